Context: an optimization exercise on an open-source flow, tuned for small area, a short achievable clock period and few clock cycles. The choices shown serve that exercise and are no tape-out recipe. Where RTL was checked, it was by simulation tests only, not by an equivalence proof against the original. Runs are listed by start time; runs that overlapped did not see each other's results, and the first one shown may already differ from the original design. Not every run is shown, and edits may drop behaviour that the tests do not exercise. The RTL of run 13 was laid out without a check of its function.

[design/flow/config.mk]
export PLATFORM = sky130hd
export DESIGN_NAME = filter
export DESIGN_NICKNAME = filter
export VERILOG_FILES = /design/flow/design.v
export SDC_FILE = /design/flow/constraint.sdc
export NUM_CORES = 4
export LEC_CHECK = 0
export CAP_MARGIN = 20
export CORE_MARGIN = 2
export CORE_UTILIZATION = 40
export PLACE_DENSITY = 0.6
export SLEW_MARGIN = 20
[design/flow/constraint.sdc]
create_clock -name core_clock -period 10.0 [get_ports {clk}]
set_input_delay 2.0000 -clock core_clock [delete_from_list [all_inputs] [get_ports {clk}]]
set_output_delay 2.0000 -clock core_clock [all_outputs]
set_load 0.01 [all_outputs]
[design/flow/design.v]
module filter (
	input wire clk,
	input wire rst_n,
	input wire fc_valid,
	input wire [7:0] working_pixel,
	input signed [7:0] fc,
	input wire start,
	output reg [7:0] out_pixel,
	output reg out_valid,
	output reg [15:0] addr,
	output wire wen,
	output reg en,
	output wire [7:0] d
);
	wire signed [8:0] calc_pixel = {1'b0, working_pixel};
	parameter IDLE   = 3'b000;
	parameter READfc = 3'b001;
	parameter CALC   = 3'b010;
	parameter WAIT   = 3'b011;
	parameter OUTPUT = 3'b100;
	parameter PIXELCOUNT = 16'd65535;
	integer i, j;
	reg START, FC_valid, next_out_valid;
	reg [2:0] state, next_state;
	reg [2:0] fc_i, fc_j, next_fc_i, next_fc_j;
	reg [4:0] calc_count, next_calc_count;
	reg [7:0] pixel_i, pixel_j, next_pixel_i, next_pixel_j, next_outPixel;
	reg [15:0] pixel_count, next_pixel_count;
	reg [15:0] next_addr;
	reg signed [7:0] temp_fc, next_temp_fc;
	reg signed [7:0] FC[0:4][0:4];
	reg signed [7:0] next_FC[0:4][0:4];
	reg signed [15:0] temp_pixel, next_temp_pixel;
	reg signed [10:0] padded_i, padded_j, next_padded_i, next_padded_j;
	reg signed [10:0] ibound, jbound, next_ibound, next_jbound;
	assign wen = 1'b1;
	assign d = 8'd0;
	always @(posedge clk) begin
		en <= 1;
		if( !rst_n ) begin
			START <= 1'b0;
			FC_valid <= 1'b0;
			state <= IDLE;
			for(i=0; i<5; i=i+1) begin
				for(j=0; j<5; j=j+1) begin
					FC[i][j] <= 8'd0;
				end
			end
			fc_i <= 3'd0;
			fc_j <= 3'd0;
			pixel_i <= 8'd0;
			pixel_j <= 8'd0;
			padded_i <= -2;
			padded_j <= -2;
			ibound <= 11'd0;
			jbound <= 11'd0;
			calc_count <= 5'd0;
			out_pixel <= 8'd0;
			out_valid <= 1'b0;
			pixel_count <= 16'd0;
			addr <= 16'd0;
			temp_pixel <= $signed(0);
			temp_fc <= 4'd0;
		end else begin
			START <= start;
			FC_valid <= fc_valid;
			state <= next_state;
			for(i=0; i<5; i=i+1) begin
				for(j=0; j<5; j=j+1) begin
					FC[i][j] <= next_FC[i][j];
				end
			end
			fc_i <= next_fc_i;
			fc_j <= next_fc_j;
			pixel_i <= next_pixel_i;
			pixel_j <= next_pixel_j;
			padded_i <= next_padded_i;
			padded_j <= next_padded_j;
			ibound <= next_ibound;
			jbound <= next_jbound;
			calc_count <= next_calc_count;
			out_pixel <= next_outPixel;
			out_valid <= next_out_valid;
			pixel_count <= next_pixel_count;
			addr <= next_addr;
			temp_pixel <= next_temp_pixel;
			temp_fc <= next_temp_fc;
		end
	end
	always @(*) begin
		next_fc_i = 8'd0;
		next_fc_j = 8'd0;
		next_pixel_i = 8'd0;
		next_pixel_j = 8'd0;
		next_padded_i = -2;
		next_padded_j = -2;
		next_ibound = -2;
		next_jbound = -2;
		next_calc_count = 5'd0;
		next_outPixel = 10'd0;
		next_pixel_count = 16'd0;
		next_addr = 16'd0;	
		next_temp_pixel = $signed(0);
		next_temp_fc = 4'd0;
		next_state = IDLE;
		next_out_valid = 1'b0;
		for(i=0; i<5; i=i+1) begin
			for(j=0; j<5; j=j+1) begin
				next_FC[i][j] = FC[i][j];
			end
		end
		case (state)
			IDLE: begin
				next_fc_i = 8'd0;
				next_fc_j = 8'd0;
				next_pixel_i = 8'd0;
				next_pixel_j = 8'd0;
				next_padded_i = -2;
				next_padded_j = -2;
				next_ibound = -2;
				next_jbound = -2;
				next_calc_count = 5'd0;
				next_outPixel = 10'd0;
				next_pixel_count = 16'd0;
				next_addr = 16'd0;	
				next_temp_pixel = $signed(0);
				next_temp_fc = 4'd0;
				next_out_valid = 1'b0;
				for(i=0; i<5; i=i+1) begin
					for(j=0; j<5; j=j+1) begin
						next_FC[i][j] = FC[i][j];
					end
				end
				if(START) begin
					next_state = READfc;
					next_temp_fc = fc;
				end else begin
					next_state = IDLE;
				end
			end
			READfc: begin
				next_pixel_i = 8'd0;
				next_pixel_j = 8'd0;
				next_padded_i = -2;
				next_padded_j = -2;
				next_ibound = -2;
				next_jbound = -2;
				next_calc_count = 5'd0;
				next_outPixel = 10'd0;
				next_pixel_count = 16'd0;
				next_addr = 16'd0;	
				next_temp_pixel = $signed(0);
				next_out_valid = 1'b0;
				for(i=0; i<5; i=i+1) begin
					for(j=0; j<5; j=j+1) begin
						if(i==fc_i && j==fc_j && FC_valid && START)begin
							next_FC[i][j] = temp_fc;
						end else begin
							next_FC[i][j] = FC[i][j];
						end
					end
				end
				if(FC_valid && START) begin
					if( fc_i >= 3'd4 && fc_j >= 3'd4 ) begin
						next_fc_i = 3'd0;
						next_fc_j = 3'd0;
					end else if( fc_j >= 3'd4 ) begin
						next_fc_i = fc_i + 3'd1;
						next_fc_j = 3'd0;
					end else begin
						next_fc_i = fc_i;
						next_fc_j = fc_j + 3'd1;
					end
					next_state = READfc;
					next_temp_fc = fc;
				end else begin
					next_fc_i = 3'd0;
					next_fc_j = 3'd0;
					next_temp_fc = 4'd0;
					next_state = CALC;
				end
			end
			CALC: begin
				next_addr = addr;	
				next_temp_fc = 4'd0;
				next_out_valid = 1'b0;
				for(i=0; i<5; i=i+1) begin
					for(j=0; j<5; j=j+1) begin
						next_FC[i][j] = FC[i][j];
					end
				end
				next_fc_i = fc_i;
				next_fc_j = fc_j;
				next_pixel_i = pixel_i;
				next_pixel_j = pixel_j;
				next_padded_i = padded_i;
				next_padded_j = padded_j;
				next_ibound = ibound;
				next_jbound = jbound;
				next_outPixel = 8'd0;
				next_pixel_count = pixel_count;
				next_calc_count = calc_count + 5'd1;
				next_state = CALC;
				next_temp_pixel = $signed(0);
				if(padded_i<$signed(0) || padded_j<$signed(0) || padded_i>$signed(255) || padded_j>$signed(255)) begin
					next_addr = 15'd0;
				end else begin
					next_addr = (padded_i << 8 ) + padded_j;
				end
				if( padded_i >= $signed(pixel_i + 10'd2) && padded_j >= $signed(pixel_j + 10'd2) ) begin
					next_padded_i = padded_i;
					next_padded_j = padded_j;
				end else if( padded_j >= $signed(pixel_j + 10'd2) ) begin
					next_padded_i = padded_i + 8'd1;
					next_padded_j = pixel_j - $signed(10'd2);
				end else begin
					next_padded_i = padded_i;
					next_padded_j = padded_j + $signed(10'd1);
				end
				if(calc_count < 5'd2) begin
					next_temp_pixel = $signed(0);
					next_ibound = ibound;
					next_jbound = jbound;
				end else begin
					if( ibound < $signed(0) || jbound < $signed(0) || ibound > $signed(255) || jbound > $signed(255)) begin
						next_temp_pixel = temp_pixel;
					end else begin
						next_temp_pixel = temp_pixel + calc_pixel * FC[fc_i][fc_j];
					end
					if( ibound >= $signed(pixel_i + 2) && jbound >= $signed(pixel_j + 2) ) begin
						next_ibound = ibound;
						next_jbound = jbound;
					end else if( jbound >= $signed(pixel_j + 2) ) begin
						next_ibound = ibound + $signed(10'd1);
						next_jbound = pixel_j - $signed(10'd2);
					end else begin
						next_ibound = ibound;
						next_jbound = jbound + $signed(10'd1);
					end
					if( fc_i >= 3'd4 && fc_j >= 3'd4 ) begin
						next_fc_i = 3'd0;
						next_fc_j = 3'd0;
						next_state = OUTPUT;
					end else if( fc_j >= 3'd4 ) begin
						next_fc_i = fc_i + 3'd1;
						next_fc_j = 3'd0;
					end else begin
						next_fc_i = fc_i;
						next_fc_j = fc_j + 3'd1;
					end
				end
			end
			WAIT: begin
				next_out_valid = 1'b1;
				next_calc_count = 5'd0;
				next_addr = 16'd0;	
				next_temp_fc = 4'd0;
				for(i=0; i<5; i=i+1) begin
					for(j=0; j<5; j=j+1) begin
						next_FC[i][j] = FC[i][j];
					end
				end
				next_temp_pixel = temp_pixel;
				next_outPixel = out_pixel;
				next_pixel_count = pixel_count + 16'd1;
				next_fc_i = 3'd0;
				next_fc_j = 3'd0;
				next_pixel_i = pixel_i;
				next_pixel_j = pixel_j;
				next_padded_i = padded_i;
				next_padded_j = padded_j;
				next_ibound = ibound;
				next_jbound = jbound;
				next_state = CALC;
			end
			OUTPUT: begin
				next_calc_count = 5'd0;
				next_addr = 16'd0;	
				next_temp_fc = 4'd0;
				for(i=0; i<5; i=i+1) begin
					for(j=0; j<5; j=j+1) begin
						next_FC[i][j] = FC[i][j];
					end
				end
				next_fc_i = 3'd0;
				next_fc_j = 3'd0;
				next_temp_pixel = temp_pixel;
				next_outPixel = out_pixel;
				next_pixel_count = pixel_count + 16'd1;
				if(pixel_count > PIXELCOUNT) begin
					next_out_valid = 1'b0;
					next_state = IDLE;
				end else begin
					next_out_valid = 1'b0;
					next_state = WAIT;
					if(temp_pixel > $signed(255))begin
						next_outPixel = 255;
					end else if(temp_pixel < $signed(0))begin
						next_outPixel = 0;
					end else begin
						next_outPixel = temp_pixel;
					end
					if( pixel_i >= 8'd255 && pixel_j >= 8'd255 ) begin
						next_pixel_i = 8'd0;
						next_pixel_j = 8'd0;
						next_padded_i = -2;
						next_padded_j = -2;
						next_ibound = -2;
						next_jbound = -2;
					end else if( pixel_j >= 8'd255 ) begin
						next_pixel_i = pixel_i + 8'd1;
						next_pixel_j = 8'd0;
						next_padded_i = pixel_i + 8'd1 - 2;
						next_padded_j = -2;
						next_ibound = pixel_i + 8'd1 - 2;
						next_jbound = -2;
					end else begin
						next_pixel_i = pixel_i;
						next_pixel_j = pixel_j + 8'd1;
						next_padded_i = pixel_i - 2;
						next_padded_j = pixel_j + 8'd1 - 2;
						next_ibound = pixel_i - 2;
						next_jbound = pixel_j + 8'd1 - 2;
					end
				end
			end
		endcase
	end
endmodule
[design/flow/run.sh]
#!/bin/bash
# synth_recipe.tcl (not shown) runs the flow's synth.tcl, then flattens the netlist and writes it again
# the make line also repeats each setting of config.mk as NAME=value (left out here)
make -C /OpenROAD-flow-scripts/flow DESIGN_CONFIG=/design/flow/config.mk WORK_HOME=/design/flow/orfs CLKGATE_MAP_FILE= SYNTH_SCRIPT=/design/flow/synth_recipe.tcl finish
==> run summary, run 1 <==
Fmax=114 MHz; clock-pin slew on the worst setup and hold paths=60 ps; Chip Width=224 um; Initial Util=40.5%; WL met3=3280 um; Wirelength per Cell=20.1 um; crit-path max FO=22; Final min period=8800 ps; Die Y=224 um; met2 wire len=26300 um; TritonCTS Sinks=325; FP Rows=80; final setup vio count=0; Routed WL=57700 um; Skew-Pair Late Insertion Delay=570 ps; worst reg-to-reg setup slack=1200 ps; sequential share of the synthesized area=33.7%; post-synth top area share=33.7%; critical path endpoint=temp_pixel[15]; first-pass GRT wire length=90800 um; Root Driver=clkbuf_16; Placer Congestion=0.929; area share of and/or/nand/nor cells after synthesis=19.4%; Synth Area in XOR/XNOR=2.83%; Final ANT Viol Nets=0; ratio of cells with drive above 1 in the final layout=5.98%; largest stage delay on the critical path=1080 ps; Yosys warning count=3; n_diodes=0; post-synthesis compound-gate area fraction=14.0%; port bufs=44; CTS tree=built; CP endpoint kind=register; post-synth cell types=86; Max Used Layer=met4; gr usage total=22.9%; area delta synth->final=11.4%; top cells by area, synth=dfxtp_1 34%, mux2i_1 10%, ha_1 7.8%, nor2_1 6.1%, fa_1 5.5%; # DRC=0; ys async rst share=0%; max_cap viols=0; Syn Std Cell Area=19300 um^2; RSZ-0062 raised after global routing=no; syn avg cell area=8.58 um^2; cell mode on critical path=fa_1; area leader, netlist=dfxtp_1; Setup crit start=fc_i[0]; Worst Min Path Start=calc_count[0]; worst reg2reg path startpoint=fc_i[0]; Worst Skew=27.4 ps; CTS hold repair buffers=0; initial antenna violation count=0; first drt pass iteration count=6; Mapped Cells=2253; routed vias=16.5k; critical path arrival=9290 ps; HPWL after DPL=40700 um; Post-synth EDFFs=0; post-synthesis mux area share=11.4%; Die ar.=50100 um^2; largest net degree at the start of global routing=149; M1 WL=26900 um; gr ovfl total=0; vias in the first global route=15.6k; relative slew slack=24.8%; area of the core=47700 um^2; H-Tree Depth=2; Vias/cell=5.73; Max clock buf depth=3; status=finished clean; adder-cell area share of the yosys netlist=13.3%; Worst-Margin Slew=1130 ps; Critical Path RT=10490 ps; Yosys reg bits=325; Main synth FF type=dfxtp_1; number of top-level pins=55; post-CTS setup buffer count=0; Hold Crit Depth=1; worst r2r path cells=27; largest family of logic cells by synthesized area=simple AND/OR/NAND/NOR gates; CTS buffer count=39; reg2reg end=temp_pixel[15]; CTS-repair resized insts=0; final worst path period share=88.0%; kind of critical path=reg -> reg; worst hold path class=reg -> reg; Fin. Hold Viols=0; drt first-iter violations=1528; Worst setup SP type=register; fin. max-slew vios=0; Final nets=2423; slowest CP cell=fa_1; Setup TNS=0 ps
## kinds of logic after synthesis
family,Yosys count
compound gates,410
buf+inv,253
xor+xnor,60
other cells,2
mux,213
flops,325
simple gates,816
fa+ha+maj,174
## flip-flops by register name, summed over array words and instances (netlist names), 5 cells and up
signal and cells:
addr 16, pixel_i 8, out_pixel 8, temp_fc 8
padded_j 11, pixel_j 8, temp_pixel 16, padded_i 11
jbound 11, FC 200, ibound 11, calc_count 5
## Yosys cell counts (all sizes together), types with 6 or more instances
master,count
fa,53
a22o,7
nor2,315
a311oi,7
a211oi,16
a221oi,7
or4,7
nor3b,7
buf,35
nand2b,21
a21oi,120
and3,18
a31oi,22
dfxtp,325
o221ai,6
nand4,14
o32ai,9
xor2,25
nor3,48
or3,13
and2,44
o211ai,15
o21a,9
o21ai,89
a21o,11
inv,105
mux2i,196
nand3,94
a22oi,28
clkbuf,111
nand2,177
nor4,13
mux2,13
xnor2,34
or2,6
nor2b,28
a32oi,11
ha,121
## critical path: cells and delay by family (launching register included)
| family | cells | cell delay [ps] |
|---|---|---|
| compound gates | 8 | 1440 |
| xor+xnor | 1 | 340 |
| simple gates | 6 | 1740 |
| flops | 1 | 460 |
| buf+inv | 3 | 160 |
| fa+ha+maj | 9 | 4590 |
## worst min-delay path by stage
stage                         end  slack [ps]
floorplan           calc_count[0]         420
global route        calc_count[0]         470
CTS                 calc_count[0]         460
detailed placement  calc_count[0]         440
finish              calc_count[0]         450
global placement    calc_count[0]         430
## stage by stage
step                cell area [um^2]  std cells  hold WS [ps]  setup WS [ps]  utilization (%)
global placement               20200       2802           432           1320             42.3
floorplan                      19400       2261           418           2420                -
CTS                            21500       2872           456           1200             45.1
finish                         21500       2872           450           1200             45.1
detailed placement             20200       2803           443           1260             42.3
global route                   21500       2872           471            658             45.1
## layout make-up
class | instances | area (um^2)
repair buffers | 73 | 666
inverters | 107 | 409
flip-flops and latches | 325 | 6510
well taps | 615 | 769
fillers | 4628 | 26200
clock buffers | 60 | 1190
clock inverters | 9 | 140
multi-input cells | 1683 | 11900
## routing by layer
metal | track usage, % | vias to the layer above
met1 | 32.1 | 8043
met4 | 6.11 | 0
met3 | 3.52 | 92
met5 | 0 | -
li1 | - | 7810
met2 | 36.6 | 512
## layout by cell type, fill, tap and decap left out, types with 24 or more instances in the layout
master	synthesis	layout
buf_4	10	28
nor3_1	48	47
nor2_1	314	312
nand3_1	94	94
clkbuf_16	0	40
a21oi_1	119	119
xnor2_1	33	33
dfxtp_1	325	323
clkdlybuf4s50_1	0	43
inv_1	105	104
ha_1	121	120
nor2b_1	28	27
mux2i_1	196	196
a22oi_1	27	27
and2_1	43	43
fa_1	53	53
xor2_1	25	24
o21ai_0	82	82
nand2_1	177	177
Testbench counts, summed over its fixed seeds: cycles 11,403,438.
Power of run 1 is not shown: the default activity estimate is doubtful for this run.
==> run 2: changes to the inputs <==
==> design/flow/design.v (replaced) <==
module filter (
	input wire clk,
	input wire rst_n,
	input wire fc_valid,
	input wire [7:0] working_pixel,
	input signed [7:0] fc,
	input wire start,
	output reg [7:0] out_pixel,
	output reg out_valid,
	output wire [15:0] addr,
	output wire wen,
	output wire en,
	output wire [7:0] d
);
	assign wen = 1'b1;
	assign en  = 1'b1;
	assign d   = 8'd0;
	localparam [15:0] INIT = 16'd45824;
	reg [7:0] c [0:24];
	integer k;
	always @(posedge clk) begin
		for (k = 0; k < 25; k = k + 1)
			if (fc_valid)
				c[k] <= (k == 24) ? fc : c[k+1];
			else
				c[k] <= c[(k+5)%25];
	end
	reg        fcv_d, run;
	reg  [9:0] rr;
	reg  [8:0] xx;
	reg  [2:0] a;
	assign addr = {rr[7:0], xx[7:0]};
	wire a4    = (a == 3'd4);
	wire a0    = (a == 3'd0);
	wire xend  = (xx == 9'd257);
	wire rowm1 = (rr == 10'h3fd);                
	wire row0  = (rr == 10'h3fe);
	wire rowe  = (rr == 10'd254);                
	wire x0    = (xx == 9'd0);
	wire emit0 = run & a0 & (x0 ? ~row0 : ((xx > 9'd2) & ~rowm1));
	wire rv0   = (rr[9:8] == 2'b00) & ~xx[8];
	always @(posedge clk) begin
		if (!rst_n) begin
			fcv_d <= 1'b0;
			run   <= 1'b0;
			rr    <= 10'h3fd;
			xx    <= 9'd256;
			a     <= 3'd0;
		end else begin
			fcv_d <= fc_valid;
			if (fcv_d & ~fc_valid & start)
				run <= 1'b1;
			else if (a0 & rowe & x0)
				run <= 1'b0;
			if (run) begin
				if (a4) begin
					a  <= 3'd0;
					xx <= xend ? 9'd0 : xx + 9'd1;
					rr <= rr - (xend ? 10'd3 : 10'd4);
				end else begin
					a  <= a + 3'd1;
					rr <= rr + 10'd1;
				end
			end
		end
	end
	reg rv1, sh1, em1;
	always @(posedge clk) begin
		rv1 <= rv0;
		sh1 <= a0;
		em1 <= emit0 & rst_n;
	end
	wire [7:0] pw = rv1 ? working_pixel : 8'd0;
	wire [8:0] pe = {pw, 1'b0};
	reg  [3:0] one, two, neg;
	reg        p7;
	always @(posedge clk) begin
		for (k = 0; k < 4; k = k + 1) begin
			one[k] <= pe[2*k+1] ^ pe[2*k];
			two[k] <= (pe[2*k+2] & ~pe[2*k+1] & ~pe[2*k]) | (~pe[2*k+2] & pe[2*k+1] & pe[2*k]);
			neg[k] <= pe[2*k+2];
		end
		p7 <= pw[7];
	end
	reg sh2, em2;
	always @(posedge clk) begin
		sh2 <= sh1;
		em2 <= em1 & rst_n;
	end
	reg  [15:0] as [0:4];
	reg  [15:0] ac [0:4];
	wire [15:0] bs [0:4];
	wire [15:0] bc [0:4];
	wire [15:0] ns [0:4];
	wire [15:0] nc [0:4];
	wire [7:0]  cf [0:4];
	genvar g;
	generate
		for (g = 0; g < 5; g = g + 1) begin : base
			assign bs[g] = sh2 ? ((g == 0) ? INIT  : as[g-1]) : as[g];
			assign bc[g] = sh2 ? ((g == 0) ? 16'd0 : ac[g-1]) : ac[g];
			assign cf[g] = c[10+g];
		end
	endgenerate
	wire m0_pp0_0;
	wire m0_pp0_1;
	wire m0_pp0_2;
	wire m0_pp0_3;
	wire m0_pp0_4;
	wire m0_pp0_5;
	wire m0_pp0_6;
	wire m0_pp0_7;
	wire m0_pp0_8;
	wire m0_pp1_0;
	wire m0_pp1_1;
	wire m0_pp1_2;
	wire m0_pp1_3;
	wire m0_pp1_4;
	wire m0_pp1_5;
	wire m0_pp1_6;
	wire m0_pp1_7;
	wire m0_pp1_8;
	wire m0_pp2_0;
	wire m0_pp2_1;
	wire m0_pp2_2;
	wire m0_pp2_3;
	wire m0_pp2_4;
	wire m0_pp2_5;
	wire m0_pp2_6;
	wire m0_pp2_7;
	wire m0_pp2_8;
	wire m0_pp3_0;
	wire m0_pp3_1;
	wire m0_pp3_2;
	wire m0_pp3_3;
	wire m0_pp3_4;
	wire m0_pp3_5;
	wire m0_pp3_6;
	wire m0_pp3_7;
	wire m0_pp3_8;
	wire m0_pp4_0;
	wire m0_pp4_1;
	wire m0_pp4_2;
	wire m0_pp4_3;
	wire m0_pp4_4;
	wire m0_pp4_5;
	wire m0_pp4_6;
	wire m0_pp4_7;
	wire m0_t1;
	wire m0_t2;
	wire m0_t3;
	wire m0_t4;
	wire m0_t5;
	wire m0_t6;
	wire m0_t7;
	wire m0_t8;
	wire m0_t9;
	wire m0_t10;
	wire m0_t11;
	wire m0_t12;
	wire m0_t13;
	wire m0_t14;
	wire m0_t15;
	wire m0_t16;
	wire m0_t17;
	wire m0_t18;
	wire m0_t19;
	wire m0_t20;
	wire m0_t21;
	wire m0_t22;
	wire m0_t23;
	wire m0_t24;
	wire m0_t25;
	wire m0_t26;
	wire m0_t27;
	wire m0_t28;
	wire m0_t29;
	wire m0_t30;
	wire m0_t31;
	wire m0_t32;
	wire m0_t33;
	wire m0_t34;
	wire m0_t35;
	wire m0_t36;
	wire m0_t37;
	wire m0_t38;
	wire m0_t39;
	wire m0_t40;
	wire m0_t41;
	wire m0_t42;
	wire m0_t43;
	wire m0_t44;
	wire m0_t45;
	wire m0_t46;
	wire m0_t47;
	wire m0_t48;
	wire m0_t49;
	wire m0_t50;
	wire m0_t51;
	wire m0_t52;
	wire m0_t53;
	wire m0_t54;
	wire m0_t55;
	wire m0_t56;
	wire m0_t57;
	wire m0_t58;
	wire m0_t59;
	wire m0_t60;
	wire m0_t61;
	wire m0_t62;
	wire m0_t63;
	wire m0_t64;
	wire m0_t65;
	wire m0_t66;
	wire m0_t67;
	wire m0_t68;
	wire m0_t69;
	wire m0_t70;
	wire m0_t71;
	wire m0_t72;
	wire m0_t73;
	wire m0_t74;
	wire m0_t75;
	wire m0_t76;
	wire m0_t77;
	wire m0_t78;
	wire m0_t79;
	wire m0_t80;
	wire m0_t81;
	wire m0_t82;
	wire m0_t83;
	wire m0_t84;
	wire m0_t85;
	wire m0_t86;
	wire m0_t87;
	wire m0_t88;
	wire m0_t89;
	wire m0_t90;
	wire m0_t91;
	wire m0_t92;
	wire m0_t93;
	wire m0_t94;
	wire m0_t95;
	wire m0_t96;
	wire m0_t97;
	wire m0_t98;
	wire m0_t99;
	wire m0_t100;
	wire m0_t101;
	wire m0_t102;
	wire m0_t103;
	wire m0_t104;
	wire m0_t105;
	wire m0_t106;
	wire m0_t107;
	wire m0_t108;
	wire m0_t109;
	wire m0_t110;
	wire m0_t111;
	wire m0_t112;
	wire m0_t113;
	wire m0_t114;
	wire m0_t115;
	wire m0_t116;
	assign m0_pp0_0 = neg[0] ^ (one[0] & cf[0][0]);
	assign m0_pp0_1 = neg[0] ^ ((one[0] & cf[0][1]) | (two[0] & cf[0][0]));
	assign m0_pp0_2 = neg[0] ^ ((one[0] & cf[0][2]) | (two[0] & cf[0][1]));
	assign m0_pp0_3 = neg[0] ^ ((one[0] & cf[0][3]) | (two[0] & cf[0][2]));
	assign m0_pp0_4 = neg[0] ^ ((one[0] & cf[0][4]) | (two[0] & cf[0][3]));
	assign m0_pp0_5 = neg[0] ^ ((one[0] & cf[0][5]) | (two[0] & cf[0][4]));
	assign m0_pp0_6 = neg[0] ^ ((one[0] & cf[0][6]) | (two[0] & cf[0][5]));
	assign m0_pp0_7 = neg[0] ^ ((one[0] & cf[0][7]) | (two[0] & cf[0][6]));
	assign m0_pp0_8 = ~(neg[0] ^ ((one[0] & cf[0][7]) | (two[0] & cf[0][7])));
	assign m0_pp1_0 = neg[1] ^ (one[1] & cf[0][0]);
	assign m0_pp1_1 = neg[1] ^ ((one[1] & cf[0][1]) | (two[1] & cf[0][0]));
	assign m0_pp1_2 = neg[1] ^ ((one[1] & cf[0][2]) | (two[1] & cf[0][1]));
	assign m0_pp1_3 = neg[1] ^ ((one[1] & cf[0][3]) | (two[1] & cf[0][2]));
	assign m0_pp1_4 = neg[1] ^ ((one[1] & cf[0][4]) | (two[1] & cf[0][3]));
	assign m0_pp1_5 = neg[1] ^ ((one[1] & cf[0][5]) | (two[1] & cf[0][4]));
	assign m0_pp1_6 = neg[1] ^ ((one[1] & cf[0][6]) | (two[1] & cf[0][5]));
	assign m0_pp1_7 = neg[1] ^ ((one[1] & cf[0][7]) | (two[1] & cf[0][6]));
	assign m0_pp1_8 = ~(neg[1] ^ ((one[1] & cf[0][7]) | (two[1] & cf[0][7])));
	assign m0_pp2_0 = neg[2] ^ (one[2] & cf[0][0]);
	assign m0_pp2_1 = neg[2] ^ ((one[2] & cf[0][1]) | (two[2] & cf[0][0]));
	assign m0_pp2_2 = neg[2] ^ ((one[2] & cf[0][2]) | (two[2] & cf[0][1]));
	assign m0_pp2_3 = neg[2] ^ ((one[2] & cf[0][3]) | (two[2] & cf[0][2]));
	assign m0_pp2_4 = neg[2] ^ ((one[2] & cf[0][4]) | (two[2] & cf[0][3]));
	assign m0_pp2_5 = neg[2] ^ ((one[2] & cf[0][5]) | (two[2] & cf[0][4]));
	assign m0_pp2_6 = neg[2] ^ ((one[2] & cf[0][6]) | (two[2] & cf[0][5]));
	assign m0_pp2_7 = neg[2] ^ ((one[2] & cf[0][7]) | (two[2] & cf[0][6]));
	assign m0_pp2_8 = ~(neg[2] ^ ((one[2] & cf[0][7]) | (two[2] & cf[0][7])));
	assign m0_pp3_0 = neg[3] ^ (one[3] & cf[0][0]);
	assign m0_pp3_1 = neg[3] ^ ((one[3] & cf[0][1]) | (two[3] & cf[0][0]));
	assign m0_pp3_2 = neg[3] ^ ((one[3] & cf[0][2]) | (two[3] & cf[0][1]));
	assign m0_pp3_3 = neg[3] ^ ((one[3] & cf[0][3]) | (two[3] & cf[0][2]));
	assign m0_pp3_4 = neg[3] ^ ((one[3] & cf[0][4]) | (two[3] & cf[0][3]));
	assign m0_pp3_5 = neg[3] ^ ((one[3] & cf[0][5]) | (two[3] & cf[0][4]));
	assign m0_pp3_6 = neg[3] ^ ((one[3] & cf[0][6]) | (two[3] & cf[0][5]));
	assign m0_pp3_7 = neg[3] ^ ((one[3] & cf[0][7]) | (two[3] & cf[0][6]));
	assign m0_pp3_8 = ~(neg[3] ^ ((one[3] & cf[0][7]) | (two[3] & cf[0][7])));
	assign m0_pp4_0 = p7 & cf[0][0];
	assign m0_pp4_1 = p7 & cf[0][1];
	assign m0_pp4_2 = p7 & cf[0][2];
	assign m0_pp4_3 = p7 & cf[0][3];
	assign m0_pp4_4 = p7 & cf[0][4];
	assign m0_pp4_5 = p7 & cf[0][5];
	assign m0_pp4_6 = p7 & cf[0][6];
	assign m0_pp4_7 = p7 & cf[0][7];
	filter_ha m0_t1_ha (.a(m0_pp0_6), .b(m0_pp1_4), .s(m0_t1), .co(m0_t2));
	filter_ha m0_t3_ha (.a(m0_pp0_7), .b(m0_pp1_5), .s(m0_t3), .co(m0_t4));
	filter_fa m0_t5_fa (.a(m0_pp0_8), .b(m0_pp1_6), .c(m0_pp2_4), .s(m0_t5), .co(m0_t6));
	filter_ha m0_t7_ha (.a(m0_pp1_7), .b(m0_pp2_5), .s(m0_t7), .co(m0_t8));
	filter_ha m0_t9_ha (.a(m0_pp1_8), .b(m0_pp2_6), .s(m0_t9), .co(m0_t10));
	filter_ha m0_t11_ha (.a(m0_pp0_2), .b(m0_pp1_0), .s(m0_t11), .co(m0_t12));
	filter_ha m0_t13_ha (.a(m0_pp0_3), .b(m0_pp1_1), .s(m0_t13), .co(m0_t14));
	filter_fa m0_t15_fa (.a(m0_pp0_4), .b(m0_pp1_2), .c(m0_pp2_0), .s(m0_t15), .co(m0_t16));
	filter_ha m0_t17_ha (.a(neg[2]), .b(bs[0][4]), .s(m0_t17), .co(m0_t18));
	filter_fa m0_t19_fa (.a(m0_pp0_5), .b(m0_pp1_3), .c(m0_pp2_1), .s(m0_t19), .co(m0_t20));
	filter_ha m0_t21_ha (.a(bs[0][5]), .b(bc[0][5]), .s(m0_t21), .co(m0_t22));
	filter_fa m0_t23_fa (.a(m0_pp2_2), .b(m0_pp3_0), .c(neg[3]), .s(m0_t23), .co(m0_t24));
	filter_fa m0_t25_fa (.a(bs[0][6]), .b(bc[0][6]), .c(m0_t1), .s(m0_t25), .co(m0_t26));
	filter_fa m0_t27_fa (.a(m0_pp2_3), .b(m0_pp3_1), .c(bs[0][7]), .s(m0_t27), .co(m0_t28));
	filter_fa m0_t29_fa (.a(bc[0][7]), .b(m0_t3), .c(m0_t2), .s(m0_t29), .co(m0_t30));
	filter_fa m0_t31_fa (.a(m0_pp3_2), .b(m0_pp4_0), .c(bs[0][8]), .s(m0_t31), .co(m0_t32));
	filter_fa m0_t33_fa (.a(bc[0][8]), .b(m0_t5), .c(m0_t4), .s(m0_t33), .co(m0_t34));
	filter_fa m0_t35_fa (.a(m0_pp3_3), .b(m0_pp4_1), .c(bs[0][9]), .s(m0_t35), .co(m0_t36));
	filter_fa m0_t37_fa (.a(bc[0][9]), .b(m0_t7), .c(m0_t6), .s(m0_t37), .co(m0_t38));
	filter_fa m0_t39_fa (.a(m0_pp3_4), .b(m0_pp4_2), .c(bs[0][10]), .s(m0_t39), .co(m0_t40));
	filter_fa m0_t41_fa (.a(bc[0][10]), .b(m0_t9), .c(m0_t8), .s(m0_t41), .co(m0_t42));
	filter_fa m0_t43_fa (.a(m0_pp2_7), .b(m0_pp3_5), .c(m0_pp4_3), .s(m0_t43), .co(m0_t44));
	filter_fa m0_t45_fa (.a(bs[0][11]), .b(bc[0][11]), .c(m0_t10), .s(m0_t45), .co(m0_t46));
	filter_fa m0_t47_fa (.a(m0_pp2_8), .b(m0_pp3_6), .c(m0_pp4_4), .s(m0_t47), .co(m0_t48));
	filter_ha m0_t49_ha (.a(bs[0][12]), .b(bc[0][12]), .s(m0_t49), .co(m0_t50));
	filter_fa m0_t51_fa (.a(m0_pp3_7), .b(m0_pp4_5), .c(bs[0][13]), .s(m0_t51), .co(m0_t52));
	filter_ha m0_t53_ha (.a(m0_pp3_8), .b(m0_pp4_6), .s(m0_t53), .co(m0_t54));
	filter_ha m0_t55_ha (.a(m0_pp0_0), .b(neg[0]), .s(m0_t55), .co(m0_t56));
	filter_ha m0_t57_ha (.a(m0_pp0_1), .b(bs[0][1]), .s(m0_t57), .co(m0_t58));
	filter_fa m0_t59_fa (.a(neg[1]), .b(bs[0][2]), .c(bc[0][2]), .s(m0_t59), .co(m0_t60));
	filter_fa m0_t61_fa (.a(bs[0][3]), .b(bc[0][3]), .c(m0_t13), .s(m0_t61), .co(m0_t62));
	filter_fa m0_t63_fa (.a(bc[0][4]), .b(m0_t15), .c(m0_t17), .s(m0_t63), .co(m0_t64));
	filter_fa m0_t65_fa (.a(m0_t19), .b(m0_t21), .c(m0_t16), .s(m0_t65), .co(m0_t66));
	filter_fa m0_t67_fa (.a(m0_t23), .b(m0_t25), .c(m0_t20), .s(m0_t67), .co(m0_t68));
	filter_fa m0_t69_fa (.a(m0_t27), .b(m0_t29), .c(m0_t24), .s(m0_t69), .co(m0_t70));
	filter_fa m0_t71_fa (.a(m0_t31), .b(m0_t33), .c(m0_t28), .s(m0_t71), .co(m0_t72));
	filter_fa m0_t73_fa (.a(m0_t35), .b(m0_t37), .c(m0_t32), .s(m0_t73), .co(m0_t74));
	filter_fa m0_t75_fa (.a(m0_t39), .b(m0_t41), .c(m0_t36), .s(m0_t75), .co(m0_t76));
	filter_fa m0_t77_fa (.a(m0_t43), .b(m0_t45), .c(m0_t40), .s(m0_t77), .co(m0_t78));
	filter_fa m0_t79_fa (.a(m0_t47), .b(m0_t49), .c(m0_t44), .s(m0_t79), .co(m0_t80));
	filter_fa m0_t81_fa (.a(bc[0][13]), .b(m0_t51), .c(m0_t48), .s(m0_t81), .co(m0_t82));
	filter_fa m0_t83_fa (.a(bs[0][14]), .b(bc[0][14]), .c(m0_t53), .s(m0_t83), .co(m0_t84));
	assign m0_t85 = m0_pp4_7 ^ bs[0][15] ^ bc[0][15];
	filter_ha m0_t86_ha (.a(bs[0][0]), .b(bc[0][0]), .s(m0_t86), .co(m0_t87));
	filter_fa m0_t88_fa (.a(bc[0][1]), .b(m0_t57), .c(m0_t56), .s(m0_t88), .co(m0_t89));
	filter_fa m0_t90_fa (.a(m0_t11), .b(m0_t59), .c(m0_t58), .s(m0_t90), .co(m0_t91));
	filter_fa m0_t92_fa (.a(m0_t12), .b(m0_t61), .c(m0_t60), .s(m0_t92), .co(m0_t93));
	filter_fa m0_t94_fa (.a(m0_t14), .b(m0_t63), .c(m0_t62), .s(m0_t94), .co(m0_t95));
	filter_fa m0_t96_fa (.a(m0_t18), .b(m0_t65), .c(m0_t64), .s(m0_t96), .co(m0_t97));
	filter_fa m0_t98_fa (.a(m0_t22), .b(m0_t67), .c(m0_t66), .s(m0_t98), .co(m0_t99));
	filter_fa m0_t100_fa (.a(m0_t26), .b(m0_t69), .c(m0_t68), .s(m0_t100), .co(m0_t101));
	filter_fa m0_t102_fa (.a(m0_t30), .b(m0_t71), .c(m0_t70), .s(m0_t102), .co(m0_t103));
	filter_fa m0_t104_fa (.a(m0_t34), .b(m0_t73), .c(m0_t72), .s(m0_t104), .co(m0_t105));
	filter_fa m0_t106_fa (.a(m0_t38), .b(m0_t75), .c(m0_t74), .s(m0_t106), .co(m0_t107));
	filter_fa m0_t108_fa (.a(m0_t42), .b(m0_t77), .c(m0_t76), .s(m0_t108), .co(m0_t109));
	filter_fa m0_t110_fa (.a(m0_t46), .b(m0_t79), .c(m0_t78), .s(m0_t110), .co(m0_t111));
	filter_fa m0_t112_fa (.a(m0_t50), .b(m0_t81), .c(m0_t80), .s(m0_t112), .co(m0_t113));
	filter_fa m0_t114_fa (.a(m0_t52), .b(m0_t83), .c(m0_t82), .s(m0_t114), .co(m0_t115));
	assign m0_t116 = m0_t54 ^ m0_t85 ^ m0_t84;
	assign ns[0][0] = m0_t55;
	assign nc[0][0] = m0_t86;
	assign ns[0][1] = m0_t88;
	assign nc[0][1] = m0_t87;
	assign ns[0][2] = m0_t90;
	assign nc[0][2] = m0_t89;
	assign ns[0][3] = m0_t92;
	assign nc[0][3] = m0_t91;
	assign ns[0][4] = m0_t94;
	assign nc[0][4] = m0_t93;
	assign ns[0][5] = m0_t96;
	assign nc[0][5] = m0_t95;
	assign ns[0][6] = m0_t98;
	assign nc[0][6] = m0_t97;
	assign ns[0][7] = m0_t100;
	assign nc[0][7] = m0_t99;
	assign ns[0][8] = m0_t102;
	assign nc[0][8] = m0_t101;
	assign ns[0][9] = m0_t104;
	assign nc[0][9] = m0_t103;
	assign ns[0][10] = m0_t106;
	assign nc[0][10] = m0_t105;
	assign ns[0][11] = m0_t108;
	assign nc[0][11] = m0_t107;
	assign ns[0][12] = m0_t110;
	assign nc[0][12] = m0_t109;
	assign ns[0][13] = m0_t112;
	assign nc[0][13] = m0_t111;
	assign ns[0][14] = m0_t114;
	assign nc[0][14] = m0_t113;
	assign ns[0][15] = m0_t116;
	assign nc[0][15] = m0_t115;
	wire m1_pp0_0;
	wire m1_pp0_1;
	wire m1_pp0_2;
	wire m1_pp0_3;
	wire m1_pp0_4;
	wire m1_pp0_5;
	wire m1_pp0_6;
	wire m1_pp0_7;
	wire m1_pp0_8;
	wire m1_pp1_0;
	wire m1_pp1_1;
	wire m1_pp1_2;
	wire m1_pp1_3;
	wire m1_pp1_4;
	wire m1_pp1_5;
	wire m1_pp1_6;
	wire m1_pp1_7;
	wire m1_pp1_8;
	wire m1_pp2_0;
	wire m1_pp2_1;
	wire m1_pp2_2;
	wire m1_pp2_3;
	wire m1_pp2_4;
	wire m1_pp2_5;
	wire m1_pp2_6;
	wire m1_pp2_7;
	wire m1_pp2_8;
	wire m1_pp3_0;
	wire m1_pp3_1;
	wire m1_pp3_2;
	wire m1_pp3_3;
	wire m1_pp3_4;
	wire m1_pp3_5;
	wire m1_pp3_6;
	wire m1_pp3_7;
	wire m1_pp3_8;
	wire m1_pp4_0;
	wire m1_pp4_1;
	wire m1_pp4_2;
	wire m1_pp4_3;
	wire m1_pp4_4;
	wire m1_pp4_5;
	wire m1_pp4_6;
	wire m1_pp4_7;
	wire m1_t1;
	wire m1_t2;
	wire m1_t3;
	wire m1_t4;
	wire m1_t5;
	wire m1_t6;
	wire m1_t7;
	wire m1_t8;
	wire m1_t9;
	wire m1_t10;
	wire m1_t11;
	wire m1_t12;
	wire m1_t13;
	wire m1_t14;
	wire m1_t15;
	wire m1_t16;
	wire m1_t17;
	wire m1_t18;
	wire m1_t19;
	wire m1_t20;
	wire m1_t21;
	wire m1_t22;
	wire m1_t23;
	wire m1_t24;
	wire m1_t25;
	wire m1_t26;
	wire m1_t27;
	wire m1_t28;
	wire m1_t29;
	wire m1_t30;
	wire m1_t31;
	wire m1_t32;
	wire m1_t33;
	wire m1_t34;
	wire m1_t35;
	wire m1_t36;
	wire m1_t37;
	wire m1_t38;
	wire m1_t39;
	wire m1_t40;
	wire m1_t41;
	wire m1_t42;
	wire m1_t43;
	wire m1_t44;
	wire m1_t45;
	wire m1_t46;
	wire m1_t47;
	wire m1_t48;
	wire m1_t49;
	wire m1_t50;
	wire m1_t51;
	wire m1_t52;
	wire m1_t53;
	wire m1_t54;
	wire m1_t55;
	wire m1_t56;
	wire m1_t57;
	wire m1_t58;
	wire m1_t59;
	wire m1_t60;
	wire m1_t61;
	wire m1_t62;
	wire m1_t63;
	wire m1_t64;
	wire m1_t65;
	wire m1_t66;
	wire m1_t67;
	wire m1_t68;
	wire m1_t69;
	wire m1_t70;
	wire m1_t71;
	wire m1_t72;
	wire m1_t73;
	wire m1_t74;
	wire m1_t75;
	wire m1_t76;
	wire m1_t77;
	wire m1_t78;
	wire m1_t79;
	wire m1_t80;
	wire m1_t81;
	wire m1_t82;
	wire m1_t83;
	wire m1_t84;
	wire m1_t85;
	wire m1_t86;
	wire m1_t87;
	wire m1_t88;
	wire m1_t89;
	wire m1_t90;
	wire m1_t91;
	wire m1_t92;
	wire m1_t93;
	wire m1_t94;
	wire m1_t95;
	wire m1_t96;
	wire m1_t97;
	wire m1_t98;
	wire m1_t99;
	wire m1_t100;
	wire m1_t101;
	wire m1_t102;
	wire m1_t103;
	wire m1_t104;
	wire m1_t105;
	wire m1_t106;
	wire m1_t107;
	wire m1_t108;
	wire m1_t109;
	wire m1_t110;
	wire m1_t111;
	wire m1_t112;
	wire m1_t113;
	wire m1_t114;
	wire m1_t115;
	wire m1_t116;
	assign m1_pp0_0 = neg[0] ^ (one[0] & cf[1][0]);
	assign m1_pp0_1 = neg[0] ^ ((one[0] & cf[1][1]) | (two[0] & cf[1][0]));
	assign m1_pp0_2 = neg[0] ^ ((one[0] & cf[1][2]) | (two[0] & cf[1][1]));
	assign m1_pp0_3 = neg[0] ^ ((one[0] & cf[1][3]) | (two[0] & cf[1][2]));
	assign m1_pp0_4 = neg[0] ^ ((one[0] & cf[1][4]) | (two[0] & cf[1][3]));
	assign m1_pp0_5 = neg[0] ^ ((one[0] & cf[1][5]) | (two[0] & cf[1][4]));
	assign m1_pp0_6 = neg[0] ^ ((one[0] & cf[1][6]) | (two[0] & cf[1][5]));
	assign m1_pp0_7 = neg[0] ^ ((one[0] & cf[1][7]) | (two[0] & cf[1][6]));
	assign m1_pp0_8 = ~(neg[0] ^ ((one[0] & cf[1][7]) | (two[0] & cf[1][7])));
	assign m1_pp1_0 = neg[1] ^ (one[1] & cf[1][0]);
	assign m1_pp1_1 = neg[1] ^ ((one[1] & cf[1][1]) | (two[1] & cf[1][0]));
	assign m1_pp1_2 = neg[1] ^ ((one[1] & cf[1][2]) | (two[1] & cf[1][1]));
	assign m1_pp1_3 = neg[1] ^ ((one[1] & cf[1][3]) | (two[1] & cf[1][2]));
	assign m1_pp1_4 = neg[1] ^ ((one[1] & cf[1][4]) | (two[1] & cf[1][3]));
	assign m1_pp1_5 = neg[1] ^ ((one[1] & cf[1][5]) | (two[1] & cf[1][4]));
	assign m1_pp1_6 = neg[1] ^ ((one[1] & cf[1][6]) | (two[1] & cf[1][5]));
	assign m1_pp1_7 = neg[1] ^ ((one[1] & cf[1][7]) | (two[1] & cf[1][6]));
	assign m1_pp1_8 = ~(neg[1] ^ ((one[1] & cf[1][7]) | (two[1] & cf[1][7])));
	assign m1_pp2_0 = neg[2] ^ (one[2] & cf[1][0]);
	assign m1_pp2_1 = neg[2] ^ ((one[2] & cf[1][1]) | (two[2] & cf[1][0]));
	assign m1_pp2_2 = neg[2] ^ ((one[2] & cf[1][2]) | (two[2] & cf[1][1]));
	assign m1_pp2_3 = neg[2] ^ ((one[2] & cf[1][3]) | (two[2] & cf[1][2]));
	assign m1_pp2_4 = neg[2] ^ ((one[2] & cf[1][4]) | (two[2] & cf[1][3]));
	assign m1_pp2_5 = neg[2] ^ ((one[2] & cf[1][5]) | (two[2] & cf[1][4]));
	assign m1_pp2_6 = neg[2] ^ ((one[2] & cf[1][6]) | (two[2] & cf[1][5]));
	assign m1_pp2_7 = neg[2] ^ ((one[2] & cf[1][7]) | (two[2] & cf[1][6]));
	assign m1_pp2_8 = ~(neg[2] ^ ((one[2] & cf[1][7]) | (two[2] & cf[1][7])));
	assign m1_pp3_0 = neg[3] ^ (one[3] & cf[1][0]);
	assign m1_pp3_1 = neg[3] ^ ((one[3] & cf[1][1]) | (two[3] & cf[1][0]));
	assign m1_pp3_2 = neg[3] ^ ((one[3] & cf[1][2]) | (two[3] & cf[1][1]));
	assign m1_pp3_3 = neg[3] ^ ((one[3] & cf[1][3]) | (two[3] & cf[1][2]));
	assign m1_pp3_4 = neg[3] ^ ((one[3] & cf[1][4]) | (two[3] & cf[1][3]));
	assign m1_pp3_5 = neg[3] ^ ((one[3] & cf[1][5]) | (two[3] & cf[1][4]));
	assign m1_pp3_6 = neg[3] ^ ((one[3] & cf[1][6]) | (two[3] & cf[1][5]));
	assign m1_pp3_7 = neg[3] ^ ((one[3] & cf[1][7]) | (two[3] & cf[1][6]));
	assign m1_pp3_8 = ~(neg[3] ^ ((one[3] & cf[1][7]) | (two[3] & cf[1][7])));
	assign m1_pp4_0 = p7 & cf[1][0];
	assign m1_pp4_1 = p7 & cf[1][1];
	assign m1_pp4_2 = p7 & cf[1][2];
	assign m1_pp4_3 = p7 & cf[1][3];
	assign m1_pp4_4 = p7 & cf[1][4];
	assign m1_pp4_5 = p7 & cf[1][5];
	assign m1_pp4_6 = p7 & cf[1][6];
	assign m1_pp4_7 = p7 & cf[1][7];
	filter_ha m1_t1_ha (.a(m1_pp0_6), .b(m1_pp1_4), .s(m1_t1), .co(m1_t2));
	filter_ha m1_t3_ha (.a(m1_pp0_7), .b(m1_pp1_5), .s(m1_t3), .co(m1_t4));
	filter_fa m1_t5_fa (.a(m1_pp0_8), .b(m1_pp1_6), .c(m1_pp2_4), .s(m1_t5), .co(m1_t6));
	filter_ha m1_t7_ha (.a(m1_pp1_7), .b(m1_pp2_5), .s(m1_t7), .co(m1_t8));
	filter_ha m1_t9_ha (.a(m1_pp1_8), .b(m1_pp2_6), .s(m1_t9), .co(m1_t10));
	filter_ha m1_t11_ha (.a(m1_pp0_2), .b(m1_pp1_0), .s(m1_t11), .co(m1_t12));
	filter_ha m1_t13_ha (.a(m1_pp0_3), .b(m1_pp1_1), .s(m1_t13), .co(m1_t14));
	filter_fa m1_t15_fa (.a(m1_pp0_4), .b(m1_pp1_2), .c(m1_pp2_0), .s(m1_t15), .co(m1_t16));
	filter_ha m1_t17_ha (.a(neg[2]), .b(bs[1][4]), .s(m1_t17), .co(m1_t18));
	filter_fa m1_t19_fa (.a(m1_pp0_5), .b(m1_pp1_3), .c(m1_pp2_1), .s(m1_t19), .co(m1_t20));
	filter_ha m1_t21_ha (.a(bs[1][5]), .b(bc[1][5]), .s(m1_t21), .co(m1_t22));
	filter_fa m1_t23_fa (.a(m1_pp2_2), .b(m1_pp3_0), .c(neg[3]), .s(m1_t23), .co(m1_t24));
	filter_fa m1_t25_fa (.a(bs[1][6]), .b(bc[1][6]), .c(m1_t1), .s(m1_t25), .co(m1_t26));
	filter_fa m1_t27_fa (.a(m1_pp2_3), .b(m1_pp3_1), .c(bs[1][7]), .s(m1_t27), .co(m1_t28));
	filter_fa m1_t29_fa (.a(bc[1][7]), .b(m1_t3), .c(m1_t2), .s(m1_t29), .co(m1_t30));
	filter_fa m1_t31_fa (.a(m1_pp3_2), .b(m1_pp4_0), .c(bs[1][8]), .s(m1_t31), .co(m1_t32));
	filter_fa m1_t33_fa (.a(bc[1][8]), .b(m1_t5), .c(m1_t4), .s(m1_t33), .co(m1_t34));
	filter_fa m1_t35_fa (.a(m1_pp3_3), .b(m1_pp4_1), .c(bs[1][9]), .s(m1_t35), .co(m1_t36));
	filter_fa m1_t37_fa (.a(bc[1][9]), .b(m1_t7), .c(m1_t6), .s(m1_t37), .co(m1_t38));
	filter_fa m1_t39_fa (.a(m1_pp3_4), .b(m1_pp4_2), .c(bs[1][10]), .s(m1_t39), .co(m1_t40));
	filter_fa m1_t41_fa (.a(bc[1][10]), .b(m1_t9), .c(m1_t8), .s(m1_t41), .co(m1_t42));
	filter_fa m1_t43_fa (.a(m1_pp2_7), .b(m1_pp3_5), .c(m1_pp4_3), .s(m1_t43), .co(m1_t44));
	filter_fa m1_t45_fa (.a(bs[1][11]), .b(bc[1][11]), .c(m1_t10), .s(m1_t45), .co(m1_t46));
	filter_fa m1_t47_fa (.a(m1_pp2_8), .b(m1_pp3_6), .c(m1_pp4_4), .s(m1_t47), .co(m1_t48));
	filter_ha m1_t49_ha (.a(bs[1][12]), .b(bc[1][12]), .s(m1_t49), .co(m1_t50));
	filter_fa m1_t51_fa (.a(m1_pp3_7), .b(m1_pp4_5), .c(bs[1][13]), .s(m1_t51), .co(m1_t52));
	filter_ha m1_t53_ha (.a(m1_pp3_8), .b(m1_pp4_6), .s(m1_t53), .co(m1_t54));
	filter_ha m1_t55_ha (.a(m1_pp0_0), .b(neg[0]), .s(m1_t55), .co(m1_t56));
	filter_ha m1_t57_ha (.a(m1_pp0_1), .b(bs[1][1]), .s(m1_t57), .co(m1_t58));
	filter_fa m1_t59_fa (.a(neg[1]), .b(bs[1][2]), .c(bc[1][2]), .s(m1_t59), .co(m1_t60));
	filter_fa m1_t61_fa (.a(bs[1][3]), .b(bc[1][3]), .c(m1_t13), .s(m1_t61), .co(m1_t62));
	filter_fa m1_t63_fa (.a(bc[1][4]), .b(m1_t15), .c(m1_t17), .s(m1_t63), .co(m1_t64));
	filter_fa m1_t65_fa (.a(m1_t19), .b(m1_t21), .c(m1_t16), .s(m1_t65), .co(m1_t66));
	filter_fa m1_t67_fa (.a(m1_t23), .b(m1_t25), .c(m1_t20), .s(m1_t67), .co(m1_t68));
	filter_fa m1_t69_fa (.a(m1_t27), .b(m1_t29), .c(m1_t24), .s(m1_t69), .co(m1_t70));
	filter_fa m1_t71_fa (.a(m1_t31), .b(m1_t33), .c(m1_t28), .s(m1_t71), .co(m1_t72));
	filter_fa m1_t73_fa (.a(m1_t35), .b(m1_t37), .c(m1_t32), .s(m1_t73), .co(m1_t74));
	filter_fa m1_t75_fa (.a(m1_t39), .b(m1_t41), .c(m1_t36), .s(m1_t75), .co(m1_t76));
	filter_fa m1_t77_fa (.a(m1_t43), .b(m1_t45), .c(m1_t40), .s(m1_t77), .co(m1_t78));
	filter_fa m1_t79_fa (.a(m1_t47), .b(m1_t49), .c(m1_t44), .s(m1_t79), .co(m1_t80));
	filter_fa m1_t81_fa (.a(bc[1][13]), .b(m1_t51), .c(m1_t48), .s(m1_t81), .co(m1_t82));
	filter_fa m1_t83_fa (.a(bs[1][14]), .b(bc[1][14]), .c(m1_t53), .s(m1_t83), .co(m1_t84));
	assign m1_t85 = m1_pp4_7 ^ bs[1][15] ^ bc[1][15];
	filter_ha m1_t86_ha (.a(bs[1][0]), .b(bc[1][0]), .s(m1_t86), .co(m1_t87));
	filter_fa m1_t88_fa (.a(bc[1][1]), .b(m1_t57), .c(m1_t56), .s(m1_t88), .co(m1_t89));
	filter_fa m1_t90_fa (.a(m1_t11), .b(m1_t59), .c(m1_t58), .s(m1_t90), .co(m1_t91));
	filter_fa m1_t92_fa (.a(m1_t12), .b(m1_t61), .c(m1_t60), .s(m1_t92), .co(m1_t93));
	filter_fa m1_t94_fa (.a(m1_t14), .b(m1_t63), .c(m1_t62), .s(m1_t94), .co(m1_t95));
	filter_fa m1_t96_fa (.a(m1_t18), .b(m1_t65), .c(m1_t64), .s(m1_t96), .co(m1_t97));
	filter_fa m1_t98_fa (.a(m1_t22), .b(m1_t67), .c(m1_t66), .s(m1_t98), .co(m1_t99));
	filter_fa m1_t100_fa (.a(m1_t26), .b(m1_t69), .c(m1_t68), .s(m1_t100), .co(m1_t101));
	filter_fa m1_t102_fa (.a(m1_t30), .b(m1_t71), .c(m1_t70), .s(m1_t102), .co(m1_t103));
	filter_fa m1_t104_fa (.a(m1_t34), .b(m1_t73), .c(m1_t72), .s(m1_t104), .co(m1_t105));
	filter_fa m1_t106_fa (.a(m1_t38), .b(m1_t75), .c(m1_t74), .s(m1_t106), .co(m1_t107));
	filter_fa m1_t108_fa (.a(m1_t42), .b(m1_t77), .c(m1_t76), .s(m1_t108), .co(m1_t109));
	filter_fa m1_t110_fa (.a(m1_t46), .b(m1_t79), .c(m1_t78), .s(m1_t110), .co(m1_t111));
	filter_fa m1_t112_fa (.a(m1_t50), .b(m1_t81), .c(m1_t80), .s(m1_t112), .co(m1_t113));
	filter_fa m1_t114_fa (.a(m1_t52), .b(m1_t83), .c(m1_t82), .s(m1_t114), .co(m1_t115));
	assign m1_t116 = m1_t54 ^ m1_t85 ^ m1_t84;
	assign ns[1][0] = m1_t55;
	assign nc[1][0] = m1_t86;
	assign ns[1][1] = m1_t88;
	assign nc[1][1] = m1_t87;
	assign ns[1][2] = m1_t90;
	assign nc[1][2] = m1_t89;
	assign ns[1][3] = m1_t92;
	assign nc[1][3] = m1_t91;
	assign ns[1][4] = m1_t94;
	assign nc[1][4] = m1_t93;
	assign ns[1][5] = m1_t96;
	assign nc[1][5] = m1_t95;
	assign ns[1][6] = m1_t98;
	assign nc[1][6] = m1_t97;
	assign ns[1][7] = m1_t100;
	assign nc[1][7] = m1_t99;
	assign ns[1][8] = m1_t102;
	assign nc[1][8] = m1_t101;
	assign ns[1][9] = m1_t104;
	assign nc[1][9] = m1_t103;
	assign ns[1][10] = m1_t106;
	assign nc[1][10] = m1_t105;
	assign ns[1][11] = m1_t108;
	assign nc[1][11] = m1_t107;
	assign ns[1][12] = m1_t110;
	assign nc[1][12] = m1_t109;
	assign ns[1][13] = m1_t112;
	assign nc[1][13] = m1_t111;
	assign ns[1][14] = m1_t114;
	assign nc[1][14] = m1_t113;
	assign ns[1][15] = m1_t116;
	assign nc[1][15] = m1_t115;
	wire m2_pp0_0;
	wire m2_pp0_1;
	wire m2_pp0_2;
	wire m2_pp0_3;
	wire m2_pp0_4;
	wire m2_pp0_5;
	wire m2_pp0_6;
	wire m2_pp0_7;
	wire m2_pp0_8;
	wire m2_pp1_0;
	wire m2_pp1_1;
	wire m2_pp1_2;
	wire m2_pp1_3;
	wire m2_pp1_4;
	wire m2_pp1_5;
	wire m2_pp1_6;
	wire m2_pp1_7;
	wire m2_pp1_8;
	wire m2_pp2_0;
	wire m2_pp2_1;
	wire m2_pp2_2;
	wire m2_pp2_3;
	wire m2_pp2_4;
	wire m2_pp2_5;
	wire m2_pp2_6;
	wire m2_pp2_7;
	wire m2_pp2_8;
	wire m2_pp3_0;
	wire m2_pp3_1;
	wire m2_pp3_2;
	wire m2_pp3_3;
	wire m2_pp3_4;
	wire m2_pp3_5;
	wire m2_pp3_6;
	wire m2_pp3_7;
	wire m2_pp3_8;
	wire m2_pp4_0;
	wire m2_pp4_1;
	wire m2_pp4_2;
	wire m2_pp4_3;
	wire m2_pp4_4;
	wire m2_pp4_5;
	wire m2_pp4_6;
	wire m2_pp4_7;
	wire m2_t1;
	wire m2_t2;
	wire m2_t3;
	wire m2_t4;
	wire m2_t5;
	wire m2_t6;
	wire m2_t7;
	wire m2_t8;
	wire m2_t9;
	wire m2_t10;
	wire m2_t11;
	wire m2_t12;
	wire m2_t13;
	wire m2_t14;
	wire m2_t15;
	wire m2_t16;
	wire m2_t17;
	wire m2_t18;
	wire m2_t19;
	wire m2_t20;
	wire m2_t21;
	wire m2_t22;
	wire m2_t23;
	wire m2_t24;
	wire m2_t25;
	wire m2_t26;
	wire m2_t27;
	wire m2_t28;
	wire m2_t29;
	wire m2_t30;
	wire m2_t31;
	wire m2_t32;
	wire m2_t33;
	wire m2_t34;
	wire m2_t35;
	wire m2_t36;
	wire m2_t37;
	wire m2_t38;
	wire m2_t39;
	wire m2_t40;
	wire m2_t41;
	wire m2_t42;
	wire m2_t43;
	wire m2_t44;
	wire m2_t45;
	wire m2_t46;
	wire m2_t47;
	wire m2_t48;
	wire m2_t49;
	wire m2_t50;
	wire m2_t51;
	wire m2_t52;
	wire m2_t53;
	wire m2_t54;
	wire m2_t55;
	wire m2_t56;
	wire m2_t57;
	wire m2_t58;
	wire m2_t59;
	wire m2_t60;
	wire m2_t61;
	wire m2_t62;
	wire m2_t63;
	wire m2_t64;
	wire m2_t65;
	wire m2_t66;
	wire m2_t67;
	wire m2_t68;
	wire m2_t69;
	wire m2_t70;
	wire m2_t71;
	wire m2_t72;
	wire m2_t73;
	wire m2_t74;
	wire m2_t75;
	wire m2_t76;
	wire m2_t77;
	wire m2_t78;
	wire m2_t79;
	wire m2_t80;
	wire m2_t81;
	wire m2_t82;
	wire m2_t83;
	wire m2_t84;
	wire m2_t85;
	wire m2_t86;
	wire m2_t87;
	wire m2_t88;
	wire m2_t89;
	wire m2_t90;
	wire m2_t91;
	wire m2_t92;
	wire m2_t93;
	wire m2_t94;
	wire m2_t95;
	wire m2_t96;
	wire m2_t97;
	wire m2_t98;
	wire m2_t99;
	wire m2_t100;
	wire m2_t101;
	wire m2_t102;
	wire m2_t103;
	wire m2_t104;
	wire m2_t105;
	wire m2_t106;
	wire m2_t107;
	wire m2_t108;
	wire m2_t109;
	wire m2_t110;
	wire m2_t111;
	wire m2_t112;
	wire m2_t113;
	wire m2_t114;
	wire m2_t115;
	wire m2_t116;
	assign m2_pp0_0 = neg[0] ^ (one[0] & cf[2][0]);
	assign m2_pp0_1 = neg[0] ^ ((one[0] & cf[2][1]) | (two[0] & cf[2][0]));
	assign m2_pp0_2 = neg[0] ^ ((one[0] & cf[2][2]) | (two[0] & cf[2][1]));
	assign m2_pp0_3 = neg[0] ^ ((one[0] & cf[2][3]) | (two[0] & cf[2][2]));
	assign m2_pp0_4 = neg[0] ^ ((one[0] & cf[2][4]) | (two[0] & cf[2][3]));
	assign m2_pp0_5 = neg[0] ^ ((one[0] & cf[2][5]) | (two[0] & cf[2][4]));
	assign m2_pp0_6 = neg[0] ^ ((one[0] & cf[2][6]) | (two[0] & cf[2][5]));
	assign m2_pp0_7 = neg[0] ^ ((one[0] & cf[2][7]) | (two[0] & cf[2][6]));
	assign m2_pp0_8 = ~(neg[0] ^ ((one[0] & cf[2][7]) | (two[0] & cf[2][7])));
	assign m2_pp1_0 = neg[1] ^ (one[1] & cf[2][0]);
	assign m2_pp1_1 = neg[1] ^ ((one[1] & cf[2][1]) | (two[1] & cf[2][0]));
	assign m2_pp1_2 = neg[1] ^ ((one[1] & cf[2][2]) | (two[1] & cf[2][1]));
	assign m2_pp1_3 = neg[1] ^ ((one[1] & cf[2][3]) | (two[1] & cf[2][2]));
	assign m2_pp1_4 = neg[1] ^ ((one[1] & cf[2][4]) | (two[1] & cf[2][3]));
	assign m2_pp1_5 = neg[1] ^ ((one[1] & cf[2][5]) | (two[1] & cf[2][4]));
	assign m2_pp1_6 = neg[1] ^ ((one[1] & cf[2][6]) | (two[1] & cf[2][5]));
	assign m2_pp1_7 = neg[1] ^ ((one[1] & cf[2][7]) | (two[1] & cf[2][6]));
	assign m2_pp1_8 = ~(neg[1] ^ ((one[1] & cf[2][7]) | (two[1] & cf[2][7])));
	assign m2_pp2_0 = neg[2] ^ (one[2] & cf[2][0]);
	assign m2_pp2_1 = neg[2] ^ ((one[2] & cf[2][1]) | (two[2] & cf[2][0]));
	assign m2_pp2_2 = neg[2] ^ ((one[2] & cf[2][2]) | (two[2] & cf[2][1]));
	assign m2_pp2_3 = neg[2] ^ ((one[2] & cf[2][3]) | (two[2] & cf[2][2]));
	assign m2_pp2_4 = neg[2] ^ ((one[2] & cf[2][4]) | (two[2] & cf[2][3]));
	assign m2_pp2_5 = neg[2] ^ ((one[2] & cf[2][5]) | (two[2] & cf[2][4]));
	assign m2_pp2_6 = neg[2] ^ ((one[2] & cf[2][6]) | (two[2] & cf[2][5]));
	assign m2_pp2_7 = neg[2] ^ ((one[2] & cf[2][7]) | (two[2] & cf[2][6]));
	assign m2_pp2_8 = ~(neg[2] ^ ((one[2] & cf[2][7]) | (two[2] & cf[2][7])));
	assign m2_pp3_0 = neg[3] ^ (one[3] & cf[2][0]);
	assign m2_pp3_1 = neg[3] ^ ((one[3] & cf[2][1]) | (two[3] & cf[2][0]));
	assign m2_pp3_2 = neg[3] ^ ((one[3] & cf[2][2]) | (two[3] & cf[2][1]));
	assign m2_pp3_3 = neg[3] ^ ((one[3] & cf[2][3]) | (two[3] & cf[2][2]));
	assign m2_pp3_4 = neg[3] ^ ((one[3] & cf[2][4]) | (two[3] & cf[2][3]));
	assign m2_pp3_5 = neg[3] ^ ((one[3] & cf[2][5]) | (two[3] & cf[2][4]));
	assign m2_pp3_6 = neg[3] ^ ((one[3] & cf[2][6]) | (two[3] & cf[2][5]));
	assign m2_pp3_7 = neg[3] ^ ((one[3] & cf[2][7]) | (two[3] & cf[2][6]));
	assign m2_pp3_8 = ~(neg[3] ^ ((one[3] & cf[2][7]) | (two[3] & cf[2][7])));
	assign m2_pp4_0 = p7 & cf[2][0];
	assign m2_pp4_1 = p7 & cf[2][1];
	assign m2_pp4_2 = p7 & cf[2][2];
	assign m2_pp4_3 = p7 & cf[2][3];
	assign m2_pp4_4 = p7 & cf[2][4];
	assign m2_pp4_5 = p7 & cf[2][5];
	assign m2_pp4_6 = p7 & cf[2][6];
	assign m2_pp4_7 = p7 & cf[2][7];
	filter_ha m2_t1_ha (.a(m2_pp0_6), .b(m2_pp1_4), .s(m2_t1), .co(m2_t2));
	filter_ha m2_t3_ha (.a(m2_pp0_7), .b(m2_pp1_5), .s(m2_t3), .co(m2_t4));
	filter_fa m2_t5_fa (.a(m2_pp0_8), .b(m2_pp1_6), .c(m2_pp2_4), .s(m2_t5), .co(m2_t6));
	filter_ha m2_t7_ha (.a(m2_pp1_7), .b(m2_pp2_5), .s(m2_t7), .co(m2_t8));
	filter_ha m2_t9_ha (.a(m2_pp1_8), .b(m2_pp2_6), .s(m2_t9), .co(m2_t10));
	filter_ha m2_t11_ha (.a(m2_pp0_2), .b(m2_pp1_0), .s(m2_t11), .co(m2_t12));
	filter_ha m2_t13_ha (.a(m2_pp0_3), .b(m2_pp1_1), .s(m2_t13), .co(m2_t14));
	filter_fa m2_t15_fa (.a(m2_pp0_4), .b(m2_pp1_2), .c(m2_pp2_0), .s(m2_t15), .co(m2_t16));
	filter_ha m2_t17_ha (.a(neg[2]), .b(bs[2][4]), .s(m2_t17), .co(m2_t18));
	filter_fa m2_t19_fa (.a(m2_pp0_5), .b(m2_pp1_3), .c(m2_pp2_1), .s(m2_t19), .co(m2_t20));
	filter_ha m2_t21_ha (.a(bs[2][5]), .b(bc[2][5]), .s(m2_t21), .co(m2_t22));
	filter_fa m2_t23_fa (.a(m2_pp2_2), .b(m2_pp3_0), .c(neg[3]), .s(m2_t23), .co(m2_t24));
	filter_fa m2_t25_fa (.a(bs[2][6]), .b(bc[2][6]), .c(m2_t1), .s(m2_t25), .co(m2_t26));
	filter_fa m2_t27_fa (.a(m2_pp2_3), .b(m2_pp3_1), .c(bs[2][7]), .s(m2_t27), .co(m2_t28));
	filter_fa m2_t29_fa (.a(bc[2][7]), .b(m2_t3), .c(m2_t2), .s(m2_t29), .co(m2_t30));
	filter_fa m2_t31_fa (.a(m2_pp3_2), .b(m2_pp4_0), .c(bs[2][8]), .s(m2_t31), .co(m2_t32));
	filter_fa m2_t33_fa (.a(bc[2][8]), .b(m2_t5), .c(m2_t4), .s(m2_t33), .co(m2_t34));
	filter_fa m2_t35_fa (.a(m2_pp3_3), .b(m2_pp4_1), .c(bs[2][9]), .s(m2_t35), .co(m2_t36));
	filter_fa m2_t37_fa (.a(bc[2][9]), .b(m2_t7), .c(m2_t6), .s(m2_t37), .co(m2_t38));
	filter_fa m2_t39_fa (.a(m2_pp3_4), .b(m2_pp4_2), .c(bs[2][10]), .s(m2_t39), .co(m2_t40));
	filter_fa m2_t41_fa (.a(bc[2][10]), .b(m2_t9), .c(m2_t8), .s(m2_t41), .co(m2_t42));
	filter_fa m2_t43_fa (.a(m2_pp2_7), .b(m2_pp3_5), .c(m2_pp4_3), .s(m2_t43), .co(m2_t44));
	filter_fa m2_t45_fa (.a(bs[2][11]), .b(bc[2][11]), .c(m2_t10), .s(m2_t45), .co(m2_t46));
	filter_fa m2_t47_fa (.a(m2_pp2_8), .b(m2_pp3_6), .c(m2_pp4_4), .s(m2_t47), .co(m2_t48));
	filter_ha m2_t49_ha (.a(bs[2][12]), .b(bc[2][12]), .s(m2_t49), .co(m2_t50));
	filter_fa m2_t51_fa (.a(m2_pp3_7), .b(m2_pp4_5), .c(bs[2][13]), .s(m2_t51), .co(m2_t52));
	filter_ha m2_t53_ha (.a(m2_pp3_8), .b(m2_pp4_6), .s(m2_t53), .co(m2_t54));
	filter_ha m2_t55_ha (.a(m2_pp0_0), .b(neg[0]), .s(m2_t55), .co(m2_t56));
	filter_ha m2_t57_ha (.a(m2_pp0_1), .b(bs[2][1]), .s(m2_t57), .co(m2_t58));
	filter_fa m2_t59_fa (.a(neg[1]), .b(bs[2][2]), .c(bc[2][2]), .s(m2_t59), .co(m2_t60));
	filter_fa m2_t61_fa (.a(bs[2][3]), .b(bc[2][3]), .c(m2_t13), .s(m2_t61), .co(m2_t62));
	filter_fa m2_t63_fa (.a(bc[2][4]), .b(m2_t15), .c(m2_t17), .s(m2_t63), .co(m2_t64));
	filter_fa m2_t65_fa (.a(m2_t19), .b(m2_t21), .c(m2_t16), .s(m2_t65), .co(m2_t66));
	filter_fa m2_t67_fa (.a(m2_t23), .b(m2_t25), .c(m2_t20), .s(m2_t67), .co(m2_t68));
	filter_fa m2_t69_fa (.a(m2_t27), .b(m2_t29), .c(m2_t24), .s(m2_t69), .co(m2_t70));
	filter_fa m2_t71_fa (.a(m2_t31), .b(m2_t33), .c(m2_t28), .s(m2_t71), .co(m2_t72));
	filter_fa m2_t73_fa (.a(m2_t35), .b(m2_t37), .c(m2_t32), .s(m2_t73), .co(m2_t74));
	filter_fa m2_t75_fa (.a(m2_t39), .b(m2_t41), .c(m2_t36), .s(m2_t75), .co(m2_t76));
	filter_fa m2_t77_fa (.a(m2_t43), .b(m2_t45), .c(m2_t40), .s(m2_t77), .co(m2_t78));
	filter_fa m2_t79_fa (.a(m2_t47), .b(m2_t49), .c(m2_t44), .s(m2_t79), .co(m2_t80));
	filter_fa m2_t81_fa (.a(bc[2][13]), .b(m2_t51), .c(m2_t48), .s(m2_t81), .co(m2_t82));
	filter_fa m2_t83_fa (.a(bs[2][14]), .b(bc[2][14]), .c(m2_t53), .s(m2_t83), .co(m2_t84));
	assign m2_t85 = m2_pp4_7 ^ bs[2][15] ^ bc[2][15];
	filter_ha m2_t86_ha (.a(bs[2][0]), .b(bc[2][0]), .s(m2_t86), .co(m2_t87));
	filter_fa m2_t88_fa (.a(bc[2][1]), .b(m2_t57), .c(m2_t56), .s(m2_t88), .co(m2_t89));
	filter_fa m2_t90_fa (.a(m2_t11), .b(m2_t59), .c(m2_t58), .s(m2_t90), .co(m2_t91));
	filter_fa m2_t92_fa (.a(m2_t12), .b(m2_t61), .c(m2_t60), .s(m2_t92), .co(m2_t93));
	filter_fa m2_t94_fa (.a(m2_t14), .b(m2_t63), .c(m2_t62), .s(m2_t94), .co(m2_t95));
	filter_fa m2_t96_fa (.a(m2_t18), .b(m2_t65), .c(m2_t64), .s(m2_t96), .co(m2_t97));
	filter_fa m2_t98_fa (.a(m2_t22), .b(m2_t67), .c(m2_t66), .s(m2_t98), .co(m2_t99));
	filter_fa m2_t100_fa (.a(m2_t26), .b(m2_t69), .c(m2_t68), .s(m2_t100), .co(m2_t101));
	filter_fa m2_t102_fa (.a(m2_t30), .b(m2_t71), .c(m2_t70), .s(m2_t102), .co(m2_t103));
	filter_fa m2_t104_fa (.a(m2_t34), .b(m2_t73), .c(m2_t72), .s(m2_t104), .co(m2_t105));
	filter_fa m2_t106_fa (.a(m2_t38), .b(m2_t75), .c(m2_t74), .s(m2_t106), .co(m2_t107));
	filter_fa m2_t108_fa (.a(m2_t42), .b(m2_t77), .c(m2_t76), .s(m2_t108), .co(m2_t109));
	filter_fa m2_t110_fa (.a(m2_t46), .b(m2_t79), .c(m2_t78), .s(m2_t110), .co(m2_t111));
	filter_fa m2_t112_fa (.a(m2_t50), .b(m2_t81), .c(m2_t80), .s(m2_t112), .co(m2_t113));
	filter_fa m2_t114_fa (.a(m2_t52), .b(m2_t83), .c(m2_t82), .s(m2_t114), .co(m2_t115));
	assign m2_t116 = m2_t54 ^ m2_t85 ^ m2_t84;
	assign ns[2][0] = m2_t55;
	assign nc[2][0] = m2_t86;
	assign ns[2][1] = m2_t88;
	assign nc[2][1] = m2_t87;
	assign ns[2][2] = m2_t90;
	assign nc[2][2] = m2_t89;
	assign ns[2][3] = m2_t92;
	assign nc[2][3] = m2_t91;
	assign ns[2][4] = m2_t94;
	assign nc[2][4] = m2_t93;
	assign ns[2][5] = m2_t96;
	assign nc[2][5] = m2_t95;
	assign ns[2][6] = m2_t98;
	assign nc[2][6] = m2_t97;
	assign ns[2][7] = m2_t100;
	assign nc[2][7] = m2_t99;
	assign ns[2][8] = m2_t102;
	assign nc[2][8] = m2_t101;
	assign ns[2][9] = m2_t104;
	assign nc[2][9] = m2_t103;
	assign ns[2][10] = m2_t106;
	assign nc[2][10] = m2_t105;
	assign ns[2][11] = m2_t108;
	assign nc[2][11] = m2_t107;
	assign ns[2][12] = m2_t110;
	assign nc[2][12] = m2_t109;
	assign ns[2][13] = m2_t112;
	assign nc[2][13] = m2_t111;
	assign ns[2][14] = m2_t114;
	assign nc[2][14] = m2_t113;
	assign ns[2][15] = m2_t116;
	assign nc[2][15] = m2_t115;
	wire m3_pp0_0;
	wire m3_pp0_1;
	wire m3_pp0_2;
	wire m3_pp0_3;
	wire m3_pp0_4;
	wire m3_pp0_5;
	wire m3_pp0_6;
	wire m3_pp0_7;
	wire m3_pp0_8;
	wire m3_pp1_0;
	wire m3_pp1_1;
	wire m3_pp1_2;
	wire m3_pp1_3;
	wire m3_pp1_4;
	wire m3_pp1_5;
	wire m3_pp1_6;
	wire m3_pp1_7;
	wire m3_pp1_8;
	wire m3_pp2_0;
	wire m3_pp2_1;
	wire m3_pp2_2;
	wire m3_pp2_3;
	wire m3_pp2_4;
	wire m3_pp2_5;
	wire m3_pp2_6;
	wire m3_pp2_7;
	wire m3_pp2_8;
	wire m3_pp3_0;
	wire m3_pp3_1;
	wire m3_pp3_2;
	wire m3_pp3_3;
	wire m3_pp3_4;
	wire m3_pp3_5;
	wire m3_pp3_6;
	wire m3_pp3_7;
	wire m3_pp3_8;
	wire m3_pp4_0;
	wire m3_pp4_1;
	wire m3_pp4_2;
	wire m3_pp4_3;
	wire m3_pp4_4;
	wire m3_pp4_5;
	wire m3_pp4_6;
	wire m3_pp4_7;
	wire m3_t1;
	wire m3_t2;
	wire m3_t3;
	wire m3_t4;
	wire m3_t5;
	wire m3_t6;
	wire m3_t7;
	wire m3_t8;
	wire m3_t9;
	wire m3_t10;
	wire m3_t11;
	wire m3_t12;
	wire m3_t13;
	wire m3_t14;
	wire m3_t15;
	wire m3_t16;
	wire m3_t17;
	wire m3_t18;
	wire m3_t19;
	wire m3_t20;
	wire m3_t21;
	wire m3_t22;
	wire m3_t23;
	wire m3_t24;
	wire m3_t25;
	wire m3_t26;
	wire m3_t27;
	wire m3_t28;
	wire m3_t29;
	wire m3_t30;
	wire m3_t31;
	wire m3_t32;
	wire m3_t33;
	wire m3_t34;
	wire m3_t35;
	wire m3_t36;
	wire m3_t37;
	wire m3_t38;
	wire m3_t39;
	wire m3_t40;
	wire m3_t41;
	wire m3_t42;
	wire m3_t43;
	wire m3_t44;
	wire m3_t45;
	wire m3_t46;
	wire m3_t47;
	wire m3_t48;
	wire m3_t49;
	wire m3_t50;
	wire m3_t51;
	wire m3_t52;
	wire m3_t53;
	wire m3_t54;
	wire m3_t55;
	wire m3_t56;
	wire m3_t57;
	wire m3_t58;
	wire m3_t59;
	wire m3_t60;
	wire m3_t61;
	wire m3_t62;
	wire m3_t63;
	wire m3_t64;
	wire m3_t65;
	wire m3_t66;
	wire m3_t67;
	wire m3_t68;
	wire m3_t69;
	wire m3_t70;
	wire m3_t71;
	wire m3_t72;
	wire m3_t73;
	wire m3_t74;
	wire m3_t75;
	wire m3_t76;
	wire m3_t77;
	wire m3_t78;
	wire m3_t79;
	wire m3_t80;
	wire m3_t81;
	wire m3_t82;
	wire m3_t83;
	wire m3_t84;
	wire m3_t85;
	wire m3_t86;
	wire m3_t87;
	wire m3_t88;
	wire m3_t89;
	wire m3_t90;
	wire m3_t91;
	wire m3_t92;
	wire m3_t93;
	wire m3_t94;
	wire m3_t95;
	wire m3_t96;
	wire m3_t97;
	wire m3_t98;
	wire m3_t99;
	wire m3_t100;
	wire m3_t101;
	wire m3_t102;
	wire m3_t103;
	wire m3_t104;
	wire m3_t105;
	wire m3_t106;
	wire m3_t107;
	wire m3_t108;
	wire m3_t109;
	wire m3_t110;
	wire m3_t111;
	wire m3_t112;
	wire m3_t113;
	wire m3_t114;
	wire m3_t115;
	wire m3_t116;
	assign m3_pp0_0 = neg[0] ^ (one[0] & cf[3][0]);
	assign m3_pp0_1 = neg[0] ^ ((one[0] & cf[3][1]) | (two[0] & cf[3][0]));
	assign m3_pp0_2 = neg[0] ^ ((one[0] & cf[3][2]) | (two[0] & cf[3][1]));
	assign m3_pp0_3 = neg[0] ^ ((one[0] & cf[3][3]) | (two[0] & cf[3][2]));
	assign m3_pp0_4 = neg[0] ^ ((one[0] & cf[3][4]) | (two[0] & cf[3][3]));
	assign m3_pp0_5 = neg[0] ^ ((one[0] & cf[3][5]) | (two[0] & cf[3][4]));
	assign m3_pp0_6 = neg[0] ^ ((one[0] & cf[3][6]) | (two[0] & cf[3][5]));
	assign m3_pp0_7 = neg[0] ^ ((one[0] & cf[3][7]) | (two[0] & cf[3][6]));
	assign m3_pp0_8 = ~(neg[0] ^ ((one[0] & cf[3][7]) | (two[0] & cf[3][7])));
	assign m3_pp1_0 = neg[1] ^ (one[1] & cf[3][0]);
	assign m3_pp1_1 = neg[1] ^ ((one[1] & cf[3][1]) | (two[1] & cf[3][0]));
	assign m3_pp1_2 = neg[1] ^ ((one[1] & cf[3][2]) | (two[1] & cf[3][1]));
	assign m3_pp1_3 = neg[1] ^ ((one[1] & cf[3][3]) | (two[1] & cf[3][2]));
	assign m3_pp1_4 = neg[1] ^ ((one[1] & cf[3][4]) | (two[1] & cf[3][3]));
	assign m3_pp1_5 = neg[1] ^ ((one[1] & cf[3][5]) | (two[1] & cf[3][4]));
	assign m3_pp1_6 = neg[1] ^ ((one[1] & cf[3][6]) | (two[1] & cf[3][5]));
	assign m3_pp1_7 = neg[1] ^ ((one[1] & cf[3][7]) | (two[1] & cf[3][6]));
	assign m3_pp1_8 = ~(neg[1] ^ ((one[1] & cf[3][7]) | (two[1] & cf[3][7])));
	assign m3_pp2_0 = neg[2] ^ (one[2] & cf[3][0]);
	assign m3_pp2_1 = neg[2] ^ ((one[2] & cf[3][1]) | (two[2] & cf[3][0]));
	assign m3_pp2_2 = neg[2] ^ ((one[2] & cf[3][2]) | (two[2] & cf[3][1]));
	assign m3_pp2_3 = neg[2] ^ ((one[2] & cf[3][3]) | (two[2] & cf[3][2]));
	assign m3_pp2_4 = neg[2] ^ ((one[2] & cf[3][4]) | (two[2] & cf[3][3]));
	assign m3_pp2_5 = neg[2] ^ ((one[2] & cf[3][5]) | (two[2] & cf[3][4]));
	assign m3_pp2_6 = neg[2] ^ ((one[2] & cf[3][6]) | (two[2] & cf[3][5]));
	assign m3_pp2_7 = neg[2] ^ ((one[2] & cf[3][7]) | (two[2] & cf[3][6]));
	assign m3_pp2_8 = ~(neg[2] ^ ((one[2] & cf[3][7]) | (two[2] & cf[3][7])));
	assign m3_pp3_0 = neg[3] ^ (one[3] & cf[3][0]);
	assign m3_pp3_1 = neg[3] ^ ((one[3] & cf[3][1]) | (two[3] & cf[3][0]));
	assign m3_pp3_2 = neg[3] ^ ((one[3] & cf[3][2]) | (two[3] & cf[3][1]));
	assign m3_pp3_3 = neg[3] ^ ((one[3] & cf[3][3]) | (two[3] & cf[3][2]));
	assign m3_pp3_4 = neg[3] ^ ((one[3] & cf[3][4]) | (two[3] & cf[3][3]));
	assign m3_pp3_5 = neg[3] ^ ((one[3] & cf[3][5]) | (two[3] & cf[3][4]));
	assign m3_pp3_6 = neg[3] ^ ((one[3] & cf[3][6]) | (two[3] & cf[3][5]));
	assign m3_pp3_7 = neg[3] ^ ((one[3] & cf[3][7]) | (two[3] & cf[3][6]));
	assign m3_pp3_8 = ~(neg[3] ^ ((one[3] & cf[3][7]) | (two[3] & cf[3][7])));
	assign m3_pp4_0 = p7 & cf[3][0];
	assign m3_pp4_1 = p7 & cf[3][1];
	assign m3_pp4_2 = p7 & cf[3][2];
	assign m3_pp4_3 = p7 & cf[3][3];
	assign m3_pp4_4 = p7 & cf[3][4];
	assign m3_pp4_5 = p7 & cf[3][5];
	assign m3_pp4_6 = p7 & cf[3][6];
	assign m3_pp4_7 = p7 & cf[3][7];
	filter_ha m3_t1_ha (.a(m3_pp0_6), .b(m3_pp1_4), .s(m3_t1), .co(m3_t2));
	filter_ha m3_t3_ha (.a(m3_pp0_7), .b(m3_pp1_5), .s(m3_t3), .co(m3_t4));
	filter_fa m3_t5_fa (.a(m3_pp0_8), .b(m3_pp1_6), .c(m3_pp2_4), .s(m3_t5), .co(m3_t6));
	filter_ha m3_t7_ha (.a(m3_pp1_7), .b(m3_pp2_5), .s(m3_t7), .co(m3_t8));
	filter_ha m3_t9_ha (.a(m3_pp1_8), .b(m3_pp2_6), .s(m3_t9), .co(m3_t10));
	filter_ha m3_t11_ha (.a(m3_pp0_2), .b(m3_pp1_0), .s(m3_t11), .co(m3_t12));
	filter_ha m3_t13_ha (.a(m3_pp0_3), .b(m3_pp1_1), .s(m3_t13), .co(m3_t14));
	filter_fa m3_t15_fa (.a(m3_pp0_4), .b(m3_pp1_2), .c(m3_pp2_0), .s(m3_t15), .co(m3_t16));
	filter_ha m3_t17_ha (.a(neg[2]), .b(bs[3][4]), .s(m3_t17), .co(m3_t18));
	filter_fa m3_t19_fa (.a(m3_pp0_5), .b(m3_pp1_3), .c(m3_pp2_1), .s(m3_t19), .co(m3_t20));
	filter_ha m3_t21_ha (.a(bs[3][5]), .b(bc[3][5]), .s(m3_t21), .co(m3_t22));
	filter_fa m3_t23_fa (.a(m3_pp2_2), .b(m3_pp3_0), .c(neg[3]), .s(m3_t23), .co(m3_t24));
	filter_fa m3_t25_fa (.a(bs[3][6]), .b(bc[3][6]), .c(m3_t1), .s(m3_t25), .co(m3_t26));
	filter_fa m3_t27_fa (.a(m3_pp2_3), .b(m3_pp3_1), .c(bs[3][7]), .s(m3_t27), .co(m3_t28));
	filter_fa m3_t29_fa (.a(bc[3][7]), .b(m3_t3), .c(m3_t2), .s(m3_t29), .co(m3_t30));
	filter_fa m3_t31_fa (.a(m3_pp3_2), .b(m3_pp4_0), .c(bs[3][8]), .s(m3_t31), .co(m3_t32));
	filter_fa m3_t33_fa (.a(bc[3][8]), .b(m3_t5), .c(m3_t4), .s(m3_t33), .co(m3_t34));
	filter_fa m3_t35_fa (.a(m3_pp3_3), .b(m3_pp4_1), .c(bs[3][9]), .s(m3_t35), .co(m3_t36));
	filter_fa m3_t37_fa (.a(bc[3][9]), .b(m3_t7), .c(m3_t6), .s(m3_t37), .co(m3_t38));
	filter_fa m3_t39_fa (.a(m3_pp3_4), .b(m3_pp4_2), .c(bs[3][10]), .s(m3_t39), .co(m3_t40));
	filter_fa m3_t41_fa (.a(bc[3][10]), .b(m3_t9), .c(m3_t8), .s(m3_t41), .co(m3_t42));
	filter_fa m3_t43_fa (.a(m3_pp2_7), .b(m3_pp3_5), .c(m3_pp4_3), .s(m3_t43), .co(m3_t44));
	filter_fa m3_t45_fa (.a(bs[3][11]), .b(bc[3][11]), .c(m3_t10), .s(m3_t45), .co(m3_t46));
	filter_fa m3_t47_fa (.a(m3_pp2_8), .b(m3_pp3_6), .c(m3_pp4_4), .s(m3_t47), .co(m3_t48));
	filter_ha m3_t49_ha (.a(bs[3][12]), .b(bc[3][12]), .s(m3_t49), .co(m3_t50));
	filter_fa m3_t51_fa (.a(m3_pp3_7), .b(m3_pp4_5), .c(bs[3][13]), .s(m3_t51), .co(m3_t52));
	filter_ha m3_t53_ha (.a(m3_pp3_8), .b(m3_pp4_6), .s(m3_t53), .co(m3_t54));
	filter_ha m3_t55_ha (.a(m3_pp0_0), .b(neg[0]), .s(m3_t55), .co(m3_t56));
	filter_ha m3_t57_ha (.a(m3_pp0_1), .b(bs[3][1]), .s(m3_t57), .co(m3_t58));
	filter_fa m3_t59_fa (.a(neg[1]), .b(bs[3][2]), .c(bc[3][2]), .s(m3_t59), .co(m3_t60));
	filter_fa m3_t61_fa (.a(bs[3][3]), .b(bc[3][3]), .c(m3_t13), .s(m3_t61), .co(m3_t62));
	filter_fa m3_t63_fa (.a(bc[3][4]), .b(m3_t15), .c(m3_t17), .s(m3_t63), .co(m3_t64));
	filter_fa m3_t65_fa (.a(m3_t19), .b(m3_t21), .c(m3_t16), .s(m3_t65), .co(m3_t66));
	filter_fa m3_t67_fa (.a(m3_t23), .b(m3_t25), .c(m3_t20), .s(m3_t67), .co(m3_t68));
	filter_fa m3_t69_fa (.a(m3_t27), .b(m3_t29), .c(m3_t24), .s(m3_t69), .co(m3_t70));
	filter_fa m3_t71_fa (.a(m3_t31), .b(m3_t33), .c(m3_t28), .s(m3_t71), .co(m3_t72));
	filter_fa m3_t73_fa (.a(m3_t35), .b(m3_t37), .c(m3_t32), .s(m3_t73), .co(m3_t74));
	filter_fa m3_t75_fa (.a(m3_t39), .b(m3_t41), .c(m3_t36), .s(m3_t75), .co(m3_t76));
	filter_fa m3_t77_fa (.a(m3_t43), .b(m3_t45), .c(m3_t40), .s(m3_t77), .co(m3_t78));
	filter_fa m3_t79_fa (.a(m3_t47), .b(m3_t49), .c(m3_t44), .s(m3_t79), .co(m3_t80));
	filter_fa m3_t81_fa (.a(bc[3][13]), .b(m3_t51), .c(m3_t48), .s(m3_t81), .co(m3_t82));
	filter_fa m3_t83_fa (.a(bs[3][14]), .b(bc[3][14]), .c(m3_t53), .s(m3_t83), .co(m3_t84));
	assign m3_t85 = m3_pp4_7 ^ bs[3][15] ^ bc[3][15];
	filter_ha m3_t86_ha (.a(bs[3][0]), .b(bc[3][0]), .s(m3_t86), .co(m3_t87));
	filter_fa m3_t88_fa (.a(bc[3][1]), .b(m3_t57), .c(m3_t56), .s(m3_t88), .co(m3_t89));
	filter_fa m3_t90_fa (.a(m3_t11), .b(m3_t59), .c(m3_t58), .s(m3_t90), .co(m3_t91));
	filter_fa m3_t92_fa (.a(m3_t12), .b(m3_t61), .c(m3_t60), .s(m3_t92), .co(m3_t93));
	filter_fa m3_t94_fa (.a(m3_t14), .b(m3_t63), .c(m3_t62), .s(m3_t94), .co(m3_t95));
	filter_fa m3_t96_fa (.a(m3_t18), .b(m3_t65), .c(m3_t64), .s(m3_t96), .co(m3_t97));
	filter_fa m3_t98_fa (.a(m3_t22), .b(m3_t67), .c(m3_t66), .s(m3_t98), .co(m3_t99));
	filter_fa m3_t100_fa (.a(m3_t26), .b(m3_t69), .c(m3_t68), .s(m3_t100), .co(m3_t101));
	filter_fa m3_t102_fa (.a(m3_t30), .b(m3_t71), .c(m3_t70), .s(m3_t102), .co(m3_t103));
	filter_fa m3_t104_fa (.a(m3_t34), .b(m3_t73), .c(m3_t72), .s(m3_t104), .co(m3_t105));
	filter_fa m3_t106_fa (.a(m3_t38), .b(m3_t75), .c(m3_t74), .s(m3_t106), .co(m3_t107));
	filter_fa m3_t108_fa (.a(m3_t42), .b(m3_t77), .c(m3_t76), .s(m3_t108), .co(m3_t109));
	filter_fa m3_t110_fa (.a(m3_t46), .b(m3_t79), .c(m3_t78), .s(m3_t110), .co(m3_t111));
	filter_fa m3_t112_fa (.a(m3_t50), .b(m3_t81), .c(m3_t80), .s(m3_t112), .co(m3_t113));
	filter_fa m3_t114_fa (.a(m3_t52), .b(m3_t83), .c(m3_t82), .s(m3_t114), .co(m3_t115));
	assign m3_t116 = m3_t54 ^ m3_t85 ^ m3_t84;
	assign ns[3][0] = m3_t55;
	assign nc[3][0] = m3_t86;
	assign ns[3][1] = m3_t88;
	assign nc[3][1] = m3_t87;
	assign ns[3][2] = m3_t90;
	assign nc[3][2] = m3_t89;
	assign ns[3][3] = m3_t92;
	assign nc[3][3] = m3_t91;
	assign ns[3][4] = m3_t94;
	assign nc[3][4] = m3_t93;
	assign ns[3][5] = m3_t96;
	assign nc[3][5] = m3_t95;
	assign ns[3][6] = m3_t98;
	assign nc[3][6] = m3_t97;
	assign ns[3][7] = m3_t100;
	assign nc[3][7] = m3_t99;
	assign ns[3][8] = m3_t102;
	assign nc[3][8] = m3_t101;
	assign ns[3][9] = m3_t104;
	assign nc[3][9] = m3_t103;
	assign ns[3][10] = m3_t106;
	assign nc[3][10] = m3_t105;
	assign ns[3][11] = m3_t108;
	assign nc[3][11] = m3_t107;
	assign ns[3][12] = m3_t110;
	assign nc[3][12] = m3_t109;
	assign ns[3][13] = m3_t112;
	assign nc[3][13] = m3_t111;
	assign ns[3][14] = m3_t114;
	assign nc[3][14] = m3_t113;
	assign ns[3][15] = m3_t116;
	assign nc[3][15] = m3_t115;
	wire m4_pp0_0;
	wire m4_pp0_1;
	wire m4_pp0_2;
	wire m4_pp0_3;
	wire m4_pp0_4;
	wire m4_pp0_5;
	wire m4_pp0_6;
	wire m4_pp0_7;
	wire m4_pp0_8;
	wire m4_pp1_0;
	wire m4_pp1_1;
	wire m4_pp1_2;
	wire m4_pp1_3;
	wire m4_pp1_4;
	wire m4_pp1_5;
	wire m4_pp1_6;
	wire m4_pp1_7;
	wire m4_pp1_8;
	wire m4_pp2_0;
	wire m4_pp2_1;
	wire m4_pp2_2;
	wire m4_pp2_3;
	wire m4_pp2_4;
	wire m4_pp2_5;
	wire m4_pp2_6;
	wire m4_pp2_7;
	wire m4_pp2_8;
	wire m4_pp3_0;
	wire m4_pp3_1;
	wire m4_pp3_2;
	wire m4_pp3_3;
	wire m4_pp3_4;
	wire m4_pp3_5;
	wire m4_pp3_6;
	wire m4_pp3_7;
	wire m4_pp3_8;
	wire m4_pp4_0;
	wire m4_pp4_1;
	wire m4_pp4_2;
	wire m4_pp4_3;
	wire m4_pp4_4;
	wire m4_pp4_5;
	wire m4_pp4_6;
	wire m4_pp4_7;
	wire m4_t1;
	wire m4_t2;
	wire m4_t3;
	wire m4_t4;
	wire m4_t5;
	wire m4_t6;
	wire m4_t7;
	wire m4_t8;
	wire m4_t9;
	wire m4_t10;
	wire m4_t11;
	wire m4_t12;
	wire m4_t13;
	wire m4_t14;
	wire m4_t15;
	wire m4_t16;
	wire m4_t17;
	wire m4_t18;
	wire m4_t19;
	wire m4_t20;
	wire m4_t21;
	wire m4_t22;
	wire m4_t23;
	wire m4_t24;
	wire m4_t25;
	wire m4_t26;
	wire m4_t27;
	wire m4_t28;
	wire m4_t29;
	wire m4_t30;
	wire m4_t31;
	wire m4_t32;
	wire m4_t33;
	wire m4_t34;
	wire m4_t35;
	wire m4_t36;
	wire m4_t37;
	wire m4_t38;
	wire m4_t39;
	wire m4_t40;
	wire m4_t41;
	wire m4_t42;
	wire m4_t43;
	wire m4_t44;
	wire m4_t45;
	wire m4_t46;
	wire m4_t47;
	wire m4_t48;
	wire m4_t49;
	wire m4_t50;
	wire m4_t51;
	wire m4_t52;
	wire m4_t53;
	wire m4_t54;
	wire m4_t55;
	wire m4_t56;
	wire m4_t57;
	wire m4_t58;
	wire m4_t59;
	wire m4_t60;
	wire m4_t61;
	wire m4_t62;
	wire m4_t63;
	wire m4_t64;
	wire m4_t65;
	wire m4_t66;
	wire m4_t67;
	wire m4_t68;
	wire m4_t69;
	wire m4_t70;
	wire m4_t71;
	wire m4_t72;
	wire m4_t73;
	wire m4_t74;
	wire m4_t75;
	wire m4_t76;
	wire m4_t77;
	wire m4_t78;
	wire m4_t79;
	wire m4_t80;
	wire m4_t81;
	wire m4_t82;
	wire m4_t83;
	wire m4_t84;
	wire m4_t85;
	wire m4_t86;
	wire m4_t87;
	wire m4_t88;
	wire m4_t89;
	wire m4_t90;
	wire m4_t91;
	wire m4_t92;
	wire m4_t93;
	wire m4_t94;
	wire m4_t95;
	wire m4_t96;
	wire m4_t97;
	wire m4_t98;
	wire m4_t99;
	wire m4_t100;
	wire m4_t101;
	wire m4_t102;
	wire m4_t103;
	wire m4_t104;
	wire m4_t105;
	wire m4_t106;
	wire m4_t107;
	wire m4_t108;
	wire m4_t109;
	wire m4_t110;
	wire m4_t111;
	wire m4_t112;
	wire m4_t113;
	wire m4_t114;
	wire m4_t115;
	wire m4_t116;
	assign m4_pp0_0 = neg[0] ^ (one[0] & cf[4][0]);
	assign m4_pp0_1 = neg[0] ^ ((one[0] & cf[4][1]) | (two[0] & cf[4][0]));
	assign m4_pp0_2 = neg[0] ^ ((one[0] & cf[4][2]) | (two[0] & cf[4][1]));
	assign m4_pp0_3 = neg[0] ^ ((one[0] & cf[4][3]) | (two[0] & cf[4][2]));
	assign m4_pp0_4 = neg[0] ^ ((one[0] & cf[4][4]) | (two[0] & cf[4][3]));
	assign m4_pp0_5 = neg[0] ^ ((one[0] & cf[4][5]) | (two[0] & cf[4][4]));
	assign m4_pp0_6 = neg[0] ^ ((one[0] & cf[4][6]) | (two[0] & cf[4][5]));
	assign m4_pp0_7 = neg[0] ^ ((one[0] & cf[4][7]) | (two[0] & cf[4][6]));
	assign m4_pp0_8 = ~(neg[0] ^ ((one[0] & cf[4][7]) | (two[0] & cf[4][7])));
	assign m4_pp1_0 = neg[1] ^ (one[1] & cf[4][0]);
	assign m4_pp1_1 = neg[1] ^ ((one[1] & cf[4][1]) | (two[1] & cf[4][0]));
	assign m4_pp1_2 = neg[1] ^ ((one[1] & cf[4][2]) | (two[1] & cf[4][1]));
	assign m4_pp1_3 = neg[1] ^ ((one[1] & cf[4][3]) | (two[1] & cf[4][2]));
	assign m4_pp1_4 = neg[1] ^ ((one[1] & cf[4][4]) | (two[1] & cf[4][3]));
	assign m4_pp1_5 = neg[1] ^ ((one[1] & cf[4][5]) | (two[1] & cf[4][4]));
	assign m4_pp1_6 = neg[1] ^ ((one[1] & cf[4][6]) | (two[1] & cf[4][5]));
	assign m4_pp1_7 = neg[1] ^ ((one[1] & cf[4][7]) | (two[1] & cf[4][6]));
	assign m4_pp1_8 = ~(neg[1] ^ ((one[1] & cf[4][7]) | (two[1] & cf[4][7])));
	assign m4_pp2_0 = neg[2] ^ (one[2] & cf[4][0]);
	assign m4_pp2_1 = neg[2] ^ ((one[2] & cf[4][1]) | (two[2] & cf[4][0]));
	assign m4_pp2_2 = neg[2] ^ ((one[2] & cf[4][2]) | (two[2] & cf[4][1]));
	assign m4_pp2_3 = neg[2] ^ ((one[2] & cf[4][3]) | (two[2] & cf[4][2]));
	assign m4_pp2_4 = neg[2] ^ ((one[2] & cf[4][4]) | (two[2] & cf[4][3]));
	assign m4_pp2_5 = neg[2] ^ ((one[2] & cf[4][5]) | (two[2] & cf[4][4]));
	assign m4_pp2_6 = neg[2] ^ ((one[2] & cf[4][6]) | (two[2] & cf[4][5]));
	assign m4_pp2_7 = neg[2] ^ ((one[2] & cf[4][7]) | (two[2] & cf[4][6]));
	assign m4_pp2_8 = ~(neg[2] ^ ((one[2] & cf[4][7]) | (two[2] & cf[4][7])));
	assign m4_pp3_0 = neg[3] ^ (one[3] & cf[4][0]);
	assign m4_pp3_1 = neg[3] ^ ((one[3] & cf[4][1]) | (two[3] & cf[4][0]));
	assign m4_pp3_2 = neg[3] ^ ((one[3] & cf[4][2]) | (two[3] & cf[4][1]));
	assign m4_pp3_3 = neg[3] ^ ((one[3] & cf[4][3]) | (two[3] & cf[4][2]));
	assign m4_pp3_4 = neg[3] ^ ((one[3] & cf[4][4]) | (two[3] & cf[4][3]));
	assign m4_pp3_5 = neg[3] ^ ((one[3] & cf[4][5]) | (two[3] & cf[4][4]));
	assign m4_pp3_6 = neg[3] ^ ((one[3] & cf[4][6]) | (two[3] & cf[4][5]));
	assign m4_pp3_7 = neg[3] ^ ((one[3] & cf[4][7]) | (two[3] & cf[4][6]));
	assign m4_pp3_8 = ~(neg[3] ^ ((one[3] & cf[4][7]) | (two[3] & cf[4][7])));
	assign m4_pp4_0 = p7 & cf[4][0];
	assign m4_pp4_1 = p7 & cf[4][1];
	assign m4_pp4_2 = p7 & cf[4][2];
	assign m4_pp4_3 = p7 & cf[4][3];
	assign m4_pp4_4 = p7 & cf[4][4];
	assign m4_pp4_5 = p7 & cf[4][5];
	assign m4_pp4_6 = p7 & cf[4][6];
	assign m4_pp4_7 = p7 & cf[4][7];
	filter_ha m4_t1_ha (.a(m4_pp0_6), .b(m4_pp1_4), .s(m4_t1), .co(m4_t2));
	filter_ha m4_t3_ha (.a(m4_pp0_7), .b(m4_pp1_5), .s(m4_t3), .co(m4_t4));
	filter_fa m4_t5_fa (.a(m4_pp0_8), .b(m4_pp1_6), .c(m4_pp2_4), .s(m4_t5), .co(m4_t6));
	filter_ha m4_t7_ha (.a(m4_pp1_7), .b(m4_pp2_5), .s(m4_t7), .co(m4_t8));
	filter_ha m4_t9_ha (.a(m4_pp1_8), .b(m4_pp2_6), .s(m4_t9), .co(m4_t10));
	filter_ha m4_t11_ha (.a(m4_pp0_2), .b(m4_pp1_0), .s(m4_t11), .co(m4_t12));
	filter_ha m4_t13_ha (.a(m4_pp0_3), .b(m4_pp1_1), .s(m4_t13), .co(m4_t14));
	filter_fa m4_t15_fa (.a(m4_pp0_4), .b(m4_pp1_2), .c(m4_pp2_0), .s(m4_t15), .co(m4_t16));
	filter_ha m4_t17_ha (.a(neg[2]), .b(bs[4][4]), .s(m4_t17), .co(m4_t18));
	filter_fa m4_t19_fa (.a(m4_pp0_5), .b(m4_pp1_3), .c(m4_pp2_1), .s(m4_t19), .co(m4_t20));
	filter_ha m4_t21_ha (.a(bs[4][5]), .b(bc[4][5]), .s(m4_t21), .co(m4_t22));
	filter_fa m4_t23_fa (.a(m4_pp2_2), .b(m4_pp3_0), .c(neg[3]), .s(m4_t23), .co(m4_t24));
	filter_fa m4_t25_fa (.a(bs[4][6]), .b(bc[4][6]), .c(m4_t1), .s(m4_t25), .co(m4_t26));
	filter_fa m4_t27_fa (.a(m4_pp2_3), .b(m4_pp3_1), .c(bs[4][7]), .s(m4_t27), .co(m4_t28));
	filter_fa m4_t29_fa (.a(bc[4][7]), .b(m4_t3), .c(m4_t2), .s(m4_t29), .co(m4_t30));
	filter_fa m4_t31_fa (.a(m4_pp3_2), .b(m4_pp4_0), .c(bs[4][8]), .s(m4_t31), .co(m4_t32));
	filter_fa m4_t33_fa (.a(bc[4][8]), .b(m4_t5), .c(m4_t4), .s(m4_t33), .co(m4_t34));
	filter_fa m4_t35_fa (.a(m4_pp3_3), .b(m4_pp4_1), .c(bs[4][9]), .s(m4_t35), .co(m4_t36));
	filter_fa m4_t37_fa (.a(bc[4][9]), .b(m4_t7), .c(m4_t6), .s(m4_t37), .co(m4_t38));
	filter_fa m4_t39_fa (.a(m4_pp3_4), .b(m4_pp4_2), .c(bs[4][10]), .s(m4_t39), .co(m4_t40));
	filter_fa m4_t41_fa (.a(bc[4][10]), .b(m4_t9), .c(m4_t8), .s(m4_t41), .co(m4_t42));
	filter_fa m4_t43_fa (.a(m4_pp2_7), .b(m4_pp3_5), .c(m4_pp4_3), .s(m4_t43), .co(m4_t44));
	filter_fa m4_t45_fa (.a(bs[4][11]), .b(bc[4][11]), .c(m4_t10), .s(m4_t45), .co(m4_t46));
	filter_fa m4_t47_fa (.a(m4_pp2_8), .b(m4_pp3_6), .c(m4_pp4_4), .s(m4_t47), .co(m4_t48));
	filter_ha m4_t49_ha (.a(bs[4][12]), .b(bc[4][12]), .s(m4_t49), .co(m4_t50));
	filter_fa m4_t51_fa (.a(m4_pp3_7), .b(m4_pp4_5), .c(bs[4][13]), .s(m4_t51), .co(m4_t52));
	filter_ha m4_t53_ha (.a(m4_pp3_8), .b(m4_pp4_6), .s(m4_t53), .co(m4_t54));
	filter_ha m4_t55_ha (.a(m4_pp0_0), .b(neg[0]), .s(m4_t55), .co(m4_t56));
	filter_ha m4_t57_ha (.a(m4_pp0_1), .b(bs[4][1]), .s(m4_t57), .co(m4_t58));
	filter_fa m4_t59_fa (.a(neg[1]), .b(bs[4][2]), .c(bc[4][2]), .s(m4_t59), .co(m4_t60));
	filter_fa m4_t61_fa (.a(bs[4][3]), .b(bc[4][3]), .c(m4_t13), .s(m4_t61), .co(m4_t62));
	filter_fa m4_t63_fa (.a(bc[4][4]), .b(m4_t15), .c(m4_t17), .s(m4_t63), .co(m4_t64));
	filter_fa m4_t65_fa (.a(m4_t19), .b(m4_t21), .c(m4_t16), .s(m4_t65), .co(m4_t66));
	filter_fa m4_t67_fa (.a(m4_t23), .b(m4_t25), .c(m4_t20), .s(m4_t67), .co(m4_t68));
	filter_fa m4_t69_fa (.a(m4_t27), .b(m4_t29), .c(m4_t24), .s(m4_t69), .co(m4_t70));
	filter_fa m4_t71_fa (.a(m4_t31), .b(m4_t33), .c(m4_t28), .s(m4_t71), .co(m4_t72));
	filter_fa m4_t73_fa (.a(m4_t35), .b(m4_t37), .c(m4_t32), .s(m4_t73), .co(m4_t74));
	filter_fa m4_t75_fa (.a(m4_t39), .b(m4_t41), .c(m4_t36), .s(m4_t75), .co(m4_t76));
	filter_fa m4_t77_fa (.a(m4_t43), .b(m4_t45), .c(m4_t40), .s(m4_t77), .co(m4_t78));
	filter_fa m4_t79_fa (.a(m4_t47), .b(m4_t49), .c(m4_t44), .s(m4_t79), .co(m4_t80));
	filter_fa m4_t81_fa (.a(bc[4][13]), .b(m4_t51), .c(m4_t48), .s(m4_t81), .co(m4_t82));
	filter_fa m4_t83_fa (.a(bs[4][14]), .b(bc[4][14]), .c(m4_t53), .s(m4_t83), .co(m4_t84));
	assign m4_t85 = m4_pp4_7 ^ bs[4][15] ^ bc[4][15];
	filter_ha m4_t86_ha (.a(bs[4][0]), .b(bc[4][0]), .s(m4_t86), .co(m4_t87));
	filter_fa m4_t88_fa (.a(bc[4][1]), .b(m4_t57), .c(m4_t56), .s(m4_t88), .co(m4_t89));
	filter_fa m4_t90_fa (.a(m4_t11), .b(m4_t59), .c(m4_t58), .s(m4_t90), .co(m4_t91));
	filter_fa m4_t92_fa (.a(m4_t12), .b(m4_t61), .c(m4_t60), .s(m4_t92), .co(m4_t93));
	filter_fa m4_t94_fa (.a(m4_t14), .b(m4_t63), .c(m4_t62), .s(m4_t94), .co(m4_t95));
	filter_fa m4_t96_fa (.a(m4_t18), .b(m4_t65), .c(m4_t64), .s(m4_t96), .co(m4_t97));
	filter_fa m4_t98_fa (.a(m4_t22), .b(m4_t67), .c(m4_t66), .s(m4_t98), .co(m4_t99));
	filter_fa m4_t100_fa (.a(m4_t26), .b(m4_t69), .c(m4_t68), .s(m4_t100), .co(m4_t101));
	filter_fa m4_t102_fa (.a(m4_t30), .b(m4_t71), .c(m4_t70), .s(m4_t102), .co(m4_t103));
	filter_fa m4_t104_fa (.a(m4_t34), .b(m4_t73), .c(m4_t72), .s(m4_t104), .co(m4_t105));
	filter_fa m4_t106_fa (.a(m4_t38), .b(m4_t75), .c(m4_t74), .s(m4_t106), .co(m4_t107));
	filter_fa m4_t108_fa (.a(m4_t42), .b(m4_t77), .c(m4_t76), .s(m4_t108), .co(m4_t109));
	filter_fa m4_t110_fa (.a(m4_t46), .b(m4_t79), .c(m4_t78), .s(m4_t110), .co(m4_t111));
	filter_fa m4_t112_fa (.a(m4_t50), .b(m4_t81), .c(m4_t80), .s(m4_t112), .co(m4_t113));
	filter_fa m4_t114_fa (.a(m4_t52), .b(m4_t83), .c(m4_t82), .s(m4_t114), .co(m4_t115));
	assign m4_t116 = m4_t54 ^ m4_t85 ^ m4_t84;
	assign ns[4][0] = m4_t55;
	assign nc[4][0] = m4_t86;
	assign ns[4][1] = m4_t88;
	assign nc[4][1] = m4_t87;
	assign ns[4][2] = m4_t90;
	assign nc[4][2] = m4_t89;
	assign ns[4][3] = m4_t92;
	assign nc[4][3] = m4_t91;
	assign ns[4][4] = m4_t94;
	assign nc[4][4] = m4_t93;
	assign ns[4][5] = m4_t96;
	assign nc[4][5] = m4_t95;
	assign ns[4][6] = m4_t98;
	assign nc[4][6] = m4_t97;
	assign ns[4][7] = m4_t100;
	assign nc[4][7] = m4_t99;
	assign ns[4][8] = m4_t102;
	assign nc[4][8] = m4_t101;
	assign ns[4][9] = m4_t104;
	assign nc[4][9] = m4_t103;
	assign ns[4][10] = m4_t106;
	assign nc[4][10] = m4_t105;
	assign ns[4][11] = m4_t108;
	assign nc[4][11] = m4_t107;
	assign ns[4][12] = m4_t110;
	assign nc[4][12] = m4_t109;
	assign ns[4][13] = m4_t112;
	assign nc[4][13] = m4_t111;
	assign ns[4][14] = m4_t114;
	assign nc[4][14] = m4_t113;
	assign ns[4][15] = m4_t116;
	assign nc[4][15] = m4_t115;
	integer b;
	always @(posedge clk)
		for (b = 0; b < 5; b = b + 1) begin
			as[b] <= ns[b];
			ac[b] <= nc[b];
		end
	wire [15:0] res = as[4] + ac[4];
	always @(posedge clk) begin
		out_pixel <= res[15] ? 8'd0 : (|res[14:8]) ? 8'd255 : res[7:0];
		if (!rst_n)
			out_valid <= 1'b0;
		else
			out_valid <= sh2 & em2;
	end
endmodule
module filter_fa (input wire a, input wire b, input wire c, output wire s, output wire co);
	assign s  = a ^ b ^ c;
	assign co = (a & b) | (a & c) | (b & c);
endmodule
module filter_ha (input wire a, input wire b, output wire s, output wire co);
	assign s  = a ^ b;
	assign co = a & b;
endmodule
==> design/flow/flow/run.sh (new file) <==
#!/bin/bash
# The standard layout (standard.sh), with timing repair asked to leave 7 ns of
# setup slack at the design's clock period, and larger clock-tree clusters.
set -euo pipefail
bash standard.sh SETUP_SLACK_MARGIN=7 \
  "CTS_ARGS=-sink_clustering_enable -repair_clock_nets -sink_clustering_size 25 -sink_clustering_max_diameter 100 -sink_buffer_max_cap_derate 1.0 -buf_list sky130_fd_sc_hd__clkbuf_16" \
  finish > flow_make.log 2>&1
==> design/flow/standard.sh (new file) <==
#!/bin/bash
# synth_recipe.tcl (not shown) runs the flow's synth.tcl, then flattens the netlist and writes it again
# the make line also repeats each setting of config.mk as NAME=value (left out here)
make -C /OpenROAD-flow-scripts/flow DESIGN_CONFIG=/design/flow/config.mk WORK_HOME=/design/flow/orfs CLKGATE_MAP_FILE= SYNTH_SCRIPT=/design/flow/synth_recipe.tcl "${@:-finish}"
==> design/flow/config.mk (replaced) <==
export PLATFORM = sky130hd
export DESIGN_NAME = filter
export DESIGN_NICKNAME = filter
export VERILOG_FILES = /design/flow/design.v
export SDC_FILE = /design/flow/constraint.sdc
export NUM_CORES = 4
export LEC_CHECK = 0
export ABC_CLOCK_PERIOD_IN_PS = 3000
export CAP_MARGIN = 20
export CORE_MARGIN = 2
export CORE_UTILIZATION = 60
export PLACE_DENSITY = 0.7
export SLEW_MARGIN = 20
export SYNTH_HIERARCHICAL = 1
export SYNTH_MINIMUM_KEEP_SIZE = 0
removed: design/flow/run.sh
==> run 2 against run 1 <==
  * Largest cell class unchanged
  * Core utilization grew 21 points
  * Worst hold slack lost 120 ps
  * Critical path depth shrank 26
  * Non-clock buffer count grew 37
==> run summary, run 2 <==
status=finished clean; syn avg cell area=11.9 um^2 (+39%); crit path cell chain=buf_6; ratio of cells with drive above 1 in the final layout=27.8% (+22 points); CP Buf/Inv Count=1 (-2); Yosys reg bits=410 (+26%); first-pass GRT wire length=82300 um (-9.3%); number of top-level pins=55 (unchanged); Worst setup SP type=register; CP endpoint kind=output port; GR Util met1=32.3% (+0.26 points); FP Rows=72 (-10%); Syn Std Cell Area=23400 um^2 (+21%); area of the core=38600 um^2 (-19%); Wirelength per Cell=20.9 um (+4.0%); Commonest cells post-synth=410 x dfxtp_1, 321 x mux2_2, 222 x fa_1; fin. max-slew vios=0 (unchanged); Die Y=201 um (-10%); CTS hold repair buffers=0 (unchanged); RSZ-0062 raised after global routing=yes; Worst-Margin Slew=774 ps (-354 ps); Worst Skew=39.2 ps (+11.9 ps); CP top delay family=flip-flops; Final min period=3060 ps (-5750 ps); area delta synth->final=9.23%; initial antenna violation count=1 (+1); TritonCTS Sinks=410 (+26%); CTS tree=built; relative slew slack=48.0% (+23 points); Critical Path RT=8000 ps (-2490 ps); HPWL after DPL=33700 um (-17%); first drt pass iteration count=6 (unchanged); Vias/cell=5.81 (+1.5%); Final ANT Viol Nets=0 (unchanged); Placer Congestion=0.784 (-16%); largest net degree at the start of global routing=114 (-23%); critical path arrival=1060 ps (-8230 ps); Fmax=327 MHz (+190%); H-Tree Depth=1 (-1); crit-path max FO=6 (-73%); Mapped Cells=1964 (-13%); CTS buffer count=21 (-46%); gr ovfl total=0 (unchanged); largest stage delay on the critical path=400 ps (-680 ps); Chip Width=201 um (-10%); gr busiest metal=met2; Main synth FF type=dfxtp_1; ys async rst share=0% (unchanged); post-synth top area share=35.1% (+1.5 points); Global Route met2 Usage=45.0% (+8.4 points); kind of critical path=reg -> out; Post-synth EDFFs=0 (unchanged); FILL cells=3057 (-34%); max_cap viols=0 (unchanged); grt met3 use=3.55% (+0.032 points); Most flops, register=c; Fin. Hold Viols=0 (unchanged); Skew-Pair Late Insertion Delay=580 ps (about the same); placed cells=2373 (-15%); routed vias=14.3k (-13%); leading registers by flop count=c x200, ac x80, as x80; count leader, synth=dfxtp_1; multi-input logic area=14500 um^2 (+22%); drt first-iter violations=891 (-42%); Die ar.=40500 um^2 (-19%); Register Area=8310 um^2 (+28%); Final nets=2266 (-6.5%); final worst path period share=30.6% (-57 points); Largest register FFs=200 (unchanged); vias in the first global route=15.3k (-2.1%); slowest CP cell=dfxtp_4; final setup vio count=0 (unchanged); fin cells=2455 (-15%); Root Driver=clkbuf_16; worst hold path class=reg -> reg; area leader, netlist=dfxtp_1; most common cell after layout, fill and taps aside=dfxtp_1; Yosys warning count=13 (+10); top cells by area, synth=dfxtp_1 35%, fa_1 19%, mux2_2 15%, xnor2_1 6.7%, ha_1 5.1%; post-synth cell types=64 (-26%); port bufs=44 (unchanged); Routed WL=51300 um (-11%); Max clock buf depth=3 (unchanged); most frequent cells in the layout=355 x dfxtp_1, 321 x mux2_2, 222 x fa_1; Setup TNS=0 ps (unchanged); sequential share of the synthesized area=35.1% (+1.5 points); Initial Util=60.6% (+20 points); gr usage total=25.5% (+2.6 points); clock-pin slew on the worst setup and hold paths=100 ps (+40 ps); # DRC=0 (unchanged)
[run 2: metrics by stage]
| step | area [um^2] | hold slack (ps) | setup WS (ps) | util [%] |
|---|---|---|---|---|
| 2_1_floorplan | 23500 | 310 | 6900 | - |
| 3_3_place_gp | 23900 | 313 | 5820 | 61.9 |
| 3_5_place_dp | 23900 | 314 | 5800 | 61.9 |
| 4_1_cts | 25000 | 334 | 6770 | 64.8 |
| 5_1_grt | 25500 | 339 | 6900 | 66.2 |
| 6_report | 25500 | 335 | 6940 | 66.2 |
[run 2: final cells by class]
cell class,instances,area share [%]
Multi-Input combinational cell,1368,56.8
Sequential cell,410,32.6
Timing Repair Buffer,110,5.48
Tap cell,518,2.54
Clock buffer,21,2.06
Clock inverter,9,0.299
Inverter,18,0.275
Antenna cell,1,0.00980
[run 2: path summary, 6_finish.rpt]
check / depth (start not counted) / endpoint / start / slack (ps)
setup / recovery: 1 / addr[0] / xx[0] / 6940
hold / removal: 0 / sh2 / sh1 / 330
setup reg to reg: 7 / as[2][8] / one[1] / 7060
hold reg to reg: 0 / sh2 / sh1 / 330
[run 2: Yosys stat by module (local to each module, per instance)]
module | copies in the design | cells | cell area (um^2) | flops+latches
filter_ha | 65 | 1 | 12.5 | 0
filter | 1 | 1679 | 18100 | 410
filter_fa | 220 | 1 | 20.0 | 0
[run 2: metal layers]
metal,up-vias,wire (um)
met5,-,0
met4,0,1770
met3,97,2280
met2,328,25800
met1,7230,21400
li1,6619,-
[run 2: what timing repair did]
item	4_1_cts	5_1_grt
gates cloned	6	6
gates resized for setup	196	63
setup endpoints to repair	223	187
buffers inserted	18	21
pin swaps	3	33
[run 2: kinds of logic (layout without fill, tap and decap cells)]
family | count (synthesis) | count (layout) | share of synthesized area [%]
other | 2 | 11 | 0.0321
AOI/OAI and AO/OA | 255 | 255 | 7.94
DFF | 410 | 410 | 35.1
buffers and inverters | 194 | 158 | 3.56
and+or+nand+nor | 241 | 241 | 5.35
muxes | 324 | 324 | 15.6
xor gates and xnor gates | 221 | 221 | 8.28
adders and majority gates | 317 | 317 | 24.1
[run 2: worst reg2reg max path: cells and delay by family (launching register included)]
family                   cells  cell delay, ps
flip-flops                   1             390
buffers and inverters        1             160
AO/OA/AOI/OAI                1             240
adder cells (fa/ha/maj)      4            1870
XOR/XNOR                     1             170
Testbench counts for the RTL of run 2, summed over its fixed seeds: cycles 1,981,686.
Power of run 2 is not shown: the default activity estimate is doubtful for this run.
==> run 3: changes to the inputs <==
--- a/design/flow/config.mk
+++ b/design/flow/config.mk
@@ -9,6 +9,7 @@
 export CAP_MARGIN = 20
 export CORE_MARGIN = 2
 export CORE_UTILIZATION = 60
+export GPL_TIMING_DRIVEN = 0
 export PLACE_DENSITY = 0.7
 export SLEW_MARGIN = 20
 export SYNTH_HIERARCHICAL = 1
==> run 3 against run 2 <==
  * Still clean on timing, DRC and antenna
  * Flip-flop and latch count unchanged
  * Via count rose by 4.7%
  * Maximum frequency fell by 3.2%
  * Clock-buffer cell count fell by 1
  * Setup slack worse by 99 ps
  * Synthesized cell count is the same
  * Worst hold slack about the same
  * Area after synthesis unchanged
  * Critical path type unchanged
==> run summary, run 3 <==
TritonCTS Sinks=410 (unchanged); first drt pass iteration count=5 (-1); Root Driver=clkbuf_16; final worst path period share=31.5% (+0.99 points); Largest register FFs=200 (unchanged); Max clock buf depth=3 (unchanged); relative slew slack=36.1% (-12 points); kind of critical path=reg -> out; Setup TNS=0 ps (unchanged); Wirelength per Cell=22.5 um (+7.8%); Final nets=2403 (+6.0%); post-synth cell types=64 (unchanged); worst hold path class=reg -> reg; Vias/cell=5.78 (-0.61%); Yosys warning count=13 (unchanged); Chip Width=201 um (unchanged); critical path arrival=1150 ps (+90 ps); Post-synth EDFFs=0 (unchanged); Main synth FF type=dfxtp_1; gr ovfl total=0 (unchanged); most common cell after layout, fill and taps aside=dfxtp_1; routed vias=15.0k (+4.7%); CP endpoint kind=output port; final setup vio count=0 (unchanged); largest net degree at the start of global routing=27 (-76%); Die Y=201 um (unchanged); Fin. Hold Viols=0 (unchanged); leading registers by flop count=c x200, ac x80, as x80; area delta synth->final=12.9%; Syn Std Cell Area=23400 um^2 (unchanged); initial antenna violation count=1 (unchanged); Worst Skew=32.7 ps (-6.56 ps); top cells by area, synth=dfxtp_1 35%, fa_1 19%, mux2_2 15%, xnor2_1 6.7%, ha_1 5.1%; count leader, synth=dfxtp_1; clock-pin slew on the worst setup and hold paths=100 ps (about the same); Initial Util=60.6% (unchanged); area of the core=38600 um^2 (unchanged); # DRC=0 (unchanged); largest stage delay on the critical path=360 ps (-40 ps); gr usage total=29.4% (+3.9 points); HPWL after DPL=45700 um (+36%); FILL cells=2933 (-4.1%); Skew-Pair Late Insertion Delay=590 ps (about the same); area leader, netlist=dfxtp_1; Commonest cells post-synth=410 x dfxtp_1, 321 x mux2_2, 222 x fa_1; FP Rows=72 (unchanged); Yosys reg bits=410 (unchanged); post-synth top area share=35.1% (unchanged); port bufs=43 (-2.3%); syn avg cell area=11.9 um^2 (unchanged); cell mode on critical path=buf_6; CTS hold repair buffers=0 (unchanged); Mapped Cells=1964 (unchanged); CP Buf/Inv Count=2 (+1); status=finished clean; Die ar.=40500 um^2 (unchanged); ys async rst share=0% (unchanged); number of top-level pins=55 (unchanged); max_cap viols=0 (unchanged); Final min period=3150 ps (+99.4 ps); first-pass GRT wire length=91500 um (+11%); Placer Congestion=0.958 (+22%); drt first-iter violations=1029 (+15%); Final ANT Viol Nets=0 (unchanged); crit-path max FO=2 (-4); CTS buffer count=20 (-4.8%); crit path cell chain=buf_6, buf_6; Worst-Margin Slew=951 ps (+178 ps); most frequent cells in the layout=380 x dfxtp_1, 321 x mux2_2, 215 x fa_1; vias in the first global route=16.0k (+4.6%); Fmax=317 MHz (-3.2%); slowest CP cell=dfxtp_4; Routed WL=58300 um (+14%); Critical Path RT=8000 ps (about the same); RSZ-0062 raised after global routing=yes; CP top delay family=flip-flops; sequential share of the synthesized area=35.1% (unchanged); Worst setup SP type=register; fin. max-slew vios=0 (unchanged); CTS tree=built; Most flops, register=c; H-Tree Depth=1 (unchanged); ratio of cells with drive above 1 in the final layout=32.5% (+4.7 points); n_diodes=0 (-1)
-- run 3: cell counts after synthesis --
Identical to the previous run, type by type.
-- run 3: cell families (layout without fill, tap and decap cells) --
group,Yosys count,after routing,synth area share [%]
compound gates,255,255,7.94
xor+xnor,221,221,8.28
fa+ha+maj,317,317,24.1
buf+inv,194,291,3.56
flops,410,410,35.1
mux,324,324,15.6
other cells,2,10,0.0321
simple gates,241,241,5.35
-- run 3: final cells by class --
class	instances	area, um^2	area share (%)
clock buffers	20	500	1.90
repair buffers	72	642	2.43
inverters	18	70.1	0.266
plain buffers	176	1460	5.52
well taps	518	648	2.46
flip-flops and latches	410	8270	31.3
multi-input cells	1368	14700	55.9
clock inverters	5	55.1	0.209
-- run 3: what timing repair did --
action	in CTS	in global routing
setup buffers	25	4
gates resized for setup	361	134
endpoints found under the setup margin	149	93
pin swaps	36	56
-- run 3: stage by stage --
stage               hold slack, ps  cells  util (%)  instance area (um^2)  setup WS [ps]
finish                         335   2587      68.4                 26400           6850
global route                   352   2587      68.4                 26400           6810
CTS                            338   2583      67.4                 26000           6820
detailed placement             314   2533      63.7                 24600           6030
global placement               314   2533      63.7                 24600           6050
floorplan                      310   1972         -                 23500           6900
-- run 3: worst paths after layout --
kind                              from  cells past startpoint        to  slack [ps]
worst min register to register     sh1                      0       sh2         340
worst max-delay path             xx[1]                      2   addr[1]        6850
worst min-delay path               sh1                      0       sh2         340
worst max register to register  one[2]                      8  as[4][8]        6940
-- run 3: Yosys stat by module (local to each module, per instance) --
module	area, um^2	flops+latches
filter	18100	410
filter_fa	20.0	0
filter_ha	12.5	0
-- run 3: layer usage --
metal / wire (um) / up-vias / track usage (%)
met5: 0 / - / 0
met4: 2690 / 0 / 12.8
li1: - / 6903 / -
met2: 28800 / 430 / 50.0
met1: 24500 / 7499 / 38.2
met3: 2350 / 118 / 2.93
Power of run 3 is not shown: the default activity estimate is doubtful for this run.
## Run 4: large edit since run 3, in outline
design/flow/design.v: 1602 -> 1426 lines; modules unchanged: 2
  filter: edited, 1594 -> 1418 lines, shown in part
==> module filter, changes in run 4, first 71 of 1150 lines <==
@@ -70,18 +70,22 @@
 		sh1 <= a0;
 		em1 <= emit0 & rst_n;
 	end
-	wire [7:0] pw = rv1 ? working_pixel : 8'd0;
+	wire [7:0] pw = (rv1 ? working_pixel : 8'd0) ^ 8'h80;
 	wire [8:0] pe = {pw, 1'b0};
 	reg  [3:0] one, two, neg;
-	reg        p7;
 	always @(posedge clk) begin
 		for (k = 0; k < 4; k = k + 1) begin
 			one[k] <= pe[2*k+1] ^ pe[2*k];
 			two[k] <= (pe[2*k+2] & ~pe[2*k+1] & ~pe[2*k]) | (~pe[2*k+2] & pe[2*k+1] & pe[2*k]);
 			neg[k] <= pe[2*k+2];
 		end
-		p7 <= pw[7];
 	end
+	reg [8:0] initr;
+	always @(posedge clk)
+		if (!rst_n)
+			initr <= INIT[15:7];
+		else if (fc_valid)
+			initr <= initr + {fc[7], fc};
 	reg sh2, em2;
 	always @(posedge clk) begin
 		sh2 <= sh1;
@@ -97,7 +101,7 @@
 	genvar g;
 	generate
 		for (g = 0; g < 5; g = g + 1) begin : base
-			assign bs[g] = sh2 ? ((g == 0) ? INIT  : as[g-1]) : as[g];
+			assign bs[g] = sh2 ? ((g == 0) ? {initr, 7'd0} : as[g-1]) : as[g];
 			assign bc[g] = sh2 ? ((g == 0) ? 16'd0 : ac[g-1]) : ac[g];
 			assign cf[g] = c[10+g];
 		end
@@ -138,14 +142,6 @@
 	wire m0_pp3_6;
 	wire m0_pp3_7;
 	wire m0_pp3_8;
-	wire m0_pp4_0;
-	wire m0_pp4_1;
-	wire m0_pp4_2;
-	wire m0_pp4_3;
-	wire m0_pp4_4;
-	wire m0_pp4_5;
-	wire m0_pp4_6;
-	wire m0_pp4_7;
 	wire m0_t1;
 	wire m0_t2;
 	wire m0_t3;
@@ -249,19 +245,6 @@
 	wire m0_t101;
 	wire m0_t102;
 	wire m0_t103;
-	wire m0_t104;
-	wire m0_t105;
-	wire m0_t106;
-	wire m0_t107;
-	wire m0_t108;
-	wire m0_t109;
-	wire m0_t110;
-	wire m0_t111;
-	wire m0_t112;
-	wire m0_t113;
-	wire m0_t114;
-	wire m0_t115;
-	wire m0_t116;
 	assign m0_pp0_0 = neg[0] ^ (one[0] & cf[0][0]);
 	assign m0_pp0_1 = neg[0] ^ ((one[0] & cf[0][1]) | (two[0] & cf[0][0]));
 	assign m0_pp0_2 = neg[0] ^ ((one[0] & cf[0][2]) | (two[0] & cf[0][1]));
@@ -298,105 +281,90 @@
--- a/design/flow/config.mk
+++ b/design/flow/config.mk
@@ -9,7 +9,6 @@
 export CAP_MARGIN = 20
 export CORE_MARGIN = 2
 export CORE_UTILIZATION = 60
-export GPL_TIMING_DRIVEN = 0
 export PLACE_DENSITY = 0.7
 export SLEW_MARGIN = 20
 export SYNTH_HIERARCHICAL = 1
==> run 4 against run 3 <==
  * Still clean on timing, DRC and antenna
  * Largest cell class unchanged
  * Flip-flop and latch count rose by 9
  * First-iteration DRC count fell by 30%
  * Via count fell by 4.8%
  * Highest routed layer unchanged
==> run summary, run 4 <==
worst r2r path cells=6 (-2); post-synth cell types=69 (+7.8%); Fin. Hold Viols=0 (unchanged); initial antenna violation count=1 (unchanged); max_cap viols=0 (unchanged); # DRC=0 (unchanged); Die Y=200 um (-0.46%); Wirelength per Cell=20.8 um (-7.5%); Setup crit start=fc[6]; port bufs=44 (+2.3%); sequential share of the synthesized area=36.2% (+1.1 points); gr ovfl total=0 (unchanged); status=finished clean; drt first-iter violations=717 (-30%); Die ar.=40200 um^2 (-0.91%); most frequent cells in the layout=382 x dfxtp_1, 328 x mux2_2, 192 x fa_1; clock-pin slew on the worst setup and hold paths=100 ps (about the same); area leader, netlist=dfxtp_1; CTS tree=built; GR Util met1=33.3% (-4.9 points); gr usage total=25.0% (-4.4 points); Final min period=3380 ps (+230 ps); Max clock buf depth=3 (unchanged); CTS buffer count=20 (unchanged); vias in the first global route=15.1k (-5.7%); Most flops, register=c; H-Tree Depth=1 (unchanged); worst hold path class=reg -> reg; HPWL after DPL=33300 um (-27%); Post-synth EDFFs=0 (unchanged); first-pass GRT wire length=80800 um (-12%); Final ANT Viol Nets=0 (unchanged); worst hold slack=330 ps (-5.45 ps); FILL cells=2962 (+0.99%); Largest register FFs=200 (unchanged); Initial Util=61.2% (+0.57 points); Mapped Cells=1963 (-0.051%); Worst-Margin Slew=722 ps (-229 ps); Placer Congestion=0.850 (-11%); kind of critical path=in -> reg; Critical Path RT=10430 ps (+2430 ps); area of the core=37800 um^2 (-1.8%); Routed WL=50400 um (-14%); multi-input logic area=14000 um^2 (-4.8%); Yosys warning count=13 (unchanged); post-synth top area share=36.2% (+1.1 points); TritonCTS Sinks=419 (+2.2%); Worst Skew=35.1 ps (+2.46 ps); worst reg2reg path startpoint=sh2; largest net degree at the start of global routing=116 (+330%); Syn Std Cell Area=23100 um^2 (-0.93%); FP Rows=71 (-1.4%); CP endpoint kind=register; Root Driver=clkbuf_16; Chip Width=200 um (-0.46%); leading registers by flop count=c x200, ac x80, as x80; Commonest cells post-synth=419 x dfxtp_1, 328 x mux2_2, 193 x fa_1; Worst setup SP type=input pin; top cells by area, synth=dfxtp_1 36%, fa_1 17%, mux2_2 16%, xnor2_1 6.8%, ha_1 5.6%; fin. max-slew vios=0 (unchanged); RSZ-0062 raised after global routing=yes; placed cells=2363 (-6.7%); most common cell after layout, fill and taps aside=dfxtp_1; Register Area=8450 um^2 (+2.2%); Vias/cell=5.89 (+1.9%); CTS hold repair buffers=0 (unchanged); Setup TNS=0 ps (unchanged); Worst Min Path Start=sh1; Hold Crit Depth=0 (unchanged); area delta synth->final=6.61%; fin cells=2416 (-6.6%); Skew-Pair Late Insertion Delay=560 ps (-30 ps); number of top-level pins=55 (unchanged); Fmax=295 MHz (-6.8%); syn avg cell area=11.8 um^2 (-0.88%); grt met3 use=3.39% (+0.46 points); ys async rst share=0% (unchanged); critical path arrival=3810 ps (+2660 ps); crit-path max FO=4 (+2); ratio of cells with drive above 1 in the final layout=25.9% (-6.5 points); Final nets=2217 (-7.7%); Global Route met2 Usage=43.2% (-6.9 points); first drt pass iteration count=5 (unchanged); final setup vio count=0 (unchanged); Main synth FF type=dfxtp_1; count leader, synth=dfxtp_1; gr busiest metal=met2; Yosys reg bits=419 (+2.2%); routed vias=14.2k (-4.8%); relative slew slack=51.5% (+15 points); final worst path period share=33.8% (+2.3 points)
[run 4: repair_timing]
item,CTS,global route
resized for setup,180,42
setup buffers,23,4
endpoints found under the setup margin,251,71
pin swaps,7,10
gates cloned,0,0
[run 4: worst max-delay path, cell delays in order]
cell and delay [ps]:
clkdlybuf4s50_1 440, ha_1 360, or2_2 310, a21oi_1 140
a21oi_1 60, mux2i_1 160, mux2_2 340
[run 4: worst paths after layout]
check,end,slack [ps]
max,initr[8],6620
min,sh2,330
max reg2reg,as[4][9],7060
min reg2reg,sh2,330
[run 4: cell families (layout without fill, tap and decap cells)]
kind of cell,after synthesis,count (layout),share of synthesized area (%)
DFF,419,419,36.2
muxes,334,334,16.2
adders and majority gates,296,296,22.3
AOI/OAI and AO/OA,272,272,8.27
and+or+nand+nor,223,223,4.93
xor gates and xnor gates,218,218,8.25
buffers and inverters,199,132,3.81
other,2,11,0.0324
[run 4: layout make-up]
type,instances,share of cell area [%]
Multi-Input combinational cell,1353,56.8
Sequential cell,419,34.2
Timing Repair Buffer,85,3.75
Tap cell,511,2.59
Clock buffer,21,2.13
Inverter,22,0.355
Clock inverter,4,0.0710
Antenna cell,1,0.0101
[run 4: layer usage]
metal / vias up / share of wire, %
met5: - / 0
met4: 0 / 1.8
met3: 65 / 4.8
met2: 320 / 49
met1: 7220 / 44
li1: 6627 / -
[run 4: through the flow]
stage,util [%],instance area (um^2),setup slack [ps]
after floorplan,-,23300,6260
after global placement,62.4,23600,5600
final,65.2,24700,6620
after CTS,64.8,24500,6620
after global routing,65.2,24700,6500
after detailed placement,62.4,23600,5550
[run 4: Yosys stat by module, one instance, submodules excluded]
module     cells inside  times used
filter             1708           1
filter_ha             1          65
filter_fa             1         190
Testbench counts for the RTL of run 4, summed over its fixed seeds: cycles 1,981,686.
Power of run 4 is not shown: the default activity estimate is doubtful for this run.
## Run 5: large edit since run 4, in outline
design/flow/design.v: 1426 -> 1291 lines; modules unchanged: 2
  filter: edited, 1418 -> 1283 lines, shown in part
==> module filter as of run 5, first 76 of 1283 lines <==
module filter (
	input wire clk,
	input wire rst_n,
	input wire fc_valid,
	input wire [7:0] working_pixel,
	input signed [7:0] fc,
	input wire start,
	output reg [7:0] out_pixel,
	output reg out_valid,
	output wire [15:0] addr,
	output wire wen,
	output wire en,
	output wire [7:0] d
);
	assign wen = 1'b1;
	assign en  = 1'b1;
	assign d   = 8'd0;
	localparam [15:0] INIT = 16'd45824;
	reg [7:0] c [0:24];
	integer k;
	always @(posedge clk) begin
		for (k = 0; k < 25; k = k + 1)
			if (fc_valid)
				c[k] <= (k == 24) ? fc : c[k+1];
			else
				c[k] <= c[(k+5)%25];
	end
	reg        fcv_d, run;
	reg  [9:0] rr;
	reg  [8:0] xx;
	reg  [2:0] a;
	assign addr = {rr[7:0], xx[7:0]};
	wire a4    = (a == 3'd4);
	wire a0    = (a == 3'd0);
	wire xend  = (xx == 9'd257);
	wire rowm1 = (rr == 10'h3fd);                
	wire row0  = (rr == 10'h3fe);
	wire rowe  = (rr == 10'd254);                
	wire x0    = (xx == 9'd0);
	wire emit0 = run & a0 & (x0 ? ~row0 : ((xx > 9'd2) & ~rowm1));
	wire rv0   = (rr[9:8] == 2'b00) & ~xx[8];
	always @(posedge clk) begin
		if (!rst_n) begin
			fcv_d <= 1'b0;
			run   <= 1'b0;
			rr    <= 10'h3fd;
			xx    <= 9'd256;
			a     <= 3'd0;
		end else begin
			fcv_d <= fc_valid;
			if (fcv_d & ~fc_valid & start)
				run <= 1'b1;
			else if (a0 & rowe & x0)
				run <= 1'b0;
			if (run) begin
				if (a4) begin
					a  <= 3'd0;
					xx <= xend ? 9'd0 : xx + 9'd1;
					rr <= rr - (xend ? 10'd3 : 10'd4);
				end else begin
					a  <= a + 3'd1;
					rr <= rr + 10'd1;
				end
			end
		end
	end
	reg rv1, sh1, em1;
	always @(posedge clk) begin
		rv1 <= rv0;
		sh1 <= a0;
		em1 <= emit0 & rst_n;
	end
	wire [7:0] pw = (rv1 ? working_pixel : 8'd0) ^ 8'h80;
	wire [8:0] pe = {pw, 1'b0};
	reg  [3:0] one, two, neg;
	always @(posedge clk) begin
==> run 5 against run 4 <==
  * Still clean on timing, DRC and antenna
  * Highest routed layer unchanged
  * Maximum frequency is 12% higher
  * Final cell count fell by 5.0%
  * Core utilization rose by 1.6 points
  * Die area fell by 4.9%
  * First-iteration DRC count increased by 39%
  * Critical endpoint is now addr[7]
  * Design area fell by 1.6%
  * Global-route usage up 0.62 points
==> run summary, run 5 <==
status=finished clean; sequential share of the synthesized area=37.2% (+0.98 points); fin. max-slew vios=0 (unchanged); Worst-Margin Slew=564 ps (-158 ps); kind of critical path=reg -> out; Die Y=195 um (-2.5%); Skew-Pair Late Insertion Delay=550 ps (about the same); gr usage total=25.6% (+0.62 points); first drt pass iteration count=8 (+3); Mapped Cells=1840 (-6.3%); relative slew slack=62.4% (+11 points); most common cell after layout, fill and taps aside=dfxtp_1; post-synth top area share=37.2% (+0.98 points); Worst setup SP type=register; Setup TNS=0 ps (unchanged); Setup WS post-layout=6970 ps (+356 ps); area delta synth->final=10.4%; Routed WL=50000 um (-0.63%); critical path arrival=1030 ps (-2780 ps); Final min period=3030 ps (-356 ps); Syn Std Cell Area=22000 um^2 (-5.0%); area leader, netlist=dfxtp_1; area of the core=36300 um^2 (-4.0%); ys async rst share=0% (unchanged); ratio of cells with drive above 1 in the final layout=30.0% (+4.0 points); Yosys reg bits=409 (-2.4%); # DRC=0 (unchanged); Root Driver=clkbuf_16; initial antenna violation count=0 (-1); FP Rows=70 (-1.4%); RSZ-0062 raised after global routing=yes; Wirelength per Cell=21.8 um (+4.7%); Chip Width=195 um (-2.5%); CP Buf/Inv Count=1 (unchanged); FILL cells=2698 (-8.9%); Initial Util=60.5% (-0.64 points); vias in the first global route=14.3k (-5.4%); Final ANT Viol Nets=0 (unchanged); gr ovfl total=0 (unchanged); worst hold path class=reg -> reg; H-Tree Depth=1 (unchanged); max_cap viols=0 (unchanged); leading registers by flop count=c x200, as x80, ac x70; Yosys warning count=13 (unchanged); Commonest cells post-synth=409 x dfxtp_1, 319 x mux2_2, 203 x fa_1; first-pass GRT wire length=76800 um (-4.9%); Most flops, register=c; Vias/cell=5.92 (+0.57%); CP endpoint kind=output port; crit path cell chain=buf_6; Final nets=2091 (-5.7%); CP top delay family=flip-flops; n_diodes=0 (-1); Main synth FF type=dfxtp_1; Worst Skew=20.6 ps (-14.5 ps); Post-synth EDFFs=0 (unchanged); Placer Congestion=0.795 (-6.4%); post-synth cell types=56 (-19%); dpl ws=5840 ps (+290 ps); largest net degree at the start of global routing=125 (+7.8%); port bufs=44 (unchanged); Fin. Hold Viols=0 (unchanged); number of top-level pins=55 (unchanged); largest stage delay on the critical path=380 ps (-60 ps); HPWL after DPL=31300 um (-6.1%); slowest CP cell=dfxtp_2; count leader, synth=dfxtp_1; Die ar.=38200 um^2 (-4.9%); CTS tree=built; Critical Path RT=8000 ps (-2430 ps); Largest register FFs=200 (unchanged); final setup vio count=0 (unchanged); most frequent cells in the layout=343 x dfxtp_1, 319 x mux2_2, 199 x fa_1; final worst path period share=30.3% (-3.6 points); CTS buffer count=20 (unchanged); top cells by area, synth=dfxtp_1 37%, fa_1 18%, mux2_2 16%, xnor2_1 7.1%, a22oi_1 4.8%; routed vias=13.6k (-4.5%); drt first-iter violations=998 (+39%); Fmax=330 MHz (+12%); clock-pin slew on the worst setup and hold paths=100 ps (about the same); crit-path max FO=3 (-1); syn avg cell area=12.0 um^2 (+1.4%); Max clock buf depth=3 (unchanged); TritonCTS Sinks=409 (-2.4%)
-- run 5: cell types whose count changed in the layout (fill, tap and decap cells not counted), sizes merged, moves of 6 or more --
cell and change:
o211ai -6, conb +10, bufbuf +7, fa +10
nand3 -11, mux2 -8, clkbuf +8, buf +8
a22oi -6, ha -57, dfxtp -10
-- run 5: modules after synthesis (local to each module, per instance) --
module     cells inside  copies in the design  cell area (um^2)
filter             1630                     1             17900
filter_fa             1                   200              20.0
filter_ha             1                    10              12.5
-- run 5: cell families after synthesis --
group | share of synthesized area (%)
simple gates | 4.20
mux | 16.8
other cells | 0.0341
compound gates | 8.14
buf+inv | 3.65
fa+ha+maj | 21.1
xor+xnor | 8.83
flops | 37.2
-- run 5: layout make-up --
type,instances,area [um^2],area share [%]
clock buffer,20,500,2.06
tap,468,586,2.41
sequential,409,8310,34.2
timing repair buffer,110,1550,6.38
multi-input combinational,1261,13200,54.4
inverter,20,78.8,0.325
clock inverter,6,43.8,0.180
-- run 5: worst paths after layout --
kind               from       end  slack [ps]  cells past startpoint
hold / removal      sh1       sh2         360                      0
setup reg to reg    sh2  as[0][9]        7010                      6
hold reg to reg     sh1       sh2         360                      0
setup / recovery  xx[7]   addr[7]        6970                      1
-- run 5: what timing repair did --
action	CTS	global route
buffers inserted	26	10
gates cloned	7	8
hold buffers	0	0
resized for setup	229	57
setup endpoints to repair	186	139
pin swaps	3	29
hold endpoints to repair	0	0
-- run 5: routing by layer --
metal  track usage (%)  wire (um)  up-vias
met3              2.26       2920       70
li1                  -          -     6198
met5                 0          0        -
met4              6.90       1300        0
met2              43.6      24300      420
met1              35.4      21600     6903
-- run 5: stage by stage --
stage	utilization, %	cell area (um^2)	hold WS (ps)	instances
after global routing	66.8	24300	363	2294
final	66.8	24300	361	2294
after floorplan	-	22300	310	1858
after global placement	61.9	22500	322	2217
after CTS	65.5	23800	356	2276
after detailed placement	61.9	22500	332	2217
Testbench counts for the RTL of run 5, summed over its fixed seeds: cycles 1,981,686.
Power of run 5 is not shown: the default activity estimate is doubtful for this run.
==> run 6: changes to the inputs <==
--- a/design/flow/design.v
+++ b/design/flow/design.v
@@ -264,79 +264,79 @@
 	assign m0_pp3_7 = neg[3] ^ ((one[3] & cf[0][7]) | (two[3] & cf[0][6]));
 	assign m0_pp3_8 = ~(neg[3] ^ ((one[3] & cf[0][7]) | (two[3] & cf[0][7])));
 	filter_fa m0_t1_fa (.a(m0_pp0_0), .b(neg[0]), .c(bs[0][0]), .s(m0_t1), .co(m0_t2));
-	filter_fa m0_t3_fa (.a(m0_pp0_1), .b(bs[0][1]), .c(bc[0][1]), .s(m0_t3), .co(m0_t4));
-	filter_fa m0_t5_fa (.a(m0_pp0_2), .b(m0_pp1_0), .c(neg[1]), .s(m0_t5), .co(m0_t6));
-	filter_fa m0_t7_fa (.a(m0_pp0_3), .b(m0_pp1_1), .c(bs[0][3]), .s(m0_t7), .co(m0_t8));
-	filter_fa m0_t9_fa (.a(m0_pp0_4), .b(m0_pp1_2), .c(m0_pp2_0), .s(m0_t9), .co(m0_t10));
-	filter_fa m0_t11_fa (.a(neg[2]), .b(bs[0][4]), .c(bc[0][4]), .s(m0_t11), .co(m0_t12));
-	filter_fa m0_t13_fa (.a(m0_pp0_5), .b(m0_pp1_3), .c(m0_pp2_1), .s(m0_t13), .co(m0_t14));
-	filter_fa m0_t15_fa (.a(m0_pp0_6), .b(m0_pp1_4), .c(m0_pp2_2), .s(m0_t15), .co(m0_t16));
-	filter_fa m0_t17_fa (.a(m0_pp3_0), .b(neg[3]), .c(bs[0][6]), .s(m0_t17), .co(m0_t18));
-	filter_fa m0_t19_fa (.a(m0_pp0_7), .b(m0_pp1_5), .c(m0_pp2_3), .s(m0_t19), .co(m0_t20));
-	filter_fa m0_t21_fa (.a(m0_pp3_1), .b(bs[0][7]), .c(bc[0][7]), .s(m0_t21), .co(m0_t22));
-	filter_fa m0_t23_fa (.a(m0_pp0_8), .b(m0_pp1_6), .c(m0_pp2_4), .s(m0_t23), .co(m0_t24));
-	filter_fa m0_t25_fa (.a(m0_pp3_2), .b(bs[0][8]), .c(bc[0][8]), .s(m0_t25), .co(m0_t26));
-	filter_fa m0_t27_fa (.a(m0_pp1_7), .b(m0_pp2_5), .c(m0_pp3_3), .s(m0_t27), .co(m0_t28));
-	filter_fa m0_t29_fa (.a(m0_pp1_8), .b(m0_pp2_6), .c(m0_pp3_4), .s(m0_t29), .co(m0_t30));
-	filter_fa m0_t31_fa (.a(m0_pp2_7), .b(m0_pp3_5), .c(bs[0][11]), .s(m0_t31), .co(m0_t32));
-	filter_fa m0_t33_fa (.a(m0_pp2_8), .b(m0_pp3_6), .c(bs[0][12]), .s(m0_t33), .co(m0_t34));
-	filter_fa m0_t35_fa (.a(m0_pp3_7), .b(bs[0][13]), .c(bc[0][13]), .s(m0_t35), .co(m0_t36));
-	filter_fa m0_t37_fa (.a(m0_pp3_8), .b(bs[0][14]), .c(bc[0][14]), .s(m0_t37), .co(m0_t38));
-	filter_fa m0_t39_fa (.a(bs[0][2]), .b(bc[0][2]), .c(m0_t5), .s(m0_t39), .co(m0_t40));
-	filter_fa m0_t41_fa (.a(bc[0][3]), .b(m0_t7), .c(m0_t6), .s(m0_t41), .co(m0_t42));
-	filter_fa m0_t43_fa (.a(m0_t9), .b(m0_t11), .c(m0_t8), .s(m0_t43), .co(m0_t44));
-	filter_fa m0_t45_fa (.a(bs[0][5]), .b(bc[0][5]), .c(m0_t13), .s(m0_t45), .co(m0_t46));
-	filter_fa m0_t47_fa (.a(bc[0][6]), .b(m0_t15), .c(m0_t17), .s(m0_t47), .co(m0_t48));
-	filter_fa m0_t49_fa (.a(m0_t19), .b(m0_t21), .c(m0_t16), .s(m0_t49), .co(m0_t50));
-	filter_fa m0_t51_fa (.a(m0_t23), .b(m0_t25), .c(m0_t20), .s(m0_t51), .co(m0_t52));
-	filter_fa m0_t53_fa (.a(bs[0][9]), .b(bc[0][9]), .c(m0_t27), .s(m0_t53), .co(m0_t54));
-	filter_fa m0_t55_fa (.a(bs[0][10]), .b(bc[0][10]), .c(m0_t29), .s(m0_t55), .co(m0_t56));
-	filter_fa m0_t57_fa (.a(bc[0][11]), .b(m0_t31), .c(m0_t30), .s(m0_t57), .co(m0_t58));
-	filter_fa m0_t59_fa (.a(bc[0][12]), .b(m0_t33), .c(m0_t32), .s(m0_t59), .co(m0_t60));
-	assign m0_t61 = bs[0][15] ^ bc[0][15] ^ m0_t38;
-	filter_fa m0_t62_fa (.a(m0_t10), .b(m0_t12), .c(m0_t45), .s(m0_t62), .co(m0_t63));
-	filter_fa m0_t64_fa (.a(m0_t14), .b(m0_t47), .c(m0_t46), .s(m0_t64), .co(m0_t65));
-	filter_fa m0_t66_fa (.a(m0_t18), .b(m0_t49), .c(m0_t48), .s(m0_t66), .co(m0_t67));
-	filter_fa m0_t68_fa (.a(m0_t22), .b(m0_t51), .c(m0_t50), .s(m0_t68), .co(m0_t69));
-	filter_fa m0_t70_fa (.a(m0_t24), .b(m0_t26), .c(m0_t53), .s(m0_t70), .co(m0_t71));
-	filter_fa m0_t72_fa (.a(m0_t28), .b(m0_t55), .c(m0_t54), .s(m0_t72), .co(m0_t73));
-	filter_fa m0_t74_fa (.a(m0_t35), .b(m0_t34), .c(m0_t60), .s(m0_t74), .co(m0_t75));
-	filter_fa m0_t76_fa (.a(m0_t52), .b(m0_t70), .c(m0_t69), .s(m0_t76), .co(m0_t77));
-	filter_ha m0_t78_ha (.a(m0_t72), .b(m0_t71), .s(m0_t78), .co(m0_t79));
-	filter_fa m0_t80_fa (.a(m0_t57), .b(m0_t56), .c(m0_t73), .s(m0_t80), .co(m0_t81));
-	filter_ha m0_t82_ha (.a(m0_t59), .b(m0_t58), .s(m0_t82), .co(m0_t83));
-	filter_fa m0_t84_fa (.a(m0_t37), .b(m0_t36), .c(m0_t75), .s(m0_t84), .co(m0_t85));
-	assign ns[0][0] = bc[0][0];
-	assign nc[0][0] = m0_t1;
-	assign ns[0][1] = m0_t3;
-	assign nc[0][1] = m0_t2;
-	assign ns[0][2] = m0_t4;
-	assign nc[0][2] = m0_t39;
-	assign ns[0][3] = m0_t41;
-	assign nc[0][3] = m0_t40;
-	assign ns[0][4] = m0_t43;
-	assign nc[0][4] = m0_t42;
-	assign ns[0][5] = m0_t44;
-	assign nc[0][5] = m0_t62;
-	assign ns[0][6] = m0_t64;
-	assign nc[0][6] = m0_t63;
-	assign ns[0][7] = m0_t66;
-	assign nc[0][7] = m0_t65;
-	assign ns[0][8] = m0_t68;
-	assign nc[0][8] = m0_t67;
+	filter_fa m0_t3_fa (.a(m0_pp0_2), .b(m0_pp1_0), .c(neg[1]), .s(m0_t3), .co(m0_t4));
+	filter_fa m0_t5_fa (.a(m0_pp0_3), .b(m0_pp1_1), .c(bs[0][3]), .s(m0_t5), .co(m0_t6));
+	filter_fa m0_t7_fa (.a(m0_pp0_4), .b(m0_pp1_2), .c(m0_pp2_0), .s(m0_t7), .co(m0_t8));
+	filter_fa m0_t9_fa (.a(neg[2]), .b(bs[0][4]), .c(bc[0][4]), .s(m0_t9), .co(m0_t10));
+	filter_fa m0_t11_fa (.a(m0_pp0_5), .b(m0_pp1_3), .c(m0_pp2_1), .s(m0_t11), .co(m0_t12));
+	filter_fa m0_t13_fa (.a(m0_pp0_6), .b(m0_pp1_4), .c(m0_pp2_2), .s(m0_t13), .co(m0_t14));
+	filter_fa m0_t15_fa (.a(m0_pp3_0), .b(neg[3]), .c(bs[0][6]), .s(m0_t15), .co(m0_t16));
+	filter_fa m0_t17_fa (.a(m0_pp0_7), .b(m0_pp1_5), .c(m0_pp2_3), .s(m0_t17), .co(m0_t18));
+	filter_fa m0_t19_fa (.a(m0_pp0_8), .b(m0_pp1_6), .c(m0_pp2_4), .s(m0_t19), .co(m0_t20));
+	filter_fa m0_t21_fa (.a(m0_pp3_2), .b(bs[0][8]), .c(bc[0][8]), .s(m0_t21), .co(m0_t22));
+	filter_fa m0_t23_fa (.a(m0_pp1_7), .b(m0_pp2_5), .c(m0_pp3_3), .s(m0_t23), .co(m0_t24));
+	filter_fa m0_t25_fa (.a(m0_pp1_8), .b(m0_pp2_6), .c(m0_pp3_4), .s(m0_t25), .co(m0_t26));
+	filter_fa m0_t27_fa (.a(m0_pp2_7), .b(m0_pp3_5), .c(bs[0][11]), .s(m0_t27), .co(m0_t28));
+	filter_fa m0_t29_fa (.a(m0_pp2_8), .b(m0_pp3_6), .c(bs[0][12]), .s(m0_t29), .co(m0_t30));
+	filter_fa m0_t31_fa (.a(m0_pp3_7), .b(bs[0][13]), .c(bc[0][13]), .s(m0_t31), .co(m0_t32));
+	filter_fa m0_t33_fa (.a(m0_pp3_8), .b(bs[0][14]), .c(bc[0][14]), .s(m0_t33), .co(m0_t34));
+	filter_fa m0_t35_fa (.a(m0_pp0_1), .b(bs[0][1]), .c(m0_t2), .s(m0_t35), .co(m0_t36));
+	filter_fa m0_t37_fa (.a(m0_t7), .b(m0_t9), .c(m0_t6), .s(m0_t37), .co(m0_t38));
+	filter_fa m0_t39_fa (.a(bs[0][5]), .b(m0_t11), .c(m0_t8), .s(m0_t39), .co(m0_t40));
+	filter_fa m0_t41_fa (.a(bc[0][6]), .b(m0_t13), .c(m0_t15), .s(m0_t41), .co(m0_t42));
+	filter_fa m0_t43_fa (.a(m0_pp3_1), .b(bs[0][7]), .c(m0_t17), .s(m0_t43), .co(m0_t44));
+	filter_fa m0_t45_fa (.a(m0_t19), .b(m0_t21), .c(m0_t18), .s(m0_t45), .co(m0_t46));
+	filter_fa m0_t47_fa (.a(bs[0][9]), .b(bc[0][9]), .c(m0_t23), .s(m0_t47), .co(m0_t48));
+	filter_fa m0_t49_fa (.a(bs[0][10]), .b(bc[0][10]), .c(m0_t25), .s(m0_t49), .co(m0_t50));
+	filter_fa m0_t51_fa (.a(bc[0][11]), .b(m0_t27), .c(m0_t26), .s(m0_t51), .co(m0_t52));
+	filter_fa m0_t53_fa (.a(bc[0][12]), .b(m0_t29), .c(m0_t28), .s(m0_t53), .co(m0_t54));
+	assign m0_t55 = bs[0][15] ^ bc[0][15] ^ m0_t34;
+	filter_fa m0_t56_fa (.a(bs[0][2]), .b(m0_t3), .c(m0_t36), .s(m0_t56), .co(m0_t57));
+	filter_fa m0_t58_fa (.a(m0_t10), .b(m0_t39), .c(m0_t38), .s(m0_t58), .co(m0_t59));
+	filter_fa m0_t60_fa (.a(m0_t12), .b(m0_t41), .c(m0_t40), .s(m0_t60), .co(m0_t61));
+	filter_fa m0_t62_fa (.a(m0_t14), .b(m0_t16), .c(m0_t43), .s(m0_t62), .co(m0_t63));
+	filter_fa m0_t64_fa (.a(m0_t20), .b(m0_t22), .c(m0_t47), .s(m0_t64), .co(m0_t65));
+	filter_fa m0_t66_fa (.a(m0_t24), .b(m0_t49), .c(m0_t48), .s(m0_t66), .co(m0_t67));
+	filter_fa m0_t68_fa (.a(m0_t31), .b(m0_t30), .c(m0_t54), .s(m0_t68), .co(m0_t69));
+	filter_fa m0_t70_fa (.a(m0_t5), .b(m0_t4), .c(m0_t57), .s(m0_t70), .co(m0_t71));
+	filter_fa m0_t72_fa (.a(m0_t42), .b(m0_t62), .c(m0_t61), .s(m0_t72), .co(m0_t73));
+	filter_fa m0_t74_fa (.a(m0_t45), .b(m0_t44), .c(m0_t63), .s(m0_t74), .co(m0_t75));
+	filter_ha m0_t76_ha (.a(m0_t46), .b(m0_t64), .s(m0_t76), .co(m0_t77));
+	filter_ha m0_t78_ha (.a(m0_t66), .b(m0_t65), .s(m0_t78), .co(m0_t79));
+	filter_fa m0_t80_fa (.a(m0_t51), .b(m0_t50), .c(m0_t67), .s(m0_t80), .co(m0_t81));
+	filter_ha m0_t82_ha (.a(m0_t53), .b(m0_t52), .s(m0_t82), .co(m0_t83));
+	filter_fa m0_t84_fa (.a(m0_t33), .b(m0_t32), .c(m0_t69), .s(m0_t84), .co(m0_t85));
+	assign ns[0][0] = m0_t1;
+	assign nc[0][0] = 1'b0;
+	assign ns[0][1] = m0_t35;
+	assign nc[0][1] = 1'b0;
+	assign ns[0][2] = m0_t56;
+	assign nc[0][2] = 1'b0;
+	assign ns[0][3] = m0_t70;
+	assign nc[0][3] = 1'b0;
+	assign ns[0][4] = m0_t37;
+	assign nc[0][4] = m0_t71;
+	assign ns[0][5] = m0_t58;
+	assign nc[0][5] = 1'b0;
+	assign ns[0][6] = m0_t60;
+	assign nc[0][6] = m0_t59;
+	assign ns[0][7] = m0_t72;
+	assign nc[0][7] = 1'b0;
+	assign ns[0][8] = m0_t74;
+	assign nc[0][8] = m0_t73;
 	assign ns[0][9] = m0_t76;
-	assign nc[0][9] = 1'b0;
+	assign nc[0][9] = m0_t75;
 	assign ns[0][10] = m0_t78;
 	assign nc[0][10] = m0_t77;
 	assign ns[0][11] = m0_t80;
 	assign nc[0][11] = m0_t79;
 	assign ns[0][12] = m0_t82;
 	assign nc[0][12] = m0_t81;
-	assign ns[0][13] = m0_t74;
+	assign ns[0][13] = m0_t68;
 	assign nc[0][13] = m0_t83;
 	assign ns[0][14] = m0_t84;
 	assign nc[0][14] = 1'b0;
-	assign ns[0][15] = m0_t61;
+	assign ns[0][15] = m0_t55;
 	assign nc[0][15] = m0_t85;
 	wire m1_pp0_0;
 	wire m1_pp0_1;
@@ -496,79 +496,79 @@
 	assign m1_pp3_7 = neg[3] ^ ((one[3] & cf[1][7]) | (two[3] & cf[1][6]));
 	assign m1_pp3_8 = ~(neg[3] ^ ((one[3] & cf[1][7]) | (two[3] & cf[1][7])));
 	filter_fa m1_t1_fa (.a(m1_pp0_0), .b(neg[0]), .c(bs[1][0]), .s(m1_t1), .co(m1_t2));
-	filter_fa m1_t3_fa (.a(m1_pp0_1), .b(bs[1][1]), .c(bc[1][1]), .s(m1_t3), .co(m1_t4));
-	filter_fa m1_t5_fa (.a(m1_pp0_2), .b(m1_pp1_0), .c(neg[1]), .s(m1_t5), .co(m1_t6));
-	filter_fa m1_t7_fa (.a(m1_pp0_3), .b(m1_pp1_1), .c(bs[1][3]), .s(m1_t7), .co(m1_t8));
-	filter_fa m1_t9_fa (.a(m1_pp0_4), .b(m1_pp1_2), .c(m1_pp2_0), .s(m1_t9), .co(m1_t10));
-	filter_fa m1_t11_fa (.a(neg[2]), .b(bs[1][4]), .c(bc[1][4]), .s(m1_t11), .co(m1_t12));
-	filter_fa m1_t13_fa (.a(m1_pp0_5), .b(m1_pp1_3), .c(m1_pp2_1), .s(m1_t13), .co(m1_t14));
-	filter_fa m1_t15_fa (.a(m1_pp0_6), .b(m1_pp1_4), .c(m1_pp2_2), .s(m1_t15), .co(m1_t16));
-	filter_fa m1_t17_fa (.a(m1_pp3_0), .b(neg[3]), .c(bs[1][6]), .s(m1_t17), .co(m1_t18));
-	filter_fa m1_t19_fa (.a(m1_pp0_7), .b(m1_pp1_5), .c(m1_pp2_3), .s(m1_t19), .co(m1_t20));
-	filter_fa m1_t21_fa (.a(m1_pp3_1), .b(bs[1][7]), .c(bc[1][7]), .s(m1_t21), .co(m1_t22));
-	filter_fa m1_t23_fa (.a(m1_pp0_8), .b(m1_pp1_6), .c(m1_pp2_4), .s(m1_t23), .co(m1_t24));
-	filter_fa m1_t25_fa (.a(m1_pp3_2), .b(bs[1][8]), .c(bc[1][8]), .s(m1_t25), .co(m1_t26));
-	filter_fa m1_t27_fa (.a(m1_pp1_7), .b(m1_pp2_5), .c(m1_pp3_3), .s(m1_t27), .co(m1_t28));
-	filter_fa m1_t29_fa (.a(m1_pp1_8), .b(m1_pp2_6), .c(m1_pp3_4), .s(m1_t29), .co(m1_t30));
-	filter_fa m1_t31_fa (.a(m1_pp2_7), .b(m1_pp3_5), .c(bs[1][11]), .s(m1_t31), .co(m1_t32));
-	filter_fa m1_t33_fa (.a(m1_pp2_8), .b(m1_pp3_6), .c(bs[1][12]), .s(m1_t33), .co(m1_t34));
-	filter_fa m1_t35_fa (.a(m1_pp3_7), .b(bs[1][13]), .c(bc[1][13]), .s(m1_t35), .co(m1_t36));
-	filter_fa m1_t37_fa (.a(m1_pp3_8), .b(bs[1][14]), .c(bc[1][14]), .s(m1_t37), .co(m1_t38));
-	filter_fa m1_t39_fa (.a(bs[1][2]), .b(bc[1][2]), .c(m1_t5), .s(m1_t39), .co(m1_t40));
-	filter_fa m1_t41_fa (.a(bc[1][3]), .b(m1_t7), .c(m1_t6), .s(m1_t41), .co(m1_t42));
-	filter_fa m1_t43_fa (.a(m1_t9), .b(m1_t11), .c(m1_t8), .s(m1_t43), .co(m1_t44));
-	filter_fa m1_t45_fa (.a(bs[1][5]), .b(bc[1][5]), .c(m1_t13), .s(m1_t45), .co(m1_t46));
-	filter_fa m1_t47_fa (.a(bc[1][6]), .b(m1_t15), .c(m1_t17), .s(m1_t47), .co(m1_t48));
-	filter_fa m1_t49_fa (.a(m1_t19), .b(m1_t21), .c(m1_t16), .s(m1_t49), .co(m1_t50));
-	filter_fa m1_t51_fa (.a(m1_t23), .b(m1_t25), .c(m1_t20), .s(m1_t51), .co(m1_t52));
-	filter_fa m1_t53_fa (.a(bs[1][9]), .b(bc[1][9]), .c(m1_t27), .s(m1_t53), .co(m1_t54));
-	filter_fa m1_t55_fa (.a(bs[1][10]), .b(bc[1][10]), .c(m1_t29), .s(m1_t55), .co(m1_t56));
-	filter_fa m1_t57_fa (.a(bc[1][11]), .b(m1_t31), .c(m1_t30), .s(m1_t57), .co(m1_t58));
-	filter_fa m1_t59_fa (.a(bc[1][12]), .b(m1_t33), .c(m1_t32), .s(m1_t59), .co(m1_t60));
-	assign m1_t61 = bs[1][15] ^ bc[1][15] ^ m1_t38;
-	filter_fa m1_t62_fa (.a(m1_t10), .b(m1_t12), .c(m1_t45), .s(m1_t62), .co(m1_t63));
-	filter_fa m1_t64_fa (.a(m1_t14), .b(m1_t47), .c(m1_t46), .s(m1_t64), .co(m1_t65));
-	filter_fa m1_t66_fa (.a(m1_t18), .b(m1_t49), .c(m1_t48), .s(m1_t66), .co(m1_t67));
-	filter_fa m1_t68_fa (.a(m1_t22), .b(m1_t51), .c(m1_t50), .s(m1_t68), .co(m1_t69));
-	filter_fa m1_t70_fa (.a(m1_t24), .b(m1_t26), .c(m1_t53), .s(m1_t70), .co(m1_t71));
-	filter_fa m1_t72_fa (.a(m1_t28), .b(m1_t55), .c(m1_t54), .s(m1_t72), .co(m1_t73));
-	filter_fa m1_t74_fa (.a(m1_t35), .b(m1_t34), .c(m1_t60), .s(m1_t74), .co(m1_t75));
-	filter_fa m1_t76_fa (.a(m1_t52), .b(m1_t70), .c(m1_t69), .s(m1_t76), .co(m1_t77));
-	filter_ha m1_t78_ha (.a(m1_t72), .b(m1_t71), .s(m1_t78), .co(m1_t79));
-	filter_fa m1_t80_fa (.a(m1_t57), .b(m1_t56), .c(m1_t73), .s(m1_t80), .co(m1_t81));
-	filter_ha m1_t82_ha (.a(m1_t59), .b(m1_t58), .s(m1_t82), .co(m1_t83));
-	filter_fa m1_t84_fa (.a(m1_t37), .b(m1_t36), .c(m1_t75), .s(m1_t84), .co(m1_t85));
-	assign ns[1][0] = bc[1][0];
-	assign nc[1][0] = m1_t1;
-	assign ns[1][1] = m1_t3;
-	assign nc[1][1] = m1_t2;
-	assign ns[1][2] = m1_t4;
-	assign nc[1][2] = m1_t39;
-	assign ns[1][3] = m1_t41;
-	assign nc[1][3] = m1_t40;
-	assign ns[1][4] = m1_t43;
-	assign nc[1][4] = m1_t42;
-	assign ns[1][5] = m1_t44;
-	assign nc[1][5] = m1_t62;
-	assign ns[1][6] = m1_t64;
-	assign nc[1][6] = m1_t63;
-	assign ns[1][7] = m1_t66;
-	assign nc[1][7] = m1_t65;
-	assign ns[1][8] = m1_t68;
-	assign nc[1][8] = m1_t67;
+	filter_fa m1_t3_fa (.a(m1_pp0_2), .b(m1_pp1_0), .c(neg[1]), .s(m1_t3), .co(m1_t4));
+	filter_fa m1_t5_fa (.a(m1_pp0_3), .b(m1_pp1_1), .c(bs[1][3]), .s(m1_t5), .co(m1_t6));
+	filter_fa m1_t7_fa (.a(m1_pp0_4), .b(m1_pp1_2), .c(m1_pp2_0), .s(m1_t7), .co(m1_t8));
+	filter_fa m1_t9_fa (.a(neg[2]), .b(bs[1][4]), .c(bc[1][4]), .s(m1_t9), .co(m1_t10));
+	filter_fa m1_t11_fa (.a(m1_pp0_5), .b(m1_pp1_3), .c(m1_pp2_1), .s(m1_t11), .co(m1_t12));
+	filter_fa m1_t13_fa (.a(m1_pp0_6), .b(m1_pp1_4), .c(m1_pp2_2), .s(m1_t13), .co(m1_t14));
+	filter_fa m1_t15_fa (.a(m1_pp3_0), .b(neg[3]), .c(bs[1][6]), .s(m1_t15), .co(m1_t16));
+	filter_fa m1_t17_fa (.a(m1_pp0_7), .b(m1_pp1_5), .c(m1_pp2_3), .s(m1_t17), .co(m1_t18));
+	filter_fa m1_t19_fa (.a(m1_pp0_8), .b(m1_pp1_6), .c(m1_pp2_4), .s(m1_t19), .co(m1_t20));
+	filter_fa m1_t21_fa (.a(m1_pp3_2), .b(bs[1][8]), .c(bc[1][8]), .s(m1_t21), .co(m1_t22));
+	filter_fa m1_t23_fa (.a(m1_pp1_7), .b(m1_pp2_5), .c(m1_pp3_3), .s(m1_t23), .co(m1_t24));
+	filter_fa m1_t25_fa (.a(m1_pp1_8), .b(m1_pp2_6), .c(m1_pp3_4), .s(m1_t25), .co(m1_t26));
+	filter_fa m1_t27_fa (.a(m1_pp2_7), .b(m1_pp3_5), .c(bs[1][11]), .s(m1_t27), .co(m1_t28));
+	filter_fa m1_t29_fa (.a(m1_pp2_8), .b(m1_pp3_6), .c(bs[1][12]), .s(m1_t29), .co(m1_t30));
+	filter_fa m1_t31_fa (.a(m1_pp3_7), .b(bs[1][13]), .c(bc[1][13]), .s(m1_t31), .co(m1_t32));
+	filter_fa m1_t33_fa (.a(m1_pp3_8), .b(bs[1][14]), .c(bc[1][14]), .s(m1_t33), .co(m1_t34));
+	filter_fa m1_t35_fa (.a(m1_pp0_1), .b(bs[1][1]), .c(m1_t2), .s(m1_t35), .co(m1_t36));
+	filter_fa m1_t37_fa (.a(m1_t7), .b(m1_t9), .c(m1_t6), .s(m1_t37), .co(m1_t38));
+	filter_fa m1_t39_fa (.a(bs[1][5]), .b(m1_t11), .c(m1_t8), .s(m1_t39), .co(m1_t40));
+	filter_fa m1_t41_fa (.a(bc[1][6]), .b(m1_t13), .c(m1_t15), .s(m1_t41), .co(m1_t42));
+	filter_fa m1_t43_fa (.a(m1_pp3_1), .b(bs[1][7]), .c(m1_t17), .s(m1_t43), .co(m1_t44));
+	filter_fa m1_t45_fa (.a(m1_t19), .b(m1_t21), .c(m1_t18), .s(m1_t45), .co(m1_t46));
+	filter_fa m1_t47_fa (.a(bs[1][9]), .b(bc[1][9]), .c(m1_t23), .s(m1_t47), .co(m1_t48));
+	filter_fa m1_t49_fa (.a(bs[1][10]), .b(bc[1][10]), .c(m1_t25), .s(m1_t49), .co(m1_t50));
+	filter_fa m1_t51_fa (.a(bc[1][11]), .b(m1_t27), .c(m1_t26), .s(m1_t51), .co(m1_t52));
+	filter_fa m1_t53_fa (.a(bc[1][12]), .b(m1_t29), .c(m1_t28), .s(m1_t53), .co(m1_t54));
+	assign m1_t55 = bs[1][15] ^ bc[1][15] ^ m1_t34;
+	filter_fa m1_t56_fa (.a(bs[1][2]), .b(m1_t3), .c(m1_t36), .s(m1_t56), .co(m1_t57));
+	filter_fa m1_t58_fa (.a(m1_t10), .b(m1_t39), .c(m1_t38), .s(m1_t58), .co(m1_t59));
+	filter_fa m1_t60_fa (.a(m1_t12), .b(m1_t41), .c(m1_t40), .s(m1_t60), .co(m1_t61));
+	filter_fa m1_t62_fa (.a(m1_t14), .b(m1_t16), .c(m1_t43), .s(m1_t62), .co(m1_t63));
+	filter_fa m1_t64_fa (.a(m1_t20), .b(m1_t22), .c(m1_t47), .s(m1_t64), .co(m1_t65));
+	filter_fa m1_t66_fa (.a(m1_t24), .b(m1_t49), .c(m1_t48), .s(m1_t66), .co(m1_t67));
+	filter_fa m1_t68_fa (.a(m1_t31), .b(m1_t30), .c(m1_t54), .s(m1_t68), .co(m1_t69));
+	filter_fa m1_t70_fa (.a(m1_t5), .b(m1_t4), .c(m1_t57), .s(m1_t70), .co(m1_t71));
+	filter_fa m1_t72_fa (.a(m1_t42), .b(m1_t62), .c(m1_t61), .s(m1_t72), .co(m1_t73));
+	filter_fa m1_t74_fa (.a(m1_t45), .b(m1_t44), .c(m1_t63), .s(m1_t74), .co(m1_t75));
+	filter_ha m1_t76_ha (.a(m1_t46), .b(m1_t64), .s(m1_t76), .co(m1_t77));
+	filter_ha m1_t78_ha (.a(m1_t66), .b(m1_t65), .s(m1_t78), .co(m1_t79));
+	filter_fa m1_t80_fa (.a(m1_t51), .b(m1_t50), .c(m1_t67), .s(m1_t80), .co(m1_t81));
+	filter_ha m1_t82_ha (.a(m1_t53), .b(m1_t52), .s(m1_t82), .co(m1_t83));
+	filter_fa m1_t84_fa (.a(m1_t33), .b(m1_t32), .c(m1_t69), .s(m1_t84), .co(m1_t85));
+	assign ns[1][0] = m1_t1;
+	assign nc[1][0] = 1'b0;
+	assign ns[1][1] = m1_t35;
+	assign nc[1][1] = 1'b0;
+	assign ns[1][2] = m1_t56;
+	assign nc[1][2] = 1'b0;
+	assign ns[1][3] = m1_t70;
+	assign nc[1][3] = 1'b0;
+	assign ns[1][4] = m1_t37;
+	assign nc[1][4] = m1_t71;
+	assign ns[1][5] = m1_t58;
+	assign nc[1][5] = 1'b0;
+	assign ns[1][6] = m1_t60;
+	assign nc[1][6] = m1_t59;
+	assign ns[1][7] = m1_t72;
+	assign nc[1][7] = 1'b0;
+	assign ns[1][8] = m1_t74;
+	assign nc[1][8] = m1_t73;
 	assign ns[1][9] = m1_t76;
-	assign nc[1][9] = 1'b0;
+	assign nc[1][9] = m1_t75;
 	assign ns[1][10] = m1_t78;
 	assign nc[1][10] = m1_t77;
 	assign ns[1][11] = m1_t80;
 	assign nc[1][11] = m1_t79;
 	assign ns[1][12] = m1_t82;
 	assign nc[1][12] = m1_t81;
-	assign ns[1][13] = m1_t74;
+	assign ns[1][13] = m1_t68;
 	assign nc[1][13] = m1_t83;
 	assign ns[1][14] = m1_t84;
 	assign nc[1][14] = 1'b0;
-	assign ns[1][15] = m1_t61;
+	assign ns[1][15] = m1_t55;
 	assign nc[1][15] = m1_t85;
 	wire m2_pp0_0;
 	wire m2_pp0_1;
@@ -728,79 +728,79 @@
 	assign m2_pp3_7 = neg[3] ^ ((one[3] & cf[2][7]) | (two[3] & cf[2][6]));
 	assign m2_pp3_8 = ~(neg[3] ^ ((one[3] & cf[2][7]) | (two[3] & cf[2][7])));
 	filter_fa m2_t1_fa (.a(m2_pp0_0), .b(neg[0]), .c(bs[2][0]), .s(m2_t1), .co(m2_t2));
-	filter_fa m2_t3_fa (.a(m2_pp0_1), .b(bs[2][1]), .c(bc[2][1]), .s(m2_t3), .co(m2_t4));
-	filter_fa m2_t5_fa (.a(m2_pp0_2), .b(m2_pp1_0), .c(neg[1]), .s(m2_t5), .co(m2_t6));
-	filter_fa m2_t7_fa (.a(m2_pp0_3), .b(m2_pp1_1), .c(bs[2][3]), .s(m2_t7), .co(m2_t8));
-	filter_fa m2_t9_fa (.a(m2_pp0_4), .b(m2_pp1_2), .c(m2_pp2_0), .s(m2_t9), .co(m2_t10));
-	filter_fa m2_t11_fa (.a(neg[2]), .b(bs[2][4]), .c(bc[2][4]), .s(m2_t11), .co(m2_t12));
-	filter_fa m2_t13_fa (.a(m2_pp0_5), .b(m2_pp1_3), .c(m2_pp2_1), .s(m2_t13), .co(m2_t14));
-	filter_fa m2_t15_fa (.a(m2_pp0_6), .b(m2_pp1_4), .c(m2_pp2_2), .s(m2_t15), .co(m2_t16));
-	filter_fa m2_t17_fa (.a(m2_pp3_0), .b(neg[3]), .c(bs[2][6]), .s(m2_t17), .co(m2_t18));
-	filter_fa m2_t19_fa (.a(m2_pp0_7), .b(m2_pp1_5), .c(m2_pp2_3), .s(m2_t19), .co(m2_t20));
-	filter_fa m2_t21_fa (.a(m2_pp3_1), .b(bs[2][7]), .c(bc[2][7]), .s(m2_t21), .co(m2_t22));
-	filter_fa m2_t23_fa (.a(m2_pp0_8), .b(m2_pp1_6), .c(m2_pp2_4), .s(m2_t23), .co(m2_t24));
-	filter_fa m2_t25_fa (.a(m2_pp3_2), .b(bs[2][8]), .c(bc[2][8]), .s(m2_t25), .co(m2_t26));
-	filter_fa m2_t27_fa (.a(m2_pp1_7), .b(m2_pp2_5), .c(m2_pp3_3), .s(m2_t27), .co(m2_t28));
-	filter_fa m2_t29_fa (.a(m2_pp1_8), .b(m2_pp2_6), .c(m2_pp3_4), .s(m2_t29), .co(m2_t30));
-	filter_fa m2_t31_fa (.a(m2_pp2_7), .b(m2_pp3_5), .c(bs[2][11]), .s(m2_t31), .co(m2_t32));
-	filter_fa m2_t33_fa (.a(m2_pp2_8), .b(m2_pp3_6), .c(bs[2][12]), .s(m2_t33), .co(m2_t34));
-	filter_fa m2_t35_fa (.a(m2_pp3_7), .b(bs[2][13]), .c(bc[2][13]), .s(m2_t35), .co(m2_t36));
-	filter_fa m2_t37_fa (.a(m2_pp3_8), .b(bs[2][14]), .c(bc[2][14]), .s(m2_t37), .co(m2_t38));
-	filter_fa m2_t39_fa (.a(bs[2][2]), .b(bc[2][2]), .c(m2_t5), .s(m2_t39), .co(m2_t40));
-	filter_fa m2_t41_fa (.a(bc[2][3]), .b(m2_t7), .c(m2_t6), .s(m2_t41), .co(m2_t42));
-	filter_fa m2_t43_fa (.a(m2_t9), .b(m2_t11), .c(m2_t8), .s(m2_t43), .co(m2_t44));
-	filter_fa m2_t45_fa (.a(bs[2][5]), .b(bc[2][5]), .c(m2_t13), .s(m2_t45), .co(m2_t46));
-	filter_fa m2_t47_fa (.a(bc[2][6]), .b(m2_t15), .c(m2_t17), .s(m2_t47), .co(m2_t48));
-	filter_fa m2_t49_fa (.a(m2_t19), .b(m2_t21), .c(m2_t16), .s(m2_t49), .co(m2_t50));
-	filter_fa m2_t51_fa (.a(m2_t23), .b(m2_t25), .c(m2_t20), .s(m2_t51), .co(m2_t52));
-	filter_fa m2_t53_fa (.a(bs[2][9]), .b(bc[2][9]), .c(m2_t27), .s(m2_t53), .co(m2_t54));
-	filter_fa m2_t55_fa (.a(bs[2][10]), .b(bc[2][10]), .c(m2_t29), .s(m2_t55), .co(m2_t56));
-	filter_fa m2_t57_fa (.a(bc[2][11]), .b(m2_t31), .c(m2_t30), .s(m2_t57), .co(m2_t58));
-	filter_fa m2_t59_fa (.a(bc[2][12]), .b(m2_t33), .c(m2_t32), .s(m2_t59), .co(m2_t60));
-	assign m2_t61 = bs[2][15] ^ bc[2][15] ^ m2_t38;
-	filter_fa m2_t62_fa (.a(m2_t10), .b(m2_t12), .c(m2_t45), .s(m2_t62), .co(m2_t63));
-	filter_fa m2_t64_fa (.a(m2_t14), .b(m2_t47), .c(m2_t46), .s(m2_t64), .co(m2_t65));
-	filter_fa m2_t66_fa (.a(m2_t18), .b(m2_t49), .c(m2_t48), .s(m2_t66), .co(m2_t67));
-	filter_fa m2_t68_fa (.a(m2_t22), .b(m2_t51), .c(m2_t50), .s(m2_t68), .co(m2_t69));
-	filter_fa m2_t70_fa (.a(m2_t24), .b(m2_t26), .c(m2_t53), .s(m2_t70), .co(m2_t71));
-	filter_fa m2_t72_fa (.a(m2_t28), .b(m2_t55), .c(m2_t54), .s(m2_t72), .co(m2_t73));
-	filter_fa m2_t74_fa (.a(m2_t35), .b(m2_t34), .c(m2_t60), .s(m2_t74), .co(m2_t75));
-	filter_fa m2_t76_fa (.a(m2_t52), .b(m2_t70), .c(m2_t69), .s(m2_t76), .co(m2_t77));
-	filter_ha m2_t78_ha (.a(m2_t72), .b(m2_t71), .s(m2_t78), .co(m2_t79));
-	filter_fa m2_t80_fa (.a(m2_t57), .b(m2_t56), .c(m2_t73), .s(m2_t80), .co(m2_t81));
-	filter_ha m2_t82_ha (.a(m2_t59), .b(m2_t58), .s(m2_t82), .co(m2_t83));
-	filter_fa m2_t84_fa (.a(m2_t37), .b(m2_t36), .c(m2_t75), .s(m2_t84), .co(m2_t85));
-	assign ns[2][0] = bc[2][0];
-	assign nc[2][0] = m2_t1;
-	assign ns[2][1] = m2_t3;
-	assign nc[2][1] = m2_t2;
-	assign ns[2][2] = m2_t4;
-	assign nc[2][2] = m2_t39;
-	assign ns[2][3] = m2_t41;
-	assign nc[2][3] = m2_t40;
-	assign ns[2][4] = m2_t43;
-	assign nc[2][4] = m2_t42;
-	assign ns[2][5] = m2_t44;
-	assign nc[2][5] = m2_t62;
-	assign ns[2][6] = m2_t64;
-	assign nc[2][6] = m2_t63;
-	assign ns[2][7] = m2_t66;
-	assign nc[2][7] = m2_t65;
-	assign ns[2][8] = m2_t68;
-	assign nc[2][8] = m2_t67;
+	filter_fa m2_t3_fa (.a(m2_pp0_2), .b(m2_pp1_0), .c(neg[1]), .s(m2_t3), .co(m2_t4));
+	filter_fa m2_t5_fa (.a(m2_pp0_3), .b(m2_pp1_1), .c(bs[2][3]), .s(m2_t5), .co(m2_t6));
+	filter_fa m2_t7_fa (.a(m2_pp0_4), .b(m2_pp1_2), .c(m2_pp2_0), .s(m2_t7), .co(m2_t8));
+	filter_fa m2_t9_fa (.a(neg[2]), .b(bs[2][4]), .c(bc[2][4]), .s(m2_t9), .co(m2_t10));
+	filter_fa m2_t11_fa (.a(m2_pp0_5), .b(m2_pp1_3), .c(m2_pp2_1), .s(m2_t11), .co(m2_t12));
+	filter_fa m2_t13_fa (.a(m2_pp0_6), .b(m2_pp1_4), .c(m2_pp2_2), .s(m2_t13), .co(m2_t14));
+	filter_fa m2_t15_fa (.a(m2_pp3_0), .b(neg[3]), .c(bs[2][6]), .s(m2_t15), .co(m2_t16));
+	filter_fa m2_t17_fa (.a(m2_pp0_7), .b(m2_pp1_5), .c(m2_pp2_3), .s(m2_t17), .co(m2_t18));
+	filter_fa m2_t19_fa (.a(m2_pp0_8), .b(m2_pp1_6), .c(m2_pp2_4), .s(m2_t19), .co(m2_t20));
+	filter_fa m2_t21_fa (.a(m2_pp3_2), .b(bs[2][8]), .c(bc[2][8]), .s(m2_t21), .co(m2_t22));
+	filter_fa m2_t23_fa (.a(m2_pp1_7), .b(m2_pp2_5), .c(m2_pp3_3), .s(m2_t23), .co(m2_t24));
+	filter_fa m2_t25_fa (.a(m2_pp1_8), .b(m2_pp2_6), .c(m2_pp3_4), .s(m2_t25), .co(m2_t26));
+	filter_fa m2_t27_fa (.a(m2_pp2_7), .b(m2_pp3_5), .c(bs[2][11]), .s(m2_t27), .co(m2_t28));
+	filter_fa m2_t29_fa (.a(m2_pp2_8), .b(m2_pp3_6), .c(bs[2][12]), .s(m2_t29), .co(m2_t30));
+	filter_fa m2_t31_fa (.a(m2_pp3_7), .b(bs[2][13]), .c(bc[2][13]), .s(m2_t31), .co(m2_t32));
+	filter_fa m2_t33_fa (.a(m2_pp3_8), .b(bs[2][14]), .c(bc[2][14]), .s(m2_t33), .co(m2_t34));
+	filter_fa m2_t35_fa (.a(m2_pp0_1), .b(bs[2][1]), .c(m2_t2), .s(m2_t35), .co(m2_t36));
+	filter_fa m2_t37_fa (.a(m2_t7), .b(m2_t9), .c(m2_t6), .s(m2_t37), .co(m2_t38));
+	filter_fa m2_t39_fa (.a(bs[2][5]), .b(m2_t11), .c(m2_t8), .s(m2_t39), .co(m2_t40));
+	filter_fa m2_t41_fa (.a(bc[2][6]), .b(m2_t13), .c(m2_t15), .s(m2_t41), .co(m2_t42));
+	filter_fa m2_t43_fa (.a(m2_pp3_1), .b(bs[2][7]), .c(m2_t17), .s(m2_t43), .co(m2_t44));
+	filter_fa m2_t45_fa (.a(m2_t19), .b(m2_t21), .c(m2_t18), .s(m2_t45), .co(m2_t46));
+	filter_fa m2_t47_fa (.a(bs[2][9]), .b(bc[2][9]), .c(m2_t23), .s(m2_t47), .co(m2_t48));
+	filter_fa m2_t49_fa (.a(bs[2][10]), .b(bc[2][10]), .c(m2_t25), .s(m2_t49), .co(m2_t50));
+	filter_fa m2_t51_fa (.a(bc[2][11]), .b(m2_t27), .c(m2_t26), .s(m2_t51), .co(m2_t52));
+	filter_fa m2_t53_fa (.a(bc[2][12]), .b(m2_t29), .c(m2_t28), .s(m2_t53), .co(m2_t54));
+	assign m2_t55 = bs[2][15] ^ bc[2][15] ^ m2_t34;
+	filter_fa m2_t56_fa (.a(bs[2][2]), .b(m2_t3), .c(m2_t36), .s(m2_t56), .co(m2_t57));
+	filter_fa m2_t58_fa (.a(m2_t10), .b(m2_t39), .c(m2_t38), .s(m2_t58), .co(m2_t59));
+	filter_fa m2_t60_fa (.a(m2_t12), .b(m2_t41), .c(m2_t40), .s(m2_t60), .co(m2_t61));
+	filter_fa m2_t62_fa (.a(m2_t14), .b(m2_t16), .c(m2_t43), .s(m2_t62), .co(m2_t63));
+	filter_fa m2_t64_fa (.a(m2_t20), .b(m2_t22), .c(m2_t47), .s(m2_t64), .co(m2_t65));
+	filter_fa m2_t66_fa (.a(m2_t24), .b(m2_t49), .c(m2_t48), .s(m2_t66), .co(m2_t67));
+	filter_fa m2_t68_fa (.a(m2_t31), .b(m2_t30), .c(m2_t54), .s(m2_t68), .co(m2_t69));
+	filter_fa m2_t70_fa (.a(m2_t5), .b(m2_t4), .c(m2_t57), .s(m2_t70), .co(m2_t71));
+	filter_fa m2_t72_fa (.a(m2_t42), .b(m2_t62), .c(m2_t61), .s(m2_t72), .co(m2_t73));
+	filter_fa m2_t74_fa (.a(m2_t45), .b(m2_t44), .c(m2_t63), .s(m2_t74), .co(m2_t75));
+	filter_ha m2_t76_ha (.a(m2_t46), .b(m2_t64), .s(m2_t76), .co(m2_t77));
+	filter_ha m2_t78_ha (.a(m2_t66), .b(m2_t65), .s(m2_t78), .co(m2_t79));
+	filter_fa m2_t80_fa (.a(m2_t51), .b(m2_t50), .c(m2_t67), .s(m2_t80), .co(m2_t81));
+	filter_ha m2_t82_ha (.a(m2_t53), .b(m2_t52), .s(m2_t82), .co(m2_t83));
+	filter_fa m2_t84_fa (.a(m2_t33), .b(m2_t32), .c(m2_t69), .s(m2_t84), .co(m2_t85));
+	assign ns[2][0] = m2_t1;
+	assign nc[2][0] = 1'b0;
+	assign ns[2][1] = m2_t35;
+	assign nc[2][1] = 1'b0;
+	assign ns[2][2] = m2_t56;
+	assign nc[2][2] = 1'b0;
+	assign ns[2][3] = m2_t70;
+	assign nc[2][3] = 1'b0;
+	assign ns[2][4] = m2_t37;
+	assign nc[2][4] = m2_t71;
+	assign ns[2][5] = m2_t58;
+	assign nc[2][5] = 1'b0;
+	assign ns[2][6] = m2_t60;
+	assign nc[2][6] = m2_t59;
+	assign ns[2][7] = m2_t72;
+	assign nc[2][7] = 1'b0;
+	assign ns[2][8] = m2_t74;
+	assign nc[2][8] = m2_t73;
 	assign ns[2][9] = m2_t76;
-	assign nc[2][9] = 1'b0;
+	assign nc[2][9] = m2_t75;
 	assign ns[2][10] = m2_t78;
 	assign nc[2][10] = m2_t77;
 	assign ns[2][11] = m2_t80;
 	assign nc[2][11] = m2_t79;
 	assign ns[2][12] = m2_t82;
 	assign nc[2][12] = m2_t81;
-	assign ns[2][13] = m2_t74;
+	assign ns[2][13] = m2_t68;
 	assign nc[2][13] = m2_t83;
 	assign ns[2][14] = m2_t84;
 	assign nc[2][14] = 1'b0;
-	assign ns[2][15] = m2_t61;
+	assign ns[2][15] = m2_t55;
 	assign nc[2][15] = m2_t85;
 	wire m3_pp0_0;
 	wire m3_pp0_1;
@@ -960,79 +960,79 @@
 	assign m3_pp3_7 = neg[3] ^ ((one[3] & cf[3][7]) | (two[3] & cf[3][6]));
 	assign m3_pp3_8 = ~(neg[3] ^ ((one[3] & cf[3][7]) | (two[3] & cf[3][7])));
 	filter_fa m3_t1_fa (.a(m3_pp0_0), .b(neg[0]), .c(bs[3][0]), .s(m3_t1), .co(m3_t2));
-	filter_fa m3_t3_fa (.a(m3_pp0_1), .b(bs[3][1]), .c(bc[3][1]), .s(m3_t3), .co(m3_t4));
-	filter_fa m3_t5_fa (.a(m3_pp0_2), .b(m3_pp1_0), .c(neg[1]), .s(m3_t5), .co(m3_t6));
-	filter_fa m3_t7_fa (.a(m3_pp0_3), .b(m3_pp1_1), .c(bs[3][3]), .s(m3_t7), .co(m3_t8));
-	filter_fa m3_t9_fa (.a(m3_pp0_4), .b(m3_pp1_2), .c(m3_pp2_0), .s(m3_t9), .co(m3_t10));
-	filter_fa m3_t11_fa (.a(neg[2]), .b(bs[3][4]), .c(bc[3][4]), .s(m3_t11), .co(m3_t12));
-	filter_fa m3_t13_fa (.a(m3_pp0_5), .b(m3_pp1_3), .c(m3_pp2_1), .s(m3_t13), .co(m3_t14));
-	filter_fa m3_t15_fa (.a(m3_pp0_6), .b(m3_pp1_4), .c(m3_pp2_2), .s(m3_t15), .co(m3_t16));
-	filter_fa m3_t17_fa (.a(m3_pp3_0), .b(neg[3]), .c(bs[3][6]), .s(m3_t17), .co(m3_t18));
-	filter_fa m3_t19_fa (.a(m3_pp0_7), .b(m3_pp1_5), .c(m3_pp2_3), .s(m3_t19), .co(m3_t20));
-	filter_fa m3_t21_fa (.a(m3_pp3_1), .b(bs[3][7]), .c(bc[3][7]), .s(m3_t21), .co(m3_t22));
-	filter_fa m3_t23_fa (.a(m3_pp0_8), .b(m3_pp1_6), .c(m3_pp2_4), .s(m3_t23), .co(m3_t24));
-	filter_fa m3_t25_fa (.a(m3_pp3_2), .b(bs[3][8]), .c(bc[3][8]), .s(m3_t25), .co(m3_t26));
-	filter_fa m3_t27_fa (.a(m3_pp1_7), .b(m3_pp2_5), .c(m3_pp3_3), .s(m3_t27), .co(m3_t28));
-	filter_fa m3_t29_fa (.a(m3_pp1_8), .b(m3_pp2_6), .c(m3_pp3_4), .s(m3_t29), .co(m3_t30));
-	filter_fa m3_t31_fa (.a(m3_pp2_7), .b(m3_pp3_5), .c(bs[3][11]), .s(m3_t31), .co(m3_t32));
-	filter_fa m3_t33_fa (.a(m3_pp2_8), .b(m3_pp3_6), .c(bs[3][12]), .s(m3_t33), .co(m3_t34));
-	filter_fa m3_t35_fa (.a(m3_pp3_7), .b(bs[3][13]), .c(bc[3][13]), .s(m3_t35), .co(m3_t36));
-	filter_fa m3_t37_fa (.a(m3_pp3_8), .b(bs[3][14]), .c(bc[3][14]), .s(m3_t37), .co(m3_t38));
-	filter_fa m3_t39_fa (.a(bs[3][2]), .b(bc[3][2]), .c(m3_t5), .s(m3_t39), .co(m3_t40));
-	filter_fa m3_t41_fa (.a(bc[3][3]), .b(m3_t7), .c(m3_t6), .s(m3_t41), .co(m3_t42));
-	filter_fa m3_t43_fa (.a(m3_t9), .b(m3_t11), .c(m3_t8), .s(m3_t43), .co(m3_t44));
-	filter_fa m3_t45_fa (.a(bs[3][5]), .b(bc[3][5]), .c(m3_t13), .s(m3_t45), .co(m3_t46));
-	filter_fa m3_t47_fa (.a(bc[3][6]), .b(m3_t15), .c(m3_t17), .s(m3_t47), .co(m3_t48));
-	filter_fa m3_t49_fa (.a(m3_t19), .b(m3_t21), .c(m3_t16), .s(m3_t49), .co(m3_t50));
-	filter_fa m3_t51_fa (.a(m3_t23), .b(m3_t25), .c(m3_t20), .s(m3_t51), .co(m3_t52));
-	filter_fa m3_t53_fa (.a(bs[3][9]), .b(bc[3][9]), .c(m3_t27), .s(m3_t53), .co(m3_t54));
-	filter_fa m3_t55_fa (.a(bs[3][10]), .b(bc[3][10]), .c(m3_t29), .s(m3_t55), .co(m3_t56));
-	filter_fa m3_t57_fa (.a(bc[3][11]), .b(m3_t31), .c(m3_t30), .s(m3_t57), .co(m3_t58));
-	filter_fa m3_t59_fa (.a(bc[3][12]), .b(m3_t33), .c(m3_t32), .s(m3_t59), .co(m3_t60));
-	assign m3_t61 = bs[3][15] ^ bc[3][15] ^ m3_t38;
-	filter_fa m3_t62_fa (.a(m3_t10), .b(m3_t12), .c(m3_t45), .s(m3_t62), .co(m3_t63));
-	filter_fa m3_t64_fa (.a(m3_t14), .b(m3_t47), .c(m3_t46), .s(m3_t64), .co(m3_t65));
-	filter_fa m3_t66_fa (.a(m3_t18), .b(m3_t49), .c(m3_t48), .s(m3_t66), .co(m3_t67));
-	filter_fa m3_t68_fa (.a(m3_t22), .b(m3_t51), .c(m3_t50), .s(m3_t68), .co(m3_t69));
-	filter_fa m3_t70_fa (.a(m3_t24), .b(m3_t26), .c(m3_t53), .s(m3_t70), .co(m3_t71));
-	filter_fa m3_t72_fa (.a(m3_t28), .b(m3_t55), .c(m3_t54), .s(m3_t72), .co(m3_t73));
-	filter_fa m3_t74_fa (.a(m3_t35), .b(m3_t34), .c(m3_t60), .s(m3_t74), .co(m3_t75));
-	filter_fa m3_t76_fa (.a(m3_t52), .b(m3_t70), .c(m3_t69), .s(m3_t76), .co(m3_t77));
-	filter_ha m3_t78_ha (.a(m3_t72), .b(m3_t71), .s(m3_t78), .co(m3_t79));
-	filter_fa m3_t80_fa (.a(m3_t57), .b(m3_t56), .c(m3_t73), .s(m3_t80), .co(m3_t81));
-	filter_ha m3_t82_ha (.a(m3_t59), .b(m3_t58), .s(m3_t82), .co(m3_t83));
-	filter_fa m3_t84_fa (.a(m3_t37), .b(m3_t36), .c(m3_t75), .s(m3_t84), .co(m3_t85));
-	assign ns[3][0] = bc[3][0];
-	assign nc[3][0] = m3_t1;
-	assign ns[3][1] = m3_t3;
-	assign nc[3][1] = m3_t2;
-	assign ns[3][2] = m3_t4;
-	assign nc[3][2] = m3_t39;
-	assign ns[3][3] = m3_t41;
-	assign nc[3][3] = m3_t40;
-	assign ns[3][4] = m3_t43;
-	assign nc[3][4] = m3_t42;
-	assign ns[3][5] = m3_t44;
-	assign nc[3][5] = m3_t62;
-	assign ns[3][6] = m3_t64;
-	assign nc[3][6] = m3_t63;
-	assign ns[3][7] = m3_t66;
-	assign nc[3][7] = m3_t65;
-	assign ns[3][8] = m3_t68;
-	assign nc[3][8] = m3_t67;
+	filter_fa m3_t3_fa (.a(m3_pp0_2), .b(m3_pp1_0), .c(neg[1]), .s(m3_t3), .co(m3_t4));
+	filter_fa m3_t5_fa (.a(m3_pp0_3), .b(m3_pp1_1), .c(bs[3][3]), .s(m3_t5), .co(m3_t6));
+	filter_fa m3_t7_fa (.a(m3_pp0_4), .b(m3_pp1_2), .c(m3_pp2_0), .s(m3_t7), .co(m3_t8));
+	filter_fa m3_t9_fa (.a(neg[2]), .b(bs[3][4]), .c(bc[3][4]), .s(m3_t9), .co(m3_t10));
+	filter_fa m3_t11_fa (.a(m3_pp0_5), .b(m3_pp1_3), .c(m3_pp2_1), .s(m3_t11), .co(m3_t12));
+	filter_fa m3_t13_fa (.a(m3_pp0_6), .b(m3_pp1_4), .c(m3_pp2_2), .s(m3_t13), .co(m3_t14));
+	filter_fa m3_t15_fa (.a(m3_pp3_0), .b(neg[3]), .c(bs[3][6]), .s(m3_t15), .co(m3_t16));
+	filter_fa m3_t17_fa (.a(m3_pp0_7), .b(m3_pp1_5), .c(m3_pp2_3), .s(m3_t17), .co(m3_t18));
+	filter_fa m3_t19_fa (.a(m3_pp0_8), .b(m3_pp1_6), .c(m3_pp2_4), .s(m3_t19), .co(m3_t20));
+	filter_fa m3_t21_fa (.a(m3_pp3_2), .b(bs[3][8]), .c(bc[3][8]), .s(m3_t21), .co(m3_t22));
+	filter_fa m3_t23_fa (.a(m3_pp1_7), .b(m3_pp2_5), .c(m3_pp3_3), .s(m3_t23), .co(m3_t24));
+	filter_fa m3_t25_fa (.a(m3_pp1_8), .b(m3_pp2_6), .c(m3_pp3_4), .s(m3_t25), .co(m3_t26));
+	filter_fa m3_t27_fa (.a(m3_pp2_7), .b(m3_pp3_5), .c(bs[3][11]), .s(m3_t27), .co(m3_t28));
+	filter_fa m3_t29_fa (.a(m3_pp2_8), .b(m3_pp3_6), .c(bs[3][12]), .s(m3_t29), .co(m3_t30));
+	filter_fa m3_t31_fa (.a(m3_pp3_7), .b(bs[3][13]), .c(bc[3][13]), .s(m3_t31), .co(m3_t32));
+	filter_fa m3_t33_fa (.a(m3_pp3_8), .b(bs[3][14]), .c(bc[3][14]), .s(m3_t33), .co(m3_t34));
+	filter_fa m3_t35_fa (.a(m3_pp0_1), .b(bs[3][1]), .c(m3_t2), .s(m3_t35), .co(m3_t36));
+	filter_fa m3_t37_fa (.a(m3_t7), .b(m3_t9), .c(m3_t6), .s(m3_t37), .co(m3_t38));
+	filter_fa m3_t39_fa (.a(bs[3][5]), .b(m3_t11), .c(m3_t8), .s(m3_t39), .co(m3_t40));
+	filter_fa m3_t41_fa (.a(bc[3][6]), .b(m3_t13), .c(m3_t15), .s(m3_t41), .co(m3_t42));
+	filter_fa m3_t43_fa (.a(m3_pp3_1), .b(bs[3][7]), .c(m3_t17), .s(m3_t43), .co(m3_t44));
+	filter_fa m3_t45_fa (.a(m3_t19), .b(m3_t21), .c(m3_t18), .s(m3_t45), .co(m3_t46));
+	filter_fa m3_t47_fa (.a(bs[3][9]), .b(bc[3][9]), .c(m3_t23), .s(m3_t47), .co(m3_t48));
+	filter_fa m3_t49_fa (.a(bs[3][10]), .b(bc[3][10]), .c(m3_t25), .s(m3_t49), .co(m3_t50));
+	filter_fa m3_t51_fa (.a(bc[3][11]), .b(m3_t27), .c(m3_t26), .s(m3_t51), .co(m3_t52));
+	filter_fa m3_t53_fa (.a(bc[3][12]), .b(m3_t29), .c(m3_t28), .s(m3_t53), .co(m3_t54));
+	assign m3_t55 = bs[3][15] ^ bc[3][15] ^ m3_t34;
+	filter_fa m3_t56_fa (.a(bs[3][2]), .b(m3_t3), .c(m3_t36), .s(m3_t56), .co(m3_t57));
+	filter_fa m3_t58_fa (.a(m3_t10), .b(m3_t39), .c(m3_t38), .s(m3_t58), .co(m3_t59));
+	filter_fa m3_t60_fa (.a(m3_t12), .b(m3_t41), .c(m3_t40), .s(m3_t60), .co(m3_t61));
+	filter_fa m3_t62_fa (.a(m3_t14), .b(m3_t16), .c(m3_t43), .s(m3_t62), .co(m3_t63));
+	filter_fa m3_t64_fa (.a(m3_t20), .b(m3_t22), .c(m3_t47), .s(m3_t64), .co(m3_t65));
+	filter_fa m3_t66_fa (.a(m3_t24), .b(m3_t49), .c(m3_t48), .s(m3_t66), .co(m3_t67));
+	filter_fa m3_t68_fa (.a(m3_t31), .b(m3_t30), .c(m3_t54), .s(m3_t68), .co(m3_t69));
+	filter_fa m3_t70_fa (.a(m3_t5), .b(m3_t4), .c(m3_t57), .s(m3_t70), .co(m3_t71));
+	filter_fa m3_t72_fa (.a(m3_t42), .b(m3_t62), .c(m3_t61), .s(m3_t72), .co(m3_t73));
+	filter_fa m3_t74_fa (.a(m3_t45), .b(m3_t44), .c(m3_t63), .s(m3_t74), .co(m3_t75));
+	filter_ha m3_t76_ha (.a(m3_t46), .b(m3_t64), .s(m3_t76), .co(m3_t77));
+	filter_ha m3_t78_ha (.a(m3_t66), .b(m3_t65), .s(m3_t78), .co(m3_t79));
+	filter_fa m3_t80_fa (.a(m3_t51), .b(m3_t50), .c(m3_t67), .s(m3_t80), .co(m3_t81));
+	filter_ha m3_t82_ha (.a(m3_t53), .b(m3_t52), .s(m3_t82), .co(m3_t83));
+	filter_fa m3_t84_fa (.a(m3_t33), .b(m3_t32), .c(m3_t69), .s(m3_t84), .co(m3_t85));
+	assign ns[3][0] = m3_t1;
+	assign nc[3][0] = 1'b0;
+	assign ns[3][1] = m3_t35;
+	assign nc[3][1] = 1'b0;
+	assign ns[3][2] = m3_t56;
+	assign nc[3][2] = 1'b0;
+	assign ns[3][3] = m3_t70;
+	assign nc[3][3] = 1'b0;
+	assign ns[3][4] = m3_t37;
+	assign nc[3][4] = m3_t71;
+	assign ns[3][5] = m3_t58;
+	assign nc[3][5] = 1'b0;
+	assign ns[3][6] = m3_t60;
+	assign nc[3][6] = m3_t59;
+	assign ns[3][7] = m3_t72;
+	assign nc[3][7] = 1'b0;
+	assign ns[3][8] = m3_t74;
+	assign nc[3][8] = m3_t73;
 	assign ns[3][9] = m3_t76;
-	assign nc[3][9] = 1'b0;
+	assign nc[3][9] = m3_t75;
 	assign ns[3][10] = m3_t78;
 	assign nc[3][10] = m3_t77;
 	assign ns[3][11] = m3_t80;
 	assign nc[3][11] = m3_t79;
 	assign ns[3][12] = m3_t82;
 	assign nc[3][12] = m3_t81;
-	assign ns[3][13] = m3_t74;
+	assign ns[3][13] = m3_t68;
 	assign nc[3][13] = m3_t83;
 	assign ns[3][14] = m3_t84;
 	assign nc[3][14] = 1'b0;
-	assign ns[3][15] = m3_t61;
+	assign ns[3][15] = m3_t55;
 	assign nc[3][15] = m3_t85;
 	wire m4_pp0_0;
 	wire m4_pp0_1;
@@ -1192,79 +1192,79 @@
 	assign m4_pp3_7 = neg[3] ^ ((one[3] & cf[4][7]) | (two[3] & cf[4][6]));
 	assign m4_pp3_8 = ~(neg[3] ^ ((one[3] & cf[4][7]) | (two[3] & cf[4][7])));
 	filter_fa m4_t1_fa (.a(m4_pp0_0), .b(neg[0]), .c(bs[4][0]), .s(m4_t1), .co(m4_t2));
-	filter_fa m4_t3_fa (.a(m4_pp0_1), .b(bs[4][1]), .c(bc[4][1]), .s(m4_t3), .co(m4_t4));
-	filter_fa m4_t5_fa (.a(m4_pp0_2), .b(m4_pp1_0), .c(neg[1]), .s(m4_t5), .co(m4_t6));
-	filter_fa m4_t7_fa (.a(m4_pp0_3), .b(m4_pp1_1), .c(bs[4][3]), .s(m4_t7), .co(m4_t8));
-	filter_fa m4_t9_fa (.a(m4_pp0_4), .b(m4_pp1_2), .c(m4_pp2_0), .s(m4_t9), .co(m4_t10));
-	filter_fa m4_t11_fa (.a(neg[2]), .b(bs[4][4]), .c(bc[4][4]), .s(m4_t11), .co(m4_t12));
-	filter_fa m4_t13_fa (.a(m4_pp0_5), .b(m4_pp1_3), .c(m4_pp2_1), .s(m4_t13), .co(m4_t14));
-	filter_fa m4_t15_fa (.a(m4_pp0_6), .b(m4_pp1_4), .c(m4_pp2_2), .s(m4_t15), .co(m4_t16));
-	filter_fa m4_t17_fa (.a(m4_pp3_0), .b(neg[3]), .c(bs[4][6]), .s(m4_t17), .co(m4_t18));
-	filter_fa m4_t19_fa (.a(m4_pp0_7), .b(m4_pp1_5), .c(m4_pp2_3), .s(m4_t19), .co(m4_t20));
-	filter_fa m4_t21_fa (.a(m4_pp3_1), .b(bs[4][7]), .c(bc[4][7]), .s(m4_t21), .co(m4_t22));
-	filter_fa m4_t23_fa (.a(m4_pp0_8), .b(m4_pp1_6), .c(m4_pp2_4), .s(m4_t23), .co(m4_t24));
-	filter_fa m4_t25_fa (.a(m4_pp3_2), .b(bs[4][8]), .c(bc[4][8]), .s(m4_t25), .co(m4_t26));
-	filter_fa m4_t27_fa (.a(m4_pp1_7), .b(m4_pp2_5), .c(m4_pp3_3), .s(m4_t27), .co(m4_t28));
-	filter_fa m4_t29_fa (.a(m4_pp1_8), .b(m4_pp2_6), .c(m4_pp3_4), .s(m4_t29), .co(m4_t30));
-	filter_fa m4_t31_fa (.a(m4_pp2_7), .b(m4_pp3_5), .c(bs[4][11]), .s(m4_t31), .co(m4_t32));
-	filter_fa m4_t33_fa (.a(m4_pp2_8), .b(m4_pp3_6), .c(bs[4][12]), .s(m4_t33), .co(m4_t34));
-	filter_fa m4_t35_fa (.a(m4_pp3_7), .b(bs[4][13]), .c(bc[4][13]), .s(m4_t35), .co(m4_t36));
-	filter_fa m4_t37_fa (.a(m4_pp3_8), .b(bs[4][14]), .c(bc[4][14]), .s(m4_t37), .co(m4_t38));
-	filter_fa m4_t39_fa (.a(bs[4][2]), .b(bc[4][2]), .c(m4_t5), .s(m4_t39), .co(m4_t40));
-	filter_fa m4_t41_fa (.a(bc[4][3]), .b(m4_t7), .c(m4_t6), .s(m4_t41), .co(m4_t42));
-	filter_fa m4_t43_fa (.a(m4_t9), .b(m4_t11), .c(m4_t8), .s(m4_t43), .co(m4_t44));
-	filter_fa m4_t45_fa (.a(bs[4][5]), .b(bc[4][5]), .c(m4_t13), .s(m4_t45), .co(m4_t46));
-	filter_fa m4_t47_fa (.a(bc[4][6]), .b(m4_t15), .c(m4_t17), .s(m4_t47), .co(m4_t48));
-	filter_fa m4_t49_fa (.a(m4_t19), .b(m4_t21), .c(m4_t16), .s(m4_t49), .co(m4_t50));
-	filter_fa m4_t51_fa (.a(m4_t23), .b(m4_t25), .c(m4_t20), .s(m4_t51), .co(m4_t52));
-	filter_fa m4_t53_fa (.a(bs[4][9]), .b(bc[4][9]), .c(m4_t27), .s(m4_t53), .co(m4_t54));
-	filter_fa m4_t55_fa (.a(bs[4][10]), .b(bc[4][10]), .c(m4_t29), .s(m4_t55), .co(m4_t56));
-	filter_fa m4_t57_fa (.a(bc[4][11]), .b(m4_t31), .c(m4_t30), .s(m4_t57), .co(m4_t58));
-	filter_fa m4_t59_fa (.a(bc[4][12]), .b(m4_t33), .c(m4_t32), .s(m4_t59), .co(m4_t60));
-	assign m4_t61 = bs[4][15] ^ bc[4][15] ^ m4_t38;
-	filter_fa m4_t62_fa (.a(m4_t10), .b(m4_t12), .c(m4_t45), .s(m4_t62), .co(m4_t63));
-	filter_fa m4_t64_fa (.a(m4_t14), .b(m4_t47), .c(m4_t46), .s(m4_t64), .co(m4_t65));
-	filter_fa m4_t66_fa (.a(m4_t18), .b(m4_t49), .c(m4_t48), .s(m4_t66), .co(m4_t67));
-	filter_fa m4_t68_fa (.a(m4_t22), .b(m4_t51), .c(m4_t50), .s(m4_t68), .co(m4_t69));
-	filter_fa m4_t70_fa (.a(m4_t24), .b(m4_t26), .c(m4_t53), .s(m4_t70), .co(m4_t71));
-	filter_fa m4_t72_fa (.a(m4_t28), .b(m4_t55), .c(m4_t54), .s(m4_t72), .co(m4_t73));
-	filter_fa m4_t74_fa (.a(m4_t35), .b(m4_t34), .c(m4_t60), .s(m4_t74), .co(m4_t75));
-	filter_fa m4_t76_fa (.a(m4_t52), .b(m4_t70), .c(m4_t69), .s(m4_t76), .co(m4_t77));
-	filter_ha m4_t78_ha (.a(m4_t72), .b(m4_t71), .s(m4_t78), .co(m4_t79));
-	filter_fa m4_t80_fa (.a(m4_t57), .b(m4_t56), .c(m4_t73), .s(m4_t80), .co(m4_t81));
-	filter_ha m4_t82_ha (.a(m4_t59), .b(m4_t58), .s(m4_t82), .co(m4_t83));
-	filter_fa m4_t84_fa (.a(m4_t37), .b(m4_t36), .c(m4_t75), .s(m4_t84), .co(m4_t85));
-	assign ns[4][0] = bc[4][0];
-	assign nc[4][0] = m4_t1;
-	assign ns[4][1] = m4_t3;
-	assign nc[4][1] = m4_t2;
-	assign ns[4][2] = m4_t4;
-	assign nc[4][2] = m4_t39;
-	assign ns[4][3] = m4_t41;
-	assign nc[4][3] = m4_t40;
-	assign ns[4][4] = m4_t43;
-	assign nc[4][4] = m4_t42;
-	assign ns[4][5] = m4_t44;
-	assign nc[4][5] = m4_t62;
-	assign ns[4][6] = m4_t64;
-	assign nc[4][6] = m4_t63;
-	assign ns[4][7] = m4_t66;
-	assign nc[4][7] = m4_t65;
-	assign ns[4][8] = m4_t68;
-	assign nc[4][8] = m4_t67;
+	filter_fa m4_t3_fa (.a(m4_pp0_2), .b(m4_pp1_0), .c(neg[1]), .s(m4_t3), .co(m4_t4));
+	filter_fa m4_t5_fa (.a(m4_pp0_3), .b(m4_pp1_1), .c(bs[4][3]), .s(m4_t5), .co(m4_t6));
+	filter_fa m4_t7_fa (.a(m4_pp0_4), .b(m4_pp1_2), .c(m4_pp2_0), .s(m4_t7), .co(m4_t8));
+	filter_fa m4_t9_fa (.a(neg[2]), .b(bs[4][4]), .c(bc[4][4]), .s(m4_t9), .co(m4_t10));
+	filter_fa m4_t11_fa (.a(m4_pp0_5), .b(m4_pp1_3), .c(m4_pp2_1), .s(m4_t11), .co(m4_t12));
+	filter_fa m4_t13_fa (.a(m4_pp0_6), .b(m4_pp1_4), .c(m4_pp2_2), .s(m4_t13), .co(m4_t14));
+	filter_fa m4_t15_fa (.a(m4_pp3_0), .b(neg[3]), .c(bs[4][6]), .s(m4_t15), .co(m4_t16));
+	filter_fa m4_t17_fa (.a(m4_pp0_7), .b(m4_pp1_5), .c(m4_pp2_3), .s(m4_t17), .co(m4_t18));
+	filter_fa m4_t19_fa (.a(m4_pp0_8), .b(m4_pp1_6), .c(m4_pp2_4), .s(m4_t19), .co(m4_t20));
+	filter_fa m4_t21_fa (.a(m4_pp3_2), .b(bs[4][8]), .c(bc[4][8]), .s(m4_t21), .co(m4_t22));
+	filter_fa m4_t23_fa (.a(m4_pp1_7), .b(m4_pp2_5), .c(m4_pp3_3), .s(m4_t23), .co(m4_t24));
+	filter_fa m4_t25_fa (.a(m4_pp1_8), .b(m4_pp2_6), .c(m4_pp3_4), .s(m4_t25), .co(m4_t26));
+	filter_fa m4_t27_fa (.a(m4_pp2_7), .b(m4_pp3_5), .c(bs[4][11]), .s(m4_t27), .co(m4_t28));
+	filter_fa m4_t29_fa (.a(m4_pp2_8), .b(m4_pp3_6), .c(bs[4][12]), .s(m4_t29), .co(m4_t30));
+	filter_fa m4_t31_fa (.a(m4_pp3_7), .b(bs[4][13]), .c(bc[4][13]), .s(m4_t31), .co(m4_t32));
+	filter_fa m4_t33_fa (.a(m4_pp3_8), .b(bs[4][14]), .c(bc[4][14]), .s(m4_t33), .co(m4_t34));
+	filter_fa m4_t35_fa (.a(m4_pp0_1), .b(bs[4][1]), .c(m4_t2), .s(m4_t35), .co(m4_t36));
+	filter_fa m4_t37_fa (.a(m4_t7), .b(m4_t9), .c(m4_t6), .s(m4_t37), .co(m4_t38));
+	filter_fa m4_t39_fa (.a(bs[4][5]), .b(m4_t11), .c(m4_t8), .s(m4_t39), .co(m4_t40));
+	filter_fa m4_t41_fa (.a(bc[4][6]), .b(m4_t13), .c(m4_t15), .s(m4_t41), .co(m4_t42));
+	filter_fa m4_t43_fa (.a(m4_pp3_1), .b(bs[4][7]), .c(m4_t17), .s(m4_t43), .co(m4_t44));
+	filter_fa m4_t45_fa (.a(m4_t19), .b(m4_t21), .c(m4_t18), .s(m4_t45), .co(m4_t46));
+	filter_fa m4_t47_fa (.a(bs[4][9]), .b(bc[4][9]), .c(m4_t23), .s(m4_t47), .co(m4_t48));
+	filter_fa m4_t49_fa (.a(bs[4][10]), .b(bc[4][10]), .c(m4_t25), .s(m4_t49), .co(m4_t50));
+	filter_fa m4_t51_fa (.a(bc[4][11]), .b(m4_t27), .c(m4_t26), .s(m4_t51), .co(m4_t52));
+	filter_fa m4_t53_fa (.a(bc[4][12]), .b(m4_t29), .c(m4_t28), .s(m4_t53), .co(m4_t54));
+	assign m4_t55 = bs[4][15] ^ bc[4][15] ^ m4_t34;
+	filter_fa m4_t56_fa (.a(bs[4][2]), .b(m4_t3), .c(m4_t36), .s(m4_t56), .co(m4_t57));
+	filter_fa m4_t58_fa (.a(m4_t10), .b(m4_t39), .c(m4_t38), .s(m4_t58), .co(m4_t59));
+	filter_fa m4_t60_fa (.a(m4_t12), .b(m4_t41), .c(m4_t40), .s(m4_t60), .co(m4_t61));
+	filter_fa m4_t62_fa (.a(m4_t14), .b(m4_t16), .c(m4_t43), .s(m4_t62), .co(m4_t63));
+	filter_fa m4_t64_fa (.a(m4_t20), .b(m4_t22), .c(m4_t47), .s(m4_t64), .co(m4_t65));
+	filter_fa m4_t66_fa (.a(m4_t24), .b(m4_t49), .c(m4_t48), .s(m4_t66), .co(m4_t67));
+	filter_fa m4_t68_fa (.a(m4_t31), .b(m4_t30), .c(m4_t54), .s(m4_t68), .co(m4_t69));
+	filter_fa m4_t70_fa (.a(m4_t5), .b(m4_t4), .c(m4_t57), .s(m4_t70), .co(m4_t71));
+	filter_fa m4_t72_fa (.a(m4_t42), .b(m4_t62), .c(m4_t61), .s(m4_t72), .co(m4_t73));
+	filter_fa m4_t74_fa (.a(m4_t45), .b(m4_t44), .c(m4_t63), .s(m4_t74), .co(m4_t75));
+	filter_ha m4_t76_ha (.a(m4_t46), .b(m4_t64), .s(m4_t76), .co(m4_t77));
+	filter_ha m4_t78_ha (.a(m4_t66), .b(m4_t65), .s(m4_t78), .co(m4_t79));
+	filter_fa m4_t80_fa (.a(m4_t51), .b(m4_t50), .c(m4_t67), .s(m4_t80), .co(m4_t81));
+	filter_ha m4_t82_ha (.a(m4_t53), .b(m4_t52), .s(m4_t82), .co(m4_t83));
+	filter_fa m4_t84_fa (.a(m4_t33), .b(m4_t32), .c(m4_t69), .s(m4_t84), .co(m4_t85));
+	assign ns[4][0] = m4_t1;
+	assign nc[4][0] = 1'b0;
+	assign ns[4][1] = m4_t35;
+	assign nc[4][1] = 1'b0;
+	assign ns[4][2] = m4_t56;
+	assign nc[4][2] = 1'b0;
+	assign ns[4][3] = m4_t70;
+	assign nc[4][3] = 1'b0;
+	assign ns[4][4] = m4_t37;
+	assign nc[4][4] = m4_t71;
+	assign ns[4][5] = m4_t58;
+	assign nc[4][5] = 1'b0;
+	assign ns[4][6] = m4_t60;
+	assign nc[4][6] = m4_t59;
+	assign ns[4][7] = m4_t72;
+	assign nc[4][7] = 1'b0;
+	assign ns[4][8] = m4_t74;
+	assign nc[4][8] = m4_t73;
 	assign ns[4][9] = m4_t76;
-	assign nc[4][9] = 1'b0;
+	assign nc[4][9] = m4_t75;
 	assign ns[4][10] = m4_t78;
 	assign nc[4][10] = m4_t77;
 	assign ns[4][11] = m4_t80;
 	assign nc[4][11] = m4_t79;
 	assign ns[4][12] = m4_t82;
 	assign nc[4][12] = m4_t81;
-	assign ns[4][13] = m4_t74;
+	assign ns[4][13] = m4_t68;
 	assign nc[4][13] = m4_t83;
 	assign ns[4][14] = m4_t84;
 	assign nc[4][14] = 1'b0;
-	assign ns[4][15] = m4_t61;
+	assign ns[4][15] = m4_t55;
 	assign nc[4][15] = m4_t85;
 	integer b;
 	always @(posedge clk)
==> run 6 against run 5 <==
  * First-iteration DRC count is 20% higher
  * Die area decreased by 3.9%
  * Clock-buffer cell count shrank 1
==> run summary, run 6 <==
FILL cells=2536 (-6.0%); RSZ-0062 raised after global routing=yes; Setup crit start=one[2]; crit path cell chain=buf_12, a22oi_2, xnor2_1, fa_1, fa_1, fa_1, fa_1; Worst-Margin Slew=783 ps (+219 ps); # DRC=0 (unchanged); Most flops, register=c; vias in the first global route=13.7k (-4.1%); Commonest cells post-synth=384 x dfxtp_1, 301 x mux2_2, 197 x fa_1; Synth Area in XOR/XNOR=8.87% (+0.041 points); Wirelength per Cell=22.3 um (+2.3%); Initial Util=61.0% (+0.47 points); Final ANT Viol Nets=0 (unchanged); Worst Skew=27.0 ps (+6.34 ps); FP Rows=68 (-2.9%); Chip Width=192 um (-2.0%); CTS buffer count=19 (-5.0%); top cells by area, synth=dfxtp_1 36%, fa_1 19%, mux2_2 16%, xnor2_1 7.3%, a22oi_1 5.0%; worst hold slack=372 ps (+11.8 ps); adder-cell area share of the yosys netlist=21.5% (+0.37 points); Critical Path RT=10410 ps (+2410 ps); CP endpoint kind=register; HPWL after DPL=29200 um (-6.7%); Fin. Hold Viols=0 (unchanged); Root Driver=clkbuf_16; Setup TNS=0 ps (unchanged); Vias/cell=6.02 (+1.6%); Yosys reg bits=384 (-6.1%); Syn Std Cell Area=21100 um^2 (-4.0%); max_cap viols=0 (unchanged); drt first-iter violations=1193 (+20%); largest net degree at the start of global routing=111 (-11%); gr ovfl total=0 (unchanged); largest stage delay on the critical path=530 ps (+150 ps); Register Area=7820 um^2 (-5.9%); post-synthesis compound-gate area fraction=8.64% (+0.50 points); multi-input logic area=12900 um^2 (-2.8%); final worst path period share=30.1% (-0.22 points); worst hold path class=reg -> reg; Yosys warning count=13 (unchanged); Post-synth EDFFs=0 (unchanged); area delta synth->final=10.2%; area of the core=34600 um^2 (-4.7%); routed vias=13.3k (-2.1%); area share of and/or/nand/nor cells after synthesis=4.42% (+0.22 points); first drt pass iteration count=5 (-3); CP top delay family=adder cells; cell mode on critical path=fa_1; area leader, netlist=dfxtp_1; critical path arrival=3420 ps (+2390 ps); TritonCTS Sinks=384 (-6.1%); sequential share of the synthesized area=36.4% (-0.82 points); post-synth cell types=59 (+5.4%); reg2reg end=as[2][11]; first-pass GRT wire length=72300 um (-5.8%); Worst setup SP type=register; CP Buf/Inv Count=1 (unchanged); Max clock buf depth=3 (unchanged); worst reg-to-reg setup slack=6990 ps (-20 ps); clock-pin slew on the worst setup and hold paths=100 ps (about the same); most frequent cells in the layout=313 x dfxtp_1, 301 x mux2_2, 196 x fa_1; final setup vio count=0 (unchanged); Fmax=333 MHz (+0.73%); Die Y=192 um (-2.0%); worst reg2reg path startpoint=one[2]; Hold Crit Endpoint=sh2; number of top-level pins=55 (unchanged); Placer Congestion=0.823 (+3.6%); Hold Crit Depth=0 (unchanged); CTS tree=built; Final nets=2017 (-3.5%); kind of critical path=reg -> reg; leading registers by flop count=c x200, as x80, ac x45; gr usage total=25.0% (-0.58 points); status=finished clean; ys async rst share=0% (unchanged); syn avg cell area=11.9 um^2 (-0.76%); Main synth FF type=dfxtp_1; Routed WL=49400 um (-1.3%); post-synthesis mux area share=16.4% (-0.41 points); H-Tree Depth=1 (unchanged); Mapped Cells=1780 (-3.3%); most common cell after layout, fill and taps aside=dfxtp_1; worst r2r path cells=7 (+1); largest family of logic cells by synthesized area=adder cells; relative slew slack=47.6% (-15 points); ratio of cells with drive above 1 in the final layout=29.9% (-0.076 points); Largest register FFs=200 (unchanged); port bufs=44 (unchanged); initial antenna violation count=1 (+1); n_diodes=0 (unchanged); slowest CP cell=fa_1; count leader, synth=dfxtp_1; crit-path max FO=23 (+20); CP Depth=7 (+6); Die ar.=36700 um^2 (-3.9%); Worst Min Path Start=sh1; Final min period=3010 ps (-22.0 ps); post-synth top area share=36.4% (-0.82 points); fin. max-slew vios=0 (unchanged); Skew-Pair Late Insertion Delay=540 ps (about the same)
[run 6: worst max path at each step]
stage	end	slack [ps]
6_report	as[2][11]	6990
5_1_grt	as[2][11]	6940
4_1_cts	addr[2]	6980
3_5_place_dp	c[7][0]	5770
3_3_place_gp	c[8][0]	5810
2_1_floorplan	as[2][7]	6920
[run 6: cells by family (layout without fill, tap and decap cells)]
family	after synthesis	after routing
xor gates and xnor gates	214	214
buffers and inverters	185	149
muxes	309	309
AOI/OAI and AO/OA	259	259
and+or+nand+nor	183	183
DFF	384	384
other	2	15
adders and majority gates	244	244
[run 6: modules after synthesis (local to each module, per instance)]
module     area (um^2)  flip-flops and latches  copies in the design
filter_ha         12.5                       0                    15
filter_fa         20.0                       0                   195
filter           17000                     384                     1
[run 6: per-stage QoR]
stage	setup WS, ps	area, um^2	std cells	util, %
after floorplan	6920	21300	1793	-
after global placement	5810	21600	2141	62.3
after detailed placement	5770	21600	2141	62.3
after CTS	6980	22500	2189	65.1
after global routing	6940	23300	2212	67.2
final	6990	23300	2212	67.2
[run 6: repair_timing]
item / CTS / global route
gates resized for setup: 201 / 87
pin swaps: 0 / 12
setup endpoints to repair: 201 / 58
hold endpoints to repair: 0 / 0
setup buffers: 22 / 8
hold buffers: 0 / 0
gates cloned: 1 / 15
[run 6: metal layers]
layer  wire length [um]  vias up  global-route usage [%]
met1              22000     6755                    35.0
met4                984        0                    5.95
met5                  0        -                       0
li1                   -     6021                       -
met3               3330       78                    2.87
met2              23100      455                    41.9
[run 6: area by class of cell]
class,instances,area share (%)
multi-input combinational,1224,55.2
sequential,384,33.6
clock buffer,19,2.04
inverter,19,0.323
tap,455,2.45
timing repair buffer,105,6.23
clock inverter,6,0.134
[run 6: worst reg2reg max path: stages, from the launching register on]
cell and delay (ps):
dfxtp_4 410, buf_12 210, a22oi_2 130, xnor2_1 230, fa_1 490, fa_1 530
fa_1 460, fa_1 430
Testbench counts for the RTL of run 6, summed over its fixed seeds: cycles 1,981,686.
Power of run 6 is not shown: the default activity estimate is doubtful for this run.
==> run 7: changes to the inputs <==
==> design/flow/flow/run.sh (replaced) <==
#!/bin/bash
# The standard layout (standard.sh), with timing repair asked to leave 6.95 ns of
# setup slack at the design's clock period, and larger clock-tree clusters.
set -euo pipefail
bash standard.sh SETUP_SLACK_MARGIN=6.95 \
  "CTS_ARGS=-sink_clustering_enable -repair_clock_nets -sink_clustering_size 25 -sink_clustering_max_diameter 100 -sink_buffer_max_cap_derate 1.0 -buf_list sky130_fd_sc_hd__clkbuf_16" \
  finish > flow_make.log 2>&1
==> run 7 against run 6 <==
  * Die area stayed put
  * First-iteration DRC count is 23% lower
  * Core utilization is 0.52 points lower
  * Synthesized cell count stayed put
  * Worst hold slack worse by 35 ps
  * Sequential share of layout area is 0.20 points higher
  * Final cell count is 0.14% higher
  * Non-clock buffer count is 3 higher
==> run summary, run 7 <==
top cells by area, synth=dfxtp_1 36%, fa_1 19%, mux2_2 16%, xnor2_1 7.3%, a22oi_1 5.0%; ratio of cells with drive above 1 in the final layout=28.7% (-1.2 points); RSZ-0062 raised after global routing=yes; CP Buf/Inv Count=1 (unchanged); dpl ws=5860 ps (+91.9 ps); gr usage total=25.7% (+0.63 points); Fin. Hold Viols=0 (unchanged); Final nets=2020 (+0.15%); ys async rst share=0% (unchanged); worst r2r path cells=6 (-1); Most flops, register=c; Max clock buf depth=3 (unchanged); Syn Std Cell Area=21100 um^2 (unchanged); port bufs=44 (unchanged); H-Tree Depth=1 (unchanged); post-synth cell types=59 (unchanged); final worst path period share=30.2% (+0.094 points); crit-path max FO=4 (-83%); relative slew slack=46.3% (-1.3 points); Skew-Pair Late Insertion Delay=540 ps (about the same); kind of critical path=reg -> out; worst reg2reg path startpoint=c[14][1]; TritonCTS Sinks=384 (unchanged); Worst-Margin Slew=802 ps (+19.6 ps); leading registers by flop count=c x200, as x80, ac x45; slowest CP cell=dfxtp_4; Hold Crit Depth=0 (unchanged); Mapped Cells=1780 (unchanged); FP Rows=68 (unchanged); most frequent cells in the layout=325 x dfxtp_1, 301 x mux2_2, 195 x fa_1; Main synth FF type=dfxtp_1; syn avg cell area=11.9 um^2 (unchanged); area delta synth->final=9.34%; clock-pin slew on the worst setup and hold paths=100 ps (about the same); CTS tree=built; CP top delay family=flip-flops; Worst setup SP type=register; Root Driver=clkbuf_16; worst reg-to-reg setup slack=6990 ps (about the same); area of the core=34600 um^2 (unchanged); largest net degree at the start of global routing=137 (+23%); post-synth top area share=36.4% (unchanged); HPWL after DPL=29500 um (+0.94%); Setup WS post-layout=6980 ps (-9.38 ps); Final Util=66.7% (-0.52 points); Placer Congestion=0.838 (+1.8%); # DRC=0 (unchanged); vias in the first global route=13.9k (+1.4%); largest stage delay on the critical path=370 ps (-160 ps); Setup TNS=0 ps (unchanged); Initial Util=61.0% (unchanged); routed vias=13.2k (-0.45%); design area=23100 um^2 (-0.77%); count leader, synth=dfxtp_1; most common cell after layout, fill and taps aside=dfxtp_1; Worst Skew=18.2 ps (-8.78 ps); Final min period=3020 ps (+9.38 ps); fin. max-slew vios=0 (unchanged); reg2reg end=as[4][7]; Final ANT Viol Nets=0 (unchanged); gr ovfl total=0 (unchanged); first drt pass iteration count=5 (unchanged); Yosys warning count=13 (unchanged); drt first-iter violations=914 (-23%); sequential share of the synthesized area=36.4% (unchanged); DP Area=21600 um^2 (about the same); Fmax=332 MHz (-0.31%); final setup vio count=0 (unchanged); Die Y=192 um (unchanged); Post-synth EDFFs=0 (unchanged); Hold Crit Endpoint=sh2; Wirelength per Cell=21.8 um (-2.1%); Largest register FFs=200 (unchanged); Chip Width=192 um (unchanged); initial antenna violation count=2 (+1); Commonest cells post-synth=384 x dfxtp_1, 301 x mux2_2, 197 x fa_1; Routed WL=48400 um (-2.0%); CTS hold repair buffers=0 (unchanged); Yosys reg bits=384 (unchanged); CP endpoint kind=output port; status=finished clean; number of top-level pins=55 (unchanged); critical path arrival=1020 ps (-2400 ps); Worst Min Path Start=sh1; area leader, netlist=dfxtp_1; worst hold path class=reg -> reg; Die ar.=36700 um^2 (unchanged); crit path cell chain=buf_6; Critical Path RT=8000 ps (-2410 ps); Vias/cell=5.98 (-0.59%); first-pass GRT wire length=74000 um (+2.3%); max_cap viols=0 (unchanged); CTS buffer count=19 (unchanged)
run 7: cell counts after synthesis:
No cell type changed its count.
run 7: repair_timing:
action                     CTS  global route
setup buffers               23            14
pin swaps                    0            12
resized for setup          165            73
setup endpoints to repair  181            94
cloned                       3            10
run 7: worst reg2reg max path: stages, from the launching register on:
cell and delay (ps):
dfxtp_1 680, a22oi_1 180, xnor2_1 200, fa_1 470, fa_1 510, fa_1 430, fa_1 430
run 7: per-layer routing:
metal | track usage (%) | vias up | wire length [um]
li1 | - | 6040 | -
met1 | 35.0 | 6694 | 20900
met2 | 43.5 | 442 | 22600
met3 | 3.36 | 73 | 3840
met4 | 6.21 | 0 | 1030
met5 | 0 | - | 0
run 7: area by class of cell:
| cell class | count | area (um^2) |
|---|---|---|
| Clock buffer | 19 | 475 |
| Tap cell | 455 | 569 |
| Inverter | 19 | 75.1 |
| Timing Repair Buffer | 108 | 1360 |
| Sequential cell | 384 | 7800 |
| Antenna cell | 1 | 2.50 |
| Fill cell | 2621 | 11500 |
| Multi-Input combinational cell | 1224 | 12800 |
| Clock inverter | 5 | 31.3 |
run 7: logic make-up (layout without fill, tap and decap cells):
kind of cell,Yosys count,in the layout,synth area share [%]
XOR/XNOR,214,214,8.87
other,2,16,0.0356
AND/OR/NAND/NOR,183,183,4.42
AO/OA/AOI/OAI,259,259,8.64
flip-flops,384,384,36.4
adder cells (fa/ha/maj),244,244,21.5
multiplexers,309,309,16.4
buffers and inverters,185,151,3.75
run 7: worst max-delay path by stage:
stage,to,startpoint,slack (ps),cells after the start
after floorplan,as[1][7],sh2,6830,7
after global placement,c[4][2],fc_valid,5890,3
after detailed placement,as[4][7],sh2,5860,7
after CTS,as[4][7],c[14][3],6910,6
after global routing,as[2][14],one[3],6910,6
final,addr[6],xx[6],6980,1
run 7: Yosys stat by module (local to each module, per instance):
| module | flip-flops and latches | cells |
|---|---|---|
| filter | 384 | 1570 |
| filter_ha | 0 | 1 |
| filter_fa | 0 | 1 |
run 7: stage by stage:
step	instances	hold WS, ps
floorplan	1793	310
global placement	2140	317
detailed placement	2140	325
CTS	2190	339
global route	2214	350
finish	2215	337
Power of run 7 is not shown: the default activity estimate is doubtful for this run.
==> run 8: changes to the inputs <==
==> design/flow/flow/run.sh (replaced) <==
#!/bin/bash
# The standard layout (standard.sh), with timing repair asked to leave 6.8 ns of
# setup slack at the design's clock period, and larger clock-tree clusters.
set -euo pipefail
bash standard.sh SETUP_SLACK_MARGIN=6.8 \
  "CTS_ARGS=-sink_clustering_enable -repair_clock_nets -sink_clustering_size 25 -sink_clustering_max_diameter 100 -sink_buffer_max_cap_derate 1.0 -buf_list sky130_fd_sc_hd__clkbuf_16" \
  finish > flow_make.log 2>&1
==> run 8 against run 7 <==
  * Critical endpoint is now addr[7]
  * Flip-flop and latch count unchanged
  * Final cell count decreased by 1.9%
  * Design area decreased by 3.3%
  * Still clean on timing, DRC and antenna
  * Setup slack got worse by 140 ps
==> run summary, run 8 <==
vias in the first global route=13.6k (-2.0%); Chip Width=192 um (unchanged); Placer Congestion=0.828 (-1.2%); Post-synth EDFFs=0 (unchanged); Commonest cells post-synth=384 x dfxtp_1, 301 x mux2_2, 197 x fa_1; H-Tree Depth=1 (unchanged); largest net degree at the start of global routing=139 (+1.5%); Yosys warning count=13 (unchanged); drt first-iter violations=766 (-16%); largest stage delay on the critical path=380 ps (about the same); fin. max-slew vios=0 (unchanged); gr busiest metal=met2; crit path cell chain=clkdlybuf4s15_1; # DRC=0 (unchanged); Worst Min Path Start=sh1; number of top-level pins=55 (unchanged); area leader, netlist=dfxtp_1; Most flops, register=c; worst r2r path cells=6 (unchanged); clock-pin slew on the worst setup and hold paths=100 ps (about the same); Skew-Pair Late Insertion Delay=540 ps (about the same); Final ANT Viol Nets=0 (unchanged); top cells by area, synth=dfxtp_1 36%, fa_1 19%, mux2_2 16%, xnor2_1 7.3%, a22oi_1 5.0%; routed vias=12.7k (-4.4%); critical path arrival=1160 ps (+140 ps); HPWL after DPL=29300 um (-0.72%); FILL cells=2717 (+3.7%); syn avg cell area=11.9 um^2 (unchanged); area of the core=34600 um^2 (unchanged); worst reg-to-reg setup slack=6860 ps (-130 ps); max_cap viols=0 (unchanged); Global Route met2 Usage=42.3% (-1.2 points); status=finished clean; Vias/cell=5.83 (-2.6%); initial antenna violation count=1 (-1); Worst-Margin Slew=803 ps (+0.583 ps); CTS hold repair buffers=0 (unchanged); Final min period=3160 ps (+145 ps); TritonCTS Sinks=384 (unchanged); post-synth cell types=59 (unchanged); first-pass GRT wire length=70800 um (-4.3%); Initial Util=61.0% (unchanged); RSZ-0062 raised after global routing=yes; CTS tree=built; Max clock buf depth=3 (unchanged); ys async rst share=0% (unchanged); Syn Std Cell Area=21100 um^2 (unchanged); CP top delay family=flip-flops; Die Y=192 um (unchanged); most frequent cells in the layout=357 x dfxtp_1, 301 x mux2_2, 197 x fa_1; DP Area=21600 um^2 (about the same); worst hold path class=reg -> reg; Routed WL=43600 um (-10%); worst hold slack=366 ps (+29.0 ps); Fin. Hold Viols=0 (unchanged); Setup TNS=0 ps (unchanged); Worst Skew=18.4 ps (+0.166 ps); final setup vio count=0 (unchanged); gr usage total=24.4% (-1.3 points); final worst path period share=31.6% (+1.4 points); gr ovfl total=0 (unchanged); sequential share of the synthesized area=36.4% (unchanged); CP Buf/Inv Count=1 (unchanged); Worst setup SP type=register; Root Driver=clkbuf_16; crit-path max FO=4 (unchanged); GR Util met1=33.1% (-1.9 points); CP endpoint kind=output port; relative slew slack=46.3% (about the same); Wirelength per Cell=20.0 um (-8.3%); most common cell after layout, fill and taps aside=dfxtp_1; Largest register FFs=200 (unchanged); Hold Crit Endpoint=sh2; Hold Crit Depth=0 (unchanged); design area=22300 um^2 (-3.3%); Fmax=316 MHz (-4.6%); area delta synth->final=5.69%; post-synth top area share=36.4% (unchanged); kind of critical path=reg -> out; Main synth FF type=dfxtp_1; leading registers by flop count=c x200, as x80, ac x45; worst reg2reg path startpoint=c[13][4]; first drt pass iteration count=5 (unchanged); FP Rows=68 (unchanged); Die ar.=36700 um^2 (unchanged); grt met3 use=2.32% (-1.0 points); port bufs=44 (unchanged); ratio of cells with drive above 1 in the final layout=22.9% (-5.8 points); Final nets=1978 (-2.1%); count leader, synth=dfxtp_1; slowest CP cell=dfxtp_2; Yosys reg bits=384 (unchanged); Critical Path RT=8000 ps (about the same); CTS buffer count=19 (unchanged); Mapped Cells=1780 (unchanged); n_diodes=0 (-1); reg2reg end=as[3][7]; Setup crit start=xx[7]
==> run 8: cell counts after synthesis <==
Identical to the previous run, type by type.
==> run 8: kinds of logic after synthesis <==
logic type / synth area share [%]
flip-flops: 36.4
multiplexers: 16.4
AO/OA/AOI/OAI: 8.64
adder cells (fa/ha/maj): 21.5
XOR/XNOR: 8.87
buffers and inverters: 3.75
AND/OR/NAND/NOR: 4.42
other: 0.0356
==> run 8: worst max-delay path by stage <==
stage,slack [ps],cells after the start,end
2_1_floorplan,6720,4,c[0][0]
3_3_place_gp,5890,3,c[8][0]
5_1_grt,6760,15,rr[8]
3_5_place_dp,5850,3,c[0][0]
4_1_cts,6780,1,addr[9]
6_report,6840,1,addr[7]
==> run 8: final cells by class <==
| type | count | area [um^2] | area share [%] |
|---|---|---|---|
| clock buffer | 19 | 475 | 2.13 |
| sequential | 384 | 7740 | 34.7 |
| timing repair buffer | 66 | 701 | 3.14 |
| clock inverter | 7 | 57.6 | 0.258 |
| multi-input combinational | 1224 | 12700 | 56.9 |
| inverter | 19 | 71.3 | 0.319 |
| tap | 455 | 569 | 2.55 |
==> run 8: per-module statistics from Yosys, one instance, submodules excluded <==
module     flops+latches  cells
filter_fa              0      1
filter               384   1570
filter_ha              0      1
==> run 8: routing by layer <==
metal	vias up	wire, um
met5	-	0
met4	0	578
met2	269	21500
li1	5934	-
met3	45	2060
met1	6421	19400
==> run 8: repair_timing <==
action | CTS | global route
resized for setup | 65 | 41
setup endpoints to repair | 140 | 41
setup buffers | 5 | 3
==> run 8: per-stage QoR <==
step	util (%)	setup slack (ps)	cells
after floorplan	-	6720	1793
after global placement	62.3	5890	2140
after detailed placement	62.3	5850	2140
after CTS	64.2	6780	2171
after global routing	64.5	6760	2174
final	64.5	6840	2174
Power of run 8 is not shown: the default activity estimate is doubtful for this run.
==> run 9: changes to the inputs <==
==> design/flow/flow/run.sh (replaced) <==
#!/bin/bash
# The standard layout (standard.sh), with timing repair asked to leave 6.6 ns of
# setup slack at the design's clock period, and larger clock-tree clusters.
set -euo pipefail
bash standard.sh SETUP_SLACK_MARGIN=6.6 \
  "CTS_ARGS=-sink_clustering_enable -repair_clock_nets -sink_clustering_size 25 -sink_clustering_max_diameter 100 -sink_buffer_max_cap_derate 1.0 -buf_list sky130_fd_sc_hd__clkbuf_16" \
  finish > flow_make.log 2>&1
==> run 9 against run 8 <==
  * Setup slack got worse by 130 ps
  * Critical path depth rose by 5
  * Final cell count fell by 0.32%
  * Highest routed layer unchanged
  * Sequential share of layout area rose by 0.11 points
  * Global-route usage barely moved
  * Via count rose by 0.14%
  * Area after synthesis did not move
  * Design area fell by 0.57%
  * Still clean on timing, DRC and antenna
  * Worst hold slack improved by 1.3 ps
==> run summary, run 9 <==
status=finished clean; relative slew slack=42.0% (-4.3 points); final worst path period share=32.9% (+1.3 points); Initial Util=61.0% (unchanged); first-pass GRT wire length=70800 um (about the same); Final ANT Viol Nets=0 (unchanged); kind of critical path=reg -> reg; max_cap viols=0 (unchanged); Setup TNS=0 ps (unchanged); port bufs=44 (unchanged); area delta synth->final=5.09%; area leader, netlist=dfxtp_1; Commonest cells post-synth=384 x dfxtp_1, 301 x mux2_2, 197 x fa_1; Worst setup SP type=register; Wirelength per Cell=20.2 um (+0.81%); Root Driver=clkbuf_16; RSZ-0062 raised after global routing=no; Largest register FFs=200 (unchanged); Global Route met2 Usage=41.9% (-0.36 points); final setup vio count=0 (unchanged); crit path cell chain=buf_8, mux2_2, fa_1, fa_1, fa_1, fa_1; drt first-iter violations=752 (-1.8%); fin. max-slew vios=0 (unchanged); TritonCTS Sinks=384 (unchanged); post-synth top area share=36.4% (unchanged); Chip Width=192 um (unchanged); n_diodes=0 (unchanged); Worst-Margin Slew=870 ps (+66.6 ps); clock-pin slew on the worst setup and hold paths=100 ps (about the same); routed vias=12.7k (+0.14%); Placer Congestion=0.835 (+0.86%); most common cell after layout, fill and taps aside=dfxtp_1; number of top-level pins=55 (unchanged); Vias/cell=5.85 (+0.47%); Final min period=3290 ps (+133 ps); # DRC=0 (unchanged); largest net degree at the start of global routing=120 (-14%); Yosys warning count=13 (unchanged); CTS tree=built; Max clock buf depth=3 (unchanged); cell mode on critical path=fa_1; Worst Skew=18.5 ps (+0.181 ps); CTS buffer count=19 (unchanged); Fmax=304 MHz (-4.0%); initial antenna violation count=0 (-1); Die ar.=36700 um^2 (unchanged); worst hold path class=reg -> reg; Die Y=192 um (unchanged); top cells by area, synth=dfxtp_1 36%, fa_1 19%, mux2_2 16%, xnor2_1 7.3%, a22oi_1 5.0%; leading registers by flop count=c x200, as x80, ac x45; Yosys reg bits=384 (unchanged); Hold Crit Depth=0 (unchanged); grt met3 use=2.56% (+0.24 points); vias in the first global route=13.6k (-0.29%); gr busiest metal=met2; area of the core=34600 um^2 (unchanged); ratio of cells with drive above 1 in the final layout=21.7% (-1.2 points); crit-path max FO=47 (+43); syn avg cell area=11.9 um^2 (unchanged); critical path arrival=3720 ps (+2560 ps); GR Util met1=33.2% (+0.088 points); sequential share of the synthesized area=36.4% (unchanged); gr ovfl total=0 (unchanged); H-Tree Depth=1 (unchanged); largest stage delay on the critical path=600 ps (+220 ps); CP endpoint kind=register; ys async rst share=0% (unchanged); count leader, synth=dfxtp_1; Mapped Cells=1780 (unchanged); Skew-Pair Late Insertion Delay=530 ps (about the same); Final nets=1972 (-0.30%); Critical Path RT=10420 ps (+2420 ps); FP Rows=68 (unchanged); Fin. Hold Viols=0 (unchanged); gr usage total=24.4% (about the same); Post-synth EDFFs=0 (unchanged); worst r2r path cells=6 (unchanged); most frequent cells in the layout=365 x dfxtp_1, 301 x mux2_2, 197 x fa_1; HPWL after DPL=29800 um (+1.7%); Most flops, register=c; Routed WL=43800 um (+0.49%); Syn Std Cell Area=21100 um^2 (unchanged); Main synth FF type=dfxtp_1; post-synth cell types=59 (unchanged); slowest CP cell=dfxtp_4; first drt pass iteration count=5 (unchanged); FILL cells=2759 (+1.5%)
==> run 9: cell counts after synthesis <==
Identical to the previous run, type by type.
==> run 9: layout make-up <==
type	instances	area [um^2]	area share, %
inverters	19	71.3	0.321
well taps	455	569	2.56
clock buffers	19	475	2.14
repair buffers	60	614	2.77
multi-input cells	1224	12700	57.2
clock inverters	6	53.8	0.242
flip-flops and latches	384	7720	34.8
==> run 9: final timing paths <==
kind	from	endpoint	slack, ps
worst min-delay path	sh1	sh2	370
worst max-delay path	sh2	as[3][7]	6710
worst max register to register	sh2	as[3][7]	6710
worst min register to register	sh1	sh2	370
==> run 9: routing by layer <==
metal	vias up	wire, um	part of all wire (%)
met4	0	710	1.6
met2	285	21200	48
li1	5920	-	-
met1	6424	19800	45
met5	-	0	0
met3	58	2070	4.7
==> run 9: cells by family after synthesis <==
| logic type | after synthesis | synth area share, % |
|---|---|---|
| DFF | 384 | 36.4 |
| other | 2 | 0.0356 |
| adders and majority gates | 244 | 21.5 |
| xor gates and xnor gates | 214 | 8.87 |
| muxes | 309 | 16.4 |
| and+or+nand+nor | 183 | 4.42 |
| AOI/OAI and AO/OA | 259 | 8.64 |
| buffers and inverters | 185 | 3.75 |
==> run 9: modules after synthesis (local to each module, per instance) <==
module / times used / cells inside / flops+latches
filter: 1 / 1570 / 384
filter_fa: 195 / 1 / 0
filter_ha: 15 / 1 / 0
==> run 9: critical path: cells and delay by family, from the launching register on <==
kind	cells	cell delay (ps)
fa+ha+maj	4	1790
flops	1	600
buf+inv	1	370
mux	1	390
==> run 9: metrics by stage <==
step	hold slack, ps	utilization (%)	instance area, um^2	worst slack (ps)	std cells
floorplan	310	-	21200	6570	1793
global placement	354	62.3	21600	5830	2141
detailed placement	355	62.3	21600	5810	2141
CTS	368	63.9	22100	6610	2166
global route	370	64.1	22200	6600	2167
finish	368	64.1	22200	6710	2167
==> run 9: what timing repair did <==
item,in CTS,in global routing
buffers inserted,0,1
resized for setup,36,19
setup endpoints to repair,113,104
cloned,0,0
hold buffers,0,0
Power of run 9 is not shown: the default activity estimate is doubtful for this run.
==> run 10: changes to the inputs <==
==> design/flow/flow/run.sh (replaced) <==
#!/bin/bash
# The standard layout (standard.sh), with timing repair asked to leave 6.9 ns of
# setup slack at the design's clock period, and larger clock-tree clusters.
set -euo pipefail
bash standard.sh SETUP_SLACK_MARGIN=6.9 \
  "CTS_ARGS=-sink_clustering_enable -repair_clock_nets -sink_clustering_size 25 -sink_clustering_max_diameter 100 -sink_buffer_max_cap_derate 1.0 -buf_list sky130_fd_sc_hd__clkbuf_16" \
  finish > flow_make.log 2>&1
==> run 10 against run 9 <==
  * Still clean
  * Area after synthesis is the same
  * Wire length up 5.2%
  * Worst hold slack worse by 0.75 ps
  * Maximum frequency up 7.5%
  * Global-route usage is 0.21 points higher
  * Largest cell class unchanged
==> run summary, run 10 <==
status=finished clean; Chip Width=192 um (unchanged); Skew-Pair Late Insertion Delay=530 ps (about the same); crit-path max FO=1 (-98%); Worst Min Path Start=sh1; final setup vio count=0 (unchanged); Post-synth EDFFs=0 (unchanged); CP Buf/Inv Count=1 (unchanged); initial antenna violation count=0 (unchanged); Routed WL=46100 um (+5.2%); vias in the first global route=13.6k (+0.066%); Vias/cell=5.86 (+0.17%); post-synth cell types=59 (unchanged); count leader, synth=dfxtp_1; Critical Path RT=8000 ps (-2420 ps); area leader, netlist=dfxtp_1; Max clock buf depth=3 (unchanged); leading registers by flop count=c x200, as x80, ac x45; clock-pin slew on the worst setup and hold paths=100 ps (about the same); sequential share of the synthesized area=36.4% (unchanged); Final nets=2002 (+1.5%); Final min period=3060 ps (-230 ps); CTS tree=built; Hold Crit Endpoint=sh2; area of the core=34600 um^2 (unchanged); gr ovfl total=0 (unchanged); worst hold path class=reg -> reg; design area=22600 um^2 (+1.9%); HPWL after DPL=29500 um (-0.74%); TritonCTS Sinks=384 (unchanged); kind of critical path=reg -> out; Die Y=192 um (unchanged); routed vias=12.9k (+1.5%); max_cap viols=0 (unchanged); placed cells=2141 (unchanged); Final ANT Viol Nets=0 (unchanged); first-pass GRT wire length=71000 um (+0.40%); top cells by area, synth=dfxtp_1 36%, fa_1 19%, mux2_2 16%, xnor2_1 7.3%, a22oi_1 5.0%; ys async rst share=0% (unchanged); Largest register FFs=200 (unchanged); fin cells=2196 (+1.3%); Yosys warning count=13 (unchanged); CP endpoint kind=output port; gr usage total=24.6% (+0.21 points); Placer Congestion=0.811 (-2.9%); H-Tree Depth=1 (unchanged); Most flops, register=c; fin. max-slew vios=0 (unchanged); Die ar.=36700 um^2 (unchanged); Mapped Cells=1780 (unchanged); largest net degree at the start of global routing=130 (+8.3%); most common cell after layout, fill and taps aside=dfxtp_1; Yosys reg bits=384 (unchanged); number of top-level pins=55 (unchanged); worst r2r path cells=6 (unchanged); syn avg cell area=11.9 um^2 (unchanged); largest stage delay on the critical path=320 ps (-280 ps); crit path cell chain=clkdlybuf4s15_1; critical path arrival=1060 ps (-2660 ps); Worst-Margin Slew=809 ps (-60.7 ps); Fmax=326 MHz (+7.5%); area delta synth->final=7.13%; worst reg-to-reg setup slack=6950 ps (+240 ps); Initial Util=61.0% (unchanged); Commonest cells post-synth=384 x dfxtp_1, 301 x mux2_2, 197 x fa_1; RSZ-0062 raised after global routing=no; reg2reg end=as[1][7]; Root Driver=clkbuf_16; DP Area=21600 um^2 (unchanged); CP top delay family=flip-flops; most frequent cells in the layout=331 x dfxtp_1, 301 x mux2_2, 196 x fa_1; post-synth top area share=36.4% (unchanged); ratio of cells with drive above 1 in the final layout=26.8% (+5.1 points); # DRC=0 (unchanged); Worst setup SP type=register; first drt pass iteration count=6 (+1); Worst Skew=15.9 ps (-2.60 ps); port bufs=44 (unchanged); Main synth FF type=dfxtp_1; drt first-iter violations=860 (+14%); Wirelength per Cell=21.0 um (+3.8%); FP Rows=68 (unchanged); Setup TNS=0 ps (unchanged); CTS hold repair buffers=0 (unchanged); n_diodes=0 (unchanged); slowest CP cell=dfxtp_1; Syn Std Cell Area=21100 um^2 (unchanged); Fin. Hold Viols=0 (unchanged); CTS buffer count=19 (unchanged); Hold Crit Depth=0 (unchanged); final worst path period share=30.6% (-2.3 points); worst reg2reg path startpoint=c[11][2]; relative slew slack=45.9% (+3.9 points)
-- run 10: changes by cell type in the layout (fill, tap and decap cells not counted), sizes merged --
cell           previous run  this run
bufinv                    1         0
clkinvlp                  0         1
clkdlybuf4s15             0         2
dlygate4sd2              18         0
clkinv                    2         1
dlymetal6s2s              7         0
buf                      17        58
clkbuf                   19        31
-- run 10: kinds of logic after synthesis --
kind of cell	synth area share (%)
flip-flops	36.4
multiplexers	16.4
AO/OA/AOI/OAI	8.64
adder cells (fa/ha/maj)	21.5
XOR/XNOR	8.87
buffers and inverters	3.75
AND/OR/NAND/NOR	4.42
other	0.0356
-- run 10: final cells by class --
class,count,area [um^2]
clock buffer,19,475
tap,455,569
clock inverter,5,31.3
sequential,384,7780
multi-input combinational,1224,12700
fill,2666,12000
inverter,19,75.1
timing repair buffer,90,978
-- run 10: worst max path at each step --
stage                       startpoint            to  slack (ps)  depth (start not counted)
after global placement        fc_valid       c[4][0]        5850                          3
after detailed placement      fc_valid      c[21][1]        5840                          3
after global routing            one[0]      as[4][7]        6880                          7
after floorplan                    sh2      as[1][7]        6830                          7
final                     out_pixel[0]  out_pixel[0]        6940                          1
after CTS                        rr[1]       addr[9]        6880                          1
-- run 10: timing repair --
action / CTS / global route
setup buffers: 19 / 7
endpoints found under the setup margin: 163 / 61
gates resized for setup: 134 / 64
pin swaps: 0 / 3
cloned: 0 / 5
-- run 10: worst reg2reg max path: stages, from the launching register on --
cell and delay [ps]:
dfxtp_1 670, a22oi_1 160, xnor2_1 240, fa_1 480
fa_1 520, fa_1 430, fa_1 450
-- run 10: routing by layer --
metal | part of all wire, % | routed length (um) | vias up | global-route usage, %
li1 | - | - | 5969 | -
met1 | 45 | 20800 | 6524 | 33.7
met2 | 48 | 22000 | 328 | 42.6
met3 | 5.2 | 2410 | 58 | 2.12
met4 | 1.6 | 747 | 0 | 5.65
met5 | 0 | 0 | - | 0
-- run 10: Yosys stat by module (local to each module, per instance) --
module | copies in the design | cells inside | flip-flops and latches
filter_ha | 15 | 1 | 0
filter | 1 | 1570 | 384
filter_fa | 195 | 1 | 0
-- run 10: per-stage QoR --
step                worst slack [ps]  util (%)  hold slack (ps)
finish                          6940      65.3              367
global route                    6880      65.3              390
CTS                             6880      64.5              378
detailed placement              5840      62.3              356
global placement                5850      62.3              355
floorplan                       6830         -              310
Power of run 10 is not shown: the default activity estimate is doubtful for this run.
==> run 11: changes to the inputs <==
--- a/design/flow/config.mk
+++ b/design/flow/config.mk
@@ -8,8 +8,8 @@
 export ABC_CLOCK_PERIOD_IN_PS = 3000
 export CAP_MARGIN = 20
 export CORE_MARGIN = 2
-export CORE_UTILIZATION = 60
-export PLACE_DENSITY = 0.7
+export CORE_UTILIZATION = 70
+export PLACE_DENSITY = 0.8
 export SLEW_MARGIN = 20
 export SYNTH_HIERARCHICAL = 1
 export SYNTH_MINIMUM_KEEP_SIZE = 0
==> run 11 against run 10 <==
  * Area after synthesis stayed put
  * Global-route usage rose by 3.7 points
  * Final cell count fell by 2.9%
  * Die area decreased by 14%
  * First-iteration DRC count up 9.4%
  * Clock skew grew 6.8 ps
==> run summary, run 11 <==
Final min period=3080 ps (+12.2 ps); post-synth top area share=36.4% (unchanged); relative slew slack=45.9% (about the same); HPWL after DPL=28700 um (-2.7%); final setup vio count=0 (unchanged); first drt pass iteration count=6 (unchanged); critical path arrival=1080 ps (+20 ps); CTS hold repair buffers=0 (unchanged); Worst setup SP type=register; number of top-level pins=55 (unchanged); multi-input logic area=12700 um^2 (about the same); largest family of logic cells by synthesized area=adder cells; syn avg cell area=11.9 um^2 (unchanged); final worst path period share=30.8% (+0.12 points); vias in the first global route=13.8k (+1.5%); Most flops, register=c; ys async rst share=0% (unchanged); Final nets=2005 (+0.15%); worst r2r path cells=6 (unchanged); area share of and/or/nand/nor cells after synthesis=4.42% (unchanged); FILL cells=1949 (-27%); Final Util=76.2% (+11 points); Hold Crit Depth=0 (unchanged); Root Driver=clkbuf_16; Wirelength per Cell=21.2 um (+1.3%); Placer Congestion=0.850 (+4.8%); fin. max-slew vios=0 (unchanged); TritonCTS Sinks=384 (unchanged); Worst-Margin Slew=809 ps (+0.298 ps); worst reg-to-reg setup slack=6970 ps (+20 ps); drt first-iter violations=941 (+9.4%); area delta synth->final=6.99%; Mapped Cells=1780 (unchanged); crit-path max FO=2 (+1); kind of critical path=reg -> out; area leader, netlist=dfxtp_1; Setup TNS=0 ps (unchanged); Max clock buf depth=3 (unchanged); CTS tree=built; RSZ-0062 raised after global routing=yes; post-synthesis mux area share=16.4% (unchanged); dpl ws=5420 ps (-424 ps); Register Area=7770 um^2 (about the same); most common cell after layout, fill and taps aside=dfxtp_1; ratio of cells with drive above 1 in the final layout=26.7% (-0.031 points); Commonest cells post-synth=384 x dfxtp_1, 301 x mux2_2, 197 x fa_1; Routed WL=45300 um (-1.6%); first-pass GRT wire length=70700 um (-0.54%); Worst Skew=22.7 ps (+6.80 ps); Syn Std Cell Area=21100 um^2 (unchanged); leading registers by flop count=c x200, as x80, ac x45; Die ar.=31600 um^2 (-14%); Post-synth EDFFs=0 (unchanged); gr ovfl total=0 (unchanged); FP Rows=63 (-7.4%); max_cap viols=0 (unchanged); Critical Path RT=8000 ps (about the same); Fmax=325 MHz (-0.40%); # DRC=0 (unchanged); area of the core=29600 um^2 (-14%); Largest register FFs=200 (unchanged); Initial Util=71.3% (+10 points); count leader, synth=dfxtp_1; slowest CP cell=dfxtp_2; initial antenna violation count=0 (unchanged); top cells by area, synth=dfxtp_1 36%, fa_1 19%, mux2_2 16%, xnor2_1 7.3%, a22oi_1 5.0%; CP top delay family=flip-flops; n_diodes=0 (unchanged); Main synth FF type=dfxtp_1; H-Tree Depth=1 (unchanged); adder-cell area share of the yosys netlist=21.5% (unchanged); post-synth cell types=59 (unchanged); Setup WS post-layout=6920 ps (-12.2 ps); worst hold path class=reg -> reg; Fin. Hold Viols=0 (unchanged); Vias/cell=6.12 (+4.3%); post-synthesis compound-gate area fraction=8.64% (unchanged); sequential share of the synthesized area=36.4% (unchanged); most frequent cells in the layout=335 x dfxtp_1, 301 x mux2_2, 197 x fa_1; CP endpoint kind=output port; Final ANT Viol Nets=0 (unchanged); CP Buf/Inv Count=1 (unchanged); largest stage delay on the critical path=340 ps (+20 ps); Skew-Pair Late Insertion Delay=540 ps (about the same); clock-pin slew on the worst setup and hold paths=100 ps (about the same); CP Depth=1 (unchanged); routed vias=13.0k (+1.3%); Synth Area in XOR/XNOR=8.87% (unchanged); Yosys reg bits=384 (unchanged); CTS buffer count=19 (unchanged); crit path cell chain=clkdlybuf4s15_2; gr usage total=28.3% (+3.7 points); Yosys warning count=13 (unchanged); port bufs=44 (unchanged); Chip Width=178 um (-7.3%); Die Y=178 um (-7.3%); largest net degree at the start of global routing=80 (-38%); status=finished clean
==> run 11: changes by cell type in the layout (fill, tap and decap cells not counted), moves of 2 or more <==
cell / previous run / this run
buf_2: 17 / 19
clkdlybuf4s15_1: 2 / 0
dfxtp_2: 42 / 39
dfxtp_1: 331 / 335
==> run 11: metrics by stage <==
stage,cells,instance area [um^2],hold WS [ps]
finish,2133,22600,333
CTS,2122,22400,332
floorplan,1793,21200,310
detailed placement,2077,21500,313
global placement,2077,21500,310
global route,2133,22600,339
==> run 11: final cells by class <==
cell class	count	share of cell area [%]
clock buffer	19	2.10
inverter	19	0.332
timing repair buffer	93	4.51
sequential	384	34.4
tap	390	2.16
multi-input combinational	1224	56.3
clock inverter	4	0.238
==> run 11: repair_timing <==
item                       4_1_cts  5_1_grt
setup endpoints to repair      247      128
buffers inserted                22        5
gates resized for setup        131       80
pin swaps                        0        2
gates cloned                     0        6
==> run 11: routing by layer <==
layer	vias up	share of wire, %	track usage [%]
li1	6003	-	-
met4	0	1.9	7.41
met3	78	6.7	4.01
met1	6522	42	37.4
met2	442	49	49.2
met5	-	0	0
==> run 11: cells by family after synthesis <==
family | count (synthesis)
compound gates | 259
xor+xnor | 214
fa+ha+maj | 244
buf+inv | 185
flops | 384
mux | 309
other cells | 2
simple gates | 183
==> run 11: final timing paths <==
check,endpoint,start
min reg2reg,sh2,sh1
min,sh2,sh1
max,addr[14],rr[6]
max reg2reg,as[1][11],c[11][7]
==> run 11: worst reg2reg max path, stage by stage (launching register included) <==
cell and delay (ps):
dfxtp_1 620, o21ai_0 240, xor2_1 210, fa_1 570, fa_1 450, fa_1 430
fa_1 430
==> run 11: per-module statistics from Yosys (local to each module, per instance) <==
module	area [um^2]	cells	flip-flops and latches	copies in the design
filter_fa	20.0	1	0	195
filter	17000	1570	384	1
filter_ha	12.5	1	0	15
Power of run 11 is not shown: the default activity estimate is doubtful for this run.
==> run 12: changes to the inputs <==
--- a/design/flow/config.mk
+++ b/design/flow/config.mk
@@ -8,8 +8,8 @@
 export ABC_CLOCK_PERIOD_IN_PS = 3000
 export CAP_MARGIN = 20
 export CORE_MARGIN = 2
-export CORE_UTILIZATION = 70
-export PLACE_DENSITY = 0.8
+export CORE_UTILIZATION = 50
+export PLACE_DENSITY = 0.6
 export SLEW_MARGIN = 20
 export SYNTH_HIERARCHICAL = 1
 export SYNTH_MINIMUM_KEEP_SIZE = 0
==> run 12 against run 11 <==
  * Largest cell class unchanged
  * Final cell count up 7.1%
  * Sequential share of layout area decreased by 0.32 points
  * Area after synthesis did not move
  * First-iteration DRC count fell by 33%
  * Die area increased by 39%
  * Setup slack improved by 9.7 ps
  * Maximum frequency is 0.31% higher
  * Flip-flop and latch count is the same
  * Global-route usage down 7.4 points
  * Clock skew grew 6.2 ps
==> run summary, run 12 <==
status=finished clean; Syn Std Cell Area=21100 um^2 (unchanged); critical path arrival=1070 ps (about the same); grt met3 use=2.32% (-1.7 points); fin cells=2285 (+7.1%); adder-cell area share of the yosys netlist=21.5% (unchanged); CTS buffer count=20 (+1); Skew-Pair Late Insertion Delay=550 ps (about the same); Critical Path RT=8000 ps (about the same); worst hold slack=370 ps (+37.2 ps); max_cap viols=0 (unchanged); TritonCTS Sinks=384 (unchanged); Initial Util=50.5% (-21 points); first-pass GRT wire length=73200 um (+3.7%); Fmax=326 MHz (+0.31%); area of the core=41900 um^2 (+41%); CP Depth=1 (unchanged); H-Tree Depth=1 (unchanged); top cells by area, synth=dfxtp_1 36%, fa_1 19%, mux2_2 16%, xnor2_1 7.3%, a22oi_1 5.0%; crit path cell chain=clkdlybuf4s15_2; worst r2r path cells=6 (unchanged); design area=22900 um^2 (+1.3%); Yosys warning count=13 (unchanged); Synth Area in XOR/XNOR=8.87% (unchanged); routed vias=12.9k (-0.90%); Chip Width=210 um (+18%); Final ANT Viol Nets=0 (unchanged); post-synth cell types=59 (unchanged); Placer Congestion=0.798 (-6.1%); post-synthesis mux area share=16.4% (unchanged); CP endpoint kind=output port; drt first-iter violations=631 (-33%); gr usage total=21.0% (-7.4 points); Largest register FFs=200 (unchanged); post-synth top area share=36.4% (unchanged); Max clock buf depth=3 (unchanged); Hold Crit Depth=0 (unchanged); CTS tree=built; kind of critical path=reg -> out; relative slew slack=47.1% (+1.2 points); fin. max-slew vios=0 (unchanged); Routed WL=47400 um (+4.6%); CP Buf/Inv Count=1 (unchanged); vias in the first global route=13.6k (-1.6%); area delta synth->final=8.33%; first drt pass iteration count=5 (-1); post-synthesis compound-gate area fraction=8.64% (unchanged); area leader, netlist=dfxtp_1; Final min period=3070 ps (-9.65 ps); largest stage delay on the critical path=320 ps (-20 ps); Mapped Cells=1780 (unchanged); gr ovfl total=0 (unchanged); Final nets=2001 (-0.20%); Worst-Margin Slew=791 ps (-18.6 ps); worst hold path class=reg -> reg; Main synth FF type=dfxtp_1; sequential share of the synthesized area=36.4% (unchanged); FP Rows=75 (+19%); DP Area=21700 um^2 (+0.80%); crit-path max FO=1 (-1); initial antenna violation count=0 (unchanged); CP top delay family=flip-flops; Fin. Hold Viols=0 (unchanged); Worst setup SP type=register; Global Route met2 Usage=35.2% (-14 points); syn avg cell area=11.9 um^2 (unchanged); area share of and/or/nand/nor cells after synthesis=4.42% (unchanged); Vias/cell=5.66 (-7.5%); Wirelength per Cell=20.8 um (-2.3%); slowest CP cell=dfxtp_1; ratio of cells with drive above 1 in the final layout=27.8% (+1.1 points); count leader, synth=dfxtp_1; GR Util met1=28.9% (-8.5 points); Yosys reg bits=384 (unchanged); Worst Skew=29.0 ps (+6.21 ps); port bufs=44 (unchanged); placed cells=2223 (+7.0%); number of top-level pins=55 (unchanged); Root Driver=clkbuf_16; Most flops, register=c; # DRC=0 (unchanged); largest family of logic cells by synthesized area=adder cells; final setup vio count=0 (unchanged); FILL cells=3566 (+83%); Die Y=210 um (+18%); gr busiest metal=met2; most frequent cells in the layout=325 x dfxtp_1, 301 x mux2_2, 197 x fa_1; Commonest cells post-synth=384 x dfxtp_1, 301 x mux2_2, 197 x fa_1; Post-synth EDFFs=0 (unchanged); largest net degree at the start of global routing=116 (+45%); leading registers by flop count=c x200, as x80, ac x45; clock-pin slew on the worst setup and hold paths=100 ps (about the same); Setup TNS=0 ps (unchanged); RSZ-0062 raised after global routing=no; ys async rst share=0% (unchanged); most common cell after layout, fill and taps aside=dfxtp_1; HPWL after DPL=30100 um (+4.6%); final worst path period share=30.7% (-0.097 points); Die ar.=43900 um^2 (+39%)
==> run 12: Yosys stat by module, one instance, submodules excluded <==
module | area (um^2) | times used | flops+latches | cells inside
filter | 17000 | 1 | 384 | 1570
filter_fa | 20.0 | 195 | 0 | 1
filter_ha | 12.5 | 15 | 0 | 1
==> run 12: final timing paths <==
path / from / endpoint / slack, ps
hold reg to reg: sh1 / sh2 / 370
setup reg to reg: sh2 / as[4][7] / 6990
hold / removal: sh1 / sh2 / 370
setup / recovery: out_pixel[5] / out_pixel[5] / 6930
==> run 12: what timing repair did <==
item,4_1_cts,5_1_grt
hold buffers,0,0
pin swaps,0,3
resized for setup,158,64
setup endpoints to repair,194,113
buffers inserted,21,4
gates cloned,0,6
==> run 12: cells by family (layout without fill, tap and decap cells) <==
logic type / count (synthesis) / in the layout
adders and majority gates: 244 / 244
muxes: 309 / 309
AOI/OAI and AO/OA: 259 / 259
and+or+nand+nor: 183 / 183
buffers and inverters: 185 / 136
DFF: 384 / 384
xor gates and xnor gates: 214 / 214
other: 2 / 17
==> run 12: area by class of cell <==
type	instances	area [um^2]	area share, %
Multi-Input combinational cell	1224	12800	55.7
Sequential cell	384	7800	34.1
Timing Repair Buffer	88	991	4.33
Tap cell	539	674	2.95
Clock buffer	21	526	2.30
Inverter	19	75.1	0.328
Clock inverter	8	58.8	0.257
Antenna cell	2	5.00	0.0219
==> run 12: metal layers <==
metal	up-vias	wire length, um	share of wire (%)
met5	-	0	0
met1	6563	22000	46
met4	0	852	1.8
met2	283	22400	47
li1	6014	-	-
met3	67	2260	4.8
==> run 12: stage by stage <==
stage	utilization (%)	setup WS, ps
after floorplan	-	6830
after global placement	51.8	5810
after detailed placement	51.8	5780
after CTS	53.9	6890
after global routing	54.7	6850
final	54.7	6930
Power of run 12 is not shown: the default activity estimate is doubtful for this run.
==> run 13: changes to the inputs <==
--- a/design/flow/design.v
+++ b/design/flow/design.v
@@ -64,6 +64,7 @@
 			end
 		end
 	end
+	genvar g;
 	reg rv1, sh1, em1;
 	always @(posedge clk) begin
 		rv1 <= rv0;
@@ -73,13 +74,27 @@
 	wire [7:0] pw = (rv1 ? working_pixel : 8'd0) ^ 8'h80;
 	wire [8:0] pe = {pw, 1'b0};
 	reg  [3:0] one, two, neg;
+	reg  [3:0] onen, twon, negn;
 	always @(posedge clk) begin
 		for (k = 0; k < 4; k = k + 1) begin
-			one[k] <= pe[2*k+1] ^ pe[2*k];
-			two[k] <= (pe[2*k+2] & ~pe[2*k+1] & ~pe[2*k]) | (~pe[2*k+2] & pe[2*k+1] & pe[2*k]);
-			neg[k] <= pe[2*k+2];
+			one[k]  <= pe[2*k+1] ^ pe[2*k];
+			two[k]  <= (pe[2*k+2] & ~pe[2*k+1] & ~pe[2*k]) | (~pe[2*k+2] & pe[2*k+1] & pe[2*k]);
+			neg[k]  <= pe[2*k+2];
+			onen[k] <= ~(pe[2*k+1] ^ pe[2*k]);
+			twon[k] <= ~((pe[2*k+2] & ~pe[2*k+1] & ~pe[2*k]) | (~pe[2*k+2] & pe[2*k+1] & pe[2*k]));
+			negn[k] <= ~pe[2*k+2];
 		end
 	end
+	wire [3:0] bone [0:4];
+	wire [3:0] btwo [0:4];
+	wire [3:0] bneg [0:4];
+	generate
+		for (g = 0; g < 5; g = g + 1) begin : digits
+			assign bone[g] = (g < 3) ? one : ~onen;
+			assign btwo[g] = (g < 3) ? two : ~twon;
+			assign bneg[g] = (g < 3) ? neg : ~negn;
+		end
+	endgenerate
 	reg [8:0] initr;
 	always @(posedge clk)
 		if (!rst_n)
@@ -98,7 +113,6 @@
 	wire [15:0] ns [0:4];
 	wire [15:0] nc [0:4];
 	wire [7:0]  cf [0:4];
-	genvar g;
 	generate
 		for (g = 0; g < 5; g = g + 1) begin : base
 			assign bs[g] = sh2 ? ((g == 0) ? {initr, 7'd0} : as[g-1]) : as[g];
@@ -227,50 +241,50 @@
 	wire m0_t83;
 	wire m0_t84;
 	wire m0_t85;
-	assign m0_pp0_0 = neg[0] ^ (one[0] & cf[0][0]);
-	assign m0_pp0_1 = neg[0] ^ ((one[0] & cf[0][1]) | (two[0] & cf[0][0]));
-	assign m0_pp0_2 = neg[0] ^ ((one[0] & cf[0][2]) | (two[0] & cf[0][1]));
-	assign m0_pp0_3 = neg[0] ^ ((one[0] & cf[0][3]) | (two[0] & cf[0][2]));
-	assign m0_pp0_4 = neg[0] ^ ((one[0] & cf[0][4]) | (two[0] & cf[0][3]));
-	assign m0_pp0_5 = neg[0] ^ ((one[0] & cf[0][5]) | (two[0] & cf[0][4]));
-	assign m0_pp0_6 = neg[0] ^ ((one[0] & cf[0][6]) | (two[0] & cf[0][5]));
-	assign m0_pp0_7 = neg[0] ^ ((one[0] & cf[0][7]) | (two[0] & cf[0][6]));
-	assign m0_pp0_8 = ~(neg[0] ^ ((one[0] & cf[0][7]) | (two[0] & cf[0][7])));
-	assign m0_pp1_0 = neg[1] ^ (one[1] & cf[0][0]);
-	assign m0_pp1_1 = neg[1] ^ ((one[1] & cf[0][1]) | (two[1] & cf[0][0]));
-	assign m0_pp1_2 = neg[1] ^ ((one[1] & cf[0][2]) | (two[1] & cf[0][1]));
-	assign m0_pp1_3 = neg[1] ^ ((one[1] & cf[0][3]) | (two[1] & cf[0][2]));
-	assign m0_pp1_4 = neg[1] ^ ((one[1] & cf[0][4]) | (two[1] & cf[0][3]));
-	assign m0_pp1_5 = neg[1] ^ ((one[1] & cf[0][5]) | (two[1] & cf[0][4]));
-	assign m0_pp1_6 = neg[1] ^ ((one[1] & cf[0][6]) | (two[1] & cf[0][5]));
-	assign m0_pp1_7 = neg[1] ^ ((one[1] & cf[0][7]) | (two[1] & cf[0][6]));
-	assign m0_pp1_8 = ~(neg[1] ^ ((one[1] & cf[0][7]) | (two[1] & cf[0][7])));
-	assign m0_pp2_0 = neg[2] ^ (one[2] & cf[0][0]);
-	assign m0_pp2_1 = neg[2] ^ ((one[2] & cf[0][1]) | (two[2] & cf[0][0]));
-	assign m0_pp2_2 = neg[2] ^ ((one[2] & cf[0][2]) | (two[2] & cf[0][1]));
-	assign m0_pp2_3 = neg[2] ^ ((one[2] & cf[0][3]) | (two[2] & cf[0][2]));
-	assign m0_pp2_4 = neg[2] ^ ((one[2] & cf[0][4]) | (two[2] & cf[0][3]));
-	assign m0_pp2_5 = neg[2] ^ ((one[2] & cf[0][5]) | (two[2] & cf[0][4]));
-	assign m0_pp2_6 = neg[2] ^ ((one[2] & cf[0][6]) | (two[2] & cf[0][5]));
-	assign m0_pp2_7 = neg[2] ^ ((one[2] & cf[0][7]) | (two[2] & cf[0][6]));
-	assign m0_pp2_8 = ~(neg[2] ^ ((one[2] & cf[0][7]) | (two[2] & cf[0][7])));
-	assign m0_pp3_0 = neg[3] ^ (one[3] & cf[0][0]);
-	assign m0_pp3_1 = neg[3] ^ ((one[3] & cf[0][1]) | (two[3] & cf[0][0]));
-	assign m0_pp3_2 = neg[3] ^ ((one[3] & cf[0][2]) | (two[3] & cf[0][1]));
-	assign m0_pp3_3 = neg[3] ^ ((one[3] & cf[0][3]) | (two[3] & cf[0][2]));
-	assign m0_pp3_4 = neg[3] ^ ((one[3] & cf[0][4]) | (two[3] & cf[0][3]));
-	assign m0_pp3_5 = neg[3] ^ ((one[3] & cf[0][5]) | (two[3] & cf[0][4]));
-	assign m0_pp3_6 = neg[3] ^ ((one[3] & cf[0][6]) | (two[3] & cf[0][5]));
-	assign m0_pp3_7 = neg[3] ^ ((one[3] & cf[0][7]) | (two[3] & cf[0][6]));
-	assign m0_pp3_8 = ~(neg[3] ^ ((one[3] & cf[0][7]) | (two[3] & cf[0][7])));
-	filter_fa m0_t1_fa (.a(m0_pp0_0), .b(neg[0]), .c(bs[0][0]), .s(m0_t1), .co(m0_t2));
-	filter_fa m0_t3_fa (.a(m0_pp0_2), .b(m0_pp1_0), .c(neg[1]), .s(m0_t3), .co(m0_t4));
+	assign m0_pp0_0 = bneg[0][0] ^ (bone[0][0] & cf[0][0]);
+	assign m0_pp0_1 = bneg[0][0] ^ ((bone[0][0] & cf[0][1]) | (btwo[0][0] & cf[0][0]));
+	assign m0_pp0_2 = bneg[0][0] ^ ((bone[0][0] & cf[0][2]) | (btwo[0][0] & cf[0][1]));
+	assign m0_pp0_3 = bneg[0][0] ^ ((bone[0][0] & cf[0][3]) | (btwo[0][0] & cf[0][2]));
+	assign m0_pp0_4 = bneg[0][0] ^ ((bone[0][0] & cf[0][4]) | (btwo[0][0] & cf[0][3]));
+	assign m0_pp0_5 = bneg[0][0] ^ ((bone[0][0] & cf[0][5]) | (btwo[0][0] & cf[0][4]));
+	assign m0_pp0_6 = bneg[0][0] ^ ((bone[0][0] & cf[0][6]) | (btwo[0][0] & cf[0][5]));
+	assign m0_pp0_7 = bneg[0][0] ^ ((bone[0][0] & cf[0][7]) | (btwo[0][0] & cf[0][6]));
+	assign m0_pp0_8 = ~(bneg[0][0] ^ ((bone[0][0] & cf[0][7]) | (btwo[0][0] & cf[0][7])));
+	assign m0_pp1_0 = bneg[0][1] ^ (bone[0][1] & cf[0][0]);
+	assign m0_pp1_1 = bneg[0][1] ^ ((bone[0][1] & cf[0][1]) | (btwo[0][1] & cf[0][0]));
+	assign m0_pp1_2 = bneg[0][1] ^ ((bone[0][1] & cf[0][2]) | (btwo[0][1] & cf[0][1]));
+	assign m0_pp1_3 = bneg[0][1] ^ ((bone[0][1] & cf[0][3]) | (btwo[0][1] & cf[0][2]));
+	assign m0_pp1_4 = bneg[0][1] ^ ((bone[0][1] & cf[0][4]) | (btwo[0][1] & cf[0][3]));
+	assign m0_pp1_5 = bneg[0][1] ^ ((bone[0][1] & cf[0][5]) | (btwo[0][1] & cf[0][4]));
+	assign m0_pp1_6 = bneg[0][1] ^ ((bone[0][1] & cf[0][6]) | (btwo[0][1] & cf[0][5]));
+	assign m0_pp1_7 = bneg[0][1] ^ ((bone[0][1] & cf[0][7]) | (btwo[0][1] & cf[0][6]));
+	assign m0_pp1_8 = ~(bneg[0][1] ^ ((bone[0][1] & cf[0][7]) | (btwo[0][1] & cf[0][7])));
+	assign m0_pp2_0 = bneg[0][2] ^ (bone[0][2] & cf[0][0]);
+	assign m0_pp2_1 = bneg[0][2] ^ ((bone[0][2] & cf[0][1]) | (btwo[0][2] & cf[0][0]));
+	assign m0_pp2_2 = bneg[0][2] ^ ((bone[0][2] & cf[0][2]) | (btwo[0][2] & cf[0][1]));
+	assign m0_pp2_3 = bneg[0][2] ^ ((bone[0][2] & cf[0][3]) | (btwo[0][2] & cf[0][2]));
+	assign m0_pp2_4 = bneg[0][2] ^ ((bone[0][2] & cf[0][4]) | (btwo[0][2] & cf[0][3]));
+	assign m0_pp2_5 = bneg[0][2] ^ ((bone[0][2] & cf[0][5]) | (btwo[0][2] & cf[0][4]));
+	assign m0_pp2_6 = bneg[0][2] ^ ((bone[0][2] & cf[0][6]) | (btwo[0][2] & cf[0][5]));
+	assign m0_pp2_7 = bneg[0][2] ^ ((bone[0][2] & cf[0][7]) | (btwo[0][2] & cf[0][6]));
+	assign m0_pp2_8 = ~(bneg[0][2] ^ ((bone[0][2] & cf[0][7]) | (btwo[0][2] & cf[0][7])));
+	assign m0_pp3_0 = bneg[0][3] ^ (bone[0][3] & cf[0][0]);
+	assign m0_pp3_1 = bneg[0][3] ^ ((bone[0][3] & cf[0][1]) | (btwo[0][3] & cf[0][0]));
+	assign m0_pp3_2 = bneg[0][3] ^ ((bone[0][3] & cf[0][2]) | (btwo[0][3] & cf[0][1]));
+	assign m0_pp3_3 = bneg[0][3] ^ ((bone[0][3] & cf[0][3]) | (btwo[0][3] & cf[0][2]));
+	assign m0_pp3_4 = bneg[0][3] ^ ((bone[0][3] & cf[0][4]) | (btwo[0][3] & cf[0][3]));
+	assign m0_pp3_5 = bneg[0][3] ^ ((bone[0][3] & cf[0][5]) | (btwo[0][3] & cf[0][4]));
+	assign m0_pp3_6 = bneg[0][3] ^ ((bone[0][3] & cf[0][6]) | (btwo[0][3] & cf[0][5]));
+	assign m0_pp3_7 = bneg[0][3] ^ ((bone[0][3] & cf[0][7]) | (btwo[0][3] & cf[0][6]));
+	assign m0_pp3_8 = ~(bneg[0][3] ^ ((bone[0][3] & cf[0][7]) | (btwo[0][3] & cf[0][7])));
+	filter_fa m0_t1_fa (.a(m0_pp0_0), .b(bneg[0][0]), .c(bs[0][0]), .s(m0_t1), .co(m0_t2));
+	filter_fa m0_t3_fa (.a(m0_pp0_2), .b(m0_pp1_0), .c(bneg[0][1]), .s(m0_t3), .co(m0_t4));
 	filter_fa m0_t5_fa (.a(m0_pp0_3), .b(m0_pp1_1), .c(bs[0][3]), .s(m0_t5), .co(m0_t6));
 	filter_fa m0_t7_fa (.a(m0_pp0_4), .b(m0_pp1_2), .c(m0_pp2_0), .s(m0_t7), .co(m0_t8));
-	filter_fa m0_t9_fa (.a(neg[2]), .b(bs[0][4]), .c(bc[0][4]), .s(m0_t9), .co(m0_t10));
+	filter_fa m0_t9_fa (.a(bneg[0][2]), .b(bs[0][4]), .c(bc[0][4]), .s(m0_t9), .co(m0_t10));
 	filter_fa m0_t11_fa (.a(m0_pp0_5), .b(m0_pp1_3), .c(m0_pp2_1), .s(m0_t11), .co(m0_t12));
 	filter_fa m0_t13_fa (.a(m0_pp0_6), .b(m0_pp1_4), .c(m0_pp2_2), .s(m0_t13), .co(m0_t14));
-	filter_fa m0_t15_fa (.a(m0_pp3_0), .b(neg[3]), .c(bs[0][6]), .s(m0_t15), .co(m0_t16));
+	filter_fa m0_t15_fa (.a(m0_pp3_0), .b(bneg[0][3]), .c(bs[0][6]), .s(m0_t15), .co(m0_t16));
 	filter_fa m0_t17_fa (.a(m0_pp0_7), .b(m0_pp1_5), .c(m0_pp2_3), .s(m0_t17), .co(m0_t18));
 	filter_fa m0_t19_fa (.a(m0_pp0_8), .b(m0_pp1_6), .c(m0_pp2_4), .s(m0_t19), .co(m0_t20));
 	filter_fa m0_t21_fa (.a(m0_pp3_2), .b(bs[0][8]), .c(bc[0][8]), .s(m0_t21), .co(m0_t22));
@@ -459,50 +473,50 @@
 	wire m1_t83;
 	wire m1_t84;
 	wire m1_t85;
-	assign m1_pp0_0 = neg[0] ^ (one[0] & cf[1][0]);
-	assign m1_pp0_1 = neg[0] ^ ((one[0] & cf[1][1]) | (two[0] & cf[1][0]));
-	assign m1_pp0_2 = neg[0] ^ ((one[0] & cf[1][2]) | (two[0] & cf[1][1]));
-	assign m1_pp0_3 = neg[0] ^ ((one[0] & cf[1][3]) | (two[0] & cf[1][2]));
-	assign m1_pp0_4 = neg[0] ^ ((one[0] & cf[1][4]) | (two[0] & cf[1][3]));
-	assign m1_pp0_5 = neg[0] ^ ((one[0] & cf[1][5]) | (two[0] & cf[1][4]));
-	assign m1_pp0_6 = neg[0] ^ ((one[0] & cf[1][6]) | (two[0] & cf[1][5]));
-	assign m1_pp0_7 = neg[0] ^ ((one[0] & cf[1][7]) | (two[0] & cf[1][6]));
-	assign m1_pp0_8 = ~(neg[0] ^ ((one[0] & cf[1][7]) | (two[0] & cf[1][7])));
-	assign m1_pp1_0 = neg[1] ^ (one[1] & cf[1][0]);
-	assign m1_pp1_1 = neg[1] ^ ((one[1] & cf[1][1]) | (two[1] & cf[1][0]));
-	assign m1_pp1_2 = neg[1] ^ ((one[1] & cf[1][2]) | (two[1] & cf[1][1]));
-	assign m1_pp1_3 = neg[1] ^ ((one[1] & cf[1][3]) | (two[1] & cf[1][2]));
-	assign m1_pp1_4 = neg[1] ^ ((one[1] & cf[1][4]) | (two[1] & cf[1][3]));
-	assign m1_pp1_5 = neg[1] ^ ((one[1] & cf[1][5]) | (two[1] & cf[1][4]));
-	assign m1_pp1_6 = neg[1] ^ ((one[1] & cf[1][6]) | (two[1] & cf[1][5]));
-	assign m1_pp1_7 = neg[1] ^ ((one[1] & cf[1][7]) | (two[1] & cf[1][6]));
-	assign m1_pp1_8 = ~(neg[1] ^ ((one[1] & cf[1][7]) | (two[1] & cf[1][7])));
-	assign m1_pp2_0 = neg[2] ^ (one[2] & cf[1][0]);
-	assign m1_pp2_1 = neg[2] ^ ((one[2] & cf[1][1]) | (two[2] & cf[1][0]));
-	assign m1_pp2_2 = neg[2] ^ ((one[2] & cf[1][2]) | (two[2] & cf[1][1]));
-	assign m1_pp2_3 = neg[2] ^ ((one[2] & cf[1][3]) | (two[2] & cf[1][2]));
-	assign m1_pp2_4 = neg[2] ^ ((one[2] & cf[1][4]) | (two[2] & cf[1][3]));
-	assign m1_pp2_5 = neg[2] ^ ((one[2] & cf[1][5]) | (two[2] & cf[1][4]));
-	assign m1_pp2_6 = neg[2] ^ ((one[2] & cf[1][6]) | (two[2] & cf[1][5]));
-	assign m1_pp2_7 = neg[2] ^ ((one[2] & cf[1][7]) | (two[2] & cf[1][6]));
-	assign m1_pp2_8 = ~(neg[2] ^ ((one[2] & cf[1][7]) | (two[2] & cf[1][7])));
-	assign m1_pp3_0 = neg[3] ^ (one[3] & cf[1][0]);
-	assign m1_pp3_1 = neg[3] ^ ((one[3] & cf[1][1]) | (two[3] & cf[1][0]));
-	assign m1_pp3_2 = neg[3] ^ ((one[3] & cf[1][2]) | (two[3] & cf[1][1]));
-	assign m1_pp3_3 = neg[3] ^ ((one[3] & cf[1][3]) | (two[3] & cf[1][2]));
-	assign m1_pp3_4 = neg[3] ^ ((one[3] & cf[1][4]) | (two[3] & cf[1][3]));
-	assign m1_pp3_5 = neg[3] ^ ((one[3] & cf[1][5]) | (two[3] & cf[1][4]));
-	assign m1_pp3_6 = neg[3] ^ ((one[3] & cf[1][6]) | (two[3] & cf[1][5]));
-	assign m1_pp3_7 = neg[3] ^ ((one[3] & cf[1][7]) | (two[3] & cf[1][6]));
-	assign m1_pp3_8 = ~(neg[3] ^ ((one[3] & cf[1][7]) | (two[3] & cf[1][7])));
-	filter_fa m1_t1_fa (.a(m1_pp0_0), .b(neg[0]), .c(bs[1][0]), .s(m1_t1), .co(m1_t2));
-	filter_fa m1_t3_fa (.a(m1_pp0_2), .b(m1_pp1_0), .c(neg[1]), .s(m1_t3), .co(m1_t4));
+	assign m1_pp0_0 = bneg[1][0] ^ (bone[1][0] & cf[1][0]);
+	assign m1_pp0_1 = bneg[1][0] ^ ((bone[1][0] & cf[1][1]) | (btwo[1][0] & cf[1][0]));
+	assign m1_pp0_2 = bneg[1][0] ^ ((bone[1][0] & cf[1][2]) | (btwo[1][0] & cf[1][1]));
+	assign m1_pp0_3 = bneg[1][0] ^ ((bone[1][0] & cf[1][3]) | (btwo[1][0] & cf[1][2]));
+	assign m1_pp0_4 = bneg[1][0] ^ ((bone[1][0] & cf[1][4]) | (btwo[1][0] & cf[1][3]));
+	assign m1_pp0_5 = bneg[1][0] ^ ((bone[1][0] & cf[1][5]) | (btwo[1][0] & cf[1][4]));
+	assign m1_pp0_6 = bneg[1][0] ^ ((bone[1][0] & cf[1][6]) | (btwo[1][0] & cf[1][5]));
+	assign m1_pp0_7 = bneg[1][0] ^ ((bone[1][0] & cf[1][7]) | (btwo[1][0] & cf[1][6]));
+	assign m1_pp0_8 = ~(bneg[1][0] ^ ((bone[1][0] & cf[1][7]) | (btwo[1][0] & cf[1][7])));
+	assign m1_pp1_0 = bneg[1][1] ^ (bone[1][1] & cf[1][0]);
+	assign m1_pp1_1 = bneg[1][1] ^ ((bone[1][1] & cf[1][1]) | (btwo[1][1] & cf[1][0]));
+	assign m1_pp1_2 = bneg[1][1] ^ ((bone[1][1] & cf[1][2]) | (btwo[1][1] & cf[1][1]));
+	assign m1_pp1_3 = bneg[1][1] ^ ((bone[1][1] & cf[1][3]) | (btwo[1][1] & cf[1][2]));
+	assign m1_pp1_4 = bneg[1][1] ^ ((bone[1][1] & cf[1][4]) | (btwo[1][1] & cf[1][3]));
+	assign m1_pp1_5 = bneg[1][1] ^ ((bone[1][1] & cf[1][5]) | (btwo[1][1] & cf[1][4]));
+	assign m1_pp1_6 = bneg[1][1] ^ ((bone[1][1] & cf[1][6]) | (btwo[1][1] & cf[1][5]));
+	assign m1_pp1_7 = bneg[1][1] ^ ((bone[1][1] & cf[1][7]) | (btwo[1][1] & cf[1][6]));
+	assign m1_pp1_8 = ~(bneg[1][1] ^ ((bone[1][1] & cf[1][7]) | (btwo[1][1] & cf[1][7])));
+	assign m1_pp2_0 = bneg[1][2] ^ (bone[1][2] & cf[1][0]);
+	assign m1_pp2_1 = bneg[1][2] ^ ((bone[1][2] & cf[1][1]) | (btwo[1][2] & cf[1][0]));
+	assign m1_pp2_2 = bneg[1][2] ^ ((bone[1][2] & cf[1][2]) | (btwo[1][2] & cf[1][1]));
+	assign m1_pp2_3 = bneg[1][2] ^ ((bone[1][2] & cf[1][3]) | (btwo[1][2] & cf[1][2]));
+	assign m1_pp2_4 = bneg[1][2] ^ ((bone[1][2] & cf[1][4]) | (btwo[1][2] & cf[1][3]));
+	assign m1_pp2_5 = bneg[1][2] ^ ((bone[1][2] & cf[1][5]) | (btwo[1][2] & cf[1][4]));
+	assign m1_pp2_6 = bneg[1][2] ^ ((bone[1][2] & cf[1][6]) | (btwo[1][2] & cf[1][5]));
+	assign m1_pp2_7 = bneg[1][2] ^ ((bone[1][2] & cf[1][7]) | (btwo[1][2] & cf[1][6]));
+	assign m1_pp2_8 = ~(bneg[1][2] ^ ((bone[1][2] & cf[1][7]) | (btwo[1][2] & cf[1][7])));
+	assign m1_pp3_0 = bneg[1][3] ^ (bone[1][3] & cf[1][0]);
+	assign m1_pp3_1 = bneg[1][3] ^ ((bone[1][3] & cf[1][1]) | (btwo[1][3] & cf[1][0]));
+	assign m1_pp3_2 = bneg[1][3] ^ ((bone[1][3] & cf[1][2]) | (btwo[1][3] & cf[1][1]));
+	assign m1_pp3_3 = bneg[1][3] ^ ((bone[1][3] & cf[1][3]) | (btwo[1][3] & cf[1][2]));
+	assign m1_pp3_4 = bneg[1][3] ^ ((bone[1][3] & cf[1][4]) | (btwo[1][3] & cf[1][3]));
+	assign m1_pp3_5 = bneg[1][3] ^ ((bone[1][3] & cf[1][5]) | (btwo[1][3] & cf[1][4]));
+	assign m1_pp3_6 = bneg[1][3] ^ ((bone[1][3] & cf[1][6]) | (btwo[1][3] & cf[1][5]));
+	assign m1_pp3_7 = bneg[1][3] ^ ((bone[1][3] & cf[1][7]) | (btwo[1][3] & cf[1][6]));
+	assign m1_pp3_8 = ~(bneg[1][3] ^ ((bone[1][3] & cf[1][7]) | (btwo[1][3] & cf[1][7])));
+	filter_fa m1_t1_fa (.a(m1_pp0_0), .b(bneg[1][0]), .c(bs[1][0]), .s(m1_t1), .co(m1_t2));
+	filter_fa m1_t3_fa (.a(m1_pp0_2), .b(m1_pp1_0), .c(bneg[1][1]), .s(m1_t3), .co(m1_t4));
 	filter_fa m1_t5_fa (.a(m1_pp0_3), .b(m1_pp1_1), .c(bs[1][3]), .s(m1_t5), .co(m1_t6));
 	filter_fa m1_t7_fa (.a(m1_pp0_4), .b(m1_pp1_2), .c(m1_pp2_0), .s(m1_t7), .co(m1_t8));
-	filter_fa m1_t9_fa (.a(neg[2]), .b(bs[1][4]), .c(bc[1][4]), .s(m1_t9), .co(m1_t10));
+	filter_fa m1_t9_fa (.a(bneg[1][2]), .b(bs[1][4]), .c(bc[1][4]), .s(m1_t9), .co(m1_t10));
 	filter_fa m1_t11_fa (.a(m1_pp0_5), .b(m1_pp1_3), .c(m1_pp2_1), .s(m1_t11), .co(m1_t12));
 	filter_fa m1_t13_fa (.a(m1_pp0_6), .b(m1_pp1_4), .c(m1_pp2_2), .s(m1_t13), .co(m1_t14));
-	filter_fa m1_t15_fa (.a(m1_pp3_0), .b(neg[3]), .c(bs[1][6]), .s(m1_t15), .co(m1_t16));
+	filter_fa m1_t15_fa (.a(m1_pp3_0), .b(bneg[1][3]), .c(bs[1][6]), .s(m1_t15), .co(m1_t16));
 	filter_fa m1_t17_fa (.a(m1_pp0_7), .b(m1_pp1_5), .c(m1_pp2_3), .s(m1_t17), .co(m1_t18));
 	filter_fa m1_t19_fa (.a(m1_pp0_8), .b(m1_pp1_6), .c(m1_pp2_4), .s(m1_t19), .co(m1_t20));
 	filter_fa m1_t21_fa (.a(m1_pp3_2), .b(bs[1][8]), .c(bc[1][8]), .s(m1_t21), .co(m1_t22));
@@ -691,50 +705,50 @@
 	wire m2_t83;
 	wire m2_t84;
 	wire m2_t85;
-	assign m2_pp0_0 = neg[0] ^ (one[0] & cf[2][0]);
-	assign m2_pp0_1 = neg[0] ^ ((one[0] & cf[2][1]) | (two[0] & cf[2][0]));
-	assign m2_pp0_2 = neg[0] ^ ((one[0] & cf[2][2]) | (two[0] & cf[2][1]));
-	assign m2_pp0_3 = neg[0] ^ ((one[0] & cf[2][3]) | (two[0] & cf[2][2]));
-	assign m2_pp0_4 = neg[0] ^ ((one[0] & cf[2][4]) | (two[0] & cf[2][3]));
-	assign m2_pp0_5 = neg[0] ^ ((one[0] & cf[2][5]) | (two[0] & cf[2][4]));
-	assign m2_pp0_6 = neg[0] ^ ((one[0] & cf[2][6]) | (two[0] & cf[2][5]));
-	assign m2_pp0_7 = neg[0] ^ ((one[0] & cf[2][7]) | (two[0] & cf[2][6]));
-	assign m2_pp0_8 = ~(neg[0] ^ ((one[0] & cf[2][7]) | (two[0] & cf[2][7])));
-	assign m2_pp1_0 = neg[1] ^ (one[1] & cf[2][0]);
-	assign m2_pp1_1 = neg[1] ^ ((one[1] & cf[2][1]) | (two[1] & cf[2][0]));
-	assign m2_pp1_2 = neg[1] ^ ((one[1] & cf[2][2]) | (two[1] & cf[2][1]));
-	assign m2_pp1_3 = neg[1] ^ ((one[1] & cf[2][3]) | (two[1] & cf[2][2]));
-	assign m2_pp1_4 = neg[1] ^ ((one[1] & cf[2][4]) | (two[1] & cf[2][3]));
-	assign m2_pp1_5 = neg[1] ^ ((one[1] & cf[2][5]) | (two[1] & cf[2][4]));
-	assign m2_pp1_6 = neg[1] ^ ((one[1] & cf[2][6]) | (two[1] & cf[2][5]));
-	assign m2_pp1_7 = neg[1] ^ ((one[1] & cf[2][7]) | (two[1] & cf[2][6]));
-	assign m2_pp1_8 = ~(neg[1] ^ ((one[1] & cf[2][7]) | (two[1] & cf[2][7])));
-	assign m2_pp2_0 = neg[2] ^ (one[2] & cf[2][0]);
-	assign m2_pp2_1 = neg[2] ^ ((one[2] & cf[2][1]) | (two[2] & cf[2][0]));
-	assign m2_pp2_2 = neg[2] ^ ((one[2] & cf[2][2]) | (two[2] & cf[2][1]));
-	assign m2_pp2_3 = neg[2] ^ ((one[2] & cf[2][3]) | (two[2] & cf[2][2]));
-	assign m2_pp2_4 = neg[2] ^ ((one[2] & cf[2][4]) | (two[2] & cf[2][3]));
-	assign m2_pp2_5 = neg[2] ^ ((one[2] & cf[2][5]) | (two[2] & cf[2][4]));
-	assign m2_pp2_6 = neg[2] ^ ((one[2] & cf[2][6]) | (two[2] & cf[2][5]));
-	assign m2_pp2_7 = neg[2] ^ ((one[2] & cf[2][7]) | (two[2] & cf[2][6]));
-	assign m2_pp2_8 = ~(neg[2] ^ ((one[2] & cf[2][7]) | (two[2] & cf[2][7])));
-	assign m2_pp3_0 = neg[3] ^ (one[3] & cf[2][0]);
-	assign m2_pp3_1 = neg[3] ^ ((one[3] & cf[2][1]) | (two[3] & cf[2][0]));
-	assign m2_pp3_2 = neg[3] ^ ((one[3] & cf[2][2]) | (two[3] & cf[2][1]));
-	assign m2_pp3_3 = neg[3] ^ ((one[3] & cf[2][3]) | (two[3] & cf[2][2]));
-	assign m2_pp3_4 = neg[3] ^ ((one[3] & cf[2][4]) | (two[3] & cf[2][3]));
-	assign m2_pp3_5 = neg[3] ^ ((one[3] & cf[2][5]) | (two[3] & cf[2][4]));
-	assign m2_pp3_6 = neg[3] ^ ((one[3] & cf[2][6]) | (two[3] & cf[2][5]));
-	assign m2_pp3_7 = neg[3] ^ ((one[3] & cf[2][7]) | (two[3] & cf[2][6]));
-	assign m2_pp3_8 = ~(neg[3] ^ ((one[3] & cf[2][7]) | (two[3] & cf[2][7])));
-	filter_fa m2_t1_fa (.a(m2_pp0_0), .b(neg[0]), .c(bs[2][0]), .s(m2_t1), .co(m2_t2));
-	filter_fa m2_t3_fa (.a(m2_pp0_2), .b(m2_pp1_0), .c(neg[1]), .s(m2_t3), .co(m2_t4));
+	assign m2_pp0_0 = bneg[2][0] ^ (bone[2][0] & cf[2][0]);
+	assign m2_pp0_1 = bneg[2][0] ^ ((bone[2][0] & cf[2][1]) | (btwo[2][0] & cf[2][0]));
+	assign m2_pp0_2 = bneg[2][0] ^ ((bone[2][0] & cf[2][2]) | (btwo[2][0] & cf[2][1]));
+	assign m2_pp0_3 = bneg[2][0] ^ ((bone[2][0] & cf[2][3]) | (btwo[2][0] & cf[2][2]));
+	assign m2_pp0_4 = bneg[2][0] ^ ((bone[2][0] & cf[2][4]) | (btwo[2][0] & cf[2][3]));
+	assign m2_pp0_5 = bneg[2][0] ^ ((bone[2][0] & cf[2][5]) | (btwo[2][0] & cf[2][4]));
+	assign m2_pp0_6 = bneg[2][0] ^ ((bone[2][0] & cf[2][6]) | (btwo[2][0] & cf[2][5]));
+	assign m2_pp0_7 = bneg[2][0] ^ ((bone[2][0] & cf[2][7]) | (btwo[2][0] & cf[2][6]));
+	assign m2_pp0_8 = ~(bneg[2][0] ^ ((bone[2][0] & cf[2][7]) | (btwo[2][0] & cf[2][7])));
+	assign m2_pp1_0 = bneg[2][1] ^ (bone[2][1] & cf[2][0]);
+	assign m2_pp1_1 = bneg[2][1] ^ ((bone[2][1] & cf[2][1]) | (btwo[2][1] & cf[2][0]));
+	assign m2_pp1_2 = bneg[2][1] ^ ((bone[2][1] & cf[2][2]) | (btwo[2][1] & cf[2][1]));
+	assign m2_pp1_3 = bneg[2][1] ^ ((bone[2][1] & cf[2][3]) | (btwo[2][1] & cf[2][2]));
+	assign m2_pp1_4 = bneg[2][1] ^ ((bone[2][1] & cf[2][4]) | (btwo[2][1] & cf[2][3]));
+	assign m2_pp1_5 = bneg[2][1] ^ ((bone[2][1] & cf[2][5]) | (btwo[2][1] & cf[2][4]));
+	assign m2_pp1_6 = bneg[2][1] ^ ((bone[2][1] & cf[2][6]) | (btwo[2][1] & cf[2][5]));
+	assign m2_pp1_7 = bneg[2][1] ^ ((bone[2][1] & cf[2][7]) | (btwo[2][1] & cf[2][6]));
+	assign m2_pp1_8 = ~(bneg[2][1] ^ ((bone[2][1] & cf[2][7]) | (btwo[2][1] & cf[2][7])));
+	assign m2_pp2_0 = bneg[2][2] ^ (bone[2][2] & cf[2][0]);
+	assign m2_pp2_1 = bneg[2][2] ^ ((bone[2][2] & cf[2][1]) | (btwo[2][2] & cf[2][0]));
+	assign m2_pp2_2 = bneg[2][2] ^ ((bone[2][2] & cf[2][2]) | (btwo[2][2] & cf[2][1]));
+	assign m2_pp2_3 = bneg[2][2] ^ ((bone[2][2] & cf[2][3]) | (btwo[2][2] & cf[2][2]));
+	assign m2_pp2_4 = bneg[2][2] ^ ((bone[2][2] & cf[2][4]) | (btwo[2][2] & cf[2][3]));
+	assign m2_pp2_5 = bneg[2][2] ^ ((bone[2][2] & cf[2][5]) | (btwo[2][2] & cf[2][4]));
+	assign m2_pp2_6 = bneg[2][2] ^ ((bone[2][2] & cf[2][6]) | (btwo[2][2] & cf[2][5]));
+	assign m2_pp2_7 = bneg[2][2] ^ ((bone[2][2] & cf[2][7]) | (btwo[2][2] & cf[2][6]));
+	assign m2_pp2_8 = ~(bneg[2][2] ^ ((bone[2][2] & cf[2][7]) | (btwo[2][2] & cf[2][7])));
+	assign m2_pp3_0 = bneg[2][3] ^ (bone[2][3] & cf[2][0]);
+	assign m2_pp3_1 = bneg[2][3] ^ ((bone[2][3] & cf[2][1]) | (btwo[2][3] & cf[2][0]));
+	assign m2_pp3_2 = bneg[2][3] ^ ((bone[2][3] & cf[2][2]) | (btwo[2][3] & cf[2][1]));
+	assign m2_pp3_3 = bneg[2][3] ^ ((bone[2][3] & cf[2][3]) | (btwo[2][3] & cf[2][2]));
+	assign m2_pp3_4 = bneg[2][3] ^ ((bone[2][3] & cf[2][4]) | (btwo[2][3] & cf[2][3]));
+	assign m2_pp3_5 = bneg[2][3] ^ ((bone[2][3] & cf[2][5]) | (btwo[2][3] & cf[2][4]));
+	assign m2_pp3_6 = bneg[2][3] ^ ((bone[2][3] & cf[2][6]) | (btwo[2][3] & cf[2][5]));
+	assign m2_pp3_7 = bneg[2][3] ^ ((bone[2][3] & cf[2][7]) | (btwo[2][3] & cf[2][6]));
+	assign m2_pp3_8 = ~(bneg[2][3] ^ ((bone[2][3] & cf[2][7]) | (btwo[2][3] & cf[2][7])));
+	filter_fa m2_t1_fa (.a(m2_pp0_0), .b(bneg[2][0]), .c(bs[2][0]), .s(m2_t1), .co(m2_t2));
+	filter_fa m2_t3_fa (.a(m2_pp0_2), .b(m2_pp1_0), .c(bneg[2][1]), .s(m2_t3), .co(m2_t4));
 	filter_fa m2_t5_fa (.a(m2_pp0_3), .b(m2_pp1_1), .c(bs[2][3]), .s(m2_t5), .co(m2_t6));
 	filter_fa m2_t7_fa (.a(m2_pp0_4), .b(m2_pp1_2), .c(m2_pp2_0), .s(m2_t7), .co(m2_t8));
-	filter_fa m2_t9_fa (.a(neg[2]), .b(bs[2][4]), .c(bc[2][4]), .s(m2_t9), .co(m2_t10));
+	filter_fa m2_t9_fa (.a(bneg[2][2]), .b(bs[2][4]), .c(bc[2][4]), .s(m2_t9), .co(m2_t10));
 	filter_fa m2_t11_fa (.a(m2_pp0_5), .b(m2_pp1_3), .c(m2_pp2_1), .s(m2_t11), .co(m2_t12));
 	filter_fa m2_t13_fa (.a(m2_pp0_6), .b(m2_pp1_4), .c(m2_pp2_2), .s(m2_t13), .co(m2_t14));
-	filter_fa m2_t15_fa (.a(m2_pp3_0), .b(neg[3]), .c(bs[2][6]), .s(m2_t15), .co(m2_t16));
+	filter_fa m2_t15_fa (.a(m2_pp3_0), .b(bneg[2][3]), .c(bs[2][6]), .s(m2_t15), .co(m2_t16));
 	filter_fa m2_t17_fa (.a(m2_pp0_7), .b(m2_pp1_5), .c(m2_pp2_3), .s(m2_t17), .co(m2_t18));
 	filter_fa m2_t19_fa (.a(m2_pp0_8), .b(m2_pp1_6), .c(m2_pp2_4), .s(m2_t19), .co(m2_t20));
 	filter_fa m2_t21_fa (.a(m2_pp3_2), .b(bs[2][8]), .c(bc[2][8]), .s(m2_t21), .co(m2_t22));
@@ -923,50 +937,50 @@
 	wire m3_t83;
 	wire m3_t84;
 	wire m3_t85;
-	assign m3_pp0_0 = neg[0] ^ (one[0] & cf[3][0]);
-	assign m3_pp0_1 = neg[0] ^ ((one[0] & cf[3][1]) | (two[0] & cf[3][0]));
-	assign m3_pp0_2 = neg[0] ^ ((one[0] & cf[3][2]) | (two[0] & cf[3][1]));
-	assign m3_pp0_3 = neg[0] ^ ((one[0] & cf[3][3]) | (two[0] & cf[3][2]));
-	assign m3_pp0_4 = neg[0] ^ ((one[0] & cf[3][4]) | (two[0] & cf[3][3]));
-	assign m3_pp0_5 = neg[0] ^ ((one[0] & cf[3][5]) | (two[0] & cf[3][4]));
-	assign m3_pp0_6 = neg[0] ^ ((one[0] & cf[3][6]) | (two[0] & cf[3][5]));
-	assign m3_pp0_7 = neg[0] ^ ((one[0] & cf[3][7]) | (two[0] & cf[3][6]));
-	assign m3_pp0_8 = ~(neg[0] ^ ((one[0] & cf[3][7]) | (two[0] & cf[3][7])));
-	assign m3_pp1_0 = neg[1] ^ (one[1] & cf[3][0]);
-	assign m3_pp1_1 = neg[1] ^ ((one[1] & cf[3][1]) | (two[1] & cf[3][0]));
-	assign m3_pp1_2 = neg[1] ^ ((one[1] & cf[3][2]) | (two[1] & cf[3][1]));
-	assign m3_pp1_3 = neg[1] ^ ((one[1] & cf[3][3]) | (two[1] & cf[3][2]));
-	assign m3_pp1_4 = neg[1] ^ ((one[1] & cf[3][4]) | (two[1] & cf[3][3]));
-	assign m3_pp1_5 = neg[1] ^ ((one[1] & cf[3][5]) | (two[1] & cf[3][4]));
-	assign m3_pp1_6 = neg[1] ^ ((one[1] & cf[3][6]) | (two[1] & cf[3][5]));
-	assign m3_pp1_7 = neg[1] ^ ((one[1] & cf[3][7]) | (two[1] & cf[3][6]));
-	assign m3_pp1_8 = ~(neg[1] ^ ((one[1] & cf[3][7]) | (two[1] & cf[3][7])));
-	assign m3_pp2_0 = neg[2] ^ (one[2] & cf[3][0]);
-	assign m3_pp2_1 = neg[2] ^ ((one[2] & cf[3][1]) | (two[2] & cf[3][0]));
-	assign m3_pp2_2 = neg[2] ^ ((one[2] & cf[3][2]) | (two[2] & cf[3][1]));
-	assign m3_pp2_3 = neg[2] ^ ((one[2] & cf[3][3]) | (two[2] & cf[3][2]));
-	assign m3_pp2_4 = neg[2] ^ ((one[2] & cf[3][4]) | (two[2] & cf[3][3]));
-	assign m3_pp2_5 = neg[2] ^ ((one[2] & cf[3][5]) | (two[2] & cf[3][4]));
-	assign m3_pp2_6 = neg[2] ^ ((one[2] & cf[3][6]) | (two[2] & cf[3][5]));
-	assign m3_pp2_7 = neg[2] ^ ((one[2] & cf[3][7]) | (two[2] & cf[3][6]));
-	assign m3_pp2_8 = ~(neg[2] ^ ((one[2] & cf[3][7]) | (two[2] & cf[3][7])));
-	assign m3_pp3_0 = neg[3] ^ (one[3] & cf[3][0]);
-	assign m3_pp3_1 = neg[3] ^ ((one[3] & cf[3][1]) | (two[3] & cf[3][0]));
-	assign m3_pp3_2 = neg[3] ^ ((one[3] & cf[3][2]) | (two[3] & cf[3][1]));
-	assign m3_pp3_3 = neg[3] ^ ((one[3] & cf[3][3]) | (two[3] & cf[3][2]));
-	assign m3_pp3_4 = neg[3] ^ ((one[3] & cf[3][4]) | (two[3] & cf[3][3]));
-	assign m3_pp3_5 = neg[3] ^ ((one[3] & cf[3][5]) | (two[3] & cf[3][4]));
-	assign m3_pp3_6 = neg[3] ^ ((one[3] & cf[3][6]) | (two[3] & cf[3][5]));
-	assign m3_pp3_7 = neg[3] ^ ((one[3] & cf[3][7]) | (two[3] & cf[3][6]));
-	assign m3_pp3_8 = ~(neg[3] ^ ((one[3] & cf[3][7]) | (two[3] & cf[3][7])));
-	filter_fa m3_t1_fa (.a(m3_pp0_0), .b(neg[0]), .c(bs[3][0]), .s(m3_t1), .co(m3_t2));
-	filter_fa m3_t3_fa (.a(m3_pp0_2), .b(m3_pp1_0), .c(neg[1]), .s(m3_t3), .co(m3_t4));
+	assign m3_pp0_0 = bneg[3][0] ^ (bone[3][0] & cf[3][0]);
+	assign m3_pp0_1 = bneg[3][0] ^ ((bone[3][0] & cf[3][1]) | (btwo[3][0] & cf[3][0]));
+	assign m3_pp0_2 = bneg[3][0] ^ ((bone[3][0] & cf[3][2]) | (btwo[3][0] & cf[3][1]));
+	assign m3_pp0_3 = bneg[3][0] ^ ((bone[3][0] & cf[3][3]) | (btwo[3][0] & cf[3][2]));
+	assign m3_pp0_4 = bneg[3][0] ^ ((bone[3][0] & cf[3][4]) | (btwo[3][0] & cf[3][3]));
+	assign m3_pp0_5 = bneg[3][0] ^ ((bone[3][0] & cf[3][5]) | (btwo[3][0] & cf[3][4]));
+	assign m3_pp0_6 = bneg[3][0] ^ ((bone[3][0] & cf[3][6]) | (btwo[3][0] & cf[3][5]));
+	assign m3_pp0_7 = bneg[3][0] ^ ((bone[3][0] & cf[3][7]) | (btwo[3][0] & cf[3][6]));
+	assign m3_pp0_8 = ~(bneg[3][0] ^ ((bone[3][0] & cf[3][7]) | (btwo[3][0] & cf[3][7])));
+	assign m3_pp1_0 = bneg[3][1] ^ (bone[3][1] & cf[3][0]);
+	assign m3_pp1_1 = bneg[3][1] ^ ((bone[3][1] & cf[3][1]) | (btwo[3][1] & cf[3][0]));
+	assign m3_pp1_2 = bneg[3][1] ^ ((bone[3][1] & cf[3][2]) | (btwo[3][1] & cf[3][1]));
+	assign m3_pp1_3 = bneg[3][1] ^ ((bone[3][1] & cf[3][3]) | (btwo[3][1] & cf[3][2]));
+	assign m3_pp1_4 = bneg[3][1] ^ ((bone[3][1] & cf[3][4]) | (btwo[3][1] & cf[3][3]));
+	assign m3_pp1_5 = bneg[3][1] ^ ((bone[3][1] & cf[3][5]) | (btwo[3][1] & cf[3][4]));
+	assign m3_pp1_6 = bneg[3][1] ^ ((bone[3][1] & cf[3][6]) | (btwo[3][1] & cf[3][5]));
+	assign m3_pp1_7 = bneg[3][1] ^ ((bone[3][1] & cf[3][7]) | (btwo[3][1] & cf[3][6]));
+	assign m3_pp1_8 = ~(bneg[3][1] ^ ((bone[3][1] & cf[3][7]) | (btwo[3][1] & cf[3][7])));
+	assign m3_pp2_0 = bneg[3][2] ^ (bone[3][2] & cf[3][0]);
+	assign m3_pp2_1 = bneg[3][2] ^ ((bone[3][2] & cf[3][1]) | (btwo[3][2] & cf[3][0]));
+	assign m3_pp2_2 = bneg[3][2] ^ ((bone[3][2] & cf[3][2]) | (btwo[3][2] & cf[3][1]));
+	assign m3_pp2_3 = bneg[3][2] ^ ((bone[3][2] & cf[3][3]) | (btwo[3][2] & cf[3][2]));
+	assign m3_pp2_4 = bneg[3][2] ^ ((bone[3][2] & cf[3][4]) | (btwo[3][2] & cf[3][3]));
+	assign m3_pp2_5 = bneg[3][2] ^ ((bone[3][2] & cf[3][5]) | (btwo[3][2] & cf[3][4]));
+	assign m3_pp2_6 = bneg[3][2] ^ ((bone[3][2] & cf[3][6]) | (btwo[3][2] & cf[3][5]));
+	assign m3_pp2_7 = bneg[3][2] ^ ((bone[3][2] & cf[3][7]) | (btwo[3][2] & cf[3][6]));
+	assign m3_pp2_8 = ~(bneg[3][2] ^ ((bone[3][2] & cf[3][7]) | (btwo[3][2] & cf[3][7])));
+	assign m3_pp3_0 = bneg[3][3] ^ (bone[3][3] & cf[3][0]);
+	assign m3_pp3_1 = bneg[3][3] ^ ((bone[3][3] & cf[3][1]) | (btwo[3][3] & cf[3][0]));
+	assign m3_pp3_2 = bneg[3][3] ^ ((bone[3][3] & cf[3][2]) | (btwo[3][3] & cf[3][1]));
+	assign m3_pp3_3 = bneg[3][3] ^ ((bone[3][3] & cf[3][3]) | (btwo[3][3] & cf[3][2]));
+	assign m3_pp3_4 = bneg[3][3] ^ ((bone[3][3] & cf[3][4]) | (btwo[3][3] & cf[3][3]));
+	assign m3_pp3_5 = bneg[3][3] ^ ((bone[3][3] & cf[3][5]) | (btwo[3][3] & cf[3][4]));
+	assign m3_pp3_6 = bneg[3][3] ^ ((bone[3][3] & cf[3][6]) | (btwo[3][3] & cf[3][5]));
+	assign m3_pp3_7 = bneg[3][3] ^ ((bone[3][3] & cf[3][7]) | (btwo[3][3] & cf[3][6]));
+	assign m3_pp3_8 = ~(bneg[3][3] ^ ((bone[3][3] & cf[3][7]) | (btwo[3][3] & cf[3][7])));
+	filter_fa m3_t1_fa (.a(m3_pp0_0), .b(bneg[3][0]), .c(bs[3][0]), .s(m3_t1), .co(m3_t2));
+	filter_fa m3_t3_fa (.a(m3_pp0_2), .b(m3_pp1_0), .c(bneg[3][1]), .s(m3_t3), .co(m3_t4));
 	filter_fa m3_t5_fa (.a(m3_pp0_3), .b(m3_pp1_1), .c(bs[3][3]), .s(m3_t5), .co(m3_t6));
 	filter_fa m3_t7_fa (.a(m3_pp0_4), .b(m3_pp1_2), .c(m3_pp2_0), .s(m3_t7), .co(m3_t8));
-	filter_fa m3_t9_fa (.a(neg[2]), .b(bs[3][4]), .c(bc[3][4]), .s(m3_t9), .co(m3_t10));
+	filter_fa m3_t9_fa (.a(bneg[3][2]), .b(bs[3][4]), .c(bc[3][4]), .s(m3_t9), .co(m3_t10));
 	filter_fa m3_t11_fa (.a(m3_pp0_5), .b(m3_pp1_3), .c(m3_pp2_1), .s(m3_t11), .co(m3_t12));
 	filter_fa m3_t13_fa (.a(m3_pp0_6), .b(m3_pp1_4), .c(m3_pp2_2), .s(m3_t13), .co(m3_t14));
-	filter_fa m3_t15_fa (.a(m3_pp3_0), .b(neg[3]), .c(bs[3][6]), .s(m3_t15), .co(m3_t16));
+	filter_fa m3_t15_fa (.a(m3_pp3_0), .b(bneg[3][3]), .c(bs[3][6]), .s(m3_t15), .co(m3_t16));
 	filter_fa m3_t17_fa (.a(m3_pp0_7), .b(m3_pp1_5), .c(m3_pp2_3), .s(m3_t17), .co(m3_t18));
 	filter_fa m3_t19_fa (.a(m3_pp0_8), .b(m3_pp1_6), .c(m3_pp2_4), .s(m3_t19), .co(m3_t20));
 	filter_fa m3_t21_fa (.a(m3_pp3_2), .b(bs[3][8]), .c(bc[3][8]), .s(m3_t21), .co(m3_t22));
@@ -1155,50 +1169,50 @@
 	wire m4_t83;
 	wire m4_t84;
 	wire m4_t85;
-	assign m4_pp0_0 = neg[0] ^ (one[0] & cf[4][0]);
-	assign m4_pp0_1 = neg[0] ^ ((one[0] & cf[4][1]) | (two[0] & cf[4][0]));
-	assign m4_pp0_2 = neg[0] ^ ((one[0] & cf[4][2]) | (two[0] & cf[4][1]));
-	assign m4_pp0_3 = neg[0] ^ ((one[0] & cf[4][3]) | (two[0] & cf[4][2]));
-	assign m4_pp0_4 = neg[0] ^ ((one[0] & cf[4][4]) | (two[0] & cf[4][3]));
-	assign m4_pp0_5 = neg[0] ^ ((one[0] & cf[4][5]) | (two[0] & cf[4][4]));
-	assign m4_pp0_6 = neg[0] ^ ((one[0] & cf[4][6]) | (two[0] & cf[4][5]));
-	assign m4_pp0_7 = neg[0] ^ ((one[0] & cf[4][7]) | (two[0] & cf[4][6]));
-	assign m4_pp0_8 = ~(neg[0] ^ ((one[0] & cf[4][7]) | (two[0] & cf[4][7])));
-	assign m4_pp1_0 = neg[1] ^ (one[1] & cf[4][0]);
-	assign m4_pp1_1 = neg[1] ^ ((one[1] & cf[4][1]) | (two[1] & cf[4][0]));
-	assign m4_pp1_2 = neg[1] ^ ((one[1] & cf[4][2]) | (two[1] & cf[4][1]));
-	assign m4_pp1_3 = neg[1] ^ ((one[1] & cf[4][3]) | (two[1] & cf[4][2]));
-	assign m4_pp1_4 = neg[1] ^ ((one[1] & cf[4][4]) | (two[1] & cf[4][3]));
-	assign m4_pp1_5 = neg[1] ^ ((one[1] & cf[4][5]) | (two[1] & cf[4][4]));
-	assign m4_pp1_6 = neg[1] ^ ((one[1] & cf[4][6]) | (two[1] & cf[4][5]));
-	assign m4_pp1_7 = neg[1] ^ ((one[1] & cf[4][7]) | (two[1] & cf[4][6]));
-	assign m4_pp1_8 = ~(neg[1] ^ ((one[1] & cf[4][7]) | (two[1] & cf[4][7])));
-	assign m4_pp2_0 = neg[2] ^ (one[2] & cf[4][0]);
-	assign m4_pp2_1 = neg[2] ^ ((one[2] & cf[4][1]) | (two[2] & cf[4][0]));
-	assign m4_pp2_2 = neg[2] ^ ((one[2] & cf[4][2]) | (two[2] & cf[4][1]));
-	assign m4_pp2_3 = neg[2] ^ ((one[2] & cf[4][3]) | (two[2] & cf[4][2]));
-	assign m4_pp2_4 = neg[2] ^ ((one[2] & cf[4][4]) | (two[2] & cf[4][3]));
-	assign m4_pp2_5 = neg[2] ^ ((one[2] & cf[4][5]) | (two[2] & cf[4][4]));
-	assign m4_pp2_6 = neg[2] ^ ((one[2] & cf[4][6]) | (two[2] & cf[4][5]));
-	assign m4_pp2_7 = neg[2] ^ ((one[2] & cf[4][7]) | (two[2] & cf[4][6]));
-	assign m4_pp2_8 = ~(neg[2] ^ ((one[2] & cf[4][7]) | (two[2] & cf[4][7])));
-	assign m4_pp3_0 = neg[3] ^ (one[3] & cf[4][0]);
-	assign m4_pp3_1 = neg[3] ^ ((one[3] & cf[4][1]) | (two[3] & cf[4][0]));
-	assign m4_pp3_2 = neg[3] ^ ((one[3] & cf[4][2]) | (two[3] & cf[4][1]));
-	assign m4_pp3_3 = neg[3] ^ ((one[3] & cf[4][3]) | (two[3] & cf[4][2]));
-	assign m4_pp3_4 = neg[3] ^ ((one[3] & cf[4][4]) | (two[3] & cf[4][3]));
-	assign m4_pp3_5 = neg[3] ^ ((one[3] & cf[4][5]) | (two[3] & cf[4][4]));
-	assign m4_pp3_6 = neg[3] ^ ((one[3] & cf[4][6]) | (two[3] & cf[4][5]));
-	assign m4_pp3_7 = neg[3] ^ ((one[3] & cf[4][7]) | (two[3] & cf[4][6]));
-	assign m4_pp3_8 = ~(neg[3] ^ ((one[3] & cf[4][7]) | (two[3] & cf[4][7])));
-	filter_fa m4_t1_fa (.a(m4_pp0_0), .b(neg[0]), .c(bs[4][0]), .s(m4_t1), .co(m4_t2));
-	filter_fa m4_t3_fa (.a(m4_pp0_2), .b(m4_pp1_0), .c(neg[1]), .s(m4_t3), .co(m4_t4));
+	assign m4_pp0_0 = bneg[4][0] ^ (bone[4][0] & cf[4][0]);
+	assign m4_pp0_1 = bneg[4][0] ^ ((bone[4][0] & cf[4][1]) | (btwo[4][0] & cf[4][0]));
+	assign m4_pp0_2 = bneg[4][0] ^ ((bone[4][0] & cf[4][2]) | (btwo[4][0] & cf[4][1]));
+	assign m4_pp0_3 = bneg[4][0] ^ ((bone[4][0] & cf[4][3]) | (btwo[4][0] & cf[4][2]));
+	assign m4_pp0_4 = bneg[4][0] ^ ((bone[4][0] & cf[4][4]) | (btwo[4][0] & cf[4][3]));
+	assign m4_pp0_5 = bneg[4][0] ^ ((bone[4][0] & cf[4][5]) | (btwo[4][0] & cf[4][4]));
+	assign m4_pp0_6 = bneg[4][0] ^ ((bone[4][0] & cf[4][6]) | (btwo[4][0] & cf[4][5]));
+	assign m4_pp0_7 = bneg[4][0] ^ ((bone[4][0] & cf[4][7]) | (btwo[4][0] & cf[4][6]));
+	assign m4_pp0_8 = ~(bneg[4][0] ^ ((bone[4][0] & cf[4][7]) | (btwo[4][0] & cf[4][7])));
+	assign m4_pp1_0 = bneg[4][1] ^ (bone[4][1] & cf[4][0]);
+	assign m4_pp1_1 = bneg[4][1] ^ ((bone[4][1] & cf[4][1]) | (btwo[4][1] & cf[4][0]));
+	assign m4_pp1_2 = bneg[4][1] ^ ((bone[4][1] & cf[4][2]) | (btwo[4][1] & cf[4][1]));
+	assign m4_pp1_3 = bneg[4][1] ^ ((bone[4][1] & cf[4][3]) | (btwo[4][1] & cf[4][2]));
+	assign m4_pp1_4 = bneg[4][1] ^ ((bone[4][1] & cf[4][4]) | (btwo[4][1] & cf[4][3]));
+	assign m4_pp1_5 = bneg[4][1] ^ ((bone[4][1] & cf[4][5]) | (btwo[4][1] & cf[4][4]));
+	assign m4_pp1_6 = bneg[4][1] ^ ((bone[4][1] & cf[4][6]) | (btwo[4][1] & cf[4][5]));
+	assign m4_pp1_7 = bneg[4][1] ^ ((bone[4][1] & cf[4][7]) | (btwo[4][1] & cf[4][6]));
+	assign m4_pp1_8 = ~(bneg[4][1] ^ ((bone[4][1] & cf[4][7]) | (btwo[4][1] & cf[4][7])));
+	assign m4_pp2_0 = bneg[4][2] ^ (bone[4][2] & cf[4][0]);
+	assign m4_pp2_1 = bneg[4][2] ^ ((bone[4][2] & cf[4][1]) | (btwo[4][2] & cf[4][0]));
+	assign m4_pp2_2 = bneg[4][2] ^ ((bone[4][2] & cf[4][2]) | (btwo[4][2] & cf[4][1]));
+	assign m4_pp2_3 = bneg[4][2] ^ ((bone[4][2] & cf[4][3]) | (btwo[4][2] & cf[4][2]));
+	assign m4_pp2_4 = bneg[4][2] ^ ((bone[4][2] & cf[4][4]) | (btwo[4][2] & cf[4][3]));
+	assign m4_pp2_5 = bneg[4][2] ^ ((bone[4][2] & cf[4][5]) | (btwo[4][2] & cf[4][4]));
+	assign m4_pp2_6 = bneg[4][2] ^ ((bone[4][2] & cf[4][6]) | (btwo[4][2] & cf[4][5]));
+	assign m4_pp2_7 = bneg[4][2] ^ ((bone[4][2] & cf[4][7]) | (btwo[4][2] & cf[4][6]));
+	assign m4_pp2_8 = ~(bneg[4][2] ^ ((bone[4][2] & cf[4][7]) | (btwo[4][2] & cf[4][7])));
+	assign m4_pp3_0 = bneg[4][3] ^ (bone[4][3] & cf[4][0]);
+	assign m4_pp3_1 = bneg[4][3] ^ ((bone[4][3] & cf[4][1]) | (btwo[4][3] & cf[4][0]));
+	assign m4_pp3_2 = bneg[4][3] ^ ((bone[4][3] & cf[4][2]) | (btwo[4][3] & cf[4][1]));
+	assign m4_pp3_3 = bneg[4][3] ^ ((bone[4][3] & cf[4][3]) | (btwo[4][3] & cf[4][2]));
+	assign m4_pp3_4 = bneg[4][3] ^ ((bone[4][3] & cf[4][4]) | (btwo[4][3] & cf[4][3]));
+	assign m4_pp3_5 = bneg[4][3] ^ ((bone[4][3] & cf[4][5]) | (btwo[4][3] & cf[4][4]));
+	assign m4_pp3_6 = bneg[4][3] ^ ((bone[4][3] & cf[4][6]) | (btwo[4][3] & cf[4][5]));
+	assign m4_pp3_7 = bneg[4][3] ^ ((bone[4][3] & cf[4][7]) | (btwo[4][3] & cf[4][6]));
+	assign m4_pp3_8 = ~(bneg[4][3] ^ ((bone[4][3] & cf[4][7]) | (btwo[4][3] & cf[4][7])));
+	filter_fa m4_t1_fa (.a(m4_pp0_0), .b(bneg[4][0]), .c(bs[4][0]), .s(m4_t1), .co(m4_t2));
+	filter_fa m4_t3_fa (.a(m4_pp0_2), .b(m4_pp1_0), .c(bneg[4][1]), .s(m4_t3), .co(m4_t4));
 	filter_fa m4_t5_fa (.a(m4_pp0_3), .b(m4_pp1_1), .c(bs[4][3]), .s(m4_t5), .co(m4_t6));
 	filter_fa m4_t7_fa (.a(m4_pp0_4), .b(m4_pp1_2), .c(m4_pp2_0), .s(m4_t7), .co(m4_t8));
-	filter_fa m4_t9_fa (.a(neg[2]), .b(bs[4][4]), .c(bc[4][4]), .s(m4_t9), .co(m4_t10));
+	filter_fa m4_t9_fa (.a(bneg[4][2]), .b(bs[4][4]), .c(bc[4][4]), .s(m4_t9), .co(m4_t10));
 	filter_fa m4_t11_fa (.a(m4_pp0_5), .b(m4_pp1_3), .c(m4_pp2_1), .s(m4_t11), .co(m4_t12));
 	filter_fa m4_t13_fa (.a(m4_pp0_6), .b(m4_pp1_4), .c(m4_pp2_2), .s(m4_t13), .co(m4_t14));
-	filter_fa m4_t15_fa (.a(m4_pp3_0), .b(neg[3]), .c(bs[4][6]), .s(m4_t15), .co(m4_t16));
+	filter_fa m4_t15_fa (.a(m4_pp3_0), .b(bneg[4][3]), .c(bs[4][6]), .s(m4_t15), .co(m4_t16));
 	filter_fa m4_t17_fa (.a(m4_pp0_7), .b(m4_pp1_5), .c(m4_pp2_3), .s(m4_t17), .co(m4_t18));
 	filter_fa m4_t19_fa (.a(m4_pp0_8), .b(m4_pp1_6), .c(m4_pp2_4), .s(m4_t19), .co(m4_t20));
 	filter_fa m4_t21_fa (.a(m4_pp3_2), .b(bs[4][8]), .c(bc[4][8]), .s(m4_t21), .co(m4_t22));
--- a/design/flow/config.mk
+++ b/design/flow/config.mk
@@ -8,8 +8,8 @@
 export ABC_CLOCK_PERIOD_IN_PS = 3000
 export CAP_MARGIN = 20
 export CORE_MARGIN = 2
-export CORE_UTILIZATION = 50
-export PLACE_DENSITY = 0.6
+export CORE_UTILIZATION = 60
+export PLACE_DENSITY = 0.7
 export SLEW_MARGIN = 20
 export SYNTH_HIERARCHICAL = 1
 export SYNTH_MINIMUM_KEEP_SIZE = 0
==> run 13 against run 12 <==
  * Highest routed layer unchanged
  * Setup slack improved by 8.6 ps
  * Final cell count did not move
  * Non-clock buffer count fell by 5
  * Global-route usage rose by 5.0 points
  * Synthesized cell count rose by 4.0%
  * Core utilization rose by 9.8 points
==> run summary, run 13 <==
gr usage total=26.0% (+5.0 points); ratio of cells with drive above 1 in the final layout=24.6% (-3.2 points); cell mode on critical path=fa_1; Chip Width=192 um (-8.1%); Register Area=8040 um^2 (+3.1%); largest stage delay on the critical path=500 ps (+180 ps); placed cells=2229 (+0.27%); routed vias=13.3k (+2.6%); Wirelength per Cell=20.8 um (about the same); final worst path period share=30.6% (-0.086 points); first drt pass iteration count=5 (unchanged); CP top delay family=adder cells; gr ovfl total=0 (unchanged); most common cell after layout, fill and taps aside=dfxtp_1; kind of critical path=reg -> reg; Final Util=64.5% (+9.8 points); Initial Util=60.4% (+9.9 points); count leader, synth=dfxtp_1; Critical Path RT=10430 ps (+2430 ps); # DRC=0 (unchanged); drt first-iter violations=1006 (+59%); Hold Crit Depth=0 (unchanged); CP Buf/Inv Count=1 (unchanged); Worst-Margin Slew=803 ps (+12.3 ps); HPWL after DPL=33200 um (+10%); port bufs=44 (unchanged); largest net degree at the start of global routing=134 (+16%); Vias/cell=5.80 (+2.6%); Root Driver=clkbuf_16; worst hold path class=reg -> reg; syn avg cell area=11.5 um^2 (-3.0%); TritonCTS Sinks=396 (+3.1%); Placer Congestion=0.811 (+1.6%); sequential share of the synthesized area=37.2% (+0.80 points); Yosys reg bits=396 (+3.1%); area of the core=35300 um^2 (-16%); Fin. Hold Viols=0 (unchanged); FILL cells=2855 (-20%); n_diodes=0 (-2); CP endpoint kind=register; CTS tree=built; Setup TNS=0 ps (unchanged); Post-synth EDFFs=0 (unchanged); Worst setup SP type=register; multi-input logic area=12600 um^2 (-1.5%); Yosys warning count=13 (unchanged); post-synth top area share=37.2% (+0.80 points); critical path arrival=3490 ps (+2420 ps); RSZ-0062 raised after global routing=yes; Fmax=327 MHz (+0.28%); Main synth FF type=dfxtp_1; FP Rows=69 (-8.0%); crit-path max FO=53 (+52); status=finished clean; relative slew slack=46.1% (-1.0 points); Mapped Cells=1851 (+4.0%); Die Y=192 um (-8.1%); leading registers by flop count=c x200, as x80, ac x45; Most flops, register=c; Max clock buf depth=3 (unchanged); number of top-level pins=55 (unchanged); Commonest cells post-synth=396 x dfxtp_1, 279 x mux2_2, 197 x fa_1; area delta synth->final=6.86%; worst r2r path cells=6 (unchanged); worst hold slack=332 ps (-38.7 ps); Routed WL=47400 um (about the same); fin cells=2285 (unchanged); Final min period=3060 ps (-8.57 ps); final setup vio count=0 (unchanged); ys async rst share=0% (unchanged); slowest CP cell=fa_1; area leader, netlist=dfxtp_1; Final ANT Viol Nets=0 (unchanged); CTS buffer count=20 (unchanged); Skew-Pair Late Insertion Delay=560 ps (about the same); H-Tree Depth=1 (unchanged); max_cap viols=0 (unchanged); clock-pin slew on the worst setup and hold paths=110 ps (about the same); most frequent cells in the layout=338 x dfxtp_1, 279 x mux2_2, 197 x fa_1; first-pass GRT wire length=74800 um (+2.1%); Final nets=2083 (+4.1%); Syn Std Cell Area=21300 um^2 (+0.90%); top cells by area, synth=dfxtp_1 37%, fa_1 19%, mux2_2 15%, xnor2_1 7.5%, a22oi_1 3.0%; CP Depth=6 (+5); crit path cell chain=buf_16, mux2_2, fa_1, fa_1, fa_1, fa_1; initial antenna violation count=0 (unchanged); fin. max-slew vios=0 (unchanged); Worst Skew=29.3 ps (+0.365 ps); Largest register FFs=200 (unchanged); post-synth cell types=56 (-5.1%); CTS hold repair buffers=0 (unchanged); vias in the first global route=13.8k (+1.9%); Die ar.=37000 um^2 (-16%)
[run 13: cell types whose count changed in the layout (fill, tap and decap cells not counted), moves of 13 or more]
cell | before | now
a22oi_1 | 137 | 85
dfxtp_1 | 325 | 338
inv_1 | 19 | 45
mux2_2 | 301 | 279
nand2_1 | 51 | 93
nor2_1 | 34 | 47
o22ai_1 | 0 | 56
[run 13: Yosys stat by module, one instance, submodules excluded]
module     times used  cell area [um^2]  flip-flops and latches  cells
filter_fa         195              20.0                       0      1
filter              1             17200                     396   1641
filter_ha          15              12.5                       0      1
[run 13: worst register-to-register path: cells and delay by family, from the launching register on]
family                     cells  cell delay, ps
muxes                          1             420
buffers and inverters          1             270
adders and majority gates      4            1790
DFF                            1             440
[run 13: repair_timing]
| action | in CTS | in global routing |
|---|---|---|
| pin swaps | 0 | 3 |
| buffers inserted | 22 | 7 |
| setup endpoints to repair | 192 | 107 |
| resized for setup | 160 | 41 |
[run 13: path summary, 6_finish.rpt]
| path | startpoint | to | slack, ps |
|---|---|---|---|
| worst min-delay path | sh1 | sh2 | 330 |
| worst max register to register | sh2 | as[4][7] | 6940 |
| worst min register to register | sh1 | sh2 | 330 |
| worst max-delay path | sh2 | as[4][7] | 6940 |
[run 13: stage by stage]
step                setup WS (ps)  area [um^2]
floorplan                    6870        21400
global placement             5850        21800
detailed placement           5820        21800
CTS                          6820        22600
global route                 6820        22800
finish                       6940        22800
[run 13: kinds of logic (layout without fill, tap and decap cells)]
| logic type | Yosys count | count (layout) | share of synthesized area [%] |
|---|---|---|---|
| AO/OA/AOI/OAI | 265 | 265 | 8.13 |
| XOR/XNOR | 214 | 214 | 8.79 |
| adder cells (fa/ha/maj) | 244 | 244 | 21.3 |
| buffers and inverters | 209 | 169 | 4.19 |
| flip-flops | 396 | 396 | 37.2 |
| multiplexers | 287 | 287 | 15.1 |
| other | 2 | 15 | 0.0352 |
| AND/OR/NAND/NOR | 234 | 234 | 5.27 |
[run 13: routing by layer]
| layer | routed length (um) | up-vias | track usage, % | share of wire (%) |
|---|---|---|---|---|
| li1 | - | 6175 | - | - |
| met3 | 2470 | 75 | 3.96 | 5.2 |
| met4 | 1580 | 0 | 8.28 | 3.3 |
| met5 | 0 | - | 0 | 0 |
| met1 | 20700 | 6629 | 35.1 | 44 |
| met2 | 22700 | 379 | 43.1 | 48 |
[run 13: final cells by class]
cell class,instances,share of cell area (%)
Clock inverter,7,0.418
Sequential cell,396,35.3
Tap cell,461,2.53
Timing Repair Buffer,83,3.31
Clock buffer,20,2.20
Multi-Input combinational cell,1259,55.1
Inverter,59,1.10
Power of run 13 is not shown: the default activity estimate is doubtful for this run.
--- run 14: outline of the changes from run 13 ---
design/flow/design.v: 1305 -> 1291 lines; modules unchanged: 2
  filter: edited, 1297 -> 1283 lines, shown in part
==> module filter, changes in run 14, first 55 of 1077 lines <==
@@ -64,7 +64,6 @@
 			end
 		end
 	end
-	genvar g;
 	reg rv1, sh1, em1;
 	always @(posedge clk) begin
 		rv1 <= rv0;
@@ -74,27 +73,13 @@
 	wire [7:0] pw = (rv1 ? working_pixel : 8'd0) ^ 8'h80;
 	wire [8:0] pe = {pw, 1'b0};
 	reg  [3:0] one, two, neg;
-	reg  [3:0] onen, twon, negn;
 	always @(posedge clk) begin
 		for (k = 0; k < 4; k = k + 1) begin
-			one[k]  <= pe[2*k+1] ^ pe[2*k];
-			two[k]  <= (pe[2*k+2] & ~pe[2*k+1] & ~pe[2*k]) | (~pe[2*k+2] & pe[2*k+1] & pe[2*k]);
-			neg[k]  <= pe[2*k+2];
-			onen[k] <= ~(pe[2*k+1] ^ pe[2*k]);
-			twon[k] <= ~((pe[2*k+2] & ~pe[2*k+1] & ~pe[2*k]) | (~pe[2*k+2] & pe[2*k+1] & pe[2*k]));
-			negn[k] <= ~pe[2*k+2];
+			one[k] <= pe[2*k+1] ^ pe[2*k];
+			two[k] <= (pe[2*k+2] & ~pe[2*k+1] & ~pe[2*k]) | (~pe[2*k+2] & pe[2*k+1] & pe[2*k]);
+			neg[k] <= pe[2*k+2];
 		end
 	end
-	wire [3:0] bone [0:4];
-	wire [3:0] btwo [0:4];
-	wire [3:0] bneg [0:4];
-	generate
-		for (g = 0; g < 5; g = g + 1) begin : digits
-			assign bone[g] = (g < 3) ? one : ~onen;
-			assign btwo[g] = (g < 3) ? two : ~twon;
-			assign bneg[g] = (g < 3) ? neg : ~negn;
-		end
-	endgenerate
 	reg [8:0] initr;
 	always @(posedge clk)
 		if (!rst_n)
@@ -113,6 +98,7 @@
 	wire [15:0] ns [0:4];
 	wire [15:0] nc [0:4];
 	wire [7:0]  cf [0:4];
+	genvar g;
 	generate
 		for (g = 0; g < 5; g = g + 1) begin : base
 			assign bs[g] = sh2 ? ((g == 0) ? {initr, 7'd0} : as[g-1]) : as[g];
@@ -241,55 +227,55 @@
 	wire m0_t83;
 	wire m0_t84;
 	wire m0_t85;
-	assign m0_pp0_0 = bneg[0][0] ^ (bone[0][0] & cf[0][0]);
-	assign m0_pp0_1 = bneg[0][0] ^ ((bone[0][0] & cf[0][1]) | (btwo[0][0] & cf[0][0]));
-	assign m0_pp0_2 = bneg[0][0] ^ ((bone[0][0] & cf[0][2]) | (btwo[0][0] & cf[0][1]));
-	assign m0_pp0_3 = bneg[0][0] ^ ((bone[0][0] & cf[0][3]) | (btwo[0][0] & cf[0][2]));
==> run 14 against run 13 <==
  * Synthesized cell count fell by 3.8%
  * Setup slack got worse by 16 ps
  * Maximum frequency fell by 0.52%
  * Sequential share of layout area shrank 1.6 points
  * Flip-flop and latch count shrank 17
  * Register-to-register slack improved by 30 ps
  * Critical endpoint is now addr[10]
  * Final cell count decreased by 3.9%
  * Global-route usage fell by 1.2 points
  * Clock skew down 11 ps
  * Via count down 1.9%
  * Wire length down 0.94%
  * Non-clock buffer count rose by 16
==> run summary, run 14 <==
CP Buf/Inv Count=1 (unchanged); clock-pin slew on the worst setup and hold paths=90 ps (-20 ps); worst hold path class=reg -> reg; CTS tree=built; max_cap viols=0 (unchanged); Syn Std Cell Area=21100 um^2 (-0.95%); sequential share of the synthesized area=35.9% (-1.3 points); Critical Path RT=8000 ps (-2430 ps); CP Depth=1 (-5); post-synth cell types=60 (+7.1%); kind of critical path=reg -> out; crit path cell chain=clkdlybuf4s15_2; DP Area=21500 um^2 (-1.4%); multi-input logic area=12700 um^2 (+1.4%); relative slew slack=55.5% (+9.4 points); Hold Crit Depth=0 (unchanged); Fin. Hold Viols=0 (unchanged); Die Y=192 um (-0.47%); Max clock buf depth=3 (unchanged); leading registers by flop count=c x200, as x80, ac x40; Root Driver=clkbuf_16; Commonest cells post-synth=379 x dfxtp_1, 299 x mux2_2, 192 x fa_1; most frequent cells in the layout=318 x dfxtp_1, 299 x mux2_2, 192 x fa_1; TritonCTS Sinks=379 (-4.3%); Setup TNS=0 ps (unchanged); area of the core=34600 um^2 (-1.9%); Yosys reg bits=379 (-4.3%); Final nets=2004 (-3.8%); Final ANT Viol Nets=0 (unchanged); largest net degree at the start of global routing=122 (-9.0%); Die ar.=36700 um^2 (-0.93%); CP top delay family=flip-flops; first drt pass iteration count=6 (+1); initial antenna violation count=0 (unchanged); # DRC=0 (unchanged); Worst-Margin Slew=667 ps (-136 ps); FILL cells=2600 (-8.9%); Yosys warning count=13 (unchanged); Final min period=3070 ps (+16.0 ps); drt first-iter violations=868 (-14%); routed vias=13.0k (-1.9%); HPWL after DPL=29300 um (-12%); port bufs=44 (unchanged); Worst Skew=18.7 ps (-10.6 ps); gr ovfl total=0 (unchanged); placed cells=2135 (-4.2%); H-Tree Depth=1 (unchanged); number of top-level pins=55 (unchanged); Hold Crit Endpoint=sh2; first-pass GRT wire length=71900 um (-3.9%); Register Area=7700 um^2 (-4.2%); ys async rst share=0% (unchanged); worst r2r path cells=6 (unchanged); slowest CP cell=dfxtp_2; gr usage total=24.8% (-1.2 points); count leader, synth=dfxtp_1; Post-synth EDFFs=0 (unchanged); design area=22800 um^2 (+0.21%); Worst Min Path Start=sh1; critical path arrival=1070 ps (-2420 ps); fin. max-slew vios=0 (unchanged); Main synth FF type=dfxtp_1; Initial Util=61.0% (+0.60 points); area delta synth->final=8.11%; Worst setup SP type=register; ratio of cells with drive above 1 in the final layout=27.5% (+2.8 points); Skew-Pair Late Insertion Delay=540 ps (-20 ps); CP endpoint kind=output port; Most flops, register=c; Chip Width=192 um (-0.47%); n_diodes=0 (unchanged); final worst path period share=30.7% (+0.16 points); status=finished clean; Routed WL=47000 um (-0.94%); Wirelength per Cell=21.4 um (+3.1%); Placer Congestion=0.786 (-3.0%); Largest register FFs=200 (unchanged); top cells by area, synth=dfxtp_1 36%, fa_1 18%, mux2_2 16%, xnor2_1 7.2%, a22oi_1 5.0%; syn avg cell area=11.9 um^2 (+2.9%); largest stage delay on the critical path=340 ps (-160 ps); fin cells=2196 (-3.9%); RSZ-0062 raised after global routing=yes; post-synth top area share=35.9% (-1.3 points); Vias/cell=5.92 (+2.1%); area leader, netlist=dfxtp_1; worst reg2reg path startpoint=sh2; most common cell after layout, fill and taps aside=dfxtp_1; crit-path max FO=2 (-96%); final setup vio count=0 (unchanged); reg2reg end=as[2][9]; worst reg-to-reg setup slack=6970 ps (+30 ps); Mapped Cells=1781 (-3.8%); Fmax=325 MHz (-0.52%); vias in the first global route=13.9k (+0.15%); FP Rows=68 (-1.4%); CTS buffer count=19 (-5.0%)
## run 14: logic make-up (layout without fill, tap and decap cells)
kind of cell | count (synthesis) | after routing | share of synthesized area (%)
XOR/XNOR | 213 | 213 | 8.84
buffers and inverters | 185 | 137 | 4.01
flip-flops | 379 | 379 | 35.9
AO/OA/AOI/OAI | 248 | 248 | 8.53
other | 2 | 10 | 0.0356
AND/OR/NAND/NOR | 200 | 200 | 4.88
adder cells (fa/ha/maj) | 244 | 244 | 21.3
multiplexers | 310 | 310 | 16.5
## run 14: metal layers
layer | global-route usage, % | share of wire [%]
met1 | 33.6 | 44
met2 | 42.5 | 48
met3 | 2.53 | 6.5
met4 | 6.63 | 1.6
met5 | 0 | 0
## run 14: final cells by class
cell class              count  area share [%]
repair buffers             99            5.43
flip-flops and latches    379            33.7
clock inverters             3           0.219
inverters                  16           0.263
well taps                 455            2.49
clock buffers              19            2.08
multi-input cells        1225            55.8
## run 14: how the worst max path moves through the flow
stage | startpoint | end | slack [ps]
floorplan | neg[0] | as[0][6] | 6880
global placement | fc_valid | c[7][0] | 5830
detailed placement | fc_valid | c[17][0] | 5800
CTS | out_pixel[6] | out_pixel[6] | 6900
global route | sh2 | as[2][9] | 6870
finish | rr[2] | addr[10] | 6930
## run 14: Yosys stat by module (local to each module, per instance)
module	cells	flops+latches	times used
filter_ha	1	0	20
filter_fa	1	0	190
filter	1571	379	1
## run 14: what timing repair did
action / CTS / global route
pin swaps: 0 / 3
endpoints found under the hold margin: 0 / 0
hold buffers: 0 / 0
buffers inserted: 20 / 6
cloned: 0 / 13
gates resized for setup: 134 / 84
setup endpoints to repair: 169 / 95
## run 14: per-stage QoR
step                utilization [%]  worst slack [ps]  hold slack [ps]
finish                         65.9              6930              329
global route                   65.9              6870              346
CTS                            64.6              6900              329
detailed placement             62.1              5800              312
global placement               62.1              5830              312
floorplan                         -              6880              310
Testbench counts for the RTL of run 14, summed over its fixed seeds: cycles 1,981,686.
Power of run 14 is not shown: the default activity estimate is doubtful for this run.
==> run 15: changes to the inputs <==
==> design/flow/design.v: back to that of run 6 <==
--- a/design/flow/config.mk
+++ b/design/flow/config.mk
@@ -5,7 +5,7 @@
 export SDC_FILE = /design/flow/constraint.sdc
 export NUM_CORES = 4
 export LEC_CHECK = 0
-export ABC_CLOCK_PERIOD_IN_PS = 3000
+export ABC_AREA = 1
 export CAP_MARGIN = 20
 export CORE_MARGIN = 2
 export CORE_UTILIZATION = 60
==> run 15 against run 14 <==
  * Wire length grew 13%
  * Flip-flop and latch count increased by 5
  * Design area grew 1.3%
  * Setup slack got worse by 43 ps
  * First-iteration DRC count up 84%
  * Synthesized cell count rose by 34%
  * Non-clock buffer count rose by 21
  * Area after synthesis is 0.89% lower
  * Highest routed layer unchanged
==> run summary, run 15 <==
Critical Path RT=10430 ps (+2430 ps); Setup crit start=one[2]; clock-pin slew on the worst setup and hold paths=100 ps (about the same); Yosys reg bits=384 (+1.3%); Final min period=3120 ps (+43.3 ps); post-synth top area share=36.7% (+0.80 points); port bufs=44 (unchanged); first-pass GRT wire length=82500 um (+15%); initial antenna violation count=0 (unchanged); Worst Skew=39.4 ps (+20.7 ps); Worst-Margin Slew=754 ps (+86.6 ps); RSZ-0062 raised after global routing=yes; count leader, synth=nand2_1; Vias/cell=5.58 (-5.8%); Worst setup SP type=register; final setup vio count=0 (unchanged); CTS hold repair buffers=0 (unchanged); Fmax=321 MHz (-1.4%); FILL cells=2846 (+9.5%); Mapped Cells=2383 (+34%); Setup TNS=0 ps (unchanged); top cells by area, synth=dfxtp_1 37%, fa_1 19%, nand2_1 10%, xor2_1 8.0%, o21ai_0 6.4%; Wirelength per Cell=18.6 um (-13%); dpl ws=5890 ps (+81.8 ps); TritonCTS Sinks=384 (+1.3%); Fin. Hold Viols=0 (unchanged); Final Util=67.1% (+1.2 points); # DRC=0 (unchanged); most frequent cells in the layout=570 x nand2_1, 354 x dfxtp_1, 265 x o21ai_0; most common cell after layout, fill and taps aside=nand2_1; area of the core=34500 um^2 (-0.49%); CTS buffer count=19 (unchanged); number of top-level pins=55 (unchanged); area delta synth->final=10.5%; Root Driver=clkbuf_16; Commonest cells post-synth=570 x nand2_1, 384 x dfxtp_1, 266 x o21ai_0; Max Used Layer=met4; max_cap viols=0 (unchanged); Skew-Pair Late Insertion Delay=560 ps (+20 ps); CTS tree=built; critical path arrival=3550 ps (+2480 ps); largest net degree at the start of global routing=126 (+3.3%); gr ovfl total=0 (unchanged); kind of critical path=reg -> reg; Worst Min Path Start=sh1; final worst path period share=31.2% (+0.43 points); met2 wire len=25100 um (+11%); ys async rst share=0% (unchanged); ratio of cells with drive above 1 in the final layout=10.5% (-17 points); area leader, netlist=dfxtp_1; Die ar.=36400 um^2 (-0.87%); H-Tree Depth=1 (unchanged); fin. max-slew vios=0 (unchanged); drt first-iter violations=1595 (+84%); relative slew slack=49.6% (-5.9 points); Main synth FF type=dfxtp_1; Routed WL=53000 um (+13%); Syn Std Cell Area=20900 um^2 (-0.89%); M1 WL=22300 um (+8.3%); FP Rows=68 (unchanged); Final ANT Viol Nets=0 (unchanged); first drt pass iteration count=6 (unchanged); Most flops, register=c; Yosys warning count=13 (unchanged); status=finished clean; Post-synth EDFFs=0 (unchanged); gr usage total=28.9% (+4.1 points); HPWL after DPL=34100 um (+17%); Final nets=2661 (+33%); worst hold path class=reg -> reg; Max clock buf depth=3 (unchanged); Die Y=191 um (-0.44%); WL met3=4090 um (+35%); crit-path max FO=17 (+15); Largest register FFs=200 (unchanged); Initial Util=60.7% (-0.24 points); leading registers by flop count=c x200, as x80, ac x45; sequential share of the synthesized area=36.7% (+0.80 points); routed vias=15.9k (+22%); CP endpoint kind=register; post-synth cell types=39 (-35%); worst reg2reg path startpoint=one[2]; Setup WS post-layout=6880 ps (-43.3 ps); syn avg cell area=8.78 um^2 (-26%); Placer Congestion=0.884 (+12%); vias in the first global route=15.7k (+13%); Chip Width=191 um (-0.44%)
-- run 15: changes by cell type after synthesis, sizes merged, moves of 46 or more --
| cell | change |
|---|---|
| xor2 | +152 |
| inv | +166 |
| a22oi | -141 |
| xnor2 | -164 |
| o22ai | +140 |
| nor2 | +46 |
| o21ai | +227 |
| nand2 | +510 |
| mux2 | -300 |
-- run 15: worst paths after layout --
kind	end	slack [ps]	cells after the start
hold / removal	sh2	340	0
setup / recovery	as[0][7]	6880	9
setup reg to reg	as[0][7]	6880	9
hold reg to reg	sh2	340	0
-- run 15: logic make-up after synthesis --
logic type	after synthesis	synth area share, %
adders and majority gates	244	21.7
DFF	384	36.7
buffers and inverters	368	7.37
and+or+nand+nor	721	13.7
other	2	0.0359
AOI/OAI and AO/OA	463	12.1
xor gates and xnor gates	201	8.45
-- run 15: cell type report --
class | count | area, um^2 | share of cell area, %
Tap cell | 455 | 569 | 2.46
Inverter | 227 | 990 | 4.28
Clock inverter | 5 | 33.8 | 0.146
Antenna cell | 1 | 2.50 | 0.0108
Timing Repair Buffer | 120 | 1320 | 5.72
Sequential cell | 384 | 7750 | 33.5
Clock buffer | 19 | 475 | 2.06
Timing Repair inverter | 1 | 7.51 | 0.0325
Multi-Input combinational cell | 1644 | 12000 | 51.7
-- run 15: critical path, cell delays in order (launching register included) --
cell and delay (ps):
dfxtp_4 390, clkinvlp_4 130, buf_12 150, clkbuf_16 190, o22ai_1 190, xor2_1 220, fa_1 470, fa_1 440
fa_1 390, fa_1 440
-- run 15: what timing repair did --
item,4_1_cts,5_1_grt
resized for setup,180,99
setup buffers,26,25
gates cloned,5,5
setup endpoints to repair,246,133
pin swaps,1,22
-- run 15: through the flow --
step	cell area, um^2	std cells	hold slack (ps)
floorplan	21000	2396	310
global placement	21400	2769	325
detailed placement	21400	2770	326
CTS	22500	2825	343
global route	23100	2855	348
finish	23100	2856	341
-- run 15: Yosys stat by module, one instance, submodules excluded --
module / times used / area [um^2] / cells inside / flops+latches
filter_fa: 195 / 20.0 / 1 / 0
filter_ha: 15 / 12.5 / 1 / 0
filter: 1 / 16800 / 2173 / 384
-- run 15: metal layers --
| layer | up-vias | global-route usage, % |
|---|---|---|
| li1 | 7587 | - |
| met1 | 7632 | 38.2 |
| met2 | 590 | 48.3 |
| met3 | 117 | 5.32 |
| met4 | 0 | 8.74 |
| met5 | - | 0 |
Testbench counts for the RTL of run 15, summed over its fixed seeds: cycles 1,981,686.
Power of run 15 is not shown: the default activity estimate is doubtful for this run.

[what the ideal ports hide]
In the flow no input, the clock included, has a driving cell. The finished layouts below were timed again as built, in two steps.
Step 1 assumes that a clkbuf_16 drives the clock port and a buf_2 every other input.
Step 2, shift: input delay + t, output delay - t, t = (earliest + latest rising clock arrival at the registers) / 2. This alone moves slack from input paths to output paths.
Three values: ideal, step 1, step 2; two values: the first two.
run	t, ns	slack for setup (ns)	latest minus earliest clock arrival (ns)	worst slew at a driven data input, ns	pins driven straight from the clock port
run 1	0.613	1.197 / 1.197 / 1.197	0.028 / 0.027	0.04	1
run 2	0.605	6.945 / 6.891 / 6.453	0.054 / 0.054	0.06	1
run 3	0.628	6.845 / 6.789 / 6.441	0.034 / 0.034	0.08	1
run 4	0.595	6.615 / 6.628 / 6.034	0.035 / 0.035	0.05	1
run 5	0.595	6.971 / 6.920 / 6.495	0.020 / 0.021	0.05	1
run 6	0.577	6.993 / 6.950 / 6.483	0.027 / 0.027	0.06	1
run 7	0.585	6.984 / 6.929 / 6.453	0.020 / 0.021	0.06	1
run 8	0.581	6.839 / 6.784 / 6.286	0.021 / 0.021	0.06	1
run 9	0.577	6.706 / 6.706 / 6.176	0.019 / 0.019	0.05	1
run 10	0.577	6.936 / 6.885 / 6.446	0.016 / 0.017	0.05	1
run 11	0.572	6.924 / 6.874 / 6.431	0.027 / 0.027	0.05	1
run 12	0.593	6.934 / 6.880 / 6.462	0.029 / 0.029	0.05	1
run 13	0.602	6.942 / 6.891 / 6.412	0.030 / 0.030	0.05	1
run 14	0.579	6.926 / 6.875 / 6.463	0.020 / 0.020	0.05	1
run 15	0.595	6.883 / 6.883 / 6.471	0.040 / 0.041	0.05	1
After both steps every run listed still meets setup and hold. The setup slack of run 4, which loses most, moves by +0.013 ns with the drivers and by -0.581 ns with both steps.
